Background: an optimization exercise with open tools, aiming at small area. Do not read the settings as production practice. Where RTL was checked, it was by simulation tests only, not by an equivalence proof against the original. The runs stand in the order in which they began. Some may have run side by side, so a run need not build on the results above it, and the first need not be the original design. Not every run is shown, and edits may drop behaviour that the tests do not exercise. No functional check of the RTL was part of runs 2, 6, 10 to 14 and 16. No activity file was given, so power comes from the tool's default toggle rates.

## design/flow/config.mk

```make
export PLATFORM = sky130hd
export DESIGN_NAME = alu_32
export DESIGN_NICKNAME = alu_32
export VERILOG_FILES = /design/flow/design.v
export SDC_FILE = /design/flow/constraint.sdc
export NUM_CORES = 4
export LEC_CHECK = 0
export CAP_MARGIN = 20
export CORE_MARGIN = 2
export CORE_UTILIZATION = 40
export SLEW_MARGIN = 20
```

## design/flow/constraint.sdc

```tcl
create_clock -name core_clock -period 10.0 [get_ports {clk}]
set_input_delay 2.0000 -clock core_clock [delete_from_list [all_inputs] [get_ports {clk}]]
set_output_delay 2.0000 -clock core_clock [all_outputs]
set_load 0.01 [all_outputs]
```

## design/flow/run.sh

```bash
#!/bin/bash
# synth_recipe.tcl (not shown) runs the flow's synth.tcl, then flattens the netlist and writes it again
# the make line also repeats each setting of config.mk as NAME=value (left out here)
make -C /OpenROAD-flow-scripts/flow DESIGN_CONFIG=/design/flow/config.mk WORK_HOME=/design/flow/orfs CLKGATE_MAP_FILE= SYNTH_SCRIPT=/design/flow/synth_recipe.tcl finish
```

## design/flow/design.v

```verilog
module alu_32(
    input clk, rst,
    input [31:0] a_in, b_in,
    input [3:0] select,
    output reg [31:0] y_out,
    output reg flag, carry_bit);
    always @ (posedge clk)
    begin
        if(rst)
        begin
            y_out=32'd0;
            carry_bit=1'd0;
            flag=1'b0;
        end
        else
        begin
            flag=1'b0;
            case(select)
                4'b0000:         
                begin
                    {carry_bit,y_out} = a_in + b_in;
                    if (carry_bit == 1'b1)
                        flag=1'b1;
                    else
                        flag=1'b0;
                end
                4'b0001: y_out=a_in - b_in;       
                4'b0010: y_out=a_in * b_in;       
                4'b0011: y_out=a_in >> b_in;      
                4'b0100: y_out=a_in << b_in;      
                4'b0101: y_out=a_in & b_in;       
                4'b0110: y_out=a_in | b_in;       
                4'b0111: y_out=a_in ^ b_in;       
                4'b1000: y_out= ~a_in;            
                default:
                        y_out=32'd0;
            endcase
        end
    end
endmodule
```

==> reports/results.tsv, run 1 <==
stage	metric	value	unit
grt	grt_max_degree	59	
setup_path	critPathMostFrequentCell	fa_1	
clock_network	root_buffer	clkbuf_16	
clock_network	cts_tree	done	
setup_path	critPathRequiredTime	10.17	ns
logic_synthesis	synth_ff_type	dfxtp_1	
route	vias	23890	
sta	min_period	9.354	ns
logic_synthesis	synthXorXnorAreaFrac	0.03086	
sta	tns	0	ns
route	routed_wl	108200	um
setup_path	reg2reg_slack	9.33	ns
logic_synthesis	async_flop_share	0	
setup_path	worstSetupEndpointType	flip-flop	
setup_path	cpPeakStageDelay	0.52	ns
logic_synthesis	syn_inst	3107	
die	rows	90	
outcome	status	no timing/DRC/antenna violations	
final_layout	layout-drive-gt1-share	0.07190	
die	ios	104	
logic_synthesis	avgSynthCellArea	7.857	um^2
setup_path	critPathMaxFanout	7	
sta	worst_pin_slew	1.157	ns
logic_synthesis	synth_simple_gate_area_frac	0.1659	
grt	grt_first_pass_wirelength	160600	um
final_layout	syn_to_final_growth	9.687	%
final_layout	fin_nets	3854	
clock_network	cts_made_buffers	5	
hold_path	hold_depth	2	
clock_network	holdBufCountCts	0	
logic_synthesis	ys_seq_area_frac	0.02788	
grt	track_usage	0.3451	
placement	place_worst_setup_slack	0.3161	ns
run	drv_cap	0	
clock_network	cts.sinks	34	
sta	fin_skew	0	ns
grt	grt_antenna_before_repair	3	
clock_network	clockBufferDepth	2	
route	vias_per_cell	6.058	
placement	io_buffers	103	
clock_network	clock_latency	0.31	ns
hold_path	hold_path.class	reg2reg	
sta	finalCritPeriodShare	0.9354	
sta	fmax	106.9	MHz
die	die_area	0.06302	mm^2
logic_synthesis	yosys.area.top_type_share	0.3362	
sta	slew_headroom	0.2269	
route	drtPass1Iterations	6	
setup_path	critPathKind	in2reg	
placement	hpwlAfterDp	84800	um
logic_synthesis	yosys-top-cells-area	fa_1, ha_1, nor2_1, inv_1, nand2_1	
setup_path	r2r_cells	2	
logic_synthesis	ys_warn_count	1	
logic_synthesis	synthAdderAreaFrac	0.4480	
clock_network	cts_resized	0	
logic_synthesis	yosysTopAreaCell	fa_1	
die	fp.dieW	251.0	um
clock_network	cts_setup_buffers	0	
logic_synthesis	synth.distinct_cells	87	
sta	setup_ws	0.6459	ns
grt	grt_pass1_vias	24360	
die	start_util	0.4044	
clock_network	h-tree-depth	2	
logic_synthesis	syn_area	0.02441	mm^2
placement	gp_congestion	1.019	
logic_synthesis	synth_compound_area_frac	0.1656	
route	ant_nets	0	
die	die_y	251.0	um
logic_synthesis	synth-edff-count	0	
final_layout	fillers	6227	
sta	hold_ws	0.5063	ns
sta	hold_violations	0	
clock_network	clk_pin_slew	0.07	ns
setup_path	arrival	9.52	ns
sta	finalMaxSlewViolations	0	
setup_path	start_kind	input pin	
sta	setup_viol	0	
die	fp.coreArea	0.06036	mm^2
route	drc	0	
logic_synthesis	synth_top_family_by_area	adder cells	
route	avgRoutedWirePerCell	27.45	um
logic_synthesis	synthMuxAreaShare	0.05156	
setup_path	crit_slowest_cell	clkinv_1	
sta	rsz0062_at_grt	false	
grt	grt-ovfl-total	0	
route	drtIter0Drc	2962	
logic_synthesis	synth_seq_cells	34	
==> layout make-up <==
type / instances / area [um^2] / area share
tap: 782 / 978.4 / 0.03654
inverter: 480 / 1802 / 0.06729
timing repair buffer: 245 / 2085 / 0.07785
clock buffer: 5 / 125.1 / 0.004673
clock inverter: 3 / 45.04 / 0.001682
antenna: 4 / 10.01 / 0.0003738
sequential: 34 / 680.7 / 0.02542
multi-input combinational: 2390 / 21050 / 0.7862
==> per-stage QoR <==
step                utilization  std cells  cell area (um^2)
CTS                      0.4434       3939             26770
global route             0.4435       3940             26770
floorplan                     -       3107             24410
detailed placement       0.4406       3931             26600
global placement         0.4406       3931             26590
finish                   0.4436       3943             26780
==> cell usage in the layout, fill, tap and decap left out, types with 21 or more instances in the layout <==
cell type,instances
a21o_1,26
o21ai_0,119
fa_1,410
nor2_1,467
a31oi_1,29
o22ai_1,41
xnor2_1,72
mux2i_1,65
clkdlybuf4s50_1,97
nand2b_1,23
inv_1,458
a21oi_1,145
buf_4,143
a221oi_1,21
a211oi_1,41
a22oi_1,25
ha_1,218
dfxtp_1,34
nand2_1,331
nor3_1,38
==> flip-flops by register name, summed over array words and instances, names as in the netlist <==
name and cells:
carry_bit 1, flag 1, y_out 32
==> per-layer routing <==
layer  global-route usage  part of all wire  vias up
met5                    0           0.00022        -
met4               0.2080             0.076        4
met3              0.08408              0.11      413
met2               0.5177              0.42     1591
met1               0.4504              0.39    11680
li1                     -                 -    10200
==> cells in the mapped netlist, drive strengths merged, types with 8 or more instances <==
cell type,count
a211o,12
a2111oi,12
o22ai,41
nand3,20
o211ai,16
xnor2,72
mux4,20
o31ai,11
a22oi,25
dfxtp,34
clkbuf,126
nand2,331
nor2b,17
clkinv,17
o221ai,8
nand4,8
o21bai,14
nor3,39
and3,10
nor4,12
a211oi,44
a221o,17
nor2,468
mux2i,65
a221oi,22
xor2,14
a31oi,29
inv,463
o21a,11
a21o,26
o21ai,132
nand2b,23
ha,218
buf,77
a21oi,145
fa,410
mux2,14
and2,15
a41oi,8
==> worst paths after layout <==
check	from	to
hold / removal	carry_bit	carry_bit
hold reg to reg	carry_bit	carry_bit
setup / recovery	a_in[5]	y_out[29]
setup reg to reg	carry_bit	carry_bit
==> kinds of logic after synthesis <==
family / after synthesis
AO/OA/AOI/OAI: 607
buffers and inverters: 683
XOR/XNOR: 86
flip-flops: 34
multiplexers: 99
AND/OR/NAND/NOR: 970
adder cells (fa/ha/maj): 628
==> worst max-delay path: cells and delay by family <==
kind / cells / cell delay, ns
buf+inv: 7 / 1.85
fa+ha+maj: 9 / 3.77
compound gates: 8 / 1.33
simple gates: 3 / 0.53
Power of run 1 is left out: the tool's default activity adds up to more than one toggle a clock period on the data nets, which glitch-free logic cannot reach.
==> run 2, diff against run 1 <==
==> design/flow/design.v (replaced) <==
module alu_32(
    input clk, rst,
    input [31:0] a_in, b_in,
    input [3:0] select,
    output reg [31:0] y_out,
    output reg flag, carry_bit);
  wire [31:0] a_rev;
  genvar gi;
  generate for (gi = 0; gi < 32; gi = gi + 1) begin : rv
    assign a_rev[gi] = a_in[31 - gi];
  end endgenerate
  wire pp1;
  wire pp2;
  wire pp3;
  wire pp4;
  wire pp5;
  wire pp6;
  wire pp7;
  wire pp8;
  wire pp9;
  wire pp10;
  wire pp11;
  wire pp12;
  wire pp13;
  wire pp14;
  wire pp15;
  wire pp16;
  wire pp17;
  wire pp18;
  wire pp19;
  wire pp20;
  wire pp21;
  wire pp22;
  wire pp23;
  wire pp24;
  wire pp25;
  wire pp26;
  wire pp27;
  wire pp28;
  wire pp29;
  wire pp30;
  wire pp31;
  wire pp32;
  wire ng33;
  wire pp34;
  wire pp35;
  wire pp36;
  wire pp37;
  wire pp38;
  wire pp39;
  wire pp40;
  wire pp41;
  wire pp42;
  wire pp43;
  wire pp44;
  wire pp45;
  wire pp46;
  wire pp47;
  wire pp48;
  wire pp49;
  wire pp50;
  wire pp51;
  wire pp52;
  wire pp53;
  wire pp54;
  wire pp55;
  wire pp56;
  wire pp57;
  wire pp58;
  wire pp59;
  wire pp60;
  wire pp61;
  wire pp62;
  wire pp63;
  wire pp64;
  wire pp65;
  wire pp66;
  wire pp67;
  wire pp68;
  wire pp69;
  wire pp70;
  wire pp71;
  wire pp72;
  wire pp73;
  wire pp74;
  wire pp75;
  wire pp76;
  wire pp77;
  wire pp78;
  wire pp79;
  wire pp80;
  wire pp81;
  wire pp82;
  wire pp83;
  wire pp84;
  wire pp85;
  wire pp86;
  wire pp87;
  wire pp88;
  wire pp89;
  wire pp90;
  wire pp91;
  wire pp92;
  wire pp93;
  wire pp94;
  wire pp95;
  wire pp96;
  wire pp97;
  wire pp98;
  wire pp99;
  wire pp100;
  wire pp101;
  wire pp102;
  wire pp103;
  wire pp104;
  wire pp105;
  wire pp106;
  wire pp107;
  wire pp108;
  wire pp109;
  wire pp110;
  wire pp111;
  wire pp112;
  wire pp113;
  wire pp114;
  wire pp115;
  wire pp116;
  wire pp117;
  wire pp118;
  wire pp119;
  wire pp120;
  wire pp121;
  wire pp122;
  wire pp123;
  wire pp124;
  wire pp125;
  wire pp126;
  wire pp127;
  wire pp128;
  wire pp129;
  wire pp130;
  wire pp131;
  wire pp132;
  wire pp133;
  wire pp134;
  wire pp135;
  wire pp136;
  wire pp137;
  wire pp138;
  wire pp139;
  wire pp140;
  wire pp141;
  wire pp142;
  wire pp143;
  wire pp144;
  wire pp145;
  wire pp146;
  wire pp147;
  wire pp148;
  wire pp149;
  wire pp150;
  wire pp151;
  wire pp152;
  wire pp153;
  wire pp154;
  wire pp155;
  wire pp156;
  wire pp157;
  wire pp158;
  wire pp159;
  wire pp160;
  wire pp161;
  wire pp162;
  wire pp163;
  wire pp164;
  wire pp165;
  wire pp166;
  wire pp167;
  wire pp168;
  wire pp169;
  wire pp170;
  wire pp171;
  wire pp172;
  wire pp173;
  wire pp174;
  wire pp175;
  wire pp176;
  wire pp177;
  wire pp178;
  wire pp179;
  wire pp180;
  wire pp181;
  wire pp182;
  wire pp183;
  wire pp184;
  wire pp185;
  wire pp186;
  wire pp187;
  wire pp188;
  wire pp189;
  wire pp190;
  wire pp191;
  wire pp192;
  wire pp193;
  wire pp194;
  wire pp195;
  wire pp196;
  wire pp197;
  wire pp198;
  wire pp199;
  wire pp200;
  wire pp201;
  wire pp202;
  wire pp203;
  wire pp204;
  wire pp205;
  wire pp206;
  wire pp207;
  wire pp208;
  wire pp209;
  wire pp210;
  wire pp211;
  wire pp212;
  wire pp213;
  wire pp214;
  wire pp215;
  wire pp216;
  wire pp217;
  wire pp218;
  wire pp219;
  wire pp220;
  wire pp221;
  wire pp222;
  wire pp223;
  wire pp224;
  wire pp225;
  wire pp226;
  wire pp227;
  wire pp228;
  wire pp229;
  wire pp230;
  wire pp231;
  wire pp232;
  wire pp233;
  wire pp234;
  wire pp235;
  wire pp236;
  wire pp237;
  wire pp238;
  wire pp239;
  wire pp240;
  wire pp241;
  wire pp242;
  wire pp243;
  wire pp244;
  wire pp245;
  wire pp246;
  wire pp247;
  wire pp248;
  wire pp249;
  wire pp250;
  wire pp251;
  wire pp252;
  wire pp253;
  wire pp254;
  wire pp255;
  wire pp256;
  wire pp257;
  wire pp258;
  wire pp259;
  wire pp260;
  wire pp261;
  wire pp262;
  wire pp263;
  wire pp264;
  wire pp265;
  wire pp266;
  wire pp267;
  wire pp268;
  wire pp269;
  wire pp270;
  wire pp271;
  wire pp272;
  wire pp273;
  wire e274;
  wire hs275;
  wire hc276;
  wire hs277;
  wire hc278;
  wire s279;
  wire c280;
  wire hs281;
  wire hc282;
  wire s283;
  wire c284;
  wire hs285;
  wire hc286;
  wire s287;
  wire c288;
  wire s289;
  wire c290;
  wire hs291;
  wire hc292;
  wire s293;
  wire c294;
  wire s295;
  wire c296;
  wire hs297;
  wire hc298;
  wire s299;
  wire c300;
  wire s301;
  wire c302;
  wire s303;
  wire c304;
  wire hs305;
  wire hc306;
  wire hs307;
  wire hc308;
  wire hs309;
  wire hc310;
  wire s311;
  wire c312;
  wire hs313;
  wire hc314;
  wire s315;
  wire c316;
  wire hs317;
  wire hc318;
  wire s319;
  wire c320;
  wire s321;
  wire c322;
  wire hs323;
  wire hc324;
  wire s325;
  wire c326;
  wire s327;
  wire c328;
  wire hs329;
  wire hc330;
  wire s331;
  wire c332;
  wire s333;
  wire c334;
  wire s335;
  wire c336;
  wire hs337;
  wire hc338;
  wire s339;
  wire c340;
  wire s341;
  wire c342;
  wire s343;
  wire c344;
  wire hs345;
  wire hc346;
  wire s347;
  wire c348;
  wire s349;
  wire c350;
  wire s351;
  wire c352;
  wire s353;
  wire c354;
  wire s355;
  wire c356;
  wire s357;
  wire c358;
  wire s359;
  wire c360;
  wire s361;
  wire c362;
  wire s363;
  wire c364;
  wire s365;
  wire c366;
  wire s367;
  wire c368;
  wire s369;
  wire c370;
  wire s371;
  wire c372;
  wire s373;
  wire c374;
  wire s375;
  wire c376;
  wire s377;
  wire c378;
  wire s379;
  wire c380;
  wire s381;
  wire c382;
  wire s383;
  wire c384;
  wire s385;
  wire c386;
  wire s387;
  wire c388;
  wire s389;
  wire c390;
  wire s391;
  wire c392;
  wire s393;
  wire c394;
  wire s395;
  wire c396;
  wire s397;
  wire c398;
  wire s399;
  wire c400;
  wire s401;
  wire c402;
  wire hs403;
  wire hc404;
  wire hs405;
  wire hc406;
  wire s407;
  wire c408;
  wire hs409;
  wire hc410;
  wire s411;
  wire c412;
  wire hs413;
  wire hc414;
  wire s415;
  wire c416;
  wire s417;
  wire c418;
  wire hs419;
  wire hc420;
  wire s421;
  wire c422;
  wire s423;
  wire c424;
  wire hs425;
  wire hc426;
  wire s427;
  wire c428;
  wire s429;
  wire c430;
  wire s431;
  wire c432;
  wire s433;
  wire c434;
  wire s435;
  wire c436;
  wire s437;
  wire c438;
  wire s439;
  wire c440;
  wire s441;
  wire c442;
  wire s443;
  wire c444;
  wire s445;
  wire c446;
  wire s447;
  wire c448;
  wire s449;
  wire c450;
  wire s451;
  wire c452;
  wire s453;
  wire c454;
  wire s455;
  wire c456;
  wire s457;
  wire c458;
  wire s459;
  wire c460;
  wire s461;
  wire c462;
  wire s463;
  wire c464;
  wire s465;
  wire c466;
  wire s467;
  wire c468;
  wire s469;
  wire c470;
  wire s471;
  wire c472;
  wire s473;
  wire c474;
  wire s475;
  wire c476;
  wire s477;
  wire c478;
  wire s479;
  wire c480;
  wire s481;
  wire c482;
  wire s483;
  wire c484;
  wire s485;
  wire c486;
  wire s487;
  wire c488;
  wire s489;
  wire c490;
  wire s491;
  wire c492;
  wire s493;
  wire c494;
  wire s495;
  wire c496;
  wire s497;
  wire c498;
  wire s499;
  wire c500;
  wire s501;
  wire c502;
  wire s503;
  wire c504;
  wire s505;
  wire c506;
  wire s507;
  wire c508;
  wire s509;
  wire c510;
  wire s511;
  wire c512;
  wire s513;
  wire c514;
  wire s515;
  wire c516;
  wire hs517;
  wire hc518;
  wire hs519;
  wire hc520;
  wire s521;
  wire c522;
  wire hs523;
  wire hc524;
  wire s525;
  wire c526;
  wire hs527;
  wire hc528;
  wire s529;
  wire c530;
  wire s531;
  wire c532;
  wire s533;
  wire c534;
  wire s535;
  wire c536;
  wire s537;
  wire c538;
  wire s539;
  wire c540;
  wire s541;
  wire c542;
  wire s543;
  wire c544;
  wire s545;
  wire c546;
  wire s547;
  wire c548;
  wire s549;
  wire c550;
  wire s551;
  wire c552;
  wire s553;
  wire c554;
  wire s555;
  wire c556;
  wire s557;
  wire c558;
  wire s559;
  wire c560;
  wire s561;
  wire c562;
  wire s563;
  wire c564;
  wire s565;
  wire c566;
  wire s567;
  wire c568;
  wire s569;
  wire c570;
  wire s571;
  wire c572;
  wire s573;
  wire c574;
  wire s575;
  wire c576;
  wire s577;
  wire c578;
  wire s579;
  wire c580;
  wire s581;
  wire c582;
  wire s583;
  wire c584;
  wire s585;
  wire c586;
  wire s587;
  wire c588;
  wire s589;
  wire c590;
  wire s591;
  wire c592;
  wire s593;
  wire c594;
  wire s595;
  wire c596;
  wire s597;
  wire c598;
  wire s599;
  wire c600;
  wire s601;
  wire c602;
  wire s603;
  wire c604;
  wire s605;
  wire c606;
  wire s607;
  wire c608;
  wire s609;
  wire c610;
  wire s611;
  wire c612;
  wire hs613;
  wire hc614;
  wire hs615;
  wire hc616;
  wire s617;
  wire c618;
  wire s619;
  wire c620;
  wire s621;
  wire c622;
  wire s623;
  wire c624;
  wire s625;
  wire c626;
  wire s627;
  wire c628;
  wire s629;
  wire c630;
  wire s631;
  wire c632;
  wire s633;
  wire c634;
  wire s635;
  wire c636;
  wire s637;
  wire c638;
  wire s639;
  wire c640;
  wire s641;
  wire c642;
  wire s643;
  wire c644;
  wire s645;
  wire c646;
  wire s647;
  wire c648;
  wire s649;
  wire c650;
  wire s651;
  wire c652;
  wire s653;
  wire c654;
  wire s655;
  wire c656;
  wire s657;
  wire c658;
  wire s659;
  wire c660;
  wire s661;
  wire c662;
  wire s663;
  wire c664;
  wire s665;
  wire c666;
  wire hs667;
  wire hc668;
  wire hs669;
  wire hc670;
  wire s671;
  wire c672;
  wire hs673;
  wire hc674;
  wire s675;
  wire c676;
  wire s677;
  wire c678;
  wire s679;
  wire c680;
  wire s681;
  wire c682;
  wire s683;
  wire c684;
  wire s685;
  wire c686;
  wire s687;
  wire c688;
  wire s689;
  wire c690;
  wire s691;
  wire c692;
  wire s693;
  wire c694;
  wire s695;
  wire c696;
  wire s697;
  wire c698;
  wire s699;
  wire c700;
  wire s701;
  wire c702;
  wire s703;
  wire c704;
  wire s705;
  wire c706;
  wire s707;
  wire c708;
  wire s709;
  wire c710;
  wire s711;
  wire c712;
  wire s713;
  wire c714;
  wire s715;
  wire c716;
  wire s717;
  wire c718;
  wire s719;
  wire c720;
  wire s721;
  wire c722;
  wire s723;
  wire c724;
  wire s725;
  wire c726;
  wire s727;
  wire c728;
  wire x729;
  wire x730;
  wire x731;
  wire x732;
  wire x733;
  wire x734;
  wire x735;
  wire x736;
  wire x737;
  wire x738;
  wire x739;
  wire x740;
  wire x741;
  wire x742;
  wire x743;
  wire x744;
  wire x745;
  wire x746;
  wire x747;
  wire x748;
  wire x749;
  wire x750;
  wire x751;
  wire x752;
  wire x753;
  wire x754;
  wire x755;
  wire x756;
  wire x757;
  wire G758;
  wire G759;
  wire P760;
  wire G761;
  wire P762;
  wire G763;
  wire P764;
  wire G765;
  wire P766;
  wire G767;
  wire P768;
  wire G769;
  wire P770;
  wire G771;
  wire P772;
  wire G773;
  wire P774;
  wire G775;
  wire P776;
  wire G777;
  wire P778;
  wire G779;
  wire P780;
  wire G781;
  wire P782;
  wire G783;
  wire P784;
  wire G785;
  wire P786;
  wire G787;
  wire G788;
  wire P789;
  wire G790;
  wire P791;
  wire G792;
  wire P793;
  wire G794;
  wire P795;
  wire G796;
  wire P797;
  wire G798;
  wire P799;
  wire G800;
  wire G801;
  wire P802;
  wire G803;
  wire P804;
  wire G805;
  wire G806;
  wire G807;
  wire G808;
  wire G809;
  wire G810;
  wire G811;
  wire G812;
  wire G813;
  wire G814;
  wire G815;
  wire G816;
  wire G817;
  wire G818;
  wire G819;
  wire G820;
  wire G821;
  wire G822;
  wire G823;
  wire G824;
  wire G825;
  wire G826;
  wire G827;
  wire G828;
  wire G829;
  wire G830;
  wire G831;
  wire op_add = (select == 4'd0);
  wire op_sub = (select == 4'd1);
  wire op_mul = (select == 4'd2);
  wire op_srl = (select == 4'd3);
  wire op_sll = (select == 4'd4);
  wire op_and = (select == 4'd5);
  wire op_or  = (select == 4'd6);
  wire op_xor = (select == 4'd7);
  wire op_not = (select == 4'd8);
  wire op_as  = op_add | op_sub;
  wire big = (b_in[5] | b_in[7]) | (b_in[6] | b_in[8]) | (b_in[9] | b_in[11]) | (b_in[10] | b_in[12]) | (b_in[13] | b_in[15]) | (b_in[14] | b_in[16]) | (b_in[17] | b_in[19]) | (b_in[18] | b_in[20]) | (b_in[21] | b_in[23]) | (b_in[22] | b_in[24]) | (b_in[25] | b_in[27]) | (b_in[26] | b_in[28]) | b_in[29] | b_in[30] | b_in[31];
  wire op_sh  = (op_srl | op_sll) & ~big;
  wire [31:0] x = op_srl ? a_rev : a_in;
  wire bx0 = b_in[0] ^ 1'b0;
  wire by0 = b_in[1] ^ b_in[0];
  wire one0 = (op_mul & bx0) | ((op_sh & (b_in[4:1] == 4'd0)) & ~b_in[0]) | op_as;
  wire two0 = (op_mul & by0 & ~bx0) | ((op_sh & (b_in[4:1] == 4'd0)) & b_in[0]);
  wire neg0 = op_mul & b_in[1];
  wire bx1 = b_in[2] ^ b_in[1];
  wire by1 = b_in[3] ^ b_in[2];
  wire one1 = (op_mul & bx1) | ((op_sh & (b_in[4:1] == 4'd1)) & ~b_in[0]);
  wire two1 = (op_mul & by1 & ~bx1) | ((op_sh & (b_in[4:1] == 4'd1)) & b_in[0]);
  wire neg1 = op_mul & b_in[3];
  wire bx2 = b_in[4] ^ b_in[3];
  wire by2 = b_in[5] ^ b_in[4];
  wire one2 = (op_mul & bx2) | ((op_sh & (b_in[4:1] == 4'd2)) & ~b_in[0]);
  wire two2 = (op_mul & by2 & ~bx2) | ((op_sh & (b_in[4:1] == 4'd2)) & b_in[0]);
  wire neg2 = op_mul & b_in[5];
  wire bx3 = b_in[6] ^ b_in[5];
  wire by3 = b_in[7] ^ b_in[6];
  wire one3 = (op_mul & bx3) | ((op_sh & (b_in[4:1] == 4'd3)) & ~b_in[0]);
  wire two3 = (op_mul & by3 & ~bx3) | ((op_sh & (b_in[4:1] == 4'd3)) & b_in[0]);
  wire neg3 = op_mul & b_in[7];
  wire bx4 = b_in[8] ^ b_in[7];
  wire by4 = b_in[9] ^ b_in[8];
  wire one4 = (op_mul & bx4) | ((op_sh & (b_in[4:1] == 4'd4)) & ~b_in[0]);
  wire two4 = (op_mul & by4 & ~bx4) | ((op_sh & (b_in[4:1] == 4'd4)) & b_in[0]);
  wire neg4 = op_mul & b_in[9];
  wire bx5 = b_in[10] ^ b_in[9];
  wire by5 = b_in[11] ^ b_in[10];
  wire one5 = (op_mul & bx5) | ((op_sh & (b_in[4:1] == 4'd5)) & ~b_in[0]);
  wire two5 = (op_mul & by5 & ~bx5) | ((op_sh & (b_in[4:1] == 4'd5)) & b_in[0]);
  wire neg5 = op_mul & b_in[11];
  wire bx6 = b_in[12] ^ b_in[11];
  wire by6 = b_in[13] ^ b_in[12];
  wire one6 = (op_mul & bx6) | ((op_sh & (b_in[4:1] == 4'd6)) & ~b_in[0]);
  wire two6 = (op_mul & by6 & ~bx6) | ((op_sh & (b_in[4:1] == 4'd6)) & b_in[0]);
  wire neg6 = op_mul & b_in[13];
  wire bx7 = b_in[14] ^ b_in[13];
  wire by7 = b_in[15] ^ b_in[14];
  wire one7 = (op_mul & bx7) | ((op_sh & (b_in[4:1] == 4'd7)) & ~b_in[0]);
  wire two7 = (op_mul & by7 & ~bx7) | ((op_sh & (b_in[4:1] == 4'd7)) & b_in[0]);
  wire neg7 = op_mul & b_in[15];
  wire bx8 = b_in[16] ^ b_in[15];
  wire by8 = b_in[17] ^ b_in[16];
  wire one8 = (op_mul & bx8) | ((op_sh & (b_in[4:1] == 4'd8)) & ~b_in[0]);
  wire two8 = (op_mul & by8 & ~bx8) | ((op_sh & (b_in[4:1] == 4'd8)) & b_in[0]);
  wire neg8 = op_mul & b_in[17];
  wire bx9 = b_in[18] ^ b_in[17];
  wire by9 = b_in[19] ^ b_in[18];
  wire one9 = (op_mul & bx9) | ((op_sh & (b_in[4:1] == 4'd9)) & ~b_in[0]);
  wire two9 = (op_mul & by9 & ~bx9) | ((op_sh & (b_in[4:1] == 4'd9)) & b_in[0]);
  wire neg9 = op_mul & b_in[19];
  wire bx10 = b_in[20] ^ b_in[19];
  wire by10 = b_in[21] ^ b_in[20];
  wire one10 = (op_mul & bx10) | ((op_sh & (b_in[4:1] == 4'd10)) & ~b_in[0]);
  wire two10 = (op_mul & by10 & ~bx10) | ((op_sh & (b_in[4:1] == 4'd10)) & b_in[0]);
  wire neg10 = op_mul & b_in[21];
  wire bx11 = b_in[22] ^ b_in[21];
  wire by11 = b_in[23] ^ b_in[22];
  wire one11 = (op_mul & bx11) | ((op_sh & (b_in[4:1] == 4'd11)) & ~b_in[0]);
  wire two11 = (op_mul & by11 & ~bx11) | ((op_sh & (b_in[4:1] == 4'd11)) & b_in[0]);
  wire neg11 = op_mul & b_in[23];
  wire bx12 = b_in[24] ^ b_in[23];
  wire by12 = b_in[25] ^ b_in[24];
  wire one12 = (op_mul & bx12) | ((op_sh & (b_in[4:1] == 4'd12)) & ~b_in[0]);
  wire two12 = (op_mul & by12 & ~bx12) | ((op_sh & (b_in[4:1] == 4'd12)) & b_in[0]);
  wire neg12 = op_mul & b_in[25];
  wire bx13 = b_in[26] ^ b_in[25];
  wire by13 = b_in[27] ^ b_in[26];
  wire one13 = (op_mul & bx13) | ((op_sh & (b_in[4:1] == 4'd13)) & ~b_in[0]);
  wire two13 = (op_mul & by13 & ~bx13) | ((op_sh & (b_in[4:1] == 4'd13)) & b_in[0]);
  wire neg13 = op_mul & b_in[27];
  wire bx14 = b_in[28] ^ b_in[27];
  wire by14 = b_in[29] ^ b_in[28];
  wire one14 = (op_mul & bx14) | ((op_sh & (b_in[4:1] == 4'd14)) & ~b_in[0]);
  wire two14 = (op_mul & by14 & ~bx14) | ((op_sh & (b_in[4:1] == 4'd14)) & b_in[0]);
  wire neg14 = op_mul & b_in[29];
  wire bx15 = b_in[30] ^ b_in[29];
  wire by15 = b_in[31] ^ b_in[30];
  wire one15 = (op_mul & bx15) | ((op_sh & (b_in[4:1] == 4'd15)) & ~b_in[0]);
  wire two15 = (op_mul & by15 & ~bx15) | ((op_sh & (b_in[4:1] == 4'd15)) & b_in[0]);
  wire neg15 = op_mul & b_in[31];
  wire xc1 = neg1 | op_sub;
  assign pp1 = ((one0 & x[0])) ^ neg0;
  assign pp2 = ((one0 & x[1]) | (two0 & x[0])) ^ neg0;
  assign pp3 = ((one0 & x[2]) | (two0 & x[1])) ^ neg0;
  assign pp4 = ((one0 & x[3]) | (two0 & x[2])) ^ neg0;
  assign pp5 = ((one0 & x[4]) | (two0 & x[3])) ^ neg0;
  assign pp6 = ((one0 & x[5]) | (two0 & x[4])) ^ neg0;
  assign pp7 = ((one0 & x[6]) | (two0 & x[5])) ^ neg0;
  assign pp8 = ((one0 & x[7]) | (two0 & x[6])) ^ neg0;
  assign pp9 = ((one0 & x[8]) | (two0 & x[7])) ^ neg0;
  assign pp10 = ((one0 & x[9]) | (two0 & x[8])) ^ neg0;
  assign pp11 = ((one0 & x[10]) | (two0 & x[9])) ^ neg0;
  assign pp12 = ((one0 & x[11]) | (two0 & x[10])) ^ neg0;
  assign pp13 = ((one0 & x[12]) | (two0 & x[11])) ^ neg0;
  assign pp14 = ((one0 & x[13]) | (two0 & x[12])) ^ neg0;
  assign pp15 = ((one0 & x[14]) | (two0 & x[13])) ^ neg0;
  assign pp16 = ((one0 & x[15]) | (two0 & x[14])) ^ neg0;
  assign pp17 = ((one0 & x[16]) | (two0 & x[15])) ^ neg0;
  assign pp18 = ((one0 & x[17]) | (two0 & x[16])) ^ neg0;
  assign pp19 = ((one0 & x[18]) | (two0 & x[17])) ^ neg0;
  assign pp20 = ((one0 & x[19]) | (two0 & x[18])) ^ neg0;
  assign pp21 = ((one0 & x[20]) | (two0 & x[19])) ^ neg0;
  assign pp22 = ((one0 & x[21]) | (two0 & x[20])) ^ neg0;
  assign pp23 = ((one0 & x[22]) | (two0 & x[21])) ^ neg0;
  assign pp24 = ((one0 & x[23]) | (two0 & x[22])) ^ neg0;
  assign pp25 = ((one0 & x[24]) | (two0 & x[23])) ^ neg0;
  assign pp26 = ((one0 & x[25]) | (two0 & x[24])) ^ neg0;
  assign pp27 = ((one0 & x[26]) | (two0 & x[25])) ^ neg0;
  assign pp28 = ((one0 & x[27]) | (two0 & x[26])) ^ neg0;
  assign pp29 = ((one0 & x[28]) | (two0 & x[27])) ^ neg0;
  assign pp30 = ((one0 & x[29]) | (two0 & x[28])) ^ neg0;
  assign pp31 = ((one0 & x[30]) | (two0 & x[29])) ^ neg0;
  assign pp32 = ((one0 & x[31]) | (two0 & x[30])) ^ neg0;
  assign ng33 = neg0 | (op_as & (b_in[0] ^ op_sub));
  assign pp34 = ((one1 & x[0]) | (op_as & b_in[2])) ^ xc1;
  assign pp35 = ((one1 & x[1]) | (two1 & x[0]) | (op_as & b_in[3])) ^ xc1;
  assign pp36 = ((one1 & x[2]) | (two1 & x[1]) | (op_as & b_in[4])) ^ xc1;
  assign pp37 = ((one1 & x[3]) | (two1 & x[2]) | (op_as & b_in[5])) ^ xc1;
  assign pp38 = ((one1 & x[4]) | (two1 & x[3]) | (op_as & b_in[6])) ^ xc1;
  assign pp39 = ((one1 & x[5]) | (two1 & x[4]) | (op_as & b_in[7])) ^ xc1;
  assign pp40 = ((one1 & x[6]) | (two1 & x[5]) | (op_as & b_in[8])) ^ xc1;
  assign pp41 = ((one1 & x[7]) | (two1 & x[6]) | (op_as & b_in[9])) ^ xc1;
  assign pp42 = ((one1 & x[8]) | (two1 & x[7]) | (op_as & b_in[10])) ^ xc1;
  assign pp43 = ((one1 & x[9]) | (two1 & x[8]) | (op_as & b_in[11])) ^ xc1;
  assign pp44 = ((one1 & x[10]) | (two1 & x[9]) | (op_as & b_in[12])) ^ xc1;
  assign pp45 = ((one1 & x[11]) | (two1 & x[10]) | (op_as & b_in[13])) ^ xc1;
  assign pp46 = ((one1 & x[12]) | (two1 & x[11]) | (op_as & b_in[14])) ^ xc1;
  assign pp47 = ((one1 & x[13]) | (two1 & x[12]) | (op_as & b_in[15])) ^ xc1;
  assign pp48 = ((one1 & x[14]) | (two1 & x[13]) | (op_as & b_in[16])) ^ xc1;
  assign pp49 = ((one1 & x[15]) | (two1 & x[14]) | (op_as & b_in[17])) ^ xc1;
  assign pp50 = ((one1 & x[16]) | (two1 & x[15]) | (op_as & b_in[18])) ^ xc1;
  assign pp51 = ((one1 & x[17]) | (two1 & x[16]) | (op_as & b_in[19])) ^ xc1;
  assign pp52 = ((one1 & x[18]) | (two1 & x[17]) | (op_as & b_in[20])) ^ xc1;
  assign pp53 = ((one1 & x[19]) | (two1 & x[18]) | (op_as & b_in[21])) ^ xc1;
  assign pp54 = ((one1 & x[20]) | (two1 & x[19]) | (op_as & b_in[22])) ^ xc1;
  assign pp55 = ((one1 & x[21]) | (two1 & x[20]) | (op_as & b_in[23])) ^ xc1;
  assign pp56 = ((one1 & x[22]) | (two1 & x[21]) | (op_as & b_in[24])) ^ xc1;
  assign pp57 = ((one1 & x[23]) | (two1 & x[22]) | (op_as & b_in[25])) ^ xc1;
  assign pp58 = ((one1 & x[24]) | (two1 & x[23]) | (op_as & b_in[26])) ^ xc1;
  assign pp59 = ((one1 & x[25]) | (two1 & x[24]) | (op_as & b_in[27])) ^ xc1;
  assign pp60 = ((one1 & x[26]) | (two1 & x[25]) | (op_as & b_in[28])) ^ xc1;
  assign pp61 = ((one1 & x[27]) | (two1 & x[26]) | (op_as & b_in[29])) ^ xc1;
  assign pp62 = ((one1 & x[28]) | (two1 & x[27]) | (op_as & b_in[30])) ^ xc1;
  assign pp63 = ((one1 & x[29]) | (two1 & x[28]) | (op_as & b_in[31])) ^ xc1;
  assign pp64 = ((one2 & x[0])) ^ neg2;
  assign pp65 = ((one2 & x[1]) | (two2 & x[0])) ^ neg2;
  assign pp66 = ((one2 & x[2]) | (two2 & x[1])) ^ neg2;
  assign pp67 = ((one2 & x[3]) | (two2 & x[2])) ^ neg2;
  assign pp68 = ((one2 & x[4]) | (two2 & x[3])) ^ neg2;
  assign pp69 = ((one2 & x[5]) | (two2 & x[4])) ^ neg2;
  assign pp70 = ((one2 & x[6]) | (two2 & x[5])) ^ neg2;
  assign pp71 = ((one2 & x[7]) | (two2 & x[6])) ^ neg2;
  assign pp72 = ((one2 & x[8]) | (two2 & x[7])) ^ neg2;
  assign pp73 = ((one2 & x[9]) | (two2 & x[8])) ^ neg2;
  assign pp74 = ((one2 & x[10]) | (two2 & x[9])) ^ neg2;
  assign pp75 = ((one2 & x[11]) | (two2 & x[10])) ^ neg2;
  assign pp76 = ((one2 & x[12]) | (two2 & x[11])) ^ neg2;
  assign pp77 = ((one2 & x[13]) | (two2 & x[12])) ^ neg2;
  assign pp78 = ((one2 & x[14]) | (two2 & x[13])) ^ neg2;
  assign pp79 = ((one2 & x[15]) | (two2 & x[14])) ^ neg2;
  assign pp80 = ((one2 & x[16]) | (two2 & x[15])) ^ neg2;
  assign pp81 = ((one2 & x[17]) | (two2 & x[16])) ^ neg2;
  assign pp82 = ((one2 & x[18]) | (two2 & x[17])) ^ neg2;
  assign pp83 = ((one2 & x[19]) | (two2 & x[18])) ^ neg2;
  assign pp84 = ((one2 & x[20]) | (two2 & x[19])) ^ neg2;
  assign pp85 = ((one2 & x[21]) | (two2 & x[20])) ^ neg2;
  assign pp86 = ((one2 & x[22]) | (two2 & x[21])) ^ neg2;
  assign pp87 = ((one2 & x[23]) | (two2 & x[22])) ^ neg2;
  assign pp88 = ((one2 & x[24]) | (two2 & x[23])) ^ neg2;
  assign pp89 = ((one2 & x[25]) | (two2 & x[24])) ^ neg2;
  assign pp90 = ((one2 & x[26]) | (two2 & x[25])) ^ neg2;
  assign pp91 = ((one2 & x[27]) | (two2 & x[26])) ^ neg2;
  assign pp92 = ((one3 & x[0])) ^ neg3;
  assign pp93 = ((one3 & x[1]) | (two3 & x[0])) ^ neg3;
  assign pp94 = ((one3 & x[2]) | (two3 & x[1])) ^ neg3;
  assign pp95 = ((one3 & x[3]) | (two3 & x[2])) ^ neg3;
  assign pp96 = ((one3 & x[4]) | (two3 & x[3])) ^ neg3;
  assign pp97 = ((one3 & x[5]) | (two3 & x[4])) ^ neg3;
  assign pp98 = ((one3 & x[6]) | (two3 & x[5])) ^ neg3;
  assign pp99 = ((one3 & x[7]) | (two3 & x[6])) ^ neg3;
  assign pp100 = ((one3 & x[8]) | (two3 & x[7])) ^ neg3;
  assign pp101 = ((one3 & x[9]) | (two3 & x[8])) ^ neg3;
  assign pp102 = ((one3 & x[10]) | (two3 & x[9])) ^ neg3;
  assign pp103 = ((one3 & x[11]) | (two3 & x[10])) ^ neg3;
  assign pp104 = ((one3 & x[12]) | (two3 & x[11])) ^ neg3;
  assign pp105 = ((one3 & x[13]) | (two3 & x[12])) ^ neg3;
  assign pp106 = ((one3 & x[14]) | (two3 & x[13])) ^ neg3;
  assign pp107 = ((one3 & x[15]) | (two3 & x[14])) ^ neg3;
  assign pp108 = ((one3 & x[16]) | (two3 & x[15])) ^ neg3;
  assign pp109 = ((one3 & x[17]) | (two3 & x[16])) ^ neg3;
  assign pp110 = ((one3 & x[18]) | (two3 & x[17])) ^ neg3;
  assign pp111 = ((one3 & x[19]) | (two3 & x[18])) ^ neg3;
  assign pp112 = ((one3 & x[20]) | (two3 & x[19])) ^ neg3;
  assign pp113 = ((one3 & x[21]) | (two3 & x[20])) ^ neg3;
  assign pp114 = ((one3 & x[22]) | (two3 & x[21])) ^ neg3;
  assign pp115 = ((one3 & x[23]) | (two3 & x[22])) ^ neg3;
  assign pp116 = ((one3 & x[24]) | (two3 & x[23])) ^ neg3;
  assign pp117 = ((one3 & x[25]) | (two3 & x[24])) ^ neg3;
  assign pp118 = ((one4 & x[0])) ^ neg4;
  assign pp119 = ((one4 & x[1]) | (two4 & x[0])) ^ neg4;
  assign pp120 = ((one4 & x[2]) | (two4 & x[1])) ^ neg4;
  assign pp121 = ((one4 & x[3]) | (two4 & x[2])) ^ neg4;
  assign pp122 = ((one4 & x[4]) | (two4 & x[3])) ^ neg4;
  assign pp123 = ((one4 & x[5]) | (two4 & x[4])) ^ neg4;
  assign pp124 = ((one4 & x[6]) | (two4 & x[5])) ^ neg4;
  assign pp125 = ((one4 & x[7]) | (two4 & x[6])) ^ neg4;
  assign pp126 = ((one4 & x[8]) | (two4 & x[7])) ^ neg4;
  assign pp127 = ((one4 & x[9]) | (two4 & x[8])) ^ neg4;
  assign pp128 = ((one4 & x[10]) | (two4 & x[9])) ^ neg4;
  assign pp129 = ((one4 & x[11]) | (two4 & x[10])) ^ neg4;
  assign pp130 = ((one4 & x[12]) | (two4 & x[11])) ^ neg4;
  assign pp131 = ((one4 & x[13]) | (two4 & x[12])) ^ neg4;
  assign pp132 = ((one4 & x[14]) | (two4 & x[13])) ^ neg4;
  assign pp133 = ((one4 & x[15]) | (two4 & x[14])) ^ neg4;
  assign pp134 = ((one4 & x[16]) | (two4 & x[15])) ^ neg4;
  assign pp135 = ((one4 & x[17]) | (two4 & x[16])) ^ neg4;
  assign pp136 = ((one4 & x[18]) | (two4 & x[17])) ^ neg4;
  assign pp137 = ((one4 & x[19]) | (two4 & x[18])) ^ neg4;
  assign pp138 = ((one4 & x[20]) | (two4 & x[19])) ^ neg4;
  assign pp139 = ((one4 & x[21]) | (two4 & x[20])) ^ neg4;
  assign pp140 = ((one4 & x[22]) | (two4 & x[21])) ^ neg4;
  assign pp141 = ((one4 & x[23]) | (two4 & x[22])) ^ neg4;
  assign pp142 = ((one5 & x[0])) ^ neg5;
  assign pp143 = ((one5 & x[1]) | (two5 & x[0])) ^ neg5;
  assign pp144 = ((one5 & x[2]) | (two5 & x[1])) ^ neg5;
  assign pp145 = ((one5 & x[3]) | (two5 & x[2])) ^ neg5;
  assign pp146 = ((one5 & x[4]) | (two5 & x[3])) ^ neg5;
  assign pp147 = ((one5 & x[5]) | (two5 & x[4])) ^ neg5;
  assign pp148 = ((one5 & x[6]) | (two5 & x[5])) ^ neg5;
  assign pp149 = ((one5 & x[7]) | (two5 & x[6])) ^ neg5;
  assign pp150 = ((one5 & x[8]) | (two5 & x[7])) ^ neg5;
  assign pp151 = ((one5 & x[9]) | (two5 & x[8])) ^ neg5;
  assign pp152 = ((one5 & x[10]) | (two5 & x[9])) ^ neg5;
  assign pp153 = ((one5 & x[11]) | (two5 & x[10])) ^ neg5;
  assign pp154 = ((one5 & x[12]) | (two5 & x[11])) ^ neg5;
  assign pp155 = ((one5 & x[13]) | (two5 & x[12])) ^ neg5;
  assign pp156 = ((one5 & x[14]) | (two5 & x[13])) ^ neg5;
  assign pp157 = ((one5 & x[15]) | (two5 & x[14])) ^ neg5;
  assign pp158 = ((one5 & x[16]) | (two5 & x[15])) ^ neg5;
  assign pp159 = ((one5 & x[17]) | (two5 & x[16])) ^ neg5;
  assign pp160 = ((one5 & x[18]) | (two5 & x[17])) ^ neg5;
  assign pp161 = ((one5 & x[19]) | (two5 & x[18])) ^ neg5;
  assign pp162 = ((one5 & x[20]) | (two5 & x[19])) ^ neg5;
  assign pp163 = ((one5 & x[21]) | (two5 & x[20])) ^ neg5;
  assign pp164 = ((one6 & x[0])) ^ neg6;
  assign pp165 = ((one6 & x[1]) | (two6 & x[0])) ^ neg6;
  assign pp166 = ((one6 & x[2]) | (two6 & x[1])) ^ neg6;
  assign pp167 = ((one6 & x[3]) | (two6 & x[2])) ^ neg6;
  assign pp168 = ((one6 & x[4]) | (two6 & x[3])) ^ neg6;
  assign pp169 = ((one6 & x[5]) | (two6 & x[4])) ^ neg6;
  assign pp170 = ((one6 & x[6]) | (two6 & x[5])) ^ neg6;
  assign pp171 = ((one6 & x[7]) | (two6 & x[6])) ^ neg6;
  assign pp172 = ((one6 & x[8]) | (two6 & x[7])) ^ neg6;
  assign pp173 = ((one6 & x[9]) | (two6 & x[8])) ^ neg6;
  assign pp174 = ((one6 & x[10]) | (two6 & x[9])) ^ neg6;
  assign pp175 = ((one6 & x[11]) | (two6 & x[10])) ^ neg6;
  assign pp176 = ((one6 & x[12]) | (two6 & x[11])) ^ neg6;
  assign pp177 = ((one6 & x[13]) | (two6 & x[12])) ^ neg6;
  assign pp178 = ((one6 & x[14]) | (two6 & x[13])) ^ neg6;
  assign pp179 = ((one6 & x[15]) | (two6 & x[14])) ^ neg6;
  assign pp180 = ((one6 & x[16]) | (two6 & x[15])) ^ neg6;
  assign pp181 = ((one6 & x[17]) | (two6 & x[16])) ^ neg6;
  assign pp182 = ((one6 & x[18]) | (two6 & x[17])) ^ neg6;
  assign pp183 = ((one6 & x[19]) | (two6 & x[18])) ^ neg6;
  assign pp184 = ((one7 & x[0])) ^ neg7;
  assign pp185 = ((one7 & x[1]) | (two7 & x[0])) ^ neg7;
  assign pp186 = ((one7 & x[2]) | (two7 & x[1])) ^ neg7;
  assign pp187 = ((one7 & x[3]) | (two7 & x[2])) ^ neg7;
  assign pp188 = ((one7 & x[4]) | (two7 & x[3])) ^ neg7;
  assign pp189 = ((one7 & x[5]) | (two7 & x[4])) ^ neg7;
  assign pp190 = ((one7 & x[6]) | (two7 & x[5])) ^ neg7;
  assign pp191 = ((one7 & x[7]) | (two7 & x[6])) ^ neg7;
  assign pp192 = ((one7 & x[8]) | (two7 & x[7])) ^ neg7;
  assign pp193 = ((one7 & x[9]) | (two7 & x[8])) ^ neg7;
  assign pp194 = ((one7 & x[10]) | (two7 & x[9])) ^ neg7;
  assign pp195 = ((one7 & x[11]) | (two7 & x[10])) ^ neg7;
  assign pp196 = ((one7 & x[12]) | (two7 & x[11])) ^ neg7;
  assign pp197 = ((one7 & x[13]) | (two7 & x[12])) ^ neg7;
  assign pp198 = ((one7 & x[14]) | (two7 & x[13])) ^ neg7;
  assign pp199 = ((one7 & x[15]) | (two7 & x[14])) ^ neg7;
  assign pp200 = ((one7 & x[16]) | (two7 & x[15])) ^ neg7;
  assign pp201 = ((one7 & x[17]) | (two7 & x[16])) ^ neg7;
  assign pp202 = ((one8 & x[0])) ^ neg8;
  assign pp203 = ((one8 & x[1]) | (two8 & x[0])) ^ neg8;
  assign pp204 = ((one8 & x[2]) | (two8 & x[1])) ^ neg8;
  assign pp205 = ((one8 & x[3]) | (two8 & x[2])) ^ neg8;
  assign pp206 = ((one8 & x[4]) | (two8 & x[3])) ^ neg8;
  assign pp207 = ((one8 & x[5]) | (two8 & x[4])) ^ neg8;
  assign pp208 = ((one8 & x[6]) | (two8 & x[5])) ^ neg8;
  assign pp209 = ((one8 & x[7]) | (two8 & x[6])) ^ neg8;
  assign pp210 = ((one8 & x[8]) | (two8 & x[7])) ^ neg8;
  assign pp211 = ((one8 & x[9]) | (two8 & x[8])) ^ neg8;
  assign pp212 = ((one8 & x[10]) | (two8 & x[9])) ^ neg8;
  assign pp213 = ((one8 & x[11]) | (two8 & x[10])) ^ neg8;
  assign pp214 = ((one8 & x[12]) | (two8 & x[11])) ^ neg8;
  assign pp215 = ((one8 & x[13]) | (two8 & x[12])) ^ neg8;
  assign pp216 = ((one8 & x[14]) | (two8 & x[13])) ^ neg8;
  assign pp217 = ((one8 & x[15]) | (two8 & x[14])) ^ neg8;
  assign pp218 = ((one9 & x[0])) ^ neg9;
  assign pp219 = ((one9 & x[1]) | (two9 & x[0])) ^ neg9;
  assign pp220 = ((one9 & x[2]) | (two9 & x[1])) ^ neg9;
  assign pp221 = ((one9 & x[3]) | (two9 & x[2])) ^ neg9;
  assign pp222 = ((one9 & x[4]) | (two9 & x[3])) ^ neg9;
  assign pp223 = ((one9 & x[5]) | (two9 & x[4])) ^ neg9;
  assign pp224 = ((one9 & x[6]) | (two9 & x[5])) ^ neg9;
  assign pp225 = ((one9 & x[7]) | (two9 & x[6])) ^ neg9;
  assign pp226 = ((one9 & x[8]) | (two9 & x[7])) ^ neg9;
  assign pp227 = ((one9 & x[9]) | (two9 & x[8])) ^ neg9;
  assign pp228 = ((one9 & x[10]) | (two9 & x[9])) ^ neg9;
  assign pp229 = ((one9 & x[11]) | (two9 & x[10])) ^ neg9;
  assign pp230 = ((one9 & x[12]) | (two9 & x[11])) ^ neg9;
  assign pp231 = ((one9 & x[13]) | (two9 & x[12])) ^ neg9;
  assign pp232 = ((one10 & x[0])) ^ neg10;
  assign pp233 = ((one10 & x[1]) | (two10 & x[0])) ^ neg10;
  assign pp234 = ((one10 & x[2]) | (two10 & x[1])) ^ neg10;
  assign pp235 = ((one10 & x[3]) | (two10 & x[2])) ^ neg10;
  assign pp236 = ((one10 & x[4]) | (two10 & x[3])) ^ neg10;
  assign pp237 = ((one10 & x[5]) | (two10 & x[4])) ^ neg10;
  assign pp238 = ((one10 & x[6]) | (two10 & x[5])) ^ neg10;
  assign pp239 = ((one10 & x[7]) | (two10 & x[6])) ^ neg10;
  assign pp240 = ((one10 & x[8]) | (two10 & x[7])) ^ neg10;
  assign pp241 = ((one10 & x[9]) | (two10 & x[8])) ^ neg10;
  assign pp242 = ((one10 & x[10]) | (two10 & x[9])) ^ neg10;
  assign pp243 = ((one10 & x[11]) | (two10 & x[10])) ^ neg10;
  assign pp244 = ((one11 & x[0])) ^ neg11;
  assign pp245 = ((one11 & x[1]) | (two11 & x[0])) ^ neg11;
  assign pp246 = ((one11 & x[2]) | (two11 & x[1])) ^ neg11;
  assign pp247 = ((one11 & x[3]) | (two11 & x[2])) ^ neg11;
  assign pp248 = ((one11 & x[4]) | (two11 & x[3])) ^ neg11;
  assign pp249 = ((one11 & x[5]) | (two11 & x[4])) ^ neg11;
  assign pp250 = ((one11 & x[6]) | (two11 & x[5])) ^ neg11;
  assign pp251 = ((one11 & x[7]) | (two11 & x[6])) ^ neg11;
  assign pp252 = ((one11 & x[8]) | (two11 & x[7])) ^ neg11;
  assign pp253 = ((one11 & x[9]) | (two11 & x[8])) ^ neg11;
  assign pp254 = ((one12 & x[0])) ^ neg12;
  assign pp255 = ((one12 & x[1]) | (two12 & x[0])) ^ neg12;
  assign pp256 = ((one12 & x[2]) | (two12 & x[1])) ^ neg12;
  assign pp257 = ((one12 & x[3]) | (two12 & x[2])) ^ neg12;
  assign pp258 = ((one12 & x[4]) | (two12 & x[3])) ^ neg12;
  assign pp259 = ((one12 & x[5]) | (two12 & x[4])) ^ neg12;
  assign pp260 = ((one12 & x[6]) | (two12 & x[5])) ^ neg12;
  assign pp261 = ((one12 & x[7]) | (two12 & x[6])) ^ neg12;
  assign pp262 = ((one13 & x[0])) ^ neg13;
  assign pp263 = ((one13 & x[1]) | (two13 & x[0])) ^ neg13;
  assign pp264 = ((one13 & x[2]) | (two13 & x[1])) ^ neg13;
  assign pp265 = ((one13 & x[3]) | (two13 & x[2])) ^ neg13;
  assign pp266 = ((one13 & x[4]) | (two13 & x[3])) ^ neg13;
  assign pp267 = ((one13 & x[5]) | (two13 & x[4])) ^ neg13;
  assign pp268 = ((one14 & x[0])) ^ neg14;
  assign pp269 = ((one14 & x[1]) | (two14 & x[0])) ^ neg14;
  assign pp270 = ((one14 & x[2]) | (two14 & x[1])) ^ neg14;
  assign pp271 = ((one14 & x[3]) | (two14 & x[2])) ^ neg14;
  assign pp272 = ((one15 & x[0])) ^ neg15;
  assign pp273 = ((one15 & x[1]) | (two15 & x[0])) ^ neg15;
  assign e274 = op_as & (b_in[1] ^ op_sub);
  assign hs275 = neg12 ^ pp25;
  assign hc276 = neg12 & pp25;
  assign hs277 = pp26 ^ pp57;
  assign hc278 = pp26 & pp57;
  assign s279 = neg13 ^ pp27 ^ pp58;
  assign c280 = (neg13 & pp27) | (neg13 & pp58) | (pp27 & pp58);
  assign hs281 = pp86 ^ pp112;
  assign hc282 = pp86 & pp112;
  assign s283 = pp28 ^ pp59 ^ pp87;
  assign c284 = (pp28 & pp59) | (pp28 & pp87) | (pp59 & pp87);
  assign hs285 = pp113 ^ pp137;
  assign hc286 = pp113 & pp137;
  assign s287 = neg14 ^ pp29 ^ pp60;
  assign c288 = (neg14 & pp29) | (neg14 & pp60) | (pp29 & pp60);
  assign s289 = pp88 ^ pp114 ^ pp138;
  assign c290 = (pp88 & pp114) | (pp88 & pp138) | (pp114 & pp138);
  assign hs291 = pp160 ^ pp180;
  assign hc292 = pp160 & pp180;
  assign s293 = pp30 ^ pp61 ^ pp89;
  assign c294 = (pp30 & pp61) | (pp30 & pp89) | (pp61 & pp89);
  assign s295 = pp115 ^ pp139 ^ pp161;
  assign c296 = (pp115 & pp139) | (pp115 & pp161) | (pp139 & pp161);
  assign hs297 = pp181 ^ pp199;
  assign hc298 = pp181 & pp199;
  assign s299 = neg15 ^ pp31 ^ pp62;
  assign c300 = (neg15 & pp31) | (neg15 & pp62) | (pp31 & pp62);
  assign s301 = pp90 ^ pp116 ^ pp140;
  assign c302 = (pp90 & pp116) | (pp90 & pp140) | (pp116 & pp140);
  assign s303 = pp162 ^ pp182 ^ pp200;
  assign c304 = (pp162 & pp182) | (pp162 & pp200) | (pp182 & pp200);
  assign hs305 = pp216 ^ pp230;
  assign hc306 = pp216 & pp230;
  assign hs307 = neg8 ^ pp17;
  assign hc308 = neg8 & pp17;
  assign hs309 = pp18 ^ pp49;
  assign hc310 = pp18 & pp49;
  assign s311 = neg9 ^ pp19 ^ pp50;
  assign c312 = (neg9 & pp19) | (neg9 & pp50) | (pp19 & pp50);
  assign hs313 = pp78 ^ pp104;
  assign hc314 = pp78 & pp104;
  assign s315 = pp20 ^ pp51 ^ pp79;
  assign c316 = (pp20 & pp51) | (pp20 & pp79) | (pp51 & pp79);
  assign hs317 = pp105 ^ pp129;
  assign hc318 = pp105 & pp129;
  assign s319 = neg10 ^ pp21 ^ pp52;
  assign c320 = (neg10 & pp21) | (neg10 & pp52) | (pp21 & pp52);
  assign s321 = pp80 ^ pp106 ^ pp130;
  assign c322 = (pp80 & pp106) | (pp80 & pp130) | (pp106 & pp130);
  assign hs323 = pp152 ^ pp172;
  assign hc324 = pp152 & pp172;
  assign s325 = pp22 ^ pp53 ^ pp81;
  assign c326 = (pp22 & pp53) | (pp22 & pp81) | (pp53 & pp81);
  assign s327 = pp107 ^ pp131 ^ pp153;
  assign c328 = (pp107 & pp131) | (pp107 & pp153) | (pp131 & pp153);
  assign hs329 = pp173 ^ pp191;
  assign hc330 = pp173 & pp191;
  assign s331 = neg11 ^ pp23 ^ pp54;
  assign c332 = (neg11 & pp23) | (neg11 & pp54) | (pp23 & pp54);
  assign s333 = pp82 ^ pp108 ^ pp132;
  assign c334 = (pp82 & pp108) | (pp82 & pp132) | (pp108 & pp132);
  assign s335 = pp154 ^ pp174 ^ pp192;
  assign c336 = (pp154 & pp174) | (pp154 & pp192) | (pp174 & pp192);
  assign hs337 = pp208 ^ pp222;
  assign hc338 = pp208 & pp222;
  assign s339 = pp24 ^ pp55 ^ pp83;
  assign c340 = (pp24 & pp55) | (pp24 & pp83) | (pp55 & pp83);
  assign s341 = pp109 ^ pp133 ^ pp155;
  assign c342 = (pp109 & pp133) | (pp109 & pp155) | (pp133 & pp155);
  assign s343 = pp175 ^ pp193 ^ pp209;
  assign c344 = (pp175 & pp193) | (pp175 & pp209) | (pp193 & pp209);
  assign hs345 = pp223 ^ pp235;
  assign hc346 = pp223 & pp235;
  assign s347 = pp56 ^ pp84 ^ pp110;
  assign c348 = (pp56 & pp84) | (pp56 & pp110) | (pp84 & pp110);
  assign s349 = pp134 ^ pp156 ^ pp176;
  assign c350 = (pp134 & pp156) | (pp134 & pp176) | (pp156 & pp176);
  assign s351 = pp194 ^ pp210 ^ pp224;
  assign c352 = (pp194 & pp210) | (pp194 & pp224) | (pp210 & pp224);
  assign s353 = pp236 ^ pp246 ^ pp254;
  assign c354 = (pp236 & pp246) | (pp236 & pp254) | (pp246 & pp254);
  assign s355 = pp85 ^ pp111 ^ pp135;
  assign c356 = (pp85 & pp111) | (pp85 & pp135) | (pp111 & pp135);
  assign s357 = pp157 ^ pp177 ^ pp195;
  assign c358 = (pp157 & pp177) | (pp157 & pp195) | (pp177 & pp195);
  assign s359 = pp211 ^ pp225 ^ pp237;
  assign c360 = (pp211 & pp225) | (pp211 & pp237) | (pp225 & pp237);
  assign s361 = pp247 ^ pp255 ^ hc276;
  assign c362 = (pp247 & pp255) | (pp247 & hc276) | (pp255 & hc276);
  assign s363 = pp136 ^ pp158 ^ pp178;
  assign c364 = (pp136 & pp158) | (pp136 & pp178) | (pp158 & pp178);
  assign s365 = pp196 ^ pp212 ^ pp226;
  assign c366 = (pp196 & pp212) | (pp196 & pp226) | (pp212 & pp226);
  assign s367 = pp238 ^ pp248 ^ pp256;
  assign c368 = (pp238 & pp248) | (pp238 & pp256) | (pp248 & pp256);
  assign s369 = pp262 ^ hc278 ^ hs281;
  assign c370 = (pp262 & hc278) | (pp262 & hs281) | (hc278 & hs281);
  assign s371 = pp159 ^ pp179 ^ pp197;
  assign c372 = (pp159 & pp179) | (pp159 & pp197) | (pp179 & pp197);
  assign s373 = pp213 ^ pp227 ^ pp239;
  assign c374 = (pp213 & pp227) | (pp213 & pp239) | (pp227 & pp239);
  assign s375 = pp249 ^ pp257 ^ pp263;
  assign c376 = (pp249 & pp257) | (pp249 & pp263) | (pp257 & pp263);
  assign s377 = hc282 ^ hs285 ^ c280;
  assign c378 = (hc282 & hs285) | (hc282 & c280) | (hs285 & c280);
  assign s379 = pp198 ^ pp214 ^ pp228;
  assign c380 = (pp198 & pp214) | (pp198 & pp228) | (pp214 & pp228);
  assign s381 = pp240 ^ pp250 ^ pp258;
  assign c382 = (pp240 & pp250) | (pp240 & pp258) | (pp250 & pp258);
  assign s383 = pp264 ^ pp268 ^ hc286;
  assign c384 = (pp264 & pp268) | (pp264 & hc286) | (pp268 & hc286);
  assign s385 = hs291 ^ c284 ^ s287;
  assign c386 = (hs291 & c284) | (hs291 & s287) | (c284 & s287);
  assign s387 = pp215 ^ pp229 ^ pp241;
  assign c388 = (pp215 & pp229) | (pp215 & pp241) | (pp229 & pp241);
  assign s389 = pp251 ^ pp259 ^ pp265;
  assign c390 = (pp251 & pp259) | (pp251 & pp265) | (pp259 & pp265);
  assign s391 = pp269 ^ hc292 ^ hs297;
  assign c392 = (pp269 & hc292) | (pp269 & hs297) | (hc292 & hs297);
  assign s393 = c288 ^ c290 ^ s293;
  assign c394 = (c288 & c290) | (c288 & s293) | (c290 & s293);
  assign s395 = pp242 ^ pp252 ^ pp260;
  assign c396 = (pp242 & pp252) | (pp242 & pp260) | (pp252 & pp260);
  assign s397 = pp266 ^ pp270 ^ pp272;
  assign c398 = (pp266 & pp270) | (pp266 & pp272) | (pp270 & pp272);
  assign s399 = hc298 ^ hs305 ^ c294;
  assign c400 = (hc298 & hs305) | (hc298 & c294) | (hs305 & c294);
  assign s401 = c296 ^ s299 ^ s301;
  assign c402 = (c296 & s299) | (c296 & s301) | (s299 & s301);
  assign hs403 = neg5 ^ pp11;
  assign hc404 = neg5 & pp11;
  assign hs405 = pp12 ^ pp43;
  assign hc406 = pp12 & pp43;
  assign s407 = neg6 ^ pp13 ^ pp44;
  assign c408 = (neg6 & pp13) | (neg6 & pp44) | (pp13 & pp44);
  assign hs409 = pp72 ^ pp98;
  assign hc410 = pp72 & pp98;
  assign s411 = pp14 ^ pp45 ^ pp73;
  assign c412 = (pp14 & pp45) | (pp14 & pp73) | (pp45 & pp73);
  assign hs413 = pp99 ^ pp123;
  assign hc414 = pp99 & pp123;
  assign s415 = neg7 ^ pp15 ^ pp46;
  assign c416 = (neg7 & pp15) | (neg7 & pp46) | (pp15 & pp46);
  assign s417 = pp74 ^ pp100 ^ pp124;
  assign c418 = (pp74 & pp100) | (pp74 & pp124) | (pp100 & pp124);
  assign hs419 = pp146 ^ pp166;
  assign hc420 = pp146 & pp166;
  assign s421 = pp16 ^ pp47 ^ pp75;
  assign c422 = (pp16 & pp47) | (pp16 & pp75) | (pp47 & pp75);
  assign s423 = pp101 ^ pp125 ^ pp147;
  assign c424 = (pp101 & pp125) | (pp101 & pp147) | (pp125 & pp147);
  assign hs425 = pp167 ^ pp185;
  assign hc426 = pp167 & pp185;
  assign s427 = pp48 ^ pp76 ^ pp102;
  assign c428 = (pp48 & pp76) | (pp48 & pp102) | (pp76 & pp102);
  assign s429 = pp126 ^ pp148 ^ pp168;
  assign c430 = (pp126 & pp148) | (pp126 & pp168) | (pp148 & pp168);
  assign s431 = pp186 ^ pp202 ^ hs307;
  assign c432 = (pp186 & pp202) | (pp186 & hs307) | (pp202 & hs307);
  assign s433 = pp77 ^ pp103 ^ pp127;
  assign c434 = (pp77 & pp103) | (pp77 & pp127) | (pp103 & pp127);
  assign s435 = pp149 ^ pp169 ^ pp187;
  assign c436 = (pp149 & pp169) | (pp149 & pp187) | (pp169 & pp187);
  assign s437 = pp203 ^ hc308 ^ hs309;
  assign c438 = (pp203 & hc308) | (pp203 & hs309) | (hc308 & hs309);
  assign s439 = pp128 ^ pp150 ^ pp170;
  assign c440 = (pp128 & pp150) | (pp128 & pp170) | (pp150 & pp170);
  assign s441 = pp188 ^ pp204 ^ pp218;
  assign c442 = (pp188 & pp204) | (pp188 & pp218) | (pp204 & pp218);
  assign s443 = hc310 ^ hs313 ^ s311;
  assign c444 = (hc310 & hs313) | (hc310 & s311) | (hs313 & s311);
  assign s445 = pp151 ^ pp171 ^ pp189;
  assign c446 = (pp151 & pp171) | (pp151 & pp189) | (pp171 & pp189);
  assign s447 = pp205 ^ pp219 ^ hc314;
  assign c448 = (pp205 & pp219) | (pp205 & hc314) | (pp219 & hc314);
  assign s449 = hs317 ^ c312 ^ s315;
  assign c450 = (hs317 & c312) | (hs317 & s315) | (c312 & s315);
  assign s451 = pp190 ^ pp206 ^ pp220;
  assign c452 = (pp190 & pp206) | (pp190 & pp220) | (pp206 & pp220);
  assign s453 = pp232 ^ hc318 ^ hs323;
  assign c454 = (pp232 & hc318) | (pp232 & hs323) | (hc318 & hs323);
  assign s455 = c316 ^ s319 ^ s321;
  assign c456 = (c316 & s319) | (c316 & s321) | (s319 & s321);
  assign s457 = pp207 ^ pp221 ^ pp233;
  assign c458 = (pp207 & pp221) | (pp207 & pp233) | (pp221 & pp233);
  assign s459 = hc324 ^ hs329 ^ c320;
  assign c460 = (hc324 & hs329) | (hc324 & c320) | (hs329 & c320);
  assign s461 = c322 ^ s325 ^ s327;
  assign c462 = (c322 & s325) | (c322 & s327) | (s325 & s327);
  assign s463 = pp234 ^ pp244 ^ hc330;
  assign c464 = (pp234 & pp244) | (pp234 & hc330) | (pp244 & hc330);
  assign s465 = hs337 ^ c326 ^ c328;
  assign c466 = (hs337 & c326) | (hs337 & c328) | (c326 & c328);
  assign s467 = s331 ^ s333 ^ s335;
  assign c468 = (s331 & s333) | (s331 & s335) | (s333 & s335);
  assign s469 = pp245 ^ hc338 ^ hs345;
  assign c470 = (pp245 & hc338) | (pp245 & hs345) | (hc338 & hs345);
  assign s471 = c332 ^ c334 ^ c336;
  assign c472 = (c332 & c334) | (c332 & c336) | (c334 & c336);
  assign s473 = s339 ^ s341 ^ s343;
  assign c474 = (s339 & s341) | (s339 & s343) | (s341 & s343);
  assign s475 = hc346 ^ hs275 ^ c340;
  assign c476 = (hc346 & hs275) | (hc346 & c340) | (hs275 & c340);
  assign s477 = c342 ^ c344 ^ s347;
  assign c478 = (c342 & c344) | (c342 & s347) | (c344 & s347);
  assign s479 = s349 ^ s351 ^ s353;
  assign c480 = (s349 & s351) | (s349 & s353) | (s351 & s353);
  assign s481 = hs277 ^ c348 ^ c350;
  assign c482 = (hs277 & c348) | (hs277 & c350) | (c348 & c350);
  assign s483 = c352 ^ c354 ^ s355;
  assign c484 = (c352 & c354) | (c352 & s355) | (c354 & s355);
  assign s485 = s357 ^ s359 ^ s361;
  assign c486 = (s357 & s359) | (s357 & s361) | (s359 & s361);
  assign s487 = c356 ^ c358 ^ c360;
  assign c488 = (c356 & c358) | (c356 & c360) | (c358 & c360);
  assign s489 = s363 ^ s365 ^ s367;
  assign c490 = (s363 & s365) | (s363 & s367) | (s365 & s367);
  assign s491 = s279 ^ c362 ^ s369;
  assign c492 = (s279 & c362) | (s279 & s369) | (c362 & s369);
  assign s493 = c364 ^ c366 ^ c368;
  assign c494 = (c364 & c366) | (c364 & c368) | (c366 & c368);
  assign s495 = s371 ^ s373 ^ s375;
  assign c496 = (s371 & s373) | (s371 & s375) | (s373 & s375);
  assign s497 = s283 ^ c370 ^ s377;
  assign c498 = (s283 & c370) | (s283 & s377) | (c370 & s377);
  assign s499 = c372 ^ c374 ^ c376;
  assign c500 = (c372 & c374) | (c372 & c376) | (c374 & c376);
  assign s501 = s379 ^ s381 ^ s289;
  assign c502 = (s379 & s381) | (s379 & s289) | (s381 & s289);
  assign s503 = c378 ^ s383 ^ s385;
  assign c504 = (c378 & s383) | (c378 & s385) | (s383 & s385);
  assign s505 = c380 ^ c382 ^ s387;
  assign c506 = (c380 & c382) | (c380 & s387) | (c382 & s387);
  assign s507 = s389 ^ s295 ^ c384;
  assign c508 = (s389 & s295) | (s389 & c384) | (s295 & c384);
  assign s509 = s391 ^ c386 ^ s393;
  assign c510 = (s391 & c386) | (s391 & s393) | (c386 & s393);
  assign s511 = c388 ^ c390 ^ s395;
  assign c512 = (c388 & c390) | (c388 & s395) | (c390 & s395);
  assign s513 = s397 ^ s303 ^ c392;
  assign c514 = (s397 & s303) | (s397 & c392) | (s303 & c392);
  assign s515 = c394 ^ s399 ^ s401;
  assign c516 = (c394 & s399) | (c394 & s401) | (s399 & s401);
  assign hs517 = neg3 ^ pp7;
  assign hc518 = neg3 & pp7;
  assign hs519 = pp8 ^ pp39;
  assign hc520 = pp8 & pp39;
  assign s521 = neg4 ^ pp9 ^ pp40;
  assign c522 = (neg4 & pp9) | (neg4 & pp40) | (pp9 & pp40);
  assign hs523 = pp68 ^ pp94;
  assign hc524 = pp68 & pp94;
  assign s525 = pp10 ^ pp41 ^ pp69;
  assign c526 = (pp10 & pp41) | (pp10 & pp69) | (pp41 & pp69);
  assign hs527 = pp95 ^ pp119;
  assign hc528 = pp95 & pp119;
  assign s529 = pp42 ^ pp70 ^ pp96;
  assign c530 = (pp42 & pp70) | (pp42 & pp96) | (pp70 & pp96);
  assign s531 = pp120 ^ pp142 ^ hs403;
  assign c532 = (pp120 & pp142) | (pp120 & hs403) | (pp142 & hs403);
  assign s533 = pp71 ^ pp97 ^ pp121;
  assign c534 = (pp71 & pp97) | (pp71 & pp121) | (pp97 & pp121);
  assign s535 = pp143 ^ hc404 ^ hs405;
  assign c536 = (pp143 & hc404) | (pp143 & hs405) | (hc404 & hs405);
  assign s537 = pp122 ^ pp144 ^ pp164;
  assign c538 = (pp122 & pp144) | (pp122 & pp164) | (pp144 & pp164);
  assign s539 = hc406 ^ hs409 ^ s407;
  assign c540 = (hc406 & hs409) | (hc406 & s407) | (hs409 & s407);
  assign s541 = pp145 ^ pp165 ^ hc410;
  assign c542 = (pp145 & pp165) | (pp145 & hc410) | (pp165 & hc410);
  assign s543 = hs413 ^ c408 ^ s411;
  assign c544 = (hs413 & c408) | (hs413 & s411) | (c408 & s411);
  assign s545 = pp184 ^ hc414 ^ hs419;
  assign c546 = (pp184 & hc414) | (pp184 & hs419) | (hc414 & hs419);
  assign s547 = c412 ^ s415 ^ s417;
  assign c548 = (c412 & s415) | (c412 & s417) | (s415 & s417);
  assign s549 = hc420 ^ hs425 ^ c416;
  assign c550 = (hc420 & hs425) | (hc420 & c416) | (hs425 & c416);
  assign s551 = c418 ^ s421 ^ s423;
  assign c552 = (c418 & s421) | (c418 & s423) | (s421 & s423);
  assign s553 = hc426 ^ c422 ^ c424;
  assign c554 = (hc426 & c422) | (hc426 & c424) | (c422 & c424);
  assign s555 = s427 ^ s429 ^ s431;
  assign c556 = (s427 & s429) | (s427 & s431) | (s429 & s431);
  assign s557 = c428 ^ c430 ^ s433;
  assign c558 = (c428 & c430) | (c428 & s433) | (c430 & s433);
  assign s559 = s435 ^ c432 ^ s437;
  assign c560 = (s435 & c432) | (s435 & s437) | (c432 & s437);
  assign s561 = c434 ^ c436 ^ s439;
  assign c562 = (c434 & c436) | (c434 & s439) | (c436 & s439);
  assign s563 = s441 ^ c438 ^ s443;
  assign c564 = (s441 & c438) | (s441 & s443) | (c438 & s443);
  assign s565 = c440 ^ c442 ^ s445;
  assign c566 = (c440 & c442) | (c440 & s445) | (c442 & s445);
  assign s567 = s447 ^ c444 ^ s449;
  assign c568 = (s447 & c444) | (s447 & s449) | (c444 & s449);
  assign s569 = c446 ^ s451 ^ c448;
  assign c570 = (c446 & s451) | (c446 & c448) | (s451 & c448);
  assign s571 = s453 ^ c450 ^ s455;
  assign c572 = (s453 & c450) | (s453 & s455) | (c450 & s455);
  assign s573 = c452 ^ s457 ^ c454;
  assign c574 = (c452 & s457) | (c452 & c454) | (s457 & c454);
  assign s575 = c456 ^ s459 ^ s461;
  assign c576 = (c456 & s459) | (c456 & s461) | (s459 & s461);
  assign s577 = c458 ^ c460 ^ s463;
  assign c578 = (c458 & c460) | (c458 & s463) | (c460 & s463);
  assign s579 = c462 ^ s465 ^ s467;
  assign c580 = (c462 & s465) | (c462 & s467) | (s465 & s467);
  assign s581 = c464 ^ c466 ^ s469;
  assign c582 = (c464 & c466) | (c464 & s469) | (c466 & s469);
  assign s583 = c468 ^ s471 ^ s473;
  assign c584 = (c468 & s471) | (c468 & s473) | (s471 & s473);
  assign s585 = c470 ^ c472 ^ c474;
  assign c586 = (c470 & c472) | (c470 & c474) | (c472 & c474);
  assign s587 = s475 ^ s477 ^ s479;
  assign c588 = (s475 & s477) | (s475 & s479) | (s477 & s479);
  assign s589 = c476 ^ c478 ^ c480;
  assign c590 = (c476 & c478) | (c476 & c480) | (c478 & c480);
  assign s591 = s481 ^ s483 ^ s485;
  assign c592 = (s481 & s483) | (s481 & s485) | (s483 & s485);
  assign s593 = c482 ^ c484 ^ s487;
  assign c594 = (c482 & c484) | (c482 & s487) | (c484 & s487);
  assign s595 = s489 ^ c486 ^ s491;
  assign c596 = (s489 & c486) | (s489 & s491) | (c486 & s491);
  assign s597 = c488 ^ c490 ^ s493;
  assign c598 = (c488 & c490) | (c488 & s493) | (c490 & s493);
  assign s599 = s495 ^ c492 ^ s497;
  assign c600 = (s495 & c492) | (s495 & s497) | (c492 & s497);
  assign s601 = c494 ^ c496 ^ s499;
  assign c602 = (c494 & c496) | (c494 & s499) | (c496 & s499);
  assign s603 = s501 ^ c498 ^ s503;
  assign c604 = (s501 & c498) | (s501 & s503) | (c498 & s503);
  assign s605 = c500 ^ c502 ^ s505;
  assign c606 = (c500 & c502) | (c500 & s505) | (c502 & s505);
  assign s607 = s507 ^ c504 ^ s509;
  assign c608 = (s507 & c504) | (s507 & s509) | (c504 & s509);
  assign s609 = c506 ^ s511 ^ c508;
  assign c610 = (c506 & s511) | (c506 & c508) | (s511 & c508);
  assign s611 = s513 ^ c510 ^ s515;
  assign c612 = (s513 & c510) | (s513 & s515) | (c510 & s515);
  assign hs613 = neg2 ^ pp5;
  assign hc614 = neg2 & pp5;
  assign hs615 = pp6 ^ pp37;
  assign hc616 = pp6 & pp37;
  assign s617 = pp38 ^ pp66 ^ pp92;
  assign c618 = (pp38 & pp66) | (pp38 & pp92) | (pp66 & pp92);
  assign s619 = pp67 ^ pp93 ^ hc518;
  assign c620 = (pp67 & pp93) | (pp67 & hc518) | (pp93 & hc518);
  assign s621 = pp118 ^ hc520 ^ hs523;
  assign c622 = (pp118 & hc520) | (pp118 & hs523) | (hc520 & hs523);
  assign s623 = hc524 ^ hs527 ^ c522;
  assign c624 = (hc524 & hs527) | (hc524 & c522) | (hs527 & c522);
  assign s625 = hc528 ^ c526 ^ s529;
  assign c626 = (hc528 & c526) | (hc528 & s529) | (c526 & s529);
  assign s627 = c530 ^ s533 ^ c532;
  assign c628 = (c530 & s533) | (c530 & c532) | (s533 & c532);
  assign s629 = c534 ^ s537 ^ c536;
  assign c630 = (c534 & s537) | (c534 & c536) | (s537 & c536);
  assign s631 = c538 ^ s541 ^ c540;
  assign c632 = (c538 & s541) | (c538 & c540) | (s541 & c540);
  assign s633 = c542 ^ s545 ^ c544;
  assign c634 = (c542 & s545) | (c542 & c544) | (s545 & c544);
  assign s635 = c546 ^ c548 ^ s549;
  assign c636 = (c546 & c548) | (c546 & s549) | (c548 & s549);
  assign s637 = c550 ^ c552 ^ s553;
  assign c638 = (c550 & c552) | (c550 & s553) | (c552 & s553);
  assign s639 = c554 ^ s557 ^ c556;
  assign c640 = (c554 & s557) | (c554 & c556) | (s557 & c556);
  assign s641 = c558 ^ s561 ^ c560;
  assign c642 = (c558 & s561) | (c558 & c560) | (s561 & c560);
  assign s643 = c562 ^ s565 ^ c564;
  assign c644 = (c562 & s565) | (c562 & c564) | (s565 & c564);
  assign s645 = c566 ^ s569 ^ c568;
  assign c646 = (c566 & s569) | (c566 & c568) | (s569 & c568);
  assign s647 = c570 ^ s573 ^ c572;
  assign c648 = (c570 & s573) | (c570 & c572) | (s573 & c572);
  assign s649 = c574 ^ s577 ^ c576;
  assign c650 = (c574 & s577) | (c574 & c576) | (s577 & c576);
  assign s651 = c578 ^ s581 ^ c580;
  assign c652 = (c578 & s581) | (c578 & c580) | (s581 & c580);
  assign s653 = c582 ^ c584 ^ s585;
  assign c654 = (c582 & c584) | (c582 & s585) | (c584 & s585);
  assign s655 = c586 ^ c588 ^ s589;
  assign c656 = (c586 & c588) | (c586 & s589) | (c588 & s589);
  assign s657 = c590 ^ s593 ^ c592;
  assign c658 = (c590 & s593) | (c590 & c592) | (s593 & c592);
  assign s659 = c594 ^ s597 ^ c596;
  assign c660 = (c594 & s597) | (c594 & c596) | (s597 & c596);
  assign s661 = c598 ^ s601 ^ c600;
  assign c662 = (c598 & s601) | (c598 & c600) | (s601 & c600);
  assign s663 = c602 ^ s605 ^ c604;
  assign c664 = (c602 & s605) | (c602 & c604) | (s605 & c604);
  assign s665 = c606 ^ s609 ^ c608;
  assign c666 = (c606 & s609) | (c606 & c608) | (s609 & c608);
  assign hs667 = op_sub ^ ng33;
  assign hc668 = op_sub & ng33;
  assign hs669 = e274 ^ pp2;
  assign hc670 = e274 & pp2;
  assign s671 = neg1 ^ pp3 ^ pp34;
  assign c672 = (neg1 & pp3) | (neg1 & pp34) | (pp3 & pp34);
  assign hs673 = pp4 ^ pp35;
  assign hc674 = pp4 & pp35;
  assign s675 = pp36 ^ pp64 ^ hs613;
  assign c676 = (pp36 & pp64) | (pp36 & hs613) | (pp64 & hs613);
  assign s677 = pp65 ^ hc614 ^ hs615;
  assign c678 = (pp65 & hc614) | (pp65 & hs615) | (hc614 & hs615);
  assign s679 = hc616 ^ hs517 ^ s617;
  assign c680 = (hc616 & hs517) | (hc616 & s617) | (hs517 & s617);
  assign s681 = hs519 ^ c618 ^ s619;
  assign c682 = (hs519 & c618) | (hs519 & s619) | (c618 & s619);
  assign s683 = s521 ^ c620 ^ s621;
  assign c684 = (s521 & c620) | (s521 & s621) | (c620 & s621);
  assign s685 = s525 ^ c622 ^ s623;
  assign c686 = (s525 & c622) | (s525 & s623) | (c622 & s623);
  assign s687 = c624 ^ s531 ^ s625;
  assign c688 = (c624 & s531) | (c624 & s625) | (s531 & s625);
  assign s689 = s535 ^ c626 ^ s627;
  assign c690 = (s535 & c626) | (s535 & s627) | (c626 & s627);
  assign s691 = s539 ^ c628 ^ s629;
  assign c692 = (s539 & c628) | (s539 & s629) | (c628 & s629);
  assign s693 = s543 ^ c630 ^ s631;
  assign c694 = (s543 & c630) | (s543 & s631) | (c630 & s631);
  assign s695 = s547 ^ c632 ^ s633;
  assign c696 = (s547 & c632) | (s547 & s633) | (c632 & s633);
  assign s697 = s551 ^ c634 ^ s635;
  assign c698 = (s551 & c634) | (s551 & s635) | (c634 & s635);
  assign s699 = c636 ^ s555 ^ s637;
  assign c700 = (c636 & s555) | (c636 & s637) | (s555 & s637);
  assign s701 = c638 ^ s559 ^ s639;
  assign c702 = (c638 & s559) | (c638 & s639) | (s559 & s639);
  assign s703 = s563 ^ c640 ^ s641;
  assign c704 = (s563 & c640) | (s563 & s641) | (c640 & s641);
  assign s705 = s567 ^ c642 ^ s643;
  assign c706 = (s567 & c642) | (s567 & s643) | (c642 & s643);
  assign s707 = s571 ^ c644 ^ s645;
  assign c708 = (s571 & c644) | (s571 & s645) | (c644 & s645);
  assign s709 = s575 ^ c646 ^ s647;
  assign c710 = (s575 & c646) | (s575 & s647) | (c646 & s647);
  assign s711 = s579 ^ c648 ^ s649;
  assign c712 = (s579 & c648) | (s579 & s649) | (c648 & s649);
  assign s713 = s583 ^ c650 ^ s651;
  assign c714 = (s583 & c650) | (s583 & s651) | (c650 & s651);
  assign s715 = s587 ^ c652 ^ s653;
  assign c716 = (s587 & c652) | (s587 & s653) | (c652 & s653);
  assign s717 = c654 ^ s591 ^ s655;
  assign c718 = (c654 & s591) | (c654 & s655) | (s591 & s655);
  assign s719 = c656 ^ s595 ^ s657;
  assign c720 = (c656 & s595) | (c656 & s657) | (s595 & s657);
  assign s721 = s599 ^ c658 ^ s659;
  assign c722 = (s599 & c658) | (s599 & s659) | (c658 & s659);
  assign s723 = s603 ^ c660 ^ s661;
  assign c724 = (s603 & c660) | (s603 & s661) | (c660 & s661);
  assign s725 = s607 ^ c662 ^ s663;
  assign c726 = (s607 & c662) | (s607 & s663) | (c662 & s663);
  assign s727 = s611 ^ c664 ^ s665;
  assign c728 = (s611 & c664) | (s611 & s665) | (c664 & s665);
  assign x729 = pp32 ^ pp63;
  assign x730 = pp91 ^ pp117;
  assign x731 = pp141 ^ pp163;
  assign x732 = pp183 ^ pp201;
  assign x733 = pp217 ^ pp231;
  assign x734 = pp243 ^ pp253;
  assign x735 = pp261 ^ pp267;
  assign x736 = pp271 ^ pp273;
  assign x737 = hc306 ^ x729;
  assign x738 = x730 ^ x731;
  assign x739 = x732 ^ x733;
  assign x740 = x734 ^ x735;
  assign x741 = x736 ^ c396;
  assign x742 = c398 ^ c300;
  assign x743 = c302 ^ c304;
  assign x744 = x737 ^ x738;
  assign x745 = x739 ^ x740;
  assign x746 = x741 ^ x742;
  assign x747 = x743 ^ c400;
  assign x748 = x744 ^ x745;
  assign x749 = c512 ^ c402;
  assign x750 = x746 ^ c514;
  assign x751 = x747 ^ x748;
  assign x752 = x749 ^ x750;
  assign x753 = c516 ^ x751;
  assign x754 = c610 ^ x752;
  assign x755 = x753 ^ c612;
  assign x756 = x754 ^ x755;
  assign x757 = c666 ^ x756;
  wire [31:0] r0 = {c728, c726, c724, c722, c720, c718, c716, c714, c712, c710, c708, c706, c704, c702, c700, c698, c696, c694, c692, c690, c688, c686, c684, c682, c680, c678, c676, hc674, c672, hc670, hc668, hs667};
  wire [31:0] r1 = {x757, s727, s725, s723, s721, s719, s717, s715, s713, s711, s709, s707, s705, s703, s701, s699, s697, s695, s693, s691, s689, s687, s685, s683, s681, s679, s677, s675, hs673, s671, hs669, pp1};
  wire [31:0] p = r0 ^ r1;
  wire [31:0] g = r0 & r1;
  assign G758 = g[1] | (p[1] & g[0]);
  assign G759 = g[3] | (p[3] & g[2]);
  assign P760 = p[3] & p[2];
  assign G761 = g[5] | (p[5] & g[4]);
  assign P762 = p[5] & p[4];
  assign G763 = g[7] | (p[7] & g[6]);
  assign P764 = p[7] & p[6];
  assign G765 = g[9] | (p[9] & g[8]);
  assign P766 = p[9] & p[8];
  assign G767 = g[11] | (p[11] & g[10]);
  assign P768 = p[11] & p[10];
  assign G769 = g[13] | (p[13] & g[12]);
  assign P770 = p[13] & p[12];
  assign G771 = g[15] | (p[15] & g[14]);
  assign P772 = p[15] & p[14];
  assign G773 = g[17] | (p[17] & g[16]);
  assign P774 = p[17] & p[16];
  assign G775 = g[19] | (p[19] & g[18]);
  assign P776 = p[19] & p[18];
  assign G777 = g[21] | (p[21] & g[20]);
  assign P778 = p[21] & p[20];
  assign G779 = g[23] | (p[23] & g[22]);
  assign P780 = p[23] & p[22];
  assign G781 = g[25] | (p[25] & g[24]);
  assign P782 = p[25] & p[24];
  assign G783 = g[27] | (p[27] & g[26]);
  assign P784 = p[27] & p[26];
  assign G785 = g[29] | (p[29] & g[28]);
  assign P786 = p[29] & p[28];
  assign G787 = G759 | (P760 & G758);
  assign G788 = G763 | (P764 & G761);
  assign P789 = P764 & P762;
  assign G790 = G767 | (P768 & G765);
  assign P791 = P768 & P766;
  assign G792 = G771 | (P772 & G769);
  assign P793 = P772 & P770;
  assign G794 = G775 | (P776 & G773);
  assign P795 = P776 & P774;
  assign G796 = G779 | (P780 & G777);
  assign P797 = P780 & P778;
  assign G798 = G783 | (P784 & G781);
  assign P799 = P784 & P782;
  assign G800 = G788 | (P789 & G787);
  assign G801 = G792 | (P793 & G790);
  assign P802 = P793 & P791;
  assign G803 = G796 | (P797 & G794);
  assign P804 = P797 & P795;
  assign G805 = G801 | (P802 & G800);
  assign G806 = G803 | (P804 & G805);
  assign G807 = G790 | (P791 & G800);
  assign G808 = G794 | (P795 & G805);
  assign G809 = G798 | (P799 & G806);
  assign G810 = G761 | (P762 & G787);
  assign G811 = G765 | (P766 & G800);
  assign G812 = G769 | (P770 & G807);
  assign G813 = G773 | (P774 & G805);
  assign G814 = G777 | (P778 & G808);
  assign G815 = G781 | (P782 & G806);
  assign G816 = G785 | (P786 & G809);
  assign G817 = g[2] | (p[2] & G758);
  assign G818 = g[4] | (p[4] & G787);
  assign G819 = g[6] | (p[6] & G810);
  assign G820 = g[8] | (p[8] & G800);
  assign G821 = g[10] | (p[10] & G811);
  assign G822 = g[12] | (p[12] & G807);
  assign G823 = g[14] | (p[14] & G812);
  assign G824 = g[16] | (p[16] & G805);
  assign G825 = g[18] | (p[18] & G813);
  assign G826 = g[20] | (p[20] & G808);
  assign G827 = g[22] | (p[22] & G814);
  assign G828 = g[24] | (p[24] & G806);
  assign G829 = g[26] | (p[26] & G815);
  assign G830 = g[28] | (p[28] & G809);
  assign G831 = g[30] | (p[30] & G816);
  wire [31:0] cy = {G831, G816, G830, G809, G829, G815, G828, G806, G827, G814, G826, G808, G825, G813, G824, G805, G823, G812, G822, G807, G821, G811, G820, G800, G819, G810, G818, G787, G817, G758, g[0], 1'b0};
  wire [31:0] r = p ^ cy;
  wire [31:0] r_rev;
  generate for (gi = 0; gi < 32; gi = gi + 1) begin : rr
    assign r_rev[gi] = r[31 - gi];
  end endgenerate
  wire op_arith = op_add | op_sub | op_mul | op_sll;
  wire [31:0] res = ({32{op_arith}} & r)
                  | ({32{op_srl}} & r_rev)
                  | ({32{op_and}} & (a_in & b_in))
                  | ({32{op_or}}  & (a_in | b_in))
                  | ({32{op_xor}} & (a_in ^ b_in))
                  | ({32{op_not}} & ~a_in);
  wire cout = (a_in[31] & b_in[31]) | ((a_in[31] | b_in[31]) & ~r[31]);
  always @(posedge clk) begin
    if (rst) begin
      y_out <= 32'd0;
      flag <= 1'b0;
      carry_bit <= 1'b0;
    end else begin
      y_out <= res;
      flag <= op_add & cout;
      if (op_add) carry_bit <= cout;
    end
  end
endmodule
==> reports/results.tsv, run 2 <==
stage	metric	value	unit
outcome	status	failed layout checks	
outcome	check-failures	setup timing	
logic_synthesis	ys_seq_area_frac	0.04328	
logic_synthesis	synth_ff_type	dfxtp_1	
logic_synthesis	synth-edff-count	0	
logic_synthesis	avgSynthCellArea	8.243	um^2
die	ios	104	
setup_path	critPathRequiredTime	10.21	ns
placement	io_buffers	103	
logic_synthesis	synth_simple_gate_area_frac	0.08624	
setup_path	arrival	10.23	ns
sta	finalMaxSlewViolations	0	
logic_synthesis	synth.distinct_cells	57	
clock_network	cts_made_buffers	5	
final_layout	final_util	0.5720	
pwr	pwr_density_cell	88.68	mW/mm^2
clock_network	cts.sinks	34	
route	vias	16640	
placement	dp.cells	2807	
placement	hpwlAfterDp	54430	um
pwr	vdd_drop_max	0.00006859	V
setup_path	critPathMostFrequentCell	xnor2_1	
die	die_area	0.04092	mm^2
route	drtPass1Iterations	8	
run	drv_cap	0	
setup_path	critPathKind	in2reg	
setup_path	path_buf_inv	7	
die	fp.coreArea	0.03874	mm^2
route	ant_nets	0	
hold_path	worstHoldStart	carry_bit	
setup_path	r2r-end	carry_bit	
setup_path	cpPeakStageDelay	0.53	ns
sta	rsz0062_at_grt	true	
route	routed_wl	68960	um
setup_path	crit_slowest_cell	or4_4	
hold_path	hold_end	carry_bit	
logic_synthesis	ys_warn_count	1	
sta	worst_pin_slew	0.7739	ns
final_layout	fin_nets	2774	
placement	gp_congestion	0.9955	
route	avgRoutedWirePerCell	23.93	um
sta	fmax	99.77	MHz
hold_path	hold_depth	2	
setup_path	start_kind	input pin	
setup_path	reg2reg_slack	9.34	ns
logic_synthesis	yosysMostFrequentCell	inv_1	
sta	setup_ws	-0.02323	ns
final_layout	syn_to_final_growth	40.87	%
grt	grt-ovfl-total	0	
sta	finalCritPeriodShare	1.002	
sta	hold_violations	0	
clock_network	cts_tree	done	
logic_synthesis	yosys.area.top_type_share	0.2711	
logic_synthesis	syn_inst	1908	
final_layout	largest_reg_flops	32	
logic_synthesis	synth_compound_area_frac	0.2022	
grt	track_usage	0.3300	
clock_network	clockBufferDepth	2	
grt	grt_first_pass_wirelength	102400	um
hold_path	hold_path.class	reg2reg	
sta	hold_ws	0.5551	ns
setup_path	worstSetupEndpointType	flip-flop	
die	die_y	202.3	um
logic_synthesis	synth_commonest_cells	inv_1, o22ai_1, xnor2_1, fa_1, ha_1	
sta	setup_viol	1	
logic_synthesis	synth_seq_cells	34	
clock_network	clk_pin_slew	0.06	ns
logic_synthesis	synthAdderAreaFrac	0.3753	
final_layout	layout-drive-gt1-share	0.3058	
grt	grt_pass1_vias	16740	
die	start_util	0.4060	
die	fp.dieW	202.3	um
route	drc	0	
setup_path	r2r-start	carry_bit	
setup_path	crit_family	adder cells	
sta	fin_skew	0	ns
logic_synthesis	synthXorXnorAreaFrac	0.1863	
route	vias_per_cell	5.777	
logic_synthesis	yosysTopAreaCell	fa_1	
final_layout	most-common-layout-cells	buf_4, inv_1, xnor2_1	
setup_path	r2r_cells	2	
final_layout	fin_cells	2881	
clock_network	holdBufCountCts	0	
pwr	power_leakage	9.440	nW
logic_synthesis	synthMuxAreaShare	0	
sta	slew_headroom	0.4707	
final_layout	layout_commonest_cell	buf_4	
setup_path	critPathMaxFanout	5	
logic_synthesis	yosys-top-cells-area	fa_1, xnor2_1, o22ai_1, ha_1, inv_1	
clock_network	root_buffer	clkbuf_16	
grt	grt_max_degree	43	
grt	grt_antenna_before_repair	1	
clock_network	clock_latency	0.29	ns
logic_synthesis	synth_top_family_by_area	adder cells	
logic_synthesis	async_flop_share	0	
clock_network	h-tree-depth	2	
die	rows	72	
sta	min_period	10.02	ns
final_layout	fillers	3579	
logic_synthesis	syn_area	0.01573	mm^2
route	drtIter0Drc	1645	
## run 2: timing repair
| action | in CTS | in global routing |
|---|---|---|
| gates cloned | 3 | 3 |
| setup endpoints to repair | 6 | 4 |
| resized for setup | 119 | 182 |
| buffers inserted | 35 | 25 |
| pin swaps | 112 | 80 |
## run 2: area by class of cell
type	instances	area [um^2]	area share
antenna	2	5.005	0.0002259
clock buffer	7	142.6	0.006438
clock inverter	1	5.005	0.0002259
inverter	277	1040	0.04693
multi-input combinational	1442	14340	0.6473
sequential	34	680.7	0.03072
tap	518	648.1	0.02925
timing repair buffer	600	5293	0.2389
## run 2: per-layer routing
layer	part of all wire	track usage	vias to the layer above	wire length [um]
met3	0.096	0.04982	205	6596
met5	0	0	-	0
li1	-	-	7320	-
met1	0.41	0.4549	8135	28440
met2	0.45	0.5265	984	30960
met4	0.043	0.1152	0	2962
## run 2: tightest hold or removal path, cell delays in order (launching register included)
cell and delay (ns):
dfxtp_1 0.32, nor2_1 0.13, a211oi_2 0.06
## run 2: worst max-delay path by stage
stage	from	endpoint	slack [ns]	cells past startpoint
finish	b_in[2]	flag	-0.02	37
global route	select[0]	flag	-0.30	39
CTS	b_in[15]	carry_bit	-0.20	36
detailed placement	b_in[24]	carry_bit	-1.26	36
global placement	b_in[20]	carry_bit	-1.08	36
floorplan	b_in[7]	carry_bit	0.01	34
## run 2: cells by family (layout without fill, tap and decap cells)
group | Yosys count | in the layout
xor+xnor | 333 | 333
buf+inv | 432 | 885
compound gates | 511 | 511
other cells | 0 | 2
fa+ha+maj | 344 | 344
simple gates | 254 | 254
flops | 34 | 34
## run 2: power by group
| part | internal [mW] | switching (mW) | total (mW) |
|---|---|---|---|
| Clock | 0.0990 | 0.0663 | 0.165 |
| Sequential | 0.158 | 0.00526 | 0.163 |
| Combinational | 0.751 | 0.885 | 1.64 |
## run 2: stage by stage
| step | setup WS [ns] | setup TNS [ns] | power [mW] | cell area, um^2 |
|---|---|---|---|---|
| detailed placement | -1.255 | -5.398 | 1.601 | 20490 |
| global placement | -1.080 | -4.389 | 1.583 | 20490 |
| floorplan | 0.01004 | 0 | 0.9147 | 15770 |
| global route | -0.3001 | -0.9774 | 2.081 | 22150 |
| finish | -0.02323 | -0.02323 | 1.965 | 22160 |
| CTS | -0.1981 | -0.5763 | 1.869 | 21360 |
## Run 3: large edit since run 2, in outline
design/flow/design.v: 1797 -> 1722 lines; modules unchanged: 0
  alu_32: edited, 1797 -> 1704 lines, shown in part
  alu_fa: new, 4 lines
  alu_ha: new, 4 lines
  alu_xor: new, 3 lines
  alu_gp: new, 4 lines
  alu_g: new, 3 lines
==> module alu_32, changes in run 3, first 123 of 2048 lines <==
@@ -285,559 +285,654 @@
   wire e274;
-  wire hs275;
-  wire hc276;
-  wire hs277;
-  wire hc278;
+  wire s275;
+  wire co276;
+  wire s277;
+  wire co278;
   wire s279;
-  wire c280;
-  wire hs281;
-  wire hc282;
+  wire co280;
+  wire s281;
+  wire co282;
   wire s283;
-  wire c284;
-  wire hs285;
-  wire hc286;
+  wire co284;
+  wire s285;
+  wire co286;
   wire s287;
-  wire c288;
+  wire co288;
   wire s289;
-  wire c290;
-  wire hs291;
-  wire hc292;
+  wire co290;
+  wire s291;
+  wire co292;
   wire s293;
-  wire c294;
+  wire co294;
   wire s295;
-  wire c296;
-  wire hs297;
-  wire hc298;
+  wire co296;
+  wire s297;
+  wire co298;
   wire s299;
-  wire c300;
+  wire co300;
   wire s301;
-  wire c302;
+  wire co302;
   wire s303;
-  wire c304;
-  wire hs305;
-  wire hc306;
-  wire hs307;
-  wire hc308;
-  wire hs309;
-  wire hc310;
+  wire co304;
+  wire s305;
+  wire co306;
+  wire s307;
+  wire co308;
+  wire s309;
+  wire co310;
   wire s311;
-  wire c312;
-  wire hs313;
-  wire hc314;
+  wire co312;
+  wire s313;
+  wire co314;
   wire s315;
-  wire c316;
-  wire hs317;
-  wire hc318;
+  wire co316;
+  wire s317;
+  wire co318;
   wire s319;
-  wire c320;
+  wire co320;
   wire s321;
-  wire c322;
-  wire hs323;
-  wire hc324;
+  wire co322;
+  wire s323;
+  wire co324;
   wire s325;
-  wire c326;
+  wire co326;
   wire s327;
-  wire c328;
-  wire hs329;
-  wire hc330;
+  wire co328;
+  wire s329;
+  wire co330;
   wire s331;
-  wire c332;
+  wire co332;
   wire s333;
-  wire c334;
+  wire co334;
   wire s335;
-  wire c336;
-  wire hs337;
-  wire hc338;
+  wire co336;
+  wire s337;
+  wire co338;
   wire s339;
-  wire c340;
+  wire co340;
   wire s341;
-  wire c342;
+  wire co342;
   wire s343;
-  wire c344;
-  wire hs345;
-  wire hc346;
+  wire co344;
==> module alu_fa as of run 3 <==
module alu_fa(input a, b, c, output s, co);
  assign s = a ^ b ^ c;
  assign co = (a & b) | (a & c) | (b & c);
endmodule
==> module alu_ha as of run 3 <==
module alu_ha(input a, b, output s, co);
  assign s = a ^ b;
  assign co = a & b;
endmodule
==> module alu_xor as of run 3 <==
module alu_xor(input a, b, output y);
  assign y = a ^ b;
endmodule
==> module alu_gp as of run 3 <==
module alu_gp(input g1, p1, g0, p0, output g, p);
  assign g = g1 | (p1 & g0);
  assign p = p1 & p0;
endmodule
==> module alu_g as of run 3 <==
module alu_g(input g1, p1, g0, output g);
  assign g = g1 | (p1 & g0);
endmodule
--- a/design/flow/config.mk
+++ b/design/flow/config.mk
@@ -10,2 +10,4 @@
 export CORE_UTILIZATION = 40
+export GPL_TIMING_DRIVEN = 0
 export SLEW_MARGIN = 20
+export SYNTH_HIERARCHICAL = 1
==> reports/results.tsv, run 3 <==
stage	metric	value	unit
outcome	status	no timing/DRC/antenna violations	
setup_path	crit_slowest_cell	clkdlybuf4s50_1	
logic_synthesis	avgSynthCellArea	8.998	um^2
sta	hold_ws	0.4785	ns
placement	hpwlAfterDp	53030	um
setup_path	critPathMostFrequentCell	fa_1	
sta	worst_pin_slew	1.187	ns
route	drc	0	
final_layout	layout_commonest_cell	xnor2_1	
die	die_y	195.9	um
pwr	power	1.660	mW
sta	slew_headroom	0.1862	
grt	grt-ovfl-total	0	
run	drv_cap	0	
logic_synthesis	ys_warn_count	7	
die	start_util	0.4043	
logic_synthesis	yosysTopAreaCell	fa_1	
final_layout	syn_to_final_growth	14.31	%
clock_network	cts_tree	done	
sta	hold_violations	0	
placement	place_area	0.01627	mm^2
clock_network	clockBufferDepth	2	
route	ant_nets	0	
logic_synthesis	async_flop_share	0	
logic_synthesis	synth_ff_type	dfxtp_1	
final_layout	fin_cells	2225	
setup_path	worstSetupEndpointType	flip-flop	
pwr	vdd_drop_max	0.0001665	V
setup_path	cpPeakStageDelay	0.73	ns
grt	grt_antenna_before_repair	0	
setup_path	critPathKind	in2reg	
final_layout	fin_area	0.01684	mm^2
setup_path	critPathRequiredTime	10.21	ns
sta	setup_ws	0.1300	ns
setup_path	arrival	10.08	ns
route	drtPass1Iterations	6	
route	routed_wl	66260	um
placement	gp_congestion	1.043	
logic_synthesis	synth_seq_cells	34	
clock_network	root_buffer	clkbuf_16	
die	rows	70	
final_layout	largest_reg_flops	32	
logic_synthesis	syn_inst	1637	
clock_network	clk_pin_slew	0.05	ns
clock_network	h-tree-depth	2	
logic_synthesis	synth_commonest_cells	xnor2_1, o22ai_1, fa_1, ha_1, buf_2	
placement	io_buffers	95	
final_layout	most-common-layout-cells	xnor2_1, o22ai_1, fa_1	
route	avgRoutedWirePerCell	29.78	um
sta	fmax	101.3	MHz
route	route.met3.wl	7496	um
final_layout	layout-drive-gt1-share	0.09744	
placement	dp.cells	2200	
die	fp.coreArea	0.03643	mm^2
grt	grt_max_degree	13	
route	dr.max_layer_used	met4	
grt	grt_first_pass_wirelength	96420	um
grt	grt_pass1_vias	14510	
logic_synthesis	yosys.area.top_type_share	0.2678	
route	met2_wirelength	28700	um
sta	fin_skew	0	ns
route	vias	14660	
final_layout	final_util	0.4621	
route	drtIter0Drc	1934	
pwr	pwr_density_cell	98.56	mW/mm^2
die	ios	104	
logic_synthesis	yosys-top-cells-area	fa_1, xnor2_1, o22ai_1, ha_1, dfxtp_1	
sta	finalCritPeriodShare	0.9870	
hold_path	hold_path.class	reg2reg	
logic_synthesis	yosysMostFrequentCell	xnor2_1	
die	die_area	0.03837	mm^2
grt	track_usage	0.3419	
setup_path	critPathMaxFanout	10	
clock_network	cts_made_buffers	5	
logic_synthesis	synth.distinct_cells	48	
placement	place_worst_setup_slack	-0.8291	ns
logic_synthesis	synth-edff-count	0	
logic_synthesis	ys_seq_area_frac	0.04621	
route	met1_length	27210	um
final_layout	fin_nets	2104	
sta	setup_viol	0	
clock_network	clock_latency	0.28	ns
pwr	power_leakage	7.487	nW
clock_network	holdBufCountCts	0	
route	vias_per_cell	6.588	
die	fp.dieW	195.9	um
logic_synthesis	syn_area	0.01473	mm^2
sta	min_period	9.870	ns
sta	tns	0	ns
sta	finalMaxSlewViolations	0	
setup_path	start_kind	input pin	
clock_network	cts.sinks	34	
## run 3: kinds of logic after synthesis
group           count (synthesis)  synth area share
flops                          34           0.04621
compound gates                503            0.2327
xor+xnor                      348            0.2069
simple gates                  205           0.07654
buf+inv                       218           0.06532
mux                            48           0.03338
fa+ha+maj                     281            0.3389
## run 3: worst max-delay path, delay by kind of cell
family / cells / cell delay, ns
AOI/OAI and AO/OA: 7 / 1.76
xor gates and xnor gates: 2 / 0.94
adders and majority gates: 7 / 2.96
buffers and inverters: 4 / 1.52
and+or+nand+nor: 5 / 0.85
## run 3: worst paths after layout
check	depth (start not counted)	endpoint	from	slack [ns]
min	2	carry_bit	carry_bit	0.48
min reg2reg	2	carry_bit	carry_bit	0.48
max reg2reg	2	carry_bit	carry_bit	9.42
max	25	y_out[1]	b_in[26]	0.13
## run 3: routing by layer
layer	GRT usage	vias to the layer above
met4	0.1355	0
met5	0	-
met2	0.5229	1010
li1	-	6166
met3	0.05965	170
met1	0.4796	7313
## run 3: final cells by class
| type | instances | area, um^2 |
|---|---|---|
| multi-input cells | 1385 | 13330 |
| clock inverters | 3 | 45.04 |
| repair buffers | 110 | 1082 |
| inverters | 45 | 168.9 |
| clock buffers | 5 | 125.1 |
| fillers | 3663 | 19600 |
| diodes | 2 | 5.005 |
| plain buffers | 173 | 812.0 |
| well taps | 468 | 585.6 |
| flip-flops and latches | 34 | 680.7 |
## run 3: per-module statistics from Yosys (local to each module, per instance)
module	area, um^2	cells
alu_32	8956	1244
alu_fa	20.02	1
alu_gp	13.76	2
alu_ha	12.51	1
alu_xor	8.758	1
alu_g	7.507	1
## run 3: repair_timing
action / CTS / global route
resized for setup: 10 / 63
setup buffers: 0 / 15
pin swaps: 0 / 9
endpoints found under the setup margin: 16 / 16
## run 3: where the power goes
group / switching (mW) / internal (mW) / leakage, nW
Sequential: 0.00603 / 0.158 / 0.280
Clock: 0.0565 / 0.117 / 0.0761
Combinational: 0.849 / 0.472 / 7.13
==> run 4, diff against run 3 <==
--- a/design/flow/config.mk
+++ b/design/flow/config.mk
@@ -10,3 +10,2 @@
 export CORE_UTILIZATION = 40
-export GPL_TIMING_DRIVEN = 0
 export SLEW_MARGIN = 20
==> reports/results.tsv, run 4 <==
stage	metric	value	unit
grt	grt_first_pass_wirelength	88220	um
pwr	pwr_density_cell	90.58	mW/mm^2
logic_synthesis	synthXorXnorAreaFrac	0.2069	
logic_synthesis	syn_inst	1637	
logic_synthesis	yosys.area.top_type_share	0.2678	
sta	setup_ws	0.4511	ns
pwr	vdd_drop_max	0.00006754	V
placement	gp_congestion	1.003	
setup_path	start_kind	input pin	
logic_synthesis	yosys-top-cells-area	fa_1, xnor2_1, o22ai_1, ha_1, dfxtp_1	
grt	grt-ovfl-total	0	
sta	tns	0	ns
grt	grt_antenna_before_repair	0	
clock_network	cts_setup_buffers	0	
sta	finalCritPeriodShare	0.9549	
die	start_util	0.4043	
logic_synthesis	synth_ff_type	dfxtp_1	
die	die_y	195.9	um
sta	min_period	9.549	ns
die	fp.coreArea	0.03643	mm^2
sta	rsz0062_at_grt	false	
logic_synthesis	avgSynthCellArea	8.998	um^2
setup_path	arrival	9.70	ns
placement	hpwlAfterDp	46120	um
route	drtPass1Iterations	6	
placement	place_worst_setup_slack	0.3199	ns
hold_path	hold_path.class	reg2reg	
die	ios	104	
placement	dp.cells	2161	
logic_synthesis	yosysTopAreaCell	fa_1	
setup_path	r2r-start	carry_bit	
logic_synthesis	synth_seq_cells	34	
logic_synthesis	synth_simple_gate_area_frac	0.07654	
final_layout	antennaDiodeCount	0	
final_layout	fin_area	0.01687	mm^2
setup_path	critPathKind	in2reg	
final_layout	syn_to_final_growth	14.57	%
clock_network	cts_tree	done	
placement	io_buffers	103	
sta	finalMaxSlewViolations	0	
sta	worst_pin_slew	0.9913	ns
clock_network	root_buffer	clkbuf_16	
die	die_area	0.03837	mm^2
final_layout	layout-drive-gt1-share	0.09994	
route	avgRoutedWirePerCell	27.24	um
clock_network	h-tree-depth	2	
setup_path	critPathMaxFanout	24	
setup_path	worstSetupEndpointType	flip-flop	
logic_synthesis	async_flop_share	0	
clock_network	clk_pin_slew	0.05	ns
final_layout	fin_nets	2050	
final_layout	final_util	0.4632	
clock_network	cts_resized	0	
final_layout	fin_cells	2169	
grt	grt_pass1_vias	13840	
setup_path	reg2reg_slack	9.43	ns
grt	track_usage	0.3045	
logic_synthesis	synth_top_family_by_area	adder cells	
sta	slew_headroom	0.3330	
logic_synthesis	synth_compound_area_frac	0.2327	
run	drv_cap	0	
placement	place_area	0.01673	mm^2
final_layout	layout_commonest_cell	xnor2_1	
setup_path	critPathRequiredTime	10.15	ns
route	drtIter0Drc	1432	
setup_path	r2r_cells	2	
setup_path	r2r-end	carry_bit	
route	vias_per_cell	6.447	
logic_synthesis	syn_area	0.01473	mm^2
outcome	status	no timing/DRC/antenna violations	
final_layout	largest_reg_flops	32	
logic_synthesis	ys_warn_count	7	
clock_network	cts.sinks	34	
pwr	power_leakage	7.572	nW
route	vias	13980	
sta	fin_skew	0	ns
final_layout	fillers	3529	
grt	grt_max_degree	35	
final_layout	most-common-layout-cells	xnor2_1, o22ai_1, fa_1	
logic_synthesis	synth.distinct_cells	48	
logic_synthesis	synth-edff-count	0	
logic_synthesis	synthAdderAreaFrac	0.3389	
sta	hold_ws	0.4777	ns
route	ant_nets	0	
sta	fmax	104.7	MHz
route	drc	0	
clock_network	clockBufferDepth	2	
setup_path	critPathLaunch	b_in[15]	
setup_path	crit_end	y_out[31]	
die	fp.dieW	195.9	um
logic_synthesis	yosysMostFrequentCell	xnor2_1	
pwr	power	1.529	mW
die	rows	70	
sta	setup_viol	0	
logic_synthesis	synth_commonest_cells	xnor2_1, o22ai_1, fa_1, ha_1, buf_2	
clock_network	cts_made_buffers	5	
clock_network	holdBufCountCts	0	
clock_network	clock_latency	0.28	ns
logic_synthesis	ys_seq_area_frac	0.04621	
sta	hold_violations	0	
route	routed_wl	59090	um
logic_synthesis	synthMuxAreaShare	0.03338	
-- run 4: cell counts after synthesis --
Identical to the previous run, type by type.
-- run 4: worst min-delay path by stage --
stage / from / slack (ns) / cells after the start / end
floorplan: carry_bit / 0.49 / 2 / carry_bit
global placement: carry_bit / 0.47 / 2 / carry_bit
detailed placement: carry_bit / 0.46 / 2 / carry_bit
CTS: carry_bit / 0.47 / 2 / carry_bit
global route: carry_bit / 0.53 / 2 / carry_bit
finish: carry_bit / 0.48 / 2 / carry_bit
-- run 4: final cells by class --
class / count / area [um^2] / area share
flip-flops and latches: 34 / 680.7 / 0.04034
clock inverters: 1 / 5.005 / 0.0002966
inverters: 45 / 168.9 / 0.01001
clock buffers: 7 / 142.6 / 0.008453
repair buffers: 229 / 2077 / 0.1231
well taps: 468 / 585.6 / 0.03470
multi-input cells: 1385 / 13220 / 0.7831
-- run 4: Yosys stat by module (local to each module, per instance) --
module | times used | cell area [um^2] | flip-flops and latches
alu_32 | 1 | 8956 | 34
alu_ha | 62 | 12.51 | 0
alu_fa | 197 | 20.02 | 0
alu_gp | 22 | 13.76 | 0
alu_g | 30 | 7.507 | 0
alu_xor | 60 | 8.758 | 0
-- run 4: cells by family (layout without fill, tap and decap cells) --
kind of cell	Yosys count	in the layout
AOI/OAI and AO/OA	503	503
buffers and inverters	218	282
DFF	34	34
and+or+nand+nor	205	205
xor gates and xnor gates	348	348
adders and majority gates	281	281
muxes	48	48
-- run 4: report_power, final --
group / switching (mW) / internal, mW
logic: 0.727 / 0.484
clock network: 0.0548 / 0.0985
registers: 0.00580 / 0.159
total: 0.787 / 0.741
-- run 4: layer usage --
layer  part of all wire  GRT usage  vias to the layer above  routed length [um]
met5                  0          0                        -                   0
met4              0.037     0.1091                        0                2169
met3              0.096    0.04538                      118                5685
met2               0.44     0.4641                      811               25940
met1               0.43     0.4378                     6998               25300
li1                   -          -                     6056                   -
-- run 4: critical path, stage by stage --
cell             delay, ns
clkdlybuf4s50_1       0.71
inv_1                 0.14
ha_1                  0.24
nand4b_1              0.26
buf_4                 0.32
nor4_1                0.11
a21oi_2               0.74
o22ai_1               0.25
xnor2_1               0.24
fa_1                  0.48
fa_1                  0.46
fa_1                  0.39
fa_1                  0.52
fa_1                  0.42
ha_1                  0.33
and2_1                0.19
and2_1                0.17
and2_1                0.16
a21o_1                0.24
a21o_1                0.24
a21o_1                0.20
a21o_1                0.17
xor2_1                0.22
a222oi_1              0.36
a21oi_1               0.11
==> run 5, diff against run 4 <==
--- a/design/flow/config.mk
+++ b/design/flow/config.mk
@@ -9,3 +9,4 @@
 export CORE_MARGIN = 2
-export CORE_UTILIZATION = 40
+export CORE_UTILIZATION = 65
+export PLACE_DENSITY = 0.75
 export SLEW_MARGIN = 20
==> reports/results.tsv, run 5 <==
stage	metric	value	unit
outcome	status	no timing/DRC/antenna violations	
final_layout	seqCellArea	680.7	um^2
setup_path	start_kind	input pin	
clock_network	clock_latency	0.28	ns
grt	grt_pass1_vias	13970	
setup_path	worstSetupEndpointType	flip-flop	
setup_path	crit_end	carry_bit	
clock_network	clockBufferDepth	2	
setup_path	r2r-start	carry_bit	
logic_synthesis	synth_seq_cells	34	
clock_network	cts.sinks	34	
grt	grt_max_degree	35	
clock_network	cts_setup_buffers	0	
die	ios	104	
sta	finalCritPeriodShare	0.9689	
setup_path	arrival	9.84	ns
setup_path	critPathLaunch	select[3]	
logic_synthesis	synth_commonest_cells	xnor2_1, o22ai_1, fa_1, ha_1, buf_2	
route	drtIter0Drc	1957	
grt	grt-ovfl-total	0	
die	rows	55	
logic_synthesis	synth-edff-count	0	
logic_synthesis	async_flop_share	0	
logic_synthesis	yosysTopAreaCell	fa_1	
clock_network	h-tree-depth	2	
setup_path	reg2reg_slack	9.44	ns
route	vias_per_cell	7.285	
route	ant_nets	0	
placement	place_area	0.01632	mm^2
placement	hpwlAfterDp	42860	um
route	vias	14340	
final_layout	multi_input_area	0.01319	mm^2
final_layout	fin_nets	2033	
clock_network	cts_resized	0	
logic_synthesis	synth.distinct_cells	48	
sta	fin_skew	0	ns
placement	gp_congestion	1.069	
logic_synthesis	ys_seq_area_frac	0.04621	
die	die_y	154.5	um
pwr	pwr_density_cell	92.27	mW/mm^2
sta	min_period	9.689	ns
logic_synthesis	synth_ff_type	dfxtp_1	
final_layout	antennaDiodeCount	0	
final_layout	final_util	0.7350	
hold_path	worstHoldStart	carry_bit	
grt	track_usage	0.4707	
setup_path	critPathKind	in2reg	
clock_network	holdBufCountCts	0	
final_layout	syn_to_final_growth	11.95	%
route	avgRoutedWirePerCell	28.63	um
sta	slew_headroom	0.3250	
setup_path	r2r_cells	2	
run	drv_cap	0	
pwr	power_leakage	7.495	nW
route	drtPass1Iterations	9	
clock_network	root_buffer	clkbuf_16	
clock_network	cts_made_buffers	5	
setup_path	r2r-end	carry_bit	
logic_synthesis	syn_inst	1637	
sta	setup_viol	0	
final_layout	layout_commonest_cell	xnor2_1	
hold_path	hold_path.class	reg2reg	
placement	io_buffers	103	
sta	finalMaxSlewViolations	0	
sta	hold_ws	0.4719	ns
die	die_area	0.02388	mm^2
sta	rsz0062_at_grt	false	
grt	grt_antenna_before_repair	0	
final_layout	most-common-layout-cells	xnor2_1, o22ai_1, fa_1	
final_layout	layout-drive-gt1-share	0.09086	
sta	hold_violations	0	
pwr	vdd_drop_max	0.00009207	V
logic_synthesis	yosysMostFrequentCell	xnor2_1	
logic_synthesis	avgSynthCellArea	8.998	um^2
clock_network	clk_pin_slew	0.05	ns
die	start_util	0.6566	
sta	fmax	103.2	MHz
final_layout	fin_area	0.01649	mm^2
setup_path	critPathRequiredTime	10.15	ns
logic_synthesis	syn_area	0.01473	mm^2
route	routed_wl	56370	um
clock_network	cts_tree	done	
final_layout	largest_reg_flops	32	
setup_path	critPathMaxFanout	18	
sta	tns	0	ns
grt	grt_first_pass_wirelength	85070	um
die	fp.dieW	154.5	um
die	fp.coreArea	0.02243	mm^2
logic_synthesis	ys_warn_count	7	
route	drc	0	
final_layout	fillers	1730	
logic_synthesis	yosys-top-cells-area	fa_1, xnor2_1, o22ai_1, ha_1, dfxtp_1	
logic_synthesis	yosys.area.top_type_share	0.2678	
sta	worst_pin_slew	0.9929	ns
[run 5: cell counts after synthesis]
Identical to the previous run, type by type.
[run 5: per-stage QoR]
step           power, mW  instances  setup WS [ns]
2_1_floorplan     0.8840       1637          1.754
5_1_grt            1.595       1969        0.08486
3_5_place_dp       1.296       1961         0.2537
6_report           1.522       1969         0.3115
3_3_place_gp       1.278       1961         0.3261
4_1_cts            1.477       1969         0.5603
[run 5: cell type report]
cell class                 instances  share of cell area
inverter                          45             0.01024
timing repair buffer             212              0.1167
multi-input combinational       1385              0.8001
sequential                        34             0.04128
tap                              285             0.02163
clock inverter                     3            0.002428
clock buffer                       5            0.007588
[run 5: report_power, final]
group	internal (mW)	switching, mW	leakage (nW)
sequential	0.158	0.00553	0.280
clock	0.116	0.0566	0.0836
combinational	0.470	0.714	7.13
total	0.745	0.776	7.50
[run 5: logic make-up (layout without fill, tap and decap cells)]
group | Yosys count | after routing | share of synthesized area
AOI/OAI and AO/OA | 503 | 503 | 0.2327
xor gates and xnor gates | 348 | 348 | 0.2069
adders and majority gates | 281 | 281 | 0.3389
buffers and inverters | 218 | 265 | 0.06532
DFF | 34 | 34 | 0.04621
muxes | 48 | 48 | 0.03338
and+or+nand+nor | 205 | 205 | 0.07654
[run 5: critical path: stages]
cell	delay, ns
clkdlybuf4s50_1	0.80
and4bb_4	0.62
buf_4	0.35
mux2i_2	0.88
buf_4	0.29
o22ai_1	0.11
xnor2_1	0.19
fa_1	0.59
fa_1	0.48
fa_1	0.55
fa_1	0.43
ha_1	0.34
and2_1	0.19
a21o_1	0.19
a21o_1	0.18
a21o_1	0.24
a21o_1	0.23
a21o_1	0.20
a21o_1	0.17
xor2_1	0.45
nand2_1	0.10
o211ai_1	0.13
a21oi_1	0.10
[run 5: routing by layer]
layer  vias up  wire length, um  share of wire  global-route usage
li1       6008                -              -                   -
met1      6930            21080           0.37              0.6364
met2      1168            24600           0.44              0.7100
met3       238             7159           0.13              0.1006
met4         0             3523          0.063              0.2553
met5         -                0              0                   0
[run 5: Yosys stat by module, one instance, submodules excluded]
module | flops+latches | copies in the design
alu_32 | 34 | 1
alu_ha | 0 | 62
alu_gp | 0 | 22
alu_xor | 0 | 60
alu_g | 0 | 30
alu_fa | 0 | 197
[run 5: worst min path at each step]
stage                      to  cells after the start  slack, ns
floorplan           carry_bit                      2       0.49
global placement    carry_bit                      2       0.47
detailed placement  carry_bit                      2       0.47
CTS                 carry_bit                      2       0.48
global route        carry_bit                      2       0.52
finish              carry_bit                      2       0.47
==> run 6: too many edits to list; what changed since run 5 <==
design/flow/design.v: 1722 -> 1459 lines; modules unchanged: 5
  alu_32: edited, 1704 -> 1166 lines, shown in part
  alu_ppa: new, 275 lines
==> module alu_32 as of run 6, first 130 of 1166 lines <==
module alu_32(
    input clk, rst,
    input [31:0] a_in, b_in,
    input [3:0] select,
    output reg [31:0] y_out,
    output reg flag, carry_bit);
  wire [31:0] a_rev;
  genvar gi;
  generate for (gi = 0; gi < 32; gi = gi + 1) begin : rv
    assign a_rev[gi] = a_in[31 - gi];
  end endgenerate
  wire ng1;
  wire e2;
  wire s3;
  wire co4;
  wire s5;
  wire co6;
  wire s7;
  wire co8;
  wire s9;
  wire co10;
  wire s11;
  wire co12;
  wire s13;
  wire co14;
  wire s15;
  wire co16;
  wire s17;
  wire co18;
  wire s19;
  wire co20;
  wire s21;
  wire co22;
  wire s23;
  wire co24;
  wire s25;
  wire co26;
  wire s27;
  wire co28;
  wire s29;
  wire co30;
  wire s31;
  wire co32;
  wire s33;
  wire co34;
  wire s35;
  wire co36;
  wire s37;
  wire co38;
  wire s39;
  wire co40;
  wire s41;
  wire co42;
  wire s43;
  wire co44;
  wire s45;
  wire co46;
  wire s47;
  wire co48;
  wire s49;
  wire co50;
  wire s51;
  wire co52;
  wire s53;
  wire co54;
  wire s55;
  wire co56;
  wire s57;
  wire co58;
  wire s59;
  wire co60;
  wire s61;
  wire co62;
  wire s63;
  wire co64;
  wire s65;
  wire co66;
  wire s67;
  wire co68;
  wire s69;
  wire co70;
  wire s71;
  wire co72;
  wire s73;
  wire co74;
  wire s75;
  wire co76;
  wire s77;
  wire co78;
  wire s79;
  wire co80;
  wire s81;
  wire co82;
  wire s83;
  wire co84;
  wire s85;
  wire co86;
  wire s87;
  wire co88;
  wire s89;
  wire co90;
  wire s91;
  wire co92;
  wire s93;
  wire co94;
  wire s95;
  wire co96;
  wire s97;
  wire co98;
  wire s99;
  wire co100;
  wire s101;
  wire co102;
  wire s103;
  wire co104;
  wire s105;
  wire co106;
  wire s107;
  wire co108;
  wire s109;
  wire co110;
  wire s111;
  wire co112;
  wire s113;
  wire co114;
  wire s115;
  wire co116;
  wire s117;
  wire co118;
  wire s119;
==> module alu_ppa as of run 6 <==
module alu_ppa(input [31:0] x, input [15:0] one, two, xc, input e,
               input [31:0] b, output [271:0] pp);
  assign pp[0] = ((one[0] & x[0])) ^ xc[0];
  assign pp[1] = ((one[0] & x[1]) | (two[0] & x[0])) ^ xc[0];
  assign pp[2] = ((one[0] & x[2]) | (two[0] & x[1])) ^ xc[0];
  assign pp[3] = ((one[0] & x[3]) | (two[0] & x[2])) ^ xc[0];
  assign pp[4] = ((one[0] & x[4]) | (two[0] & x[3])) ^ xc[0];
  assign pp[5] = ((one[0] & x[5]) | (two[0] & x[4])) ^ xc[0];
  assign pp[6] = ((one[0] & x[6]) | (two[0] & x[5])) ^ xc[0];
  assign pp[7] = ((one[0] & x[7]) | (two[0] & x[6])) ^ xc[0];
  assign pp[8] = ((one[0] & x[8]) | (two[0] & x[7])) ^ xc[0];
  assign pp[9] = ((one[0] & x[9]) | (two[0] & x[8])) ^ xc[0];
  assign pp[10] = ((one[0] & x[10]) | (two[0] & x[9])) ^ xc[0];
  assign pp[11] = ((one[0] & x[11]) | (two[0] & x[10])) ^ xc[0];
  assign pp[12] = ((one[0] & x[12]) | (two[0] & x[11])) ^ xc[0];
  assign pp[13] = ((one[0] & x[13]) | (two[0] & x[12])) ^ xc[0];
  assign pp[14] = ((one[0] & x[14]) | (two[0] & x[13])) ^ xc[0];
  assign pp[15] = ((one[0] & x[15]) | (two[0] & x[14])) ^ xc[0];
  assign pp[16] = ((one[0] & x[16]) | (two[0] & x[15])) ^ xc[0];
  assign pp[17] = ((one[0] & x[17]) | (two[0] & x[16])) ^ xc[0];
  assign pp[18] = ((one[0] & x[18]) | (two[0] & x[17])) ^ xc[0];
  assign pp[19] = ((one[0] & x[19]) | (two[0] & x[18])) ^ xc[0];
  assign pp[20] = ((one[0] & x[20]) | (two[0] & x[19])) ^ xc[0];
  assign pp[21] = ((one[0] & x[21]) | (two[0] & x[20])) ^ xc[0];
  assign pp[22] = ((one[0] & x[22]) | (two[0] & x[21])) ^ xc[0];
  assign pp[23] = ((one[0] & x[23]) | (two[0] & x[22])) ^ xc[0];
  assign pp[24] = ((one[0] & x[24]) | (two[0] & x[23])) ^ xc[0];
  assign pp[25] = ((one[0] & x[25]) | (two[0] & x[24])) ^ xc[0];
  assign pp[26] = ((one[0] & x[26]) | (two[0] & x[25])) ^ xc[0];
  assign pp[27] = ((one[0] & x[27]) | (two[0] & x[26])) ^ xc[0];
  assign pp[28] = ((one[0] & x[28]) | (two[0] & x[27])) ^ xc[0];
  assign pp[29] = ((one[0] & x[29]) | (two[0] & x[28])) ^ xc[0];
  assign pp[30] = ((one[0] & x[30]) | (two[0] & x[29])) ^ xc[0];
  assign pp[31] = ((one[0] & x[31]) | (two[0] & x[30])) ^ xc[0];
  assign pp[32] = ((one[1] & x[0]) | (e & b[2])) ^ xc[1];
  assign pp[33] = ((one[1] & x[1]) | (two[1] & x[0]) | (e & b[3])) ^ xc[1];
  assign pp[34] = ((one[1] & x[2]) | (two[1] & x[1]) | (e & b[4])) ^ xc[1];
  assign pp[35] = ((one[1] & x[3]) | (two[1] & x[2]) | (e & b[5])) ^ xc[1];
  assign pp[36] = ((one[1] & x[4]) | (two[1] & x[3]) | (e & b[6])) ^ xc[1];
  assign pp[37] = ((one[1] & x[5]) | (two[1] & x[4]) | (e & b[7])) ^ xc[1];
  assign pp[38] = ((one[1] & x[6]) | (two[1] & x[5]) | (e & b[8])) ^ xc[1];
  assign pp[39] = ((one[1] & x[7]) | (two[1] & x[6]) | (e & b[9])) ^ xc[1];
  assign pp[40] = ((one[1] & x[8]) | (two[1] & x[7]) | (e & b[10])) ^ xc[1];
  assign pp[41] = ((one[1] & x[9]) | (two[1] & x[8]) | (e & b[11])) ^ xc[1];
  assign pp[42] = ((one[1] & x[10]) | (two[1] & x[9]) | (e & b[12])) ^ xc[1];
  assign pp[43] = ((one[1] & x[11]) | (two[1] & x[10]) | (e & b[13])) ^ xc[1];
  assign pp[44] = ((one[1] & x[12]) | (two[1] & x[11]) | (e & b[14])) ^ xc[1];
  assign pp[45] = ((one[1] & x[13]) | (two[1] & x[12]) | (e & b[15])) ^ xc[1];
  assign pp[46] = ((one[1] & x[14]) | (two[1] & x[13]) | (e & b[16])) ^ xc[1];
  assign pp[47] = ((one[1] & x[15]) | (two[1] & x[14]) | (e & b[17])) ^ xc[1];
  assign pp[48] = ((one[1] & x[16]) | (two[1] & x[15]) | (e & b[18])) ^ xc[1];
  assign pp[49] = ((one[1] & x[17]) | (two[1] & x[16]) | (e & b[19])) ^ xc[1];
  assign pp[50] = ((one[1] & x[18]) | (two[1] & x[17]) | (e & b[20])) ^ xc[1];
  assign pp[51] = ((one[1] & x[19]) | (two[1] & x[18]) | (e & b[21])) ^ xc[1];
  assign pp[52] = ((one[1] & x[20]) | (two[1] & x[19]) | (e & b[22])) ^ xc[1];
  assign pp[53] = ((one[1] & x[21]) | (two[1] & x[20]) | (e & b[23])) ^ xc[1];
  assign pp[54] = ((one[1] & x[22]) | (two[1] & x[21]) | (e & b[24])) ^ xc[1];
  assign pp[55] = ((one[1] & x[23]) | (two[1] & x[22]) | (e & b[25])) ^ xc[1];
  assign pp[56] = ((one[1] & x[24]) | (two[1] & x[23]) | (e & b[26])) ^ xc[1];
  assign pp[57] = ((one[1] & x[25]) | (two[1] & x[24]) | (e & b[27])) ^ xc[1];
  assign pp[58] = ((one[1] & x[26]) | (two[1] & x[25]) | (e & b[28])) ^ xc[1];
  assign pp[59] = ((one[1] & x[27]) | (two[1] & x[26]) | (e & b[29])) ^ xc[1];
  assign pp[60] = ((one[1] & x[28]) | (two[1] & x[27]) | (e & b[30])) ^ xc[1];
  assign pp[61] = ((one[1] & x[29]) | (two[1] & x[28]) | (e & b[31])) ^ xc[1];
  assign pp[62] = ((one[2] & x[0])) ^ xc[2];
  assign pp[63] = ((one[2] & x[1]) | (two[2] & x[0])) ^ xc[2];
  assign pp[64] = ((one[2] & x[2]) | (two[2] & x[1])) ^ xc[2];
  assign pp[65] = ((one[2] & x[3]) | (two[2] & x[2])) ^ xc[2];
  assign pp[66] = ((one[2] & x[4]) | (two[2] & x[3])) ^ xc[2];
  assign pp[67] = ((one[2] & x[5]) | (two[2] & x[4])) ^ xc[2];
  assign pp[68] = ((one[2] & x[6]) | (two[2] & x[5])) ^ xc[2];
  assign pp[69] = ((one[2] & x[7]) | (two[2] & x[6])) ^ xc[2];
  assign pp[70] = ((one[2] & x[8]) | (two[2] & x[7])) ^ xc[2];
  assign pp[71] = ((one[2] & x[9]) | (two[2] & x[8])) ^ xc[2];
  assign pp[72] = ((one[2] & x[10]) | (two[2] & x[9])) ^ xc[2];
  assign pp[73] = ((one[2] & x[11]) | (two[2] & x[10])) ^ xc[2];
  assign pp[74] = ((one[2] & x[12]) | (two[2] & x[11])) ^ xc[2];
  assign pp[75] = ((one[2] & x[13]) | (two[2] & x[12])) ^ xc[2];
  assign pp[76] = ((one[2] & x[14]) | (two[2] & x[13])) ^ xc[2];
  assign pp[77] = ((one[2] & x[15]) | (two[2] & x[14])) ^ xc[2];
  assign pp[78] = ((one[2] & x[16]) | (two[2] & x[15])) ^ xc[2];
  assign pp[79] = ((one[2] & x[17]) | (two[2] & x[16])) ^ xc[2];
  assign pp[80] = ((one[2] & x[18]) | (two[2] & x[17])) ^ xc[2];
  assign pp[81] = ((one[2] & x[19]) | (two[2] & x[18])) ^ xc[2];
  assign pp[82] = ((one[2] & x[20]) | (two[2] & x[19])) ^ xc[2];
  assign pp[83] = ((one[2] & x[21]) | (two[2] & x[20])) ^ xc[2];
  assign pp[84] = ((one[2] & x[22]) | (two[2] & x[21])) ^ xc[2];
  assign pp[85] = ((one[2] & x[23]) | (two[2] & x[22])) ^ xc[2];
  assign pp[86] = ((one[2] & x[24]) | (two[2] & x[23])) ^ xc[2];
  assign pp[87] = ((one[2] & x[25]) | (two[2] & x[24])) ^ xc[2];
  assign pp[88] = ((one[2] & x[26]) | (two[2] & x[25])) ^ xc[2];
  assign pp[89] = ((one[2] & x[27]) | (two[2] & x[26])) ^ xc[2];
  assign pp[90] = ((one[3] & x[0])) ^ xc[3];
  assign pp[91] = ((one[3] & x[1]) | (two[3] & x[0])) ^ xc[3];
  assign pp[92] = ((one[3] & x[2]) | (two[3] & x[1])) ^ xc[3];
  assign pp[93] = ((one[3] & x[3]) | (two[3] & x[2])) ^ xc[3];
  assign pp[94] = ((one[3] & x[4]) | (two[3] & x[3])) ^ xc[3];
  assign pp[95] = ((one[3] & x[5]) | (two[3] & x[4])) ^ xc[3];
  assign pp[96] = ((one[3] & x[6]) | (two[3] & x[5])) ^ xc[3];
  assign pp[97] = ((one[3] & x[7]) | (two[3] & x[6])) ^ xc[3];
  assign pp[98] = ((one[3] & x[8]) | (two[3] & x[7])) ^ xc[3];
  assign pp[99] = ((one[3] & x[9]) | (two[3] & x[8])) ^ xc[3];
  assign pp[100] = ((one[3] & x[10]) | (two[3] & x[9])) ^ xc[3];
  assign pp[101] = ((one[3] & x[11]) | (two[3] & x[10])) ^ xc[3];
  assign pp[102] = ((one[3] & x[12]) | (two[3] & x[11])) ^ xc[3];
  assign pp[103] = ((one[3] & x[13]) | (two[3] & x[12])) ^ xc[3];
  assign pp[104] = ((one[3] & x[14]) | (two[3] & x[13])) ^ xc[3];
  assign pp[105] = ((one[3] & x[15]) | (two[3] & x[14])) ^ xc[3];
  assign pp[106] = ((one[3] & x[16]) | (two[3] & x[15])) ^ xc[3];
  assign pp[107] = ((one[3] & x[17]) | (two[3] & x[16])) ^ xc[3];
  assign pp[108] = ((one[3] & x[18]) | (two[3] & x[17])) ^ xc[3];
  assign pp[109] = ((one[3] & x[19]) | (two[3] & x[18])) ^ xc[3];
  assign pp[110] = ((one[3] & x[20]) | (two[3] & x[19])) ^ xc[3];
  assign pp[111] = ((one[3] & x[21]) | (two[3] & x[20])) ^ xc[3];
  assign pp[112] = ((one[3] & x[22]) | (two[3] & x[21])) ^ xc[3];
  assign pp[113] = ((one[3] & x[23]) | (two[3] & x[22])) ^ xc[3];
  assign pp[114] = ((one[3] & x[24]) | (two[3] & x[23])) ^ xc[3];
  assign pp[115] = ((one[3] & x[25]) | (two[3] & x[24])) ^ xc[3];
  assign pp[116] = ((one[4] & x[0])) ^ xc[4];
  assign pp[117] = ((one[4] & x[1]) | (two[4] & x[0])) ^ xc[4];
  assign pp[118] = ((one[4] & x[2]) | (two[4] & x[1])) ^ xc[4];
  assign pp[119] = ((one[4] & x[3]) | (two[4] & x[2])) ^ xc[4];
  assign pp[120] = ((one[4] & x[4]) | (two[4] & x[3])) ^ xc[4];
  assign pp[121] = ((one[4] & x[5]) | (two[4] & x[4])) ^ xc[4];
  assign pp[122] = ((one[4] & x[6]) | (two[4] & x[5])) ^ xc[4];
  assign pp[123] = ((one[4] & x[7]) | (two[4] & x[6])) ^ xc[4];
  assign pp[124] = ((one[4] & x[8]) | (two[4] & x[7])) ^ xc[4];
  assign pp[125] = ((one[4] & x[9]) | (two[4] & x[8])) ^ xc[4];
  assign pp[126] = ((one[4] & x[10]) | (two[4] & x[9])) ^ xc[4];
  assign pp[127] = ((one[4] & x[11]) | (two[4] & x[10])) ^ xc[4];
  assign pp[128] = ((one[4] & x[12]) | (two[4] & x[11])) ^ xc[4];
  assign pp[129] = ((one[4] & x[13]) | (two[4] & x[12])) ^ xc[4];
  assign pp[130] = ((one[4] & x[14]) | (two[4] & x[13])) ^ xc[4];
  assign pp[131] = ((one[4] & x[15]) | (two[4] & x[14])) ^ xc[4];
  assign pp[132] = ((one[4] & x[16]) | (two[4] & x[15])) ^ xc[4];
  assign pp[133] = ((one[4] & x[17]) | (two[4] & x[16])) ^ xc[4];
  assign pp[134] = ((one[4] & x[18]) | (two[4] & x[17])) ^ xc[4];
  assign pp[135] = ((one[4] & x[19]) | (two[4] & x[18])) ^ xc[4];
  assign pp[136] = ((one[4] & x[20]) | (two[4] & x[19])) ^ xc[4];
  assign pp[137] = ((one[4] & x[21]) | (two[4] & x[20])) ^ xc[4];
  assign pp[138] = ((one[4] & x[22]) | (two[4] & x[21])) ^ xc[4];
  assign pp[139] = ((one[4] & x[23]) | (two[4] & x[22])) ^ xc[4];
  assign pp[140] = ((one[5] & x[0])) ^ xc[5];
  assign pp[141] = ((one[5] & x[1]) | (two[5] & x[0])) ^ xc[5];
  assign pp[142] = ((one[5] & x[2]) | (two[5] & x[1])) ^ xc[5];
  assign pp[143] = ((one[5] & x[3]) | (two[5] & x[2])) ^ xc[5];
  assign pp[144] = ((one[5] & x[4]) | (two[5] & x[3])) ^ xc[5];
  assign pp[145] = ((one[5] & x[5]) | (two[5] & x[4])) ^ xc[5];
  assign pp[146] = ((one[5] & x[6]) | (two[5] & x[5])) ^ xc[5];
  assign pp[147] = ((one[5] & x[7]) | (two[5] & x[6])) ^ xc[5];
  assign pp[148] = ((one[5] & x[8]) | (two[5] & x[7])) ^ xc[5];
  assign pp[149] = ((one[5] & x[9]) | (two[5] & x[8])) ^ xc[5];
  assign pp[150] = ((one[5] & x[10]) | (two[5] & x[9])) ^ xc[5];
  assign pp[151] = ((one[5] & x[11]) | (two[5] & x[10])) ^ xc[5];
  assign pp[152] = ((one[5] & x[12]) | (two[5] & x[11])) ^ xc[5];
  assign pp[153] = ((one[5] & x[13]) | (two[5] & x[12])) ^ xc[5];
  assign pp[154] = ((one[5] & x[14]) | (two[5] & x[13])) ^ xc[5];
  assign pp[155] = ((one[5] & x[15]) | (two[5] & x[14])) ^ xc[5];
  assign pp[156] = ((one[5] & x[16]) | (two[5] & x[15])) ^ xc[5];
  assign pp[157] = ((one[5] & x[17]) | (two[5] & x[16])) ^ xc[5];
  assign pp[158] = ((one[5] & x[18]) | (two[5] & x[17])) ^ xc[5];
  assign pp[159] = ((one[5] & x[19]) | (two[5] & x[18])) ^ xc[5];
  assign pp[160] = ((one[5] & x[20]) | (two[5] & x[19])) ^ xc[5];
  assign pp[161] = ((one[5] & x[21]) | (two[5] & x[20])) ^ xc[5];
  assign pp[162] = ((one[6] & x[0])) ^ xc[6];
  assign pp[163] = ((one[6] & x[1]) | (two[6] & x[0])) ^ xc[6];
  assign pp[164] = ((one[6] & x[2]) | (two[6] & x[1])) ^ xc[6];
  assign pp[165] = ((one[6] & x[3]) | (two[6] & x[2])) ^ xc[6];
  assign pp[166] = ((one[6] & x[4]) | (two[6] & x[3])) ^ xc[6];
  assign pp[167] = ((one[6] & x[5]) | (two[6] & x[4])) ^ xc[6];
  assign pp[168] = ((one[6] & x[6]) | (two[6] & x[5])) ^ xc[6];
  assign pp[169] = ((one[6] & x[7]) | (two[6] & x[6])) ^ xc[6];
  assign pp[170] = ((one[6] & x[8]) | (two[6] & x[7])) ^ xc[6];
  assign pp[171] = ((one[6] & x[9]) | (two[6] & x[8])) ^ xc[6];
  assign pp[172] = ((one[6] & x[10]) | (two[6] & x[9])) ^ xc[6];
  assign pp[173] = ((one[6] & x[11]) | (two[6] & x[10])) ^ xc[6];
  assign pp[174] = ((one[6] & x[12]) | (two[6] & x[11])) ^ xc[6];
  assign pp[175] = ((one[6] & x[13]) | (two[6] & x[12])) ^ xc[6];
  assign pp[176] = ((one[6] & x[14]) | (two[6] & x[13])) ^ xc[6];
  assign pp[177] = ((one[6] & x[15]) | (two[6] & x[14])) ^ xc[6];
  assign pp[178] = ((one[6] & x[16]) | (two[6] & x[15])) ^ xc[6];
  assign pp[179] = ((one[6] & x[17]) | (two[6] & x[16])) ^ xc[6];
  assign pp[180] = ((one[6] & x[18]) | (two[6] & x[17])) ^ xc[6];
  assign pp[181] = ((one[6] & x[19]) | (two[6] & x[18])) ^ xc[6];
  assign pp[182] = ((one[7] & x[0])) ^ xc[7];
  assign pp[183] = ((one[7] & x[1]) | (two[7] & x[0])) ^ xc[7];
  assign pp[184] = ((one[7] & x[2]) | (two[7] & x[1])) ^ xc[7];
  assign pp[185] = ((one[7] & x[3]) | (two[7] & x[2])) ^ xc[7];
  assign pp[186] = ((one[7] & x[4]) | (two[7] & x[3])) ^ xc[7];
  assign pp[187] = ((one[7] & x[5]) | (two[7] & x[4])) ^ xc[7];
  assign pp[188] = ((one[7] & x[6]) | (two[7] & x[5])) ^ xc[7];
  assign pp[189] = ((one[7] & x[7]) | (two[7] & x[6])) ^ xc[7];
  assign pp[190] = ((one[7] & x[8]) | (two[7] & x[7])) ^ xc[7];
  assign pp[191] = ((one[7] & x[9]) | (two[7] & x[8])) ^ xc[7];
  assign pp[192] = ((one[7] & x[10]) | (two[7] & x[9])) ^ xc[7];
  assign pp[193] = ((one[7] & x[11]) | (two[7] & x[10])) ^ xc[7];
  assign pp[194] = ((one[7] & x[12]) | (two[7] & x[11])) ^ xc[7];
  assign pp[195] = ((one[7] & x[13]) | (two[7] & x[12])) ^ xc[7];
  assign pp[196] = ((one[7] & x[14]) | (two[7] & x[13])) ^ xc[7];
  assign pp[197] = ((one[7] & x[15]) | (two[7] & x[14])) ^ xc[7];
  assign pp[198] = ((one[7] & x[16]) | (two[7] & x[15])) ^ xc[7];
  assign pp[199] = ((one[7] & x[17]) | (two[7] & x[16])) ^ xc[7];
  assign pp[200] = ((one[8] & x[0])) ^ xc[8];
  assign pp[201] = ((one[8] & x[1]) | (two[8] & x[0])) ^ xc[8];
  assign pp[202] = ((one[8] & x[2]) | (two[8] & x[1])) ^ xc[8];
  assign pp[203] = ((one[8] & x[3]) | (two[8] & x[2])) ^ xc[8];
  assign pp[204] = ((one[8] & x[4]) | (two[8] & x[3])) ^ xc[8];
  assign pp[205] = ((one[8] & x[5]) | (two[8] & x[4])) ^ xc[8];
  assign pp[206] = ((one[8] & x[6]) | (two[8] & x[5])) ^ xc[8];
  assign pp[207] = ((one[8] & x[7]) | (two[8] & x[6])) ^ xc[8];
  assign pp[208] = ((one[8] & x[8]) | (two[8] & x[7])) ^ xc[8];
  assign pp[209] = ((one[8] & x[9]) | (two[8] & x[8])) ^ xc[8];
  assign pp[210] = ((one[8] & x[10]) | (two[8] & x[9])) ^ xc[8];
  assign pp[211] = ((one[8] & x[11]) | (two[8] & x[10])) ^ xc[8];
  assign pp[212] = ((one[8] & x[12]) | (two[8] & x[11])) ^ xc[8];
  assign pp[213] = ((one[8] & x[13]) | (two[8] & x[12])) ^ xc[8];
  assign pp[214] = ((one[8] & x[14]) | (two[8] & x[13])) ^ xc[8];
  assign pp[215] = ((one[8] & x[15]) | (two[8] & x[14])) ^ xc[8];
  assign pp[216] = ((one[9] & x[0])) ^ xc[9];
  assign pp[217] = ((one[9] & x[1]) | (two[9] & x[0])) ^ xc[9];
  assign pp[218] = ((one[9] & x[2]) | (two[9] & x[1])) ^ xc[9];
  assign pp[219] = ((one[9] & x[3]) | (two[9] & x[2])) ^ xc[9];
  assign pp[220] = ((one[9] & x[4]) | (two[9] & x[3])) ^ xc[9];
  assign pp[221] = ((one[9] & x[5]) | (two[9] & x[4])) ^ xc[9];
  assign pp[222] = ((one[9] & x[6]) | (two[9] & x[5])) ^ xc[9];
  assign pp[223] = ((one[9] & x[7]) | (two[9] & x[6])) ^ xc[9];
  assign pp[224] = ((one[9] & x[8]) | (two[9] & x[7])) ^ xc[9];
  assign pp[225] = ((one[9] & x[9]) | (two[9] & x[8])) ^ xc[9];
  assign pp[226] = ((one[9] & x[10]) | (two[9] & x[9])) ^ xc[9];
  assign pp[227] = ((one[9] & x[11]) | (two[9] & x[10])) ^ xc[9];
  assign pp[228] = ((one[9] & x[12]) | (two[9] & x[11])) ^ xc[9];
  assign pp[229] = ((one[9] & x[13]) | (two[9] & x[12])) ^ xc[9];
  assign pp[230] = ((one[10] & x[0])) ^ xc[10];
  assign pp[231] = ((one[10] & x[1]) | (two[10] & x[0])) ^ xc[10];
  assign pp[232] = ((one[10] & x[2]) | (two[10] & x[1])) ^ xc[10];
  assign pp[233] = ((one[10] & x[3]) | (two[10] & x[2])) ^ xc[10];
  assign pp[234] = ((one[10] & x[4]) | (two[10] & x[3])) ^ xc[10];
  assign pp[235] = ((one[10] & x[5]) | (two[10] & x[4])) ^ xc[10];
  assign pp[236] = ((one[10] & x[6]) | (two[10] & x[5])) ^ xc[10];
  assign pp[237] = ((one[10] & x[7]) | (two[10] & x[6])) ^ xc[10];
  assign pp[238] = ((one[10] & x[8]) | (two[10] & x[7])) ^ xc[10];
  assign pp[239] = ((one[10] & x[9]) | (two[10] & x[8])) ^ xc[10];
  assign pp[240] = ((one[10] & x[10]) | (two[10] & x[9])) ^ xc[10];
  assign pp[241] = ((one[10] & x[11]) | (two[10] & x[10])) ^ xc[10];
  assign pp[242] = ((one[11] & x[0])) ^ xc[11];
  assign pp[243] = ((one[11] & x[1]) | (two[11] & x[0])) ^ xc[11];
  assign pp[244] = ((one[11] & x[2]) | (two[11] & x[1])) ^ xc[11];
  assign pp[245] = ((one[11] & x[3]) | (two[11] & x[2])) ^ xc[11];
  assign pp[246] = ((one[11] & x[4]) | (two[11] & x[3])) ^ xc[11];
  assign pp[247] = ((one[11] & x[5]) | (two[11] & x[4])) ^ xc[11];
  assign pp[248] = ((one[11] & x[6]) | (two[11] & x[5])) ^ xc[11];
  assign pp[249] = ((one[11] & x[7]) | (two[11] & x[6])) ^ xc[11];
  assign pp[250] = ((one[11] & x[8]) | (two[11] & x[7])) ^ xc[11];
  assign pp[251] = ((one[11] & x[9]) | (two[11] & x[8])) ^ xc[11];
  assign pp[252] = ((one[12] & x[0])) ^ xc[12];
  assign pp[253] = ((one[12] & x[1]) | (two[12] & x[0])) ^ xc[12];
  assign pp[254] = ((one[12] & x[2]) | (two[12] & x[1])) ^ xc[12];
  assign pp[255] = ((one[12] & x[3]) | (two[12] & x[2])) ^ xc[12];
  assign pp[256] = ((one[12] & x[4]) | (two[12] & x[3])) ^ xc[12];
  assign pp[257] = ((one[12] & x[5]) | (two[12] & x[4])) ^ xc[12];
  assign pp[258] = ((one[12] & x[6]) | (two[12] & x[5])) ^ xc[12];
  assign pp[259] = ((one[12] & x[7]) | (two[12] & x[6])) ^ xc[12];
  assign pp[260] = ((one[13] & x[0])) ^ xc[13];
  assign pp[261] = ((one[13] & x[1]) | (two[13] & x[0])) ^ xc[13];
  assign pp[262] = ((one[13] & x[2]) | (two[13] & x[1])) ^ xc[13];
  assign pp[263] = ((one[13] & x[3]) | (two[13] & x[2])) ^ xc[13];
  assign pp[264] = ((one[13] & x[4]) | (two[13] & x[3])) ^ xc[13];
  assign pp[265] = ((one[13] & x[5]) | (two[13] & x[4])) ^ xc[13];
  assign pp[266] = ((one[14] & x[0])) ^ xc[14];
  assign pp[267] = ((one[14] & x[1]) | (two[14] & x[0])) ^ xc[14];
  assign pp[268] = ((one[14] & x[2]) | (two[14] & x[1])) ^ xc[14];
  assign pp[269] = ((one[14] & x[3]) | (two[14] & x[2])) ^ xc[14];
  assign pp[270] = ((one[15] & x[0])) ^ xc[15];
  assign pp[271] = ((one[15] & x[1]) | (two[15] & x[0])) ^ xc[15];
endmodule
--- a/design/flow/config.mk
+++ b/design/flow/config.mk
@@ -9,4 +9,3 @@
 export CORE_MARGIN = 2
-export CORE_UTILIZATION = 65
-export PLACE_DENSITY = 0.75
+export CORE_UTILIZATION = 40
 export SLEW_MARGIN = 20
==> reports/results.tsv, run 6 <==
stage	metric	value	unit
clock_network	h-tree-depth	2	
die	fp.dieW	200.1	um
logic_synthesis	synth.distinct_cells	53	
sta	setup_ws	0.3514	ns
setup_path	reg2reg_slack	9.34	ns
setup_path	critPathKind	in2reg	
final_layout	largest_reg_flops	32	
clock_network	root_buffer	clkbuf_16	
pwr	p_seq_frac	0.092	
final_layout	antennaDiodeCount	0	
logic_synthesis	yosys-top-cells-area	fa_1, xnor2_1, a22oi_1, ha_1, dfxtp_1	
hold_path	hold_depth	2	
run	drv_cap	0	
route	drc	0	
final_layout	seqCellArea	680.7	um^2
outcome	status	no timing/DRC/antenna violations	
die	fp.coreArea	0.03776	mm^2
pwr	p_int	0.8328	mW
final_layout	syn_to_final_growth	12.39	%
route	vias_per_cell	6.323	
clock_network	clock_latency	0.29	ns
clock_network	cts_setup_buffers	0	
placement	dp.cells	2184	
sta	hold_violations	0	
logic_synthesis	async_flop_share	0	
die	die_y	200.1	um
die	ios	104	
pwr	pwr_density_cell	100.1	mW/mm^2
hold_path	hold_path.class	reg2reg	
setup_path	critPathRequiredTime	10.23	ns
logic_synthesis	yosys.area.top_type_share	0.2563	
route	avgRoutedWirePerCell	26.18	um
hold_path	worstHoldStart	carry_bit	
logic_synthesis	synth_commonest_cells	xnor2_1, a22oi_1, fa_1, buf_2, ha_1	
pwr	p_sw_frac	0.5190	
pwr	power_leakage	7.284	nW
logic_synthesis	syn_inst	1659	
placement	hpwlAfterDp	44940	um
hold_path	hold_end	carry_bit	
final_layout	layout-drive-gt1-share	0.1083	
die	die_area	0.04005	mm^2
pwr	vdd_drop_max	0.00007274	V
sta	rsz0062_at_grt	false	
setup_path	start_kind	input pin	
die	rows	71	
grt	grt_max_degree	41	
grt	grt-ovfl-total	0	
setup_path	critPathLaunch	select[0]	
final_layout	layout_commonest_cell	xnor2_1	
sta	setup_viol	0	
final_layout	fin_nets	2030	
sta	finalCritPeriodShare	0.9649	
clock_network	cts_resized	0	
pwr	clock_power_share	0.123	
logic_synthesis	synth-edff-count	0	
setup_path	r2r_cells	2	
setup_path	arrival	9.88	ns
logic_synthesis	avgSynthCellArea	9.274	um^2
grt	grt_first_pass_wirelength	88420	um
final_layout	fillers	3667	
logic_synthesis	syn_area	0.01538	mm^2
sta	finalMaxSlewViolations	0	
route	vias	13860	
sta	worst_pin_slew	1.047	ns
pwr	p_sw	0.8988	mW
sta	fin_skew	0	ns
clock_network	holdBufCountCts	0	
route	routed_wl	57390	um
logic_synthesis	ys_seq_area_frac	0.04424	
pwr	pwr-share-comb	0.786	
clock_network	clockBufferDepth	2	
route	ant_nets	0	
final_layout	most-common-layout-cells	xnor2_1, a22oi_1, fa_1	
placement	io_buffers	103	
grt	grt_antenna_before_repair	0	
clock_network	cts_made_buffers	5	
sta	fmax	103.6	MHz
sta	hold_ws	0.5155	ns
sta	min_period	9.649	ns
die	start_util	0.4075	
setup_path	r2r-start	carry_bit	
sta	slew_headroom	0.3022	
clock_network	cts.sinks	34	
pwr	power	1.732	mW
clock_network	clk_pin_slew	0.07	ns
logic_synthesis	yosysTopAreaCell	fa_1	
route	drtIter0Drc	1470	
setup_path	critPathMaxFanout	40	
logic_synthesis	synth_ff_type	dfxtp_1	
setup_path	worstSetupEndpointType	flip-flop	
grt	grt_pass1_vias	14290	
route	drtPass1Iterations	9	
setup_path	r2r-end	carry_bit	
final_layout	multi_input_area	0.01379	mm^2
clock_network	cts_tree	done	
logic_synthesis	synth_seq_cells	34	
placement	gp_congestion	0.9447	
logic_synthesis	ys_warn_count	7	
sta	tns	0	ns
final_layout	fin_cells	2192	
logic_synthesis	yosysMostFrequentCell	xnor2_1	
grt	track_usage	0.2840	
placement	place_worst_setup_slack	0.1187	ns
## run 6: per-layer routing
| layer | vias to the layer above | track usage | routed length, um |
|---|---|---|---|
| met5 | - | 0 | 0 |
| met4 | 0 | 0.1063 | 2116 |
| met3 | 121 | 0.05158 | 5194 |
| met2 | 764 | 0.4459 | 25870 |
| met1 | 6946 | 0.3892 | 24210 |
| li1 | 6029 | - | - |
## run 6: how the worst max path moves through the flow
| stage | cells past startpoint | to | slack, ns |
|---|---|---|---|
| detailed placement | 24 | carry_bit | 0.12 |
| CTS | 24 | carry_bit | 0.42 |
| global placement | 24 | carry_bit | 0.22 |
| global route | 25 | carry_bit | 0.02 |
| finish | 24 | carry_bit | 0.35 |
| floorplan | 26 | carry_bit | 1.46 |
## run 6: per-stage QoR
step / area [um^2] / util
floorplan: 15380 / -
global placement: 17060 / 0.4517
detailed placement: 17080 / 0.4523
CTS: 17270 / 0.4575
global route: 17290 / 0.4580
finish: 17290 / 0.4580
## run 6: final cells by class
type,instances,share of cell area
clock buffers,5,0.007236
flip-flops and latches,34,0.03937
multi-input cells,1393,0.7978
repair buffers,206,0.1059
well taps,511,0.03698
inverters,40,0.008684
clock inverters,3,0.003980
## run 6: Yosys stat by module, one instance, submodules excluded
module   copies in the design  area (um^2)  flops+latches  cells inside
alu_32                      1         4499             34           586
alu_fa                    197        20.02              0             1
alu_g                      30        7.507              0             1
alu_gp                     22        13.76              0             2
alu_ha                     62        12.51              0             1
alu_ppa                     1         5112              0           680
alu_xor                    60        8.758              0             1
## run 6: cell families (layout without fill, tap and decap cells)
family,Yosys count,after routing,share of synthesized area
multiplexers,56,56,0.03944
adder cells (fa/ha/maj),281,281,0.3245
XOR/XNOR,349,349,0.1987
flip-flops,34,34,0.04424
AND/OR/NAND/NOR,181,181,0.06482
AO/OA/AOI/OAI,526,526,0.2562
buffers and inverters,232,254,0.07214
## run 6: power by group through the flow
stage	Clock, mW	Sequential (mW)	Combinational, mW
after floorplan	0	0.171	0.835
after global placement	0	0.162	1.32
after detailed placement	0	0.162	1.33
after CTS	0.216	0.159	1.34
after global routing	0.220	0.160	1.47
final	0.213	0.159	1.36
## run 6: worst max-delay path: stages
cell	delay (ns)
clkdlybuf4s50_1	0.79
nand2_1	0.20
nor3_4	0.19
buf_12	0.25
mux2_2	0.54
a222oi_1	0.47
xnor2_1	0.22
fa_1	0.52
fa_1	0.53
fa_1	0.41
fa_1	0.51
fa_1	0.43
ha_1	0.34
and2_1	0.18
and2_1	0.16
and2_1	0.15
a21o_1	0.27
a21o_1	0.25
a21o_1	0.20
a21o_1	0.17
xor2_1	0.24
maj3_1	0.37
or3_1	0.34
a21oi_1	0.13
==> run 7, diff against run 6 <==
==> design/flow/design.v: back to that of run 3 <==
==> design/flow/flow/run.sh (new file) <==
#!/bin/bash
# Layout flow: the standard ORFS flow (standard.sh, unchanged synthesis),
# with the port buffers made of the smallest buffer cell instead of the
# default delay buffer, and power/area recovery on paths with positive slack
# after global routing. Each tool's output goes to a log in this folder.
set -euo pipefail
export BUFFER_PORTS_ARGS="-buffer_cell sky130_fd_sc_hd__buf_1"
export RECOVER_POWER=100
bash standard.sh > standard.log 2>&1
==> design/flow/standard.sh (new file) <==
#!/bin/bash
# synth_recipe.tcl (not shown) runs the flow's synth.tcl, then flattens the netlist and writes it again
# the make line also repeats each setting of config.mk as NAME=value (left out here)
make -C /OpenROAD-flow-scripts/flow DESIGN_CONFIG=/design/flow/config.mk WORK_HOME=/design/flow/orfs CLKGATE_MAP_FILE= SYNTH_SCRIPT=/design/flow/synth_recipe.tcl "${@:-finish}"
removed: design/flow/run.sh
==> reports/results.tsv, run 7 <==
stage	metric	value	unit
final_layout	antennaDiodeCount	0	
final_layout	multi_input_area	0.01322	mm^2
clock_network	cts.sinks	34	
die	die_area	0.03837	mm^2
final_layout	syn_to_final_growth	9.812	%
grt	grt_pass1_vias	13700	
grt	grt_first_pass_wirelength	87470	um
placement	hpwlAfterDp	45810	um
logic_synthesis	ys_warn_count	7	
final_layout	final_util	0.4439	
setup_path	critPathLaunch	select[1]	
logic_synthesis	yosys-top-cells-area	fa_1, xnor2_1, o22ai_1, ha_1, dfxtp_1	
sta	worst_pin_slew	1.085	ns
logic_synthesis	async_flop_share	0	
setup_path	critPathMaxFanout	23	
placement	dp.cells	2158	
logic_synthesis	ys_seq_area_frac	0.04621	
logic_synthesis	avgSynthCellArea	8.998	um^2
sta	setup_viol	0	
setup_path	critPathKind	in2reg	
setup_path	r2r-start	carry_bit	
clock_network	cts_made_buffers	5	
route	vias	13900	
clock_network	cts_setup_buffers	0	
logic_synthesis	synth_seq_cells	34	
hold_path	hold_path.class	reg2reg	
die	rows	70	
die	start_util	0.4043	
pwr	power_leakage	7.279	nW
pwr	pwr_density_cell	94.43	mW/mm^2
route	drtIter0Drc	2015	
final_layout	fin_nets	2047	
final_layout	most-common-layout-cells	xnor2_1, o22ai_1, fa_1	
sta	fin_skew	0	ns
sta	hold_violations	0	
final_layout	largest_reg_flops	32	
setup_path	arrival	9.51	ns
clock_network	cts_resized	0	
sta	slew_headroom	0.2765	
route	routed_wl	58850	um
setup_path	critPathRequiredTime	10.15	ns
outcome	status	no timing/DRC/antenna violations	
clock_network	clock_latency	0.28	ns
clock_network	cts_tree	done	
setup_path	worstSetupEndpointType	flip-flop	
logic_synthesis	synth_ff_type	dfxtp_1	
grt	use_met3	0.06447	
logic_synthesis	syn_area	0.01473	mm^2
clock_network	clockBufferDepth	2	
die	fp.dieW	195.9	um
pwr	vdd_drop_max	0.00005529	V
grt	grt_busiest_layer	met2	
setup_path	start_kind	input pin	
route	ant_nets	0	
clock_network	root_buffer	clkbuf_16	
sta	min_period	9.365	ns
sta	rsz0062_at_grt	false	
clock_network	h-tree-depth	2	
final_layout	layout_commonest_cell	xnor2_1	
sta	tns	0	ns
final_layout	fin_area	0.01617	mm^2
route	avgRoutedWirePerCell	27.17	um
logic_synthesis	yosys.area.top_type_share	0.2678	
route	drc	0	
logic_synthesis	syn_inst	1637	
logic_synthesis	yosysMostFrequentCell	xnor2_1	
logic_synthesis	synth-edff-count	0	
hold_path	worstHoldStart	carry_bit	
logic_synthesis	synth.distinct_cells	48	
die	ios	104	
clock_network	holdBufCountCts	0	
grt	grt-ovfl-total	0	
logic_synthesis	synth_commonest_cells	xnor2_1, o22ai_1, fa_1, ha_1, buf_2	
run	drv_cap	0	
pwr	power	1.527	mW
clock_network	clk_pin_slew	0.05	ns
die	fp.coreArea	0.03643	mm^2
grt	grt_use_met2	0.4575	
final_layout	fin_cells	2166	
placement	place_area	0.01598	mm^2
route	drtPass1Iterations	9	
die	die_y	195.9	um
sta	finalMaxSlewViolations	0	
final_layout	seqCellArea	680.7	um^2
sta	finalCritPeriodShare	0.9365	
grt	use_met1	0.4268	
final_layout	layout-drive-gt1-share	0.1001	
grt	grt_max_degree	35	
final_layout	fillers	3640	
sta	fmax	106.8	MHz
route	vias_per_cell	6.417	
placement	gp_congestion	0.9910	
grt	track_usage	0.3034	
placement	io_buffers	103	
logic_synthesis	yosysTopAreaCell	fa_1	
grt	grt_antenna_before_repair	0	
[run 7: through the flow]
step	setup WS (ns)	hold WS, ns
2_1_floorplan	1.754	0.4910
3_3_place_gp	0.5381	0.4730
3_5_place_dp	0.5106	0.4703
4_1_cts	0.7900	0.4777
5_1_grt	0.4249	0.5131
6_report	0.6354	0.4769
[run 7: cell type report]
class / instances / share of cell area
Multi-Input combinational cell: 1385 / 0.8175
Timing Repair Buffer: 226 / 0.08177
Sequential cell: 34 / 0.04208
Tap cell: 468 / 0.03620
Inverter: 45 / 0.01044
Clock buffer: 5 / 0.007736
Clock inverter: 3 / 0.004255
[run 7: cells by family (layout without fill, tap and decap cells)]
group / after synthesis / count (layout) / share of synthesized area
adder cells (fa/ha/maj): 281 / 281 / 0.3389
XOR/XNOR: 348 / 348 / 0.2069
AO/OA/AOI/OAI: 503 / 503 / 0.2327
flip-flops: 34 / 34 / 0.04621
buffers and inverters: 218 / 279 / 0.06532
AND/OR/NAND/NOR: 205 / 205 / 0.07654
multiplexers: 48 / 48 / 0.03338
[run 7: modules after synthesis (local to each module, per instance)]
| module | flip-flops and latches | cell area (um^2) |
|---|---|---|
| alu_gp | 0 | 13.76 |
| alu_32 | 34 | 8956 |
| alu_xor | 0 | 8.758 |
| alu_g | 0 | 7.507 |
| alu_ha | 0 | 12.51 |
| alu_fa | 0 | 20.02 |
[run 7: power breakdown]
part | internal [mW] | switching (mW) | total, mW
Combinational | 0.433 | 0.729 | 1.16
Clock | 0.143 | 0.0573 | 0.200
Sequential | 0.158 | 0.00574 | 0.164
Total | 0.735 | 0.792 | 1.53
[run 7: path summary, 6_finish.rpt]
check / endpoint / slack, ns / depth (start not counted)
max: y_out[31] / 0.64 / 23
min: carry_bit / 0.48 / 2
max reg2reg: carry_bit / 9.43 / 2
min reg2reg: carry_bit / 0.48 / 2
[run 7: worst max-delay path, cell delays in order]
cell	delay, ns
clkbuf_1	0.43
and4bb_4	0.69
buf_4	0.30
mux2i_2	0.69
a2bb2oi_1	0.29
o221ai_1	0.17
xnor2_1	0.28
fa_1	0.49
fa_1	0.47
fa_1	0.54
fa_1	0.44
ha_1	0.33
and2_0	0.19
and2_0	0.17
and2_0	0.15
a21o_1	0.28
a21o_1	0.28
a21o_1	0.23
a21o_1	0.20
a21o_1	0.18
xor2_1	0.20
a222oi_1	0.35
a21oi_1	0.11
[run 7: layer usage]
| metal | up-vias | wire, um |
|---|---|---|
| li1 | 6034 | - |
| met1 | 6899 | 25160 |
| met2 | 832 | 25420 |
| met3 | 134 | 5828 |
| met4 | 0 | 2444 |
| met5 | - | 0 |
==> run 8, diff against run 7 <==
==> design/flow/design.v (replaced) <==
module alu_32(
    input clk, rst,
    input [31:0] a_in, b_in,
    input [3:0] select,
    output reg [31:0] y_out,
    output reg flag, carry_bit);
  wire [31:0] a_rev;
  genvar gi;
  generate for (gi = 0; gi < 32; gi = gi + 1) begin : rv
    assign a_rev[gi] = a_in[31 - gi];
  end endgenerate
  wire ng1;
  wire e2;
  wire s3;
  wire co4;
  wire s5;
  wire co6;
  wire s7;
  wire co8;
  wire s9;
  wire co10;
  wire s11;
  wire co12;
  wire s13;
  wire co14;
  wire s15;
  wire co16;
  wire s17;
  wire co18;
  wire s19;
  wire co20;
  wire s21;
  wire co22;
  wire s23;
  wire co24;
  wire s25;
  wire co26;
  wire s27;
  wire co28;
  wire s29;
  wire co30;
  wire s31;
  wire co32;
  wire s33;
  wire co34;
  wire s35;
  wire co36;
  wire s37;
  wire co38;
  wire s39;
  wire co40;
  wire s41;
  wire co42;
  wire s43;
  wire co44;
  wire s45;
  wire co46;
  wire s47;
  wire co48;
  wire s49;
  wire co50;
  wire s51;
  wire co52;
  wire s53;
  wire co54;
  wire s55;
  wire co56;
  wire s57;
  wire co58;
  wire s59;
  wire co60;
  wire s61;
  wire co62;
  wire s63;
  wire co64;
  wire s65;
  wire co66;
  wire s67;
  wire co68;
  wire s69;
  wire co70;
  wire s71;
  wire co72;
  wire s73;
  wire co74;
  wire s75;
  wire co76;
  wire s77;
  wire co78;
  wire s79;
  wire co80;
  wire s81;
  wire co82;
  wire s83;
  wire co84;
  wire s85;
  wire co86;
  wire s87;
  wire co88;
  wire s89;
  wire co90;
  wire s91;
  wire co92;
  wire s93;
  wire co94;
  wire s95;
  wire co96;
  wire s97;
  wire co98;
  wire s99;
  wire co100;
  wire s101;
  wire co102;
  wire s103;
  wire co104;
  wire s105;
  wire co106;
  wire s107;
  wire co108;
  wire s109;
  wire co110;
  wire s111;
  wire co112;
  wire s113;
  wire co114;
  wire s115;
  wire co116;
  wire s117;
  wire co118;
  wire s119;
  wire co120;
  wire s121;
  wire co122;
  wire s123;
  wire co124;
  wire s125;
  wire co126;
  wire s127;
  wire co128;
  wire s129;
  wire co130;
  wire s131;
  wire co132;
  wire s133;
  wire co134;
  wire s135;
  wire co136;
  wire s137;
  wire co138;
  wire s139;
  wire co140;
  wire s141;
  wire co142;
  wire s143;
  wire co144;
  wire s145;
  wire co146;
  wire s147;
  wire co148;
  wire s149;
  wire co150;
  wire s151;
  wire co152;
  wire s153;
  wire co154;
  wire s155;
  wire co156;
  wire s157;
  wire co158;
  wire s159;
  wire co160;
  wire s161;
  wire co162;
  wire s163;
  wire co164;
  wire s165;
  wire co166;
  wire s167;
  wire co168;
  wire s169;
  wire co170;
  wire s171;
  wire co172;
  wire s173;
  wire co174;
  wire s175;
  wire co176;
  wire s177;
  wire co178;
  wire s179;
  wire co180;
  wire s181;
  wire co182;
  wire s183;
  wire co184;
  wire s185;
  wire co186;
  wire s187;
  wire co188;
  wire s189;
  wire co190;
  wire s191;
  wire co192;
  wire s193;
  wire co194;
  wire s195;
  wire co196;
  wire s197;
  wire co198;
  wire s199;
  wire co200;
  wire s201;
  wire co202;
  wire s203;
  wire co204;
  wire s205;
  wire co206;
  wire s207;
  wire co208;
  wire s209;
  wire co210;
  wire s211;
  wire co212;
  wire s213;
  wire co214;
  wire s215;
  wire co216;
  wire s217;
  wire co218;
  wire s219;
  wire co220;
  wire s221;
  wire co222;
  wire s223;
  wire co224;
  wire s225;
  wire co226;
  wire s227;
  wire co228;
  wire s229;
  wire co230;
  wire s231;
  wire co232;
  wire s233;
  wire co234;
  wire s235;
  wire co236;
  wire s237;
  wire co238;
  wire s239;
  wire co240;
  wire s241;
  wire co242;
  wire s243;
  wire co244;
  wire s245;
  wire co246;
  wire s247;
  wire co248;
  wire s249;
  wire co250;
  wire s251;
  wire co252;
  wire s253;
  wire co254;
  wire s255;
  wire co256;
  wire s257;
  wire co258;
  wire s259;
  wire co260;
  wire s261;
  wire co262;
  wire s263;
  wire co264;
  wire s265;
  wire co266;
  wire s267;
  wire co268;
  wire s269;
  wire co270;
  wire s271;
  wire co272;
  wire s273;
  wire co274;
  wire s275;
  wire co276;
  wire s277;
  wire co278;
  wire s279;
  wire co280;
  wire s281;
  wire co282;
  wire s283;
  wire co284;
  wire s285;
  wire co286;
  wire s287;
  wire co288;
  wire s289;
  wire co290;
  wire s291;
  wire co292;
  wire s293;
  wire co294;
  wire s295;
  wire co296;
  wire s297;
  wire co298;
  wire s299;
  wire co300;
  wire s301;
  wire co302;
  wire s303;
  wire co304;
  wire s305;
  wire co306;
  wire s307;
  wire co308;
  wire s309;
  wire co310;
  wire s311;
  wire co312;
  wire s313;
  wire co314;
  wire s315;
  wire co316;
  wire s317;
  wire co318;
  wire s319;
  wire co320;
  wire s321;
  wire co322;
  wire s323;
  wire co324;
  wire s325;
  wire co326;
  wire s327;
  wire co328;
  wire s329;
  wire co330;
  wire s331;
  wire co332;
  wire s333;
  wire co334;
  wire s335;
  wire co336;
  wire s337;
  wire co338;
  wire s339;
  wire co340;
  wire s341;
  wire co342;
  wire s343;
  wire co344;
  wire s345;
  wire co346;
  wire s347;
  wire co348;
  wire s349;
  wire co350;
  wire s351;
  wire co352;
  wire s353;
  wire co354;
  wire s355;
  wire co356;
  wire s357;
  wire co358;
  wire s359;
  wire co360;
  wire s361;
  wire co362;
  wire s363;
  wire co364;
  wire s365;
  wire co366;
  wire s367;
  wire co368;
  wire s369;
  wire co370;
  wire s371;
  wire co372;
  wire s373;
  wire co374;
  wire s375;
  wire co376;
  wire s377;
  wire co378;
  wire s379;
  wire co380;
  wire s381;
  wire co382;
  wire s383;
  wire co384;
  wire s385;
  wire co386;
  wire s387;
  wire co388;
  wire s389;
  wire co390;
  wire s391;
  wire co392;
  wire s393;
  wire co394;
  wire s395;
  wire co396;
  wire s397;
  wire co398;
  wire s399;
  wire co400;
  wire s401;
  wire co402;
  wire s403;
  wire co404;
  wire s405;
  wire co406;
  wire s407;
  wire co408;
  wire s409;
  wire co410;
  wire s411;
  wire co412;
  wire s413;
  wire co414;
  wire s415;
  wire co416;
  wire s417;
  wire co418;
  wire s419;
  wire co420;
  wire s421;
  wire co422;
  wire s423;
  wire co424;
  wire s425;
  wire co426;
  wire s427;
  wire co428;
  wire s429;
  wire co430;
  wire s431;
  wire co432;
  wire s433;
  wire co434;
  wire s435;
  wire co436;
  wire s437;
  wire co438;
  wire s439;
  wire co440;
  wire s441;
  wire co442;
  wire s443;
  wire co444;
  wire s445;
  wire co446;
  wire s447;
  wire co448;
  wire s449;
  wire co450;
  wire s451;
  wire co452;
  wire s453;
  wire co454;
  wire s455;
  wire co456;
  wire y457;
  wire y458;
  wire y459;
  wire y460;
  wire y461;
  wire y462;
  wire y463;
  wire y464;
  wire y465;
  wire y466;
  wire y467;
  wire y468;
  wire y469;
  wire y470;
  wire y471;
  wire y472;
  wire y473;
  wire y474;
  wire y475;
  wire y476;
  wire y477;
  wire y478;
  wire y479;
  wire y480;
  wire y481;
  wire y482;
  wire y483;
  wire y484;
  wire y485;
  wire s486;
  wire co487;
  wire s488;
  wire co489;
  wire s490;
  wire co491;
  wire s492;
  wire co493;
  wire s494;
  wire co495;
  wire s496;
  wire co497;
  wire s498;
  wire co499;
  wire s500;
  wire co501;
  wire s502;
  wire co503;
  wire s504;
  wire co505;
  wire s506;
  wire co507;
  wire s508;
  wire co509;
  wire s510;
  wire co511;
  wire s512;
  wire co513;
  wire s514;
  wire co515;
  wire s516;
  wire co517;
  wire s518;
  wire co519;
  wire s520;
  wire co521;
  wire s522;
  wire co523;
  wire s524;
  wire co525;
  wire s526;
  wire co527;
  wire s528;
  wire co529;
  wire s530;
  wire co531;
  wire s532;
  wire co533;
  wire s534;
  wire co535;
  wire s536;
  wire co537;
  wire s538;
  wire co539;
  wire s540;
  wire co541;
  wire s542;
  wire co543;
  wire s544;
  wire co545;
  wire s546;
  wire co547;
  wire s548;
  wire co549;
  wire g550;
  wire g551;
  wire p552;
  wire g553;
  wire p554;
  wire g555;
  wire p556;
  wire g557;
  wire p558;
  wire g559;
  wire p560;
  wire g561;
  wire p562;
  wire g563;
  wire p564;
  wire g565;
  wire p566;
  wire g567;
  wire p568;
  wire g569;
  wire p570;
  wire g571;
  wire p572;
  wire g573;
  wire p574;
  wire g575;
  wire p576;
  wire g577;
  wire p578;
  wire g579;
  wire g580;
  wire p581;
  wire g582;
  wire p583;
  wire g584;
  wire p585;
  wire g586;
  wire p587;
  wire g588;
  wire p589;
  wire g590;
  wire p591;
  wire g592;
  wire g593;
  wire p594;
  wire g595;
  wire p596;
  wire g597;
  wire g598;
  wire g599;
  wire g600;
  wire g601;
  wire g602;
  wire g603;
  wire g604;
  wire g605;
  wire g606;
  wire g607;
  wire g608;
  wire g609;
  wire g610;
  wire g611;
  wire g612;
  wire g613;
  wire g614;
  wire g615;
  wire g616;
  wire g617;
  wire g618;
  wire g619;
  wire g620;
  wire g621;
  wire g622;
  wire g623;
  wire y624;
  wire y625;
  wire y626;
  wire y627;
  wire y628;
  wire y629;
  wire y630;
  wire y631;
  wire y632;
  wire y633;
  wire y634;
  wire y635;
  wire y636;
  wire y637;
  wire y638;
  wire y639;
  wire y640;
  wire y641;
  wire y642;
  wire y643;
  wire y644;
  wire y645;
  wire y646;
  wire y647;
  wire y648;
  wire y649;
  wire y650;
  wire y651;
  wire y652;
  wire y653;
  wire y654;
  wire op_add = (select == 4'd0);
  wire op_sub = (select == 4'd1);
  wire op_mul = (select == 4'd2);
  wire op_srl = (select == 4'd3);
  wire op_sll = (select == 4'd4);
  wire op_and = (select == 4'd5);
  wire op_or  = (select == 4'd6);
  wire op_xor = (select == 4'd7);
  wire op_not = (select == 4'd8);
  wire op_as  = op_add | op_sub;
  wire big;
  alu_big u_big (.b(b_in[31:5]), .y(big));
  wire op_sh  = op_srl | op_sll;   
  wire [31:0] x = op_srl ? a_rev : a_in;
  wire [15:0] shd;
  alu_dec u_dec (.s(b_in[4:1]), .en(op_sh), .d(shd));
  wire bx0 = b_in[0] ^ 1'b0;
  wire by0 = b_in[1] ^ b_in[0];
  wire one0 = (op_mul & bx0) | (shd[0] & ~b_in[0]) | op_as;
  wire two0 = (op_mul & by0 & ~bx0) | (shd[0] & b_in[0]);
  wire neg0 = op_mul & b_in[1];
  wire bx1 = b_in[2] ^ b_in[1];
  wire by1 = b_in[3] ^ b_in[2];
  wire one1 = (op_mul & bx1) | (shd[1] & ~b_in[0]);
  wire two1 = (op_mul & by1 & ~bx1) | (shd[1] & b_in[0]);
  wire neg1 = op_mul & b_in[3];
  wire bx2 = b_in[4] ^ b_in[3];
  wire by2 = b_in[5] ^ b_in[4];
  wire one2 = (op_mul & bx2) | (shd[2] & ~b_in[0]);
  wire two2 = (op_mul & by2 & ~bx2) | (shd[2] & b_in[0]);
  wire neg2 = op_mul & b_in[5];
  wire bx3 = b_in[6] ^ b_in[5];
  wire by3 = b_in[7] ^ b_in[6];
  wire one3 = (op_mul & bx3) | (shd[3] & ~b_in[0]);
  wire two3 = (op_mul & by3 & ~bx3) | (shd[3] & b_in[0]);
  wire neg3 = op_mul & b_in[7];
  wire bx4 = b_in[8] ^ b_in[7];
  wire by4 = b_in[9] ^ b_in[8];
  wire one4 = (op_mul & bx4) | (shd[4] & ~b_in[0]);
  wire two4 = (op_mul & by4 & ~bx4) | (shd[4] & b_in[0]);
  wire neg4 = op_mul & b_in[9];
  wire bx5 = b_in[10] ^ b_in[9];
  wire by5 = b_in[11] ^ b_in[10];
  wire one5 = (op_mul & bx5) | (shd[5] & ~b_in[0]);
  wire two5 = (op_mul & by5 & ~bx5) | (shd[5] & b_in[0]);
  wire neg5 = op_mul & b_in[11];
  wire bx6 = b_in[12] ^ b_in[11];
  wire by6 = b_in[13] ^ b_in[12];
  wire one6 = (op_mul & bx6) | (shd[6] & ~b_in[0]);
  wire two6 = (op_mul & by6 & ~bx6) | (shd[6] & b_in[0]);
  wire neg6 = op_mul & b_in[13];
  wire bx7 = b_in[14] ^ b_in[13];
  wire by7 = b_in[15] ^ b_in[14];
  wire one7 = (op_mul & bx7) | (shd[7] & ~b_in[0]);
  wire two7 = (op_mul & by7 & ~bx7) | (shd[7] & b_in[0]);
  wire neg7 = op_mul & b_in[15];
  wire bx8 = b_in[16] ^ b_in[15];
  wire by8 = b_in[17] ^ b_in[16];
  wire one8 = (op_mul & bx8) | (shd[8] & ~b_in[0]);
  wire two8 = (op_mul & by8 & ~bx8) | (shd[8] & b_in[0]);
  wire neg8 = op_mul & b_in[17];
  wire bx9 = b_in[18] ^ b_in[17];
  wire by9 = b_in[19] ^ b_in[18];
  wire one9 = (op_mul & bx9) | (shd[9] & ~b_in[0]);
  wire two9 = (op_mul & by9 & ~bx9) | (shd[9] & b_in[0]);
  wire neg9 = op_mul & b_in[19];
  wire bx10 = b_in[20] ^ b_in[19];
  wire by10 = b_in[21] ^ b_in[20];
  wire one10 = (op_mul & bx10) | (shd[10] & ~b_in[0]);
  wire two10 = (op_mul & by10 & ~bx10) | (shd[10] & b_in[0]);
  wire neg10 = op_mul & b_in[21];
  wire bx11 = b_in[22] ^ b_in[21];
  wire by11 = b_in[23] ^ b_in[22];
  wire one11 = (op_mul & bx11) | (shd[11] & ~b_in[0]);
  wire two11 = (op_mul & by11 & ~bx11) | (shd[11] & b_in[0]);
  wire neg11 = op_mul & b_in[23];
  wire bx12 = b_in[24] ^ b_in[23];
  wire by12 = b_in[25] ^ b_in[24];
  wire one12 = (op_mul & bx12) | (shd[12] & ~b_in[0]);
  wire two12 = (op_mul & by12 & ~bx12) | (shd[12] & b_in[0]);
  wire neg12 = op_mul & b_in[25];
  wire bx13 = b_in[26] ^ b_in[25];
  wire by13 = b_in[27] ^ b_in[26];
  wire one13 = (op_mul & bx13) | (shd[13] & ~b_in[0]);
  wire two13 = (op_mul & by13 & ~bx13) | (shd[13] & b_in[0]);
  wire neg13 = op_mul & b_in[27];
  wire bx14 = b_in[28] ^ b_in[27];
  wire by14 = b_in[29] ^ b_in[28];
  wire one14 = (op_mul & bx14) | (shd[14] & ~b_in[0]);
  wire two14 = (op_mul & by14 & ~bx14) | (shd[14] & b_in[0]);
  wire neg14 = op_mul & b_in[29];
  wire bx15 = b_in[30] ^ b_in[29];
  wire by15 = b_in[31] ^ b_in[30];
  wire one15 = (op_mul & bx15) | (shd[15] & ~b_in[0]);
  wire two15 = (op_mul & by15 & ~bx15) | (shd[15] & b_in[0]);
  wire neg15 = op_mul & b_in[31];
  wire xc1 = neg1 | op_sub;
  wire [272-1:0] ppv;
  alu_ppa u_ppa (.x(x), .one(one_v), .two(two_v), .xc(xc_v), .e(op_as), .b(b_in), .pp(ppv));
  wire [15:0] one_v = {one15, one14, one13, one12, one11, one10, one9, one8, one7, one6, one5, one4, one3, one2, one1, one0};
  wire [15:0] two_v = {two15, two14, two13, two12, two11, two10, two9, two8, two7, two6, two5, two4, two3, two2, two1, two0};
  wire [15:0] xc_v = {neg15, neg14, neg13, neg12, neg11, neg10, neg9, neg8, neg7, neg6, neg5, neg4, neg3, neg2, xc1, neg0};
  assign ng1 = neg0 | (op_as & (b_in[0] ^ op_sub));
  assign e2 = op_as & (b_in[1] ^ op_sub);
  alu_ha u4 (.a(neg12), .b(ppv[24]), .s(s3), .co(co4));
  alu_ha u6 (.a(ppv[25]), .b(ppv[55]), .s(s5), .co(co6));
  alu_fa u8 (.a(neg13), .b(ppv[26]), .c(ppv[56]), .s(s7), .co(co8));
  alu_ha u10 (.a(ppv[84]), .b(ppv[110]), .s(s9), .co(co10));
  alu_fa u12 (.a(ppv[27]), .b(ppv[57]), .c(ppv[85]), .s(s11), .co(co12));
  alu_ha u14 (.a(ppv[111]), .b(ppv[135]), .s(s13), .co(co14));
  alu_fa u16 (.a(neg14), .b(ppv[28]), .c(ppv[58]), .s(s15), .co(co16));
  alu_fa u18 (.a(ppv[86]), .b(ppv[112]), .c(ppv[136]), .s(s17), .co(co18));
  alu_ha u20 (.a(ppv[158]), .b(ppv[178]), .s(s19), .co(co20));
  alu_fa u22 (.a(ppv[29]), .b(ppv[59]), .c(ppv[87]), .s(s21), .co(co22));
  alu_fa u24 (.a(ppv[113]), .b(ppv[137]), .c(ppv[159]), .s(s23), .co(co24));
  alu_ha u26 (.a(ppv[179]), .b(ppv[197]), .s(s25), .co(co26));
  alu_fa u28 (.a(neg15), .b(ppv[30]), .c(ppv[60]), .s(s27), .co(co28));
  alu_fa u30 (.a(ppv[88]), .b(ppv[114]), .c(ppv[138]), .s(s29), .co(co30));
  alu_fa u32 (.a(ppv[160]), .b(ppv[180]), .c(ppv[198]), .s(s31), .co(co32));
  alu_ha u34 (.a(ppv[214]), .b(ppv[228]), .s(s33), .co(co34));
  alu_ha u36 (.a(neg8), .b(ppv[16]), .s(s35), .co(co36));
  alu_ha u38 (.a(ppv[17]), .b(ppv[47]), .s(s37), .co(co38));
  alu_fa u40 (.a(neg9), .b(ppv[18]), .c(ppv[48]), .s(s39), .co(co40));
  alu_ha u42 (.a(ppv[76]), .b(ppv[102]), .s(s41), .co(co42));
  alu_fa u44 (.a(ppv[19]), .b(ppv[49]), .c(ppv[77]), .s(s43), .co(co44));
  alu_ha u46 (.a(ppv[103]), .b(ppv[127]), .s(s45), .co(co46));
  alu_fa u48 (.a(neg10), .b(ppv[20]), .c(ppv[50]), .s(s47), .co(co48));
  alu_fa u50 (.a(ppv[78]), .b(ppv[104]), .c(ppv[128]), .s(s49), .co(co50));
  alu_ha u52 (.a(ppv[150]), .b(ppv[170]), .s(s51), .co(co52));
  alu_fa u54 (.a(ppv[21]), .b(ppv[51]), .c(ppv[79]), .s(s53), .co(co54));
  alu_fa u56 (.a(ppv[105]), .b(ppv[129]), .c(ppv[151]), .s(s55), .co(co56));
  alu_ha u58 (.a(ppv[171]), .b(ppv[189]), .s(s57), .co(co58));
  alu_fa u60 (.a(neg11), .b(ppv[22]), .c(ppv[52]), .s(s59), .co(co60));
  alu_fa u62 (.a(ppv[80]), .b(ppv[106]), .c(ppv[130]), .s(s61), .co(co62));
  alu_fa u64 (.a(ppv[152]), .b(ppv[172]), .c(ppv[190]), .s(s63), .co(co64));
  alu_ha u66 (.a(ppv[206]), .b(ppv[220]), .s(s65), .co(co66));
  alu_fa u68 (.a(ppv[23]), .b(ppv[53]), .c(ppv[81]), .s(s67), .co(co68));
  alu_fa u70 (.a(ppv[107]), .b(ppv[131]), .c(ppv[153]), .s(s69), .co(co70));
  alu_fa u72 (.a(ppv[173]), .b(ppv[191]), .c(ppv[207]), .s(s71), .co(co72));
  alu_ha u74 (.a(ppv[221]), .b(ppv[233]), .s(s73), .co(co74));
  alu_fa u76 (.a(ppv[54]), .b(ppv[82]), .c(ppv[108]), .s(s75), .co(co76));
  alu_fa u78 (.a(ppv[132]), .b(ppv[154]), .c(ppv[174]), .s(s77), .co(co78));
  alu_fa u80 (.a(ppv[192]), .b(ppv[208]), .c(ppv[222]), .s(s79), .co(co80));
  alu_fa u82 (.a(ppv[234]), .b(ppv[244]), .c(ppv[252]), .s(s81), .co(co82));
  alu_fa u84 (.a(ppv[83]), .b(ppv[109]), .c(ppv[133]), .s(s83), .co(co84));
  alu_fa u86 (.a(ppv[155]), .b(ppv[175]), .c(ppv[193]), .s(s85), .co(co86));
  alu_fa u88 (.a(ppv[209]), .b(ppv[223]), .c(ppv[235]), .s(s87), .co(co88));
  alu_fa u90 (.a(ppv[245]), .b(ppv[253]), .c(co4), .s(s89), .co(co90));
  alu_fa u92 (.a(ppv[134]), .b(ppv[156]), .c(ppv[176]), .s(s91), .co(co92));
  alu_fa u94 (.a(ppv[194]), .b(ppv[210]), .c(ppv[224]), .s(s93), .co(co94));
  alu_fa u96 (.a(ppv[236]), .b(ppv[246]), .c(ppv[254]), .s(s95), .co(co96));
  alu_fa u98 (.a(ppv[260]), .b(co6), .c(s9), .s(s97), .co(co98));
  alu_fa u100 (.a(ppv[157]), .b(ppv[177]), .c(ppv[195]), .s(s99), .co(co100));
  alu_fa u102 (.a(ppv[211]), .b(ppv[225]), .c(ppv[237]), .s(s101), .co(co102));
  alu_fa u104 (.a(ppv[247]), .b(ppv[255]), .c(ppv[261]), .s(s103), .co(co104));
  alu_fa u106 (.a(co10), .b(s13), .c(co8), .s(s105), .co(co106));
  alu_fa u108 (.a(ppv[196]), .b(ppv[212]), .c(ppv[226]), .s(s107), .co(co108));
  alu_fa u110 (.a(ppv[238]), .b(ppv[248]), .c(ppv[256]), .s(s109), .co(co110));
  alu_fa u112 (.a(ppv[262]), .b(ppv[266]), .c(co14), .s(s111), .co(co112));
  alu_fa u114 (.a(s19), .b(co12), .c(s15), .s(s113), .co(co114));
  alu_fa u116 (.a(ppv[213]), .b(ppv[227]), .c(ppv[239]), .s(s115), .co(co116));
  alu_fa u118 (.a(ppv[249]), .b(ppv[257]), .c(ppv[263]), .s(s117), .co(co118));
  alu_fa u120 (.a(ppv[267]), .b(co20), .c(s25), .s(s119), .co(co120));
  alu_fa u122 (.a(co16), .b(co18), .c(s21), .s(s121), .co(co122));
  alu_fa u124 (.a(ppv[240]), .b(ppv[250]), .c(ppv[258]), .s(s123), .co(co124));
  alu_fa u126 (.a(ppv[264]), .b(ppv[268]), .c(ppv[270]), .s(s125), .co(co126));
  alu_fa u128 (.a(co26), .b(s33), .c(co22), .s(s127), .co(co128));
  alu_fa u130 (.a(co24), .b(s27), .c(s29), .s(s129), .co(co130));
  alu_ha u132 (.a(neg5), .b(ppv[10]), .s(s131), .co(co132));
  alu_ha u134 (.a(ppv[11]), .b(ppv[41]), .s(s133), .co(co134));
  alu_fa u136 (.a(neg6), .b(ppv[12]), .c(ppv[42]), .s(s135), .co(co136));
  alu_ha u138 (.a(ppv[70]), .b(ppv[96]), .s(s137), .co(co138));
  alu_fa u140 (.a(ppv[13]), .b(ppv[43]), .c(ppv[71]), .s(s139), .co(co140));
  alu_ha u142 (.a(ppv[97]), .b(ppv[121]), .s(s141), .co(co142));
  alu_fa u144 (.a(neg7), .b(ppv[14]), .c(ppv[44]), .s(s143), .co(co144));
  alu_fa u146 (.a(ppv[72]), .b(ppv[98]), .c(ppv[122]), .s(s145), .co(co146));
  alu_ha u148 (.a(ppv[144]), .b(ppv[164]), .s(s147), .co(co148));
  alu_fa u150 (.a(ppv[15]), .b(ppv[45]), .c(ppv[73]), .s(s149), .co(co150));
  alu_fa u152 (.a(ppv[99]), .b(ppv[123]), .c(ppv[145]), .s(s151), .co(co152));
  alu_ha u154 (.a(ppv[165]), .b(ppv[183]), .s(s153), .co(co154));
  alu_fa u156 (.a(ppv[46]), .b(ppv[74]), .c(ppv[100]), .s(s155), .co(co156));
  alu_fa u158 (.a(ppv[124]), .b(ppv[146]), .c(ppv[166]), .s(s157), .co(co158));
  alu_fa u160 (.a(ppv[184]), .b(ppv[200]), .c(s35), .s(s159), .co(co160));
  alu_fa u162 (.a(ppv[75]), .b(ppv[101]), .c(ppv[125]), .s(s161), .co(co162));
  alu_fa u164 (.a(ppv[147]), .b(ppv[167]), .c(ppv[185]), .s(s163), .co(co164));
  alu_fa u166 (.a(ppv[201]), .b(co36), .c(s37), .s(s165), .co(co166));
  alu_fa u168 (.a(ppv[126]), .b(ppv[148]), .c(ppv[168]), .s(s167), .co(co168));
  alu_fa u170 (.a(ppv[186]), .b(ppv[202]), .c(ppv[216]), .s(s169), .co(co170));
  alu_fa u172 (.a(co38), .b(s41), .c(s39), .s(s171), .co(co172));
  alu_fa u174 (.a(ppv[149]), .b(ppv[169]), .c(ppv[187]), .s(s173), .co(co174));
  alu_fa u176 (.a(ppv[203]), .b(ppv[217]), .c(co42), .s(s175), .co(co176));
  alu_fa u178 (.a(s45), .b(co40), .c(s43), .s(s177), .co(co178));
  alu_fa u180 (.a(ppv[188]), .b(ppv[204]), .c(ppv[218]), .s(s179), .co(co180));
  alu_fa u182 (.a(ppv[230]), .b(co46), .c(s51), .s(s181), .co(co182));
  alu_fa u184 (.a(co44), .b(s47), .c(s49), .s(s183), .co(co184));
  alu_fa u186 (.a(ppv[205]), .b(ppv[219]), .c(ppv[231]), .s(s185), .co(co186));
  alu_fa u188 (.a(co52), .b(s57), .c(co48), .s(s187), .co(co188));
  alu_fa u190 (.a(co50), .b(s53), .c(s55), .s(s189), .co(co190));
  alu_fa u192 (.a(ppv[232]), .b(ppv[242]), .c(co58), .s(s191), .co(co192));
  alu_fa u194 (.a(s65), .b(co54), .c(co56), .s(s193), .co(co194));
  alu_fa u196 (.a(s59), .b(s61), .c(s63), .s(s195), .co(co196));
  alu_fa u198 (.a(ppv[243]), .b(co66), .c(s73), .s(s197), .co(co198));
  alu_fa u200 (.a(co60), .b(co62), .c(co64), .s(s199), .co(co200));
  alu_fa u202 (.a(s67), .b(s69), .c(s71), .s(s201), .co(co202));
  alu_fa u204 (.a(co74), .b(s3), .c(co68), .s(s203), .co(co204));
  alu_fa u206 (.a(co70), .b(co72), .c(s75), .s(s205), .co(co206));
  alu_fa u208 (.a(s77), .b(s79), .c(s81), .s(s207), .co(co208));
  alu_fa u210 (.a(s5), .b(co76), .c(co78), .s(s209), .co(co210));
  alu_fa u212 (.a(co80), .b(co82), .c(s83), .s(s211), .co(co212));
  alu_fa u214 (.a(s85), .b(s87), .c(s89), .s(s213), .co(co214));
  alu_fa u216 (.a(co84), .b(co86), .c(co88), .s(s215), .co(co216));
  alu_fa u218 (.a(s91), .b(s93), .c(s95), .s(s217), .co(co218));
  alu_fa u220 (.a(s7), .b(co90), .c(s97), .s(s219), .co(co220));
  alu_fa u222 (.a(co92), .b(co94), .c(co96), .s(s221), .co(co222));
  alu_fa u224 (.a(s99), .b(s101), .c(s103), .s(s223), .co(co224));
  alu_fa u226 (.a(s11), .b(co98), .c(s105), .s(s225), .co(co226));
  alu_fa u228 (.a(co100), .b(co102), .c(co104), .s(s227), .co(co228));
  alu_fa u230 (.a(s107), .b(s109), .c(s17), .s(s229), .co(co230));
  alu_fa u232 (.a(co106), .b(s111), .c(s113), .s(s231), .co(co232));
  alu_fa u234 (.a(co108), .b(co110), .c(s115), .s(s233), .co(co234));
  alu_fa u236 (.a(s117), .b(s23), .c(co112), .s(s235), .co(co236));
  alu_fa u238 (.a(s119), .b(co114), .c(s121), .s(s237), .co(co238));
  alu_fa u240 (.a(co116), .b(co118), .c(s123), .s(s239), .co(co240));
  alu_fa u242 (.a(s125), .b(s31), .c(co120), .s(s241), .co(co242));
  alu_fa u244 (.a(co122), .b(s127), .c(s129), .s(s243), .co(co244));
  alu_ha u246 (.a(neg3), .b(ppv[6]), .s(s245), .co(co246));
  alu_ha u248 (.a(ppv[7]), .b(ppv[37]), .s(s247), .co(co248));
  alu_fa u250 (.a(neg4), .b(ppv[8]), .c(ppv[38]), .s(s249), .co(co250));
  alu_ha u252 (.a(ppv[66]), .b(ppv[92]), .s(s251), .co(co252));
  alu_fa u254 (.a(ppv[9]), .b(ppv[39]), .c(ppv[67]), .s(s253), .co(co254));
  alu_ha u256 (.a(ppv[93]), .b(ppv[117]), .s(s255), .co(co256));
  alu_fa u258 (.a(ppv[40]), .b(ppv[68]), .c(ppv[94]), .s(s257), .co(co258));
  alu_fa u260 (.a(ppv[118]), .b(ppv[140]), .c(s131), .s(s259), .co(co260));
  alu_fa u262 (.a(ppv[69]), .b(ppv[95]), .c(ppv[119]), .s(s261), .co(co262));
  alu_fa u264 (.a(ppv[141]), .b(co132), .c(s133), .s(s263), .co(co264));
  alu_fa u266 (.a(ppv[120]), .b(ppv[142]), .c(ppv[162]), .s(s265), .co(co266));
  alu_fa u268 (.a(co134), .b(s137), .c(s135), .s(s267), .co(co268));
  alu_fa u270 (.a(ppv[143]), .b(ppv[163]), .c(co138), .s(s269), .co(co270));
  alu_fa u272 (.a(s141), .b(co136), .c(s139), .s(s271), .co(co272));
  alu_fa u274 (.a(ppv[182]), .b(co142), .c(s147), .s(s273), .co(co274));
  alu_fa u276 (.a(co140), .b(s143), .c(s145), .s(s275), .co(co276));
  alu_fa u278 (.a(co148), .b(s153), .c(co144), .s(s277), .co(co278));
  alu_fa u280 (.a(co146), .b(s149), .c(s151), .s(s279), .co(co280));
  alu_fa u282 (.a(co154), .b(co150), .c(co152), .s(s281), .co(co282));
  alu_fa u284 (.a(s155), .b(s157), .c(s159), .s(s283), .co(co284));
  alu_fa u286 (.a(co156), .b(co158), .c(s161), .s(s285), .co(co286));
  alu_fa u288 (.a(s163), .b(co160), .c(s165), .s(s287), .co(co288));
  alu_fa u290 (.a(co162), .b(co164), .c(s167), .s(s289), .co(co290));
  alu_fa u292 (.a(s169), .b(co166), .c(s171), .s(s291), .co(co292));
  alu_fa u294 (.a(co168), .b(co170), .c(s173), .s(s293), .co(co294));
  alu_fa u296 (.a(s175), .b(co172), .c(s177), .s(s295), .co(co296));
  alu_fa u298 (.a(co174), .b(s179), .c(co176), .s(s297), .co(co298));
  alu_fa u300 (.a(s181), .b(co178), .c(s183), .s(s299), .co(co300));
  alu_fa u302 (.a(co180), .b(s185), .c(co182), .s(s301), .co(co302));
  alu_fa u304 (.a(co184), .b(s187), .c(s189), .s(s303), .co(co304));
  alu_fa u306 (.a(co186), .b(co188), .c(s191), .s(s305), .co(co306));
  alu_fa u308 (.a(co190), .b(s193), .c(s195), .s(s307), .co(co308));
  alu_fa u310 (.a(co192), .b(co194), .c(s197), .s(s309), .co(co310));
  alu_fa u312 (.a(co196), .b(s199), .c(s201), .s(s311), .co(co312));
  alu_fa u314 (.a(co198), .b(co200), .c(co202), .s(s313), .co(co314));
  alu_fa u316 (.a(s203), .b(s205), .c(s207), .s(s315), .co(co316));
  alu_fa u318 (.a(co204), .b(co206), .c(co208), .s(s317), .co(co318));
  alu_fa u320 (.a(s209), .b(s211), .c(s213), .s(s319), .co(co320));
  alu_fa u322 (.a(co210), .b(co212), .c(s215), .s(s321), .co(co322));
  alu_fa u324 (.a(s217), .b(co214), .c(s219), .s(s323), .co(co324));
  alu_fa u326 (.a(co216), .b(co218), .c(s221), .s(s325), .co(co326));
  alu_fa u328 (.a(s223), .b(co220), .c(s225), .s(s327), .co(co328));
  alu_fa u330 (.a(co222), .b(co224), .c(s227), .s(s329), .co(co330));
  alu_fa u332 (.a(s229), .b(co226), .c(s231), .s(s331), .co(co332));
  alu_fa u334 (.a(co228), .b(co230), .c(s233), .s(s333), .co(co334));
  alu_fa u336 (.a(s235), .b(co232), .c(s237), .s(s335), .co(co336));
  alu_fa u338 (.a(co234), .b(s239), .c(co236), .s(s337), .co(co338));
  alu_fa u340 (.a(s241), .b(co238), .c(s243), .s(s339), .co(co340));
  alu_ha u342 (.a(neg2), .b(ppv[4]), .s(s341), .co(co342));
  alu_ha u344 (.a(ppv[5]), .b(ppv[35]), .s(s343), .co(co344));
  alu_fa u346 (.a(ppv[36]), .b(ppv[64]), .c(ppv[90]), .s(s345), .co(co346));
  alu_fa u348 (.a(ppv[65]), .b(ppv[91]), .c(co246), .s(s347), .co(co348));
  alu_fa u350 (.a(ppv[116]), .b(co248), .c(s251), .s(s349), .co(co350));
  alu_fa u352 (.a(co252), .b(s255), .c(co250), .s(s351), .co(co352));
  alu_fa u354 (.a(co256), .b(co254), .c(s257), .s(s353), .co(co354));
  alu_fa u356 (.a(co258), .b(s261), .c(co260), .s(s355), .co(co356));
  alu_fa u358 (.a(co262), .b(s265), .c(co264), .s(s357), .co(co358));
  alu_fa u360 (.a(co266), .b(s269), .c(co268), .s(s359), .co(co360));
  alu_fa u362 (.a(co270), .b(s273), .c(co272), .s(s361), .co(co362));
  alu_fa u364 (.a(co274), .b(co276), .c(s277), .s(s363), .co(co364));
  alu_fa u366 (.a(co278), .b(co280), .c(s281), .s(s365), .co(co366));
  alu_fa u368 (.a(co282), .b(s285), .c(co284), .s(s367), .co(co368));
  alu_fa u370 (.a(co286), .b(s289), .c(co288), .s(s369), .co(co370));
  alu_fa u372 (.a(co290), .b(s293), .c(co292), .s(s371), .co(co372));
  alu_fa u374 (.a(co294), .b(s297), .c(co296), .s(s373), .co(co374));
  alu_fa u376 (.a(co298), .b(s301), .c(co300), .s(s375), .co(co376));
  alu_fa u378 (.a(co302), .b(s305), .c(co304), .s(s377), .co(co378));
  alu_fa u380 (.a(co306), .b(s309), .c(co308), .s(s379), .co(co380));
  alu_fa u382 (.a(co310), .b(co312), .c(s313), .s(s381), .co(co382));
  alu_fa u384 (.a(co314), .b(co316), .c(s317), .s(s383), .co(co384));
  alu_fa u386 (.a(co318), .b(s321), .c(co320), .s(s385), .co(co386));
  alu_fa u388 (.a(co322), .b(s325), .c(co324), .s(s387), .co(co388));
  alu_fa u390 (.a(co326), .b(s329), .c(co328), .s(s389), .co(co390));
  alu_fa u392 (.a(co330), .b(s333), .c(co332), .s(s391), .co(co392));
  alu_fa u394 (.a(co334), .b(s337), .c(co336), .s(s393), .co(co394));
  alu_ha u396 (.a(op_sub), .b(ng1), .s(s395), .co(co396));
  alu_ha u398 (.a(e2), .b(ppv[1]), .s(s397), .co(co398));
  alu_fa u400 (.a(neg1), .b(ppv[2]), .c(ppv[32]), .s(s399), .co(co400));
  alu_ha u402 (.a(ppv[3]), .b(ppv[33]), .s(s401), .co(co402));
  alu_fa u404 (.a(ppv[34]), .b(ppv[62]), .c(s341), .s(s403), .co(co404));
  alu_fa u406 (.a(ppv[63]), .b(co342), .c(s343), .s(s405), .co(co406));
  alu_fa u408 (.a(co344), .b(s245), .c(s345), .s(s407), .co(co408));
  alu_fa u410 (.a(s247), .b(co346), .c(s347), .s(s409), .co(co410));
  alu_fa u412 (.a(s249), .b(co348), .c(s349), .s(s411), .co(co412));
  alu_fa u414 (.a(s253), .b(co350), .c(s351), .s(s413), .co(co414));
  alu_fa u416 (.a(co352), .b(s259), .c(s353), .s(s415), .co(co416));
  alu_fa u418 (.a(s263), .b(co354), .c(s355), .s(s417), .co(co418));
  alu_fa u420 (.a(s267), .b(co356), .c(s357), .s(s419), .co(co420));
  alu_fa u422 (.a(s271), .b(co358), .c(s359), .s(s421), .co(co422));
  alu_fa u424 (.a(s275), .b(co360), .c(s361), .s(s423), .co(co424));
  alu_fa u426 (.a(s279), .b(co362), .c(s363), .s(s425), .co(co426));
  alu_fa u428 (.a(co364), .b(s283), .c(s365), .s(s427), .co(co428));
  alu_fa u430 (.a(co366), .b(s287), .c(s367), .s(s429), .co(co430));
  alu_fa u432 (.a(s291), .b(co368), .c(s369), .s(s431), .co(co432));
  alu_fa u434 (.a(s295), .b(co370), .c(s371), .s(s433), .co(co434));
  alu_fa u436 (.a(s299), .b(co372), .c(s373), .s(s435), .co(co436));
  alu_fa u438 (.a(s303), .b(co374), .c(s375), .s(s437), .co(co438));
  alu_fa u440 (.a(s307), .b(co376), .c(s377), .s(s439), .co(co440));
  alu_fa u442 (.a(s311), .b(co378), .c(s379), .s(s441), .co(co442));
  alu_fa u444 (.a(s315), .b(co380), .c(s381), .s(s443), .co(co444));
  alu_fa u446 (.a(co382), .b(s319), .c(s383), .s(s445), .co(co446));
  alu_fa u448 (.a(co384), .b(s323), .c(s385), .s(s447), .co(co448));
  alu_fa u450 (.a(s327), .b(co386), .c(s387), .s(s449), .co(co450));
  alu_fa u452 (.a(s331), .b(co388), .c(s389), .s(s451), .co(co452));
  alu_fa u454 (.a(s335), .b(co390), .c(s391), .s(s453), .co(co454));
  alu_fa u456 (.a(s339), .b(co392), .c(s393), .s(s455), .co(co456));
  alu_xor u457 (.a(ppv[31]), .b(ppv[61]), .y(y457));
  alu_xor u458 (.a(ppv[89]), .b(ppv[115]), .y(y458));
  alu_xor u459 (.a(ppv[139]), .b(ppv[161]), .y(y459));
  alu_xor u460 (.a(ppv[181]), .b(ppv[199]), .y(y460));
  alu_xor u461 (.a(ppv[215]), .b(ppv[229]), .y(y461));
  alu_xor u462 (.a(ppv[241]), .b(ppv[251]), .y(y462));
  alu_xor u463 (.a(ppv[259]), .b(ppv[265]), .y(y463));
  alu_xor u464 (.a(ppv[269]), .b(ppv[271]), .y(y464));
  alu_xor u465 (.a(co34), .b(y457), .y(y465));
  alu_xor u466 (.a(y458), .b(y459), .y(y466));
  alu_xor u467 (.a(y460), .b(y461), .y(y467));
  alu_xor u468 (.a(y462), .b(y463), .y(y468));
  alu_xor u469 (.a(y464), .b(co124), .y(y469));
  alu_xor u470 (.a(co126), .b(co28), .y(y470));
  alu_xor u471 (.a(co30), .b(co32), .y(y471));
  alu_xor u472 (.a(y465), .b(y466), .y(y472));
  alu_xor u473 (.a(y467), .b(y468), .y(y473));
  alu_xor u474 (.a(y469), .b(y470), .y(y474));
  alu_xor u475 (.a(y471), .b(co128), .y(y475));
  alu_xor u476 (.a(y472), .b(y473), .y(y476));
  alu_xor u477 (.a(co240), .b(co130), .y(y477));
  alu_xor u478 (.a(y474), .b(co242), .y(y478));
  alu_xor u479 (.a(y475), .b(y476), .y(y479));
  alu_xor u480 (.a(y477), .b(y478), .y(y480));
  alu_xor u481 (.a(co244), .b(y479), .y(y481));
  alu_xor u482 (.a(co338), .b(y480), .y(y482));
  alu_xor u483 (.a(y481), .b(co340), .y(y483));
  alu_xor u484 (.a(y482), .b(y483), .y(y484));
  alu_xor u485 (.a(co394), .b(y484), .y(y485));
  alu_ha u487 (.a(s395), .b(ppv[0]), .s(s486), .co(co487));
  alu_ha u489 (.a(co396), .b(s397), .s(s488), .co(co489));
  alu_ha u491 (.a(co398), .b(s399), .s(s490), .co(co491));
  alu_ha u493 (.a(co400), .b(s401), .s(s492), .co(co493));
  alu_ha u495 (.a(co402), .b(s403), .s(s494), .co(co495));
  alu_ha u497 (.a(co404), .b(s405), .s(s496), .co(co497));
  alu_ha u499 (.a(co406), .b(s407), .s(s498), .co(co499));
  alu_ha u501 (.a(co408), .b(s409), .s(s500), .co(co501));
  alu_ha u503 (.a(co410), .b(s411), .s(s502), .co(co503));
  alu_ha u505 (.a(co412), .b(s413), .s(s504), .co(co505));
  alu_ha u507 (.a(co414), .b(s415), .s(s506), .co(co507));
  alu_ha u509 (.a(co416), .b(s417), .s(s508), .co(co509));
  alu_ha u511 (.a(co418), .b(s419), .s(s510), .co(co511));
  alu_ha u513 (.a(co420), .b(s421), .s(s512), .co(co513));
  alu_ha u515 (.a(co422), .b(s423), .s(s514), .co(co515));
  alu_ha u517 (.a(co424), .b(s425), .s(s516), .co(co517));
  alu_ha u519 (.a(co426), .b(s427), .s(s518), .co(co519));
  alu_ha u521 (.a(co428), .b(s429), .s(s520), .co(co521));
  alu_ha u523 (.a(co430), .b(s431), .s(s522), .co(co523));
  alu_ha u525 (.a(co432), .b(s433), .s(s524), .co(co525));
  alu_ha u527 (.a(co434), .b(s435), .s(s526), .co(co527));
  alu_ha u529 (.a(co436), .b(s437), .s(s528), .co(co529));
  alu_ha u531 (.a(co438), .b(s439), .s(s530), .co(co531));
  alu_ha u533 (.a(co440), .b(s441), .s(s532), .co(co533));
  alu_ha u535 (.a(co442), .b(s443), .s(s534), .co(co535));
  alu_ha u537 (.a(co444), .b(s445), .s(s536), .co(co537));
  alu_ha u539 (.a(co446), .b(s447), .s(s538), .co(co539));
  alu_ha u541 (.a(co448), .b(s449), .s(s540), .co(co541));
  alu_ha u543 (.a(co450), .b(s451), .s(s542), .co(co543));
  alu_ha u545 (.a(co452), .b(s453), .s(s544), .co(co545));
  alu_ha u547 (.a(co454), .b(s455), .s(s546), .co(co547));
  alu_ha u549 (.a(co456), .b(y485), .s(s548), .co(co549));
  alu_g u550 (.g1(co489), .p1(s488), .g0(co487), .g(g550));
  alu_gp u552 (.g1(co493), .p1(s492), .g0(co491), .p0(s490), .g(g551), .p(p552));
  alu_gp u554 (.g1(co497), .p1(s496), .g0(co495), .p0(s494), .g(g553), .p(p554));
  alu_gp u556 (.g1(co501), .p1(s500), .g0(co499), .p0(s498), .g(g555), .p(p556));
  alu_gp u558 (.g1(co505), .p1(s504), .g0(co503), .p0(s502), .g(g557), .p(p558));
  alu_gp u560 (.g1(co509), .p1(s508), .g0(co507), .p0(s506), .g(g559), .p(p560));
  alu_gp u562 (.g1(co513), .p1(s512), .g0(co511), .p0(s510), .g(g561), .p(p562));
  alu_gp u564 (.g1(co517), .p1(s516), .g0(co515), .p0(s514), .g(g563), .p(p564));
  alu_gp u566 (.g1(co521), .p1(s520), .g0(co519), .p0(s518), .g(g565), .p(p566));
  alu_gp u568 (.g1(co525), .p1(s524), .g0(co523), .p0(s522), .g(g567), .p(p568));
  alu_gp u570 (.g1(co529), .p1(s528), .g0(co527), .p0(s526), .g(g569), .p(p570));
  alu_gp u572 (.g1(co533), .p1(s532), .g0(co531), .p0(s530), .g(g571), .p(p572));
  alu_gp u574 (.g1(co537), .p1(s536), .g0(co535), .p0(s534), .g(g573), .p(p574));
  alu_gp u576 (.g1(co541), .p1(s540), .g0(co539), .p0(s538), .g(g575), .p(p576));
  alu_gp u578 (.g1(co545), .p1(s544), .g0(co543), .p0(s542), .g(g577), .p(p578));
  alu_g u579 (.g1(g551), .p1(p552), .g0(g550), .g(g579));
  alu_gp u581 (.g1(g555), .p1(p556), .g0(g553), .p0(p554), .g(g580), .p(p581));
  alu_gp u583 (.g1(g559), .p1(p560), .g0(g557), .p0(p558), .g(g582), .p(p583));
  alu_gp u585 (.g1(g563), .p1(p564), .g0(g561), .p0(p562), .g(g584), .p(p585));
  alu_gp u587 (.g1(g567), .p1(p568), .g0(g565), .p0(p566), .g(g586), .p(p587));
  alu_gp u589 (.g1(g571), .p1(p572), .g0(g569), .p0(p570), .g(g588), .p(p589));
  alu_gp u591 (.g1(g575), .p1(p576), .g0(g573), .p0(p574), .g(g590), .p(p591));
  alu_g u592 (.g1(g580), .p1(p581), .g0(g579), .g(g592));
  alu_gp u594 (.g1(g584), .p1(p585), .g0(g582), .p0(p583), .g(g593), .p(p594));
  alu_gp u596 (.g1(g588), .p1(p589), .g0(g586), .p0(p587), .g(g595), .p(p596));
  alu_g u597 (.g1(g593), .p1(p594), .g0(g592), .g(g597));
  alu_g u598 (.g1(g595), .p1(p596), .g0(g597), .g(g598));
  alu_g u599 (.g1(g582), .p1(p583), .g0(g592), .g(g599));
  alu_g u600 (.g1(g586), .p1(p587), .g0(g597), .g(g600));
  alu_g u601 (.g1(g590), .p1(p591), .g0(g598), .g(g601));
  alu_g u602 (.g1(g553), .p1(p554), .g0(g579), .g(g602));
  alu_g u603 (.g1(g557), .p1(p558), .g0(g592), .g(g603));
  alu_g u604 (.g1(g561), .p1(p562), .g0(g599), .g(g604));
  alu_g u605 (.g1(g565), .p1(p566), .g0(g597), .g(g605));
  alu_g u606 (.g1(g569), .p1(p570), .g0(g600), .g(g606));
  alu_g u607 (.g1(g573), .p1(p574), .g0(g598), .g(g607));
  alu_g u608 (.g1(g577), .p1(p578), .g0(g601), .g(g608));
  alu_g u609 (.g1(co491), .p1(s490), .g0(g550), .g(g609));
  alu_g u610 (.g1(co495), .p1(s494), .g0(g579), .g(g610));
  alu_g u611 (.g1(co499), .p1(s498), .g0(g602), .g(g611));
  alu_g u612 (.g1(co503), .p1(s502), .g0(g592), .g(g612));
  alu_g u613 (.g1(co507), .p1(s506), .g0(g603), .g(g613));
  alu_g u614 (.g1(co511), .p1(s510), .g0(g599), .g(g614));
  alu_g u615 (.g1(co515), .p1(s514), .g0(g604), .g(g615));
  alu_g u616 (.g1(co519), .p1(s518), .g0(g597), .g(g616));
  alu_g u617 (.g1(co523), .p1(s522), .g0(g605), .g(g617));
  alu_g u618 (.g1(co527), .p1(s526), .g0(g600), .g(g618));
  alu_g u619 (.g1(co531), .p1(s530), .g0(g606), .g(g619));
  alu_g u620 (.g1(co535), .p1(s534), .g0(g598), .g(g620));
  alu_g u621 (.g1(co539), .p1(s538), .g0(g607), .g(g621));
  alu_g u622 (.g1(co543), .p1(s542), .g0(g601), .g(g622));
  alu_g u623 (.g1(co547), .p1(s546), .g0(g608), .g(g623));
  alu_xor u624 (.a(s488), .b(co487), .y(y624));
  alu_xor u625 (.a(s490), .b(g550), .y(y625));
  alu_xor u626 (.a(s492), .b(g609), .y(y626));
  alu_xor u627 (.a(s494), .b(g579), .y(y627));
  alu_xor u628 (.a(s496), .b(g610), .y(y628));
  alu_xor u629 (.a(s498), .b(g602), .y(y629));
  alu_xor u630 (.a(s500), .b(g611), .y(y630));
  alu_xor u631 (.a(s502), .b(g592), .y(y631));
  alu_xor u632 (.a(s504), .b(g612), .y(y632));
  alu_xor u633 (.a(s506), .b(g603), .y(y633));
  alu_xor u634 (.a(s508), .b(g613), .y(y634));
  alu_xor u635 (.a(s510), .b(g599), .y(y635));
  alu_xor u636 (.a(s512), .b(g614), .y(y636));
  alu_xor u637 (.a(s514), .b(g604), .y(y637));
  alu_xor u638 (.a(s516), .b(g615), .y(y638));
  alu_xor u639 (.a(s518), .b(g597), .y(y639));
  alu_xor u640 (.a(s520), .b(g616), .y(y640));
  alu_xor u641 (.a(s522), .b(g605), .y(y641));
  alu_xor u642 (.a(s524), .b(g617), .y(y642));
  alu_xor u643 (.a(s526), .b(g600), .y(y643));
  alu_xor u644 (.a(s528), .b(g618), .y(y644));
  alu_xor u645 (.a(s530), .b(g606), .y(y645));
  alu_xor u646 (.a(s532), .b(g619), .y(y646));
  alu_xor u647 (.a(s534), .b(g598), .y(y647));
  alu_xor u648 (.a(s536), .b(g620), .y(y648));
  alu_xor u649 (.a(s538), .b(g607), .y(y649));
  alu_xor u650 (.a(s540), .b(g621), .y(y650));
  alu_xor u651 (.a(s542), .b(g601), .y(y651));
  alu_xor u652 (.a(s544), .b(g622), .y(y652));
  alu_xor u653 (.a(s546), .b(g608), .y(y653));
  alu_xor u654 (.a(s548), .b(g623), .y(y654));
  wire [31:0] r = {y654, y653, y652, y651, y650, y649, y648, y647, y646, y645, y644, y643, y642, y641, y640, y639, y638, y637, y636, y635, y634, y633, y632, y631, y630, y629, y628, y627, y626, y625, y624, s486};
  wire [31:0] r_rev;
  generate for (gi = 0; gi < 32; gi = gi + 1) begin : rr
    assign r_rev[gi] = r[31 - gi];
  end endgenerate
  wire op_arith = op_add | op_sub | op_mul | (op_sll & ~big);
  wire op_rev = op_srl & ~big;
  wire lc11 = op_and | op_or;
  wire lc10 = op_or | op_xor;
  wire lc01 = op_or | op_xor | op_not;
  wire [31:0] res = ({32{op_arith}} & r)
                  | ({32{op_rev}} & r_rev)
                  | ({32{lc11}} & a_in & b_in)
                  | ({32{lc10}} & a_in & ~b_in)
                  | ({32{lc01}} & ~a_in & b_in)
                  | ({32{op_not}} & ~a_in & ~b_in);
  wire cout = (a_in[31] & b_in[31]) | ((a_in[31] | b_in[31]) & ~r[31]);
  always @(posedge clk) begin
    if (rst) begin
      y_out <= 32'd0;
      flag <= 1'b0;
      carry_bit <= 1'b0;
    end else begin
      y_out <= res;
      flag <= op_add & cout;
      if (op_add) carry_bit <= cout;
    end
  end
endmodule
module alu_fa(input a, b, c, output s, co);
  assign s = a ^ b ^ c;
  assign co = (a & b) | (a & c) | (b & c);
endmodule
module alu_ha(input a, b, output s, co);
  assign s = a ^ b;
  assign co = a & b;
endmodule
module alu_xor(input a, b, output y);
  assign y = a ^ b;
endmodule
module alu_big(input [26:0] b, output y);
  assign y = |b;
endmodule
module alu_dec(input [3:0] s, input en, output [15:0] d);
  genvar i;
  generate for (i = 0; i < 16; i = i + 1) begin : g
    assign d[i] = en & (s == i);
  end endgenerate
endmodule
module alu_gp(input g1, p1, g0, p0, output g, p);
  assign g = g1 | (p1 & g0);
  assign p = p1 & p0;
endmodule
module alu_g(input g1, p1, g0, output g);
  assign g = g1 | (p1 & g0);
endmodule
module alu_ppa(input [31:0] x, input [15:0] one, two, xc, input e,
               input [31:0] b, output [271:0] pp);
  assign pp[0] = ((one[0] & x[0])) ^ xc[0];
  assign pp[1] = ((one[0] & x[1]) | (two[0] & x[0])) ^ xc[0];
  assign pp[2] = ((one[0] & x[2]) | (two[0] & x[1])) ^ xc[0];
  assign pp[3] = ((one[0] & x[3]) | (two[0] & x[2])) ^ xc[0];
  assign pp[4] = ((one[0] & x[4]) | (two[0] & x[3])) ^ xc[0];
  assign pp[5] = ((one[0] & x[5]) | (two[0] & x[4])) ^ xc[0];
  assign pp[6] = ((one[0] & x[6]) | (two[0] & x[5])) ^ xc[0];
  assign pp[7] = ((one[0] & x[7]) | (two[0] & x[6])) ^ xc[0];
  assign pp[8] = ((one[0] & x[8]) | (two[0] & x[7])) ^ xc[0];
  assign pp[9] = ((one[0] & x[9]) | (two[0] & x[8])) ^ xc[0];
  assign pp[10] = ((one[0] & x[10]) | (two[0] & x[9])) ^ xc[0];
  assign pp[11] = ((one[0] & x[11]) | (two[0] & x[10])) ^ xc[0];
  assign pp[12] = ((one[0] & x[12]) | (two[0] & x[11])) ^ xc[0];
  assign pp[13] = ((one[0] & x[13]) | (two[0] & x[12])) ^ xc[0];
  assign pp[14] = ((one[0] & x[14]) | (two[0] & x[13])) ^ xc[0];
  assign pp[15] = ((one[0] & x[15]) | (two[0] & x[14])) ^ xc[0];
  assign pp[16] = ((one[0] & x[16]) | (two[0] & x[15])) ^ xc[0];
  assign pp[17] = ((one[0] & x[17]) | (two[0] & x[16])) ^ xc[0];
  assign pp[18] = ((one[0] & x[18]) | (two[0] & x[17])) ^ xc[0];
  assign pp[19] = ((one[0] & x[19]) | (two[0] & x[18])) ^ xc[0];
  assign pp[20] = ((one[0] & x[20]) | (two[0] & x[19])) ^ xc[0];
  assign pp[21] = ((one[0] & x[21]) | (two[0] & x[20])) ^ xc[0];
  assign pp[22] = ((one[0] & x[22]) | (two[0] & x[21])) ^ xc[0];
  assign pp[23] = ((one[0] & x[23]) | (two[0] & x[22])) ^ xc[0];
  assign pp[24] = ((one[0] & x[24]) | (two[0] & x[23])) ^ xc[0];
  assign pp[25] = ((one[0] & x[25]) | (two[0] & x[24])) ^ xc[0];
  assign pp[26] = ((one[0] & x[26]) | (two[0] & x[25])) ^ xc[0];
  assign pp[27] = ((one[0] & x[27]) | (two[0] & x[26])) ^ xc[0];
  assign pp[28] = ((one[0] & x[28]) | (two[0] & x[27])) ^ xc[0];
  assign pp[29] = ((one[0] & x[29]) | (two[0] & x[28])) ^ xc[0];
  assign pp[30] = ((one[0] & x[30]) | (two[0] & x[29])) ^ xc[0];
  assign pp[31] = ((one[0] & x[31]) | (two[0] & x[30])) ^ xc[0];
  assign pp[32] = ((one[1] & x[0]) | (e & b[2])) ^ xc[1];
  assign pp[33] = ((one[1] & x[1]) | (two[1] & x[0]) | (e & b[3])) ^ xc[1];
  assign pp[34] = ((one[1] & x[2]) | (two[1] & x[1]) | (e & b[4])) ^ xc[1];
  assign pp[35] = ((one[1] & x[3]) | (two[1] & x[2]) | (e & b[5])) ^ xc[1];
  assign pp[36] = ((one[1] & x[4]) | (two[1] & x[3]) | (e & b[6])) ^ xc[1];
  assign pp[37] = ((one[1] & x[5]) | (two[1] & x[4]) | (e & b[7])) ^ xc[1];
  assign pp[38] = ((one[1] & x[6]) | (two[1] & x[5]) | (e & b[8])) ^ xc[1];
  assign pp[39] = ((one[1] & x[7]) | (two[1] & x[6]) | (e & b[9])) ^ xc[1];
  assign pp[40] = ((one[1] & x[8]) | (two[1] & x[7]) | (e & b[10])) ^ xc[1];
  assign pp[41] = ((one[1] & x[9]) | (two[1] & x[8]) | (e & b[11])) ^ xc[1];
  assign pp[42] = ((one[1] & x[10]) | (two[1] & x[9]) | (e & b[12])) ^ xc[1];
  assign pp[43] = ((one[1] & x[11]) | (two[1] & x[10]) | (e & b[13])) ^ xc[1];
  assign pp[44] = ((one[1] & x[12]) | (two[1] & x[11]) | (e & b[14])) ^ xc[1];
  assign pp[45] = ((one[1] & x[13]) | (two[1] & x[12]) | (e & b[15])) ^ xc[1];
  assign pp[46] = ((one[1] & x[14]) | (two[1] & x[13]) | (e & b[16])) ^ xc[1];
  assign pp[47] = ((one[1] & x[15]) | (two[1] & x[14]) | (e & b[17])) ^ xc[1];
  assign pp[48] = ((one[1] & x[16]) | (two[1] & x[15]) | (e & b[18])) ^ xc[1];
  assign pp[49] = ((one[1] & x[17]) | (two[1] & x[16]) | (e & b[19])) ^ xc[1];
  assign pp[50] = ((one[1] & x[18]) | (two[1] & x[17]) | (e & b[20])) ^ xc[1];
  assign pp[51] = ((one[1] & x[19]) | (two[1] & x[18]) | (e & b[21])) ^ xc[1];
  assign pp[52] = ((one[1] & x[20]) | (two[1] & x[19]) | (e & b[22])) ^ xc[1];
  assign pp[53] = ((one[1] & x[21]) | (two[1] & x[20]) | (e & b[23])) ^ xc[1];
  assign pp[54] = ((one[1] & x[22]) | (two[1] & x[21]) | (e & b[24])) ^ xc[1];
  assign pp[55] = ((one[1] & x[23]) | (two[1] & x[22]) | (e & b[25])) ^ xc[1];
  assign pp[56] = ((one[1] & x[24]) | (two[1] & x[23]) | (e & b[26])) ^ xc[1];
  assign pp[57] = ((one[1] & x[25]) | (two[1] & x[24]) | (e & b[27])) ^ xc[1];
  assign pp[58] = ((one[1] & x[26]) | (two[1] & x[25]) | (e & b[28])) ^ xc[1];
  assign pp[59] = ((one[1] & x[27]) | (two[1] & x[26]) | (e & b[29])) ^ xc[1];
  assign pp[60] = ((one[1] & x[28]) | (two[1] & x[27]) | (e & b[30])) ^ xc[1];
  assign pp[61] = ((one[1] & x[29]) | (two[1] & x[28]) | (e & b[31])) ^ xc[1];
  assign pp[62] = ((one[2] & x[0])) ^ xc[2];
  assign pp[63] = ((one[2] & x[1]) | (two[2] & x[0])) ^ xc[2];
  assign pp[64] = ((one[2] & x[2]) | (two[2] & x[1])) ^ xc[2];
  assign pp[65] = ((one[2] & x[3]) | (two[2] & x[2])) ^ xc[2];
  assign pp[66] = ((one[2] & x[4]) | (two[2] & x[3])) ^ xc[2];
  assign pp[67] = ((one[2] & x[5]) | (two[2] & x[4])) ^ xc[2];
  assign pp[68] = ((one[2] & x[6]) | (two[2] & x[5])) ^ xc[2];
  assign pp[69] = ((one[2] & x[7]) | (two[2] & x[6])) ^ xc[2];
  assign pp[70] = ((one[2] & x[8]) | (two[2] & x[7])) ^ xc[2];
  assign pp[71] = ((one[2] & x[9]) | (two[2] & x[8])) ^ xc[2];
  assign pp[72] = ((one[2] & x[10]) | (two[2] & x[9])) ^ xc[2];
  assign pp[73] = ((one[2] & x[11]) | (two[2] & x[10])) ^ xc[2];
  assign pp[74] = ((one[2] & x[12]) | (two[2] & x[11])) ^ xc[2];
  assign pp[75] = ((one[2] & x[13]) | (two[2] & x[12])) ^ xc[2];
  assign pp[76] = ((one[2] & x[14]) | (two[2] & x[13])) ^ xc[2];
  assign pp[77] = ((one[2] & x[15]) | (two[2] & x[14])) ^ xc[2];
  assign pp[78] = ((one[2] & x[16]) | (two[2] & x[15])) ^ xc[2];
  assign pp[79] = ((one[2] & x[17]) | (two[2] & x[16])) ^ xc[2];
  assign pp[80] = ((one[2] & x[18]) | (two[2] & x[17])) ^ xc[2];
  assign pp[81] = ((one[2] & x[19]) | (two[2] & x[18])) ^ xc[2];
  assign pp[82] = ((one[2] & x[20]) | (two[2] & x[19])) ^ xc[2];
  assign pp[83] = ((one[2] & x[21]) | (two[2] & x[20])) ^ xc[2];
  assign pp[84] = ((one[2] & x[22]) | (two[2] & x[21])) ^ xc[2];
  assign pp[85] = ((one[2] & x[23]) | (two[2] & x[22])) ^ xc[2];
  assign pp[86] = ((one[2] & x[24]) | (two[2] & x[23])) ^ xc[2];
  assign pp[87] = ((one[2] & x[25]) | (two[2] & x[24])) ^ xc[2];
  assign pp[88] = ((one[2] & x[26]) | (two[2] & x[25])) ^ xc[2];
  assign pp[89] = ((one[2] & x[27]) | (two[2] & x[26])) ^ xc[2];
  assign pp[90] = ((one[3] & x[0])) ^ xc[3];
  assign pp[91] = ((one[3] & x[1]) | (two[3] & x[0])) ^ xc[3];
  assign pp[92] = ((one[3] & x[2]) | (two[3] & x[1])) ^ xc[3];
  assign pp[93] = ((one[3] & x[3]) | (two[3] & x[2])) ^ xc[3];
  assign pp[94] = ((one[3] & x[4]) | (two[3] & x[3])) ^ xc[3];
  assign pp[95] = ((one[3] & x[5]) | (two[3] & x[4])) ^ xc[3];
  assign pp[96] = ((one[3] & x[6]) | (two[3] & x[5])) ^ xc[3];
  assign pp[97] = ((one[3] & x[7]) | (two[3] & x[6])) ^ xc[3];
  assign pp[98] = ((one[3] & x[8]) | (two[3] & x[7])) ^ xc[3];
  assign pp[99] = ((one[3] & x[9]) | (two[3] & x[8])) ^ xc[3];
  assign pp[100] = ((one[3] & x[10]) | (two[3] & x[9])) ^ xc[3];
  assign pp[101] = ((one[3] & x[11]) | (two[3] & x[10])) ^ xc[3];
  assign pp[102] = ((one[3] & x[12]) | (two[3] & x[11])) ^ xc[3];
  assign pp[103] = ((one[3] & x[13]) | (two[3] & x[12])) ^ xc[3];
  assign pp[104] = ((one[3] & x[14]) | (two[3] & x[13])) ^ xc[3];
  assign pp[105] = ((one[3] & x[15]) | (two[3] & x[14])) ^ xc[3];
  assign pp[106] = ((one[3] & x[16]) | (two[3] & x[15])) ^ xc[3];
  assign pp[107] = ((one[3] & x[17]) | (two[3] & x[16])) ^ xc[3];
  assign pp[108] = ((one[3] & x[18]) | (two[3] & x[17])) ^ xc[3];
  assign pp[109] = ((one[3] & x[19]) | (two[3] & x[18])) ^ xc[3];
  assign pp[110] = ((one[3] & x[20]) | (two[3] & x[19])) ^ xc[3];
  assign pp[111] = ((one[3] & x[21]) | (two[3] & x[20])) ^ xc[3];
  assign pp[112] = ((one[3] & x[22]) | (two[3] & x[21])) ^ xc[3];
  assign pp[113] = ((one[3] & x[23]) | (two[3] & x[22])) ^ xc[3];
  assign pp[114] = ((one[3] & x[24]) | (two[3] & x[23])) ^ xc[3];
  assign pp[115] = ((one[3] & x[25]) | (two[3] & x[24])) ^ xc[3];
  assign pp[116] = ((one[4] & x[0])) ^ xc[4];
  assign pp[117] = ((one[4] & x[1]) | (two[4] & x[0])) ^ xc[4];
  assign pp[118] = ((one[4] & x[2]) | (two[4] & x[1])) ^ xc[4];
  assign pp[119] = ((one[4] & x[3]) | (two[4] & x[2])) ^ xc[4];
  assign pp[120] = ((one[4] & x[4]) | (two[4] & x[3])) ^ xc[4];
  assign pp[121] = ((one[4] & x[5]) | (two[4] & x[4])) ^ xc[4];
  assign pp[122] = ((one[4] & x[6]) | (two[4] & x[5])) ^ xc[4];
  assign pp[123] = ((one[4] & x[7]) | (two[4] & x[6])) ^ xc[4];
  assign pp[124] = ((one[4] & x[8]) | (two[4] & x[7])) ^ xc[4];
  assign pp[125] = ((one[4] & x[9]) | (two[4] & x[8])) ^ xc[4];
  assign pp[126] = ((one[4] & x[10]) | (two[4] & x[9])) ^ xc[4];
  assign pp[127] = ((one[4] & x[11]) | (two[4] & x[10])) ^ xc[4];
  assign pp[128] = ((one[4] & x[12]) | (two[4] & x[11])) ^ xc[4];
  assign pp[129] = ((one[4] & x[13]) | (two[4] & x[12])) ^ xc[4];
  assign pp[130] = ((one[4] & x[14]) | (two[4] & x[13])) ^ xc[4];
  assign pp[131] = ((one[4] & x[15]) | (two[4] & x[14])) ^ xc[4];
  assign pp[132] = ((one[4] & x[16]) | (two[4] & x[15])) ^ xc[4];
  assign pp[133] = ((one[4] & x[17]) | (two[4] & x[16])) ^ xc[4];
  assign pp[134] = ((one[4] & x[18]) | (two[4] & x[17])) ^ xc[4];
  assign pp[135] = ((one[4] & x[19]) | (two[4] & x[18])) ^ xc[4];
  assign pp[136] = ((one[4] & x[20]) | (two[4] & x[19])) ^ xc[4];
  assign pp[137] = ((one[4] & x[21]) | (two[4] & x[20])) ^ xc[4];
  assign pp[138] = ((one[4] & x[22]) | (two[4] & x[21])) ^ xc[4];
  assign pp[139] = ((one[4] & x[23]) | (two[4] & x[22])) ^ xc[4];
  assign pp[140] = ((one[5] & x[0])) ^ xc[5];
  assign pp[141] = ((one[5] & x[1]) | (two[5] & x[0])) ^ xc[5];
  assign pp[142] = ((one[5] & x[2]) | (two[5] & x[1])) ^ xc[5];
  assign pp[143] = ((one[5] & x[3]) | (two[5] & x[2])) ^ xc[5];
  assign pp[144] = ((one[5] & x[4]) | (two[5] & x[3])) ^ xc[5];
  assign pp[145] = ((one[5] & x[5]) | (two[5] & x[4])) ^ xc[5];
  assign pp[146] = ((one[5] & x[6]) | (two[5] & x[5])) ^ xc[5];
  assign pp[147] = ((one[5] & x[7]) | (two[5] & x[6])) ^ xc[5];
  assign pp[148] = ((one[5] & x[8]) | (two[5] & x[7])) ^ xc[5];
  assign pp[149] = ((one[5] & x[9]) | (two[5] & x[8])) ^ xc[5];
  assign pp[150] = ((one[5] & x[10]) | (two[5] & x[9])) ^ xc[5];
  assign pp[151] = ((one[5] & x[11]) | (two[5] & x[10])) ^ xc[5];
  assign pp[152] = ((one[5] & x[12]) | (two[5] & x[11])) ^ xc[5];
  assign pp[153] = ((one[5] & x[13]) | (two[5] & x[12])) ^ xc[5];
  assign pp[154] = ((one[5] & x[14]) | (two[5] & x[13])) ^ xc[5];
  assign pp[155] = ((one[5] & x[15]) | (two[5] & x[14])) ^ xc[5];
  assign pp[156] = ((one[5] & x[16]) | (two[5] & x[15])) ^ xc[5];
  assign pp[157] = ((one[5] & x[17]) | (two[5] & x[16])) ^ xc[5];
  assign pp[158] = ((one[5] & x[18]) | (two[5] & x[17])) ^ xc[5];
  assign pp[159] = ((one[5] & x[19]) | (two[5] & x[18])) ^ xc[5];
  assign pp[160] = ((one[5] & x[20]) | (two[5] & x[19])) ^ xc[5];
  assign pp[161] = ((one[5] & x[21]) | (two[5] & x[20])) ^ xc[5];
  assign pp[162] = ((one[6] & x[0])) ^ xc[6];
  assign pp[163] = ((one[6] & x[1]) | (two[6] & x[0])) ^ xc[6];
  assign pp[164] = ((one[6] & x[2]) | (two[6] & x[1])) ^ xc[6];
  assign pp[165] = ((one[6] & x[3]) | (two[6] & x[2])) ^ xc[6];
  assign pp[166] = ((one[6] & x[4]) | (two[6] & x[3])) ^ xc[6];
  assign pp[167] = ((one[6] & x[5]) | (two[6] & x[4])) ^ xc[6];
  assign pp[168] = ((one[6] & x[6]) | (two[6] & x[5])) ^ xc[6];
  assign pp[169] = ((one[6] & x[7]) | (two[6] & x[6])) ^ xc[6];
  assign pp[170] = ((one[6] & x[8]) | (two[6] & x[7])) ^ xc[6];
  assign pp[171] = ((one[6] & x[9]) | (two[6] & x[8])) ^ xc[6];
  assign pp[172] = ((one[6] & x[10]) | (two[6] & x[9])) ^ xc[6];
  assign pp[173] = ((one[6] & x[11]) | (two[6] & x[10])) ^ xc[6];
  assign pp[174] = ((one[6] & x[12]) | (two[6] & x[11])) ^ xc[6];
  assign pp[175] = ((one[6] & x[13]) | (two[6] & x[12])) ^ xc[6];
  assign pp[176] = ((one[6] & x[14]) | (two[6] & x[13])) ^ xc[6];
  assign pp[177] = ((one[6] & x[15]) | (two[6] & x[14])) ^ xc[6];
  assign pp[178] = ((one[6] & x[16]) | (two[6] & x[15])) ^ xc[6];
  assign pp[179] = ((one[6] & x[17]) | (two[6] & x[16])) ^ xc[6];
  assign pp[180] = ((one[6] & x[18]) | (two[6] & x[17])) ^ xc[6];
  assign pp[181] = ((one[6] & x[19]) | (two[6] & x[18])) ^ xc[6];
  assign pp[182] = ((one[7] & x[0])) ^ xc[7];
  assign pp[183] = ((one[7] & x[1]) | (two[7] & x[0])) ^ xc[7];
  assign pp[184] = ((one[7] & x[2]) | (two[7] & x[1])) ^ xc[7];
  assign pp[185] = ((one[7] & x[3]) | (two[7] & x[2])) ^ xc[7];
  assign pp[186] = ((one[7] & x[4]) | (two[7] & x[3])) ^ xc[7];
  assign pp[187] = ((one[7] & x[5]) | (two[7] & x[4])) ^ xc[7];
  assign pp[188] = ((one[7] & x[6]) | (two[7] & x[5])) ^ xc[7];
  assign pp[189] = ((one[7] & x[7]) | (two[7] & x[6])) ^ xc[7];
  assign pp[190] = ((one[7] & x[8]) | (two[7] & x[7])) ^ xc[7];
  assign pp[191] = ((one[7] & x[9]) | (two[7] & x[8])) ^ xc[7];
  assign pp[192] = ((one[7] & x[10]) | (two[7] & x[9])) ^ xc[7];
  assign pp[193] = ((one[7] & x[11]) | (two[7] & x[10])) ^ xc[7];
  assign pp[194] = ((one[7] & x[12]) | (two[7] & x[11])) ^ xc[7];
  assign pp[195] = ((one[7] & x[13]) | (two[7] & x[12])) ^ xc[7];
  assign pp[196] = ((one[7] & x[14]) | (two[7] & x[13])) ^ xc[7];
  assign pp[197] = ((one[7] & x[15]) | (two[7] & x[14])) ^ xc[7];
  assign pp[198] = ((one[7] & x[16]) | (two[7] & x[15])) ^ xc[7];
  assign pp[199] = ((one[7] & x[17]) | (two[7] & x[16])) ^ xc[7];
  assign pp[200] = ((one[8] & x[0])) ^ xc[8];
  assign pp[201] = ((one[8] & x[1]) | (two[8] & x[0])) ^ xc[8];
  assign pp[202] = ((one[8] & x[2]) | (two[8] & x[1])) ^ xc[8];
  assign pp[203] = ((one[8] & x[3]) | (two[8] & x[2])) ^ xc[8];
  assign pp[204] = ((one[8] & x[4]) | (two[8] & x[3])) ^ xc[8];
  assign pp[205] = ((one[8] & x[5]) | (two[8] & x[4])) ^ xc[8];
  assign pp[206] = ((one[8] & x[6]) | (two[8] & x[5])) ^ xc[8];
  assign pp[207] = ((one[8] & x[7]) | (two[8] & x[6])) ^ xc[8];
  assign pp[208] = ((one[8] & x[8]) | (two[8] & x[7])) ^ xc[8];
  assign pp[209] = ((one[8] & x[9]) | (two[8] & x[8])) ^ xc[8];
  assign pp[210] = ((one[8] & x[10]) | (two[8] & x[9])) ^ xc[8];
  assign pp[211] = ((one[8] & x[11]) | (two[8] & x[10])) ^ xc[8];
  assign pp[212] = ((one[8] & x[12]) | (two[8] & x[11])) ^ xc[8];
  assign pp[213] = ((one[8] & x[13]) | (two[8] & x[12])) ^ xc[8];
  assign pp[214] = ((one[8] & x[14]) | (two[8] & x[13])) ^ xc[8];
  assign pp[215] = ((one[8] & x[15]) | (two[8] & x[14])) ^ xc[8];
  assign pp[216] = ((one[9] & x[0])) ^ xc[9];
  assign pp[217] = ((one[9] & x[1]) | (two[9] & x[0])) ^ xc[9];
  assign pp[218] = ((one[9] & x[2]) | (two[9] & x[1])) ^ xc[9];
  assign pp[219] = ((one[9] & x[3]) | (two[9] & x[2])) ^ xc[9];
  assign pp[220] = ((one[9] & x[4]) | (two[9] & x[3])) ^ xc[9];
  assign pp[221] = ((one[9] & x[5]) | (two[9] & x[4])) ^ xc[9];
  assign pp[222] = ((one[9] & x[6]) | (two[9] & x[5])) ^ xc[9];
  assign pp[223] = ((one[9] & x[7]) | (two[9] & x[6])) ^ xc[9];
  assign pp[224] = ((one[9] & x[8]) | (two[9] & x[7])) ^ xc[9];
  assign pp[225] = ((one[9] & x[9]) | (two[9] & x[8])) ^ xc[9];
  assign pp[226] = ((one[9] & x[10]) | (two[9] & x[9])) ^ xc[9];
  assign pp[227] = ((one[9] & x[11]) | (two[9] & x[10])) ^ xc[9];
  assign pp[228] = ((one[9] & x[12]) | (two[9] & x[11])) ^ xc[9];
  assign pp[229] = ((one[9] & x[13]) | (two[9] & x[12])) ^ xc[9];
  assign pp[230] = ((one[10] & x[0])) ^ xc[10];
  assign pp[231] = ((one[10] & x[1]) | (two[10] & x[0])) ^ xc[10];
  assign pp[232] = ((one[10] & x[2]) | (two[10] & x[1])) ^ xc[10];
  assign pp[233] = ((one[10] & x[3]) | (two[10] & x[2])) ^ xc[10];
  assign pp[234] = ((one[10] & x[4]) | (two[10] & x[3])) ^ xc[10];
  assign pp[235] = ((one[10] & x[5]) | (two[10] & x[4])) ^ xc[10];
  assign pp[236] = ((one[10] & x[6]) | (two[10] & x[5])) ^ xc[10];
  assign pp[237] = ((one[10] & x[7]) | (two[10] & x[6])) ^ xc[10];
  assign pp[238] = ((one[10] & x[8]) | (two[10] & x[7])) ^ xc[10];
  assign pp[239] = ((one[10] & x[9]) | (two[10] & x[8])) ^ xc[10];
  assign pp[240] = ((one[10] & x[10]) | (two[10] & x[9])) ^ xc[10];
  assign pp[241] = ((one[10] & x[11]) | (two[10] & x[10])) ^ xc[10];
  assign pp[242] = ((one[11] & x[0])) ^ xc[11];
  assign pp[243] = ((one[11] & x[1]) | (two[11] & x[0])) ^ xc[11];
  assign pp[244] = ((one[11] & x[2]) | (two[11] & x[1])) ^ xc[11];
  assign pp[245] = ((one[11] & x[3]) | (two[11] & x[2])) ^ xc[11];
  assign pp[246] = ((one[11] & x[4]) | (two[11] & x[3])) ^ xc[11];
  assign pp[247] = ((one[11] & x[5]) | (two[11] & x[4])) ^ xc[11];
  assign pp[248] = ((one[11] & x[6]) | (two[11] & x[5])) ^ xc[11];
  assign pp[249] = ((one[11] & x[7]) | (two[11] & x[6])) ^ xc[11];
  assign pp[250] = ((one[11] & x[8]) | (two[11] & x[7])) ^ xc[11];
  assign pp[251] = ((one[11] & x[9]) | (two[11] & x[8])) ^ xc[11];
  assign pp[252] = ((one[12] & x[0])) ^ xc[12];
  assign pp[253] = ((one[12] & x[1]) | (two[12] & x[0])) ^ xc[12];
  assign pp[254] = ((one[12] & x[2]) | (two[12] & x[1])) ^ xc[12];
  assign pp[255] = ((one[12] & x[3]) | (two[12] & x[2])) ^ xc[12];
  assign pp[256] = ((one[12] & x[4]) | (two[12] & x[3])) ^ xc[12];
  assign pp[257] = ((one[12] & x[5]) | (two[12] & x[4])) ^ xc[12];
  assign pp[258] = ((one[12] & x[6]) | (two[12] & x[5])) ^ xc[12];
  assign pp[259] = ((one[12] & x[7]) | (two[12] & x[6])) ^ xc[12];
  assign pp[260] = ((one[13] & x[0])) ^ xc[13];
  assign pp[261] = ((one[13] & x[1]) | (two[13] & x[0])) ^ xc[13];
  assign pp[262] = ((one[13] & x[2]) | (two[13] & x[1])) ^ xc[13];
  assign pp[263] = ((one[13] & x[3]) | (two[13] & x[2])) ^ xc[13];
  assign pp[264] = ((one[13] & x[4]) | (two[13] & x[3])) ^ xc[13];
  assign pp[265] = ((one[13] & x[5]) | (two[13] & x[4])) ^ xc[13];
  assign pp[266] = ((one[14] & x[0])) ^ xc[14];
  assign pp[267] = ((one[14] & x[1]) | (two[14] & x[0])) ^ xc[14];
  assign pp[268] = ((one[14] & x[2]) | (two[14] & x[1])) ^ xc[14];
  assign pp[269] = ((one[14] & x[3]) | (two[14] & x[2])) ^ xc[14];
  assign pp[270] = ((one[15] & x[0])) ^ xc[15];
  assign pp[271] = ((one[15] & x[1]) | (two[15] & x[0])) ^ xc[15];
endmodule
==> reports/results.tsv, run 8 <==
stage	metric	value	unit
sta	finalMaxSlewViolations	0	
clock_network	cts_tree	done	
final_layout	fin_nets	1998	
setup_path	critPathRequiredTime	10.16	ns
route	vias	13910	
logic_synthesis	yosys-top-cells-area	fa_1, xnor2_1, a22oi_1, ha_1, dfxtp_1	
setup_path	arrival	9.86	ns
final_layout	fillers	3662	
final_layout	final_util	0.4325	
grt	grt_max_degree	53	
final_layout	most-common-layout-cells	xnor2_1, a22oi_1, fa_1	
clock_network	h-tree-depth	2	
grt	grt_antenna_before_repair	0	
clock_network	cts.sinks	34	
route	drc	0	
sta	setup_ws	0.3027	ns
setup_path	r2r-start	carry_bit	
placement	io_buffers	103	
sta	rsz0062_at_grt	false	
route	drtIter0Drc	1825	
grt	grt_pass1_vias	13860	
pwr	power_leakage	6.449	nW
setup_path	worstSetupEndpointType	flip-flop	
final_layout	layout-drive-gt1-share	0.09042	
logic_synthesis	synth_seq_cells	34	
route	avgRoutedWirePerCell	26.68	um
sta	tns	0	ns
placement	gp_congestion	0.9355	
clock_network	cts_setup_buffers	0	
sta	worst_pin_slew	0.9015	ns
sta	slew_headroom	0.3990	
clock_network	holdBufCountCts	0	
outcome	status	no timing/DRC/antenna violations	
die	ios	104	
final_layout	multi_input_area	0.01321	mm^2
hold_path	hold_path.class	reg2reg	
setup_path	cpPeakStageDelay	0.57	ns
placement	place_worst_setup_slack	0.2046	ns
die	fp.dieW	197.3	um
logic_synthesis	yosysMostFrequentCell	xnor2_1	
logic_synthesis	yosys.area.top_type_share	0.2640	
logic_synthesis	syn_area	0.01494	mm^2
final_layout	syn_to_final_growth	6.231	%
die	start_util	0.4071	
clock_network	cts_resized	0	
die	die_y	197.3	um
final_layout	seqCellArea	680.7	um^2
logic_synthesis	avgSynthCellArea	8.892	um^2
sta	fmax	103.1	MHz
setup_path	critPathMaxFanout	10	
clock_network	clockBufferDepth	2	
clock_network	clk_pin_slew	0.06	ns
setup_path	start_kind	input pin	
setup_path	critPathKind	in2reg	
pwr	vdd_drop_max	0.00007130	V
final_layout	largest_reg_flops	32	
logic_synthesis	synth.distinct_cells	47	
logic_synthesis	synth_ff_type	dfxtp_1	
setup_path	critPathLaunch	select[0]	
placement	dp.cells	2130	
die	die_area	0.03891	mm^2
clock_network	root_buffer	clkbuf_16	
route	routed_wl	57040	um
setup_path	r2r_cells	2	
sta	setup_viol	0	
setup_path	crit_end	carry_bit	
sta	finalCritPeriodShare	0.9697	
setup_path	reg2reg_slack	9.38	ns
setup_path	critPathMostFrequentCell	a21o_1	
sta	min_period	9.697	ns
logic_synthesis	ys_seq_area_frac	0.04556	
final_layout	fin_cells	2138	
logic_synthesis	synth_commonest_cells	xnor2_1, a22oi_1, fa_1, buf_2, a21oi_1	
route	ant_nets	0	
logic_synthesis	ys_warn_count	7	
logic_synthesis	yosysTopAreaCell	fa_1	
route	drtPass1Iterations	12	
placement	hpwlAfterDp	43990	um
logic_synthesis	synth-edff-count	0	
sta	hold_ws	0.5239	ns
route	vias_per_cell	6.504	
clock_network	clock_latency	0.28	ns
die	rows	70	
final_layout	antennaDiodeCount	0	
setup_path	r2r-end	carry_bit	
grt	grt-ovfl-total	0	
logic_synthesis	async_flop_share	0	
die	fp.coreArea	0.03670	mm^2
clock_network	cts_made_buffers	5	
setup_path	crit_slowest_cell	o22ai_2	
sta	fin_skew	0	ns
grt	track_usage	0.2909	
pwr	pwr_density_cell	100.3	mW/mm^2
sta	hold_violations	0	
grt	grt_first_pass_wirelength	86370	um
final_layout	layout_commonest_cell	xnor2_1	
logic_synthesis	syn_inst	1680	
run	drv_cap	0	
run 8: cell types whose count changed after synthesis, sizes merged, moves of 38 or more:
cell | before | now
mux2i | 48 | 1
buf | 101 | 144
o22ai | 227 | 31
a31oi | 15 | 63
a22oi | 19 | 259
nor3 | 15 | 53
run 8: critical path, delay by kind of cell:
family          cells  cell delay (ns)
fa+ha+maj           6             2.54
simple gates        7             1.39
buf+inv             5             0.84
mux                 1             0.14
compound gates      8             2.23
xor+xnor            2             0.71
run 8: cell type report:
cell class,count,share of cell area
clock buffers,7,0.008988
clock inverters,1,0.0003154
well taps,468,0.03690
inverters,48,0.01135
flip-flops and latches,34,0.04289
multi-input cells,1395,0.8326
repair buffers,185,0.06693
run 8: cells by family (layout without fill, tap and decap cells):
group                      after synthesis  count (layout)  synth area share
DFF                                     34              34           0.04556
and+or+nand+nor                        203             203           0.07479
xor gates and xnor gates               350             350            0.2052
adders and majority gates              260             260            0.3166
buffers and inverters                  251             241           0.07848
AOI/OAI and AO/OA                      549             549            0.2546
muxes                                   33              33           0.02479
run 8: worst min path at each step:
| stage | start | to | slack [ns] | depth (start not counted) |
|---|---|---|---|---|
| after global routing | carry_bit | carry_bit | 0.56 | 2 |
| after CTS | carry_bit | carry_bit | 0.53 | 2 |
| after global placement | carry_bit | carry_bit | 0.52 | 2 |
| after floorplan | carry_bit | carry_bit | 0.54 | 2 |
| final | carry_bit | carry_bit | 0.52 | 2 |
| after detailed placement | carry_bit | carry_bit | 0.51 | 2 |
run 8: where the power goes:
group          switching (mW)  total (mW)  internal [mW]
combinational           0.806        1.28          0.470
sequential            0.00445       0.159          0.155
clock                  0.0584       0.157         0.0987
total                   0.868        1.59          0.723
run 8: stage by stage:
step                      cell area [um^2]  power, mW
after floorplan                      14940      1.002
after global placement               15720      1.388
after detailed placement             15730      1.402
after CTS                            15870      1.567
after global routing                 15870      1.700
final                                15870      1.591
run 8: per-module statistics from Yosys (local to each module, per instance):
module / times used / flip-flops and latches
alu_ppa: 1 / 0
alu_32: 1 / 34
alu_dec: 1 / 0
alu_big: 1 / 0
alu_fa: 197 / 0
alu_gp: 22 / 0
alu_ha: 62 / 0
alu_xor: 60 / 0
alu_g: 30 / 0
run 8: metal layers:
metal / GRT usage / routed length, um / vias to the layer above
li1: - / - / 5997
met1: 0.4120 / 24240 / 6912
met2: 0.4551 / 25320 / 862
met3: 0.03568 / 5365 / 135
met4: 0.1061 / 2110 / 0
met5: 0 / 0 / -
==> run 9, diff against run 8 <==
--- a/design/flow/config.mk
+++ b/design/flow/config.mk
@@ -7,6 +7,6 @@
 export LEC_CHECK = 0
-export CAP_MARGIN = 20
+export CAP_MARGIN = 0
 export CORE_MARGIN = 2
 export CORE_UTILIZATION = 40
-export SLEW_MARGIN = 20
+export SLEW_MARGIN = 0
 export SYNTH_HIERARCHICAL = 1
==> reports/results.tsv, run 9 <==
stage	metric	value	unit
outcome	status	no timing/DRC/antenna violations	
logic_synthesis	synth_seq_cells	34	
clock_network	cts_tree	done	
clock_network	h-tree-depth	2	
route	vias_per_cell	6.507	
die	die_area	0.03891	mm^2
final_layout	layout-drive-gt1-share	0.09047	
setup_path	crit_family	adder cells	
pwr	p_int	0.7138	mW
setup_path	crit_slowest_cell	o22ai_2	
logic_synthesis	ys_seq_area_frac	0.04556	
final_layout	layout_commonest_cell	xnor2_1	
die	start_util	0.4071	
pwr	pwr_density_cell	99.63	mW/mm^2
sta	min_period	9.657	ns
pwr	p_sw_frac	0.5481	
die	ios	104	
route	drtIter0Drc	1914	
logic_synthesis	synth.distinct_cells	47	
placement	gp_congestion	0.9355	
sta	rsz0062_at_grt	false	
setup_path	start_kind	input pin	
pwr	vdd_drop_max	0.00006862	V
sta	tns	0	ns
logic_synthesis	yosysTopAreaCell	fa_1	
route	avgRoutedWirePerCell	26.71	um
final_layout	fin_area	0.01586	mm^2
grt	use_met3	0.02868	
sta	setup_viol	0	
grt	grt_first_pass_wirelength	86610	um
grt	grt_antenna_before_repair	0	
die	fp.dieW	197.3	um
logic_synthesis	async_flop_share	0	
clock_network	cts.sinks	34	
setup_path	arrival	9.82	ns
sta	hold_violations	0	
setup_path	cpPeakStageDelay	0.56	ns
pwr	clock_power_share	0.096	
clock_network	cts_setup_buffers	0	
grt	grt-ovfl-total	0	
die	rows	70	
clock_network	clk_pin_slew	0.05	ns
final_layout	syn_to_final_growth	6.131	%
hold_path	hold_path.class	reg2reg	
die	die_y	197.3	um
setup_path	path_buf_inv	5	
clock_network	holdBufCountCts	0	
route	drc	0	
final_layout	most-common-layout-cells	xnor2_1, a22oi_1, fa_1	
setup_path	critPathRequiredTime	10.16	ns
logic_synthesis	yosys.area.top_type_share	0.2640	
final_layout	fin_nets	1998	
grt	track_usage	0.2918	
sta	fmax	103.6	MHz
logic_synthesis	yosysMostFrequentCell	xnor2_1	
placement	dp.cells	2130	
grt	grt_pass1_vias	13860	
route	ant_nets	0	
logic_synthesis	syn_inst	1680	
die	fp.coreArea	0.03670	mm^2
logic_synthesis	avgSynthCellArea	8.892	um^2
route	drtPass1Iterations	8	
pwr	p_seq_frac	0.101	
clock_network	clock_latency	0.28	ns
pwr	pwr-share-comb	0.804	
logic_synthesis	synth-edff-count	0	
clock_network	cts_made_buffers	5	
setup_path	critPathKind	in2reg	
grt	grt_use_met2	0.4589	
sta	finalMaxSlewViolations	0	
clock_network	clockBufferDepth	2	
grt	use_met1	0.4163	
sta	fin_skew	0	ns
clock_network	cts_resized	0	
logic_synthesis	synth_commonest_cells	xnor2_1, a22oi_1, fa_1, buf_2, a21oi_1	
logic_synthesis	yosys-top-cells-area	fa_1, xnor2_1, a22oi_1, ha_1, dfxtp_1	
logic_synthesis	syn_area	0.01494	mm^2
sta	finalCritPeriodShare	0.9657	
final_layout	largest_reg_flops	32	
setup_path	critPathMaxFanout	10	
sta	worst_pin_slew	1.386	ns
setup_path	worstSetupEndpointType	flip-flop	
grt	grt_max_degree	53	
final_layout	fin_cells	2137	
route	vias	13910	
sta	slew_headroom	0.07597	
grt	grt_busiest_layer	met2	
run	drv_cap	0	
clock_network	root_buffer	clkbuf_16	
pwr	power_leakage	6.448	nW
pwr	p_sw	0.8658	mW
setup_path	critPathMostFrequentCell	a21o_1	
route	routed_wl	57090	um
placement	io_buffers	103	
final_layout	antennaDiodeCount	0	
placement	hpwlAfterDp	44000	um
logic_synthesis	ys_warn_count	7	
placement	place_area	0.01572	mm^2
logic_synthesis	synth_ff_type	dfxtp_1	
-- run 9: layout make-up --
class | count | area (um^2)
tap | 468 | 585.6
fill | 3627 | 20840
multi-input combinational | 1395 | 13210
timing repair buffer | 185 | 1066
clock inverter | 2 | 10.01
inverter | 48 | 180.2
sequential | 34 | 680.7
clock buffer | 5 | 125.1
-- run 9: power by group through the flow --
| stage | Clock, mW | Combinational (mW) | Sequential (mW) |
|---|---|---|---|
| floorplan | 0 | 0.829 | 0.173 |
| global placement | 0 | 1.23 | 0.162 |
| detailed placement | 0 | 1.24 | 0.162 |
| CTS | 0.152 | 1.25 | 0.159 |
| global route | 0.157 | 1.37 | 0.161 |
| finish | 0.151 | 1.27 | 0.159 |
-- run 9: tightest hold or removal path, stage by stage, from the launching register on --
cell	delay (ns)
dfxtp_1	0.33
mux2i_1	0.07
nor2_1	0.07
-- run 9: path summary, 6_finish.rpt --
| kind | startpoint | end | slack, ns | cells after the start |
|---|---|---|---|---|
| worst min-delay path | carry_bit | carry_bit | 0.52 | 2 |
| worst max-delay path | select[0] | carry_bit | 0.34 | 29 |
| worst max register to register | carry_bit | carry_bit | 9.38 | 2 |
| worst min register to register | carry_bit | carry_bit | 0.52 | 2 |
-- run 9: layer usage --
metal	share of wire	wire length (um)
met5	0	0
met1	0.43	24310
met3	0.093	5302
met2	0.44	25390
met4	0.036	2080
-- run 9: kinds of logic after synthesis --
group	Yosys count	share of synthesized area
AOI/OAI and AO/OA	549	0.2546
xor gates and xnor gates	350	0.2052
adders and majority gates	260	0.3166
buffers and inverters	251	0.07848
and+or+nand+nor	203	0.07479
DFF	34	0.04556
muxes	33	0.02479
-- run 9: stage by stage --
stage	setup slack (ns)	total power, mW	utilization	hold WS, ns
3_5_place_dp	0.2142	1.400	0.4284	0.5017
6_report	0.3430	1.580	0.4320	0.5158
4_1_cts	0.4855	1.558	0.4320	0.5168
5_1_grt	0.01546	1.690	0.4320	0.5312
2_1_floorplan	1.126	1.002	-	0.5358
3_3_place_gp	0.2706	1.388	0.4284	0.5227
-- run 9: modules after synthesis (local to each module, per instance), excerpt --
module | cell area [um^2] | flops+latches
alu_32 | 3879 | 34
alu_dec | 117.6 | 0
alu_fa | 20.02 | 0
alu_gp | 13.76 | 0
alu_ppa | 5112 | 0
alu_xor | 8.758 | 0
==> run 10, diff against run 9 <==
--- a/design/flow/design.v
+++ b/design/flow/design.v
@@ -562,25 +562,25 @@
   wire g551;
-  wire p552;
-  wire g553;
-  wire p554;
-  wire g555;
-  wire p556;
-  wire g557;
-  wire p558;
-  wire g559;
-  wire p560;
-  wire g561;
-  wire p562;
-  wire g563;
-  wire p564;
-  wire g565;
-  wire p566;
-  wire g567;
-  wire p568;
-  wire g569;
-  wire p570;
-  wire g571;
-  wire p572;
-  wire g573;
-  wire p574;
+  wire g552;
+  wire p553;
+  wire g554;
+  wire p555;
+  wire g556;
+  wire p557;
+  wire g558;
+  wire p559;
+  wire g560;
+  wire p561;
+  wire g562;
+  wire p563;
+  wire g564;
+  wire p565;
+  wire g566;
+  wire p567;
+  wire g568;
+  wire p569;
+  wire g570;
+  wire p571;
+  wire g572;
+  wire p573;
+  wire g574;
   wire g575;
@@ -590,8 +590,8 @@
   wire g579;
-  wire g580;
-  wire p581;
-  wire g582;
-  wire p583;
-  wire g584;
-  wire p585;
+  wire p580;
+  wire g581;
+  wire p582;
+  wire g583;
+  wire p584;
+  wire g585;
   wire g586;
@@ -601,8 +601,8 @@
   wire g590;
-  wire p591;
+  wire g591;
   wire g592;
   wire g593;
-  wire p594;
+  wire g594;
   wire g595;
-  wire p596;
+  wire g596;
   wire g597;
@@ -621,15 +621,15 @@
   wire g610;
-  wire g611;
-  wire g612;
-  wire g613;
-  wire g614;
-  wire g615;
-  wire g616;
-  wire g617;
-  wire g618;
-  wire g619;
-  wire g620;
-  wire g621;
-  wire g622;
-  wire g623;
+  wire y611;
+  wire y612;
+  wire y613;
+  wire y614;
+  wire y615;
+  wire y616;
+  wire y617;
+  wire y618;
+  wire y619;
+  wire y620;
+  wire y621;
+  wire y622;
+  wire y623;
   wire y624;
@@ -647,20 +647,2 @@
   wire y636;
-  wire y637;
-  wire y638;
-  wire y639;
-  wire y640;
-  wire y641;
-  wire y642;
-  wire y643;
-  wire y644;
-  wire y645;
-  wire y646;
-  wire y647;
-  wire y648;
-  wire y649;
-  wire y650;
-  wire y651;
-  wire y652;
-  wire y653;
-  wire y654;
   wire op_add = (select == 4'd0);
@@ -680,7 +662,9 @@
   wire [15:0] shd;
-  alu_dec u_dec (.s(b_in[4:1]), .en(op_sh), .d(shd));
+  alu_dec u_dec (.s(b_in[4:1]), .d(shd));
+  wire sh1 = op_sh & ~b_in[0];   
+  wire sh2 = op_sh & b_in[0];    
   wire bx0 = b_in[0] ^ 1'b0;
   wire by0 = b_in[1] ^ b_in[0];
-  wire one0 = (op_mul & bx0) | (shd[0] & ~b_in[0]) | op_as;
-  wire two0 = (op_mul & by0 & ~bx0) | (shd[0] & b_in[0]);
+  wire one0 = (op_mul & bx0) | (shd[0] & sh1) | op_as;
+  wire two0 = (op_mul & by0 & ~bx0) | (shd[0] & sh2);
   wire neg0 = op_mul & b_in[1];
@@ -688,4 +672,4 @@
   wire by1 = b_in[3] ^ b_in[2];
-  wire one1 = (op_mul & bx1) | (shd[1] & ~b_in[0]);
-  wire two1 = (op_mul & by1 & ~bx1) | (shd[1] & b_in[0]);
+  wire one1 = (op_mul & bx1) | (shd[1] & sh1);
+  wire two1 = (op_mul & by1 & ~bx1) | (shd[1] & sh2);
   wire neg1 = op_mul & b_in[3];
@@ -693,4 +677,4 @@
   wire by2 = b_in[5] ^ b_in[4];
-  wire one2 = (op_mul & bx2) | (shd[2] & ~b_in[0]);
-  wire two2 = (op_mul & by2 & ~bx2) | (shd[2] & b_in[0]);
+  wire one2 = (op_mul & bx2) | (shd[2] & sh1);
+  wire two2 = (op_mul & by2 & ~bx2) | (shd[2] & sh2);
   wire neg2 = op_mul & b_in[5];
@@ -698,4 +682,4 @@
   wire by3 = b_in[7] ^ b_in[6];
-  wire one3 = (op_mul & bx3) | (shd[3] & ~b_in[0]);
-  wire two3 = (op_mul & by3 & ~bx3) | (shd[3] & b_in[0]);
+  wire one3 = (op_mul & bx3) | (shd[3] & sh1);
+  wire two3 = (op_mul & by3 & ~bx3) | (shd[3] & sh2);
   wire neg3 = op_mul & b_in[7];
@@ -703,4 +687,4 @@
   wire by4 = b_in[9] ^ b_in[8];
-  wire one4 = (op_mul & bx4) | (shd[4] & ~b_in[0]);
-  wire two4 = (op_mul & by4 & ~bx4) | (shd[4] & b_in[0]);
+  wire one4 = (op_mul & bx4) | (shd[4] & sh1);
+  wire two4 = (op_mul & by4 & ~bx4) | (shd[4] & sh2);
   wire neg4 = op_mul & b_in[9];
@@ -708,4 +692,4 @@
   wire by5 = b_in[11] ^ b_in[10];
-  wire one5 = (op_mul & bx5) | (shd[5] & ~b_in[0]);
-  wire two5 = (op_mul & by5 & ~bx5) | (shd[5] & b_in[0]);
+  wire one5 = (op_mul & bx5) | (shd[5] & sh1);
+  wire two5 = (op_mul & by5 & ~bx5) | (shd[5] & sh2);
   wire neg5 = op_mul & b_in[11];
@@ -713,4 +697,4 @@
   wire by6 = b_in[13] ^ b_in[12];
-  wire one6 = (op_mul & bx6) | (shd[6] & ~b_in[0]);
-  wire two6 = (op_mul & by6 & ~bx6) | (shd[6] & b_in[0]);
+  wire one6 = (op_mul & bx6) | (shd[6] & sh1);
+  wire two6 = (op_mul & by6 & ~bx6) | (shd[6] & sh2);
   wire neg6 = op_mul & b_in[13];
@@ -718,4 +702,4 @@
   wire by7 = b_in[15] ^ b_in[14];
-  wire one7 = (op_mul & bx7) | (shd[7] & ~b_in[0]);
-  wire two7 = (op_mul & by7 & ~bx7) | (shd[7] & b_in[0]);
+  wire one7 = (op_mul & bx7) | (shd[7] & sh1);
+  wire two7 = (op_mul & by7 & ~bx7) | (shd[7] & sh2);
   wire neg7 = op_mul & b_in[15];
@@ -723,4 +707,4 @@
   wire by8 = b_in[17] ^ b_in[16];
-  wire one8 = (op_mul & bx8) | (shd[8] & ~b_in[0]);
-  wire two8 = (op_mul & by8 & ~bx8) | (shd[8] & b_in[0]);
+  wire one8 = (op_mul & bx8) | (shd[8] & sh1);
+  wire two8 = (op_mul & by8 & ~bx8) | (shd[8] & sh2);
   wire neg8 = op_mul & b_in[17];
@@ -728,4 +712,4 @@
   wire by9 = b_in[19] ^ b_in[18];
-  wire one9 = (op_mul & bx9) | (shd[9] & ~b_in[0]);
-  wire two9 = (op_mul & by9 & ~bx9) | (shd[9] & b_in[0]);
+  wire one9 = (op_mul & bx9) | (shd[9] & sh1);
+  wire two9 = (op_mul & by9 & ~bx9) | (shd[9] & sh2);
   wire neg9 = op_mul & b_in[19];
@@ -733,4 +717,4 @@
   wire by10 = b_in[21] ^ b_in[20];
-  wire one10 = (op_mul & bx10) | (shd[10] & ~b_in[0]);
-  wire two10 = (op_mul & by10 & ~bx10) | (shd[10] & b_in[0]);
+  wire one10 = (op_mul & bx10) | (shd[10] & sh1);
+  wire two10 = (op_mul & by10 & ~bx10) | (shd[10] & sh2);
   wire neg10 = op_mul & b_in[21];
@@ -738,4 +722,4 @@
   wire by11 = b_in[23] ^ b_in[22];
-  wire one11 = (op_mul & bx11) | (shd[11] & ~b_in[0]);
-  wire two11 = (op_mul & by11 & ~bx11) | (shd[11] & b_in[0]);
+  wire one11 = (op_mul & bx11) | (shd[11] & sh1);
+  wire two11 = (op_mul & by11 & ~bx11) | (shd[11] & sh2);
   wire neg11 = op_mul & b_in[23];
@@ -743,4 +727,4 @@
   wire by12 = b_in[25] ^ b_in[24];
-  wire one12 = (op_mul & bx12) | (shd[12] & ~b_in[0]);
-  wire two12 = (op_mul & by12 & ~bx12) | (shd[12] & b_in[0]);
+  wire one12 = (op_mul & bx12) | (shd[12] & sh1);
+  wire two12 = (op_mul & by12 & ~bx12) | (shd[12] & sh2);
   wire neg12 = op_mul & b_in[25];
@@ -748,4 +732,4 @@
   wire by13 = b_in[27] ^ b_in[26];
-  wire one13 = (op_mul & bx13) | (shd[13] & ~b_in[0]);
-  wire two13 = (op_mul & by13 & ~bx13) | (shd[13] & b_in[0]);
+  wire one13 = (op_mul & bx13) | (shd[13] & sh1);
+  wire two13 = (op_mul & by13 & ~bx13) | (shd[13] & sh2);
   wire neg13 = op_mul & b_in[27];
@@ -753,4 +737,4 @@
   wire by14 = b_in[29] ^ b_in[28];
-  wire one14 = (op_mul & bx14) | (shd[14] & ~b_in[0]);
-  wire two14 = (op_mul & by14 & ~bx14) | (shd[14] & b_in[0]);
+  wire one14 = (op_mul & bx14) | (shd[14] & sh1);
+  wire two14 = (op_mul & by14 & ~bx14) | (shd[14] & sh2);
   wire neg14 = op_mul & b_in[29];
@@ -758,4 +742,4 @@
   wire by15 = b_in[31] ^ b_in[30];
-  wire one15 = (op_mul & bx15) | (shd[15] & ~b_in[0]);
-  wire two15 = (op_mul & by15 & ~bx15) | (shd[15] & b_in[0]);
+  wire one15 = (op_mul & bx15) | (shd[15] & sh1);
+  wire two15 = (op_mul & by15 & ~bx15) | (shd[15] & sh2);
   wire neg15 = op_mul & b_in[31];
@@ -1026,7 +1010,7 @@
   alu_ha u487 (.a(s395), .b(ppv[0]), .s(s486), .co(co487));
-  alu_ha u489 (.a(co396), .b(s397), .s(s488), .co(co489));
-  alu_ha u491 (.a(co398), .b(s399), .s(s490), .co(co491));
-  alu_ha u493 (.a(co400), .b(s401), .s(s492), .co(co493));
-  alu_ha u495 (.a(co402), .b(s403), .s(s494), .co(co495));
-  alu_ha u497 (.a(co404), .b(s405), .s(s496), .co(co497));
+  alu_fa u489 (.a(co396), .b(s397), .c(co487), .s(s488), .co(co489));
+  alu_fa u491 (.a(co398), .b(s399), .c(co489), .s(s490), .co(co491));
+  alu_fa u493 (.a(co400), .b(s401), .c(co491), .s(s492), .co(co493));
+  alu_fa u495 (.a(co402), .b(s403), .c(co493), .s(s494), .co(co495));
+  alu_fa u497 (.a(co404), .b(s405), .c(co495), .s(s496), .co(co497));
   alu_ha u499 (.a(co406), .b(s407), .s(s498), .co(co499));
@@ -1057,86 +1041,74 @@
   alu_ha u549 (.a(co456), .b(y485), .s(s548), .co(co549));
-  alu_g u550 (.g1(co489), .p1(s488), .g0(co487), .g(g550));
-  alu_gp u552 (.g1(co493), .p1(s492), .g0(co491), .p0(s490), .g(g551), .p(p552));
-  alu_gp u554 (.g1(co497), .p1(s496), .g0(co495), .p0(s494), .g(g553), .p(p554));
-  alu_gp u556 (.g1(co501), .p1(s500), .g0(co499), .p0(s498), .g(g555), .p(p556));
-  alu_gp u558 (.g1(co505), .p1(s504), .g0(co503), .p0(s502), .g(g557), .p(p558));
-  alu_gp u560 (.g1(co509), .p1(s508), .g0(co507), .p0(s506), .g(g559), .p(p560));
-  alu_gp u562 (.g1(co513), .p1(s512), .g0(co511), .p0(s510), .g(g561), .p(p562));
-  alu_gp u564 (.g1(co517), .p1(s516), .g0(co515), .p0(s514), .g(g563), .p(p564));
-  alu_gp u566 (.g1(co521), .p1(s520), .g0(co519), .p0(s518), .g(g565), .p(p566));
-  alu_gp u568 (.g1(co525), .p1(s524), .g0(co523), .p0(s522), .g(g567), .p(p568));
-  alu_gp u570 (.g1(co529), .p1(s528), .g0(co527), .p0(s526), .g(g569), .p(p570));
-  alu_gp u572 (.g1(co533), .p1(s532), .g0(co531), .p0(s530), .g(g571), .p(p572));
-  alu_gp u574 (.g1(co537), .p1(s536), .g0(co535), .p0(s534), .g(g573), .p(p574));
-  alu_gp u576 (.g1(co541), .p1(s540), .g0(co539), .p0(s538), .g(g575), .p(p576));
-  alu_gp u578 (.g1(co545), .p1(s544), .g0(co543), .p0(s542), .g(g577), .p(p578));
-  alu_g u579 (.g1(g551), .p1(p552), .g0(g550), .g(g579));
-  alu_gp u581 (.g1(g555), .p1(p556), .g0(g553), .p0(p554), .g(g580), .p(p581));
-  alu_gp u583 (.g1(g559), .p1(p560), .g0(g557), .p0(p558), .g(g582), .p(p583));
-  alu_gp u585 (.g1(g563), .p1(p564), .g0(g561), .p0(p562), .g(g584), .p(p585));
-  alu_gp u587 (.g1(g567), .p1(p568), .g0(g565), .p0(p566), .g(g586), .p(p587));
-  alu_gp u589 (.g1(g571), .p1(p572), .g0(g569), .p0(p570), .g(g588), .p(p589));
-  alu_gp u591 (.g1(g575), .p1(p576), .g0(g573), .p0(p574), .g(g590), .p(p591));
-  alu_g u592 (.g1(g580), .p1(p581), .g0(g579), .g(g592));
-  alu_gp u594 (.g1(g584), .p1(p585), .g0(g582), .p0(p583), .g(g593), .p(p594));
-  alu_gp u596 (.g1(g588), .p1(p589), .g0(g586), .p0(p587), .g(g595), .p(p596));
-  alu_g u597 (.g1(g593), .p1(p594), .g0(g592), .g(g597));
-  alu_g u598 (.g1(g595), .p1(p596), .g0(g597), .g(g598));
-  alu_g u599 (.g1(g582), .p1(p583), .g0(g592), .g(g599));
-  alu_g u600 (.g1(g586), .p1(p587), .g0(g597), .g(g600));
-  alu_g u601 (.g1(g590), .p1(p591), .g0(g598), .g(g601));
-  alu_g u602 (.g1(g553), .p1(p554), .g0(g579), .g(g602));
-  alu_g u603 (.g1(g557), .p1(p558), .g0(g592), .g(g603));
-  alu_g u604 (.g1(g561), .p1(p562), .g0(g599), .g(g604));
-  alu_g u605 (.g1(g565), .p1(p566), .g0(g597), .g(g605));
-  alu_g u606 (.g1(g569), .p1(p570), .g0(g600), .g(g606));
-  alu_g u607 (.g1(g573), .p1(p574), .g0(g598), .g(g607));
-  alu_g u608 (.g1(g577), .p1(p578), .g0(g601), .g(g608));
-  alu_g u609 (.g1(co491), .p1(s490), .g0(g550), .g(g609));
-  alu_g u610 (.g1(co495), .p1(s494), .g0(g579), .g(g610));
-  alu_g u611 (.g1(co499), .p1(s498), .g0(g602), .g(g611));
-  alu_g u612 (.g1(co503), .p1(s502), .g0(g592), .g(g612));
-  alu_g u613 (.g1(co507), .p1(s506), .g0(g603), .g(g613));
-  alu_g u614 (.g1(co511), .p1(s510), .g0(g599), .g(g614));
-  alu_g u615 (.g1(co515), .p1(s514), .g0(g604), .g(g615));
-  alu_g u616 (.g1(co519), .p1(s518), .g0(g597), .g(g616));
-  alu_g u617 (.g1(co523), .p1(s522), .g0(g605), .g(g617));
-  alu_g u618 (.g1(co527), .p1(s526), .g0(g600), .g(g618));
-  alu_g u619 (.g1(co531), .p1(s530), .g0(g606), .g(g619));
-  alu_g u620 (.g1(co535), .p1(s534), .g0(g598), .g(g620));
-  alu_g u621 (.g1(co539), .p1(s538), .g0(g607), .g(g621));
-  alu_g u622 (.g1(co543), .p1(s542), .g0(g601), .g(g622));
-  alu_g u623 (.g1(co547), .p1(s546), .g0(g608), .g(g623));
-  alu_xor u624 (.a(s488), .b(co487), .y(y624));
-  alu_xor u625 (.a(s490), .b(g550), .y(y625));
-  alu_xor u626 (.a(s492), .b(g609), .y(y626));
-  alu_xor u627 (.a(s494), .b(g579), .y(y627));
-  alu_xor u628 (.a(s496), .b(g610), .y(y628));
-  alu_xor u629 (.a(s498), .b(g602), .y(y629));
-  alu_xor u630 (.a(s500), .b(g611), .y(y630));
-  alu_xor u631 (.a(s502), .b(g592), .y(y631));
-  alu_xor u632 (.a(s504), .b(g612), .y(y632));
-  alu_xor u633 (.a(s506), .b(g603), .y(y633));
-  alu_xor u634 (.a(s508), .b(g613), .y(y634));
-  alu_xor u635 (.a(s510), .b(g599), .y(y635));
-  alu_xor u636 (.a(s512), .b(g614), .y(y636));
-  alu_xor u637 (.a(s514), .b(g604), .y(y637));
-  alu_xor u638 (.a(s516), .b(g615), .y(y638));
-  alu_xor u639 (.a(s518), .b(g597), .y(y639));
-  alu_xor u640 (.a(s520), .b(g616), .y(y640));
-  alu_xor u641 (.a(s522), .b(g605), .y(y641));
-  alu_xor u642 (.a(s524), .b(g617), .y(y642));
-  alu_xor u643 (.a(s526), .b(g600), .y(y643));
-  alu_xor u644 (.a(s528), .b(g618), .y(y644));
-  alu_xor u645 (.a(s530), .b(g606), .y(y645));
-  alu_xor u646 (.a(s532), .b(g619), .y(y646));
-  alu_xor u647 (.a(s534), .b(g598), .y(y647));
-  alu_xor u648 (.a(s536), .b(g620), .y(y648));
-  alu_xor u649 (.a(s538), .b(g607), .y(y649));
-  alu_xor u650 (.a(s540), .b(g621), .y(y650));
-  alu_xor u651 (.a(s542), .b(g601), .y(y651));
-  alu_xor u652 (.a(s544), .b(g622), .y(y652));
-  alu_xor u653 (.a(s546), .b(g608), .y(y653));
-  alu_xor u654 (.a(s548), .b(g623), .y(y654));
-  wire [31:0] r = {y654, y653, y652, y651, y650, y649, y648, y647, y646, y645, y644, y643, y642, y641, y640, y639, y638, y637, y636, y635, y634, y633, y632, y631, y630, y629, y628, y627, y626, y625, y624, s486};
+  alu_g u550 (.g1(co499), .p1(s498), .g0(co497), .g(g550));
+  alu_g u551 (.g1(co501), .p1(s500), .g0(g550), .g(g551));
+  alu_gp u553 (.g1(co505), .p1(s504), .g0(co503), .p0(s502), .g(g552), .p(p553));
+  alu_gp u555 (.g1(co509), .p1(s508), .g0(co507), .p0(s506), .g(g554), .p(p555));
+  alu_gp u557 (.g1(co513), .p1(s512), .g0(co511), .p0(s510), .g(g556), .p(p557));
+  alu_gp u559 (.g1(co517), .p1(s516), .g0(co515), .p0(s514), .g(g558), .p(p559));
+  alu_gp u561 (.g1(co521), .p1(s520), .g0(co519), .p0(s518), .g(g560), .p(p561));
+  alu_gp u563 (.g1(co525), .p1(s524), .g0(co523), .p0(s522), .g(g562), .p(p563));
+  alu_gp u565 (.g1(co529), .p1(s528), .g0(co527), .p0(s526), .g(g564), .p(p565));
+  alu_gp u567 (.g1(co533), .p1(s532), .g0(co531), .p0(s530), .g(g566), .p(p567));
+  alu_gp u569 (.g1(co537), .p1(s536), .g0(co535), .p0(s534), .g(g568), .p(p569));
+  alu_gp u571 (.g1(co541), .p1(s540), .g0(co539), .p0(s538), .g(g570), .p(p571));
+  alu_gp u573 (.g1(co545), .p1(s544), .g0(co543), .p0(s542), .g(g572), .p(p573));
+  alu_g u574 (.g1(g552), .p1(p553), .g0(g551), .g(g574));
+  alu_gp u576 (.g1(g556), .p1(p557), .g0(g554), .p0(p555), .g(g575), .p(p576));
+  alu_gp u578 (.g1(g560), .p1(p561), .g0(g558), .p0(p559), .g(g577), .p(p578));
+  alu_gp u580 (.g1(g564), .p1(p565), .g0(g562), .p0(p563), .g(g579), .p(p580));
+  alu_gp u582 (.g1(g568), .p1(p569), .g0(g566), .p0(p567), .g(g581), .p(p582));
+  alu_gp u584 (.g1(g572), .p1(p573), .g0(g570), .p0(p571), .g(g583), .p(p584));
+  alu_g u585 (.g1(g575), .p1(p576), .g0(g574), .g(g585));
+  alu_gp u587 (.g1(g579), .p1(p580), .g0(g577), .p0(p578), .g(g586), .p(p587));
+  alu_gp u589 (.g1(g583), .p1(p584), .g0(g581), .p0(p582), .g(g588), .p(p589));
+  alu_g u590 (.g1(g586), .p1(p587), .g0(g585), .g(g590));
+  alu_g u591 (.g1(g588), .p1(p589), .g0(g590), .g(g591));
+  alu_g u592 (.g1(g577), .p1(p578), .g0(g585), .g(g592));
+  alu_g u593 (.g1(g581), .p1(p582), .g0(g590), .g(g593));
+  alu_g u594 (.g1(g554), .p1(p555), .g0(g574), .g(g594));
+  alu_g u595 (.g1(g558), .p1(p559), .g0(g585), .g(g595));
+  alu_g u596 (.g1(g562), .p1(p563), .g0(g592), .g(g596));
+  alu_g u597 (.g1(g566), .p1(p567), .g0(g590), .g(g597));
+  alu_g u598 (.g1(g570), .p1(p571), .g0(g593), .g(g598));
+  alu_g u599 (.g1(co503), .p1(s502), .g0(g551), .g(g599));
+  alu_g u600 (.g1(co507), .p1(s506), .g0(g574), .g(g600));
+  alu_g u601 (.g1(co511), .p1(s510), .g0(g594), .g(g601));
+  alu_g u602 (.g1(co515), .p1(s514), .g0(g585), .g(g602));
+  alu_g u603 (.g1(co519), .p1(s518), .g0(g595), .g(g603));
+  alu_g u604 (.g1(co523), .p1(s522), .g0(g592), .g(g604));
+  alu_g u605 (.g1(co527), .p1(s526), .g0(g596), .g(g605));
+  alu_g u606 (.g1(co531), .p1(s530), .g0(g590), .g(g606));
+  alu_g u607 (.g1(co535), .p1(s534), .g0(g597), .g(g607));
+  alu_g u608 (.g1(co539), .p1(s538), .g0(g593), .g(g608));
+  alu_g u609 (.g1(co543), .p1(s542), .g0(g598), .g(g609));
+  alu_g u610 (.g1(co547), .p1(s546), .g0(g591), .g(g610));
+  alu_xor u611 (.a(s498), .b(co497), .y(y611));
+  alu_xor u612 (.a(s500), .b(g550), .y(y612));
+  alu_xor u613 (.a(s502), .b(g551), .y(y613));
+  alu_xor u614 (.a(s504), .b(g599), .y(y614));
+  alu_xor u615 (.a(s506), .b(g574), .y(y615));
+  alu_xor u616 (.a(s508), .b(g600), .y(y616));
+  alu_xor u617 (.a(s510), .b(g594), .y(y617));
+  alu_xor u618 (.a(s512), .b(g601), .y(y618));
+  alu_xor u619 (.a(s514), .b(g585), .y(y619));
+  alu_xor u620 (.a(s516), .b(g602), .y(y620));
+  alu_xor u621 (.a(s518), .b(g595), .y(y621));
+  alu_xor u622 (.a(s520), .b(g603), .y(y622));
+  alu_xor u623 (.a(s522), .b(g592), .y(y623));
+  alu_xor u624 (.a(s524), .b(g604), .y(y624));
+  alu_xor u625 (.a(s526), .b(g596), .y(y625));
+  alu_xor u626 (.a(s528), .b(g605), .y(y626));
+  alu_xor u627 (.a(s530), .b(g590), .y(y627));
+  alu_xor u628 (.a(s532), .b(g606), .y(y628));
+  alu_xor u629 (.a(s534), .b(g597), .y(y629));
+  alu_xor u630 (.a(s536), .b(g607), .y(y630));
+  alu_xor u631 (.a(s538), .b(g593), .y(y631));
+  alu_xor u632 (.a(s540), .b(g608), .y(y632));
+  alu_xor u633 (.a(s542), .b(g598), .y(y633));
+  alu_xor u634 (.a(s544), .b(g609), .y(y634));
+  alu_xor u635 (.a(s546), .b(g591), .y(y635));
+  alu_xor u636 (.a(s548), .b(g610), .y(y636));
+  wire [31:0] r = {y636, y635, y634, y633, y632, y631, y630, y629, y628, y627, y626, y625, y624, y623, y622, y621, y620, y619, y618, y617, y616, y615, y614, y613, y612, y611, s496, s494, s492, s490, s488, s486};
+  wire p31 = s548;
+  wire c31 = g610;
   wire [31:0] r_rev;
@@ -1145,9 +1117,11 @@
   end endgenerate
-  wire op_arith = op_add | op_sub | op_mul | (op_sll & ~big);
-  wire op_rev = op_srl & ~big;
-  wire lc11 = op_and | op_or;
-  wire lc10 = op_or | op_xor;
-  wire lc01 = op_or | op_xor | op_not;
-  wire [31:0] res = ({32{op_arith}} & r)
-                  | ({32{op_rev}} & r_rev)
+  wire nr = ~rst;
+  wire o_arith = nr & (op_add | op_sub | op_mul | (op_sll & ~big));
+  wire o_rev = nr & op_srl & ~big;
+  wire lc11 = nr & (op_and | op_or);
+  wire lc10 = nr & (op_or | op_xor);
+  wire lc01 = nr & (op_or | op_xor | op_not);
+  wire lc00 = nr & op_not;
+  wire [31:0] res = ({32{o_arith}} & r)
+                  | ({32{o_rev}} & r_rev)
                   | ({32{lc11}} & a_in & b_in)
@@ -1155,14 +1129,11 @@
                   | ({32{lc01}} & ~a_in & b_in)
-                  | ({32{op_not}} & ~a_in & ~b_in);
-  wire cout = (a_in[31] & b_in[31]) | ((a_in[31] | b_in[31]) & ~r[31]);
+                  | ({32{lc00}} & ~a_in & ~b_in);
+  wire k1 = (a_in[31] & b_in[31]) | ((a_in[31] | b_in[31]) & p31);
+  wire k0 = (a_in[31] & b_in[31]) | ((a_in[31] | b_in[31]) & ~p31);
+  wire cout = c31 ? k1 : k0;
+  wire o_add = nr & op_add;
   always @(posedge clk) begin
-    if (rst) begin
-      y_out <= 32'd0;
-      flag <= 1'b0;
-      carry_bit <= 1'b0;
-    end else begin
-      y_out <= res;
-      flag <= op_add & cout;
-      if (op_add) carry_bit <= cout;
-    end
+    y_out <= res;
+    flag <= o_add & cout;
+    carry_bit <= o_add ? cout : (carry_bit & nr);
   end
@@ -1183,6 +1154,6 @@
 endmodule
-module alu_dec(input [3:0] s, input en, output [15:0] d);
+module alu_dec(input [3:0] s, output [15:0] d);
   genvar i;
   generate for (i = 0; i < 16; i = i + 1) begin : g
-    assign d[i] = en & (s == i);
+    assign d[i] = (s == i);
   end endgenerate
--- a/design/flow/config.mk
+++ b/design/flow/config.mk
@@ -7,6 +7,7 @@
 export LEC_CHECK = 0
-export CAP_MARGIN = 0
+export CAP_MARGIN = 20
 export CORE_MARGIN = 2
 export CORE_UTILIZATION = 40
-export SLEW_MARGIN = 0
+export CTS_BUF_LIST = sky130_fd_sc_hd__clkbuf_8
+export SLEW_MARGIN = 20
 export SYNTH_HIERARCHICAL = 1
==> reports/results.tsv, run 10 <==
stage	metric	value	unit
die	start_util	0.4057	
logic_synthesis	synth_commonest_cells	xnor2_1, a22oi_1, fa_1, nand2_1, buf_2	
setup_path	critPathRequiredTime	10.20	ns
clock_network	holdBufCountCts	0	
final_layout	layout_commonest_cell	xnor2_1	
logic_synthesis	yosysTopAreaCell	fa_1	
setup_path	critPathMaxFanout	17	
clock_network	root_buffer	clkbuf_8	
route	routed_wl	55070	um
pwr	pwr_density_cell	93.73	mW/mm^2
clock_network	clockBufferDepth	2	
route	avgRoutedWirePerCell	26.06	um
logic_synthesis	syn_inst	1637	
sta	finalCritPeriodShare	0.9383	
pwr	vdd_drop_max	0.0001146	V
die	ios	104	
logic_synthesis	synth.distinct_cells	53	
clock_network	clock_latency	0.30	ns
placement	gp_congestion	0.9535	
pwr	power	1.484	mW
final_layout	largest_reg_flops	32	
pwr	p_sw	0.8160	mW
pwr	p_seq_frac	0.107	
grt	track_usage	0.2819	
clock_network	cts_setup_buffers	0	
setup_path	critPathMostFrequentCell	a21o_1	
sta	setup_ws	0.6166	ns
pwr	power_leakage	6.897	nW
die	fp.coreArea	0.03661	mm^2
sta	fmax	106.6	MHz
logic_synthesis	yosysMostFrequentCell	xnor2_1	
outcome	status	no timing/DRC/antenna violations	
sta	fin_skew	0	ns
logic_synthesis	synth_seq_cells	34	
final_layout	layout-drive-gt1-share	0.08328	
die	rows	70	
clock_network	cts_made_buffers	5	
final_layout	most-common-layout-cells	xnor2_1, a22oi_1, fa_1	
sta	slew_headroom	0.2079	
sta	rsz0062_at_grt	false	
final_layout	antennaDiodeCount	0	
logic_synthesis	ys_warn_count	7	
setup_path	path_buf_inv	2	
clock_network	h-tree-depth	2	
sta	tns	0	ns
grt	grt_max_degree	42	
route	drc	0	
die	die_y	196.7	um
sta	worst_pin_slew	1.188	ns
final_layout	fillers	3654	
setup_path	cpPeakStageDelay	0.51	ns
placement	place_worst_setup_slack	0.4783	ns
die	die_area	0.03869	mm^2
route	drtPass1Iterations	9	
clock_network	cts.sinks	34	
clock_network	cts_resized	0	
logic_synthesis	avgSynthCellArea	9.073	um^2
placement	io_buffers	103	
setup_path	path_cells	clkbuf_1, or3b_1, a21o_1, nor2_8, a22o_1, buf_4, a222oi_1, xnor2_1, fa_1, fa_1, fa_1, fa_1, fa_1, ha_1, a21o_1, a21o_1, a21o_1, a21o_1, a21o_1, a21o_1, a21o_1, xor2_1, a32o_1, a211o_1	
sta	hold_violations	0	
setup_path	worstSetupEndpointType	flip-flop	
logic_synthesis	synth-edff-count	0	
placement	hpwlAfterDp	41140	um
grt	grt_first_pass_wirelength	83270	um
grt	grt-ovfl-total	0	
setup_path	crit_slowest_cell	a21o_1	
setup_path	start_kind	input pin	
run	drv_cap	0	
placement	place_area	0.01569	mm^2
die	fp.dieW	196.7	um
final_layout	syn_to_final_growth	6.562	%
grt	grt_pass1_vias	13500	
logic_synthesis	yosys-top-cells-area	fa_1, xnor2_1, a22oi_1, xor2_1, ha_1	
hold_path	hold_path.class	reg2reg	
grt	grt_antenna_before_repair	0	
setup_path	crit_family	compound AO/OA/AOI/OAI gates	
route	vias_per_cell	6.323	
sta	min_period	9.383	ns
clock_network	clk_pin_slew	0.09	ns
logic_synthesis	async_flop_share	0	
clock_network	cts_tree	done	
setup_path	arrival	9.59	ns
logic_synthesis	yosys.area.top_type_share	0.2723	
sta	setup_viol	0	
route	drtIter0Drc	1720	
route	vias	13360	
pwr	clock_power_share	0.110	
final_layout	final_util	0.4323	
pwr	p_int	0.6675	mW
pwr	p_sw_frac	0.5500	
pwr	pwr-share-comb	0.784	
logic_synthesis	ys_seq_area_frac	0.04583	
final_layout	fin_area	0.01583	mm^2
logic_synthesis	synth_ff_type	dfxtp_1	
sta	finalMaxSlewViolations	0	
logic_synthesis	syn_area	0.01485	mm^2
route	ant_nets	0	
setup_path	critPathKind	in2reg	
final_layout	fin_nets	1973	
-- run 10: changes by cell type after synthesis, moves of 31 or more --
cell      previous run  this run
a211o_1              0        31
a21oi_1             79        16
nand3b_1            35         2
nor3_1              52         4
a32o_1               0        31
xor2_1              61       102
nand2_1             20       139
a31oi_1             63         0
a22oi_1            259       228
mux2_2              32         1
-- run 10: area by class of cell --
type	count	area (um^2)	share of cell area
Multi-Input combinational cell	1371	13170	0.8323
Clock inverter	3	68.82	0.004348
Timing Repair Buffer	200	1130	0.07138
Sequential cell	34	680.7	0.04300
Inverter	32	120.1	0.007589
Tap cell	468	585.6	0.03700
Clock buffer	5	68.82	0.004348
-- run 10: cells by family (layout without fill, tap and decap cells) --
family / Yosys count / count (layout) / synth area share
buffers and inverters: 232 / 240 / 0.07472
AOI/OAI and AO/OA: 477 / 477 / 0.2437
muxes: 3 / 3 / 0.002106
and+or+nand+nor: 256 / 256 / 0.09157
adders and majority gates: 260 / 260 / 0.3210
DFF: 34 / 34 / 0.04583
xor gates and xnor gates: 375 / 375 / 0.2211
-- run 10: metal layers --
metal,up-vias,track usage,wire length [um]
li1,5800,-,-
met1,6701,0.3849,22600
met2,745,0.4538,25350
met3,114,0.05356,5468
met4,0,0.08549,1659
met5,-,0,0
-- run 10: final timing paths --
kind,endpoint,slack [ns],start,depth (start not counted)
max,y_out[2],0.62,select[2],24
min,carry_bit,0.52,carry_bit,2
max reg2reg,carry_bit,9.39,carry_bit,2
min reg2reg,carry_bit,0.52,carry_bit,2
-- run 10: worst register-to-register path: stages, from the launching register on --
cell and delay (ns):
dfxtp_1 0.32, mux2i_1 0.12, nor2_1 0.05
-- run 10: power by group through the flow --
| stage | registers [mW] | logic [mW] | clock network (mW) |
|---|---|---|---|
| 6_report | 0.158 | 1.16 | 0.163 |
| 4_1_cts | 0.159 | 1.16 | 0.164 |
| 2_1_floorplan | 0.170 | 0.732 | 0 |
| 3_5_place_dp | 0.162 | 1.15 | 0 |
| 5_1_grt | 0.160 | 1.25 | 0.170 |
| 3_3_place_gp | 0.161 | 1.14 | 0 |
-- run 10: modules after synthesis (local to each module, per instance), a selection --
module	copies in the design	area, um^2	flops+latches
alu_ppa	1	5112	0
alu_gp	18	13.76	0
alu_fa	202	20.02	0
alu_ha	57	12.51	0
alu_xor	55	8.758	0
alu_big	1	57.56	0
alu_g	25	7.507	0
alu_dec	1	276.5	0
-- run 10: per-stage QoR --
step	hold WS [ns]	instances
2_1_floorplan	0.5279	1637
3_5_place_dp	0.4987	2105
5_1_grt	0.5389	2113
3_3_place_gp	0.5172	2105
4_1_cts	0.5223	2113
6_report	0.5205	2113
==> run 11, diff against run 10 <==
==> design/flow/flow/run.sh (replaced) <==
#!/bin/bash
# Layout flow: the standard ORFS flow (standard.sh, unchanged synthesis),
# with the port buffers made of the smallest buffer cell instead of the
# default delay buffer, and synthesis's buffers removed at floorplan so that
# the placer's repair rebuffers only the nets that need it. Each tool's
# output goes to a log in this folder.
set -euo pipefail
export BUFFER_PORTS_ARGS="-buffer_cell sky130_fd_sc_hd__buf_1"
export REMOVE_ABC_BUFFERS=1
bash standard.sh > standard.log 2>&1
--- a/design/flow/config.mk
+++ b/design/flow/config.mk
@@ -11,2 +11,3 @@
 export CTS_BUF_LIST = sky130_fd_sc_hd__clkbuf_8
+export GPL_TIMING_DRIVEN = 0
 export SLEW_MARGIN = 20
==> reports/results.tsv, run 11 <==
stage	metric	value	unit
setup_path	critPathKind	in2reg	
route	vias	13400	
placement	dp.cells	2058	
outcome	status	no timing/DRC/antenna violations	
setup_path	cpPeakStageDelay	1.03	ns
placement	io_buffers	103	
clock_network	cts_made_buffers	5	
grt	grt_max_degree	65	
grt	grt_antenna_before_repair	1	
pwr	power	1.428	mW
placement	gp_congestion	0.9202	
placement	hpwlAfterDp	39840	um
setup_path	critPathMostFrequentCell	fa_1	
clock_network	cts_resized	0	
logic_synthesis	avgSynthCellArea	9.073	um^2
route	vias_per_cell	6.487	
logic_synthesis	synth_commonest_cells	xnor2_1, a22oi_1, fa_1, nand2_1, buf_2	
final_layout	antennaDiodeCount	0	
grt	grt_first_pass_wirelength	83460	um
sta	hold_violations	0	
logic_synthesis	syn_area	0.01485	mm^2
setup_path	r2r-end	carry_bit	
setup_path	crit_family	adder cells	
setup_path	reg2reg_slack	9.39	ns
clock_network	clk_pin_slew	0.08	ns
logic_synthesis	yosys-top-cells-area	fa_1, xnor2_1, a22oi_1, xor2_1, ha_1	
pwr	vdd_drop_max	0.00008500	V
clock_network	h-tree-depth	2	
setup_path	start_kind	input pin	
die	ios	104	
die	fp.coreArea	0.03661	mm^2
clock_network	cts_tree	done	
logic_synthesis	async_flop_share	0	
pwr	power_leakage	6.860	nW
clock_network	root_buffer	clkbuf_8	
logic_synthesis	syn_inst	1637	
setup_path	r2r-start	carry_bit	
route	drtIter0Drc	1680	
logic_synthesis	synth.distinct_cells	53	
route	ant_nets	0	
setup_path	critPathLaunch	select[2]	
setup_path	cp.depth	23	
final_layout	syn_to_final_growth	8.812	%
sta	finalCritPeriodShare	0.9701	
logic_synthesis	synth-edff-count	0	
setup_path	critPathRequiredTime	10.22	ns
logic_synthesis	yosysMostFrequentCell	xnor2_1	
clock_network	clockBufferDepth	2	
setup_path	path_buf_inv	1	
die	die_y	196.7	um
run	drv_cap	0	
setup_path	arrival	9.92	ns
sta	worst_pin_slew	1.239	ns
logic_synthesis	ys_warn_count	7	
final_layout	fin_cells	2066	
sta	slew_headroom	0.1743	
final_layout	layout-drive-gt1-share	0.07947	
setup_path	path_cells	buf_1, or3b_1, a21o_2, nor2_8, a22o_1, a22oi_1, xnor2_1, ha_1, fa_1, fa_1, fa_1, fa_1, fa_1, ha_1, and2_1, and2_1, and2_1, a21o_1, a21o_1, xnor2_1, maj3_1, mux2i_1, nor2_1	
route	drc	0	
clock_network	cts_setup_buffers	0	
clock_network	cts.sinks	34	
pwr	pwr_density_cell	88.33	mW/mm^2
final_layout	layout_commonest_cell	xnor2_1	
route	avgRoutedWirePerCell	25.94	um
setup_path	r2r_cells	2	
sta	fin_skew	0	ns
clock_network	holdBufCountCts	0	
setup_path	crit_end	carry_bit	
setup_path	critPathMaxFanout	22	
logic_synthesis	synth_ff_type	dfxtp_1	
final_layout	fin_nets	1926	
sta	min_period	9.701	ns
final_layout	largest_reg_flops	32	
route	drtPass1Iterations	7	
final_layout	most-common-layout-cells	xnor2_1, a22oi_1, fa_1	
route	routed_wl	53590	um
logic_synthesis	ys_seq_area_frac	0.04583	
sta	tns	0	ns
logic_synthesis	yosysTopAreaCell	fa_1	
sta	setup_viol	0	
grt	grt_pass1_vias	13780	
die	die_area	0.03869	mm^2
setup_path	worstSetupEndpointType	flip-flop	
setup_path	crit_slowest_cell	a22o_1	
hold_path	hold_path.class	reg2reg	
grt	track_usage	0.2811	
logic_synthesis	synth_seq_cells	34	
sta	fmax	103.1	MHz
sta	finalMaxSlewViolations	0	
die	start_util	0.4057	
clock_network	clock_latency	0.34	ns
die	fp.dieW	196.7	um
grt	grt-ovfl-total	0	
sta	rsz0062_at_grt	false	
logic_synthesis	yosys.area.top_type_share	0.2723	
die	rows	70	
[run 11: cell counts after synthesis]
Identical to the previous run, type by type.
[run 11: area by class of cell]
cell class | instances | area [um^2]
clock buffers | 6 | 82.58
fillers | 3579 | 20450
inverters | 32 | 120.1
well taps | 468 | 585.6
flip-flops and latches | 34 | 680.7
clock inverters | 2 | 12.51
multi-input cells | 1371 | 13410
repair buffers | 153 | 1272
[run 11: worst min-delay path by stage]
stage              start        end  slack [ns]  cells after the start
6_report       carry_bit  carry_bit        0.52                      2
5_1_grt        carry_bit  carry_bit        0.56                      2
4_1_cts        carry_bit  carry_bit        0.52                      2
3_5_place_dp   carry_bit  carry_bit        0.50                      2
3_3_place_gp   carry_bit  carry_bit        0.48                      2
2_1_floorplan  carry_bit  carry_bit        0.53                      2
[run 11: cell families (layout without fill, tap and decap cells)]
logic type	count (synthesis)	after routing	synth area share
compound gates	477	477	0.2437
xor+xnor	375	375	0.2211
fa+ha+maj	260	260	0.3210
simple gates	256	256	0.09157
buf+inv	232	193	0.07472
flops	34	34	0.04583
mux	3	3	0.002106
[run 11: per-layer routing]
layer | up-vias | track usage | wire [um]
met5 | - | 0 | 13
met4 | 2 | 0.1192 | 2427
met3 | 155 | 0.06263 | 5699
met2 | 860 | 0.4502 | 24660
met1 | 6668 | 0.3668 | 20790
li1 | 5717 | - | -
[run 11: Yosys stat by module, one instance, submodules excluded]
module / times used / area, um^2 / cells inside / flops+latches
alu_ppa: 1 / 5112 / 680 / 0
alu_32: 1 / 3732 / 553 / 34
alu_dec: 1 / 276.5 / 20 / 0
alu_big: 1 / 57.56 / 9 / 0
alu_fa: 202 / 20.02 / 1 / 0
alu_gp: 18 / 13.76 / 2 / 0
alu_ha: 57 / 12.51 / 1 / 0
alu_xor: 55 / 8.758 / 1 / 0
alu_g: 25 / 7.507 / 1 / 0
[run 11: tightest hold or removal path, delay by kind of cell, from the launching register on]
family / cells / cell delay [ns]
DFF: 1 / 0.33
and+or+nand+nor: 1 / 0.08
muxes: 1 / 0.07
[run 11: where the power goes]
group / internal [mW] / switching (mW)
logic: 0.431 / 0.715
registers: 0.153 / 0.00478
clock network: 0.0555 / 0.0684
total: 0.640 / 0.788
[run 11: per-stage QoR]
stage	worst slack, ns	hold slack, ns	cell area [um^2]	utilization
after global placement	-4.693	0.4824	14840	0.4052
after CTS	0.3764	0.5231	16160	0.4414
after detailed placement	0.03709	0.5031	16060	0.4388
after global routing	0.06688	0.5644	16160	0.4415
final	0.2995	0.5172	16160	0.4415
after floorplan	-0.05937	0.5279	13860	-
==> run 12, diff against run 11 <==
==> design/flow/flow/run.sh (replaced) <==
#!/bin/bash
# Layout flow: the standard ORFS flow (standard.sh). Synthesis runs
# unchanged; the layout steps after it use the smallest buffer for the port
# buffers and leave the largest buffers out of timing/design repair. Each
# tool's output goes to a log in this folder.
set -euo pipefail
bash standard.sh synth > synth.log 2>&1
export BUFFER_PORTS_ARGS="-buffer_cell sky130_fd_sc_hd__buf_1"
export DONT_USE_CELLS="sky130_fd_sc_hd__buf_6 sky130_fd_sc_hd__buf_8 sky130_fd_sc_hd__buf_12 sky130_fd_sc_hd__buf_16 sky130_fd_sc_hd__bufinv_8 sky130_fd_sc_hd__bufinv_16"
bash standard.sh > standard.log 2>&1
--- a/design/flow/config.mk
+++ b/design/flow/config.mk
@@ -11,3 +11,2 @@
 export CTS_BUF_LIST = sky130_fd_sc_hd__clkbuf_8
-export GPL_TIMING_DRIVEN = 0
 export SLEW_MARGIN = 20
==> reports/results.tsv, run 12 <==
stage	metric	value	unit
outcome	status	no timing/DRC/antenna violations	
grt	grt_pass1_vias	13500	
placement	place_worst_setup_slack	0.4783	ns
route	vias_per_cell	6.324	
clock_network	cts_made_buffers	5	
sta	slew_headroom	0.2299	
final_layout	syn_to_final_growth	6.562	%
logic_synthesis	synth-edff-count	0	
route	avgRoutedWirePerCell	25.96	um
final_layout	largest_reg_flops	32	
run	drv_cap	0	
setup_path	start_kind	input pin	
die	fp.dieW	196.7	um
setup_path	critPathLaunch	select[2]	
setup_path	r2r_cells	2	
placement	hpwlAfterDp	41140	um
sta	finalMaxSlewViolations	0	
sta	hold_violations	0	
route	drtPass1Iterations	8	
setup_path	crit_end	y_out[2]	
placement	io_buffers	103	
logic_synthesis	yosysMostFrequentCell	xnor2_1	
grt	track_usage	0.2819	
die	die_y	196.7	um
final_layout	antennaDiodeCount	0	
sta	hold_ws	0.5205	ns
clock_network	clock_latency	0.30	ns
logic_synthesis	synth_top_family_by_area	adder cells	
clock_network	cts.sinks	34	
placement	gp_congestion	0.9535	
sta	rsz0062_at_grt	false	
sta	fin_skew	0	ns
setup_path	reg2reg_slack	9.39	ns
hold_path	hold_path.class	reg2reg	
logic_synthesis	syn_inst	1637	
pwr	power_leakage	6.901	nW
logic_synthesis	synth_commonest_cells	xnor2_1, a22oi_1, fa_1, nand2_1, buf_2	
route	vias	13360	
sta	min_period	9.358	ns
setup_path	cp.depth	24	
grt	grt_max_degree	42	
route	ant_nets	0	
final_layout	layout-drive-gt1-share	0.08328	
sta	setup_ws	0.6415	ns
clock_network	h-tree-depth	2	
pwr	vdd_drop_max	0.0001160	V
setup_path	worstSetupEndpointType	flip-flop	
setup_path	path_cells	buf_1, or3b_1, a21o_1, nor2_8, a22o_1, buf_4, a222oi_1, xnor2_1, fa_1, fa_1, fa_1, fa_1, fa_1, ha_1, a21o_1, a21o_1, a21o_1, a21o_1, a21o_1, a21o_1, a21o_1, xor2_1, a32o_1, a211o_1	
clock_network	clockBufferDepth	2	
grt	grt-ovfl-total	0	
logic_synthesis	synth.distinct_cells	53	
logic_synthesis	yosys-top-cells-area	fa_1, xnor2_1, a22oi_1, xor2_1, ha_1	
die	rows	70	
clock_network	holdBufCountCts	0	
clock_network	root_buffer	clkbuf_8	
setup_path	r2r-start	carry_bit	
logic_synthesis	synth_ff_type	dfxtp_1	
setup_path	path_buf_inv	2	
clock_network	cts_setup_buffers	0	
final_layout	layout_commonest_cell	xnor2_1	
clock_network	cts_resized	0	
setup_path	cpPeakStageDelay	0.51	ns
clock_network	cts_tree	done	
sta	fmax	106.9	MHz
sta	tns	0	ns
setup_path	critPathMaxFanout	17	
logic_synthesis	avgSynthCellArea	9.073	um^2
setup_path	critPathKind	in2reg	
sta	finalCritPeriodShare	0.9358	
grt	grt_antenna_before_repair	0	
final_layout	fin_nets	1973	
logic_synthesis	synthXorXnorAreaFrac	0.2211	
setup_path	crit_family	compound AO/OA/AOI/OAI gates	
setup_path	critPathRequiredTime	10.21	ns
sta	setup_viol	0	
route	routed_wl	54860	um
logic_synthesis	async_flop_share	0	
final_layout	most-common-layout-cells	xnor2_1, a22oi_1, fa_1	
logic_synthesis	synthAdderAreaFrac	0.3210	
logic_synthesis	yosysTopAreaCell	fa_1	
grt	grt_first_pass_wirelength	83270	um
die	ios	104	
die	start_util	0.4057	
logic_synthesis	synth_compound_area_frac	0.2437	
route	drc	0	
logic_synthesis	synth_seq_cells	34	
logic_synthesis	synthMuxAreaShare	0.002106	
die	die_area	0.03869	mm^2
logic_synthesis	synth_simple_gate_area_frac	0.09157	
setup_path	arrival	9.56	ns
clock_network	clk_pin_slew	0.09	ns
setup_path	r2r-end	carry_bit	
die	fp.coreArea	0.03661	mm^2
sta	worst_pin_slew	1.155	ns
route	drtIter0Drc	1720	
setup_path	critPathMostFrequentCell	a21o_1	
logic_synthesis	yosys.area.top_type_share	0.2723	
logic_synthesis	ys_seq_area_frac	0.04583	
setup_path	crit_slowest_cell	fa_1	
pwr	pwr_density_cell	93.78	mW/mm^2
logic_synthesis	syn_area	0.01485	mm^2
logic_synthesis	ys_warn_count	7	
[run 12: changes by cell type in the layout (fill, tap and decap cells not counted), sizes merged]
cell,before,now
buf,153,198
bufinv,0,2
clkbuf,6,7
clkinvlp,1,0
[run 12: kinds of logic after synthesis]
kind of cell	after synthesis
DFF	34
muxes	3
and+or+nand+nor	256
AOI/OAI and AO/OA	477
buffers and inverters	232
xor gates and xnor gates	375
adders and majority gates	260
[run 12: how the worst min path moves through the flow]
stage                   start        end  slack, ns  cells past startpoint
detailed placement  carry_bit  carry_bit       0.50                      2
global route        carry_bit  carry_bit       0.54                      2
global placement    carry_bit  carry_bit       0.52                      2
finish              carry_bit  carry_bit       0.52                      2
floorplan           carry_bit  carry_bit       0.53                      2
CTS                 carry_bit  carry_bit       0.52                      2
[run 12: cell type report]
cell class	instances	area (um^2)
inverter	32	120.1
tap	468	585.6
multi-input combinational	1371	13170
clock inverter	3	68.82
sequential	34	680.7
clock buffer	5	68.82
timing repair buffer	200	1130
fill	3654	20780
[run 12: routing by layer]
layer | up-vias | global-route usage | part of all wire
li1 | 5799 | - | -
met3 | 105 | 0.05356 | 0.093
met2 | 736 | 0.4538 | 0.46
met4 | 0 | 0.08549 | 0.030
met5 | - | 0 | 0
met1 | 6723 | 0.3849 | 0.42
[run 12: per-stage QoR]
| step | total power [mW] | util | instance area [um^2] | cells |
|---|---|---|---|---|
| 2_1_floorplan | 0.9024 | - | 14850 | 1637 |
| 3_3_place_gp | 1.298 | 0.4286 | 15690 | 2105 |
| 3_5_place_dp | 1.308 | 0.4286 | 15690 | 2105 |
| 4_1_cts | 1.479 | 0.4323 | 15830 | 2113 |
| 5_1_grt | 1.580 | 0.4323 | 15830 | 2113 |
| 6_report | 1.484 | 0.4323 | 15830 | 2113 |
[run 12: modules after synthesis, one instance, submodules excluded, a selection]
module | cells inside | times used | flops+latches | area (um^2)
alu_ha | 1 | 57 | 0 | 12.51
alu_ppa | 680 | 1 | 0 | 5112
alu_g | 1 | 25 | 0 | 7.507
alu_gp | 2 | 18 | 0 | 13.76
alu_fa | 1 | 202 | 0 | 20.02
alu_big | 9 | 1 | 0 | 57.56
[run 12: where the power goes]
part / internal [mW] / total, mW / switching (mW)
Combinational: 0.415 / 1.16 / 0.748
Sequential: 0.153 / 0.158 / 0.00517
Clock: 0.100 / 0.163 / 0.0628
[run 12: worst reg2reg max path: stages, from the launching register on]
cell and delay [ns]:
dfxtp_1 0.32, mux2i_1 0.12, nor2_1 0.05
==> run 13, diff against run 12 <==
==> design/flow/flow/run.sh (replaced) <==
#!/bin/bash
# Layout flow: the standard ORFS flow (standard.sh, unchanged synthesis),
# with the port buffers made of the smallest buffer cell instead of the
# default delay buffer, and power/area recovery on paths with positive slack
# after global routing. Each tool's output goes to a log in this folder.
set -euo pipefail
export BUFFER_PORTS_ARGS="-buffer_cell sky130_fd_sc_hd__buf_1"
export RECOVER_POWER=100
bash standard.sh > standard.log 2>&1
--- a/design/flow/config.mk
+++ b/design/flow/config.mk
@@ -9,4 +9,5 @@
 export CORE_MARGIN = 2
-export CORE_UTILIZATION = 40
+export CORE_UTILIZATION = 60
 export CTS_BUF_LIST = sky130_fd_sc_hd__clkbuf_8
+export PLACE_DENSITY = 0.7
 export SLEW_MARGIN = 20
==> reports/results.tsv, run 13 <==
stage	metric	value	unit
outcome	status	no timing/DRC/antenna violations	
route	drtIter0Drc	1952	
route	drtPass1Iterations	9	
clock_network	clk_pin_slew	0.08	ns
die	ios	104	
die	rows	57	
logic_synthesis	synth_seq_cells	34	
sta	slew_headroom	0.1916	
logic_synthesis	synth_ff_type	dfxtp_1	
logic_synthesis	synth_compound_area_frac	0.2437	
sta	fmax	106.7	MHz
placement	hpwlAfterDp	38750	um
logic_synthesis	yosys.area.top_type_share	0.2723	
final_layout	most-common-layout-cells	xnor2_1, a22oi_1, fa_1	
die	fp.dieW	161.3	um
setup_path	r2r-end	carry_bit	
grt	grt_first_pass_wirelength	79520	um
sta	rsz0062_at_grt	false	
logic_synthesis	synth_commonest_cells	xnor2_1, a22oi_1, fa_1, nand2_1, buf_2	
setup_path	arrival	9.58	ns
pwr	power	1.433	mW
logic_synthesis	synth-edff-count	0	
clock_network	clock_latency	0.30	ns
pwr	power_leakage	6.849	nW
logic_synthesis	synthXorXnorAreaFrac	0.2211	
grt	grt-ovfl-total	0	
final_layout	syn_to_final_growth	4.675	%
hold_path	hold_path.class	reg2reg	
logic_synthesis	yosysMostFrequentCell	xnor2_1	
logic_synthesis	yosys-top-cells-area	fa_1, xnor2_1, a22oi_1, xor2_1, ha_1	
clock_network	cts_resized	0	
setup_path	reg2reg_slack	9.40	ns
sta	hold_ws	0.5054	ns
setup_path	r2r-start	carry_bit	
logic_synthesis	yosysTopAreaCell	fa_1	
placement	io_buffers	103	
clock_network	cts.sinks	34	
sta	min_period	9.372	ns
sta	setup_viol	0	
final_layout	fin_cells	1961	
final_layout	layout_commonest_cell	xnor2_1	
setup_path	worstSetupEndpointType	flip-flop	
sta	finalCritPeriodShare	0.9372	
route	routed_wl	51590	um
setup_path	start_kind	input pin	
grt	grt_antenna_before_repair	0	
clock_network	cts_made_buffers	5	
setup_path	r2r_cells	2	
route	vias	13510	
logic_synthesis	synth_top_family_by_area	adder cells	
sta	finalMaxSlewViolations	0	
final_layout	largest_reg_flops	32	
grt	track_usage	0.3965	
setup_path	critPathRequiredTime	10.21	ns
clock_network	cts_setup_buffers	0	
hold_path	hold_end	carry_bit	
placement	gp_congestion	0.9754	
logic_synthesis	synth.distinct_cells	53	
logic_synthesis	synthMuxAreaShare	0.002106	
grt	grt_pass1_vias	13500	
sta	setup_ws	0.6278	ns
logic_synthesis	syn_inst	1637	
logic_synthesis	async_flop_share	0	
final_layout	antennaDiodeCount	0	
route	drc	0	
die	die_area	0.02603	mm^2
logic_synthesis	synth_simple_gate_area_frac	0.09157	
setup_path	critPathMaxFanout	17	
hold_path	hold_depth	2	
die	die_y	161.3	um
clock_network	h-tree-depth	2	
clock_network	holdBufCountCts	0	
logic_synthesis	ys_seq_area_frac	0.04583	
pwr	vdd_drop_max	0.0001979	V
placement	dp.cells	1953	
placement	place_worst_setup_slack	0.5479	ns
final_layout	fin_nets	1965	
die	fp.coreArea	0.02432	mm^2
logic_synthesis	synthAdderAreaFrac	0.3210	
route	avgRoutedWirePerCell	26.31	um
die	start_util	0.6107	
clock_network	root_buffer	clkbuf_8	
sta	hold_violations	0	
sta	tns	0	ns
sta	fin_skew	0	ns
clock_network	clockBufferDepth	2	
logic_synthesis	ys_warn_count	7	
logic_synthesis	avgSynthCellArea	9.073	um^2
setup_path	critPathKind	in2reg	
run	drv_cap	0	
pwr	pwr_density_cell	92.17	mW/mm^2
hold_path	worstHoldStart	carry_bit	
final_layout	layout-drive-gt1-share	0.07819	
sta	worst_pin_slew	1.200	ns
grt	grt_max_degree	35	
clock_network	cts_tree	done	
route	vias_per_cell	6.890	
route	ant_nets	0	
logic_synthesis	syn_area	0.01485	mm^2
run 13: how the worst max path moves through the flow:
stage | start | to | slack (ns)
6_report | select[2] | y_out[2] | 0.63
2_1_floorplan | select[2] | flag | 1.75
3_5_place_dp | select[2] | y_out[2] | 0.55
4_1_cts | select[2] | y_out[2] | 0.85
3_3_place_gp | select[2] | carry_bit | 0.57
5_1_grt | select[2] | y_out[2] | 0.37
run 13: layer usage:
layer / part of all wire / vias to the layer above / GRT usage
li1: - / 5783 / -
met1: 0.39 / 6714 / 0.5324
met2: 0.46 / 858 / 0.6313
met3: 0.10 / 156 / 0.07730
met4: 0.052 / 0 / 0.1607
met5: 0 / - / 0
run 13: modules after synthesis, one instance, submodules excluded:
module   flip-flops and latches  area (um^2)
alu_big                       0        57.56
alu_32                       34         3732
alu_gp                        0        13.76
alu_dec                       0        276.5
alu_ha                        0        12.51
alu_ppa                       0         5112
alu_fa                        0        20.02
alu_g                         0        7.507
alu_xor                       0        8.758
run 13: through the flow:
stage / utilization / cell area [um^2]
after detailed placement: 0.6350 / 15440
final: 0.6393 / 15550
after CTS: 0.6393 / 15550
after global placement: 0.6350 / 15440
after floorplan: - / 14850
after global routing: 0.6393 / 15550
run 13: cell type report:
class,instances,area [um^2]
flip-flops and latches,34,680.7
multi-input cells,1371,13170
clock buffers,5,68.82
clock inverters,3,37.54
inverters,32,120.1
well taps,324,405.4
repair buffers,192,1069
fillers,2141,8772
run 13: cell families (layout without fill, tap and decap cells):
kind of cell	count (synthesis)	in the layout
flops	34	34
mux	3	3
buf+inv	232	232
xor+xnor	375	375
fa+ha+maj	260	260
compound gates	477	477
simple gates	256	256
run 13: worst max-delay path, stage by stage:
cell	delay (ns)
clkbuf_1	0.44
or3b_1	0.40
a21o_1	0.47
nor2_8	0.37
a221o_1	0.57
clkbuf_1	0.29
a22oi_1	0.13
xnor2_1	0.17
fa_1	0.59
fa_1	0.44
fa_1	0.40
fa_1	0.54
fa_1	0.43
ha_1	0.33
and2_0	0.17
and2_0	0.18
and2_0	0.16
a21o_1	0.28
a21o_1	0.23
a21o_1	0.19
a21o_1	0.17
xor2_1	0.20
a32o_1	0.23
a211o_1	0.21
run 13: where the power goes:
part	switching, mW	leakage [nW]	internal (mW)
clock	0.0575	0.0607	0.0726
combinational	0.730	6.51	0.414
sequential	0.00539	0.278	0.153
total	0.793	6.85	0.640
==> run 14, diff against run 13 <==
--- a/design/flow/config.mk
+++ b/design/flow/config.mk
@@ -9,5 +9,5 @@
 export CORE_MARGIN = 2
-export CORE_UTILIZATION = 60
+export CORE_UTILIZATION = 70
 export CTS_BUF_LIST = sky130_fd_sc_hd__clkbuf_8
-export PLACE_DENSITY = 0.7
+export PLACE_DENSITY = 0.8
 export SLEW_MARGIN = 20
==> reports/results.tsv, run 14 <==
stage	metric	value	unit
logic_synthesis	yosysTopAreaCell	fa_1	
logic_synthesis	synth_seq_cells	34	
logic_synthesis	synth_ff_type	dfxtp_1	
final_layout	syn_to_final_growth	4.380	%
grt	grt_first_pass_wirelength	78420	um
setup_path	critPathRequiredTime	10.18	ns
sta	fmax	105.6	MHz
route	ant_nets	0	
die	start_util	0.7088	
placement	gp_congestion	0.9949	
clock_network	cts_tree	done	
sta	hold_ws	0.5716	ns
grt	grt_max_degree	35	
grt	grt_pass1_vias	13830	
placement	io_buffers	103	
logic_synthesis	avgSynthCellArea	9.073	um^2
die	fp.dieW	149.7	um
logic_synthesis	syn_area	0.01485	mm^2
route	vias_per_cell	7.221	
clock_network	cts.sinks	34	
clock_network	clock_latency	0.30	ns
grt	use_met3	0.1119	
sta	slew_headroom	0.3027	
route	drtPass1Iterations	10	
logic_synthesis	async_flop_share	0	
route	vias	13820	
sta	setup_ws	0.5261	ns
clock_network	cts_resized	0	
clock_network	holdBufCountCts	0	
logic_synthesis	synth-edff-count	0	
run	drv_cap	0	
sta	tns	0	ns
setup_path	path_cells	clkbuf_2, or3b_1, a21o_1, nor2_8, a221o_1, clkbuf_1, a22oi_1, xnor2_1, fa_1, fa_1, fa_1, fa_1, fa_1, ha_1, a21o_1, a21o_1, a21o_1, a21o_1, a21o_1, a21o_1, xnor2_1, maj3_1, mux2i_1, nor2_1	
clock_network	clockBufferDepth	2	
logic_synthesis	syn_inst	1637	
sta	fin_skew	0	ns
placement	place_worst_setup_slack	0.5295	ns
setup_path	arrival	9.65	ns
setup_path	worstSetupEndpointType	flip-flop	
clock_network	clk_pin_slew	0.07	ns
pwr	power_leakage	6.853	nW
setup_path	path_buf_inv	2	
clock_network	cts_setup_buffers	0	
outcome	status	no timing/DRC/antenna violations	
final_layout	fin_nets	1967	
setup_path	cpPeakStageDelay	0.63	ns
clock_network	h-tree-depth	2	
sta	hold_violations	0	
pwr	pwr_density_cell	91.55	mW/mm^2
placement	hpwlAfterDp	38510	um
logic_synthesis	synth_commonest_cells	xnor2_1, a22oi_1, fa_1, nand2_1, buf_2	
logic_synthesis	ys_seq_area_frac	0.04583	
die	die_area	0.02240	mm^2
route	drc	0	
logic_synthesis	yosys.area.top_type_share	0.2723	
setup_path	crit_slowest_cell	a221o_1	
pwr	vdd_drop_max	0.0001218	V
final_layout	layout-drive-gt1-share	0.07749	
grt	use_met1	0.5976	
clock_network	cts_made_buffers	5	
sta	min_period	9.474	ns
final_layout	antennaDiodeCount	0	
setup_path	crit_family	adder cells	
logic_synthesis	yosys-top-cells-area	fa_1, xnor2_1, a22oi_1, xor2_1, ha_1	
final_layout	largest_reg_flops	32	
die	die_y	149.7	um
grt	grt_busiest_layer	met2	
setup_path	critPathKind	in2reg	
grt	grt-ovfl-total	0	
final_layout	most-common-layout-cells	xnor2_1, a22oi_1, fa_1	
logic_synthesis	synth.distinct_cells	53	
clock_network	root_buffer	clkbuf_8	
grt	grt_antenna_before_repair	0	
sta	finalCritPeriodShare	0.9474	
grt	grt_use_met2	0.7032	
route	avgRoutedWirePerCell	26.81	um
final_layout	layout_commonest_cell	xnor2_1	
grt	track_usage	0.4597	
sta	rsz0062_at_grt	false	
sta	setup_viol	0	
sta	worst_pin_slew	1.046	ns
route	drtIter0Drc	2127	
die	ios	104	
die	fp.coreArea	0.02096	mm^2
logic_synthesis	ys_warn_count	7	
setup_path	start_kind	input pin	
route	routed_wl	51320	um
setup_path	critPathMaxFanout	25	
hold_path	hold_path.class	reg2reg	
sta	finalMaxSlewViolations	0	
setup_path	critPathMostFrequentCell	a21o_1	
logic_synthesis	yosysMostFrequentCell	xnor2_1	
die	rows	53	
-- run 14: cell counts after synthesis --
Identical to the previous run, type by type.
-- run 14: worst min-delay path: cells and delay by family, from the launching register on --
family | cells | cell delay [ns]
AND/OR/NAND/NOR | 1 | 0.08
multiplexers | 1 | 0.09
flip-flops | 1 | 0.37
-- run 14: path summary, 6_finish.rpt --
check        cells past startpoint  slack (ns)   endpoint  startpoint
max                             24        0.53  carry_bit   select[0]
min                              2        0.57  carry_bit   carry_bit
max reg2reg                      2        9.35  carry_bit   carry_bit
min reg2reg                      2        0.57  carry_bit   carry_bit
-- run 14: area by class of cell --
type	instances	area [um^2]
multi-input combinational	1371	13160
timing repair buffer	194	1106
clock buffer	6	82.58
tap	275	344.1
fill	1619	5451
clock inverter	2	8.758
inverter	32	120.1
sequential	34	680.7
-- run 14: logic make-up after synthesis --
logic type               count (synthesis)  share of synthesized area
XOR/XNOR                               375                     0.2211
buffers and inverters                  232                    0.07472
adder cells (fa/ha/maj)                260                     0.3210
multiplexers                             3                   0.002106
AO/OA/AOI/OAI                          477                     0.2437
flip-flops                              34                    0.04583
AND/OR/NAND/NOR                        256                    0.09157
-- run 14: power breakdown --
group | leakage [nW] | switching [mW] | internal (mW)
Clock | 0.0524 | 0.0561 | 0.0546
Sequential | 0.278 | 0.00556 | 0.153
Combinational | 6.52 | 0.727 | 0.423
Total | 6.85 | 0.788 | 0.631
-- run 14: per-module statistics from Yosys, one instance, submodules excluded --
| module | times used | flip-flops and latches |
|---|---|---|
| alu_ppa | 1 | 0 |
| alu_32 | 1 | 34 |
| alu_dec | 1 | 0 |
| alu_big | 1 | 0 |
| alu_fa | 202 | 0 |
| alu_gp | 18 | 0 |
| alu_ha | 57 | 0 |
| alu_xor | 55 | 0 |
| alu_g | 25 | 0 |
-- run 14: per-stage QoR --
step / util / std cells / cell area, um^2 / total power [mW]
floorplan: - / 1637 / 14850 / 0.9024
global placement: 0.7357 / 1906 / 15420 / 1.244
detailed placement: 0.7357 / 1906 / 15420 / 1.261
CTS: 0.7400 / 1914 / 15510 / 1.382
global route: 0.7399 / 1914 / 15500 / 1.495
finish: 0.7399 / 1914 / 15500 / 1.419
-- run 14: per-layer routing --
metal,vias to the layer above,share of wire
met3,281,0.13
met5,-,0.0013
met4,2,0.071
met2,1141,0.44
li1,5792,-
met1,6605,0.35
==> run 15, diff against run 14 <==
--- a/design/flow/design.v
+++ b/design/flow/design.v
@@ -583,4 +583,4 @@
   wire g572;
-  wire p573;
-  wire g574;
+  wire g573;
+  wire p574;
   wire g575;
@@ -592,10 +592,10 @@
   wire g581;
-  wire p582;
-  wire g583;
-  wire p584;
+  wire g582;
+  wire p583;
+  wire g584;
   wire g585;
   wire g586;
-  wire p587;
+  wire g587;
   wire g588;
-  wire p589;
+  wire g589;
   wire g590;
@@ -613,10 +613,10 @@
   wire g602;
-  wire g603;
-  wire g604;
-  wire g605;
-  wire g606;
-  wire g607;
-  wire g608;
-  wire g609;
-  wire g610;
+  wire y603;
+  wire y604;
+  wire y605;
+  wire y606;
+  wire y607;
+  wire y608;
+  wire y609;
+  wire y610;
   wire y611;
@@ -637,12 +637,2 @@
   wire y626;
-  wire y627;
-  wire y628;
-  wire y629;
-  wire y630;
-  wire y631;
-  wire y632;
-  wire y633;
-  wire y634;
-  wire y635;
-  wire y636;
   wire op_add = (select == 4'd0);
@@ -1015,4 +1005,4 @@
   alu_fa u497 (.a(co404), .b(s405), .c(co495), .s(s496), .co(co497));
-  alu_ha u499 (.a(co406), .b(s407), .s(s498), .co(co499));
-  alu_ha u501 (.a(co408), .b(s409), .s(s500), .co(co501));
+  alu_fa u499 (.a(co406), .b(s407), .c(co497), .s(s498), .co(co499));
+  alu_fa u501 (.a(co408), .b(s409), .c(co499), .s(s500), .co(co501));
   alu_ha u503 (.a(co410), .b(s411), .s(s502), .co(co503));
@@ -1041,74 +1031,67 @@
   alu_ha u549 (.a(co456), .b(y485), .s(s548), .co(co549));
-  alu_g u550 (.g1(co499), .p1(s498), .g0(co497), .g(g550));
-  alu_g u551 (.g1(co501), .p1(s500), .g0(g550), .g(g551));
-  alu_gp u553 (.g1(co505), .p1(s504), .g0(co503), .p0(s502), .g(g552), .p(p553));
-  alu_gp u555 (.g1(co509), .p1(s508), .g0(co507), .p0(s506), .g(g554), .p(p555));
-  alu_gp u557 (.g1(co513), .p1(s512), .g0(co511), .p0(s510), .g(g556), .p(p557));
-  alu_gp u559 (.g1(co517), .p1(s516), .g0(co515), .p0(s514), .g(g558), .p(p559));
-  alu_gp u561 (.g1(co521), .p1(s520), .g0(co519), .p0(s518), .g(g560), .p(p561));
-  alu_gp u563 (.g1(co525), .p1(s524), .g0(co523), .p0(s522), .g(g562), .p(p563));
-  alu_gp u565 (.g1(co529), .p1(s528), .g0(co527), .p0(s526), .g(g564), .p(p565));
-  alu_gp u567 (.g1(co533), .p1(s532), .g0(co531), .p0(s530), .g(g566), .p(p567));
-  alu_gp u569 (.g1(co537), .p1(s536), .g0(co535), .p0(s534), .g(g568), .p(p569));
-  alu_gp u571 (.g1(co541), .p1(s540), .g0(co539), .p0(s538), .g(g570), .p(p571));
-  alu_gp u573 (.g1(co545), .p1(s544), .g0(co543), .p0(s542), .g(g572), .p(p573));
-  alu_g u574 (.g1(g552), .p1(p553), .g0(g551), .g(g574));
-  alu_gp u576 (.g1(g556), .p1(p557), .g0(g554), .p0(p555), .g(g575), .p(p576));
-  alu_gp u578 (.g1(g560), .p1(p561), .g0(g558), .p0(p559), .g(g577), .p(p578));
-  alu_gp u580 (.g1(g564), .p1(p565), .g0(g562), .p0(p563), .g(g579), .p(p580));
-  alu_gp u582 (.g1(g568), .p1(p569), .g0(g566), .p0(p567), .g(g581), .p(p582));
-  alu_gp u584 (.g1(g572), .p1(p573), .g0(g570), .p0(p571), .g(g583), .p(p584));
-  alu_g u585 (.g1(g575), .p1(p576), .g0(g574), .g(g585));
-  alu_gp u587 (.g1(g579), .p1(p580), .g0(g577), .p0(p578), .g(g586), .p(p587));
-  alu_gp u589 (.g1(g583), .p1(p584), .g0(g581), .p0(p582), .g(g588), .p(p589));
-  alu_g u590 (.g1(g586), .p1(p587), .g0(g585), .g(g590));
-  alu_g u591 (.g1(g588), .p1(p589), .g0(g590), .g(g591));
-  alu_g u592 (.g1(g577), .p1(p578), .g0(g585), .g(g592));
-  alu_g u593 (.g1(g581), .p1(p582), .g0(g590), .g(g593));
-  alu_g u594 (.g1(g554), .p1(p555), .g0(g574), .g(g594));
-  alu_g u595 (.g1(g558), .p1(p559), .g0(g585), .g(g595));
-  alu_g u596 (.g1(g562), .p1(p563), .g0(g592), .g(g596));
-  alu_g u597 (.g1(g566), .p1(p567), .g0(g590), .g(g597));
-  alu_g u598 (.g1(g570), .p1(p571), .g0(g593), .g(g598));
-  alu_g u599 (.g1(co503), .p1(s502), .g0(g551), .g(g599));
-  alu_g u600 (.g1(co507), .p1(s506), .g0(g574), .g(g600));
-  alu_g u601 (.g1(co511), .p1(s510), .g0(g594), .g(g601));
-  alu_g u602 (.g1(co515), .p1(s514), .g0(g585), .g(g602));
-  alu_g u603 (.g1(co519), .p1(s518), .g0(g595), .g(g603));
-  alu_g u604 (.g1(co523), .p1(s522), .g0(g592), .g(g604));
-  alu_g u605 (.g1(co527), .p1(s526), .g0(g596), .g(g605));
-  alu_g u606 (.g1(co531), .p1(s530), .g0(g590), .g(g606));
-  alu_g u607 (.g1(co535), .p1(s534), .g0(g597), .g(g607));
-  alu_g u608 (.g1(co539), .p1(s538), .g0(g593), .g(g608));
-  alu_g u609 (.g1(co543), .p1(s542), .g0(g598), .g(g609));
-  alu_g u610 (.g1(co547), .p1(s546), .g0(g591), .g(g610));
-  alu_xor u611 (.a(s498), .b(co497), .y(y611));
-  alu_xor u612 (.a(s500), .b(g550), .y(y612));
-  alu_xor u613 (.a(s502), .b(g551), .y(y613));
-  alu_xor u614 (.a(s504), .b(g599), .y(y614));
-  alu_xor u615 (.a(s506), .b(g574), .y(y615));
-  alu_xor u616 (.a(s508), .b(g600), .y(y616));
-  alu_xor u617 (.a(s510), .b(g594), .y(y617));
-  alu_xor u618 (.a(s512), .b(g601), .y(y618));
-  alu_xor u619 (.a(s514), .b(g585), .y(y619));
-  alu_xor u620 (.a(s516), .b(g602), .y(y620));
-  alu_xor u621 (.a(s518), .b(g595), .y(y621));
-  alu_xor u622 (.a(s520), .b(g603), .y(y622));
-  alu_xor u623 (.a(s522), .b(g592), .y(y623));
-  alu_xor u624 (.a(s524), .b(g604), .y(y624));
-  alu_xor u625 (.a(s526), .b(g596), .y(y625));
-  alu_xor u626 (.a(s528), .b(g605), .y(y626));
-  alu_xor u627 (.a(s530), .b(g590), .y(y627));
-  alu_xor u628 (.a(s532), .b(g606), .y(y628));
-  alu_xor u629 (.a(s534), .b(g597), .y(y629));
-  alu_xor u630 (.a(s536), .b(g607), .y(y630));
-  alu_xor u631 (.a(s538), .b(g593), .y(y631));
-  alu_xor u632 (.a(s540), .b(g608), .y(y632));
-  alu_xor u633 (.a(s542), .b(g598), .y(y633));
-  alu_xor u634 (.a(s544), .b(g609), .y(y634));
-  alu_xor u635 (.a(s546), .b(g591), .y(y635));
-  alu_xor u636 (.a(s548), .b(g610), .y(y636));
-  wire [31:0] r = {y636, y635, y634, y633, y632, y631, y630, y629, y628, y627, y626, y625, y624, y623, y622, y621, y620, y619, y618, y617, y616, y615, y614, y613, y612, y611, s496, s494, s492, s490, s488, s486};
+  alu_g u550 (.g1(co503), .p1(s502), .g0(co501), .g(g550));
+  alu_g u551 (.g1(co505), .p1(s504), .g0(g550), .g(g551));
+  alu_gp u553 (.g1(co509), .p1(s508), .g0(co507), .p0(s506), .g(g552), .p(p553));
+  alu_gp u555 (.g1(co513), .p1(s512), .g0(co511), .p0(s510), .g(g554), .p(p555));
+  alu_gp u557 (.g1(co517), .p1(s516), .g0(co515), .p0(s514), .g(g556), .p(p557));
+  alu_gp u559 (.g1(co521), .p1(s520), .g0(co519), .p0(s518), .g(g558), .p(p559));
+  alu_gp u561 (.g1(co525), .p1(s524), .g0(co523), .p0(s522), .g(g560), .p(p561));
+  alu_gp u563 (.g1(co529), .p1(s528), .g0(co527), .p0(s526), .g(g562), .p(p563));
+  alu_gp u565 (.g1(co533), .p1(s532), .g0(co531), .p0(s530), .g(g564), .p(p565));
+  alu_gp u567 (.g1(co537), .p1(s536), .g0(co535), .p0(s534), .g(g566), .p(p567));
+  alu_gp u569 (.g1(co541), .p1(s540), .g0(co539), .p0(s538), .g(g568), .p(p569));
+  alu_gp u571 (.g1(co545), .p1(s544), .g0(co543), .p0(s542), .g(g570), .p(p571));
+  alu_g u572 (.g1(g552), .p1(p553), .g0(g551), .g(g572));
+  alu_gp u574 (.g1(g556), .p1(p557), .g0(g554), .p0(p555), .g(g573), .p(p574));
+  alu_gp u576 (.g1(g560), .p1(p561), .g0(g558), .p0(p559), .g(g575), .p(p576));
+  alu_gp u578 (.g1(g564), .p1(p565), .g0(g562), .p0(p563), .g(g577), .p(p578));
+  alu_gp u580 (.g1(g568), .p1(p569), .g0(g566), .p0(p567), .g(g579), .p(p580));
+  alu_g u581 (.g1(g573), .p1(p574), .g0(g572), .g(g581));
+  alu_gp u583 (.g1(g577), .p1(p578), .g0(g575), .p0(p576), .g(g582), .p(p583));
+  alu_g u584 (.g1(g582), .p1(p583), .g0(g581), .g(g584));
+  alu_g u585 (.g1(g575), .p1(p576), .g0(g581), .g(g585));
+  alu_g u586 (.g1(g579), .p1(p580), .g0(g584), .g(g586));
+  alu_g u587 (.g1(g554), .p1(p555), .g0(g572), .g(g587));
+  alu_g u588 (.g1(g558), .p1(p559), .g0(g581), .g(g588));
+  alu_g u589 (.g1(g562), .p1(p563), .g0(g585), .g(g589));
+  alu_g u590 (.g1(g566), .p1(p567), .g0(g584), .g(g590));
+  alu_g u591 (.g1(g570), .p1(p571), .g0(g586), .g(g591));
+  alu_g u592 (.g1(co507), .p1(s506), .g0(g551), .g(g592));
+  alu_g u593 (.g1(co511), .p1(s510), .g0(g572), .g(g593));
+  alu_g u594 (.g1(co515), .p1(s514), .g0(g587), .g(g594));
+  alu_g u595 (.g1(co519), .p1(s518), .g0(g581), .g(g595));
+  alu_g u596 (.g1(co523), .p1(s522), .g0(g588), .g(g596));
+  alu_g u597 (.g1(co527), .p1(s526), .g0(g585), .g(g597));
+  alu_g u598 (.g1(co531), .p1(s530), .g0(g589), .g(g598));
+  alu_g u599 (.g1(co535), .p1(s534), .g0(g584), .g(g599));
+  alu_g u600 (.g1(co539), .p1(s538), .g0(g590), .g(g600));
+  alu_g u601 (.g1(co543), .p1(s542), .g0(g586), .g(g601));
+  alu_g u602 (.g1(co547), .p1(s546), .g0(g591), .g(g602));
+  alu_xor u603 (.a(s502), .b(co501), .y(y603));
+  alu_xor u604 (.a(s504), .b(g550), .y(y604));
+  alu_xor u605 (.a(s506), .b(g551), .y(y605));
+  alu_xor u606 (.a(s508), .b(g592), .y(y606));
+  alu_xor u607 (.a(s510), .b(g572), .y(y607));
+  alu_xor u608 (.a(s512), .b(g593), .y(y608));
+  alu_xor u609 (.a(s514), .b(g587), .y(y609));
+  alu_xor u610 (.a(s516), .b(g594), .y(y610));
+  alu_xor u611 (.a(s518), .b(g581), .y(y611));
+  alu_xor u612 (.a(s520), .b(g595), .y(y612));
+  alu_xor u613 (.a(s522), .b(g588), .y(y613));
+  alu_xor u614 (.a(s524), .b(g596), .y(y614));
+  alu_xor u615 (.a(s526), .b(g585), .y(y615));
+  alu_xor u616 (.a(s528), .b(g597), .y(y616));
+  alu_xor u617 (.a(s530), .b(g589), .y(y617));
+  alu_xor u618 (.a(s532), .b(g598), .y(y618));
+  alu_xor u619 (.a(s534), .b(g584), .y(y619));
+  alu_xor u620 (.a(s536), .b(g599), .y(y620));
+  alu_xor u621 (.a(s538), .b(g590), .y(y621));
+  alu_xor u622 (.a(s540), .b(g600), .y(y622));
+  alu_xor u623 (.a(s542), .b(g586), .y(y623));
+  alu_xor u624 (.a(s544), .b(g601), .y(y624));
+  alu_xor u625 (.a(s546), .b(g591), .y(y625));
+  alu_xor u626 (.a(s548), .b(g602), .y(y626));
+  wire [31:0] r = {y626, y625, y624, y623, y622, y621, y620, y619, y618, y617, y616, y615, y614, y613, y612, y611, y610, y609, y608, y607, y606, y605, y604, y603, s500, s498, s496, s494, s492, s490, s488, s486};
   wire p31 = s548;
-  wire c31 = g610;
+  wire c31 = g602;
   wire [31:0] r_rev;
--- a/design/flow/config.mk
+++ b/design/flow/config.mk
@@ -9,5 +9,5 @@
 export CORE_MARGIN = 2
-export CORE_UTILIZATION = 70
+export CORE_UTILIZATION = 60
 export CTS_BUF_LIST = sky130_fd_sc_hd__clkbuf_8
-export PLACE_DENSITY = 0.8
+export PLACE_DENSITY = 0.7
 export SLEW_MARGIN = 20
==> reports/results.tsv, run 15 <==
stage	metric	value	unit
final_layout	layout_commonest_cell	xnor2_1	
placement	io_buffers	103	
final_layout	layout-drive-gt1-share	0.08155	
pwr	power_leakage	6.799	nW
logic_synthesis	yosys-top-cells-area	fa_1, xnor2_1, a22oi_1, xor2_1, ha_1	
sta	finalCritPeriodShare	0.9327	
sta	worst_pin_slew	0.9244	ns
route	vias	13380	
setup_path	start_kind	input pin	
clock_network	holdBufCountCts	0	
outcome	status	no timing/DRC/antenna violations	
pwr	clock_power_share	0.110	
logic_synthesis	async_flop_share	0	
pwr	pwr-share-comb	0.781	
pwr	p_sw	0.7929	mW
pwr	p_int	0.6659	mW
clock_network	clock_latency	0.31	ns
pwr	p_sw_frac	0.5435	
die	start_util	0.6101	
sta	setup_ws	0.6728	ns
pwr	vdd_drop_max	0.0001044	V
logic_synthesis	avgSynthCellArea	9.093	um^2
setup_path	crit_slowest_cell	fa_1	
pwr	pwr_density_cell	93.87	mW/mm^2
grt	grt-ovfl-total	0	
sta	rsz0062_at_grt	false	
clock_network	clockBufferDepth	2	
logic_synthesis	synth_ff_type	dfxtp_1	
die	die_area	0.02593	mm^2
setup_path	reg2reg_slack	9.39	ns
route	vias_per_cell	6.840	
grt	track_usage	0.3941	
hold_path	hold_path.class	reg2reg	
clock_network	cts_resized	0	
grt	grt_antenna_before_repair	1	
logic_synthesis	synth-edff-count	0	
final_layout	syn_to_final_growth	5.049	%
logic_synthesis	yosysTopAreaCell	fa_1	
hold_path	hold_depth	2	
placement	dp.cells	1947	
route	drtIter0Drc	1798	
run	drv_cap	0	
setup_path	r2r_cells	2	
setup_path	path_buf_inv	2	
die	die_y	161.0	um
setup_path	cp.depth	27	
die	fp.dieW	161.0	um
final_layout	largest_reg_flops	32	
logic_synthesis	yosysMostFrequentCell	xnor2_1	
setup_path	arrival	9.52	ns
final_layout	most-common-layout-cells	xnor2_1, a22oi_1, fa_1	
route	drc	0	
sta	hold_violations	0	
logic_synthesis	synth_commonest_cells	xnor2_1, a22oi_1, fa_1, nand2_1, buf_2	
setup_path	critPathMaxFanout	21	
logic_synthesis	ys_warn_count	7	
clock_network	clk_pin_slew	0.08	ns
route	avgRoutedWirePerCell	26.25	um
placement	gp_congestion	0.9688	
final_layout	fin_cells	1956	
clock_network	root_buffer	clkbuf_8	
sta	min_period	9.327	ns
setup_path	critPathRequiredTime	10.19	ns
logic_synthesis	yosys.area.top_type_share	0.2760	
clock_network	cts_setup_buffers	0	
setup_path	cpPeakStageDelay	0.47	ns
grt	grt_pass1_vias	13130	
placement	place_worst_setup_slack	0.4916	ns
logic_synthesis	synth.distinct_cells	53	
logic_synthesis	syn_area	0.01479	mm^2
clock_network	cts_made_buffers	5	
clock_network	h-tree-depth	2	
placement	place_area	0.01540	mm^2
route	drtPass1Iterations	9	
final_layout	fin_area	0.01554	mm^2
sta	fmax	107.2	MHz
setup_path	critPathKind	in2reg	
die	fp.coreArea	0.02425	mm^2
clock_network	cts.sinks	34	
final_layout	fin_nets	1959	
setup_path	crit_family	adder cells	
route	ant_nets	0	
final_layout	final_util	0.6409	
grt	grt_first_pass_wirelength	78780	um
die	ios	104	
sta	setup_viol	0	
setup_path	critPathMostFrequentCell	a21o_1	
logic_synthesis	synth_seq_cells	34	
die	rows	57	
sta	slew_headroom	0.3837	
logic_synthesis	syn_inst	1627	
route	routed_wl	51340	um
placement	hpwlAfterDp	38790	um
pwr	power	1.459	mW
grt	grt_max_degree	34	
sta	tns	0	ns
pwr	p_seq_frac	0.108	
logic_synthesis	ys_seq_area_frac	0.04601	
sta	hold_ws	0.5096	ns
sta	finalMaxSlewViolations	0	
clock_network	cts_tree	done	
sta	fin_skew	0	ns
setup_path	worstSetupEndpointType	flip-flop	
==> run 15: kinds of logic (layout without fill, tap and decap cells) <==
family | after synthesis | in the layout | share of synthesized area
flip-flops | 34 | 34 | 0.04601
adder cells (fa/ha/maj) | 260 | 260 | 0.3232
other | 0 | 1 | 0
AO/OA/AOI/OAI | 472 | 472 | 0.2421
multiplexers | 3 | 3 | 0.002114
buffers and inverters | 232 | 236 | 0.07502
AND/OR/NAND/NOR | 253 | 253 | 0.09066
XOR/XNOR | 373 | 373 | 0.2208
==> run 15: area by class of cell <==
type,instances,area (um^2)
clock buffers,5,68.82
clock inverters,3,68.82
well taps,324,405.4
repair buffers,196,1087
inverters,32,120.1
multi-input cells,1361,13110
fillers,2147,8707
flip-flops and latches,34,680.7
diodes,1,2.502
==> run 15: path summary, 6_finish.rpt <==
check | startpoint | endpoint
worst max-delay path | select[0] | carry_bit
worst min-delay path | carry_bit | carry_bit
worst max register to register | carry_bit | carry_bit
worst min register to register | carry_bit | carry_bit
==> run 15: routing by layer <==
metal | wire length (um) | track usage | up-vias
met5 | 0 | 0 | -
met3 | 5251 | 0.06292 | 165
met2 | 23400 | 0.6186 | 875
met1 | 19750 | 0.5390 | 6589
met4 | 2934 | 0.1790 | 0
li1 | - | - | 5751
==> run 15: power groups by stage <==
stage / Sequential (mW) / Clock, mW / Combinational [mW]
2_1_floorplan: 0.170 / 0 / 0.724
3_3_place_gp: 0.160 / 0 / 1.09
3_5_place_dp: 0.161 / 0 / 1.10
4_1_cts: 0.158 / 0.161 / 1.11
5_1_grt: 0.160 / 0.168 / 1.21
6_report: 0.158 / 0.161 / 1.14
==> run 15: Yosys stat by module (local to each module, per instance) <==
module / area [um^2] / flops+latches / cells inside
alu_xor: 8.758 / 0 / 1
alu_big: 57.56 / 0 / 9
alu_gp: 13.76 / 0 / 2
alu_dec: 276.5 / 0 / 20
alu_g: 7.507 / 0 / 1
alu_fa: 20.02 / 0 / 1
alu_ha: 12.51 / 0 / 1
alu_32: 3732 / 34 / 553
alu_ppa: 5112 / 0 / 680
==> run 15: worst register-to-register path: stages, from the launching register on <==
cell and delay (ns):
dfxtp_1 0.32, mux2i_1 0.12, nor2_1 0.05
==> run 16, diff against run 15 <==
--- a/design/flow/design.v
+++ b/design/flow/design.v
@@ -581,4 +581,4 @@
   wire g570;
-  wire p571;
-  wire g572;
+  wire g571;
+  wire p572;
   wire g573;
@@ -590,6 +590,6 @@
   wire g579;
-  wire p580;
-  wire g581;
+  wire g580;
+  wire p581;
   wire g582;
-  wire p583;
+  wire g583;
   wire g584;
@@ -609,6 +609,6 @@
   wire g598;
-  wire g599;
-  wire g600;
-  wire g601;
-  wire g602;
+  wire y599;
+  wire y600;
+  wire y601;
+  wire y602;
   wire y603;
@@ -631,8 +631,2 @@
   wire y620;
-  wire y621;
-  wire y622;
-  wire y623;
-  wire y624;
-  wire y625;
-  wire y626;
   wire op_add = (select == 4'd0);
@@ -1007,4 +1001,4 @@
   alu_fa u501 (.a(co408), .b(s409), .c(co499), .s(s500), .co(co501));
-  alu_ha u503 (.a(co410), .b(s411), .s(s502), .co(co503));
-  alu_ha u505 (.a(co412), .b(s413), .s(s504), .co(co505));
+  alu_fa u503 (.a(co410), .b(s411), .c(co501), .s(s502), .co(co503));
+  alu_fa u505 (.a(co412), .b(s413), .c(co503), .s(s504), .co(co505));
   alu_ha u507 (.a(co414), .b(s415), .s(s506), .co(co507));
@@ -1031,67 +1025,62 @@
   alu_ha u549 (.a(co456), .b(y485), .s(s548), .co(co549));
-  alu_g u550 (.g1(co503), .p1(s502), .g0(co501), .g(g550));
-  alu_g u551 (.g1(co505), .p1(s504), .g0(g550), .g(g551));
-  alu_gp u553 (.g1(co509), .p1(s508), .g0(co507), .p0(s506), .g(g552), .p(p553));
-  alu_gp u555 (.g1(co513), .p1(s512), .g0(co511), .p0(s510), .g(g554), .p(p555));
-  alu_gp u557 (.g1(co517), .p1(s516), .g0(co515), .p0(s514), .g(g556), .p(p557));
-  alu_gp u559 (.g1(co521), .p1(s520), .g0(co519), .p0(s518), .g(g558), .p(p559));
-  alu_gp u561 (.g1(co525), .p1(s524), .g0(co523), .p0(s522), .g(g560), .p(p561));
-  alu_gp u563 (.g1(co529), .p1(s528), .g0(co527), .p0(s526), .g(g562), .p(p563));
-  alu_gp u565 (.g1(co533), .p1(s532), .g0(co531), .p0(s530), .g(g564), .p(p565));
-  alu_gp u567 (.g1(co537), .p1(s536), .g0(co535), .p0(s534), .g(g566), .p(p567));
-  alu_gp u569 (.g1(co541), .p1(s540), .g0(co539), .p0(s538), .g(g568), .p(p569));
-  alu_gp u571 (.g1(co545), .p1(s544), .g0(co543), .p0(s542), .g(g570), .p(p571));
-  alu_g u572 (.g1(g552), .p1(p553), .g0(g551), .g(g572));
-  alu_gp u574 (.g1(g556), .p1(p557), .g0(g554), .p0(p555), .g(g573), .p(p574));
-  alu_gp u576 (.g1(g560), .p1(p561), .g0(g558), .p0(p559), .g(g575), .p(p576));
-  alu_gp u578 (.g1(g564), .p1(p565), .g0(g562), .p0(p563), .g(g577), .p(p578));
-  alu_gp u580 (.g1(g568), .p1(p569), .g0(g566), .p0(p567), .g(g579), .p(p580));
-  alu_g u581 (.g1(g573), .p1(p574), .g0(g572), .g(g581));
-  alu_gp u583 (.g1(g577), .p1(p578), .g0(g575), .p0(p576), .g(g582), .p(p583));
-  alu_g u584 (.g1(g582), .p1(p583), .g0(g581), .g(g584));
-  alu_g u585 (.g1(g575), .p1(p576), .g0(g581), .g(g585));
-  alu_g u586 (.g1(g579), .p1(p580), .g0(g584), .g(g586));
-  alu_g u587 (.g1(g554), .p1(p555), .g0(g572), .g(g587));
-  alu_g u588 (.g1(g558), .p1(p559), .g0(g581), .g(g588));
-  alu_g u589 (.g1(g562), .p1(p563), .g0(g585), .g(g589));
-  alu_g u590 (.g1(g566), .p1(p567), .g0(g584), .g(g590));
-  alu_g u591 (.g1(g570), .p1(p571), .g0(g586), .g(g591));
-  alu_g u592 (.g1(co507), .p1(s506), .g0(g551), .g(g592));
-  alu_g u593 (.g1(co511), .p1(s510), .g0(g572), .g(g593));
-  alu_g u594 (.g1(co515), .p1(s514), .g0(g587), .g(g594));
-  alu_g u595 (.g1(co519), .p1(s518), .g0(g581), .g(g595));
-  alu_g u596 (.g1(co523), .p1(s522), .g0(g588), .g(g596));
-  alu_g u597 (.g1(co527), .p1(s526), .g0(g585), .g(g597));
-  alu_g u598 (.g1(co531), .p1(s530), .g0(g589), .g(g598));
-  alu_g u599 (.g1(co535), .p1(s534), .g0(g584), .g(g599));
-  alu_g u600 (.g1(co539), .p1(s538), .g0(g590), .g(g600));
-  alu_g u601 (.g1(co543), .p1(s542), .g0(g586), .g(g601));
-  alu_g u602 (.g1(co547), .p1(s546), .g0(g591), .g(g602));
-  alu_xor u603 (.a(s502), .b(co501), .y(y603));
-  alu_xor u604 (.a(s504), .b(g550), .y(y604));
-  alu_xor u605 (.a(s506), .b(g551), .y(y605));
-  alu_xor u606 (.a(s508), .b(g592), .y(y606));
-  alu_xor u607 (.a(s510), .b(g572), .y(y607));
-  alu_xor u608 (.a(s512), .b(g593), .y(y608));
-  alu_xor u609 (.a(s514), .b(g587), .y(y609));
-  alu_xor u610 (.a(s516), .b(g594), .y(y610));
-  alu_xor u611 (.a(s518), .b(g581), .y(y611));
-  alu_xor u612 (.a(s520), .b(g595), .y(y612));
-  alu_xor u613 (.a(s522), .b(g588), .y(y613));
-  alu_xor u614 (.a(s524), .b(g596), .y(y614));
-  alu_xor u615 (.a(s526), .b(g585), .y(y615));
-  alu_xor u616 (.a(s528), .b(g597), .y(y616));
-  alu_xor u617 (.a(s530), .b(g589), .y(y617));
-  alu_xor u618 (.a(s532), .b(g598), .y(y618));
-  alu_xor u619 (.a(s534), .b(g584), .y(y619));
-  alu_xor u620 (.a(s536), .b(g599), .y(y620));
-  alu_xor u621 (.a(s538), .b(g590), .y(y621));
-  alu_xor u622 (.a(s540), .b(g600), .y(y622));
-  alu_xor u623 (.a(s542), .b(g586), .y(y623));
-  alu_xor u624 (.a(s544), .b(g601), .y(y624));
-  alu_xor u625 (.a(s546), .b(g591), .y(y625));
-  alu_xor u626 (.a(s548), .b(g602), .y(y626));
-  wire [31:0] r = {y626, y625, y624, y623, y622, y621, y620, y619, y618, y617, y616, y615, y614, y613, y612, y611, y610, y609, y608, y607, y606, y605, y604, y603, s500, s498, s496, s494, s492, s490, s488, s486};
+  alu_g u550 (.g1(co507), .p1(s506), .g0(co505), .g(g550));
+  alu_g u551 (.g1(co509), .p1(s508), .g0(g550), .g(g551));
+  alu_gp u553 (.g1(co513), .p1(s512), .g0(co511), .p0(s510), .g(g552), .p(p553));
+  alu_gp u555 (.g1(co517), .p1(s516), .g0(co515), .p0(s514), .g(g554), .p(p555));
+  alu_gp u557 (.g1(co521), .p1(s520), .g0(co519), .p0(s518), .g(g556), .p(p557));
+  alu_gp u559 (.g1(co525), .p1(s524), .g0(co523), .p0(s522), .g(g558), .p(p559));
+  alu_gp u561 (.g1(co529), .p1(s528), .g0(co527), .p0(s526), .g(g560), .p(p561));
+  alu_gp u563 (.g1(co533), .p1(s532), .g0(co531), .p0(s530), .g(g562), .p(p563));
+  alu_gp u565 (.g1(co537), .p1(s536), .g0(co535), .p0(s534), .g(g564), .p(p565));
+  alu_gp u567 (.g1(co541), .p1(s540), .g0(co539), .p0(s538), .g(g566), .p(p567));
+  alu_gp u569 (.g1(co545), .p1(s544), .g0(co543), .p0(s542), .g(g568), .p(p569));
+  alu_g u570 (.g1(g552), .p1(p553), .g0(g551), .g(g570));
+  alu_gp u572 (.g1(g556), .p1(p557), .g0(g554), .p0(p555), .g(g571), .p(p572));
+  alu_gp u574 (.g1(g560), .p1(p561), .g0(g558), .p0(p559), .g(g573), .p(p574));
+  alu_gp u576 (.g1(g564), .p1(p565), .g0(g562), .p0(p563), .g(g575), .p(p576));
+  alu_gp u578 (.g1(g568), .p1(p569), .g0(g566), .p0(p567), .g(g577), .p(p578));
+  alu_g u579 (.g1(g571), .p1(p572), .g0(g570), .g(g579));
+  alu_gp u581 (.g1(g575), .p1(p576), .g0(g573), .p0(p574), .g(g580), .p(p581));
+  alu_g u582 (.g1(g580), .p1(p581), .g0(g579), .g(g582));
+  alu_g u583 (.g1(g573), .p1(p574), .g0(g579), .g(g583));
+  alu_g u584 (.g1(g577), .p1(p578), .g0(g582), .g(g584));
+  alu_g u585 (.g1(g554), .p1(p555), .g0(g570), .g(g585));
+  alu_g u586 (.g1(g558), .p1(p559), .g0(g579), .g(g586));
+  alu_g u587 (.g1(g562), .p1(p563), .g0(g583), .g(g587));
+  alu_g u588 (.g1(g566), .p1(p567), .g0(g582), .g(g588));
+  alu_g u589 (.g1(co511), .p1(s510), .g0(g551), .g(g589));
+  alu_g u590 (.g1(co515), .p1(s514), .g0(g570), .g(g590));
+  alu_g u591 (.g1(co519), .p1(s518), .g0(g585), .g(g591));
+  alu_g u592 (.g1(co523), .p1(s522), .g0(g579), .g(g592));
+  alu_g u593 (.g1(co527), .p1(s526), .g0(g586), .g(g593));
+  alu_g u594 (.g1(co531), .p1(s530), .g0(g583), .g(g594));
+  alu_g u595 (.g1(co535), .p1(s534), .g0(g587), .g(g595));
+  alu_g u596 (.g1(co539), .p1(s538), .g0(g582), .g(g596));
+  alu_g u597 (.g1(co543), .p1(s542), .g0(g588), .g(g597));
+  alu_g u598 (.g1(co547), .p1(s546), .g0(g584), .g(g598));
+  alu_xor u599 (.a(s506), .b(co505), .y(y599));
+  alu_xor u600 (.a(s508), .b(g550), .y(y600));
+  alu_xor u601 (.a(s510), .b(g551), .y(y601));
+  alu_xor u602 (.a(s512), .b(g589), .y(y602));
+  alu_xor u603 (.a(s514), .b(g570), .y(y603));
+  alu_xor u604 (.a(s516), .b(g590), .y(y604));
+  alu_xor u605 (.a(s518), .b(g585), .y(y605));
+  alu_xor u606 (.a(s520), .b(g591), .y(y606));
+  alu_xor u607 (.a(s522), .b(g579), .y(y607));
+  alu_xor u608 (.a(s524), .b(g592), .y(y608));
+  alu_xor u609 (.a(s526), .b(g586), .y(y609));
+  alu_xor u610 (.a(s528), .b(g593), .y(y610));
+  alu_xor u611 (.a(s530), .b(g583), .y(y611));
+  alu_xor u612 (.a(s532), .b(g594), .y(y612));
+  alu_xor u613 (.a(s534), .b(g587), .y(y613));
+  alu_xor u614 (.a(s536), .b(g595), .y(y614));
+  alu_xor u615 (.a(s538), .b(g582), .y(y615));
+  alu_xor u616 (.a(s540), .b(g596), .y(y616));
+  alu_xor u617 (.a(s542), .b(g588), .y(y617));
+  alu_xor u618 (.a(s544), .b(g597), .y(y618));
+  alu_xor u619 (.a(s546), .b(g584), .y(y619));
+  alu_xor u620 (.a(s548), .b(g598), .y(y620));
+  wire [31:0] r = {y620, y619, y618, y617, y616, y615, y614, y613, y612, y611, y610, y609, y608, y607, y606, y605, y604, y603, y602, y601, y600, y599, s504, s502, s500, s498, s496, s494, s492, s490, s488, s486};
   wire p31 = s548;
-  wire c31 = g602;
+  wire c31 = g598;
   wire [31:0] r_rev;
==> design/flow/flow/run.sh (replaced) <==
#!/bin/bash
# Layout flow: the standard ORFS flow (standard.sh, unchanged synthesis),
# with the port buffers made of the smallest buffer cell instead of the
# default delay buffer, clock tree synthesis without dummy balancing loads,
# and power/area recovery on paths with positive slack after global routing.
# Each tool's output goes to a log in this folder.
set -euo pipefail
export BUFFER_PORTS_ARGS="-buffer_cell sky130_fd_sc_hd__buf_1"
export RECOVER_POWER=100
export CTS_ARGS="-sink_clustering_enable -repair_clock_nets -buf_list sky130_fd_sc_hd__clkbuf_8 -dont_use_dummy_load"
bash standard.sh > standard.log 2>&1
==> reports/results.tsv, run 16 <==
stage	metric	value	unit
outcome	status	no timing/DRC/antenna violations	
logic_synthesis	synth_ff_type	dfxtp_1	
clock_network	holdBufCountCts	0	
grt	grt_antenna_before_repair	0	
logic_synthesis	syn_inst	1621	
logic_synthesis	yosys-top-cells-area	fa_1, xnor2_1, a22oi_1, xor2_1, dfxtp_1	
final_layout	syn_to_final_growth	4.771	%
die	die_area	0.02588	mm^2
logic_synthesis	yosys.area.top_type_share	0.2793	
logic_synthesis	async_flop_share	0	
setup_path	worstSetupEndpointType	flip-flop	
route	avgRoutedWirePerCell	26.35	um
final_layout	most-common-layout-cells	xnor2_1, a22oi_1, fa_1	
logic_synthesis	synth_seq_cells	34	
die	die_y	160.9	um
route	routed_wl	51310	um
clock_network	cts.sinks	34	
placement	hpwlAfterDp	38550	um
logic_synthesis	yosysTopAreaCell	fa_1	
clock_network	cts_resized	0	
setup_path	cpPeakStageDelay	0.44	ns
placement	dp.cells	1942	
route	drtIter0Drc	1968	
sta	hold_ws	0.5240	ns
setup_path	critPathKind	in2reg	
final_layout	final_util	0.6379	
pwr	power_leakage	6.729	nW
route	vias_per_cell	6.949	
logic_synthesis	ys_seq_area_frac	0.04611	
setup_path	critPathMostFrequentCell	fa_1	
clock_network	cts_made_buffers	5	
clock_network	root_buffer	clkbuf_8	
setup_path	start_kind	input pin	
route	drc	0	
final_layout	layout_commonest_cell	xnor2_1	
sta	fin_skew	0	ns
die	rows	57	
route	ant_nets	0	
sta	tns	0	ns
final_layout	layout-drive-gt1-share	0.08133	
sta	slew_headroom	0.2325	
logic_synthesis	avgSynthCellArea	9.107	um^2
placement	io_buffers	103	
die	start_util	0.6088	
die	ios	104	
final_layout	largest_reg_flops	32	
final_layout	fin_nets	1954	
pwr	pwr_density_cell	90.99	mW/mm^2
route	vias	13530	
clock_network	cts_tree	done	
sta	finalCritPeriodShare	0.9620	
setup_path	critPathRequiredTime	10.18	ns
placement	gp_congestion	1.039	
setup_path	arrival	9.80	ns
sta	finalMaxSlewViolations	0	
grt	track_usage	0.3959	
grt	grt_first_pass_wirelength	78930	um
sta	fmax	103.9	MHz
sta	setup_viol	0	
hold_path	hold_path.class	reg2reg	
die	fp.coreArea	0.02425	mm^2
final_layout	fin_cells	1947	
route	drtPass1Iterations	11	
clock_network	h-tree-depth	2	
setup_path	crit_slowest_cell	fa_1	
grt	grt_pass1_vias	13280	
clock_network	cts_setup_buffers	0	
setup_path	path_buf_inv	2	
clock_network	clockBufferDepth	2	
sta	worst_pin_slew	1.144	ns
grt	grt-ovfl-total	0	
die	fp.dieW	160.9	um
logic_synthesis	syn_area	0.01476	mm^2
grt	grt_max_degree	47	
final_layout	antennaDiodeCount	0	
setup_path	critPathMaxFanout	27	
sta	hold_violations	0	
logic_synthesis	synth.distinct_cells	53	
pwr	power	1.407	mW
logic_synthesis	yosysMostFrequentCell	xnor2_1	
logic_synthesis	ys_warn_count	7	
pwr	vdd_drop_max	0.00008768	V
sta	min_period	9.620	ns
sta	rsz0062_at_grt	false	
setup_path	crit_family	adder cells	
clock_network	clock_latency	0.30	ns
clock_network	clk_pin_slew	0.08	ns
run	drv_cap	0	
logic_synthesis	synth_commonest_cells	xnor2_1, a22oi_1, fa_1, nand2_1, buf_2	
logic_synthesis	synth-edff-count	0	
## run 16: cell types whose count changed after synthesis, sizes merged
| cell | delta |
|---|---|
| a21o | -3 |
| and2 | -1 |
| fa | +2 |
| ha | -2 |
| xor2 | -2 |
## run 16: worst register-to-register path, cell delays in order, from the launching register on
cell and delay [ns]:
dfxtp_1 0.32, mux2i_1 0.13, nor2_1 0.05
## run 16: modules after synthesis (local to each module, per instance)
module | times used | area [um^2] | cells | flops+latches
alu_32 | 1 | 3732 | 553 | 34
alu_big | 1 | 57.56 | 9 | 0
alu_dec | 1 | 276.5 | 20 | 0
alu_fa | 206 | 20.02 | 1 | 0
alu_g | 21 | 7.507 | 1 | 0
alu_gp | 14 | 13.76 | 2 | 0
alu_ha | 53 | 12.51 | 1 | 0
alu_ppa | 1 | 5112 | 680 | 0
alu_xor | 51 | 8.758 | 1 | 0
## run 16: where the power goes
group | leakage, nW | switching (mW) | internal [mW]
logic | 6.41 | 0.716 | 0.432
registers | 0.278 | 0.00566 | 0.153
clock network | 0.0359 | 0.0551 | 0.0451
## run 16: cell families (layout without fill, tap and decap cells)
logic type,count (synthesis),in the layout,share of synthesized area
simple gates,252,252,0.09043
xor+xnor,371,371,0.2201
buf+inv,232,234,0.07518
fa+ha+maj,260,260,0.3249
compound gates,469,469,0.2411
flops,34,34,0.04611
mux,3,3,0.002119
## run 16: area by class of cell
cell class	count	area, um^2
multi-input combinational	1355	13090
clock buffer	5	68.82
inverter	32	120.1
timing repair buffer	197	1106
sequential	34	680.7
fill	2096	8781
tap	324	405.4
## run 16: path summary, 6_finish.rpt
| path | cells after the start | startpoint | slack [ns] | end |
|---|---|---|---|---|
| max | 27 | select[1] | 0.38 | carry_bit |
| min | 2 | carry_bit | 0.52 | carry_bit |
| max reg2reg | 2 | carry_bit | 9.38 | carry_bit |
| min reg2reg | 2 | carry_bit | 0.52 | carry_bit |
## run 16: routing by layer
layer	wire length (um)	track usage	vias up	part of all wire
li1	-	-	5739	-
met2	22900	0.6085	971	0.45
met5	0	0	-	0
met4	3577	0.2163	0	0.070
met1	19440	0.5318	6631	0.38
met3	5392	0.07128	188	0.11
## run 16: through the flow
step	cell area, um^2	setup slack [ns]
floorplan	14760	0.5814
global placement	15390	0.3637
detailed placement	15400	0.2994
CTS	15460	0.5393
global route	15470	0.1296
finish	15470	0.3796
==> run 17, diff against run 16 <==
==> design/flow/design.v: back to that of run 15 <==
==> reports/results.tsv, run 17 <==
stage	metric	value	unit
pwr	pwr_density_cell	90.04	mW/mm^2
logic_synthesis	yosysMostFrequentCell	xnor2_1	
logic_synthesis	avgSynthCellArea	9.093	um^2
pwr	clock_power_share	0.069	
clock_network	clk_pin_slew	0.07	ns
final_layout	layout_commonest_cell	xnor2_1	
grt	grt_max_degree	34	
hold_path	worstHoldStart	carry_bit	
logic_synthesis	syn_area	0.01479	mm^2
sta	hold_violations	0	
sta	rsz0062_at_grt	false	
route	routed_wl	51190	um
clock_network	cts_tree	done	
setup_path	start_kind	input pin	
pwr	p_sw_frac	0.5616	
grt	grt_antenna_before_repair	1	
logic_synthesis	ys_seq_area_frac	0.04601	
final_layout	largest_reg_flops	32	
clock_network	clock_latency	0.29	ns
placement	place_area	0.01540	mm^2
sta	finalCritPeriodShare	0.9320	
die	fp.dieW	161.0	um
final_layout	most-common-layout-cells	xnor2_1, a22oi_1, fa_1	
die	die_y	161.0	um
sta	finalMaxSlewViolations	0	
logic_synthesis	synth_ff_type	dfxtp_1	
clock_network	root_buffer	clkbuf_8	
route	drc	0	
clock_network	cts_setup_buffers	0	
setup_path	critPathRequiredTime	10.17	ns
outcome	status	no timing/DRC/antenna violations	
logic_synthesis	synth-edff-count	0	
final_layout	fin_nets	1959	
pwr	p_int	0.6107	mW
route	drtPass1Iterations	15	
run	drv_cap	0	
setup_path	r2r-end	carry_bit	
final_layout	fin_area	0.01547	mm^2
setup_path	reg2reg_slack	9.39	ns
final_layout	syn_to_final_growth	4.584	%
die	die_area	0.02593	mm^2
grt	grt_first_pass_wirelength	78730	um
route	drtIter0Drc	1885	
logic_synthesis	synth.distinct_cells	53	
clock_network	cts_resized	0	
die	start_util	0.6101	
clock_network	clockBufferDepth	2	
clock_network	cts.sinks	34	
sta	min_period	9.320	ns
pwr	pwr-share-comb	0.817	
route	avgRoutedWirePerCell	26.21	um
hold_path	hold_path.class	reg2reg	
setup_path	critPathKind	in2reg	
sta	slew_headroom	0.3735	
grt	grt-ovfl-total	0	
logic_synthesis	async_flop_share	0	
setup_path	arrival	9.49	ns
pwr	vdd_drop_max	0.0001049	V
placement	place_worst_setup_slack	0.4916	ns
sta	setup_viol	0	
placement	gp_congestion	0.9688	
sta	setup_ws	0.6796	ns
setup_path	r2r_cells	2	
hold_path	hold_end	carry_bit	
pwr	p_sw	0.7824	mW
logic_synthesis	synth_commonest_cells	xnor2_1, a22oi_1, fa_1, nand2_1, buf_2	
setup_path	r2r-start	carry_bit	
route	vias	13380	
sta	worst_pin_slew	0.9397	ns
pwr	p_seq_frac	0.114	
logic_synthesis	synth_seq_cells	34	
logic_synthesis	yosys-top-cells-area	fa_1, xnor2_1, a22oi_1, xor2_1, ha_1	
sta	fmax	107.3	MHz
grt	track_usage	0.3932	
setup_path	critPathMaxFanout	21	
logic_synthesis	yosys.area.top_type_share	0.2760	
clock_network	holdBufCountCts	0	
clock_network	cts_made_buffers	5	
sta	fin_skew	0	ns
logic_synthesis	ys_warn_count	7	
final_layout	layout-drive-gt1-share	0.07985	
pwr	power_leakage	6.766	nW
placement	io_buffers	103	
sta	tns	0	ns
grt	grt_pass1_vias	13150	
logic_synthesis	yosysTopAreaCell	fa_1	
logic_synthesis	syn_inst	1627	
hold_path	hold_depth	2	
route	ant_nets	0	
setup_path	worstSetupEndpointType	flip-flop	
die	ios	104	
route	vias_per_cell	6.852	
die	fp.coreArea	0.02425	mm^2
die	rows	57	
placement	hpwlAfterDp	38790	um
clock_network	h-tree-depth	2	
-- run 17: cell count changes after synthesis, sizes merged --
cell  previous run  this run
a21o            36        39
fa             206       204
and2            31        32
xor2            98       100
ha              53        55
-- run 17: cell type report --
class / count / area, um^2
diodes: 1 / 2.502
clock buffers: 5 / 68.82
fillers: 2159 / 8776
inverters: 32 / 120.1
multi-input cells: 1361 / 13110
flip-flops and latches: 34 / 680.7
well taps: 324 / 405.4
repair buffers: 196 / 1087
-- run 17: cells by family after synthesis --
family,after synthesis,synth area share
compound gates,472,0.2421
fa+ha+maj,260,0.3232
mux,3,0.002114
simple gates,253,0.09066
xor+xnor,373,0.2208
buf+inv,232,0.07502
flops,34,0.04601
-- run 17: per-module statistics from Yosys, one instance, submodules excluded --
module,times used,flops+latches,cells,area (um^2)
alu_g,23,0,1,7.507
alu_gp,15,0,2,13.76
alu_dec,1,0,20,276.5
alu_big,1,0,9,57.56
alu_xor,53,0,1,8.758
alu_ppa,1,0,680,5112
alu_fa,204,0,1,20.02
alu_32,1,34,553,3732
alu_ha,55,0,1,12.51
-- run 17: how the worst max path moves through the flow --
stage	startpoint	to	slack, ns	cells past startpoint
after floorplan	select[2]	flag	1.16	28
after global placement	select[0]	carry_bit	0.56	27
after detailed placement	select[0]	carry_bit	0.49	27
after CTS	select[0]	carry_bit	0.75	27
after global routing	select[0]	carry_bit	0.45	28
final	select[0]	carry_bit	0.68	28
-- run 17: critical path, cell delays in order --
cell and delay (ns):
clkbuf_2 0.26, or3b_1 0.43, a21o_1 0.26, nor2_8 0.26, a221o_1 0.26, buf_4 0.19, nand2_1 0.08, xnor2_1 0.13
ha_1 0.20, fa_1 0.39, fa_1 0.41, fa_1 0.42, fa_1 0.40, fa_1 0.41, fa_1 0.41, fa_1 0.42
a21o_1 0.21, a21o_1 0.20, a21o_1 0.22, a21o_1 0.28, a21o_1 0.28, a21o_1 0.22, a21o_1 0.18, a21o_1 0.23
xnor2_1 0.17, maj3_1 0.38, mux2i_1 0.14, nor2_1 0.05
-- run 17: power by group through the flow --
stage / logic, mW / registers (mW) / clock network [mW]
after floorplan: 0.724 / 0.170 / 0
after CTS: 1.11 / 0.158 / 0.0966
after detailed placement: 1.10 / 0.161 / 0
after global placement: 1.09 / 0.160 / 0
final: 1.14 / 0.158 / 0.0966
after global routing: 1.21 / 0.160 / 0.102
-- run 17: per-stage QoR --
step / utilization / hold slack, ns / total power [mW] / cells
3_3_place_gp: 0.6351 / 0.5143 / 1.251 / 1947
2_1_floorplan: - / 0.5279 / 0.8944 / 1627
3_5_place_dp: 0.6351 / 0.4916 / 1.263 / 1947
6_report: 0.6381 / 0.5072 / 1.393 / 1953
4_1_cts: 0.6380 / 0.5081 / 1.368 / 1952
5_1_grt: 0.6380 / 0.5563 / 1.470 / 1952
-- run 17: per-layer routing --
layer,track usage,up-vias,share of wire
li1,-,5748,-
met1,0.5388,6612,0.39
met2,0.6180,861,0.46
met3,0.05984,161,0.10
met4,0.1786,0,0.057
met5,0,-,0
==> run 18, diff against run 17 <==
--- a/design/flow/config.mk
+++ b/design/flow/config.mk
@@ -11,2 +11,3 @@
 export CTS_BUF_LIST = sky130_fd_sc_hd__clkbuf_8
+export GPL_ROUTABILITY_DRIVEN = 0
 export PLACE_DENSITY = 0.7
==> reports/results.tsv, run 18 <==
stage	metric	value	unit
route	vias	13390	
logic_synthesis	synth_top_family_by_area	adder cells	
final_layout	layout_commonest_cell	xnor2_1	
final_layout	antennaDiodeCount	0	
logic_synthesis	ys_seq_area_frac	0.04601	
die	fp.coreArea	0.02425	mm^2
sta	worst_pin_slew	1.180	ns
outcome	status	no timing/DRC/antenna violations	
pwr	vdd_drop_max	0.0001284	V
logic_synthesis	synth-edff-count	0	
final_layout	seqCellArea	680.7	um^2
setup_path	arrival	9.52	ns
logic_synthesis	yosysMostFrequentCell	xnor2_1	
setup_path	critPathMaxFanout	21	
pwr	pwr_density_cell	89.84	mW/mm^2
final_layout	most-common-layout-cells	xnor2_1, a22oi_1, fa_1	
sta	min_period	9.334	ns
die	die_y	161.0	um
run	drv_cap	0	
sta	rsz0062_at_grt	false	
clock_network	root_buffer	clkbuf_8	
clock_network	cts_made_buffers	5	
clock_network	cts_setup_buffers	0	
logic_synthesis	async_flop_share	0	
sta	finalCritPeriodShare	0.9334	
grt	grt_antenna_before_repair	0	
logic_synthesis	synth.distinct_cells	53	
setup_path	critPathRequiredTime	10.18	ns
grt	grt_pass1_vias	13340	
clock_network	clock_latency	0.30	ns
sta	hold_ws	0.5197	ns
pwr	power	1.386	mW
logic_synthesis	synth_compound_area_frac	0.2421	
clock_network	holdBufCountCts	0	
logic_synthesis	synthAdderAreaFrac	0.3232	
final_layout	syn_to_final_growth	4.313	%
die	start_util	0.6101	
logic_synthesis	synth_ff_type	dfxtp_1	
clock_network	clk_pin_slew	0.09	ns
clock_network	cts.sinks	34	
route	drtPass1Iterations	9	
logic_synthesis	synth_seq_cells	34	
setup_path	worstSetupEndpointType	flip-flop	
sta	setup_ws	0.6664	ns
die	fp.dieW	161.0	um
clock_network	cts_resized	0	
grt	grt_first_pass_wirelength	77890	um
logic_synthesis	yosys-top-cells-area	fa_1, xnor2_1, a22oi_1, xor2_1, ha_1	
final_layout	multi_input_area	0.01311	mm^2
route	drtIter0Drc	1924	
setup_path	r2r_cells	2	
grt	grt_max_degree	34	
logic_synthesis	yosys.area.top_type_share	0.2760	
hold_path	hold_depth	2	
die	ios	104	
grt	grt-ovfl-total	0	
route	avgRoutedWirePerCell	25.96	um
sta	setup_viol	0	
clock_network	cts_tree	done	
logic_synthesis	yosysTopAreaCell	fa_1	
setup_path	r2r-start	carry_bit	
sta	finalMaxSlewViolations	0	
hold_path	worstHoldStart	carry_bit	
final_layout	fin_nets	1954	
logic_synthesis	ys_warn_count	7	
placement	hpwlAfterDp	37670	um
grt	track_usage	0.3877	
die	rows	57	
setup_path	start_kind	input pin	
sta	tns	0	ns
logic_synthesis	synthMuxAreaShare	0.002114	
setup_path	critPathKind	in2reg	
logic_synthesis	synthXorXnorAreaFrac	0.2208	
sta	fin_skew	0	ns
logic_synthesis	syn_inst	1627	
clock_network	clockBufferDepth	2	
final_layout	layout-drive-gt1-share	0.07702	
hold_path	hold_path.class	reg2reg	
sta	slew_headroom	0.2048	
route	vias_per_cell	6.878	
route	routed_wl	50540	um
placement	place_area	0.01537	mm^2
logic_synthesis	synth_simple_gate_area_frac	0.09066	
placement	io_buffers	103	
setup_path	critPathLaunch	select[0]	
final_layout	largest_reg_flops	32	
clock_network	h-tree-depth	2	
sta	fmax	107.1	MHz
logic_synthesis	avgSynthCellArea	9.093	um^2
final_layout	fin_area	0.01543	mm^2
route	ant_nets	0	
logic_synthesis	syn_area	0.01479	mm^2
pwr	power_leakage	6.741	nW
placement	place_worst_setup_slack	0.5094	ns
sta	hold_violations	0	
logic_synthesis	synth_commonest_cells	xnor2_1, a22oi_1, fa_1, nand2_1, buf_2	
die	die_area	0.02593	mm^2
final_layout	fillers	2113	
route	drc	0	
-- run 18: report_power, final --
| part | internal, mW | switching [mW] |
|---|---|---|
| clock | 0.0449 | 0.0496 |
| sequential | 0.153 | 0.00489 |
| combinational | 0.413 | 0.721 |
| total | 0.611 | 0.775 |
-- run 18: worst paths after layout --
check / endpoint / slack (ns)
hold / removal: carry_bit / 0.52
setup reg to reg: carry_bit / 9.39
setup / recovery: carry_bit / 0.67
hold reg to reg: carry_bit / 0.52
-- run 18: cells by family (layout without fill, tap and decap cells) --
group	after synthesis	in the layout
compound gates	472	472
flops	34	34
buf+inv	232	228
fa+ha+maj	260	260
xor+xnor	373	373
simple gates	253	253
mux	3	3
-- run 18: layout make-up --
cell class,count,share of cell area
inverters,32,0.007783
well taps,324,0.02627
flip-flops and latches,34,0.04411
clock buffers,5,0.004459
repair buffers,191,0.06802
multi-input cells,1361,0.8494
-- run 18: routing by layer --
| metal | global-route usage | part of all wire | wire (um) | up-vias |
|---|---|---|---|---|
| met2 | 0.6020 | 0.45 | 22720 | 890 |
| li1 | - | - | - | 5750 |
| met4 | 0.1826 | 0.057 | 2881 | 0 |
| met1 | 0.5214 | 0.38 | 19380 | 6575 |
| met3 | 0.07961 | 0.11 | 5561 | 176 |
| met5 | 0 | 0 | 0 | - |
-- run 18: worst max-delay path, cell delays in order --
cell	delay, ns
clkbuf_2	0.32
and4bb_2	0.60
buf_4	0.26
buf_4	0.22
nand2_1	0.07
o21ai_0	0.13
a22oi_1	0.13
xnor2_1	0.24
fa_1	0.48
fa_1	0.43
fa_1	0.41
fa_1	0.41
fa_1	0.40
fa_1	0.41
fa_1	0.42
a21o_1	0.20
a21o_1	0.21
a21o_1	0.23
a21o_1	0.27
a21o_1	0.28
a21o_1	0.23
a21o_1	0.20
a21o_1	0.25
xnor2_1	0.16
maj3_1	0.37
mux2i_1	0.14
nor2_1	0.05
-- run 18: through the flow --
step           std cells    util
2_1_floorplan       1627       -
3_3_place_gp        1942  0.6336
3_5_place_dp        1942  0.6337
4_1_cts             1947  0.6366
5_1_grt             1947  0.6364
6_report            1947  0.6364
-- run 18: per-module statistics from Yosys, one instance, submodules excluded, a selection --
module	area, um^2	cells	copies in the design	flops+latches
alu_g	7.507	1	23	0
alu_fa	20.02	1	204	0
alu_xor	8.758	1	53	0
alu_ha	12.51	1	55	0
alu_big	57.56	9	1	0
alu_32	3732	553	1	34
alu_dec	276.5	20	1	0

-- static timing again, ports no longer ideal --
The results above use ideal ports. As a check the final layouts listed here were re-extracted and re-timed, cells and wires unchanged. Step 1: set_driving_cell puts a clkbuf_16 on clk and a buf_2 on each other input, an assumption about the parent block. Step 2 moves the port delays by t, midway between the first and last clock arrival at a register: inputs arrive t later, outputs are due t later. That takes back most of the time a late clock gives input paths. Slacks: ideal ports / drivers / drivers and shift; pairs: ideal ports / drivers.
run	t, ns	slack for setup (ns)	worst setup path at the end	clock arrival spread, ns
run 1	0.369	0.646 / 0.667 / 0.297	input to register	0.021 / 0.021
run 2	0.330	-0.023 / -0.024 / -0.353	input to register	0.008 / 0.007
run 3	0.313	0.130 / 0.135 / -0.178	input to register	0.005 / 0.004
run 4	0.316	0.451 / 0.464 / 0.148	input to register	0.008 / 0.009
run 5	0.312	0.311 / 0.318 / 0.005	input to register	0.005 / 0.005
run 6	0.331	0.351 / 0.371 / 0.040	input to register	0.020 / 0.020
run 7	0.314	0.635 / 0.648 / 0.335	input to register	0.005 / 0.005
run 8	0.319	0.303 / 0.322 / 0.004	input to register	0.005 / 0.005
run 9	0.328	0.343 / 0.367 / 0.039	input to register	0.002 / 0.002
run 10	0.333	0.617 / 0.623 / 0.290	input to register	0.012 / 0.012
run 11	0.386	0.299 / 0.305 / -0.080	input to register	0.007 / 0.007
run 12	0.333	0.642 / 0.647 / 0.314	input to register	0.011 / 0.012
run 13	0.336	0.628 / 0.636 / 0.300	input to register	0.010 / 0.011
run 14	0.334	0.526 / 0.538 / 0.204	input to register	0.016 / 0.016
run 15	0.336	0.673 / 0.686 / 0.350	input to register	0.013 / 0.012
run 16	0.326	0.380 / 0.389 / 0.063	input to register	0.012 / 0.013
run 17	0.325	0.680 / 0.692 / 0.368	input to register	0.037 / 0.037
run 18	0.322	0.666 / 0.677 / 0.356	input to register	0.029 / 0.029
Met with ideal ports but missed after step 2: setup timing in run 3 and run 11. For run 11, which loses most, drivers alone change the setup slack by +0.006 ns; drivers and shift together by -0.379 ns.
